Context: an optimization exercise on an open-source flow, tuned for small area and a short achievable clock period. The choices shown serve that exercise and are no tape-out recipe. Only simulation tests tie the RTL to the original design; equivalence was not proved. Runs are listed by start time; runs that overlapped did not see each other's results, and the first one shown may already differ from the original design. Not every run is shown, and edits may drop behaviour that the tests do not exercise.

`design/flow/config.mk`:
```
export PLATFORM = sky130hd
export DESIGN_NAME = aes_round_top
export DESIGN_NICKNAME = aes_round_top
export VERILOG_FILES = /design/flow/design.v
export SDC_FILE = /design/flow/constraint.sdc
export NUM_CORES = 4
export LEC_CHECK = 0
export CAP_MARGIN = 20
export CORE_MARGIN = 2
export CORE_UTILIZATION = 30
export PLACE_DENSITY = 0.55
export SLEW_MARGIN = 20
```
`design/flow/constraint.sdc`:
```
create_clock -name core_clock -period 7.0 [get_ports {clk}]
set_input_delay 1.4000 -clock core_clock [delete_from_list [all_inputs] [get_ports {clk}]]
set_output_delay 1.4000 -clock core_clock [all_outputs]
set_load 0.01 [all_outputs]
```
`design/flow/design.v`:
```
module inv_mixcol (
    input  wire [31:0] x,
    output wire [31:0] y
);
    wire n32 = x[5] ^ x[21];
    wire n33 = x[13] ^ x[29];
    wire n34 = x[14] ^ x[30];
    wire n35 = x[6] ^ x[22];
    wire n36 = n32 ^ n33;
    wire n37 = x[23] ^ x[27];
    wire n38 = x[3] ^ x[31];
    wire n39 = x[7] ^ x[15];
    wire n40 = x[18] ^ n34;
    wire n41 = x[10] ^ n35;
    wire n42 = x[16] ^ n36;
    wire n43 = x[8] ^ x[24];
    wire n44 = x[9] ^ x[25];
    wire n45 = x[4] ^ x[20];
    wire n46 = x[1] ^ x[17];
    wire n47 = x[12] ^ x[28];
    wire n48 = x[26] ^ n41;
    wire n49 = x[2] ^ n40;
    wire n50 = x[11] ^ x[19];
    wire n51 = n39 ^ n50;
    wire n52 = n37 ^ n38;
    wire n53 = x[0] ^ n42;
    wire n54 = n36 ^ n44;
    wire n55 = x[15] ^ n48;
    wire n56 = x[0] ^ x[31];
    wire n57 = x[7] ^ x[11];
    wire n58 = n45 ^ n47;
    wire n59 = n35 ^ n43;
    wire n60 = n51 ^ n52;
    wire n61 = n46 ^ n54;
    wire n62 = x[15] ^ x[23];
    wire n63 = x[7] ^ x[23];
    wire n64 = x[31] ^ n58;
    wire n65 = x[4] ^ n49;
    wire n66 = n48 ^ n57;
    wire n67 = x[20] ^ n49;
    wire n68 = x[19] ^ n55;
    wire n69 = n34 ^ n53;
    wire n70 = x[17] ^ n56;
    wire n71 = x[25] ^ n56;
    wire n72 = n43 ^ n44;
    wire n73 = n34 ^ n45;
    wire n74 = n32 ^ n37;
    wire n75 = x[28] ^ n38;
    wire n76 = n35 ^ n47;
    wire n77 = n35 ^ n46;
    wire n78 = x[22] ^ n39;
    wire n79 = n34 ^ n70;
    wire n80 = x[26] ^ n59;
    wire n81 = n41 ^ n43;
    wire n82 = x[5] ^ n60;
    wire n83 = n32 ^ n64;
    wire n84 = x[21] ^ n60;
    wire n85 = n49 ^ n63;
    wire n86 = n47 ^ n61;
    wire n87 = x[16] ^ n55;
    wire n88 = n46 ^ n53;
    wire n89 = n45 ^ n61;
    wire n90 = n66 ^ n74;
    wire n91 = x[12] ^ n68;
    wire n92 = x[3] ^ x[26];
    wire n93 = x[10] ^ x[19];
    wire n94 = x[1] ^ x[8];
    wire n95 = x[9] ^ x[24];
    wire n96 = x[14] ^ x[29];
    wire n97 = x[23] ^ x[24];
    wire n98 = x[6] ^ x[14];
    wire n99 = x[6] ^ x[30];
    wire n100 = x[8] ^ x[23];
    wire n101 = x[18] ^ x[27];
    wire n102 = x[7] ^ x[31];
    wire n103 = x[12] ^ x[29];
    wire n104 = x[1] ^ x[9];
    wire n105 = x[13] ^ x[30];
    wire n106 = x[2] ^ x[15];
    wire n107 = x[13] ^ x[28];
    wire n108 = x[2] ^ x[9];
    wire n109 = x[22] ^ x[29];
    wire n110 = x[6] ^ x[13];
    wire n111 = x[17] ^ x[25];
    wire n112 = x[7] ^ x[8];
    wire n113 = x[23] ^ x[30];
    wire n114 = x[21] ^ n33;
    wire n115 = n37 ^ n50;
    wire n116 = x[5] ^ n38;
    wire n117 = n33 ^ n98;
    wire n118 = x[31] ^ n100;
    wire n119 = n57 ^ n101;
    wire n120 = n39 ^ n44;
    wire n121 = x[2] ^ n93;
    wire n122 = x[0] ^ n62;
    wire n123 = n62 ^ n99;
    wire n124 = n33 ^ n113;
    wire n125 = x[24] ^ n39;
    wire n126 = n34 ^ n94;
    wire n127 = n62 ^ n95;
    wire n128 = n120 ^ n126;
    wire n129 = n58 ^ n124;
    wire n130 = n71 ^ n112;
    wire n131 = n38 ^ n119;
    wire n132 = n76 ^ n96;
    wire n133 = n52 ^ n121;
    wire n134 = n40 ^ n51;
    wire n135 = n36 ^ n59;
    wire n136 = n77 ^ n127;
    wire n137 = n40 ^ n71;
    wire n138 = n72 ^ n92;
    wire n139 = n63 ^ n117;
    wire n140 = n76 ^ n105;
    wire n141 = n36 ^ n77;
    wire n142 = n59 ^ n102;
    wire n143 = n73 ^ n109;
    wire n144 = n33 ^ n116;
    wire n145 = n73 ^ n110;
    wire n146 = n75 ^ n114;
    wire n147 = x[14] ^ n78;
    wire n148 = n106 ^ n115;
    wire n149 = x[1] ^ n137;
    wire n150 = n79 ^ n97;
    wire n151 = n80 ^ n104;
    wire n152 = n81 ^ n131;
    wire n153 = n42 ^ n142;
    wire n154 = n72 ^ n133;
    wire n155 = n130 ^ n141;
    wire n156 = n64 ^ n139;
    wire n157 = n80 ^ n148;
    wire n158 = n78 ^ n129;
    wire n159 = n42 ^ n128;
    wire n160 = n134 ^ n138;
    wire n161 = n81 ^ n111;
    wire n162 = n79 ^ n108;
    wire n163 = n42 ^ n136;
    wire n164 = n122 ^ n135;
    wire n165 = n82 ^ n140;
    wire n166 = n51 ^ n65;
    wire n167 = n52 ^ n67;
    wire n168 = n83 ^ n123;
    wire n169 = n66 ^ n75;
    wire n170 = n65 ^ n146;
    wire n171 = n67 ^ n144;
    wire n172 = n65 ^ n103;
    wire n173 = n84 ^ n132;
    wire n174 = n54 ^ n150;
    wire n175 = n53 ^ n160;
    wire n176 = n82 ^ n143;
    wire n177 = n85 ^ n151;
    wire n178 = n83 ^ n147;
    wire n179 = n84 ^ n145;
    wire n180 = n85 ^ n161;
    wire n181 = n67 ^ n107;
    wire n182 = n88 ^ n157;
    wire n183 = n69 ^ n125;
    wire n184 = n37 ^ n89;
    wire n185 = n68 ^ n170;
    wire n186 = n86 ^ n167;
    wire n187 = n90 ^ n172;
    wire n188 = n87 ^ n149;
    wire n189 = n88 ^ n152;
    wire n190 = n87 ^ n162;
    wire n191 = n69 ^ n154;
    wire n192 = n90 ^ n181;
    wire n193 = n86 ^ n166;
    wire n194 = n89 ^ n169;
    wire n195 = n69 ^ n118;
    wire n196 = n91 ^ n184;
    wire n197 = n91 ^ n171;
    assign y[0] = n153;
    assign y[1] = n174;
    assign y[2] = n188;
    assign y[3] = n182;
    assign y[4] = n186;
    assign y[5] = n185;
    assign y[6] = n176;
    assign y[7] = n168;
    assign y[8] = n183;
    assign y[9] = n155;
    assign y[10] = n177;
    assign y[11] = n191;
    assign y[12] = n194;
    assign y[13] = n187;
    assign y[14] = n165;
    assign y[15] = n156;
    assign y[16] = n164;
    assign y[17] = n159;
    assign y[18] = n190;
    assign y[19] = n189;
    assign y[20] = n193;
    assign y[21] = n197;
    assign y[22] = n179;
    assign y[23] = n178;
    assign y[24] = n195;
    assign y[25] = n163;
    assign y[26] = n180;
    assign y[27] = n175;
    assign y[28] = n196;
    assign y[29] = n192;
    assign y[30] = n173;
    assign y[31] = n158;
endmodule
module inv_sbox (
    input  wire clk,
    input  wire [7:0] y,
    output wire [7:0] s
);
    wire n8 = y[4] ^ y[6];
    wire n9 = y[0] ^ y[1];
    wire n10 = y[3] ^ y[4];
    wire n11 = y[3] ^ y[6];
    wire n12 = y[2] ^ y[7];
    wire n13 = n8 ^ n9;
    wire n14 = y[6] ^ y[7];
    wire n15 = y[7] ^ n8;
    wire n16 = n9 ^ n11;
    wire n17 = y[5] ^ n8;
    wire n18 = y[0] ^ y[3];
    wire n19 = y[1] ^ y[2];
    wire n20 = y[4] ^ y[7];
    wire n21 = y[0] ^ y[7];
    wire n22 = y[1] ^ y[5];
    wire n23 = y[5] ^ n10;
    wire n24 = y[0] ^ n10;
    wire n25 = n9 ^ n14;
    wire n26 = y[5] ^ n12;
    wire n27 = n9 ^ n10;
    wire n28 = n11 ^ n21;
    wire n29 = n10 ^ n19;
    wire n30 = n11 ^ n22;
    wire n31 = y[3] ^ n15;
    wire n32 = n12 ^ n13;
    wire n33 = y[0] ^ n17;
    wire n34 = n12 ^ n16;
    wire n35 = y[2] ^ n17;
    wire n36 = y[5] ^ n13;
    wire n37 = ~n26;
    wire n38 = ~n15;
    wire n39 = ~n24;
    wire n40 = ~n30;
    wire n41 = ~n32;
    wire n42 = ~n29;
    wire n43 = ~n13;
    wire n44 = ~n25;
    wire n45 = ~n16;
    wire n46 = ~n8;
    wire n47 = ~n14;
    wire n48 = ~n31;
    wire n49 = ~n18;
    wire n50 = ~n34;
    wire n51 = ~n23;
    wire n52 = ~n33;
    wire n53 = n37 & n43;
    wire n54 = n38 & n20;
    wire n55 = n35 & n44;
    wire n56 = n36 & n45;
    wire n57 = n39 & n46;
    wire n58 = n40 & n27;
    wire n59 = n41 & n10;
    wire n60 = n28 & n47;
    wire n61 = n42 & n48;
    wire n62 = n58 ^ n59;
    wire n63 = n55 ^ n59;
    wire n64 = n53 ^ n60;
    wire n65 = n56 ^ n51;
    wire n66 = n57 ^ n52;
    wire n67 = n54 ^ n50;
    wire n68 = n60 ^ n62;
    wire n69 = n61 ^ n67;
    wire n70 = n61 ^ n62;
    wire n71 = n49 ^ n64;
    wire n72 = n63 ^ n69;
    wire n73 = n66 ^ n70;
    wire n74 = n63 ^ n71;
    wire n75 = n65 ^ n68;
    reg r76;
    reg r77;
    reg r78;
    reg r79;
    reg r80;
    reg r81;
    reg r82;
    reg r83;
    reg r84;
    reg r85;
    reg r86;
    reg r87;
    wire n88 = r80 ^ r82;
    wire n89 = r81 ^ r83;
    wire n90 = r80 ^ r81;
    wire n91 = r82 ^ r83;
    wire n92 = n88 ^ n89;
    wire n93 = r84 ^ r86;
    wire n94 = r85 ^ r87;
    wire n95 = r84 ^ r85;
    wire n96 = r86 ^ r87;
    wire n97 = n93 ^ n94;
    wire n98 = r76 ^ r78;
    wire n99 = r77 ^ r79;
    wire n100 = n99 ^ n98;
    wire n101 = r76 & r78;
    wire n102 = r77 & r79;
    wire n103 = r76 ^ r77;
    wire n104 = r78 ^ r79;
    wire n105 = n103 & n104;
    wire n106 = n105 ^ n101;
    wire n107 = n105 ^ n102;
    wire n108 = n106 ^ n100;
    wire n109 = n107 ^ n99;
    wire n110 = n109 & r78;
    wire n111 = n108 & r79;
    wire n112 = n109 ^ n108;
    wire n113 = r78 ^ r79;
    wire n114 = n112 & n113;
    wire n115 = n114 ^ n110;
    wire n116 = n114 ^ n111;
    wire n117 = n109 & r76;
    wire n118 = n108 & r77;
    wire n119 = n109 ^ n108;
    wire n120 = r76 ^ r77;
    wire n121 = n119 & n120;
    wire n122 = n121 ^ n117;
    wire n123 = n121 ^ n118;
    wire n124 = n115 ^ n122;
    wire n125 = n116 ^ n123;
    wire n126 = n115 ^ n116;
    wire n127 = n122 ^ n123;
    wire n128 = n124 ^ n125;
    wire n129 = n115 & r84;
    wire n130 = n116 & r85;
    wire n131 = n126 & n95;
    wire n132 = n122 & r86;
    wire n133 = n123 & r87;
    wire n134 = n127 & n96;
    wire n135 = n124 & n93;
    wire n136 = n125 & n94;
    wire n137 = n128 & n97;
    wire n138 = n115 & r80;
    wire n139 = n116 & r81;
    wire n140 = n126 & n90;
    wire n141 = n122 & r82;
    wire n142 = n123 & r83;
    wire n143 = n127 & n91;
    wire n144 = n124 & n88;
    wire n145 = n125 & n89;
    wire n146 = n128 & n92;
    wire n147 = n135 ^ n144;
    wire n148 = n134 ^ n147;
    wire n149 = n133 ^ n148;
    wire n150 = n137 ^ n145;
    wire n151 = n142 ^ n143;
    wire n152 = n130 ^ n138;
    wire n153 = n149 ^ n150;
    wire n154 = n140 ^ n141;
    wire n155 = n131 ^ n136;
    wire n156 = n132 ^ n139;
    wire n157 = n129 ^ n152;
    wire n158 = n142 ^ n154;
    wire n159 = n151 ^ n156;
    wire n160 = n146 ^ n149;
    wire n161 = n138 ^ n140;
    wire n162 = n129 ^ n135;
    wire n163 = n133 ^ n145;
    wire n164 = n141 ^ n143;
    wire n165 = n152 ^ n155;
    wire n166 = n155 ^ n162;
    wire n167 = n147 ^ n163;
    wire n168 = n137 ^ n151;
    wire n169 = n150 ^ n157;
    wire n170 = n159 ^ n165;
    wire n171 = n136 ^ n157;
    wire n172 = n148 ^ n159;
    wire n173 = n139 ^ n158;
    wire n174 = n158 ^ n171;
    wire n175 = n167 ^ n170;
    wire n176 = n169 ^ n172;
    wire n177 = n160 ^ n174;
    wire n178 = n153 ^ n164;
    wire n179 = n153 ^ n161;
    wire n180 = n153 ^ n173;
    wire n181 = n160 ^ n168;
    always @(posedge clk) begin
        r76 <= n74;
        r77 <= n72;
        r78 <= n75;
        r79 <= n73;
        r80 <= n37;
        r81 <= n38;
        r82 <= n36;
        r83 <= n39;
        r84 <= n43;
        r85 <= n20;
        r86 <= n45;
        r87 <= n46;
    end
    assign s[0] = n166;
    assign s[1] = n181;
    assign s[2] = n180;
    assign s[3] = n177;
    assign s[4] = n179;
    assign s[5] = n176;
    assign s[6] = n175;
    assign s[7] = n178;
endmodule
module aes_round_top (
    input  wire         clk,
    input  wire         rst,
    input  wire         in_valid,
    input  wire [127:0] state_in,
    input  wire [127:0] round_key,
    output wire         out_valid,
    output wire [127:0] state_out
);
    reg [2:0] vld;
    always @(posedge clk) begin
        if (rst) vld <= 3'd0;
        else     vld <= {vld[1:0], in_valid};
    end
    assign out_valid = vld[2];
    wire [127:0] ark = state_in ^ round_key;
    reg  [127:0] ark_q;
    always @(posedge clk) ark_q <= ark;
    wire [127:0] mc;
    genvar c, r;
    generate
        for (c = 0; c < 4; c = c + 1) begin : g_col
            inv_mixcol u_mc (.x(ark_q[127 - 32*c -: 32]), .y(mc[127 - 32*c -: 32]));
        end
    endgenerate
    wire [127:0] mc_q = mc;
    wire [127:0] sb;
    generate
        for (c = 0; c < 4; c = c + 1) begin : g_sc
            for (r = 0; r < 4; r = r + 1) begin : g_sr
                inv_sbox u_sb (.clk(clk), .y(mc_q[127 - 8*(4*((c + 4 - r) % 4) + r) -: 8]), .s(sb[127 - 8*(4*c + r) -: 8]));
            end
        end
    endgenerate
    reg  [127:0] sb_q;
    always @(posedge clk) sb_q <= sb;
    assign state_out = sb_q;
endmodule
```
`design/flow/run.sh`:
```
#!/bin/bash
# synth_recipe.tcl (not shown) runs the flow's synth.tcl, then flattens the netlist and writes it again
# the make line also repeats each setting of config.mk as NAME=value (left out here)
make -C /OpenROAD-flow-scripts/flow DESIGN_CONFIG=/design/flow/config.mk WORK_HOME=/design/flow/orfs CLKGATE_MAP_FILE= SYNTH_SCRIPT=/design/flow/synth_recipe.tcl finish
```
==> impl_results.md, run 1 <==
- Outcome: no timing/DRC/antenna violations
- GP Congestion: 0.8352
- Worst setup path end: sb_q[23]
- Share of cells above drive strength 1: 6.807%
- Clock Tree Buf Depth: 3
- Layout area overhead: 16.21%
- Simple-gate share of the synthesized area: 11.15%
- Post-synth top area cell: xnor2_1
- Final Cycle Share: 63.18%
- Critical path's largest stage delay: 0.78 ns
- # fillers: 15300
- Crit. End Element: register
- Row count: 142
- Area contributors post-synth: xnor2_1 (24%), dfxtp_1 (20%), xor2_1 (13%)
- R2R depth: 11
- Post-Synth XOR/XNOR Area: 48.06%
- Die X: 391.2 um
- TritonCTS clock tree: done
- Syn Inst Count: 5139
- Hold Path Class: reg -> reg
- Seq/Total Area, Yosys: 20.07%
- Pin count of the biggest net entering global routing: 19
- Total GRT Usage: 13.57%
- Non-Filler Instances: 7349
- Router iterations before antenna repair: 7
- Clock Root Buffer: clkbuf_16
- Tightest Pin Transition: 1.087 ns
- Clk slew on worst S/H paths: 0.06 ns
- Synth warn: 2
- Initial antenna violation count: 7
- Resized Gates After CTS: 0
- Setup violators final: 0
- Slowest CP cell: a22oi_1
- Setup Skew: 0.01574 ns
- Ratio of routed vias to standard cells: 4.561
- Post-Route WL: 106800 um
- Latest clock arrival within the worst-skew pair: 0.64 ns
- Syn Area/Cell: 8.754 sq um
- Initial Util: 30.11%
- Final Max Slew Viols: 0
- Critical path fanouts, max: 13
- CP Class: reg -> reg
- Routed Antenna Nets: 0
- Final worst path period need: 4.423 ns
- Post CTS Setup Buffer Count: 0
- Mapped cell area: 44990 sq um
- #FFs+latches synth: 451
- Highest clock rate: 226.1 MHz
- CP Launch Type: register
- Placed wire-length estimate: 84090 um
- Final hold slack: 0.4450 ns
- CTS Hold Bufs: 0
- Gr ovfl total: 0
- Area share of the largest cell type after synthesis: 23.99%
- Relative slew slack: 27.27%
- Synth async-reset ratio: 0%
- CTS HTree Levels: 2
- Top-Level Pins: 388
- Final hold viol count: 0
- Worst r2r dst: sb_q[23]
- Total negative setup slack: 0 ns
- RSZ-0062 raised after global routing: no
- DR vias: 33520
- Most frequent cells in the layout: xnor2_1 (1229), xor2_1 (658), dfxtp_1 (451)
- Dominant synthesized flop cell: dfxtp_1
- Clock sink count: 451
- Synth Net Count: 5430
- Main combinational cell family by area after synthesis: XOR/XNOR gates
- Synth Area in Adders: 0.9345%
- Diode count: 0
- DRT iter0 DRCs: 1845
- MaxCap Viol Count: 0
- Critical path's most frequent cell: xnor2_1
- Post-synth EDFFs: 0
- Biggest regs: ark_q: 128 flops, sb_q: 128 flops
- DP Cell Count: 7239
- Most common cell after layout, fill and taps aside: xnor2_1
- Launch point of the worst reg-to-reg path: g_sc[3].g_sr[1].u_sb.r77
- Vias in the first global route: 32140
- DIE AREA: 153100 sq um
- Routed len/inst: 14.53 um
- Post-synthesis compound-gate area fraction: 11.75%
- Synth cell types: 74
- First-pass GRT wire length: 171800 um
- Port buffer count: 387
- DRC: 0
- Mux contribution to synthesized area: 4.361%
- WP data arrival: 4.94 ns
- CP Data Required Time: 7.52 ns
- CTS buffer count: 58
- Core area: 149400 sq um
- Worst path cell trace: ha_1 -> xnor3_1 -> xnor2_1 -> mux2_2 -> a22oi_1 -> xnor2_1 -> xnor2_1 -> or2_2 -> xor2_1 -> xor2_1 -> xnor2_1
- Crit. Startpoint: g_sc[3].g_sr[1].u_sb.r77
- Die extent in y: 391.2 um
- Fin nets: 5575
- FF-to-FF setup slack: 2.58 ns
how the worst min path moves through the flow:
stage,depth (start not counted),slack [ns],from,to
2_1_floorplan,1,0.41,vld[0],vld[1]
3_3_place_gp,1,0.42,vld[1],vld[2]
3_5_place_dp,1,0.44,vld[0],vld[1]
4_1_cts,1,0.45,vld[1],vld[2]
5_1_grt,1,0.46,vld[1],vld[2]
6_report,1,0.45,vld[1],vld[2]
cell usage after synthesis, drive strengths merged (7+ instances only):
master      n
o21ai     236
inv        93
a22oi      98
a211o       8
clkbuf    278
ha         32
a211oi     24
and3       18
nand3      66
o22a        9
o22ai      50
nor3       68
mux2       90
xnor3     116
dfxtp     451
a21oi     164
a21o       21
or2        31
a32oi      11
a31oi      31
nand3b     18
xor3       37
mux2i      94
or3        18
a221o      19
o211ai     41
o2bb2ai    25
nand2b     92
nor2      288
nor2b      45
o221ai     11
a221oi      8
a22o       28
xnor2    1292
buf        51
nand2     402
and2       27
nor4        7
xor2      684
through the flow:
| stage | setup slack, ns | util, % | cell area [sq um] |
|---|---|---|---|
| after detailed placement | 2.573 | 33.64 | 50270 |
| after floorplan | 3.557 | - | 44990 |
| after global placement | 2.668 | 33.64 | 50260 |
| after CTS | 2.555 | 34.96 | 52240 |
| final | 2.577 | 34.99 | 52280 |
| after global routing | 2.174 | 34.99 | 52280 |
logic make-up after synthesis:
| kind of cell | after synthesis |
|---|---|
| muxes | 184 |
| and+or+nand+nor | 1097 |
| xor gates and xnor gates | 2129 |
| buffers and inverters | 422 |
| AOI/OAI and AO/OA | 822 |
| DFF | 451 |
| adders and majority gates | 34 |
critical path: cells and delay by family (launching register included):
kind	cells	cell delay, ns
simple gates	1	0.34
flops	1	0.51
mux	1	0.37
fa+ha+maj	1	0.25
xor+xnor	7	2.06
compound gates	1	0.78
cell type report:
cell class / count / area [sq um] / area share [%]
inverter: 93 / 349.1 / 0.6678
timing repair buffer: 414 / 4071 / 7.788
clock buffer: 71 / 1614 / 3.088
sequential: 451 / 9029 / 17.27
clock inverter: 38 / 359.1 / 0.6869
multi-input combinational: 4266 / 34330 / 65.67
tap: 2016 / 2522 / 4.825
routing by layer:
metal  wire length (um)  track usage [%]
met1              50100            17.95
met2              50960            23.27
met3               3816            1.876
met4               1932            3.033
met5                  0                0
Power of run 1 is left out: the tool's default activity adds up to more than one toggle a clock period on the data nets, which glitch-free logic cannot reach.
==> run 2: changes to the inputs <==
==> design/flow/design.v (replaced) <==
module g_xor2 (input wire a, input wire b, output wire y); assign y = a ^ b; endmodule
module g_xnor2 (input wire a, input wire b, output wire y); assign y = ~(a ^ b); endmodule
module g_nand2 (input wire a, input wire b, output wire y); assign y = ~(a & b); endmodule
module g_nor2 (input wire a, input wire b, output wire y); assign y = ~(a | b); endmodule
module g_nand2b (input wire an, input wire b, output wire y); assign y = ~(~an & b); endmodule
module g_inv (input wire a, output wire y); assign y = ~a; endmodule
module inv_mixcol (
    input  wire [31:0] x,
    output wire [31:0] y
);
    wire w32, w33, w34, w35, w36, w37, w38, w39, w40, w41, w42, w43, w44, w45, w46, w47, w48, w49, w50, w51, w52, w53, w54, w55, w56, w57, w58, w59, w60, w61, w62, w63, w64, w65, w66, w67, w68, w69, w70, w71, w72, w73, w74, w75, w76, w77, w78, w79, w80, w81, w82, w83, w84, w85, w86, w87, w88, w89, w90, w91, w92, w93, w94, w95, w96, w97, w98, w99, w100, w101, w102, w103, w104, w105, w106, w107, w108, w109, w110, w111, w112, w113, w114, w115, w116, w117, w118, w119, w120, w121, w122, w123, w124, w125, w126, w127, w128, w129, w130, w131, w132, w133, w134, w135, w136, w137, w138, w139, w140, w141, w142, w143, w144, w145, w146, w147, w148, w149, w150, w151, w152, w153, w154, w155, w156, w157, w158, w159, w160, w161, w162, w163, w164, w165, w166, w167, w168, w169, w170, w171, w172, w173, w174, w175, w176, w177, w178, w179, w180, w181, w182, w183, w184, w185, w186, w187, w188, w189, w190, w191, w192, w193, w194, w195;
    g_xor2 g0 (.a(x[13]), .b(x[29]), .y(w32));
    g_xor2 g1 (.a(x[5]), .b(x[21]), .y(w33));
    g_xor2 g2 (.a(x[14]), .b(x[30]), .y(w34));
    g_xor2 g3 (.a(x[6]), .b(x[22]), .y(w35));
    g_xor2 g4 (.a(w32), .b(w33), .y(w36));
    g_xor2 g5 (.a(x[7]), .b(x[23]), .y(w37));
    g_xor2 g6 (.a(x[15]), .b(x[31]), .y(w38));
    g_xor2 g7 (.a(x[26]), .b(w35), .y(w39));
    g_xor2 g8 (.a(x[18]), .b(w34), .y(w40));
    g_xor2 g9 (.a(x[9]), .b(w36), .y(w41));
    g_xor2 g10 (.a(x[1]), .b(x[17]), .y(w42));
    g_xor2 g11 (.a(x[12]), .b(x[28]), .y(w43));
    g_xor2 g12 (.a(x[0]), .b(x[16]), .y(w44));
    g_xor2 g13 (.a(x[8]), .b(x[24]), .y(w45));
    g_xor2 g14 (.a(x[4]), .b(x[20]), .y(w46));
    g_xor2 g15 (.a(x[3]), .b(x[19]), .y(w47));
    g_xor2 g16 (.a(x[11]), .b(x[27]), .y(w48));
    g_xor2 g17 (.a(x[10]), .b(w39), .y(w49));
    g_xor2 g18 (.a(x[2]), .b(w40), .y(w50));
    g_xor2 g19 (.a(x[25]), .b(w41), .y(w51));
    g_xor2 g20 (.a(w37), .b(w48), .y(w52));
    g_xor2 g21 (.a(w38), .b(w47), .y(w53));
    g_xor2 g22 (.a(x[15]), .b(x[23]), .y(w54));
    g_xor2 g23 (.a(x[7]), .b(x[15]), .y(w55));
    g_xor2 g24 (.a(x[7]), .b(x[31]), .y(w56));
    g_xor2 g25 (.a(x[23]), .b(x[31]), .y(w57));
    g_xor2 g26 (.a(w43), .b(w46), .y(w58));
    g_xor2 g27 (.a(w34), .b(w44), .y(w59));
    g_xor2 g28 (.a(w35), .b(w45), .y(w60));
    g_xor2 g29 (.a(w52), .b(w53), .y(w61));
    g_xor2 g30 (.a(w49), .b(w50), .y(w62));
    g_xor2 g31 (.a(w42), .b(w51), .y(w63));
    g_xor2 g32 (.a(w36), .b(w42), .y(w64));
    g_xor2 g33 (.a(w32), .b(w37), .y(w65));
    g_xor2 g34 (.a(x[19]), .b(w54), .y(w66));
    g_xor2 g35 (.a(w33), .b(w38), .y(w67));
    g_xor2 g36 (.a(w34), .b(w46), .y(w68));
    g_xor2 g37 (.a(w35), .b(w43), .y(w69));
    g_xor2 g38 (.a(w45), .b(w47), .y(w70));
    g_xor2 g39 (.a(x[11]), .b(w55), .y(w71));
    g_xor2 g40 (.a(x[27]), .b(w57), .y(w72));
    g_xor2 g41 (.a(x[3]), .b(w56), .y(w73));
    g_xor2 g42 (.a(w44), .b(w48), .y(w74));
    g_xor2 g43 (.a(w36), .b(w59), .y(w75));
    g_xor2 g44 (.a(w39), .b(w45), .y(w76));
    g_xor2 g45 (.a(w36), .b(w60), .y(w77));
    g_xor2 g46 (.a(x[6]), .b(w58), .y(w78));
    g_xor2 g47 (.a(w40), .b(w44), .y(w79));
    g_xor2 g48 (.a(w33), .b(w52), .y(w80));
    g_xor2 g49 (.a(w32), .b(w53), .y(w81));
    g_xor2 g50 (.a(x[10]), .b(w60), .y(w82));
    g_xor2 g51 (.a(x[2]), .b(w59), .y(w83));
    g_xor2 g52 (.a(x[22]), .b(w58), .y(w84));
    g_xor2 g53 (.a(x[29]), .b(w61), .y(w85));
    g_xor2 g54 (.a(w43), .b(w50), .y(w86));
    g_xor2 g55 (.a(w38), .b(w49), .y(w87));
    g_xor2 g56 (.a(w64), .b(w74), .y(w88));
    g_xor2 g57 (.a(w46), .b(w49), .y(w89));
    g_xor2 g58 (.a(x[13]), .b(w61), .y(w90));
    g_xor2 g59 (.a(w37), .b(w50), .y(w91));
    g_xor2 g60 (.a(w62), .b(w81), .y(w92));
    g_xor2 g61 (.a(w34), .b(w51), .y(w93));
    g_xor2 g62 (.a(w62), .b(w80), .y(w94));
    g_xor2 g63 (.a(w51), .b(w70), .y(w95));
    g_xor2 g64 (.a(w63), .b(w89), .y(w96));
    g_xor2 g65 (.a(w63), .b(w86), .y(w97));
    g_xor2 g66 (.a(x[13]), .b(x[28]), .y(w98));
    g_xor2 g67 (.a(x[4]), .b(x[21]), .y(w99));
    g_xor2 g68 (.a(x[12]), .b(x[27]), .y(w100));
    g_xor2 g69 (.a(x[3]), .b(x[20]), .y(w101));
    g_xor2 g70 (.a(x[1]), .b(x[16]), .y(w102));
    g_xor2 g71 (.a(x[17]), .b(x[24]), .y(w103));
    g_xor2 g72 (.a(x[4]), .b(x[19]), .y(w104));
    g_xor2 g73 (.a(x[11]), .b(x[28]), .y(w105));
    g_xor2 g74 (.a(x[14]), .b(x[31]), .y(w106));
    g_xor2 g75 (.a(x[17]), .b(x[25]), .y(w107));
    g_xor2 g76 (.a(x[5]), .b(x[20]), .y(w108));
    g_xor2 g77 (.a(x[1]), .b(x[9]), .y(w109));
    g_xor2 g78 (.a(x[6]), .b(x[21]), .y(w110));
    g_xor2 g79 (.a(x[14]), .b(x[21]), .y(w111));
    g_xor2 g80 (.a(x[7]), .b(x[14]), .y(w112));
    g_xor2 g81 (.a(x[8]), .b(x[25]), .y(w113));
    g_xor2 g82 (.a(x[5]), .b(x[30]), .y(w114));
    g_xor2 g83 (.a(x[4]), .b(x[12]), .y(w115));
    g_xor2 g84 (.a(x[15]), .b(x[30]), .y(w116));
    g_xor2 g85 (.a(x[1]), .b(x[25]), .y(w117));
    g_xor2 g86 (.a(x[16]), .b(x[24]), .y(w118));
    g_xor2 g87 (.a(x[5]), .b(x[22]), .y(w119));
    g_xor2 g88 (.a(x[9]), .b(x[17]), .y(w120));
    g_xor2 g89 (.a(x[23]), .b(x[30]), .y(w121));
    g_xor2 g90 (.a(x[20]), .b(w98), .y(w122));
    g_xor2 g91 (.a(x[0]), .b(w54), .y(w123));
    g_xor2 g92 (.a(x[0]), .b(w35), .y(w124));
    g_xor2 g93 (.a(w35), .b(w54), .y(w125));
    g_xor2 g94 (.a(x[28]), .b(w99), .y(w126));
    g_xor2 g95 (.a(x[24]), .b(w55), .y(w127));
    g_xor2 g96 (.a(x[12]), .b(w108), .y(w128));
    g_xor2 g97 (.a(w57), .b(w103), .y(w129));
    g_xor2 g98 (.a(w42), .b(w118), .y(w130));
    g_xor2 g99 (.a(x[8]), .b(w57), .y(w131));
    g_xor2 g100 (.a(x[29]), .b(w115), .y(w132));
    g_xor2 g101 (.a(x[8]), .b(w102), .y(w133));
    g_xor2 g102 (.a(w56), .b(w113), .y(w134));
    g_xor2 g103 (.a(x[16]), .b(w56), .y(w135));
    g_xor2 g104 (.a(w65), .b(w116), .y(w136));
    g_xor2 g105 (.a(w72), .b(w101), .y(w137));
    g_xor2 g106 (.a(w125), .b(w130), .y(w138));
    g_xor2 g107 (.a(x[18]), .b(w73), .y(w139));
    g_xor2 g108 (.a(w65), .b(w106), .y(w140));
    g_xor2 g109 (.a(x[10]), .b(w72), .y(w141));
    g_xor2 g110 (.a(w66), .b(w100), .y(w142));
    g_xor2 g111 (.a(w55), .b(w133), .y(w143));
    g_xor2 g112 (.a(x[0]), .b(w129), .y(w144));
    g_xor2 g113 (.a(w71), .b(w104), .y(w145));
    g_xor2 g114 (.a(w73), .b(w105), .y(w146));
    g_xor2 g115 (.a(w67), .b(w121), .y(w147));
    g_xor2 g116 (.a(w69), .b(w114), .y(w148));
    g_xor2 g117 (.a(x[2]), .b(w66), .y(w149));
    g_xor2 g118 (.a(w69), .b(w111), .y(w150));
    g_xor2 g119 (.a(w68), .b(w110), .y(w151));
    g_xor2 g120 (.a(w68), .b(w119), .y(w152));
    g_xor2 g121 (.a(w67), .b(w112), .y(w153));
    g_xor2 g122 (.a(w124), .b(w134), .y(w154));
    g_xor2 g123 (.a(x[26]), .b(w71), .y(w155));
    g_xor2 g124 (.a(w41), .b(w138), .y(w156));
    g_xor2 g125 (.a(w77), .b(w123), .y(w157));
    g_xor2 g126 (.a(w84), .b(w153), .y(w158));
    g_xor2 g127 (.a(w77), .b(w135), .y(w159));
    g_xor2 g128 (.a(w79), .b(w117), .y(w160));
    g_xor2 g129 (.a(w79), .b(w155), .y(w161));
    g_xor2 g130 (.a(w83), .b(w120), .y(w162));
    g_xor2 g131 (.a(w82), .b(w139), .y(w163));
    g_xor2 g132 (.a(w82), .b(w107), .y(w164));
    g_xor2 g133 (.a(w84), .b(w136), .y(w165));
    g_xor2 g134 (.a(w76), .b(w109), .y(w166));
    g_xor2 g135 (.a(w78), .b(w140), .y(w167));
    g_xor2 g136 (.a(w83), .b(w141), .y(w168));
    g_xor2 g137 (.a(w76), .b(w149), .y(w169));
    g_xor2 g138 (.a(w78), .b(w147), .y(w170));
    g_xor2 g139 (.a(w75), .b(w127), .y(w171));
    g_xor2 g140 (.a(w75), .b(w131), .y(w172));
    g_xor2 g141 (.a(w64), .b(w154), .y(w173));
    g_xor2 g142 (.a(w91), .b(w166), .y(w174));
    g_xor2 g143 (.a(w90), .b(w151), .y(w175));
    g_xor2 g144 (.a(w85), .b(w150), .y(w176));
    g_xor2 g145 (.a(w91), .b(w164), .y(w177));
    g_xor2 g146 (.a(w88), .b(w163), .y(w178));
    g_xor2 g147 (.a(w90), .b(w148), .y(w179));
    g_xor2 g148 (.a(w85), .b(w152), .y(w180));
    g_xor2 g149 (.a(w87), .b(w160), .y(w181));
    g_xor2 g150 (.a(w88), .b(w169), .y(w182));
    g_xor2 g151 (.a(w87), .b(w162), .y(w183));
    g_xor2 g152 (.a(w95), .b(w161), .y(w184));
    g_xor2 g153 (.a(w94), .b(w132), .y(w185));
    g_xor2 g154 (.a(w92), .b(w126), .y(w186));
    g_xor2 g155 (.a(w92), .b(w128), .y(w187));
    g_xor2 g156 (.a(w93), .b(w143), .y(w188));
    g_xor2 g157 (.a(w93), .b(w144), .y(w189));
    g_xor2 g158 (.a(w94), .b(w122), .y(w190));
    g_xor2 g159 (.a(w95), .b(w168), .y(w191));
    g_xor2 g160 (.a(w96), .b(w142), .y(w192));
    g_xor2 g161 (.a(w96), .b(w146), .y(w193));
    g_xor2 g162 (.a(w97), .b(w137), .y(w194));
    g_xor2 g163 (.a(w97), .b(w145), .y(w195));
    assign y[0] = w159;
    assign y[1] = w189;
    assign y[2] = w181;
    assign y[3] = w182;
    assign y[4] = w194;
    assign y[5] = w186;
    assign y[6] = w180;
    assign y[7] = w170;
    assign y[8] = w171;
    assign y[9] = w173;
    assign y[10] = w174;
    assign y[11] = w191;
    assign y[12] = w193;
    assign y[13] = w185;
    assign y[14] = w179;
    assign y[15] = w167;
    assign y[16] = w157;
    assign y[17] = w188;
    assign y[18] = w183;
    assign y[19] = w178;
    assign y[20] = w195;
    assign y[21] = w187;
    assign y[22] = w175;
    assign y[23] = w158;
    assign y[24] = w172;
    assign y[25] = w156;
    assign y[26] = w177;
    assign y[27] = w184;
    assign y[28] = w192;
    assign y[29] = w190;
    assign y[30] = w176;
    assign y[31] = w165;
endmodule
module sb_a (
    input  wire [7:0] y,
    output wire [7:0] x,
    output wire [3:0] t
);
    wire w8, w9, w10, w11, w12, w13, w14, w15, w16, w17, w18, w19, w20, w21, w22, w23, w24, w25, w26, w27, w28, w29, w38, w39, w40, w41, w42, w43, w44, w45, w46, w47, w48, w49, w50, w51, w52, w53, w54, w55, w56, w57, w58, w59, w60;
    g_xnor2 g0 (.a(y[1]), .b(y[2]), .y(w8));
    g_xnor2 g1 (.a(y[0]), .b(y[4]), .y(w9));
    g_xor2 g2 (.a(y[0]), .b(y[5]), .y(w10));
    g_xnor2 g3 (.a(y[1]), .b(w9), .y(w11));
    g_xnor2 g4 (.a(y[1]), .b(w10), .y(w12));
    g_xor2 g5 (.a(y[4]), .b(w10), .y(w13));
    g_xor2 g6 (.a(y[2]), .b(w11), .y(w14));
    g_xor2 g7 (.a(y[2]), .b(w12), .y(w15));
    g_xor2 g8 (.a(w11), .b(w15), .y(w16));
    g_xnor2 g9 (.a(y[6]), .b(w15), .y(w17));
    g_xor2 g10 (.a(y[5]), .b(y[7]), .y(w18));
    g_xnor2 g11 (.a(w12), .b(w18), .y(w19));
    g_xor2 g12 (.a(w14), .b(w18), .y(w20));
    g_xor2 g13 (.a(w17), .b(w19), .y(w21));
    g_xnor2 g14 (.a(y[3]), .b(w8), .y(w22));
    g_xor2 g15 (.a(y[0]), .b(w22), .y(w23));
    g_xor2 g16 (.a(y[7]), .b(w23), .y(w24));
    g_xnor2 g17 (.a(w16), .b(w22), .y(w25));
    g_xor2 g18 (.a(w17), .b(w23), .y(w26));
    g_xor2 g19 (.a(w25), .b(w26), .y(w27));
    g_xor2 g20 (.a(w21), .b(w25), .y(w28));
    g_xor2 g21 (.a(w19), .b(w27), .y(w29));
    g_nand2 g22 (.a(w11), .b(w21), .y(w38));
    g_nand2 g23 (.a(w15), .b(w17), .y(w39));
    g_nand2 g24 (.a(w16), .b(w19), .y(w40));
    g_nand2b g25 (.an(y[1]), .b(w25), .y(w41));
    g_nand2 g26 (.a(w10), .b(w26), .y(w42));
    g_nand2 g27 (.a(w12), .b(w27), .y(w43));
    g_nand2 g28 (.a(w9), .b(w28), .y(w44));
    g_nand2 g29 (.a(w8), .b(w23), .y(w45));
    g_nand2 g30 (.a(w14), .b(w29), .y(w46));
    g_xor2 g31 (.a(w40), .b(w44), .y(w47));
    g_xor2 g32 (.a(w43), .b(w44), .y(w48));
    g_xor2 g33 (.a(w39), .b(w46), .y(w49));
    g_xor2 g34 (.a(w47), .b(w49), .y(w50));
    g_xor2 g35 (.a(w13), .b(w50), .y(w51));
    g_xor2 g36 (.a(w42), .b(w46), .y(w52));
    g_xnor2 g37 (.a(y[6]), .b(w48), .y(w53));
    g_xor2 g38 (.a(w52), .b(w53), .y(w54));
    g_xor2 g39 (.a(w41), .b(w45), .y(w55));
    g_xnor2 g40 (.a(w20), .b(w55), .y(w56));
    g_xor2 g41 (.a(w48), .b(w56), .y(w57));
    g_xor2 g42 (.a(w38), .b(w45), .y(w58));
    g_xor2 g43 (.a(w24), .b(w58), .y(w59));
    g_xor2 g44 (.a(w47), .b(w59), .y(w60));
    assign x[0] = w26;
    assign x[1] = w25;
    assign x[2] = w17;
    assign x[3] = w21;
    assign x[4] = w10;
    g_inv g45 (.a(y[1]), .y(x[5]));
    assign x[6] = w15;
    assign x[7] = w11;
    assign t[0] = w54;
    assign t[1] = w57;
    assign t[2] = w51;
    assign t[3] = w60;
endmodule
module sb_b (
    input  wire [7:0] x,
    input  wire [3:0] t,
    output wire [7:0] s
);
    wire w12, w13, w14, w15, w16, w17, w18, w19, w20, w21, w22, w23, w24, w25, w26, w27, w28, w29, w30, w31, w32, w33, w34, w35, w36, w37, w38, w39, w40, w41, w42, w43, w44, w45, w46, w47, w48, w49, w50, w51, w52, w53, w54, w55, w56, w57, w58, w59, w60, w61, w62, w63, w64, w65, w66, w67, w68, w69, w70, w71, w72, w73, w74, w75, w76, w77, w78, w79, w80, w81, w82, w83, w84, w85, w86, w87, w88, w89, w90, w91, w92, w93, w94, w95, w96, w97, w98, w99, w100;
    g_xor2 g0 (.a(x[7]), .b(x[5]), .y(w12));
    g_xor2 g1 (.a(x[6]), .b(x[4]), .y(w13));
    g_xor2 g2 (.a(x[7]), .b(x[6]), .y(w14));
    g_xor2 g3 (.a(x[5]), .b(x[4]), .y(w15));
    g_xor2 g4 (.a(w12), .b(w13), .y(w16));
    g_xor2 g5 (.a(x[3]), .b(x[1]), .y(w17));
    g_xor2 g6 (.a(x[2]), .b(x[0]), .y(w18));
    g_xor2 g7 (.a(x[3]), .b(x[2]), .y(w19));
    g_xor2 g8 (.a(x[1]), .b(x[0]), .y(w20));
    g_xor2 g9 (.a(w17), .b(w18), .y(w21));
    g_xor2 g10 (.a(t[3]), .b(t[1]), .y(w22));
    g_xor2 g11 (.a(t[2]), .b(t[0]), .y(w23));
    g_xor2 g12 (.a(w23), .b(w22), .y(w24));
    g_nand2 g13 (.a(t[3]), .b(t[1]), .y(w25));
    g_nand2 g14 (.a(t[2]), .b(t[0]), .y(w26));
    g_xor2 g15 (.a(t[3]), .b(t[2]), .y(w27));
    g_xor2 g16 (.a(t[1]), .b(t[0]), .y(w28));
    g_nand2 g17 (.a(w27), .b(w28), .y(w29));
    g_xor2 g18 (.a(w29), .b(w25), .y(w30));
    g_xor2 g19 (.a(w29), .b(w26), .y(w31));
    g_xor2 g20 (.a(w30), .b(w24), .y(w32));
    g_xor2 g21 (.a(w31), .b(w23), .y(w33));
    g_nand2 g22 (.a(w33), .b(t[1]), .y(w34));
    g_nand2 g23 (.a(w32), .b(t[0]), .y(w35));
    g_xor2 g24 (.a(w33), .b(w32), .y(w36));
    g_xor2 g25 (.a(t[1]), .b(t[0]), .y(w37));
    g_nand2 g26 (.a(w36), .b(w37), .y(w38));
    g_xor2 g27 (.a(w38), .b(w34), .y(w39));
    g_xor2 g28 (.a(w38), .b(w35), .y(w40));
    g_nand2 g29 (.a(w33), .b(t[3]), .y(w41));
    g_nand2 g30 (.a(w32), .b(t[2]), .y(w42));
    g_xor2 g31 (.a(w33), .b(w32), .y(w43));
    g_xor2 g32 (.a(t[3]), .b(t[2]), .y(w44));
    g_nand2 g33 (.a(w43), .b(w44), .y(w45));
    g_xor2 g34 (.a(w45), .b(w41), .y(w46));
    g_xor2 g35 (.a(w45), .b(w42), .y(w47));
    g_xor2 g36 (.a(w39), .b(w46), .y(w48));
    g_xor2 g37 (.a(w40), .b(w47), .y(w49));
    g_xor2 g38 (.a(w39), .b(w40), .y(w50));
    g_xor2 g39 (.a(w46), .b(w47), .y(w51));
    g_xor2 g40 (.a(w48), .b(w49), .y(w52));
    g_nand2 g41 (.a(w39), .b(x[3]), .y(w53));
    g_nand2 g42 (.a(w40), .b(x[2]), .y(w54));
    g_nand2 g43 (.a(w50), .b(w19), .y(w55));
    g_nand2 g44 (.a(w46), .b(x[1]), .y(w56));
    g_nand2 g45 (.a(w47), .b(x[0]), .y(w57));
    g_nand2 g46 (.a(w51), .b(w20), .y(w58));
    g_nand2 g47 (.a(w48), .b(w17), .y(w59));
    g_nand2 g48 (.a(w49), .b(w18), .y(w60));
    g_nand2 g49 (.a(w52), .b(w21), .y(w61));
    g_nand2 g50 (.a(w39), .b(x[7]), .y(w62));
    g_nand2 g51 (.a(w40), .b(x[6]), .y(w63));
    g_nand2 g52 (.a(w50), .b(w14), .y(w64));
    g_nand2 g53 (.a(w46), .b(x[5]), .y(w65));
    g_nand2 g54 (.a(w47), .b(x[4]), .y(w66));
    g_nand2 g55 (.a(w51), .b(w15), .y(w67));
    g_nand2 g56 (.a(w48), .b(w12), .y(w68));
    g_nand2 g57 (.a(w49), .b(w13), .y(w69));
    g_nand2 g58 (.a(w52), .b(w16), .y(w70));
    g_xor2 g59 (.a(w69), .b(w70), .y(w71));
    g_xnor2 g60 (.a(w63), .b(w71), .y(w72));
    g_xnor2 g61 (.a(w62), .b(w72), .y(w73));
    g_xor2 g62 (.a(w53), .b(w56), .y(w74));
    g_xor2 g63 (.a(w73), .b(w74), .y(w75));
    g_xor2 g64 (.a(w55), .b(w58), .y(w76));
    g_xor2 g65 (.a(w75), .b(w76), .y(w77));
    g_xor2 g66 (.a(w54), .b(w57), .y(w78));
    g_xor2 g67 (.a(w75), .b(w78), .y(w79));
    g_xor2 g68 (.a(w54), .b(w61), .y(w80));
    g_xor2 g69 (.a(w55), .b(w59), .y(w81));
    g_xor2 g70 (.a(w80), .b(w81), .y(w82));
    g_xor2 g71 (.a(w73), .b(w82), .y(w83));
    g_xor2 g72 (.a(w65), .b(w67), .y(w84));
    g_xor2 g73 (.a(w65), .b(w66), .y(w85));
    g_xor2 g74 (.a(w71), .b(w85), .y(w86));
    g_xor2 g75 (.a(w79), .b(w84), .y(w87));
    g_xor2 g76 (.a(w68), .b(w69), .y(w88));
    g_xor2 g77 (.a(w62), .b(w64), .y(w89));
    g_xor2 g78 (.a(w87), .b(w89), .y(w90));
    g_xor2 g79 (.a(w56), .b(w60), .y(w91));
    g_xor2 g80 (.a(w80), .b(w91), .y(w92));
    g_xor2 g81 (.a(w76), .b(w92), .y(w93));
    g_xor2 g82 (.a(w82), .b(w88), .y(w94));
    g_xor2 g83 (.a(w74), .b(w84), .y(w95));
    g_xor2 g84 (.a(w92), .b(w95), .y(w96));
    g_xor2 g85 (.a(w94), .b(w96), .y(w97));
    g_xor2 g86 (.a(w86), .b(w94), .y(w98));
    g_xor2 g87 (.a(w77), .b(w98), .y(w99));
    g_xor2 g88 (.a(w87), .b(w99), .y(w100));
    assign s[0] = w83;
    assign s[1] = w100;
    assign s[2] = w77;
    assign s[3] = w93;
    assign s[4] = w90;
    assign s[5] = w79;
    assign s[6] = w97;
    assign s[7] = w86;
endmodule
module aes_round_top (
    input  wire         clk,
    input  wire         rst,
    input  wire         in_valid,
    input  wire [127:0] state_in,
    input  wire [127:0] round_key,
    output wire         out_valid,
    output wire [127:0] state_out
);
    reg [2:0] vld;
    always @(posedge clk) begin
        if (rst) vld <= 3'd0;
        else     vld <= {vld[1:0], in_valid};
    end
    assign out_valid = vld[2];
    wire [127:0] ark = state_in ^ round_key;
    wire [127:0] ark_q = ark;
    wire [127:0] mc;
    genvar c, i;
    generate
        for (c = 0; c < 4; c = c + 1) begin : g_col
            inv_mixcol u_mc (.x(ark_q[127 - 32*c -: 32]), .y(mc[127 - 32*c -: 32]));
        end
    endgenerate
    reg  [127:0] mc_q;
    always @(posedge clk) mc_q <= mc;
    wire [127:0] x0;
    reg  [127:0] x0_q;
    always @(posedge clk) x0_q <= x0;
    wire [63:0] t0;
    reg  [63:0] t0_q;
    always @(posedge clk) t0_q <= t0;
    wire [127:0] sb;
    generate
        for (i = 0; i < 16; i = i + 1) begin : g_sb
            sb_a u_sb_a (.y(mc_q[127 - 8*i -: 8]), .x(x0[8*i +: 8]), .t(t0[4*i +: 4]));
            sb_b u_sb_b (.x(x0_q[8*i +: 8]), .t(t0_q[4*i +: 4]), .s(sb[127 - 8*(4*(((i / 4) + (i % 4)) % 4) + (i % 4)) -: 8]));
        end
    endgenerate
    reg  [127:0] sb_q;
    always @(posedge clk) sb_q <= sb;
    assign state_out = sb_q;
endmodule
--- a/design/flow/config.mk
+++ b/design/flow/config.mk
@@ -8,5 +8,7 @@
 export CAP_MARGIN = 20
 export CORE_MARGIN = 2
-export CORE_UTILIZATION = 30
-export PLACE_DENSITY = 0.55
+export CORE_UTILIZATION = 50
+export PLACE_DENSITY = 0.65
 export SLEW_MARGIN = 20
+export SYNTH_HIERARCHICAL = 1
+export SYNTH_MINIMUM_KEEP_SIZE = 0
==> impl_results.md, run 2 <==
- Critical path's largest stage delay: 0.43 ns (-0.35 ns)
- Dominant synthesized flop cell: dfxtp_1
- Post CTS Setup Buffer Count: 0 (unchanged)
- Resized Gates After CTS: 0 (unchanged)
- WP data arrival: 4.94 ns (about the same)
- Setup violators final: 0 (unchanged)
- Final Cycle Share: 63.40% (+0.22 points)
- Synth Net Count: 4089 (-25%)
- Critical path's most frequent cell: xor2_1
- CTS Hold Bufs: 0 (unchanged)
- Die extent in y: 269.2 um (-31%)
- CTS HTree Levels: 2 (unchanged)
- DIE AREA: 72440 sq um (-53%)
- DRC: 0 (unchanged)
- Slowest CP cell: dfxtp_1
- Initial antenna violation count: 1 (-6)
- Mapped cell area: 35150 sq um (-22%)
- Relative slew slack: 40.77% (+13 points)
- Synth warn: 7 (+5)
- Layout Utilization: 55.72% (+21 points)
- Post-synth EDFFs: 0 (unchanged)
- Syn Inst Count: 3830 (-25%)
- Commonest cells post-synth: xor2_1 (2160), nand2_1 (560), dfxtp_1 (451)
- Most frequent cells in the layout: xor2_1 (2160), nand2_1 (560), dfxtp_1 (451)
- CP Class: reg -> reg
- Final Max Slew Viols: 0 (unchanged)
- CP Buf/Inv Count: 0 (unchanged)
- Row count: 97 (-32%)
- #FFs+latches synth: 451 (unchanged)
- Area share of the largest cell type after synthesis: 53.82% (+30 points)
- Dpl ws: 2.304 ns (-0.2687 ns)
- Syn Area/Cell: 9.178 sq um (+4.8%)
- Ratio of routed vias to standard cells: 4.386 (-3.8%)
- Clock Root Buffer: clkbuf_16
- GP Congestion: 0.8636 (+3.4%)
- Layout area overhead: 10.62%
- TritonCTS clock tree: done
- Vias in the first global route: 21640 (-33%)
- Diode count: 0 (unchanged)
- Clock Tree Buf Depth: 3 (unchanged)
- Most frequent cell after synthesis: xor2_1
- Gr ovfl total: 0 (unchanged)
- CP Data Required Time: 7.50 ns (-0.02 ns)
- Total GRT Usage: 18.31% (+4.7 points)
- DR vias: 21130 (-37%)
- Highest clock rate: 225.3 MHz (-0.34%)
- CP Launch Type: register
- Clock sink count: 451 (unchanged)
- RSZ-0062 raised after global routing: no
- Clk slew on worst S/H paths: 0.06 ns (about the same)
- Worst path cell trace: xor2_1 -> xor2_1 -> xor2_1 -> xor2_1 -> nand2_1 -> xor2_1 -> xor2_1 -> xor2_1 -> nand2_1 -> xor2_1 -> xnor2_1 -> xnor2_1 -> xor2_1 -> xor2_1 -> xor2_1 -> xor2_1
- Synth cell types: 8 (-89%)
- Hold Path Class: reg -> reg
- Post-Route WL: 67250 um (-37%)
- Biggest regs: mc_q: 128 flops, sb_q: 128 flops, x0_q: 128 flops
- # fillers: 6412 (-58%)
- Worst path top cell family by delay: XOR/XNOR gates
- Top-Level Pins: 388 (unchanged)
- Seq/Total Area, Yosys: 25.68% (+5.6 points)
- Pin count of the biggest net entering global routing: 15 (-4)
- Final WS setup: 2.562 ns (-0.01532 ns)
- Total negative setup slack: 0 ns (unchanged)
- MaxCap Viol Count: 0 (unchanged)
- Synth async-reset ratio: 0% (unchanged)
- Final worst path period need: 4.438 ns (+0.01532 ns)
- Port buffer count: 387 (unchanged)
- Router iterations before antenna repair: 5 (-2)
- Routed Antenna Nets: 0 (unchanged)
- Critical path fanouts, max: 5 (-8)
- Tightest Pin Transition: 0.8854 ns (-0.2018 ns)
- Share of cells above drive strength 1: 2.218% (-4.6 points)
- Outcome: no timing/DRC/antenna violations
- Die X: 269.2 um (-31%)
- Area contributors post-synth: xor2_1 (54%), dfxtp_1 (26%), buf_4 (9.2%)
- DRT iter0 DRCs: 575 (-69%)
- Latest clock arrival within the worst-skew pair: 0.59 ns (-0.05 ns)
- Setup Skew: 0.01552 ns (-0.0002203 ns)
- Post-synth top area cell: xor2_1
- First-pass GRT wire length: 109900 um (-36%)
- Crit. End Element: register
- Placed wire-length estimate: 55780 um (-34%)
- Fin nets: 4099 (-26%)
- Initial Util: 50.37% (+20 points)
- Routed len/inst: 13.96 um (-4.0%)
- CTS buffer count: 51 (-12%)
- Core area: 69790 sq um (-53%)
- Final hold viol count: 0 (unchanged)
- Most common cell after layout, fill and taps aside: xor2_1
run 2: Yosys stat by module (local to each module, per instance), excerpt:
module | flip-flops and latches | copies in the design | cells
g_nand2b | 0 | 16 | 1
g_nand2 | 0 | 560 | 1
sb_a | 0 | 16 | 11
g_xnor2 | 0 | 192 | 1
inv_mixcol | 0 | 4 | 32
sb_b | 0 | 16 | 8
g_inv | 0 | 16 | 1
g_xor2 | 0 | 2032 | 1
run 2: final cells by class:
| class | instances | area (sq um) | share of cell area, % |
|---|---|---|---|
| clock buffer | 68 | 1463 | 3.761 |
| sequential | 451 | 9029 | 23.22 |
| tap | 940 | 1176 | 3.025 |
| multi-input combinational | 2931 | 22820 | 58.69 |
| inverter | 16 | 60.06 | 0.1545 |
| clock inverter | 23 | 447.9 | 1.152 |
| timing repair buffer | 389 | 3889 | 10.00 |
run 2: per-stage QoR:
step | std cells | instance area, sq um | hold slack, ns
6_report | 4818 | 38880 | 0.4375
5_1_grt | 4818 | 38880 | 0.4596
3_5_place_dp | 4727 | 36970 | 0.4303
2_1_floorplan | 3830 | 35150 | 0.4138
3_3_place_gp | 4727 | 36970 | 0.4224
4_1_cts | 4818 | 38880 | 0.4442
run 2: layer usage:
metal	wire, um	GRT usage [%]	vias to the layer above
met1	32360	24.34	9610
met3	2025	2.485	71
met4	1240	4.543	2
met2	31610	31.21	275
met5	13	0	-
li1	-	-	11170
run 2: worst paths after layout:
path	cells past startpoint	slack, ns	start	endpoint
min	1	0.44	vld[1]	vld[2]
min reg2reg	1	0.44	vld[1]	vld[2]
max	16	2.56	t0_q[18]	sb_q[92]
max reg2reg	16	2.56	t0_q[18]	sb_q[92]
run 2: cells by family (layout without fill, tap and decap cells):
logic type	count (synthesis)	count (layout)	synth area share, %
flip-flops	451	451	25.68
AND/OR/NAND/NOR	579	579	6.318
buffers and inverters	448	496	9.397
XOR/XNOR	2352	2352	58.60
Power of run 2 is left out for the same reason.
==> run 3: changes to the inputs <==
--- a/design/flow/config.mk
+++ b/design/flow/config.mk
@@ -10,4 +10,5 @@
 export CORE_UTILIZATION = 50
 export PLACE_DENSITY = 0.65
+export SETUP_SLACK_MARGIN = 4.3
 export SLEW_MARGIN = 20
 export SYNTH_HIERARCHICAL = 1
==> impl_results.md, run 3 <==
- RSZ-0062 raised after global routing: yes
- Core area: 69790 sq um (unchanged)
- Final Cycle Share: 59.73% (-3.7 points)
- Final Max Slew Viols: 0 (unchanged)
- CP Class: reg -> reg
- Top-Level Pins: 388 (unchanged)
- Die X: 269.2 um (unchanged)
- Final hold viol count: 0 (unchanged)
- Vias in the first global route: 27950 (+29%)
- Row count: 97 (unchanged)
- FF+latch area: 9414 sq um (+4.3%)
- Share of cells above drive strength 1: 46.65% (+44 points)
- Initial Util: 50.37% (unchanged)
- Setup violators final: 0 (unchanged)
- CTS buffer count: 52 (+2.0%)
- Clock sink count: 451 (unchanged)
- Commonest cells post-synth: xor2_1 (2160), nand2_1 (560), dfxtp_1 (451)
- Biggest regs: mc_q: 128 flops, sb_q: 128 flops, x0_q: 128 flops
- Dominant synthesized flop cell: dfxtp_1
- Routed Antenna Nets: 0 (unchanged)
- Most frequent cells in the layout: xor2_1 (1305), buf_4 (764), nand2_1 (481)
- FF-to-FF setup slack: 2.82 ns (+0.26 ns)
- Seq/Total Area, Yosys: 25.68% (unchanged)
- Tightest Pin Transition: 0.6532 ns (-0.2322 ns)
- Synth async-reset ratio: 0% (unchanged)
- Mapped cell area: 35150 sq um (unchanged)
- Most common cell after layout, fill and taps aside: xor2_1
- CP Launch Type: register
- Syn Inst Count: 3830 (unchanged)
- Port buffer count: 387 (unchanged)
- DR vias: 25960 (+23%)
- Clk slew on worst S/H paths: 0.06 ns (about the same)
- # fillers: 3711 (-42%)
- Total GRT Usage: 24.19% (+5.9 points)
- DIE AREA: 72440 sq um (unchanged)
- Syn Area/Cell: 9.178 sq um (unchanged)
- CTS HTree Levels: 2 (unchanged)
- Clock Tree Buf Depth: 3 (unchanged)
- DRT iter0 DRCs: 1036 (+80%)
- Synth Net Count: 4089 (unchanged)
- Setup Skew: 0.01829 ns (+0.002769 ns)
- TritonCTS clock tree: done
- Pin count of the biggest net entering global routing: 14 (-1)
- Gr ovfl total: 0 (unchanged)
- Post-Route WL: 100800 um (+50%)
- Post-synth EDFFs: 0 (unchanged)
- Placed wire-length estimate: 59990 um (+7.5%)
- Highest clock rate: 239.2 MHz (+6.1%)
- Most frequent cell after synthesis: xor2_1
- Area of the multi-input gates: 34900 sq um (+53%)
- Router iterations before antenna repair: 5 (unchanged)
- Total negative setup slack: 0 ns (unchanged)
- Routed len/inst: 17.72 um (+27%)
- Hold Path Class: reg -> reg
- Ratio of routed vias to standard cells: 4.566 (+4.1%)
- Final worst path period need: 4.181 ns (-0.2570 ns)
- Latest clock arrival within the worst-skew pair: 0.61 ns (+0.02 ns)
- Critical path fanouts, max: 4 (-1)
- DRC: 0 (unchanged)
- CTS Hold Bufs: 0 (unchanged)
- Fin nets: 4961 (+21%)
- Clock Root Buffer: clkbuf_16
- Crit. End Element: register
- CP Data Required Time: 7.53 ns (+0.03 ns)
- MaxCap Viol Count: 0 (unchanged)
- Outcome: no timing/DRC/antenna violations
- Layout area overhead: 64.50%
- First-pass GRT wire length: 142600 um (+30%)
- Synth warn: 7 (unchanged)
- Final WS setup: 2.819 ns (+0.2571 ns)
- #FFs+latches synth: 451 (unchanged)
- Area share of the largest cell type after synthesis: 53.82% (unchanged)
- Synth cell types: 8 (unchanged)
- Dpl ws: 2.668 ns (+0.3641 ns)
- Area contributors post-synth: xor2_1 (54%), dfxtp_1 (26%), buf_4 (9.2%)
- Relative slew slack: 56.31% (+16 points)
- Die extent in y: 269.2 um (unchanged)
- Post-synth top area cell: xor2_1
- GP Congestion: 0.9049 (+4.8%)
- Initial antenna violation count: 1 (unchanged)
- WP data arrival: 4.71 ns (-0.23 ns)
[run 3: cell counts after synthesis]
Identical to the previous run, type by type.
[run 3: kinds of logic (layout without fill, tap and decap cells)]
| family | count (synthesis) | count (layout) | share of synthesized area [%] |
|---|---|---|---|
| xor gates and xnor gates | 2352 | 2352 | 58.60 |
| buffers and inverters | 448 | 1364 | 9.397 |
| DFF | 451 | 451 | 25.68 |
| other | 0 | 1 | 0 |
| and+or+nand+nor | 579 | 579 | 6.318 |
[run 3: layout make-up]
cell class,count,area share [%]
Multi-Input combinational cell,2931,60.36
Timing Repair Buffer,1250,18.27
Sequential cell,451,16.28
Clock buffer,67,2.471
Tap cell,940,2.034
Clock inverter,31,0.4825
Inverter,16,0.1039
Antenna cell,1,0.004328
[run 3: stage by stage]
| step | hold WS (ns) | instances | area (sq um) | utilization [%] |
|---|---|---|---|---|
| 2_1_floorplan | 0.4138 | 3830 | 39540 | - |
| 3_3_place_gp | 0.4275 | 4725 | 41350 | 59.25 |
| 3_5_place_dp | 0.4322 | 4725 | 41350 | 59.25 |
| 4_1_cts | 0.4470 | 5409 | 52280 | 74.91 |
| 5_1_grt | 0.4690 | 5687 | 57830 | 82.86 |
| 6_report | 0.4382 | 5687 | 57830 | 82.86 |
[run 3: worst max-delay path: stages, from the launching register on]
cell and delay (ns):
dfxtp_4 0.40, xor2_2 0.15, nand2_2 0.11, xor2_2 0.22, xor2_2 0.23, xor2_1 0.21
nand2_2 0.16, xor2_4 0.24, xor2_2 0.19, xor2_1 0.21, nand2_1 0.12, xor2_2 0.18
xnor2_1 0.16, xnor2_1 0.30, xor2_1 0.35, xor2_1 0.34, xor2_1 0.31, xor2_1 0.21
[run 3: final timing paths]
kind / startpoint / end / cells past startpoint
worst min-delay path: vld[1] / vld[2] / 1
worst max register to register: t0_q[52] / sb_q[113] / 17
worst max-delay path: t0_q[52] / sb_q[113] / 17
worst min register to register: vld[1] / vld[2] / 1
[run 3: repair_timing]
item                                    in CTS  in global routing
endpoints found under the setup margin     412                289
resized for setup                         1125                706
setup buffers                              586                277
pin swaps                                  699                614
[run 3: per-layer routing]
layer | GRT usage, % | share of wire [%] | vias to the layer above
met5 | 0 | 0 | -
met4 | 8.571 | 3.7 | 0
met3 | 3.571 | 3.4 | 223
met2 | 44.80 | 54 | 629
met1 | 28.27 | 38 | 12860
li1 | - | - | 12250
[run 3: per-module statistics from Yosys (local to each module, per instance)]
module | times used | cells inside | flip-flops and latches | cell area, sq um
g_xnor2 | 192 | 1 | 0 | 8.758
g_xor2 | 2032 | 1 | 0 | 8.758
aes_round_top | 1 | 582 | 451 | 10170
sb_a | 16 | 11 | 0 | 82.58
sb_b | 16 | 8 | 0 | 60.06
g_inv | 16 | 1 | 0 | 3.754
g_nand2 | 560 | 1 | 0 | 3.754
g_nand2b | 16 | 1 | 0 | 6.256
inv_mixcol | 4 | 32 | 0 | 240.2
Power of run 3 is left out for the same reason.
==> run 4: changes to the inputs <==
==> design/flow/design.v (replaced) <==
module g_xor2 (input wire a, input wire b, output wire y); assign y = a ^ b; endmodule
module g_xnor2 (input wire a, input wire b, output wire y); assign y = ~(a ^ b); endmodule
module g_nand2 (input wire a, input wire b, output wire y); assign y = ~(a & b); endmodule
module g_nor2 (input wire a, input wire b, output wire y); assign y = ~(a | b); endmodule
module g_nand2b (input wire an, input wire b, output wire y); assign y = ~(~an & b); endmodule
module g_inv (input wire a, output wire y); assign y = ~a; endmodule
module inv_mixcol (
    input  wire [31:0] x,
    output wire [31:0] y
);
    wire w32, w33, w34, w35, w36, w37, w38, w39, w40, w41, w42, w43, w44, w45, w46, w47, w48, w49, w50, w51, w52, w53, w54, w55, w56, w57, w58, w59, w60, w61, w62, w63, w64, w65, w66, w67, w68, w69, w70, w71, w72, w73, w74, w75, w76, w77, w78, w79, w80, w81, w82, w83, w84, w85, w86, w87, w88, w89, w90, w91, w92, w93, w94, w95, w96, w97, w98, w99, w100, w101, w102, w103, w104, w105, w106, w107, w108, w109, w110, w111, w112, w113, w114, w115, w116, w117, w118, w119, w120, w121, w122, w123, w124, w125, w126, w127, w128, w129, w130, w131, w132, w133, w134, w135, w136, w137, w138, w139, w140, w141, w142, w143, w144, w145, w146, w147, w148, w149, w150, w151, w152, w153, w154, w155, w156, w157, w158, w159, w160, w161, w162, w163, w164, w165, w166, w167, w168, w169, w170, w171, w172, w173, w174, w175, w176, w177, w178, w179, w180, w181, w182, w183, w184, w185, w186, w187, w188, w189, w190, w191, w192, w193, w194, w195, w196, w197, w198, w199, w200, w201, w202, w203, w204;
    g_xor2 g0 (.a(x[5]), .b(x[21]), .y(w32));
    g_xor2 g1 (.a(x[13]), .b(x[29]), .y(w33));
    g_xor2 g2 (.a(x[14]), .b(x[30]), .y(w34));
    g_xor2 g3 (.a(x[6]), .b(x[22]), .y(w35));
    g_xor2 g4 (.a(w32), .b(w33), .y(w36));
    g_xor2 g5 (.a(x[15]), .b(x[19]), .y(w37));
    g_xor2 g6 (.a(x[7]), .b(x[23]), .y(w38));
    g_xor2 g7 (.a(x[18]), .b(w34), .y(w39));
    g_xor2 g8 (.a(x[3]), .b(x[31]), .y(w40));
    g_xor2 g9 (.a(x[10]), .b(w35), .y(w41));
    g_xor2 g10 (.a(x[25]), .b(w36), .y(w42));
    g_xor2 g11 (.a(x[12]), .b(x[28]), .y(w43));
    g_xor2 g12 (.a(x[26]), .b(w41), .y(w44));
    g_xor2 g13 (.a(x[0]), .b(x[16]), .y(w45));
    g_xor2 g14 (.a(x[1]), .b(x[17]), .y(w46));
    g_xor2 g15 (.a(x[11]), .b(x[27]), .y(w47));
    g_xor2 g16 (.a(x[8]), .b(x[24]), .y(w48));
    g_xor2 g17 (.a(x[4]), .b(x[20]), .y(w49));
    g_xor2 g18 (.a(x[2]), .b(w39), .y(w50));
    g_xor2 g19 (.a(x[9]), .b(w46), .y(w51));
    g_xor2 g20 (.a(w38), .b(w47), .y(w52));
    g_xor2 g21 (.a(w37), .b(w40), .y(w53));
    g_xor2 g22 (.a(w43), .b(w49), .y(w54));
    g_xor2 g23 (.a(x[15]), .b(x[31]), .y(w55));
    g_xor2 g24 (.a(x[9]), .b(w34), .y(w56));
    g_xor2 g25 (.a(w45), .b(w48), .y(w57));
    g_xor2 g26 (.a(w44), .b(w50), .y(w58));
    g_xor2 g27 (.a(x[23]), .b(w36), .y(w59));
    g_xor2 g28 (.a(w52), .b(w53), .y(w60));
    g_xor2 g29 (.a(w42), .b(w51), .y(w61));
    g_xor2 g30 (.a(x[7]), .b(x[11]), .y(w62));
    g_xor2 g31 (.a(x[23]), .b(x[27]), .y(w63));
    g_xor2 g32 (.a(w35), .b(w48), .y(w64));
    g_xor2 g33 (.a(x[7]), .b(w36), .y(w65));
    g_xor2 g34 (.a(w42), .b(w56), .y(w66));
    g_xor2 g35 (.a(x[15]), .b(x[24]), .y(w67));
    g_xor2 g36 (.a(x[9]), .b(x[26]), .y(w68));
    g_xor2 g37 (.a(x[0]), .b(x[31]), .y(w69));
    g_xor2 g38 (.a(x[7]), .b(x[8]), .y(w70));
    g_xor2 g39 (.a(w35), .b(w43), .y(w71));
    g_xor2 g40 (.a(w37), .b(w62), .y(w72));
    g_xor2 g41 (.a(w46), .b(w47), .y(w73));
    g_xor2 g42 (.a(w45), .b(w55), .y(w74));
    g_xor2 g43 (.a(w40), .b(w63), .y(w75));
    g_xor2 g44 (.a(w32), .b(w55), .y(w76));
    g_xor2 g45 (.a(w34), .b(w45), .y(w77));
    g_xor2 g46 (.a(w34), .b(w49), .y(w78));
    g_xor2 g47 (.a(w33), .b(w38), .y(w79));
    g_xor2 g48 (.a(w57), .b(w73), .y(w80));
    g_xor2 g49 (.a(w54), .b(w79), .y(w81));
    g_xor2 g50 (.a(w32), .b(w52), .y(w82));
    g_xor2 g51 (.a(w33), .b(w53), .y(w83));
    g_xor2 g52 (.a(w54), .b(w76), .y(w84));
    g_xor2 g53 (.a(w38), .b(w50), .y(w85));
    g_xor2 g54 (.a(x[29]), .b(w60), .y(w86));
    g_xor2 g55 (.a(x[13]), .b(w60), .y(w87));
    g_xor2 g56 (.a(w44), .b(w74), .y(w88));
    g_xor2 g57 (.a(w35), .b(w59), .y(w89));
    g_xor2 g58 (.a(x[5]), .b(x[22]), .y(w90));
    g_xor2 g59 (.a(x[7]), .b(x[22]), .y(w91));
    g_xor2 g60 (.a(x[5]), .b(x[20]), .y(w92));
    g_xor2 g61 (.a(x[15]), .b(x[30]), .y(w93));
    g_xor2 g62 (.a(x[4]), .b(x[21]), .y(w94));
    g_xor2 g63 (.a(x[2]), .b(x[10]), .y(w95));
    g_xor2 g64 (.a(x[2]), .b(x[26]), .y(w96));
    g_xor2 g65 (.a(x[5]), .b(x[30]), .y(w97));
    g_xor2 g66 (.a(x[6]), .b(x[14]), .y(w98));
    g_xor2 g67 (.a(x[1]), .b(x[16]), .y(w99));
    g_xor2 g68 (.a(x[6]), .b(x[30]), .y(w100));
    g_xor2 g69 (.a(x[17]), .b(x[25]), .y(w101));
    g_xor2 g70 (.a(x[17]), .b(x[24]), .y(w102));
    g_xor2 g71 (.a(x[20]), .b(x[28]), .y(w103));
    g_xor2 g72 (.a(x[8]), .b(x[31]), .y(w104));
    g_xor2 g73 (.a(x[2]), .b(x[17]), .y(w105));
    g_xor2 g74 (.a(x[12]), .b(x[29]), .y(w106));
    g_xor2 g75 (.a(x[14]), .b(x[21]), .y(w107));
    g_xor2 g76 (.a(x[6]), .b(x[21]), .y(w108));
    g_xor2 g77 (.a(w69), .b(w102), .y(w109));
    g_xor2 g78 (.a(x[1]), .b(x[25]), .y(w110));
    g_xor2 g79 (.a(x[16]), .b(x[31]), .y(w111));
    g_xor2 g80 (.a(x[0]), .b(x[15]), .y(w112));
    g_xor2 g81 (.a(w37), .b(w96), .y(w113));
    g_xor2 g82 (.a(x[28]), .b(w49), .y(w114));
    g_xor2 g83 (.a(w48), .b(w101), .y(w115));
    g_xor2 g84 (.a(x[12]), .b(w92), .y(w116));
    g_xor2 g85 (.a(w46), .b(w69), .y(w117));
    g_xor2 g86 (.a(x[12]), .b(w37), .y(w118));
    g_xor2 g87 (.a(x[15]), .b(w70), .y(w119));
    g_xor2 g88 (.a(x[28]), .b(w94), .y(w120));
    g_xor2 g89 (.a(x[16]), .b(w67), .y(w121));
    g_xor2 g90 (.a(x[4]), .b(w106), .y(w122));
    g_xor2 g91 (.a(x[3]), .b(w68), .y(w123));
    g_xor2 g92 (.a(x[4]), .b(w43), .y(w124));
    g_xor2 g93 (.a(x[31]), .b(w98), .y(w125));
    g_xor2 g94 (.a(w40), .b(w62), .y(w126));
    g_xor2 g95 (.a(x[1]), .b(w68), .y(w127));
    g_xor2 g96 (.a(x[22]), .b(w93), .y(w128));
    g_xor2 g97 (.a(x[20]), .b(w43), .y(w129));
    g_xor2 g98 (.a(x[14]), .b(w91), .y(w130));
    g_xor2 g99 (.a(x[19]), .b(w95), .y(w131));
    g_xor2 g100 (.a(w35), .b(w70), .y(w132));
    g_xor2 g101 (.a(x[13]), .b(w103), .y(w133));
    g_xor2 g102 (.a(x[18]), .b(w40), .y(w134));
    g_xor2 g103 (.a(w49), .b(w63), .y(w135));
    g_xor2 g104 (.a(x[23]), .b(w100), .y(w136));
    g_xor2 g105 (.a(w39), .b(w72), .y(w137));
    g_xor2 g106 (.a(w114), .b(w126), .y(w138));
    g_xor2 g107 (.a(w72), .b(w124), .y(w139));
    g_xor2 g108 (.a(w99), .b(w119), .y(w140));
    g_xor2 g109 (.a(x[23]), .b(w109), .y(w141));
    g_xor2 g110 (.a(w56), .b(w105), .y(w142));
    g_xor2 g111 (.a(w71), .b(w107), .y(w143));
    g_xor2 g112 (.a(w41), .b(w134), .y(w144));
    g_xor2 g113 (.a(w64), .b(w127), .y(w145));
    g_xor2 g114 (.a(w51), .b(w121), .y(w146));
    g_xor2 g115 (.a(w64), .b(w111), .y(w147));
    g_xor2 g116 (.a(w78), .b(w90), .y(w148));
    g_xor2 g117 (.a(w117), .b(w132), .y(w149));
    g_xor2 g118 (.a(w78), .b(w108), .y(w150));
    g_xor2 g119 (.a(w75), .b(w129), .y(w151));
    g_xor2 g120 (.a(w67), .b(w77), .y(w152));
    g_xor2 g121 (.a(w75), .b(w131), .y(w153));
    g_xor2 g122 (.a(w64), .b(w112), .y(w154));
    g_xor2 g123 (.a(w77), .b(w104), .y(w155));
    g_xor2 g124 (.a(w41), .b(w115), .y(w156));
    g_xor2 g125 (.a(w71), .b(w97), .y(w157));
    g_xor2 g126 (.a(w118), .b(w135), .y(w158));
    g_xor2 g127 (.a(w57), .b(w123), .y(w159));
    g_xor2 g128 (.a(w39), .b(w110), .y(w160));
    g_xor2 g129 (.a(w44), .b(w138), .y(w161));
    g_xor2 g130 (.a(w82), .b(w133), .y(w162));
    g_xor2 g131 (.a(w57), .b(w153), .y(w163));
    g_xor2 g132 (.a(w59), .b(w155), .y(w164));
    g_xor2 g133 (.a(w84), .b(w130), .y(w165));
    g_xor2 g134 (.a(w42), .b(w149), .y(w166));
    g_xor2 g135 (.a(w65), .b(w152), .y(w167));
    g_xor2 g136 (.a(w80), .b(w144), .y(w168));
    g_xor2 g137 (.a(w82), .b(w122), .y(w169));
    g_xor2 g138 (.a(w42), .b(w137), .y(w170));
    g_xor2 g139 (.a(w50), .b(w139), .y(w171));
    g_xor2 g140 (.a(w50), .b(w151), .y(w172));
    g_xor2 g141 (.a(w81), .b(w125), .y(w173));
    g_xor2 g142 (.a(w80), .b(w113), .y(w174));
    g_xor2 g143 (.a(w65), .b(w147), .y(w175));
    g_xor2 g144 (.a(w59), .b(w154), .y(w176));
    g_xor2 g145 (.a(w84), .b(w136), .y(w177));
    g_xor2 g146 (.a(w44), .b(w158), .y(w178));
    g_xor2 g147 (.a(w61), .b(w178), .y(w179));
    g_xor2 g148 (.a(w83), .b(w120), .y(w180));
    g_xor2 g149 (.a(w81), .b(w128), .y(w181));
    g_xor2 g150 (.a(w83), .b(w116), .y(w182));
    g_xor2 g151 (.a(w88), .b(w160), .y(w183));
    g_xor2 g152 (.a(w58), .b(w162), .y(w184));
    g_xor2 g153 (.a(w86), .b(w148), .y(w185));
    g_xor2 g154 (.a(w85), .b(w156), .y(w186));
    g_xor2 g155 (.a(w87), .b(w150), .y(w187));
    g_xor2 g156 (.a(w85), .b(w145), .y(w188));
    g_xor2 g157 (.a(w66), .b(w163), .y(w189));
    g_xor2 g158 (.a(w66), .b(w141), .y(w190));
    g_xor2 g159 (.a(w89), .b(w174), .y(w191));
    g_xor2 g160 (.a(w65), .b(w168), .y(w192));
    g_xor2 g161 (.a(w66), .b(w140), .y(w193));
    g_xor2 g162 (.a(w61), .b(w172), .y(w194));
    g_xor2 g163 (.a(w58), .b(w180), .y(w195));
    g_xor2 g164 (.a(w61), .b(w171), .y(w196));
    g_xor2 g165 (.a(w87), .b(w157), .y(w197));
    g_xor2 g166 (.a(w89), .b(w146), .y(w198));
    g_xor2 g167 (.a(w88), .b(w142), .y(w199));
    g_xor2 g168 (.a(w58), .b(w169), .y(w200));
    g_xor2 g169 (.a(w61), .b(w161), .y(w201));
    g_xor2 g170 (.a(w159), .b(w170), .y(w202));
    g_xor2 g171 (.a(w58), .b(w182), .y(w203));
    g_xor2 g172 (.a(w86), .b(w143), .y(w204));
    assign y[0] = w175;
    assign y[1] = w190;
    assign y[2] = w183;
    assign y[3] = w191;
    assign y[4] = w194;
    assign y[5] = w195;
    assign y[6] = w185;
    assign y[7] = w177;
    assign y[8] = w167;
    assign y[9] = w166;
    assign y[10] = w188;
    assign y[11] = w189;
    assign y[12] = w201;
    assign y[13] = w200;
    assign y[14] = w197;
    assign y[15] = w173;
    assign y[16] = w176;
    assign y[17] = w193;
    assign y[18] = w199;
    assign y[19] = w192;
    assign y[20] = w196;
    assign y[21] = w203;
    assign y[22] = w187;
    assign y[23] = w165;
    assign y[24] = w164;
    assign y[25] = w198;
    assign y[26] = w186;
    assign y[27] = w202;
    assign y[28] = w179;
    assign y[29] = w184;
    assign y[30] = w204;
    assign y[31] = w181;
endmodule
module sb_a (
    input  wire [7:0] y,
    output wire [7:0] x,
    output wire [3:0] t
);
    wire w8, w9, w10, w11, w12, w13, w14, w15, w16, w17, w18, w19, w20, w21, w22, w23, w24, w25, w26, w27, w28, w29, w30, w31, w32, w33, w34, w43, w44, w45, w46, w47, w48, w49, w50, w51, w52, w53, w54, w55, w56, w57, w58, w59, w60, w61, w62, w63, w64, w65;
    g_xor2 g0 (.a(y[0]), .b(y[1]), .y(w8));
    g_xor2 g1 (.a(y[2]), .b(y[5]), .y(w9));
    g_xor2 g2 (.a(y[6]), .b(y[7]), .y(w10));
    g_xnor2 g3 (.a(y[0]), .b(y[4]), .y(w11));
    g_xor2 g4 (.a(y[7]), .b(w8), .y(w12));
    g_xor2 g5 (.a(y[1]), .b(y[4]), .y(w13));
    g_xor2 g6 (.a(y[2]), .b(y[3]), .y(w14));
    g_xor2 g7 (.a(y[0]), .b(y[5]), .y(w15));
    g_xnor2 g8 (.a(y[1]), .b(y[2]), .y(w16));
    g_xor2 g9 (.a(y[3]), .b(y[5]), .y(w17));
    g_xor2 g10 (.a(y[4]), .b(w8), .y(w18));
    g_xnor2 g11 (.a(w8), .b(w9), .y(w19));
    g_xnor2 g12 (.a(y[4]), .b(w9), .y(w20));
    g_xor2 g13 (.a(w10), .b(w13), .y(w21));
    g_xnor2 g14 (.a(w10), .b(w11), .y(w22));
    g_xor2 g15 (.a(w8), .b(w14), .y(w23));
    g_xor2 g16 (.a(y[6]), .b(w13), .y(w24));
    g_xor2 g17 (.a(w12), .b(w14), .y(w25));
    g_xnor2 g18 (.a(y[5]), .b(w8), .y(w26));
    g_xor2 g19 (.a(w13), .b(w17), .y(w27));
    g_xnor2 g20 (.a(y[5]), .b(w11), .y(w28));
    g_xor2 g21 (.a(w9), .b(w10), .y(w29));
    g_xor2 g22 (.a(y[6]), .b(w17), .y(w30));
    g_xnor2 g23 (.a(w12), .b(w20), .y(w31));
    g_xor2 g24 (.a(y[2]), .b(w18), .y(w32));
    g_xnor2 g25 (.a(y[6]), .b(w19), .y(w33));
    g_xor2 g26 (.a(w14), .b(w21), .y(w34));
    g_nand2 g27 (.a(w18), .b(w29), .y(w43));
    g_nand2 g28 (.a(w19), .b(w33), .y(w44));
    g_nand2 g29 (.a(w20), .b(w12), .y(w45));
    g_nand2b g30 (.an(y[1]), .b(w27), .y(w46));
    g_nand2 g31 (.a(w15), .b(w30), .y(w47));
    g_nand2 g32 (.a(w26), .b(w24), .y(w48));
    g_nand2 g33 (.a(w11), .b(w34), .y(w49));
    g_nand2 g34 (.a(w16), .b(w23), .y(w50));
    g_nand2 g35 (.a(w32), .b(w22), .y(w51));
    g_xor2 g36 (.a(w45), .b(w49), .y(w52));
    g_xor2 g37 (.a(w48), .b(w49), .y(w53));
    g_xor2 g38 (.a(w44), .b(w51), .y(w54));
    g_xor2 g39 (.a(w52), .b(w54), .y(w55));
    g_xor2 g40 (.a(w28), .b(w55), .y(w56));
    g_xor2 g41 (.a(w47), .b(w51), .y(w57));
    g_xnor2 g42 (.a(y[6]), .b(w53), .y(w58));
    g_xor2 g43 (.a(w57), .b(w58), .y(w59));
    g_xor2 g44 (.a(w46), .b(w50), .y(w60));
    g_xnor2 g45 (.a(w31), .b(w60), .y(w61));
    g_xor2 g46 (.a(w53), .b(w61), .y(w62));
    g_xor2 g47 (.a(w43), .b(w50), .y(w63));
    g_xor2 g48 (.a(w25), .b(w63), .y(w64));
    g_xor2 g49 (.a(w52), .b(w64), .y(w65));
    assign x[0] = w30;
    assign x[1] = w27;
    assign x[2] = w33;
    assign x[3] = w29;
    assign x[4] = w15;
    g_inv g50 (.a(y[1]), .y(x[5]));
    assign x[6] = w19;
    assign x[7] = w18;
    assign t[0] = w59;
    assign t[1] = w62;
    assign t[2] = w56;
    assign t[3] = w65;
endmodule
module sb_b (
    input  wire [7:0] x,
    input  wire [3:0] t,
    output wire [3:0] ti
);
    wire w12, w13, w14, w15, w16, w17, w18, w19, w20, w21, w22, w23, w24, w25, w26, w27, w28;
    g_xnor2 g0 (.a(t[2]), .b(t[3]), .y(w12));
    g_nand2 g1 (.a(t[2]), .b(t[0]), .y(w13));
    g_xor2 g2 (.a(t[1]), .b(w13), .y(w14));
    g_xnor2 g3 (.a(t[0]), .b(t[1]), .y(w15));
    g_xor2 g4 (.a(t[3]), .b(w13), .y(w16));
    g_nor2 g5 (.a(w16), .b(w15), .y(w17));
    g_nor2 g6 (.a(w14), .b(w12), .y(w18));
    g_nand2 g7 (.a(t[0]), .b(t[3]), .y(w19));
    g_nor2 g8 (.a(w15), .b(w19), .y(w20));
    g_xor2 g9 (.a(w15), .b(w13), .y(w21));
    g_nand2 g10 (.a(t[1]), .b(t[2]), .y(w22));
    g_nor2 g11 (.a(w12), .b(w22), .y(w23));
    g_xor2 g12 (.a(w12), .b(w13), .y(w24));
    g_xor2 g13 (.a(t[1]), .b(w17), .y(w25));
    g_xor2 g14 (.a(w20), .b(w21), .y(w26));
    g_xor2 g15 (.a(t[3]), .b(w18), .y(w27));
    g_xor2 g16 (.a(w23), .b(w24), .y(w28));
    assign ti[0] = w28;
    assign ti[1] = w27;
    assign ti[2] = w26;
    assign ti[3] = w25;
endmodule
module sb_c (
    input  wire [7:0] x,
    input  wire [3:0] ti,
    output wire [7:0] s
);
    wire w12, w13, w14, w15, w16, w17, w18, w19, w20, w21, w22, w23, w24, w25, w26, w27, w28, w29, w30, w31, w32, w33, w34, w35, w36, w37, w38, w39, w40, w41, w42, w43, w44, w45, w46, w47, w48, w49, w50, w51, w52, w53, w54, w55, w56, w57, w58, w59, w60, w61, w62, w63, w64, w65, w66, w67, w68, w69, w70, w71, w72, w73, w74, w75, w76, w77, w78;
    g_xor2 g0 (.a(x[7]), .b(x[5]), .y(w12));
    g_xor2 g1 (.a(x[6]), .b(x[4]), .y(w13));
    g_xor2 g2 (.a(x[7]), .b(x[6]), .y(w14));
    g_xor2 g3 (.a(x[5]), .b(x[4]), .y(w15));
    g_xor2 g4 (.a(w12), .b(w13), .y(w16));
    g_xor2 g5 (.a(x[3]), .b(x[1]), .y(w17));
    g_xor2 g6 (.a(x[2]), .b(x[0]), .y(w18));
    g_xor2 g7 (.a(x[3]), .b(x[2]), .y(w19));
    g_xor2 g8 (.a(x[1]), .b(x[0]), .y(w20));
    g_xor2 g9 (.a(w17), .b(w18), .y(w21));
    g_xor2 g10 (.a(ti[3]), .b(ti[1]), .y(w22));
    g_xor2 g11 (.a(ti[2]), .b(ti[0]), .y(w23));
    g_xor2 g12 (.a(ti[3]), .b(ti[2]), .y(w24));
    g_xor2 g13 (.a(ti[1]), .b(ti[0]), .y(w25));
    g_xor2 g14 (.a(w22), .b(w23), .y(w26));
    g_nand2 g15 (.a(ti[3]), .b(x[3]), .y(w27));
    g_nand2 g16 (.a(ti[2]), .b(x[2]), .y(w28));
    g_nand2 g17 (.a(w24), .b(w19), .y(w29));
    g_nand2 g18 (.a(ti[1]), .b(x[1]), .y(w30));
    g_nand2 g19 (.a(ti[0]), .b(x[0]), .y(w31));
    g_nand2 g20 (.a(w25), .b(w20), .y(w32));
    g_nand2 g21 (.a(w22), .b(w17), .y(w33));
    g_nand2 g22 (.a(w23), .b(w18), .y(w34));
    g_nand2 g23 (.a(w26), .b(w21), .y(w35));
    g_nand2 g24 (.a(ti[3]), .b(x[7]), .y(w36));
    g_nand2 g25 (.a(ti[2]), .b(x[6]), .y(w37));
    g_nand2 g26 (.a(w24), .b(w14), .y(w38));
    g_nand2 g27 (.a(ti[1]), .b(x[5]), .y(w39));
    g_nand2 g28 (.a(ti[0]), .b(x[4]), .y(w40));
    g_nand2 g29 (.a(w25), .b(w15), .y(w41));
    g_nand2 g30 (.a(w22), .b(w12), .y(w42));
    g_nand2 g31 (.a(w23), .b(w13), .y(w43));
    g_nand2 g32 (.a(w26), .b(w16), .y(w44));
    g_xor2 g33 (.a(w27), .b(w43), .y(w45));
    g_xor2 g34 (.a(w37), .b(w44), .y(w46));
    g_xor2 g35 (.a(w28), .b(w30), .y(w47));
    g_xnor2 g36 (.a(w36), .b(w46), .y(w48));
    g_xor2 g37 (.a(w29), .b(w34), .y(w49));
    g_xor2 g38 (.a(w32), .b(w35), .y(w50));
    g_xor2 g39 (.a(w40), .b(w44), .y(w51));
    g_xor2 g40 (.a(w39), .b(w41), .y(w52));
    g_xor2 g41 (.a(w45), .b(w52), .y(w53));
    g_xor2 g42 (.a(w33), .b(w42), .y(w54));
    g_xnor2 g43 (.a(w31), .b(w47), .y(w55));
    g_xor2 g44 (.a(w45), .b(w48), .y(w56));
    g_xor2 g45 (.a(w28), .b(w29), .y(w57));
    g_xor2 g46 (.a(w39), .b(w43), .y(w58));
    g_xor2 g47 (.a(w31), .b(w41), .y(w59));
    g_xor2 g48 (.a(w35), .b(w43), .y(w60));
    g_xor2 g49 (.a(w29), .b(w32), .y(w61));
    g_xor2 g50 (.a(w50), .b(w54), .y(w62));
    g_xor2 g51 (.a(w49), .b(w50), .y(w63));
    g_xnor2 g52 (.a(w33), .b(w60), .y(w64));
    g_xnor2 g53 (.a(w30), .b(w61), .y(w65));
    g_xor2 g54 (.a(w51), .b(w58), .y(w66));
    g_xnor2 g55 (.a(w38), .b(w46), .y(w67));
    g_xor2 g56 (.a(w49), .b(w54), .y(w68));
    g_xor2 g57 (.a(w51), .b(w59), .y(w69));
    g_xor2 g58 (.a(w48), .b(w64), .y(w70));
    g_xor2 g59 (.a(w53), .b(w55), .y(w71));
    g_xor2 g60 (.a(w53), .b(w68), .y(w72));
    g_xor2 g61 (.a(w62), .b(w69), .y(w73));
    g_xor2 g62 (.a(w47), .b(w63), .y(w74));
    g_xor2 g63 (.a(w57), .b(w70), .y(w75));
    g_xor2 g64 (.a(w67), .b(w71), .y(w76));
    g_xor2 g65 (.a(w56), .b(w65), .y(w77));
    g_xor2 g66 (.a(w55), .b(w56), .y(w78));
    assign s[0] = w75;
    assign s[1] = w73;
    assign s[2] = w77;
    assign s[3] = w74;
    assign s[4] = w76;
    assign s[5] = w78;
    assign s[6] = w72;
    assign s[7] = w66;
endmodule
module aes_round_top (
    input  wire         clk,
    input  wire         rst,
    input  wire         in_valid,
    input  wire [127:0] state_in,
    input  wire [127:0] round_key,
    output wire         out_valid,
    output wire [127:0] state_out
);
    reg [3:0] vld;
    always @(posedge clk) begin
        if (rst) vld <= 4'd0;
        else     vld <= {vld[2:0], in_valid};
    end
    assign out_valid = vld[3];
    wire [127:0] ark = state_in ^ round_key;
    wire [127:0] ark_q = ark;
    wire [127:0] mc;
    genvar c, i;
    generate
        for (c = 0; c < 4; c = c + 1) begin : g_col
            inv_mixcol u_mc (.x(ark_q[127 - 32*c -: 32]), .y(mc[127 - 32*c -: 32]));
        end
    endgenerate
    reg  [127:0] mc_q;
    always @(posedge clk) mc_q <= mc;
    wire [127:0] x0;
    wire [63:0] t0;
    reg  [63:0] t0_q;
    always @(posedge clk) t0_q <= t0;
    reg  [127:0] x0_q;
    always @(posedge clk) x0_q <= x0;
    wire [63:0] ti1;
    reg  [63:0] ti1_q;
    always @(posedge clk) ti1_q <= ti1;
    reg  [127:0] x0_q_q;
    always @(posedge clk) x0_q_q <= x0_q;
    wire [127:0] sb;
    generate
        for (i = 0; i < 16; i = i + 1) begin : g_sb
            sb_a u_sb_a (.y(mc_q[127 - 8*i -: 8]), .x(x0[8*i +: 8]), .t(t0[4*i +: 4]));
            sb_b u_sb_b (.x(x0_q[8*i +: 8]), .t(t0_q[4*i +: 4]), .ti(ti1[4*i +: 4]));
            sb_c u_sb_c (.x(x0_q_q[8*i +: 8]), .ti(ti1_q[4*i +: 4]), .s(sb[127 - 8*(4*(((i / 4) + (i % 4)) % 4) + (i % 4)) -: 8]));
        end
    endgenerate
    reg  [127:0] sb_q;
    always @(posedge clk) sb_q <= sb;
    assign state_out = sb_q;
endmodule
--- a/design/flow/config.mk
+++ b/design/flow/config.mk
@@ -10,5 +10,4 @@
 export CORE_UTILIZATION = 50
 export PLACE_DENSITY = 0.65
-export SETUP_SLACK_MARGIN = 4.3
 export SLEW_MARGIN = 20
 export SYNTH_HIERARCHICAL = 1
==> impl_results.md, run 4 <==
- MaxCap Viol Count: 0 (unchanged)
- DIE AREA: 82230 sq um (+14%)
- Synth cell types: 9 (+1)
- Port buffer count: 387 (unchanged)
- Seq/Total Area, Yosys: 32.25% (+6.6 points)
- Routed Antenna Nets: 0 (unchanged)
- Stages on worst setup path: 7 (-10)
- Gr ovfl total: 0 (unchanged)
- Relative slew slack: 22.89% (-33 points)
- CTS HTree Levels: 3 (+1)
- Final worst path period need: 3.890 ns (-0.2906 ns)
- Final hold slack: 0.3128 ns (-0.1254 ns)
- Top-Level Pins: 388 (unchanged)
- Share of cells above drive strength 1: 3.082% (-44 points)
- Core area: 79130 sq um (+13%)
- Resized Gates After CTS: 0 (-100%)
- Setup violators final: 0 (unchanged)
- Critical path's largest stage delay: 0.49 ns (+0.09 ns)
- Final hold viol count: 0 (unchanged)
- CTS buffer count: 72 (+38%)
- Final Max Slew Viols: 0 (unchanged)
- Hold Path Class: reg -> reg
- Router iterations before antenna repair: 5 (unchanged)
- Outcome: no timing/DRC/antenna violations
- Ratio of routed vias to standard cells: 4.340 (-4.9%)
- CTS Hold Bufs: 0 (unchanged)
- Crit. End Element: register
- Critical path fanouts, max: 4 (unchanged)
- Clock sink count: 644 (+43%)
- Diode count: 0 (-1)
- Most frequent cell after synthesis: xor2_1
- Mapped cell area: 39980 sq um (+14%)
- RSZ-0062 raised after global routing: no
- Initial Util: 50.52% (+0.15 points)
- Post-Synth XOR/XNOR Area: 53.02% (-5.6 points)
- Highest clock rate: 257.0 MHz (+7.5%)
- Routed len/inst: 14.30 um (-19%)
- Latest clock arrival within the worst-skew pair: 0.60 ns (about the same)
- Tightest Pin Transition: 1.153 ns (+0.4996 ns)
- FF+latch area: 12890 sq um (+37%)
- Worst path top cell family by delay: XOR/XNOR gates
- Post-synthesis compound-gate area fraction: 0% (unchanged)
- Critical path's most frequent cell: xor2_1
- Synth async-reset ratio: 0% (unchanged)
- Hold path depth: 0 (-1)
- Vias in the first global route: 22900 (-18%)
- R2R depth: 7 (-10)
- Pin count of the biggest net entering global routing: 16 (+2)
- # fillers: 7078 (+91%)
- Fin nets: 4352 (-12%)
- Syn Inst Count: 4124 (+7.7%)
- DRC: 0 (unchanged)
- #FFs+latches synth: 644 (+43%)
- Total negative setup slack: 0 ns (unchanged)
- Final Cycle Share: 55.58% (-4.2 points)
- Synth warn: 7 (unchanged)
- Most frequent cells in the layout: xor2_1 (2131), dfxtp_1 (644), nand2_1 (464)
- Post-Route WL: 74390 um (-26%)
- Synth Net Count: 4383 (+7.2%)
- DR vias: 22580 (-13%)
- CP Launch Type: input pin
- Die extent in y: 286.8 um (+6.5%)
- Clock Root Buffer: clkbuf_16
- Mux contribution to synthesized area: 0% (unchanged)
- Clk slew on worst S/H paths: 0.06 ns (about the same)
- Post CTS Setup Buffer Count: 0 (-100%)
- GP Congestion: 0.8678 (-4.1%)
- Area contributors post-synth: xor2_1 (47%), dfxtp_1 (32%), buf_4 (9.3%)
- Synth Area in Adders: 0% (unchanged)
- Row count: 103 (+6.2%)
- Area share of the largest cell type after synthesis: 46.71% (-7.1 points)
- WP data arrival: 4.35 ns (-0.36 ns)
- Post-synth top area cell: xor2_1
- Most common cell after layout, fill and taps aside: xor2_1
- Simple-gate share of the synthesized area: 5.270% (-1.0 points)
- First-pass GRT wire length: 118000 um (-17%)
- CP Data Required Time: 7.46 ns (-0.07 ns)
- Layout area overhead: 10.02%
- Slowest CP cell: clkdlybuf4s50_1
- Area of the multi-input gates: 23310 sq um (-33%)
- Clock Tree Buf Depth: 3 (unchanged)
- Setup Skew: 0.01591 ns (-0.002381 ns)
- Initial antenna violation count: 0 (-1)
- Placed wire-length estimate: 61030 um (+1.7%)
- Worst path cell trace: clkdlybuf4s50_1 -> xor2_1 -> xor2_1 -> xor2_1 -> xor2_1 -> xor2_1 -> xor2_1
- Commonest cells post-synth: xor2_1 (2132), dfxtp_1 (644), buf_4 (496)
- Post-synth EDFFs: 0 (unchanged)
- Die X: 286.8 um (+6.5%)
- CP Class: in -> reg
- Main combinational cell family by area after synthesis: XOR/XNOR gates
- TritonCTS clock tree: done
- DRT iter0 DRCs: 789 (-24%)
- Syn Area/Cell: 9.694 sq um (+5.6%)
- Total GRT Usage: 17.83% (-6.4 points)
- CP Buf/Inv Count: 1 (+1)
- Dominant synthesized flop cell: dfxtp_1
## run 4: cell count changes in the layout (fill, tap and decap cells not counted), sizes merged, moves of 96 or more
| cell | previous run | this run |
|---|---|---|
| buf | 916 | 4 |
| clkdlybuf4s50 | 40 | 387 |
| nand2 | 560 | 464 |
| dfxtp | 451 | 644 |
| dlygate4sd2 | 167 | 0 |
| xnor2 | 192 | 288 |
## run 4: layer usage
metal	wire length, um	vias up	track usage (%)	part of all wire (%)
met4	1630	0	4.935	2.2
met5	0	-	0	0
li1	-	11940	-	-
met2	33180	378	28.76	45
met3	3253	100	3.196	4.4
met1	36330	10160	24.43	49
## run 4: final timing paths
check | from | slack, ns | end
max reg2reg | mc_q[65] | 4.64 | t0_q[30]
max | round_key[21] | 3.11 | mc_q[28]
min | x0_q[103] | 0.31 | x0_q_q[103]
min reg2reg | x0_q[103] | 0.31 | x0_q_q[103]
## run 4: cell type report
class	count	share of cell area, %
flip-flops and latches	644	29.31
clock buffers	93	4.529
repair buffers	391	8.875
clock inverters	41	1.163
well taps	1050	2.987
multi-input cells	2968	53.00
inverters	16	0.1365
## run 4: kinds of logic after synthesis
kind of cell	after synthesis
flops	644
buf+inv	512
simple gates	548
xor+xnor	2420
## run 4: stage by stage
step	setup WS (ns)	util (%)	cells	cell area, sq um
after floorplan	3.362	-	4124	39980
after global placement	2.638	52.41	5069	41470
after detailed placement	2.544	52.41	5069	41470
after CTS	3.180	55.58	5203	43980
after global routing	2.975	55.58	5203	43980
final	3.110	55.58	5203	43980
## run 4: modules after synthesis (local to each module, per instance)
module         area (sq um)  times used  cells
inv_mixcol            240.2           4     32
g_xor2                8.758        2004      1
g_xnor2               8.758         288      1
g_nand2b              6.256          16      1
sb_b                  30.03          16      4
sb_a                  82.58          16     11
sb_c                  60.06          16      8
aes_round_top         14040           1    776
g_nand2               3.754         464      1
g_inv                 3.754          16      1
g_nor2                3.754          64      1
## run 4: worst register-to-register path, cell delays in order (launching register included)
cell     delay, ns
dfxtp_1       0.48
xor2_1        0.53
xor2_1        0.39
xor2_1        0.19
nand2_1       0.14
xor2_1        0.19
xor2_1        0.17
xor2_1        0.17
Power of run 4 is left out for the same reason.
==> run 5: changes to the inputs <==
==> design/flow/flow/run.sh (new file) <==
#!/bin/bash
set -euo pipefail
export BUFFER_PORTS_ARGS="-buffer_cell sky130_fd_sc_hd__buf_2"
bash standard.sh > standard_flow.log 2>&1
==> design/flow/standard.sh (new file) <==
#!/bin/bash
# synth_recipe.tcl (not shown) runs the flow's synth.tcl, then flattens the netlist and writes it again
# the make line also repeats each setting of config.mk as NAME=value (left out here)
make -C /OpenROAD-flow-scripts/flow DESIGN_CONFIG=/design/flow/config.mk WORK_HOME=/design/flow/orfs CLKGATE_MAP_FILE= SYNTH_SCRIPT=/design/flow/synth_recipe.tcl "${@:-finish}"
removed: design/flow/run.sh
==> impl_results.md, run 5 <==
- Relative slew slack: 29.92% (+7.0 points)
- Worst r2r dst: t0_q[30]
- Top-Level Pins: 388 (unchanged)
- Diode count: 0 (unchanged)
- First-pass GRT wire length: 116100 um (-1.6%)
- Synth warn: 7 (unchanged)
- Final WS setup: 3.440 ns (+0.3306 ns)
- Setup violators final: 0 (unchanged)
- Routed Antenna Nets: 0 (unchanged)
- Dominant synthesized flop cell: dfxtp_1
- Share of cells above drive strength 1: 12.36% (+9.3 points)
- FF-to-FF setup slack: 4.68 ns (+0.04 ns)
- Critical path fanouts, max: 5 (+1)
- Placed wire-length estimate: 59240 um (-2.9%)
- Layout area overhead: 5.201%
- Outcome: no timing/DRC/antenna violations
- CP Data Required Time: 7.45 ns (about the same)
- Post CTS Setup Buffer Count: 0 (unchanged)
- GP Congestion: 0.8753 (+0.86%)
- Area contributors post-synth: xor2_1 (47%), dfxtp_1 (32%), buf_4 (9.3%)
- Final Max Slew Viols: 0 (unchanged)
- RSZ-0062 raised after global routing: no
- Initial antenna violation count: 1 (+1)
- Row count: 103 (unchanged)
- Syn Inst Count: 4124 (unchanged)
- #FFs+latches synth: 644 (unchanged)
- Die X: 286.8 um (unchanged)
- Most frequent cells in the layout: xor2_1 (2132), dfxtp_1 (644), nand2_1 (464)
- Clock Tree Buf Depth: 3 (unchanged)
- DRT iter0 DRCs: 733 (-7.1%)
- Core area: 79130 sq um (unchanged)
- CTS buffer count: 71 (-1.4%)
- Port buffer count: 387 (unchanged)
- Synth Net Count: 4383 (unchanged)
- Clock sink count: 644 (unchanged)
- DRC: 0 (unchanged)
- Initial Util: 50.52% (unchanged)
- Pin count of the biggest net entering global routing: 16 (unchanged)
- Post-synth top area cell: xor2_1
- Crit. Startpoint: round_key[6]
- Clk slew on worst S/H paths: 0.06 ns (about the same)
- Final worst path period need: 3.560 ns (-0.3306 ns)
- Ratio of routed vias to standard cells: 4.337 (about the same)
- Seq/Total Area, Yosys: 32.25% (unchanged)
- Tightest Pin Transition: 1.048 ns (-0.1052 ns)
- Gr ovfl total: 0 (unchanged)
- Hold Path Class: reg -> reg
- MaxCap Viol Count: 0 (unchanged)
- Final hold viol count: 0 (unchanged)
- Router iterations before antenna repair: 4 (-1)
- Total GRT Usage: 17.37% (-0.46 points)
- Area share of the largest cell type after synthesis: 46.71% (unchanged)
- Die extent in y: 286.8 um (unchanged)
- Most common cell after layout, fill and taps aside: xor2_1
- CP Class: in -> reg
- DIE AREA: 82230 sq um (unchanged)
- Mapped cell area: 39980 sq um (unchanged)
- Fin nets: 4353 (+0.023%)
- Highest clock rate: 280.9 MHz (+9.3%)
- TritonCTS clock tree: done
- Launch point of the worst reg-to-reg path: mc_q[65]
- CP Launch Type: input pin
- Commonest cells post-synth: xor2_1 (2132), dfxtp_1 (644), buf_4 (496)
- Post-Route WL: 72520 um (-2.5%)
- Vias in the first global route: 23070 (+0.73%)
- R2R depth: 7 (unchanged)
- Routed len/inst: 13.94 um (-2.5%)
- Synth cell types: 9 (unchanged)
- DP Area: 39550 sq um (-4.6%)
- Most frequent cell after synthesis: xor2_1
- Clock Root Buffer: clkbuf_16
- WP data arrival: 4.01 ns (-0.34 ns)
- Fin area: 42060 sq um (-4.4%)
- Setup Skew: 0.01652 ns (+0.0006110 ns)
- Post-synth EDFFs: 0 (unchanged)
- Dpl ws: 2.890 ns (+0.3465 ns)
- CTS Hold Bufs: 0 (unchanged)
- Synth async-reset ratio: 0% (unchanged)
- CTS HTree Levels: 3 (unchanged)
- Latest clock arrival within the worst-skew pair: 0.60 ns (about the same)
- DR vias: 22560 (-0.093%)
- Total negative setup slack: 0 ns (unchanged)
- Resized Gates After CTS: 0 (unchanged)
- Final Cycle Share: 50.85% (-4.7 points)
- Syn Area/Cell: 9.694 sq um (unchanged)
- Crit. End Element: register
- Worst setup path end: mc_q[13]
-- run 5: cell count changes in the layout (fill, tap and decap cells not counted), moves of 2 or more --
cell / before / now
buf_2: 0 / 387
buf_4: 4 / 6
clkinvlp_4: 10 / 6
bufinv_16: 8 / 10
clkdlybuf4s50_1: 387 / 0
-- run 5: cells by family after synthesis --
| kind of cell | after synthesis | synth area share, % |
|---|---|---|
| xor gates and xnor gates | 2420 | 53.02 |
| buffers and inverters | 512 | 9.464 |
| DFF | 644 | 32.25 |
| and+or+nand+nor | 548 | 5.270 |
-- run 5: cell type report --
| type | count | area (sq um) |
|---|---|---|
| Timing Repair Buffer | 393 | 1982 |
| Sequential cell | 644 | 12890 |
| Tap cell | 1050 | 1314 |
| Inverter | 16 | 60.06 |
| Clock buffer | 91 | 1953 |
| Clock inverter | 40 | 554.3 |
| Fill cell | 7267 | 37070 |
| Multi-Input combinational cell | 2968 | 23300 |
-- run 5: stage by stage --
stage                     util, %  hold slack (ns)  cells
after floorplan                 -           0.3096   4124
after global placement      49.98           0.3098   5071
after detailed placement    49.98           0.3121   5071
after CTS                   53.15           0.3163   5202
after global routing        53.15           0.3275   5202
final                       53.15           0.3176   5202
-- run 5: worst min path at each step --
stage,cells after the start,from,endpoint
after floorplan,0,x0_q[0],x0_q_q[0]
after global placement,0,x0_q[97],x0_q_q[97]
after detailed placement,0,x0_q[102],x0_q_q[102]
after CTS,0,x0_q[4],x0_q_q[4]
after global routing,0,x0_q[60],x0_q_q[60]
final,0,x0_q[55],x0_q_q[55]
-- run 5: critical path, cell delays in order --
cell and delay (ns):
buf_2 0.10, xor2_1 0.40, xor2_1 0.67, xor2_1 0.42
xor2_1 0.44, xor2_1 0.45, xor2_1 0.13
-- run 5: modules after synthesis (local to each module, per instance) --
module,times used,flip-flops and latches,area [sq um]
sb_a,16,0,82.58
g_nand2,464,0,3.754
g_nand2b,16,0,6.256
g_inv,16,0,3.754
sb_c,16,0,60.06
inv_mixcol,4,0,240.2
aes_round_top,1,644,14040
g_xor2,2004,0,8.758
g_xnor2,288,0,8.758
sb_b,16,0,30.03
g_nor2,64,0,3.754
-- run 5: metal layers --
layer / part of all wire, % / GRT usage (%) / wire length (um)
met1: 48 / 23.35 / 34790
met2: 45 / 28.38 / 32750
met3: 4.5 / 2.862 / 3244
met4: 2.4 / 5.612 / 1732
met5: 0 / 0 / 0
Power of run 5 is left out for the same reason.
==> run 6: changes to the inputs <==
--- a/design/flow/design.v
+++ b/design/flow/design.v
@@ -219,7 +219,7 @@
     input  wire [7:0] y,
     output wire [7:0] x,
-    output wire [3:0] t
+    output wire [3:0] ti
 );
-    wire w8, w9, w10, w11, w12, w13, w14, w15, w16, w17, w18, w19, w20, w21, w22, w23, w24, w25, w26, w27, w28, w29, w30, w31, w32, w33, w34, w43, w44, w45, w46, w47, w48, w49, w50, w51, w52, w53, w54, w55, w56, w57, w58, w59, w60, w61, w62, w63, w64, w65;
+    wire w8, w9, w10, w11, w12, w13, w14, w15, w16, w17, w18, w19, w20, w21, w22, w23, w24, w25, w26, w27, w28, w29, w30, w31, w32, w33, w34, w43, w44, w45, w46, w47, w48, w49, w50, w51, w52, w53, w54, w55, w56, w57, w58, w59, w60, w61, w62, w63, w64, w65, w66, w67, w68, w69, w70, w71, w72, w73, w74, w75, w76, w77, w78, w79, w80, w81, w82;
     g_xor2 g0 (.a(y[0]), .b(y[1]), .y(w8));
     g_xor2 g1 (.a(y[2]), .b(y[5]), .y(w9));
@@ -272,4 +272,21 @@
     g_xor2 g48 (.a(w25), .b(w63), .y(w64));
     g_xor2 g49 (.a(w52), .b(w64), .y(w65));
+    g_xnor2 g50 (.a(w56), .b(w65), .y(w66));
+    g_nand2 g51 (.a(w56), .b(w59), .y(w67));
+    g_xor2 g52 (.a(w62), .b(w67), .y(w68));
+    g_xnor2 g53 (.a(w59), .b(w62), .y(w69));
+    g_xor2 g54 (.a(w65), .b(w67), .y(w70));
+    g_nor2 g55 (.a(w70), .b(w69), .y(w71));
+    g_nor2 g56 (.a(w68), .b(w66), .y(w72));
+    g_nand2 g57 (.a(w59), .b(w65), .y(w73));
+    g_nor2 g58 (.a(w69), .b(w73), .y(w74));
+    g_xor2 g59 (.a(w69), .b(w67), .y(w75));
+    g_nand2 g60 (.a(w62), .b(w56), .y(w76));
+    g_nor2 g61 (.a(w66), .b(w76), .y(w77));
+    g_xor2 g62 (.a(w66), .b(w67), .y(w78));
+    g_xor2 g63 (.a(w62), .b(w71), .y(w79));
+    g_xor2 g64 (.a(w74), .b(w75), .y(w80));
+    g_xor2 g65 (.a(w65), .b(w72), .y(w81));
+    g_xor2 g66 (.a(w77), .b(w78), .y(w82));
     assign x[0] = w30;
     assign x[1] = w27;
@@ -277,42 +294,14 @@
     assign x[3] = w29;
     assign x[4] = w15;
-    g_inv g50 (.a(y[1]), .y(x[5]));
+    g_inv g67 (.a(y[1]), .y(x[5]));
     assign x[6] = w19;
     assign x[7] = w18;
-    assign t[0] = w59;
-    assign t[1] = w62;
-    assign t[2] = w56;
-    assign t[3] = w65;
+    assign ti[0] = w82;
+    assign ti[1] = w81;
+    assign ti[2] = w80;
+    assign ti[3] = w79;
 endmodule
 module sb_b (
     input  wire [7:0] x,
-    input  wire [3:0] t,
-    output wire [3:0] ti
-);
-    wire w12, w13, w14, w15, w16, w17, w18, w19, w20, w21, w22, w23, w24, w25, w26, w27, w28;
-    g_xnor2 g0 (.a(t[2]), .b(t[3]), .y(w12));
-    g_nand2 g1 (.a(t[2]), .b(t[0]), .y(w13));
-    g_xor2 g2 (.a(t[1]), .b(w13), .y(w14));
-    g_xnor2 g3 (.a(t[0]), .b(t[1]), .y(w15));
-    g_xor2 g4 (.a(t[3]), .b(w13), .y(w16));
-    g_nor2 g5 (.a(w16), .b(w15), .y(w17));
-    g_nor2 g6 (.a(w14), .b(w12), .y(w18));
-    g_nand2 g7 (.a(t[0]), .b(t[3]), .y(w19));
-    g_nor2 g8 (.a(w15), .b(w19), .y(w20));
-    g_xor2 g9 (.a(w15), .b(w13), .y(w21));
-    g_nand2 g10 (.a(t[1]), .b(t[2]), .y(w22));
-    g_nor2 g11 (.a(w12), .b(w22), .y(w23));
-    g_xor2 g12 (.a(w12), .b(w13), .y(w24));
-    g_xor2 g13 (.a(t[1]), .b(w17), .y(w25));
-    g_xor2 g14 (.a(w20), .b(w21), .y(w26));
-    g_xor2 g15 (.a(t[3]), .b(w18), .y(w27));
-    g_xor2 g16 (.a(w23), .b(w24), .y(w28));
-    assign ti[0] = w28;
-    assign ti[1] = w27;
-    assign ti[2] = w26;
-    assign ti[3] = w25;
-endmodule
-module sb_c (
-    input  wire [7:0] x,
     input  wire [3:0] ti,
     output wire [7:0] s
@@ -404,10 +393,10 @@
     output wire [127:0] state_out
 );
-    reg [3:0] vld;
+    reg [2:0] vld;
     always @(posedge clk) begin
-        if (rst) vld <= 4'd0;
-        else     vld <= {vld[2:0], in_valid};
+        if (rst) vld <= 3'd0;
+        else     vld <= {vld[1:0], in_valid};
     end
-    assign out_valid = vld[3];
+    assign out_valid = vld[2];
     wire [127:0] ark = state_in ^ round_key;
     wire [127:0] ark_q = ark;
@@ -422,20 +411,14 @@
     always @(posedge clk) mc_q <= mc;
     wire [127:0] x0;
-    wire [63:0] t0;
-    reg  [63:0] t0_q;
-    always @(posedge clk) t0_q <= t0;
+    wire [63:0] ti0;
+    reg  [63:0] ti0_q;
+    always @(posedge clk) ti0_q <= ti0;
     reg  [127:0] x0_q;
     always @(posedge clk) x0_q <= x0;
-    wire [63:0] ti1;
-    reg  [63:0] ti1_q;
-    always @(posedge clk) ti1_q <= ti1;
-    reg  [127:0] x0_q_q;
-    always @(posedge clk) x0_q_q <= x0_q;
     wire [127:0] sb;
     generate
         for (i = 0; i < 16; i = i + 1) begin : g_sb
-            sb_a u_sb_a (.y(mc_q[127 - 8*i -: 8]), .x(x0[8*i +: 8]), .t(t0[4*i +: 4]));
-            sb_b u_sb_b (.x(x0_q[8*i +: 8]), .t(t0_q[4*i +: 4]), .ti(ti1[4*i +: 4]));
-            sb_c u_sb_c (.x(x0_q_q[8*i +: 8]), .ti(ti1_q[4*i +: 4]), .s(sb[127 - 8*(4*(((i / 4) + (i % 4)) % 4) + (i % 4)) -: 8]));
+            sb_a u_sb_a (.y(mc_q[127 - 8*i -: 8]), .x(x0[8*i +: 8]), .ti(ti0[4*i +: 4]));
+            sb_b u_sb_b (.x(x0_q[8*i +: 8]), .ti(ti0_q[4*i +: 4]), .s(sb[127 - 8*(4*(((i / 4) + (i % 4)) % 4) + (i % 4)) -: 8]));
         end
     endgenerate
==> impl_results.md, run 6 <==
- Layout area overhead: 5.398%
- Gr ovfl total: 0 (unchanged)
- Clk slew on worst S/H paths: 0.06 ns (about the same)
- Clock sink count: 451 (-30%)
- Final worst path period need: 3.695 ns (+0.1356 ns)
- GP Congestion: 0.8695 (-0.66%)
- Final Max Slew Viols: 0 (unchanged)
- Synth Area in Adders: 0% (unchanged)
- Mux contribution to synthesized area: 0% (unchanged)
- Final WS setup: 3.305 ns (-0.1356 ns)
- MaxCap Viol Count: 0 (unchanged)
- Crit. End Element: register
- Hold Path Class: reg -> reg
- Synth async-reset ratio: 0% (unchanged)
- Syn Inst Count: 3866 (-6.3%)
- RSZ-0062 raised after global routing: no
- Relative slew slack: 39.35% (+9.4 points)
- Row count: 97 (-5.8%)
- Latest clock arrival within the worst-skew pair: 0.63 ns (+0.03 ns)
- Synth Net Count: 4125 (-5.9%)
- Simple-gate share of the synthesized area: 5.896% (+0.63 points)
- DRT iter0 DRCs: 713 (-2.7%)
- DR vias: 21240 (-5.9%)
- Launch point of the worst reg-to-reg path: mc_q[113]
- Hold Path End: vld[1]
- Most frequent cell after synthesis: xor2_1
- Post-Synth XOR/XNOR Area: 59.49% (+6.5 points)
- Area contributors post-synth: xor2_1 (52%), dfxtp_1 (25%), buf_4 (9.1%)
- Synth warn: 7 (unchanged)
- Initial antenna violation count: 1 (unchanged)
- Initial Util: 50.70% (+0.18 points)
- Ratio of routed vias to standard cells: 4.363 (+0.60%)
- DP Cell Count: 4767 (-6.0%)
- Main combinational cell family by area after synthesis: XOR/XNOR gates
- Dominant synthesized flop cell: dfxtp_1
- #FFs+latches synth: 451 (-30%)
- Post CTS Setup Buffer Count: 0 (unchanged)
- CP Data Required Time: 7.49 ns (+0.04 ns)
- Diode count: 0 (unchanged)
- Router iterations before antenna repair: 5 (+1)
- Port buffer count: 387 (unchanged)
- Pin count of the biggest net entering global routing: 17 (+1)
- Area share of the largest cell type after synthesis: 52.41% (+5.7 points)
- Hold path depth: 1 (+1)
- Die extent in y: 270.9 um (-5.5%)
- Worst r2r dst: ti0_q[5]
- Setup Skew: 0.03953 ns (+0.02301 ns)
- Vias in the first global route: 21980 (-4.7%)
- CP Launch Type: input pin
- Total GRT Usage: 18.99% (+1.6 points)
- Seq/Total Area, Yosys: 25.34% (-6.9 points)
- Clock Root Buffer: clkbuf_16
- Post-synthesis compound-gate area fraction: 0% (unchanged)
- WP data arrival: 4.18 ns (+0.17 ns)
- Total negative setup slack: 0 ns (unchanged)
- Biggest regs: mc_q: 128 flops, sb_q: 128 flops, x0_q: 128 flops
- Resized Gates After CTS: 0 (unchanged)
- Routed Antenna Nets: 0 (unchanged)
- CTS HTree Levels: 2 (-1)
- Min-delay src: vld[0]
- Top-Level Pins: 388 (unchanged)
- Final hold viol count: 0 (unchanged)
- Critical path's largest stage delay: 0.67 ns (about the same)
- Outcome: no timing/DRC/antenna violations
- Mapped cell area: 35630 sq um (-11%)
- Final Cycle Share: 52.79% (+1.9 points)
- Slowest CP cell: xor2_1
- Placed wire-length estimate: 58540 um (-1.2%)
- Post-Route WL: 70170 um (-3.2%)
- Fin nets: 4142 (-4.8%)
- Critical path's most frequent cell: xor2_1
- # fillers: 6482 (-11%)
- Core area: 70270 sq um (-11%)
- Die X: 270.9 um (-5.5%)
- DRC: 0 (unchanged)
- First-pass GRT wire length: 114100 um (-1.7%)
- Highest clock rate: 270.6 MHz (-3.7%)
- Clock Tree Buf Depth: 3 (unchanged)
- Worst path cell trace: buf_2 -> xor2_1 -> xor2_1 -> xor2_1 -> xor2_1 -> xor2_1 -> xor2_1
- CP Class: in -> reg
- Critical path fanouts, max: 5 (unchanged)
- DIE AREA: 73410 sq um (-11%)
- CTS buffer count: 54 (-24%)
- CTS Hold Bufs: 0 (unchanged)
- R2R depth: 11 (+4)
- Post-synth top area cell: xor2_1
- FF-to-FF setup slack: 3.85 ns (-0.83 ns)
- Dpl ws: 2.713 ns (-0.1774 ns)
- TritonCTS clock tree: done
- Post-synth EDFFs: 0 (unchanged)
- Routed len/inst: 14.42 um (+3.4%)
- Commonest cells post-synth: xor2_1 (2132), nand2_1 (464), dfxtp_1 (451)
- Setup violators final: 0 (unchanged)
- Most frequent cells in the layout: xor2_1 (2132), nand2_1 (464), dfxtp_1 (451)
- Non-Filler Instances: 4868 (-6.4%)
- Tightest Pin Transition: 0.9066 ns (-0.1410 ns)
- Syn Area/Cell: 9.216 sq um (-4.9%)
- Share of cells above drive strength 1: 12.45% (+0.094 points)
- Most common cell after layout, fill and taps aside: xor2_1
- Synth cell types: 9 (unchanged)
run 6: cell families after synthesis:
kind of cell | Yosys count
xor gates and xnor gates | 2420
buffers and inverters | 448
and+or+nand+nor | 547
DFF | 451
run 6: worst max-delay path by stage:
stage | startpoint | endpoint | slack (ns)
3_5_place_dp | round_key[38] | mc_q[53] | 2.71
4_1_cts | round_key[38] | mc_q[53] | 3.39
3_3_place_gp | round_key[38] | mc_q[45] | 2.80
5_1_grt | round_key[54] | mc_q[53] | 3.17
2_1_floorplan | round_key[118] | mc_q[101] | 3.36
6_report | round_key[38] | mc_q[53] | 3.30
run 6: per-stage QoR:
step                      cell area (sq um)  util [%]  hold WS [ns]
after floorplan                       35630         -        0.4138
after global placement                35540     50.58        0.4173
after detailed placement              35540     50.58        0.4348
after CTS                             37550     53.44        0.4500
after global routing                  37550     53.44        0.4571
final                                 37550     53.44        0.4427
run 6: worst max-delay path, delay by kind of cell:
kind | cells | cell delay, ns
xor+xnor | 6 | 2.68
buf+inv | 1 | 0.10
run 6: area by class of cell:
class,count,area [sq um],area share [%]
Multi-Input combinational cell,2967,23300,62.04
Sequential cell,451,9029,24.04
Clock buffer,70,1521,4.052
Inverter,16,60.06,0.1599
Clock inverter,31,486.7,1.296
Timing Repair Buffer,393,1982,5.278
Tap cell,940,1176,3.132
run 6: per-module statistics from Yosys, one instance, submodules excluded, excerpt:
module,copies in the design,flops+latches,area (sq um),cells
g_xor2,2004,0,8.758,1
g_xnor2,288,0,8.758,1
g_inv,16,0,3.754,1
sb_b,16,0,60.06,8
aes_round_top,1,451,10170,582
g_nand2,464,0,3.754,1
g_nor2,64,0,3.754,1
g_nand2b,16,0,6.256,1
sb_a,16,0,82.58,11
run 6: metal layers:
layer	track usage [%]	routed length [um]
met1	26.34	35000
met2	31.48	31690
met3	2.592	2375
met4	3.606	1107
met5	0	0
Power of run 6 is left out for the same reason.
==> run 7: changes to the inputs <==
--- a/design/flow/config.mk
+++ b/design/flow/config.mk
@@ -10,4 +10,5 @@
 export CORE_UTILIZATION = 50
 export PLACE_DENSITY = 0.65
+export SETUP_SLACK_MARGIN = 4.1
 export SLEW_MARGIN = 20
 export SYNTH_HIERARCHICAL = 1
==> impl_results.md, run 7 <==
- Outcome: no timing/DRC/antenna violations
- Worst r2r dst: ti0_q[15]
- Relative slew slack: 38.73% (-0.62 points)
- Most frequent cells in the layout: xor2_1 (1848), nand2_1 (458), buf_2 (387)
- First-pass GRT wire length: 106100 um (-7.0%)
- Top-Level Pins: 388 (unchanged)
- Crit. End Element: register
- Post-Synth XOR/XNOR Area: 59.49% (unchanged)
- DIE AREA: 73410 sq um (unchanged)
- CP Class: in -> reg
- Routed len/inst: 13.38 um (-7.2%)
- #FFs+latches synth: 451 (unchanged)
- Share of cells above drive strength 1: 21.90% (+9.4 points)
- FF-to-FF setup slack: 4.27 ns (+0.42 ns)
- Die extent in y: 270.9 um (unchanged)
- # fillers: 6124 (-5.5%)
- Core area: 70270 sq um (unchanged)
- Critical path fanouts, max: 5 (unchanged)
- Simple-gate share of the synthesized area: 5.896% (unchanged)
- WP data arrival: 3.31 ns (-0.87 ns)
- Fin nets: 4160 (+0.43%)
- Tightest Pin Transition: 0.9159 ns (+0.009256 ns)
- Initial antenna violation count: 0 (-1)
- Total negative setup slack: 0 ns (unchanged)
- Final hold viol count: 0 (unchanged)
- Synth Net Count: 4125 (unchanged)
- MaxCap Viol Count: 0 (unchanged)
- Mux contribution to synthesized area: 0% (unchanged)
- Synth Area in Adders: 0% (unchanged)
- DP Area: 37690 sq um (+6.0%)
- Routed Antenna Nets: 0 (unchanged)
- CP Data Required Time: 7.52 ns (+0.03 ns)
- Final Cycle Share: 39.98% (-13 points)
- DRT iter0 DRCs: 506 (-29%)
- Area contributors post-synth: xor2_1 (52%), dfxtp_1 (25%), buf_4 (9.1%)
- Port buffer count: 387 (unchanged)
- R2R depth: 11 (unchanged)
- Diode count: 0 (unchanged)
- Gr ovfl total: 0 (unchanged)
- Synth cell types: 9 (unchanged)
- Synth warn: 7 (unchanged)
- FF+latch area: 9125 sq um (+1.1%)
- Most frequent cell after synthesis: xor2_1
- Clock Tree Buf Depth: 3 (unchanged)
- Clock sink count: 451 (unchanged)
- Placed wire-length estimate: 54250 um (-7.3%)
- Die X: 270.9 um (unchanged)
- CTS Hold Bufs: 0 (unchanged)
- Crit. Startpoint: state_in[102]
- Post-Route WL: 65300 um (-6.9%)
- Biggest regs: mc_q: 128 flops, sb_q: 128 flops, x0_q: 128 flops
- Worst setup path end: mc_q[114]
- Total GRT Usage: 17.41% (-1.6 points)
- Router iterations before antenna repair: 4 (-1)
- Hold Path Class: reg -> reg
- Launch point of the worst reg-to-reg path: mc_q[103]
- Seq/Total Area, Yosys: 25.34% (unchanged)
- DP Cell Count: 4761 (-0.13%)
- Area share of the largest cell type after synthesis: 52.41% (unchanged)
- Final hold slack: 0.4406 ns (-0.002129 ns)
- Ratio of routed vias to standard cells: 4.305 (-1.3%)
- Clock Root Buffer: clkbuf_16
- Post-synth EDFFs: 0 (unchanged)
- Fin area: 40810 sq um (+8.7%)
- CTS buffer count: 51 (-5.6%)
- Synth async-reset ratio: 0% (unchanged)
- Vias in the first global route: 21700 (-1.3%)
- TritonCTS clock tree: done
- Non-Filler Instances: 4881 (+0.27%)
- Pin count of the biggest net entering global routing: 16 (-1)
- Dominant synthesized flop cell: dfxtp_1
- Setup violators final: 0 (unchanged)
- Setup Skew: 0.01936 ns (-0.02017 ns)
- Area of the multi-input gates: 26500 sq um (+14%)
- CP Launch Type: input pin
- Syn Inst Count: 3866 (unchanged)
- Commonest cells post-synth: xor2_1 (2132), nand2_1 (464), dfxtp_1 (451)
- Post-synth top area cell: xor2_1
- Final worst path period need: 2.799 ns (-0.8967 ns)
- GP Congestion: 0.8611 (-0.97%)
- Row count: 97 (unchanged)
- DR vias: 21010 (-1.1%)
- Layout area overhead: 14.54%
- Initial Util: 50.70% (unchanged)
- RSZ-0062 raised after global routing: yes
- Final Max Slew Viols: 0 (unchanged)
- Mapped cell area: 35630 sq um (unchanged)
- DRC: 0 (unchanged)
- Clk slew on worst S/H paths: 0.06 ns (about the same)
- Main combinational cell family by area after synthesis: XOR/XNOR gates
- Syn Area/Cell: 9.216 sq um (unchanged)
- Latest clock arrival within the worst-skew pair: 0.59 ns (-0.04 ns)
- Post-synthesis compound-gate area fraction: 0% (unchanged)
- Highest clock rate: 357.3 MHz (+32%)
- Most common cell after layout, fill and taps aside: xor2_1
- CTS HTree Levels: 2 (unchanged)
-- run 7: cell count changes in the layout (fill, tap and decap cells not counted), sizes merged --
cell	delta
bufinv	-5
clkbuf	+3
buf	+21
clkinv	-11
clkinvlp	+2
inv	+3
-- run 7: routing by layer --
layer	vias to the layer above	track usage [%]	share of wire, %
li1	11120	-	-
met1	9527	21.24	43
met2	289	32.01	52
met3	78	2.388	3.0
met4	0	4.318	2.0
met5	-	0	0
-- run 7: how the worst min path moves through the flow --
stage / from / endpoint / slack (ns) / depth (start not counted)
final: vld[0] / vld[1] / 0.44 / 1
after global routing: vld[1] / vld[2] / 0.46 / 1
after CTS: vld[0] / vld[1] / 0.45 / 1
after detailed placement: vld[0] / vld[1] / 0.43 / 1
after global placement: vld[0] / vld[1] / 0.42 / 1
after floorplan: vld[0] / vld[1] / 0.41 / 1
-- run 7: logic make-up (layout without fill, tap and decap cells) --
family	Yosys count	count (layout)
xor gates and xnor gates	2420	2420
buffers and inverters	448	523
DFF	451	451
and+or+nand+nor	547	547
-- run 7: Yosys stat by module (local to each module, per instance) --
module / area, sq um / copies in the design / flops+latches
g_nor2: 3.754 / 64 / 0
g_nand2: 3.754 / 464 / 0
g_xnor2: 8.758 / 288 / 0
inv_mixcol: 240.2 / 4 / 0
g_nand2b: 6.256 / 16 / 0
sb_a: 82.58 / 16 / 0
sb_b: 60.06 / 16 / 0
g_inv: 3.754 / 16 / 0
g_xor2: 8.758 / 2004 / 0
aes_round_top: 10170 / 1 / 451
-- run 7: worst max-delay path, stage by stage --
cell and delay [ns]:
buf_2 0.13, xor2_4 0.31, xor2_4 0.35, xor2_2 0.29, xor2_2 0.34, xor2_1 0.31, xor2_1 0.18
-- run 7: stage by stage --
step                setup slack (ns)  utilization, %
floorplan                      3.883               -
global placement               3.573           53.64
detailed placement             3.587           53.64
CTS                            4.104           56.52
global route                   4.054           58.07
finish                         4.201           58.07
-- run 7: layout make-up --
class	instances	area share, %
clock buffers	73	3.778
flip-flops and latches	451	22.36
inverters	16	0.1472
well taps	940	2.882
multi-input cells	2967	64.94
clock inverters	20	0.6439
repair buffers	414	5.243
-- run 7: what timing repair did --
action	in CTS	in global routing
endpoints found under the setup margin	63	66
pin swaps	1	28
setup buffers	0	27
hold endpoints to repair	0	0
resized for setup	36	166
Power of run 7 is left out for the same reason.
==> run 8: changes to the inputs <==
==> design/flow/design.v (replaced) <==
module g_xor2 (input wire a, input wire b, output wire y); assign y = a ^ b; endmodule
module g_xnor2 (input wire a, input wire b, output wire y); assign y = ~(a ^ b); endmodule
module g_nand2 (input wire a, input wire b, output wire y); assign y = ~(a & b); endmodule
module g_nor2 (input wire a, input wire b, output wire y); assign y = ~(a | b); endmodule
module g_nand2b (input wire an, input wire b, output wire y); assign y = ~(~an & b); endmodule
module g_inv (input wire a, output wire y); assign y = ~a; endmodule
module inv_mixcol (
    input  wire [31:0] x,
    output wire [31:0] y
);
    wire w32, w33, w34, w35, w36, w37, w38, w39, w40, w41, w42, w43, w44, w45, w46, w47, w48, w49, w50, w51, w52, w53, w54, w55, w56, w57, w58, w59, w60, w61, w62, w63, w64, w65, w66, w67, w68, w69, w70, w71, w72, w73, w74, w75, w76, w77, w78, w79, w80, w81, w82, w83, w84, w85, w86, w87, w88, w89, w90, w91, w92, w93, w94, w95, w96, w97, w98, w99, w100, w101, w102, w103, w104, w105, w106, w107, w108, w109, w110, w111, w112, w113, w114, w115, w116, w117, w118, w119, w120, w121, w122, w123, w124, w125, w126, w127, w128, w129, w130, w131, w132, w133, w134, w135, w136, w137, w138, w139, w140, w141, w142, w143, w144, w145, w146, w147, w148, w149, w150, w151, w152, w153, w154, w155, w156, w157, w158, w159, w160, w161, w162, w163, w164, w165, w166, w167, w168, w169, w170, w171, w172, w173, w174, w175, w176, w177, w178, w179, w180, w181, w182, w183, w184, w185, w186, w187, w188, w189, w190, w191, w192, w193, w194, w195;
    g_xor2 g0 (.a(x[15]), .b(x[31]), .y(w32));
    g_xor2 g1 (.a(x[7]), .b(x[23]), .y(w33));
    g_xor2 g2 (.a(w32), .b(w33), .y(w34));
    g_xor2 g3 (.a(x[18]), .b(w34), .y(w35));
    g_xor2 g4 (.a(x[9]), .b(x[25]), .y(w36));
    g_xor2 g5 (.a(x[11]), .b(x[27]), .y(w37));
    g_xor2 g6 (.a(x[1]), .b(x[17]), .y(w38));
    g_xor2 g7 (.a(x[6]), .b(x[22]), .y(w39));
    g_xor2 g8 (.a(x[12]), .b(x[28]), .y(w40));
    g_xor2 g9 (.a(x[10]), .b(x[26]), .y(w41));
    g_xor2 g10 (.a(x[14]), .b(x[30]), .y(w42));
    g_xor2 g11 (.a(x[4]), .b(x[20]), .y(w43));
    g_xor2 g12 (.a(x[3]), .b(x[19]), .y(w44));
    g_xor2 g13 (.a(x[5]), .b(x[21]), .y(w45));
    g_xor2 g14 (.a(x[0]), .b(x[24]), .y(w46));
    g_xor2 g15 (.a(x[13]), .b(x[29]), .y(w47));
    g_xor2 g16 (.a(x[8]), .b(x[16]), .y(w48));
    g_xor2 g17 (.a(x[2]), .b(w41), .y(w49));
    g_xor2 g18 (.a(w34), .b(w44), .y(w50));
    g_xor2 g19 (.a(w35), .b(w36), .y(w51));
    g_xor2 g20 (.a(x[24]), .b(x[25]), .y(w52));
    g_xor2 g21 (.a(w37), .b(w50), .y(w53));
    g_xor2 g22 (.a(x[8]), .b(x[9]), .y(w54));
    g_xor2 g23 (.a(w37), .b(w38), .y(w55));
    g_xor2 g24 (.a(w45), .b(w47), .y(w56));
    g_xor2 g25 (.a(w39), .b(w42), .y(w57));
    g_xor2 g26 (.a(w40), .b(w43), .y(w58));
    g_xor2 g27 (.a(x[20]), .b(w46), .y(w59));
    g_xor2 g28 (.a(x[4]), .b(w48), .y(w60));
    g_xor2 g29 (.a(w35), .b(w55), .y(w61));
    g_xor2 g30 (.a(x[2]), .b(x[10]), .y(w62));
    g_xor2 g31 (.a(x[1]), .b(x[16]), .y(w63));
    g_xor2 g32 (.a(x[2]), .b(x[26]), .y(w64));
    g_xor2 g33 (.a(x[0]), .b(x[17]), .y(w65));
    g_xor2 g34 (.a(x[2]), .b(x[18]), .y(w66));
    g_xor2 g35 (.a(w42), .b(w43), .y(w67));
    g_xor2 g36 (.a(x[28]), .b(w54), .y(w68));
    g_xor2 g37 (.a(x[31]), .b(w48), .y(w69));
    g_xor2 g38 (.a(w40), .b(w66), .y(w70));
    g_xor2 g39 (.a(w33), .b(w36), .y(w71));
    g_xor2 g40 (.a(w41), .b(w43), .y(w72));
    g_xor2 g41 (.a(x[12]), .b(w52), .y(w73));
    g_xor2 g42 (.a(w44), .b(w47), .y(w74));
    g_xor2 g43 (.a(w33), .b(w47), .y(w75));
    g_xor2 g44 (.a(w38), .b(w54), .y(w76));
    g_xor2 g45 (.a(x[15]), .b(w46), .y(w77));
    g_xor2 g46 (.a(w39), .b(w40), .y(w78));
    g_xor2 g47 (.a(w32), .b(w45), .y(w79));
    g_xor2 g48 (.a(w38), .b(w52), .y(w80));
    g_xor2 g49 (.a(w46), .b(w57), .y(w81));
    g_xor2 g50 (.a(w49), .b(w59), .y(w82));
    g_xor2 g51 (.a(w56), .b(w77), .y(w83));
    g_xor2 g52 (.a(w56), .b(w69), .y(w84));
    g_xor2 g53 (.a(w49), .b(w60), .y(w85));
    g_xor2 g54 (.a(x[22]), .b(w58), .y(w86));
    g_xor2 g55 (.a(x[6]), .b(w58), .y(w87));
    g_xor2 g56 (.a(x[0]), .b(x[3]), .y(w88));
    g_xor2 g57 (.a(w48), .b(w57), .y(w89));
    g_xor2 g58 (.a(x[23]), .b(x[30]), .y(w90));
    g_xor2 g59 (.a(x[13]), .b(x[30]), .y(w91));
    g_xor2 g60 (.a(x[17]), .b(x[19]), .y(w92));
    g_xor2 g61 (.a(x[11]), .b(x[24]), .y(w93));
    g_xor2 g62 (.a(x[1]), .b(x[27]), .y(w94));
    g_xor2 g63 (.a(x[16]), .b(x[19]), .y(w95));
    g_xor2 g64 (.a(x[5]), .b(x[22]), .y(w96));
    g_xor2 g65 (.a(x[3]), .b(x[10]), .y(w97));
    g_xor2 g66 (.a(x[6]), .b(x[21]), .y(w98));
    g_xor2 g67 (.a(x[21]), .b(x[28]), .y(w99));
    g_xor2 g68 (.a(x[0]), .b(x[23]), .y(w100));
    g_xor2 g69 (.a(x[0]), .b(x[1]), .y(w101));
    g_xor2 g70 (.a(x[14]), .b(x[31]), .y(w102));
    g_xor2 g71 (.a(x[7]), .b(x[14]), .y(w103));
    g_xor2 g72 (.a(x[0]), .b(x[19]), .y(w104));
    g_xor2 g73 (.a(x[8]), .b(x[27]), .y(w105));
    g_xor2 g74 (.a(x[8]), .b(x[23]), .y(w106));
    g_xor2 g75 (.a(x[5]), .b(x[12]), .y(w107));
    g_xor2 g76 (.a(x[14]), .b(x[29]), .y(w108));
    g_xor2 g77 (.a(x[16]), .b(x[17]), .y(w109));
    g_xor2 g78 (.a(x[7]), .b(x[16]), .y(w110));
    g_xor2 g79 (.a(x[11]), .b(w92), .y(w111));
    g_xor2 g80 (.a(x[7]), .b(x[24]), .y(w112));
    g_xor2 g81 (.a(x[15]), .b(x[30]), .y(w113));
    g_xor2 g82 (.a(x[26]), .b(w44), .y(w114));
    g_xor2 g83 (.a(w62), .b(w101), .y(w115));
    g_xor2 g84 (.a(x[29]), .b(w96), .y(w116));
    g_xor2 g85 (.a(w63), .b(w107), .y(w117));
    g_xor2 g86 (.a(x[13]), .b(w98), .y(w118));
    g_xor2 g87 (.a(x[11]), .b(w88), .y(w119));
    g_xor2 g88 (.a(w62), .b(w105), .y(w120));
    g_xor2 g89 (.a(x[3]), .b(w94), .y(w121));
    g_xor2 g90 (.a(x[13]), .b(w45), .y(w122));
    g_xor2 g91 (.a(x[27]), .b(w95), .y(w123));
    g_xor2 g92 (.a(w64), .b(w109), .y(w124));
    g_xor2 g93 (.a(x[16]), .b(w97), .y(w125));
    g_xor2 g94 (.a(w65), .b(w99), .y(w126));
    g_xor2 g95 (.a(x[29]), .b(w45), .y(w127));
    g_xor2 g96 (.a(x[5]), .b(w91), .y(w128));
    g_xor2 g97 (.a(x[21]), .b(w108), .y(w129));
    g_xor2 g98 (.a(w39), .b(w106), .y(w130));
    g_xor2 g99 (.a(w64), .b(w104), .y(w131));
    g_xor2 g100 (.a(w42), .b(w100), .y(w132));
    g_xor2 g101 (.a(w39), .b(w112), .y(w133));
    g_xor2 g102 (.a(w42), .b(w110), .y(w134));
    g_xor2 g103 (.a(w59), .b(w70), .y(w135));
    g_xor2 g104 (.a(w49), .b(w80), .y(w136));
    g_xor2 g105 (.a(w72), .b(w123), .y(w137));
    g_xor2 g106 (.a(w60), .b(w70), .y(w138));
    g_xor2 g107 (.a(w68), .b(w72), .y(w139));
    g_xor2 g108 (.a(w74), .b(w117), .y(w140));
    g_xor2 g109 (.a(w67), .b(w118), .y(w141));
    g_xor2 g110 (.a(w79), .b(w103), .y(w142));
    g_xor2 g111 (.a(w63), .b(w71), .y(w143));
    g_xor2 g112 (.a(w34), .b(w55), .y(w144));
    g_xor2 g113 (.a(w75), .b(w113), .y(w145));
    g_xor2 g114 (.a(w67), .b(w116), .y(w146));
    g_xor2 g115 (.a(w78), .b(w129), .y(w147));
    g_xor2 g116 (.a(w32), .b(w76), .y(w148));
    g_xor2 g117 (.a(w68), .b(w122), .y(w149));
    g_xor2 g118 (.a(w32), .b(w80), .y(w150));
    g_xor2 g119 (.a(w75), .b(w102), .y(w151));
    g_xor2 g120 (.a(w93), .b(w114), .y(w152));
    g_xor2 g121 (.a(w74), .b(w126), .y(w153));
    g_xor2 g122 (.a(w41), .b(w76), .y(w154));
    g_xor2 g123 (.a(w36), .b(w120), .y(w155));
    g_xor2 g124 (.a(w79), .b(w90), .y(w156));
    g_xor2 g125 (.a(w65), .b(w71), .y(w157));
    g_xor2 g126 (.a(w78), .b(w128), .y(w158));
    g_xor2 g127 (.a(w73), .b(w127), .y(w159));
    g_xor2 g128 (.a(w82), .b(w149), .y(w160));
    g_xor2 g129 (.a(w34), .b(w136), .y(w161));
    g_xor2 g130 (.a(w82), .b(w140), .y(w162));
    g_xor2 g131 (.a(w119), .b(w139), .y(w163));
    g_xor2 g132 (.a(w86), .b(w145), .y(w164));
    g_xor2 g133 (.a(w87), .b(w151), .y(w165));
    g_xor2 g134 (.a(w84), .b(w132), .y(w166));
    g_xor2 g135 (.a(w111), .b(w138), .y(w167));
    g_xor2 g136 (.a(w85), .b(w159), .y(w168));
    g_xor2 g137 (.a(w73), .b(w137), .y(w169));
    g_xor2 g138 (.a(w89), .b(w157), .y(w170));
    g_xor2 g139 (.a(w87), .b(w156), .y(w171));
    g_xor2 g140 (.a(w81), .b(w148), .y(w172));
    g_xor2 g141 (.a(w81), .b(w143), .y(w173));
    g_xor2 g142 (.a(w83), .b(w134), .y(w174));
    g_xor2 g143 (.a(w131), .b(w144), .y(w175));
    g_xor2 g144 (.a(w83), .b(w130), .y(w176));
    g_xor2 g145 (.a(w85), .b(w153), .y(w177));
    g_xor2 g146 (.a(w50), .b(w155), .y(w178));
    g_xor2 g147 (.a(w121), .b(w135), .y(w179));
    g_xor2 g148 (.a(w86), .b(w142), .y(w180));
    g_xor2 g149 (.a(w35), .b(w154), .y(w181));
    g_xor2 g150 (.a(w84), .b(w133), .y(w182));
    g_xor2 g151 (.a(w89), .b(w150), .y(w183));
    g_xor2 g152 (.a(w51), .b(w124), .y(w184));
    g_xor2 g153 (.a(w53), .b(w141), .y(w185));
    g_xor2 g154 (.a(w51), .b(w152), .y(w186));
    g_xor2 g155 (.a(w61), .b(w160), .y(w187));
    g_xor2 g156 (.a(w53), .b(w147), .y(w188));
    g_xor2 g157 (.a(w61), .b(w125), .y(w189));
    g_xor2 g158 (.a(w51), .b(w177), .y(w190));
    g_xor2 g159 (.a(w51), .b(w162), .y(w191));
    g_xor2 g160 (.a(w53), .b(w158), .y(w192));
    g_xor2 g161 (.a(w61), .b(w168), .y(w193));
    g_xor2 g162 (.a(w53), .b(w146), .y(w194));
    g_xor2 g163 (.a(w51), .b(w115), .y(w195));
    assign y[0] = w181;
    assign y[1] = w175;
    assign y[2] = w179;
    assign y[3] = w190;
    assign y[4] = w194;
    assign y[5] = w171;
    assign y[6] = w182;
    assign y[7] = w170;
    assign y[8] = w184;
    assign y[9] = w178;
    assign y[10] = w163;
    assign y[11] = w193;
    assign y[12] = w192;
    assign y[13] = w165;
    assign y[14] = w174;
    assign y[15] = w183;
    assign y[16] = w161;
    assign y[17] = w189;
    assign y[18] = w167;
    assign y[19] = w191;
    assign y[20] = w185;
    assign y[21] = w180;
    assign y[22] = w176;
    assign y[23] = w173;
    assign y[24] = w195;
    assign y[25] = w186;
    assign y[26] = w169;
    assign y[27] = w187;
    assign y[28] = w188;
    assign y[29] = w164;
    assign y[30] = w166;
    assign y[31] = w172;
endmodule
module sb_a (
    input  wire [7:0] y,
    output wire [7:0] x,
    output wire [3:0] ti
);
    wire w8, w9, w10, w11, w12, w13, w14, w15, w16, w17, w18, w19, w20, w21, w22, w23, w24, w25, w26, w27, w28, w29, w30, w31, w32, w33, w42, w43, w44, w45, w46, w47, w48, w49, w50, w51, w52, w53, w54, w55, w56, w57, w58, w59, w60, w61, w62, w63, w64, w65, w66, w67, w68, w69, w70, w71, w72, w73, w74, w75, w76, w77, w78, w79, w80, w81;
    g_xnor2 g0 (.a(y[0]), .b(y[6]), .y(w8));
    g_xor2 g1 (.a(y[3]), .b(y[7]), .y(w9));
    g_xor2 g2 (.a(y[5]), .b(y[7]), .y(w10));
    g_xnor2 g3 (.a(y[2]), .b(y[4]), .y(w11));
    g_xor2 g4 (.a(y[2]), .b(y[6]), .y(w12));
    g_xnor2 g5 (.a(y[1]), .b(w8), .y(w13));
    g_xnor2 g6 (.a(y[2]), .b(w8), .y(w14));
    g_xor2 g7 (.a(y[3]), .b(y[5]), .y(w15));
    g_xor2 g8 (.a(y[0]), .b(y[4]), .y(w16));
    g_xor2 g9 (.a(y[6]), .b(w9), .y(w17));
    g_xnor2 g10 (.a(w10), .b(w11), .y(w18));
    g_xnor2 g11 (.a(y[2]), .b(y[7]), .y(w19));
    g_xor2 g12 (.a(y[1]), .b(y[4]), .y(w20));
    g_xor2 g13 (.a(y[2]), .b(y[3]), .y(w21));
    g_xnor2 g14 (.a(y[6]), .b(y[7]), .y(w22));
    g_xor2 g15 (.a(w9), .b(w12), .y(w23));
    g_xor2 g16 (.a(w9), .b(w16), .y(w24));
    g_xnor2 g17 (.a(y[0]), .b(w9), .y(w25));
    g_xor2 g18 (.a(w15), .b(w16), .y(w26));
    g_xnor2 g19 (.a(w9), .b(w14), .y(w27));
    g_xor2 g20 (.a(w17), .b(w20), .y(w28));
    g_xor2 g21 (.a(w14), .b(w15), .y(w29));
    g_xor2 g22 (.a(y[1]), .b(w23), .y(w30));
    g_xor2 g23 (.a(y[5]), .b(w13), .y(w31));
    g_xor2 g24 (.a(y[7]), .b(w14), .y(w32));
    g_xor2 g25 (.a(w13), .b(w18), .y(w33));
    g_nand2 g26 (.a(w12), .b(w26), .y(w42));
    g_nand2 g27 (.a(w25), .b(w24), .y(w43));
    g_nand2 g28 (.a(w27), .b(w10), .y(w44));
    g_nand2 g29 (.a(w22), .b(w30), .y(w45));
    g_nand2 g30 (.a(w17), .b(w28), .y(w46));
    g_nor2 g31 (.a(y[3]), .b(w11), .y(w47));
    g_nand2 g32 (.a(w19), .b(w33), .y(w48));
    g_nand2 g33 (.a(w8), .b(w13), .y(w49));
    g_nand2 g34 (.a(w32), .b(w18), .y(w50));
    g_xor2 g35 (.a(w44), .b(w48), .y(w51));
    g_xnor2 g36 (.a(w47), .b(w48), .y(w52));
    g_xor2 g37 (.a(w43), .b(w50), .y(w53));
    g_xor2 g38 (.a(w51), .b(w53), .y(w54));
    g_xor2 g39 (.a(w21), .b(w54), .y(w55));
    g_xor2 g40 (.a(w46), .b(w50), .y(w56));
    g_xnor2 g41 (.a(y[4]), .b(w52), .y(w57));
    g_xor2 g42 (.a(w56), .b(w57), .y(w58));
    g_xor2 g43 (.a(w45), .b(w49), .y(w59));
    g_xnor2 g44 (.a(w29), .b(w59), .y(w60));
    g_xor2 g45 (.a(w52), .b(w60), .y(w61));
    g_xor2 g46 (.a(w42), .b(w49), .y(w62));
    g_xor2 g47 (.a(w31), .b(w62), .y(w63));
    g_xor2 g48 (.a(w51), .b(w63), .y(w64));
    g_xnor2 g49 (.a(w55), .b(w64), .y(w65));
    g_nand2 g50 (.a(w55), .b(w58), .y(w66));
    g_xor2 g51 (.a(w61), .b(w66), .y(w67));
    g_xnor2 g52 (.a(w58), .b(w61), .y(w68));
    g_xor2 g53 (.a(w64), .b(w66), .y(w69));
    g_nor2 g54 (.a(w69), .b(w68), .y(w70));
    g_nor2 g55 (.a(w67), .b(w65), .y(w71));
    g_nand2 g56 (.a(w58), .b(w64), .y(w72));
    g_nor2 g57 (.a(w68), .b(w72), .y(w73));
    g_xor2 g58 (.a(w68), .b(w66), .y(w74));
    g_nand2 g59 (.a(w61), .b(w55), .y(w75));
    g_nor2 g60 (.a(w65), .b(w75), .y(w76));
    g_xor2 g61 (.a(w65), .b(w66), .y(w77));
    g_xor2 g62 (.a(w61), .b(w70), .y(w78));
    g_xor2 g63 (.a(w73), .b(w74), .y(w79));
    g_xor2 g64 (.a(w64), .b(w71), .y(w80));
    g_xor2 g65 (.a(w76), .b(w77), .y(w81));
    assign x[0] = w28;
    assign x[1] = w30;
    assign x[2] = w24;
    assign x[3] = w26;
    assign x[4] = w17;
    assign x[5] = w22;
    assign x[6] = w25;
    assign x[7] = w12;
    assign ti[0] = w81;
    assign ti[1] = w80;
    assign ti[2] = w79;
    assign ti[3] = w78;
endmodule
module sb_b (
    input  wire [7:0] x,
    input  wire [3:0] ti,
    output wire [7:0] s
);
    wire w12, w13, w14, w15, w16, w17, w18, w19, w20, w21, w22, w23, w24, w25, w26, w27, w28, w29, w30, w31, w32, w33, w34, w35, w36, w37, w38, w39, w40, w41, w42, w43, w44, w45, w46, w47, w48, w49, w50, w51, w52, w53, w54, w55, w56, w57, w58, w59, w60, w61, w62, w63, w64, w65, w66, w67, w68, w69, w70, w71, w72, w73, w74, w75, w76, w77, w78;
    g_xor2 g0 (.a(x[7]), .b(x[5]), .y(w12));
    g_xor2 g1 (.a(x[6]), .b(x[4]), .y(w13));
    g_xor2 g2 (.a(x[7]), .b(x[6]), .y(w14));
    g_xor2 g3 (.a(x[5]), .b(x[4]), .y(w15));
    g_xor2 g4 (.a(w12), .b(w13), .y(w16));
    g_xor2 g5 (.a(x[3]), .b(x[1]), .y(w17));
    g_xor2 g6 (.a(x[2]), .b(x[0]), .y(w18));
    g_xor2 g7 (.a(x[3]), .b(x[2]), .y(w19));
    g_xor2 g8 (.a(x[1]), .b(x[0]), .y(w20));
    g_xor2 g9 (.a(w17), .b(w18), .y(w21));
    g_xor2 g10 (.a(ti[3]), .b(ti[1]), .y(w22));
    g_xor2 g11 (.a(ti[2]), .b(ti[0]), .y(w23));
    g_xor2 g12 (.a(ti[3]), .b(ti[2]), .y(w24));
    g_xor2 g13 (.a(ti[1]), .b(ti[0]), .y(w25));
    g_xor2 g14 (.a(w22), .b(w23), .y(w26));
    g_nand2 g15 (.a(ti[3]), .b(x[3]), .y(w27));
    g_nand2 g16 (.a(ti[2]), .b(x[2]), .y(w28));
    g_nand2 g17 (.a(w24), .b(w19), .y(w29));
    g_nand2 g18 (.a(ti[1]), .b(x[1]), .y(w30));
    g_nand2 g19 (.a(ti[0]), .b(x[0]), .y(w31));
    g_nand2 g20 (.a(w25), .b(w20), .y(w32));
    g_nand2 g21 (.a(w22), .b(w17), .y(w33));
    g_nand2 g22 (.a(w23), .b(w18), .y(w34));
    g_nand2 g23 (.a(w26), .b(w21), .y(w35));
    g_nand2 g24 (.a(ti[3]), .b(x[7]), .y(w36));
    g_nand2 g25 (.a(ti[2]), .b(x[6]), .y(w37));
    g_nand2 g26 (.a(w24), .b(w14), .y(w38));
    g_nand2 g27 (.a(ti[1]), .b(x[5]), .y(w39));
    g_nand2 g28 (.a(ti[0]), .b(x[4]), .y(w40));
    g_nand2 g29 (.a(w25), .b(w15), .y(w41));
    g_nand2 g30 (.a(w22), .b(w12), .y(w42));
    g_nand2 g31 (.a(w23), .b(w13), .y(w43));
    g_nand2 g32 (.a(w26), .b(w16), .y(w44));
    g_xor2 g33 (.a(w27), .b(w43), .y(w45));
    g_xor2 g34 (.a(w37), .b(w44), .y(w46));
    g_xor2 g35 (.a(w28), .b(w30), .y(w47));
    g_xnor2 g36 (.a(w36), .b(w46), .y(w48));
    g_xor2 g37 (.a(w29), .b(w34), .y(w49));
    g_xor2 g38 (.a(w32), .b(w35), .y(w50));
    g_xor2 g39 (.a(w40), .b(w44), .y(w51));
    g_xor2 g40 (.a(w39), .b(w41), .y(w52));
    g_xor2 g41 (.a(w45), .b(w52), .y(w53));
    g_xor2 g42 (.a(w33), .b(w42), .y(w54));
    g_xnor2 g43 (.a(w31), .b(w47), .y(w55));
    g_xor2 g44 (.a(w45), .b(w48), .y(w56));
    g_xor2 g45 (.a(w28), .b(w29), .y(w57));
    g_xor2 g46 (.a(w39), .b(w43), .y(w58));
    g_xor2 g47 (.a(w31), .b(w41), .y(w59));
    g_xor2 g48 (.a(w35), .b(w43), .y(w60));
    g_xor2 g49 (.a(w29), .b(w32), .y(w61));
    g_xor2 g50 (.a(w50), .b(w54), .y(w62));
    g_xor2 g51 (.a(w49), .b(w50), .y(w63));
    g_xnor2 g52 (.a(w33), .b(w60), .y(w64));
    g_xnor2 g53 (.a(w30), .b(w61), .y(w65));
    g_xor2 g54 (.a(w51), .b(w58), .y(w66));
    g_xnor2 g55 (.a(w38), .b(w46), .y(w67));
    g_xor2 g56 (.a(w49), .b(w54), .y(w68));
    g_xor2 g57 (.a(w51), .b(w59), .y(w69));
    g_xor2 g58 (.a(w48), .b(w64), .y(w70));
    g_xor2 g59 (.a(w53), .b(w55), .y(w71));
    g_xor2 g60 (.a(w53), .b(w68), .y(w72));
    g_xor2 g61 (.a(w62), .b(w69), .y(w73));
    g_xor2 g62 (.a(w47), .b(w63), .y(w74));
    g_xor2 g63 (.a(w57), .b(w70), .y(w75));
    g_xor2 g64 (.a(w67), .b(w71), .y(w76));
    g_xor2 g65 (.a(w56), .b(w65), .y(w77));
    g_xor2 g66 (.a(w55), .b(w56), .y(w78));
    assign s[0] = w75;
    assign s[1] = w73;
    assign s[2] = w77;
    assign s[3] = w74;
    assign s[4] = w76;
    assign s[5] = w78;
    assign s[6] = w72;
    assign s[7] = w66;
endmodule
module aes_round_top (
    input  wire         clk,
    input  wire         rst,
    input  wire         in_valid,
    input  wire [127:0] state_in,
    input  wire [127:0] round_key,
    output wire         out_valid,
    output wire [127:0] state_out
);
    reg [2:0] vld;
    always @(posedge clk) begin
        if (rst) vld <= 3'd0;
        else     vld <= {vld[1:0], in_valid};
    end
    assign out_valid = vld[2];
    wire [127:0] ark = state_in ^ round_key;
    wire [127:0] ark_q = ark;
    wire [127:0] mc;
    genvar c, i;
    generate
        for (c = 0; c < 4; c = c + 1) begin : g_col
            inv_mixcol u_mc (.x(ark_q[127 - 32*c -: 32]), .y(mc[127 - 32*c -: 32]));
        end
    endgenerate
    reg  [127:0] mc_q;
    always @(posedge clk) mc_q <= mc;
    wire [127:0] x0;
    wire [63:0] ti0;
    reg  [63:0] ti0_q;
    always @(posedge clk) ti0_q <= ti0;
    reg  [127:0] x0_q;
    always @(posedge clk) x0_q <= x0;
    wire [127:0] sb;
    generate
        for (i = 0; i < 16; i = i + 1) begin : g_sb
            sb_a u_sb_a (.y(mc_q[127 - 8*i -: 8]), .x(x0[8*i +: 8]), .ti(ti0[4*i +: 4]));
            sb_b u_sb_b (.x(x0_q[8*i +: 8]), .ti(ti0_q[4*i +: 4]), .s(sb[127 - 8*(4*(((i / 4) + (i % 4)) % 4) + (i % 4)) -: 8]));
        end
    endgenerate
    reg  [127:0] sb_q;
    always @(posedge clk) sb_q <= sb;
    assign state_out = sb_q;
endmodule
==> design/flow/flow/run.sh (replaced) <==
#!/bin/bash
set -euo pipefail
export BUFFER_PORTS_ARGS="-buffer_cell sky130_fd_sc_hd__buf_1"
bash standard.sh > standard_flow.log 2>&1
--- a/design/flow/config.mk
+++ b/design/flow/config.mk
@@ -10,5 +10,5 @@
 export CORE_UTILIZATION = 50
 export PLACE_DENSITY = 0.65
-export SETUP_SLACK_MARGIN = 4.1
+export SETUP_SLACK_MARGIN = 4.2
 export SLEW_MARGIN = 20
 export SYNTH_HIERARCHICAL = 1
==> impl_results.md, run 8 <==
- Routed Antenna Nets: 0 (unchanged)
- Slowest CP cell: xor2_4
- Pin count of the biggest net entering global routing: 15 (-1)
- Fin nets: 4124 (-0.87%)
- CP Data Required Time: 7.50 ns (-0.02 ns)
- Routed len/inst: 13.74 um (+2.7%)
- Gr ovfl total: 0 (unchanged)
- Most frequent cells in the layout: xor2_1 (1818), nand2_1 (452), buf_1 (387)
- RSZ-0062 raised after global routing: yes
- Critical path fanouts, max: 5 (unchanged)
- CP Buf/Inv Count: 1 (unchanged)
- Critical path's largest stage delay: 0.29 ns (-0.06 ns)
- Clock Root Buffer: clkbuf_16
- Final Cycle Share: 39.20% (-0.78 points)
- Port buffer count: 387 (unchanged)
- Worst path cell trace: buf_1 -> xor2_4 -> xor2_4 -> xor2_4 -> xor2_4 -> xor2_4 -> xor2_1
- Area share of the largest cell type after synthesis: 51.37% (-1.0 points)
- Post-synth EDFFs: 0 (unchanged)
- DRT iter0 DRCs: 539 (+6.5%)
- Post-Route WL: 66540 um (+1.9%)
- Syn Inst Count: 3814 (-1.3%)
- Die extent in y: 269.3 um (-0.60%)
- Clock Tree Buf Depth: 3 (unchanged)
- Die X: 269.3 um (-0.60%)
- Diode count: 0 (unchanged)
- CTS buffer count: 53 (+3.9%)
- Total GRT Usage: 17.49% (+0.079 points)
- Most common cell after layout, fill and taps aside: xor2_1
- GP Congestion: 0.8732 (+1.4%)
- Synth cell types: 7 (-2)
- DRC: 0 (unchanged)
- Final Max Slew Viols: 0 (unchanged)
- Share of cells above drive strength 1: 14.30% (-7.6 points)
- Total negative setup slack: 0 ns (unchanged)
- Post-Synth XOR/XNOR Area: 58.93% (-0.56 points)
- Final hold viol count: 0 (unchanged)
- CTS HTree Levels: 2 (unchanged)
- Dominant synthesized flop cell: dfxtp_1
- Vias in the first global route: 21130 (-2.6%)
- Synth warn: 7 (unchanged)
- First-pass GRT wire length: 105100 um (-0.92%)
- WP data arrival: 3.25 ns (-0.06 ns)
- TritonCTS clock tree: done
- Initial antenna violation count: 4 (+4)
- Clock sink count: 451 (unchanged)
- Synth Net Count: 4073 (-1.3%)
- Main combinational cell family by area after synthesis: XOR/XNOR gates
- Mux contribution to synthesized area: 0% (unchanged)
- Seq/Total Area, Yosys: 25.66% (+0.31 points)
- DR vias: 21150 (+0.65%)
- Most frequent cell after synthesis: xor2_1
- Highest clock rate: 364.4 MHz (+2.0%)
- Setup Skew: 0.02033 ns (+0.0009721 ns)
- Tightest Pin Transition: 0.7978 ns (-0.1181 ns)
- Commonest cells post-synth: xor2_1 (2064), nand2_1 (464), dfxtp_1 (451)
- Hold Path Class: reg -> reg
- Worst path top cell family by delay: XOR/XNOR gates
- Placed wire-length estimate: 53870 um (-0.70%)
- Synth async-reset ratio: 0% (unchanged)
- Ratio of routed vias to standard cells: 4.367 (+1.4%)
- Biggest regs: mc_q: 128 flops, sb_q: 128 flops, x0_q: 128 flops
- Router iterations before antenna repair: 4 (unchanged)
- Clk slew on worst S/H paths: 0.06 ns (about the same)
- Post-synthesis compound-gate area fraction: 0% (unchanged)
- Top-Level Pins: 388 (unchanged)
- Initial Util: 50.34% (-0.36 points)
- Crit. End Element: register
- Simple-gate share of the synthesized area: 5.856% (-0.041 points)
- Mapped cell area: 35190 sq um (-1.2%)
- Row count: 97 (unchanged)
- Area contributors post-synth: xor2_1 (51%), dfxtp_1 (26%), buf_4 (9.6%)
- Layout area overhead: 13.83%
- Post-synth top area cell: xor2_1
- CP Launch Type: input pin
- Relative slew slack: 46.63% (+7.9 points)
- Core area: 69910 sq um (-0.52%)
- DIE AREA: 72520 sq um (-1.2%)
- CTS Hold Bufs: 0 (unchanged)
- MaxCap Viol Count: 0 (unchanged)
- Final worst path period need: 2.744 ns (-0.05487 ns)
- Setup violators final: 0 (unchanged)
- Synth Area in Adders: 0% (unchanged)
- Outcome: no timing/DRC/antenna violations
- #FFs+latches synth: 451 (unchanged)
- Latest clock arrival within the worst-skew pair: 0.59 ns (about the same)
- Critical path's most frequent cell: xor2_4
- CP Class: in -> reg
- Syn Area/Cell: 9.227 sq um (+0.12%)
run 8: cell count changes in the layout (fill, tap and decap cells not counted), moves of 52 or more:
cell     change
xnor2_1     -52
xnor2_2     +57
buf_2      -387
buf_1      +387
run 8: layout make-up:
class                           instances  area (sq um)
Clock inverter                         20         282.8
Tap cell                              940          1176
Clock buffer                           73          1524
Sequential cell                       451          9165
Multi-Input combinational cell       2915         26030
Timing Repair Buffer                  444          1881
Fill cell                            6191         29850
run 8: routing by layer:
metal	track usage [%]	wire length (um)	vias to the layer above
met5	0	0	-
met2	29.63	32410	309
met4	4.123	1207	0
li1	-	-	11050
met3	2.440	2040	81
met1	23.54	30890	9712
run 8: metrics by stage:
step           instances  util, %  hold slack [ns]  worst slack (ns)  instance area, sq um
2_1_floorplan       3814        -           0.4138             3.859                 36590
3_3_place_gp        4693    51.29           0.4194             3.584                 35850
3_5_place_dp        4693    51.29           0.4309             3.520                 35850
4_1_cts             4788    54.51           0.4438             4.142                 38100
5_1_grt             4843    57.31           0.4668             4.067                 40060
6_report            4843    57.31           0.4410             4.256                 40060
run 8: final timing paths:
path,startpoint,end,slack [ns],cells past startpoint
worst max register to register,mc_q[79],ti0_q[27],4.27,11
worst min-delay path,vld[0],vld[1],0.44,1
worst max-delay path,round_key[103],mc_q[115],4.26,7
worst min register to register,vld[0],vld[1],0.44,1
run 8: cell families after synthesis:
logic type             count (synthesis)
flip-flops                           451
AND/OR/NAND/NOR                      547
buffers and inverters                448
XOR/XNOR                            2368
run 8: what timing repair did:
| item | in CTS | in global routing |
|---|---|---|
| buffers inserted | 2 | 55 |
| pin swaps | 5 | 61 |
| setup endpoints to repair | 83 | 114 |
| cloned | 0 | 0 |
| resized for setup | 62 | 263 |
run 8: modules after synthesis (local to each module, per instance):
| module | cell area [sq um] | cells |
|---|---|---|
| aes_round_top | 10170 | 582 |
| inv_mixcol | 240.2 | 32 |
| sb_a | 90.09 | 12 |
| sb_b | 60.06 | 8 |
| g_xnor2 | 8.758 | 1 |
| g_xor2 | 8.758 | 1 |
| g_nand2 | 3.754 | 1 |
| g_nor2 | 3.754 | 1 |
Power of run 8 is left out for the same reason.
==> run 9: changes to the inputs <==
==> design/flow/design.v (replaced) <==
module g_xor2 (input wire a, input wire b, output wire y); assign y = a ^ b; endmodule
module g_xnor2 (input wire a, input wire b, output wire y); assign y = ~(a ^ b); endmodule
module g_nand2 (input wire a, input wire b, output wire y); assign y = ~(a & b); endmodule
module g_nor2 (input wire a, input wire b, output wire y); assign y = ~(a | b); endmodule
module g_nand2b (input wire an, input wire b, output wire y); assign y = ~(~an & b); endmodule
module g_inv (input wire a, output wire y); assign y = ~a; endmodule
module inv_mixcol (
    input  wire [31:0] x,
    output wire [31:0] y
);
    wire w32, w33, w34, w35, w36, w37, w38, w39, w40, w41, w42, w43, w44, w45, w46, w47, w48, w49, w50, w51, w52, w53, w54, w55, w56, w57, w58, w59, w60, w61, w62, w63, w64, w65, w66, w67, w68, w69, w70, w71, w72, w73, w74, w75, w76, w77, w78, w79, w80, w81, w82, w83, w84, w85, w86, w87, w88, w89, w90, w91, w92, w93, w94, w95, w96, w97, w98, w99, w100, w101, w102, w103, w104, w105, w106, w107, w108, w109, w110, w111, w112, w113, w114, w115, w116, w117, w118, w119, w120, w121, w122, w123, w124, w125, w126, w127, w128, w129, w130, w131, w132, w133, w134, w135, w136, w137, w138, w139, w140, w141, w142, w143, w144, w145, w146, w147, w148, w149, w150, w151, w152, w153, w154, w155, w156, w157, w158, w159, w160, w161, w162, w163, w164, w165, w166, w167, w168, w169, w170, w171, w172, w173, w174, w175, w176, w177, w178, w179, w180, w181, w182, w183, w184, w185, w186, w187, w188, w189, w190, w191, w192, w193, w194, w195, w196, w197, w198, w199, w200, w201, w202, w203, w204, w205, w206, w207, w208, w209, w210, w211, w212, w213, w214, w215, w216, w217, w218, w219, w220, w221, w222, w223;
    g_xor2 g0 (.a(x[1]), .b(x[31]), .y(w32));
    g_xor2 g1 (.a(x[9]), .b(x[18]), .y(w33));
    g_xor2 g2 (.a(x[2]), .b(x[25]), .y(w34));
    g_xor2 g3 (.a(x[15]), .b(x[17]), .y(w35));
    g_xor2 g4 (.a(x[14]), .b(x[16]), .y(w36));
    g_xor2 g5 (.a(x[0]), .b(x[29]), .y(w37));
    g_xor2 g6 (.a(x[22]), .b(x[24]), .y(w38));
    g_xor2 g7 (.a(x[6]), .b(x[8]), .y(w39));
    g_xor2 g8 (.a(x[23]), .b(x[26]), .y(w40));
    g_xor2 g9 (.a(x[7]), .b(x[10]), .y(w41));
    g_xor2 g10 (.a(x[5]), .b(x[11]), .y(w42));
    g_xor2 g11 (.a(x[13]), .b(x[19]), .y(w43));
    g_xor2 g12 (.a(x[21]), .b(x[27]), .y(w44));
    g_xor2 g13 (.a(x[4]), .b(x[30]), .y(w45));
    g_xor2 g14 (.a(x[3]), .b(x[24]), .y(w46));
    g_xor2 g15 (.a(x[12]), .b(w39), .y(w47));
    g_xor2 g16 (.a(x[0]), .b(w32), .y(w48));
    g_xor2 g17 (.a(x[20]), .b(x[26]), .y(w49));
    g_xor2 g18 (.a(w33), .b(w35), .y(w50));
    g_xor2 g19 (.a(x[17]), .b(x[28]), .y(w51));
    g_xor2 g20 (.a(x[3]), .b(x[7]), .y(w52));
    g_xor2 g21 (.a(x[1]), .b(x[23]), .y(w53));
    g_xor2 g22 (.a(x[9]), .b(x[13]), .y(w54));
    g_xor2 g23 (.a(x[11]), .b(x[21]), .y(w55));
    g_xor2 g24 (.a(x[19]), .b(x[29]), .y(w56));
    g_xor2 g25 (.a(x[5]), .b(x[27]), .y(w57));
    g_xor2 g26 (.a(x[16]), .b(x[28]), .y(w58));
    g_xor2 g27 (.a(x[8]), .b(x[20]), .y(w59));
    g_xor2 g28 (.a(x[9]), .b(w38), .y(w60));
    g_xor2 g29 (.a(w34), .b(w40), .y(w61));
    g_xor2 g30 (.a(x[10]), .b(w36), .y(w62));
    g_xor2 g31 (.a(x[8]), .b(w32), .y(w63));
    g_xor2 g32 (.a(w37), .b(w45), .y(w64));
    g_xor2 g33 (.a(x[25]), .b(w40), .y(w65));
    g_xor2 g34 (.a(w36), .b(w43), .y(w66));
    g_xor2 g35 (.a(x[2]), .b(x[18]), .y(w67));
    g_xor2 g36 (.a(x[12]), .b(x[18]), .y(w68));
    g_xor2 g37 (.a(x[4]), .b(x[25]), .y(w69));
    g_xor2 g38 (.a(x[1]), .b(w49), .y(w70));
    g_xor2 g39 (.a(x[13]), .b(x[21]), .y(w71));
    g_xor2 g40 (.a(w42), .b(w46), .y(w72));
    g_xor2 g41 (.a(w41), .b(w44), .y(w73));
    g_xor2 g42 (.a(w54), .b(w57), .y(w74));
    g_xor2 g43 (.a(x[16]), .b(w46), .y(w75));
    g_xor2 g44 (.a(w38), .b(w56), .y(w76));
    g_xor2 g45 (.a(w51), .b(w52), .y(w77));
    g_xor2 g46 (.a(w42), .b(w59), .y(w78));
    g_xor2 g47 (.a(w43), .b(w58), .y(w79));
    g_xor2 g48 (.a(x[2]), .b(w39), .y(w80));
    g_xor2 g49 (.a(w35), .b(w55), .y(w81));
    g_xor2 g50 (.a(w34), .b(w42), .y(w82));
    g_xor2 g51 (.a(x[24]), .b(w35), .y(w83));
    g_xor2 g52 (.a(w33), .b(w41), .y(w84));
    g_xor2 g53 (.a(x[23]), .b(w34), .y(w85));
    g_xor2 g54 (.a(w48), .b(w85), .y(w86));
    g_xor2 g55 (.a(x[16]), .b(w50), .y(w87));
    g_xor2 g56 (.a(x[4]), .b(x[10]), .y(w88));
    g_xor2 g57 (.a(w47), .b(w72), .y(w89));
    g_xor2 g58 (.a(x[6]), .b(x[27]), .y(w90));
    g_xor2 g59 (.a(w64), .b(w75), .y(w91));
    g_xor2 g60 (.a(x[12]), .b(x[30]), .y(w92));
    g_xor2 g61 (.a(x[0]), .b(x[30]), .y(w93));
    g_xor2 g62 (.a(x[12]), .b(x[22]), .y(w94));
    g_xor2 g63 (.a(x[18]), .b(x[23]), .y(w95));
    g_xor2 g64 (.a(x[2]), .b(x[29]), .y(w96));
    g_xor2 g65 (.a(x[5]), .b(x[15]), .y(w97));
    g_xor2 g66 (.a(x[26]), .b(x[30]), .y(w98));
    g_xor2 g67 (.a(x[4]), .b(x[9]), .y(w99));
    g_xor2 g68 (.a(x[6]), .b(x[20]), .y(w100));
    g_xor2 g69 (.a(x[10]), .b(x[17]), .y(w101));
    g_xor2 g70 (.a(x[8]), .b(x[26]), .y(w102));
    g_xor2 g71 (.a(x[3]), .b(x[30]), .y(w103));
    g_xor2 g72 (.a(x[7]), .b(x[17]), .y(w104));
    g_xor2 g73 (.a(x[19]), .b(x[30]), .y(w105));
    g_xor2 g74 (.a(x[0]), .b(x[31]), .y(w106));
    g_xor2 g75 (.a(x[10]), .b(x[14]), .y(w107));
    g_xor2 g76 (.a(x[25]), .b(x[31]), .y(w108));
    g_xor2 g77 (.a(x[15]), .b(x[28]), .y(w109));
    g_xor2 g78 (.a(x[25]), .b(x[26]), .y(w110));
    g_xor2 g79 (.a(x[7]), .b(x[31]), .y(w111));
    g_xor2 g80 (.a(x[1]), .b(x[22]), .y(w112));
    g_xor2 g81 (.a(w54), .b(w93), .y(w113));
    g_xor2 g82 (.a(w38), .b(w57), .y(w114));
    g_xor2 g83 (.a(w35), .b(w44), .y(w115));
    g_xor2 g84 (.a(w33), .b(w71), .y(w116));
    g_xor2 g85 (.a(w37), .b(w100), .y(w117));
    g_xor2 g86 (.a(w68), .b(w101), .y(w118));
    g_xor2 g87 (.a(w36), .b(w44), .y(w119));
    g_xor2 g88 (.a(x[5]), .b(w34), .y(w120));
    g_xor2 g89 (.a(w59), .b(w104), .y(w121));
    g_xor2 g90 (.a(w34), .b(w58), .y(w122));
    g_xor2 g91 (.a(x[20]), .b(w32), .y(w123));
    g_xor2 g92 (.a(w69), .b(w112), .y(w124));
    g_xor2 g93 (.a(w40), .b(w41), .y(w125));
    g_xor2 g94 (.a(w45), .b(w53), .y(w126));
    g_xor2 g95 (.a(w69), .b(w95), .y(w127));
    g_xor2 g96 (.a(w39), .b(w45), .y(w128));
    g_xor2 g97 (.a(x[10]), .b(w37), .y(w129));
    g_xor2 g98 (.a(w36), .b(w96), .y(w130));
    g_xor2 g99 (.a(w53), .b(w56), .y(w131));
    g_xor2 g100 (.a(w33), .b(w108), .y(w132));
    g_xor2 g101 (.a(x[0]), .b(w43), .y(w133));
    g_xor2 g102 (.a(w41), .b(w53), .y(w134));
    g_xor2 g103 (.a(w44), .b(w97), .y(w135));
    g_xor2 g104 (.a(x[14]), .b(w99), .y(w136));
    g_xor2 g105 (.a(w38), .b(w92), .y(w137));
    g_xor2 g106 (.a(x[11]), .b(w52), .y(w138));
    g_xor2 g107 (.a(w44), .b(w49), .y(w139));
    g_xor2 g108 (.a(w68), .b(w98), .y(w140));
    g_xor2 g109 (.a(w51), .b(w107), .y(w141));
    g_xor2 g110 (.a(w37), .b(w94), .y(w142));
    g_xor2 g111 (.a(w37), .b(w55), .y(w143));
    g_xor2 g112 (.a(w32), .b(w41), .y(w144));
    g_xor2 g113 (.a(w49), .b(w52), .y(w145));
    g_xor2 g114 (.a(w51), .b(w103), .y(w146));
    g_xor2 g115 (.a(w88), .b(w109), .y(w147));
    g_xor2 g116 (.a(w71), .b(w106), .y(w148));
    g_xor2 g117 (.a(w70), .b(w119), .y(w149));
    g_xor2 g118 (.a(w62), .b(w123), .y(w150));
    g_xor2 g119 (.a(w47), .b(w131), .y(w151));
    g_xor2 g120 (.a(w65), .b(w121), .y(w152));
    g_xor2 g121 (.a(w64), .b(w110), .y(w153));
    g_xor2 g122 (.a(w67), .b(w78), .y(w154));
    g_xor2 g123 (.a(w46), .b(w73), .y(w155));
    g_xor2 g124 (.a(x[28]), .b(w81), .y(w156));
    g_xor2 g125 (.a(w47), .b(w132), .y(w157));
    g_xor2 g126 (.a(w80), .b(w113), .y(w158));
    g_xor2 g127 (.a(w63), .b(w122), .y(w159));
    g_xor2 g128 (.a(w48), .b(w114), .y(w160));
    g_xor2 g129 (.a(w82), .b(w141), .y(w161));
    g_xor2 g130 (.a(w65), .b(w105), .y(w162));
    g_xor2 g131 (.a(w60), .b(w79), .y(w163));
    g_xor2 g132 (.a(w84), .b(w124), .y(w164));
    g_xor2 g133 (.a(w38), .b(w116), .y(w165));
    g_xor2 g134 (.a(w61), .b(w146), .y(w166));
    g_xor2 g135 (.a(w118), .b(w126), .y(w167));
    g_xor2 g136 (.a(w78), .b(w83), .y(w168));
    g_xor2 g137 (.a(w83), .b(w144), .y(w169));
    g_xor2 g138 (.a(w62), .b(w127), .y(w170));
    g_xor2 g139 (.a(x[15]), .b(w84), .y(w171));
    g_xor2 g140 (.a(w62), .b(w80), .y(w172));
    g_xor2 g141 (.a(w50), .b(w137), .y(w173));
    g_xor2 g142 (.a(w70), .b(w77), .y(w174));
    g_xor2 g143 (.a(w67), .b(w115), .y(w175));
    g_xor2 g144 (.a(w47), .b(w66), .y(w176));
    g_xor2 g145 (.a(w63), .b(w125), .y(w177));
    g_xor2 g146 (.a(w79), .b(w90), .y(w178));
    g_xor2 g147 (.a(w60), .b(w82), .y(w179));
    g_xor2 g148 (.a(w73), .b(w102), .y(w180));
    g_xor2 g149 (.a(w50), .b(w148), .y(w181));
    g_xor2 g150 (.a(w48), .b(w66), .y(w182));
    g_xor2 g151 (.a(w61), .b(w111), .y(w183));
    g_xor2 g152 (.a(w138), .b(w142), .y(w184));
    g_xor2 g153 (.a(w76), .b(w135), .y(w185));
    g_xor2 g154 (.a(w60), .b(w117), .y(w186));
    g_xor2 g155 (.a(w66), .b(w143), .y(w187));
    g_xor2 g156 (.a(w74), .b(w134), .y(w188));
    g_xor2 g157 (.a(w48), .b(w128), .y(w189));
    g_xor2 g158 (.a(w65), .b(w129), .y(w190));
    g_xor2 g159 (.a(w63), .b(w136), .y(w191));
    g_xor2 g160 (.a(w74), .b(w150), .y(w192));
    g_xor2 g161 (.a(w89), .b(w190), .y(w193));
    g_xor2 g162 (.a(w76), .b(w170), .y(w194));
    g_xor2 g163 (.a(w77), .b(w165), .y(w195));
    g_xor2 g164 (.a(w91), .b(w188), .y(w196));
    g_xor2 g165 (.a(w166), .b(w186), .y(w197));
    g_xor2 g166 (.a(w130), .b(w174), .y(w198));
    g_xor2 g167 (.a(w86), .b(w178), .y(w199));
    g_xor2 g168 (.a(w91), .b(w175), .y(w200));
    g_xor2 g169 (.a(w87), .b(w183), .y(w201));
    g_xor2 g170 (.a(w120), .b(w151), .y(w202));
    g_xor2 g171 (.a(w161), .b(w189), .y(w203));
    g_xor2 g172 (.a(w140), .b(w160), .y(w204));
    g_xor2 g173 (.a(w50), .b(w177), .y(w205));
    g_xor2 g174 (.a(w133), .b(w167), .y(w206));
    g_xor2 g175 (.a(w81), .b(w153), .y(w207));
    g_xor2 g176 (.a(w155), .b(w191), .y(w208));
    g_xor2 g177 (.a(w154), .b(w182), .y(w209));
    g_xor2 g178 (.a(w145), .b(w158), .y(w210));
    g_xor2 g179 (.a(w147), .b(w179), .y(w211));
    g_xor2 g180 (.a(w163), .b(w180), .y(w212));
    g_xor2 g181 (.a(w149), .b(w173), .y(w213));
    g_xor2 g182 (.a(w164), .b(w176), .y(w214));
    g_xor2 g183 (.a(w162), .b(w168), .y(w215));
    g_xor2 g184 (.a(w89), .b(w181), .y(w216));
    g_xor2 g185 (.a(w61), .b(w169), .y(w217));
    g_xor2 g186 (.a(w159), .b(w185), .y(w218));
    g_xor2 g187 (.a(w152), .b(w187), .y(w219));
    g_xor2 g188 (.a(w87), .b(w184), .y(w220));
    g_xor2 g189 (.a(w156), .b(w172), .y(w221));
    g_xor2 g190 (.a(w86), .b(w171), .y(w222));
    g_xor2 g191 (.a(w139), .b(w157), .y(w223));
    assign y[0] = w209;
    assign y[1] = w216;
    assign y[2] = w214;
    assign y[3] = w205;
    assign y[4] = w192;
    assign y[5] = w221;
    assign y[6] = w220;
    assign y[7] = w206;
    assign y[8] = w212;
    assign y[9] = w219;
    assign y[10] = w213;
    assign y[11] = w201;
    assign y[12] = w195;
    assign y[13] = w194;
    assign y[14] = w215;
    assign y[15] = w223;
    assign y[16] = w200;
    assign y[17] = w218;
    assign y[18] = w197;
    assign y[19] = w217;
    assign y[20] = w207;
    assign y[21] = w204;
    assign y[22] = w199;
    assign y[23] = w198;
    assign y[24] = w193;
    assign y[25] = w196;
    assign y[26] = w203;
    assign y[27] = w222;
    assign y[28] = w202;
    assign y[29] = w210;
    assign y[30] = w208;
    assign y[31] = w211;
endmodule
module sb_a (
    input  wire [7:0] y,
    output wire [7:0] x,
    output wire [3:0] ti
);
    wire w8, w9, w10, w11, w12, w13, w14, w15, w16, w17, w18, w19, w20, w21, w22, w23, w24, w25, w26, w27, w28, w29, w30, w31, w32, w33, w34, w35, w36, w37, w38, w47, w48, w49, w50, w51, w52, w53, w54, w55, w56, w57, w58, w59, w60, w61, w62, w63, w64, w65, w66, w67, w68, w69, w70, w71, w72, w73, w74, w75, w76, w77, w78, w79, w80, w81, w82, w83, w84, w85, w86;
    g_xor2 g0 (.a(y[1]), .b(y[6]), .y(w8));
    g_xor2 g1 (.a(y[5]), .b(y[7]), .y(w9));
    g_xor2 g2 (.a(y[2]), .b(y[4]), .y(w10));
    g_xor2 g3 (.a(y[0]), .b(w8), .y(w11));
    g_xor2 g4 (.a(w9), .b(w10), .y(w12));
    g_xor2 g5 (.a(y[4]), .b(y[5]), .y(w13));
    g_xnor2 g6 (.a(y[4]), .b(y[7]), .y(w14));
    g_xnor2 g7 (.a(y[3]), .b(w8), .y(w15));
    g_xor2 g8 (.a(y[2]), .b(y[5]), .y(w16));
    g_xor2 g9 (.a(y[2]), .b(y[7]), .y(w17));
    g_xor2 g10 (.a(y[0]), .b(w16), .y(w18));
    g_xor2 g11 (.a(y[3]), .b(y[6]), .y(w19));
    g_xor2 g12 (.a(w8), .b(w9), .y(w20));
    g_xor2 g13 (.a(y[1]), .b(y[3]), .y(w21));
    g_xor2 g14 (.a(y[0]), .b(y[7]), .y(w22));
    g_xnor2 g15 (.a(y[6]), .b(w14), .y(w23));
    g_xnor2 g16 (.a(w8), .b(w17), .y(w24));
    g_xnor2 g17 (.a(y[6]), .b(w9), .y(w25));
    g_xor2 g18 (.a(y[0]), .b(w10), .y(w26));
    g_xor2 g19 (.a(y[7]), .b(w10), .y(w27));
    g_xnor2 g20 (.a(w16), .b(w19), .y(w28));
    g_xor2 g21 (.a(y[6]), .b(w13), .y(w29));
    g_xor2 g22 (.a(w9), .b(w21), .y(w30));
    g_xor2 g23 (.a(y[5]), .b(w11), .y(w31));
    g_xor2 g24 (.a(y[4]), .b(w20), .y(w32));
    g_xor2 g25 (.a(y[4]), .b(w11), .y(w33));
    g_xor2 g26 (.a(y[0]), .b(w12), .y(w34));
    g_xnor2 g27 (.a(w10), .b(w15), .y(w35));
    g_xor2 g28 (.a(w11), .b(w17), .y(w36));
    g_xor2 g29 (.a(w12), .b(w19), .y(w37));
    g_xnor2 g30 (.a(y[1]), .b(w12), .y(w38));
    g_nand2 g31 (.a(w29), .b(w26), .y(w47));
    g_nand2 g32 (.a(w25), .b(w13), .y(w48));
    g_nand2 g33 (.a(w14), .b(w18), .y(w49));
    g_nand2 g34 (.a(w24), .b(w22), .y(w50));
    g_nand2 g35 (.a(w30), .b(w31), .y(w51));
    g_nand2 g36 (.a(w28), .b(w20), .y(w52));
    g_nand2 g37 (.a(w38), .b(w27), .y(w53));
    g_nand2 g38 (.a(w15), .b(w33), .y(w54));
    g_nand2 g39 (.a(w37), .b(w36), .y(w55));
    g_xor2 g40 (.a(w49), .b(w53), .y(w56));
    g_xor2 g41 (.a(w52), .b(w53), .y(w57));
    g_xor2 g42 (.a(w48), .b(w55), .y(w58));
    g_xor2 g43 (.a(w56), .b(w58), .y(w59));
    g_xor2 g44 (.a(w35), .b(w59), .y(w60));
    g_xor2 g45 (.a(w51), .b(w55), .y(w61));
    g_xnor2 g46 (.a(w23), .b(w57), .y(w62));
    g_xor2 g47 (.a(w61), .b(w62), .y(w63));
    g_xor2 g48 (.a(w50), .b(w54), .y(w64));
    g_xnor2 g49 (.a(w34), .b(w64), .y(w65));
    g_xor2 g50 (.a(w57), .b(w65), .y(w66));
    g_xor2 g51 (.a(w47), .b(w54), .y(w67));
    g_xor2 g52 (.a(w32), .b(w67), .y(w68));
    g_xor2 g53 (.a(w56), .b(w68), .y(w69));
    g_xnor2 g54 (.a(w60), .b(w69), .y(w70));
    g_nand2 g55 (.a(w60), .b(w63), .y(w71));
    g_xor2 g56 (.a(w66), .b(w71), .y(w72));
    g_xnor2 g57 (.a(w63), .b(w66), .y(w73));
    g_xor2 g58 (.a(w69), .b(w71), .y(w74));
    g_nor2 g59 (.a(w74), .b(w73), .y(w75));
    g_nor2 g60 (.a(w72), .b(w70), .y(w76));
    g_nand2 g61 (.a(w63), .b(w69), .y(w77));
    g_nor2 g62 (.a(w73), .b(w77), .y(w78));
    g_xor2 g63 (.a(w73), .b(w71), .y(w79));
    g_nand2 g64 (.a(w66), .b(w60), .y(w80));
    g_nor2 g65 (.a(w70), .b(w80), .y(w81));
    g_xor2 g66 (.a(w70), .b(w71), .y(w82));
    g_xor2 g67 (.a(w66), .b(w75), .y(w83));
    g_xor2 g68 (.a(w78), .b(w79), .y(w84));
    g_xor2 g69 (.a(w69), .b(w76), .y(w85));
    g_xor2 g70 (.a(w81), .b(w82), .y(w86));
    assign x[0] = w31;
    assign x[1] = w22;
    assign x[2] = w13;
    assign x[3] = w26;
    assign x[4] = w30;
    assign x[5] = w24;
    assign x[6] = w25;
    assign x[7] = w29;
    assign ti[0] = w86;
    assign ti[1] = w85;
    assign ti[2] = w84;
    assign ti[3] = w83;
endmodule
module sb_b (
    input  wire [7:0] x,
    input  wire [3:0] ti,
    output wire [7:0] s
);
    wire w12, w13, w14, w15, w16, w17, w18, w19, w20, w21, w22, w23, w24, w25, w26, w27, w28, w29, w30, w31, w32, w33, w34, w35, w36, w37, w38, w39, w40, w41, w42, w43, w44, w45, w46, w47, w48, w49, w50, w51, w52, w53, w54, w55, w56, w57, w58, w59, w60, w61, w62, w63, w64, w65, w66, w67, w68, w69, w70, w71, w72, w73, w74, w75, w76, w77, w78;
    g_xor2 g0 (.a(x[7]), .b(x[5]), .y(w12));
    g_xor2 g1 (.a(x[6]), .b(x[4]), .y(w13));
    g_xor2 g2 (.a(x[7]), .b(x[6]), .y(w14));
    g_xor2 g3 (.a(x[5]), .b(x[4]), .y(w15));
    g_xor2 g4 (.a(w12), .b(w13), .y(w16));
    g_xor2 g5 (.a(x[3]), .b(x[1]), .y(w17));
    g_xor2 g6 (.a(x[2]), .b(x[0]), .y(w18));
    g_xor2 g7 (.a(x[3]), .b(x[2]), .y(w19));
    g_xor2 g8 (.a(x[1]), .b(x[0]), .y(w20));
    g_xor2 g9 (.a(w17), .b(w18), .y(w21));
    g_xor2 g10 (.a(ti[3]), .b(ti[1]), .y(w22));
    g_xor2 g11 (.a(ti[2]), .b(ti[0]), .y(w23));
    g_xor2 g12 (.a(ti[3]), .b(ti[2]), .y(w24));
    g_xor2 g13 (.a(ti[1]), .b(ti[0]), .y(w25));
    g_xor2 g14 (.a(w22), .b(w23), .y(w26));
    g_nand2 g15 (.a(ti[3]), .b(x[3]), .y(w27));
    g_nand2 g16 (.a(ti[2]), .b(x[2]), .y(w28));
    g_nand2 g17 (.a(w24), .b(w19), .y(w29));
    g_nand2 g18 (.a(ti[1]), .b(x[1]), .y(w30));
    g_nand2 g19 (.a(ti[0]), .b(x[0]), .y(w31));
    g_nand2 g20 (.a(w25), .b(w20), .y(w32));
    g_nand2 g21 (.a(w22), .b(w17), .y(w33));
    g_nand2 g22 (.a(w23), .b(w18), .y(w34));
    g_nand2 g23 (.a(w26), .b(w21), .y(w35));
    g_nand2 g24 (.a(ti[3]), .b(x[7]), .y(w36));
    g_nand2 g25 (.a(ti[2]), .b(x[6]), .y(w37));
    g_nand2 g26 (.a(w24), .b(w14), .y(w38));
    g_nand2 g27 (.a(ti[1]), .b(x[5]), .y(w39));
    g_nand2 g28 (.a(ti[0]), .b(x[4]), .y(w40));
    g_nand2 g29 (.a(w25), .b(w15), .y(w41));
    g_nand2 g30 (.a(w22), .b(w12), .y(w42));
    g_nand2 g31 (.a(w23), .b(w13), .y(w43));
    g_nand2 g32 (.a(w26), .b(w16), .y(w44));
    g_xor2 g33 (.a(w27), .b(w43), .y(w45));
    g_xor2 g34 (.a(w37), .b(w44), .y(w46));
    g_xor2 g35 (.a(w28), .b(w30), .y(w47));
    g_xnor2 g36 (.a(w36), .b(w46), .y(w48));
    g_xor2 g37 (.a(w29), .b(w34), .y(w49));
    g_xor2 g38 (.a(w32), .b(w35), .y(w50));
    g_xor2 g39 (.a(w40), .b(w44), .y(w51));
    g_xor2 g40 (.a(w39), .b(w41), .y(w52));
    g_xor2 g41 (.a(w45), .b(w52), .y(w53));
    g_xor2 g42 (.a(w33), .b(w42), .y(w54));
    g_xnor2 g43 (.a(w31), .b(w47), .y(w55));
    g_xor2 g44 (.a(w45), .b(w48), .y(w56));
    g_xor2 g45 (.a(w28), .b(w29), .y(w57));
    g_xor2 g46 (.a(w39), .b(w43), .y(w58));
    g_xor2 g47 (.a(w31), .b(w41), .y(w59));
    g_xor2 g48 (.a(w35), .b(w43), .y(w60));
    g_xor2 g49 (.a(w29), .b(w32), .y(w61));
    g_xor2 g50 (.a(w50), .b(w54), .y(w62));
    g_xor2 g51 (.a(w49), .b(w50), .y(w63));
    g_xnor2 g52 (.a(w33), .b(w60), .y(w64));
    g_xnor2 g53 (.a(w30), .b(w61), .y(w65));
    g_xor2 g54 (.a(w51), .b(w58), .y(w66));
    g_xnor2 g55 (.a(w38), .b(w46), .y(w67));
    g_xor2 g56 (.a(w49), .b(w54), .y(w68));
    g_xor2 g57 (.a(w51), .b(w59), .y(w69));
    g_xor2 g58 (.a(w48), .b(w64), .y(w70));
    g_xor2 g59 (.a(w53), .b(w55), .y(w71));
    g_xor2 g60 (.a(w53), .b(w68), .y(w72));
    g_xor2 g61 (.a(w62), .b(w69), .y(w73));
    g_xor2 g62 (.a(w47), .b(w63), .y(w74));
    g_xor2 g63 (.a(w57), .b(w70), .y(w75));
    g_xor2 g64 (.a(w67), .b(w71), .y(w76));
    g_xor2 g65 (.a(w56), .b(w65), .y(w77));
    g_xor2 g66 (.a(w55), .b(w56), .y(w78));
    assign s[0] = w75;
    assign s[1] = w73;
    assign s[2] = w77;
    assign s[3] = w74;
    assign s[4] = w76;
    assign s[5] = w78;
    assign s[6] = w72;
    assign s[7] = w66;
endmodule
module aes_round_top (
    input  wire         clk,
    input  wire         rst,
    input  wire         in_valid,
    input  wire [127:0] state_in,
    input  wire [127:0] round_key,
    output wire         out_valid,
    output wire [127:0] state_out
);
    reg [2:0] vld;
    always @(posedge clk) begin
        if (rst) vld <= 3'd0;
        else     vld <= {vld[1:0], in_valid};
    end
    assign out_valid = vld[2];
    wire [127:0] ark = state_in ^ round_key;
    wire [127:0] ark_q = ark;
    wire [127:0] mc;
    genvar c, i;
    generate
        for (c = 0; c < 4; c = c + 1) begin : g_col
            inv_mixcol u_mc (.x(ark_q[127 - 32*c -: 32]), .y(mc[127 - 32*c -: 32]));
        end
    endgenerate
    reg  [127:0] mc_q;
    always @(posedge clk) mc_q <= mc;
    wire [127:0] x0;
    wire [63:0] ti0;
    reg  [63:0] ti0_q;
    always @(posedge clk) ti0_q <= ti0;
    reg  [127:0] x0_q;
    always @(posedge clk) x0_q <= x0;
    wire [127:0] sb;
    generate
        for (i = 0; i < 16; i = i + 1) begin : g_sb
            sb_a u_sb_a (.y(mc_q[127 - 8*i -: 8]), .x(x0[8*i +: 8]), .ti(ti0[4*i +: 4]));
            sb_b u_sb_b (.x(x0_q[8*i +: 8]), .ti(ti0_q[4*i +: 4]), .s(sb[127 - 8*(4*(((i / 4) + (i % 4)) % 4) + (i % 4)) -: 8]));
        end
    endgenerate
    reg  [127:0] sb_q;
    always @(posedge clk) sb_q <= sb;
    assign state_out = sb_q;
endmodule
==> impl_results.md, run 9 <==
- Outcome: no timing/DRC/antenna violations
- Share of cells above drive strength 1: 15.61% (+1.3 points)
- Clk slew on worst S/H paths: 0.05 ns (about the same)
- Hold path depth: 1 (unchanged)
- Post-synth EDFFs: 0 (unchanged)
- Row count: 99 (+2.1%)
- Most common cell after layout, fill and taps aside: xor2_1
- Launch point of the worst reg-to-reg path: mc_q[95]
- CP Class: in -> reg
- GP Congestion: 0.9413 (+7.8%)
- Setup violators final: 0 (unchanged)
- Layout area overhead: 15.96%
- Crit. End Element: register
- Post-Route WL: 71060 um (+6.8%)
- Worst r2r dst: ti0_q[19]
- Syn Area/Cell: 9.205 sq um (-0.24%)
- #FFs+latches synth: 451 (unchanged)
- Highest clock rate: 365.1 MHz (+0.18%)
- MaxCap Viol Count: 0 (unchanged)
- CP Data Required Time: 7.50 ns (about the same)
- Syn Inst Count: 4006 (+5.0%)
- First-pass GRT wire length: 111800 um (+6.4%)
- Gr ovfl total: 0 (unchanged)
- Critical path's largest stage delay: 0.39 ns (+0.10 ns)
- Clock sink count: 451 (unchanged)
- Final Max Slew Viols: 0 (unchanged)
- DIE AREA: 75940 sq um (+4.7%)
- Tightest Pin Transition: 0.6535 ns (-0.1443 ns)
- Dominant synthesized flop cell: dfxtp_1
- Layout Utilization: 58.61% (+1.3 points)
- Mux contribution to synthesized area: 0% (unchanged)
- Synth async-reset ratio: 0% (unchanged)
- Initial Util: 50.54% (+0.20 points)
- CTS Hold Bufs: 0 (unchanged)
- Ratio of routed vias to standard cells: 4.364 (about the same)
- Final worst path period need: 2.739 ns (-0.004970 ns)
- Hold Path Class: reg -> reg
- CTS buffer count: 53 (unchanged)
- RSZ-0062 raised after global routing: yes
- Total negative setup slack: 0 ns (unchanged)
- Port buffer count: 387 (unchanged)
- Post-synth top area cell: xor2_1
- Total GRT Usage: 18.04% (+0.55 points)
- Seq/Total Area, Yosys: 24.49% (-1.2 points)
- Mapped cell area: 36870 sq um (+4.8%)
- Router iterations before antenna repair: 4 (unchanged)
- Synth cell types: 7 (unchanged)
- Synth Area in Adders: 0% (unchanged)
- Worst path cell trace: buf_1 -> xor2_4 -> xor2_4 -> xor2_1 -> xor2_1 -> xor2_1
- DRT iter0 DRCs: 627 (+16%)
- Latest clock arrival within the worst-skew pair: 0.59 ns (about the same)
- Biggest regs: mc_q: 128 flops, sb_q: 128 flops, x0_q: 128 flops
- Most frequent cells in the layout: xor2_1 (1952), nand2_1 (461), buf_1 (387)
- Final WS setup: 4.261 ns (+0.004970 ns)
- Hold Path End: vld[2]
- FF-to-FF setup slack: 4.31 ns (+0.04 ns)
- Vias in the first global route: 22540 (+6.7%)
- Area contributors post-synth: xor2_1 (54%), dfxtp_1 (24%), buf_4 (9.1%)
- Top-Level Pins: 388 (unchanged)
- Critical path's most frequent cell: xor2_1
- # fillers: 6369 (+2.9%)
- DRC: 0 (unchanged)
- Routed len/inst: 13.91 um (+1.2%)
- Main combinational cell family by area after synthesis: XOR/XNOR gates
- Relative slew slack: 56.39% (+9.8 points)
- Initial antenna violation count: 3 (-1)
- Post-Synth XOR/XNOR Area: 60.81% (+1.9 points)
- Clock Tree Buf Depth: 3 (unchanged)
- CTS HTree Levels: 2 (unchanged)
- Area share of the largest cell type after synthesis: 54.34% (+3.0 points)
- Routed Antenna Nets: 0 (unchanged)
- WP data arrival: 3.24 ns (about the same)
- Synth Net Count: 4265 (+4.7%)
- Die X: 275.6 um (+2.3%)
- Placed wire-length estimate: 57900 um (+7.5%)
- Synth warn: 7 (unchanged)
- Core area: 72960 sq um (+4.4%)
- DR vias: 22300 (+5.4%)
- Min-delay src: vld[1]
- Dpl ws: 3.674 ns (+0.1538 ns)
- Post-synthesis compound-gate area fraction: 0% (unchanged)
- CP Launch Type: input pin
- R2R depth: 12 (+1)
- Slowest CP cell: xor2_4
- Fin nets: 4371 (+6.0%)
- Die extent in y: 275.6 um (+2.3%)
- Critical path fanouts, max: 5 (unchanged)
- Setup Skew: 0.01423 ns (-0.006108 ns)
- Clock Root Buffer: clkbuf_16
- Commonest cells post-synth: xor2_1 (2288), nand2_1 (480), dfxtp_1 (451)
- Most frequent cell after synthesis: xor2_1
- Pin count of the biggest net entering global routing: 14 (-1)
- TritonCTS clock tree: done
- Final Cycle Share: 39.13% (-0.071 points)
- Final hold viol count: 0 (unchanged)
- Simple-gate share of the synthesized area: 5.589% (-0.27 points)
-- run 9: worst max-delay path by stage --
stage | from | end | slack (ns) | cells past startpoint
2_1_floorplan | round_key[122] | mc_q[107] | 4.19 | 6
3_3_place_gp | round_key[96] | mc_q[121] | 3.67 | 6
3_5_place_dp | round_key[96] | mc_q[121] | 3.67 | 6
4_1_cts | mc_q[62] | ti0_q[32] | 4.18 | 10
5_1_grt | mc_q[103] | ti0_q[15] | 4.11 | 11
6_report | round_key[96] | mc_q[121] | 4.26 | 6
-- run 9: metrics by stage --
| step | hold slack [ns] | std cells | area, sq um |
|---|---|---|---|
| finish | 0.4323 | 5110 | 42760 |
| global route | 0.4718 | 5109 | 42760 |
| detailed placement | 0.4223 | 4904 | 38600 |
| global placement | 0.4271 | 4904 | 38600 |
| CTS | 0.4355 | 5009 | 41180 |
| floorplan | 0.4138 | 4006 | 39310 |
-- run 9: what timing repair did --
action | in CTS | in global routing
gates resized for setup | 142 | 164
setup endpoints to repair | 64 | 64
setup buffers | 12 | 100
pin swaps | 30 | 98
cloned | 0 | 0
-- run 9: worst max-delay path: cells and delay by family --
family	cells	cell delay, ns
XOR/XNOR	5	1.64
buffers and inverters	1	0.19
-- run 9: final cells by class --
class / instances / area [sq um] / share of cell area, %
clock buffers: 72 / 1500 / 3.509
flip-flops and latches: 451 / 9240 / 21.61
multi-input cells: 3107 / 28330 / 66.26
repair buffers: 499 / 2293 / 5.364
clock inverters: 21 / 190.2 / 0.4448
diodes: 1 / 2.502 / 0.005852
well taps: 959 / 1200 / 2.806
-- run 9: cells by family after synthesis --
logic type	Yosys count
xor+xnor	2560
simple gates	547
flops	451
buf+inv	448
-- run 9: per-layer routing --
metal | GRT usage, % | vias up | part of all wire (%)
met5 | 0 | - | 0
met4 | 5.164 | 0 | 2.4
met3 | 2.549 | 118 | 3.3
met2 | 32.03 | 332 | 51
met1 | 22.69 | 10210 | 43
li1 | - | 11640 | -
-- run 9: modules after synthesis, one instance, submodules excluded --
module / copies in the design / cells / area (sq um)
sb_b: 16 / 8 / 60.06
g_nor2: 64 / 1 / 3.754
g_xnor2: 272 / 1 / 8.758
g_xor2: 2160 / 1 / 8.758
g_nand2: 480 / 1 / 3.754
inv_mixcol: 4 / 32 / 240.2
aes_round_top: 1 / 582 / 10170
sb_a: 16 / 12 / 90.09
Power of run 9 is left out for the same reason.
==> run 10: changes to the inputs <==
==> design/flow/design.v: back to that of run 8 <==
--- a/design/flow/config.mk
+++ b/design/flow/config.mk
@@ -10,5 +10,5 @@
 export CORE_UTILIZATION = 50
 export PLACE_DENSITY = 0.65
-export SETUP_SLACK_MARGIN = 4.2
+export SETUP_SLACK_MARGIN = 4.35
 export SLEW_MARGIN = 20
 export SYNTH_HIERARCHICAL = 1
==> impl_results.md, run 10 <==
- Outcome: no timing/DRC/antenna violations
- CP Launch Type: input pin
- Final hold viol count: 0 (unchanged)
- Final hold slack: 0.4466 ns (+0.01432 ns)
- Routed len/inst: 13.85 um (-0.43%)
- MaxCap Viol Count: 0 (unchanged)
- Total GRT Usage: 18.04% (about the same)
- CP Data Required Time: 7.48 ns (-0.02 ns)
- Hold path depth: 1 (unchanged)
- Crit. End Element: register
- Non-Filler Instances: 5010 (-2.0%)
- Area share of the largest cell type after synthesis: 51.37% (-3.0 points)
- Synth Net Count: 4073 (-4.5%)
- DRT iter0 DRCs: 560 (-11%)
- Latest clock arrival within the worst-skew pair: 0.60 ns (about the same)
- Synth async-reset ratio: 0% (unchanged)
- Placed wire-length estimate: 54360 um (-6.1%)
- Syn Inst Count: 3814 (-4.8%)
- # fillers: 5830 (-8.5%)
- Commonest cells post-synth: xor2_1 (2064), nand2_1 (464), dfxtp_1 (451)
- FF+latch area: 9258 sq um (+0.19%)
- R2R depth: 7 (-5)
- Clock Tree Buf Depth: 3 (unchanged)
- Ratio of routed vias to standard cells: 4.368 (+0.10%)
- Synth warn: 7 (unchanged)
- CTS Hold Bufs: 0 (unchanged)
- Post-synth top area cell: xor2_1
- Final Cycle Share: 37.83% (-1.3 points)
- Dominant synthesized flop cell: dfxtp_1
- Vias in the first global route: 22150 (-1.7%)
- Total negative setup slack: 0 ns (unchanged)
- FF-to-FF setup slack: 4.37 ns (+0.06 ns)
- DP Area: 37250 sq um (-3.5%)
- WP data arrival: 3.13 ns (-0.11 ns)
- Mapped cell area: 35190 sq um (-4.6%)
- Router iterations before antenna repair: 5 (+1)
- #FFs+latches synth: 451 (unchanged)
- Tightest Pin Transition: 0.6847 ns (+0.03113 ns)
- Gr ovfl total: 0 (unchanged)
- Min-delay src: vld[1]
- Clk slew on worst S/H paths: 0.06 ns (about the same)
- Fin area: 43630 sq um (+2.0%)
- Top-Level Pins: 388 (unchanged)
- Die extent in y: 269.3 um (-2.3%)
- DRC: 0 (unchanged)
- Area contributors post-synth: xor2_1 (51%), dfxtp_1 (26%), buf_4 (9.6%)
- Share of cells above drive strength 1: 22.32% (+6.7 points)
- Initial antenna violation count: 3 (unchanged)
- Layout area overhead: 23.97%
- Most common cell after layout, fill and taps aside: xor2_1
- RSZ-0062 raised after global routing: yes
- Post-synth EDFFs: 0 (unchanged)
- Biggest regs: mc_q: 128 flops, sb_q: 128 flops, x0_q: 128 flops
- Row count: 97 (-2.0%)
- Setup Skew: 0.02432 ns (+0.01010 ns)
- Initial Util: 50.34% (-0.20 points)
- DIE AREA: 72520 sq um (-4.5%)
- Seq/Total Area, Yosys: 25.66% (+1.2 points)
- CTS HTree Levels: 2 (unchanged)
- Routed Antenna Nets: 0 (unchanged)
- Highest clock rate: 377.6 MHz (+3.4%)
- Pin count of the biggest net entering global routing: 14 (unchanged)
- Synth cell types: 7 (unchanged)
- Most frequent cells in the layout: xor2_1 (1737), nand2_1 (429), buf_1 (361)
- Post-Route WL: 69370 um (-2.4%)
- TritonCTS clock tree: done
- Die X: 269.3 um (-2.3%)
- Critical path fanouts, max: 4 (-1)
- Clock Root Buffer: clkbuf_16
- DP Cell Count: 4693 (-4.3%)
- Clock sink count: 451 (unchanged)
- Core area: 69910 sq um (-4.2%)
- Worst r2r dst: sb_q[101]
- Port buffer count: 387 (unchanged)
- First-pass GRT wire length: 108400 um (-3.0%)
- Hold Path Class: reg -> reg
- Setup violators final: 0 (unchanged)
- Syn Area/Cell: 9.227 sq um (+0.24%)
- Relative slew slack: 54.20% (-2.2 points)
- Area of the multi-input gates: 28160 sq um (-0.59%)
- Most frequent cell after synthesis: xor2_1
- Final Max Slew Viols: 0 (unchanged)
- Final worst path period need: 2.648 ns (-0.09067 ns)
- GP Congestion: 0.8619 (-8.4%)
- Fin nets: 4287 (-1.9%)
- Hold Path End: vld[2]
- CTS buffer count: 51 (-3.8%)
- DR vias: 21890 (-1.9%)
- CP Class: in -> reg
- Launch point of the worst reg-to-reg path: ti0_q[30]
run 10: changes by cell type after synthesis, sizes merged:
cell / before / now
nand2: 480 / 464
nor2: 64 / 80
xnor2: 272 / 304
xor2: 2288 / 2064
run 10: kinds of logic (layout without fill, tap and decap cells):
kind of cell / count (synthesis) / after routing / share of synthesized area, %
xor+xnor: 2368 / 2368 / 58.93
flops: 451 / 451 / 25.66
other cells: 0 / 1 / 0
buf+inv: 448 / 703 / 9.557
simple gates: 547 / 547 / 5.856
run 10: modules after synthesis (local to each module, per instance):
module         cell area [sq um]  cells inside  flops+latches  times used
aes_round_top              10170           582            451           1
g_nor2                     3.754             1              0          80
sb_a                       90.09            12              0          16
inv_mixcol                 240.2            32              0           4
sb_b                       60.06             8              0          16
g_nand2                    3.754             1              0         464
g_xor2                     8.758             1              0        1936
g_xnor2                    8.758             1              0         304
run 10: layout make-up:
class / count / share of cell area (%)
multi-input cells: 2915 / 64.56
well taps: 940 / 2.696
repair buffers: 609 / 7.428
clock buffers: 73 / 3.416
flip-flops and latches: 451 / 21.22
diodes: 1 / 0.005736
clock inverters: 21 / 0.6797
run 10: metrics by stage:
| step | worst slack (ns) | utilization [%] |
|---|---|---|
| 2_1_floorplan | 3.859 | - |
| 3_3_place_gp | 3.587 | 53.29 |
| 3_5_place_dp | 3.475 | 53.29 |
| 4_1_cts | 4.302 | 58.01 |
| 5_1_grt | 4.173 | 62.41 |
| 6_report | 4.352 | 62.41 |
run 10: routing by layer:
metal	GRT usage [%]	share of wire [%]	vias to the layer above	wire length, um
li1	-	-	11330	-
met5	0	0	-	0
met2	32.71	52	317	35870
met1	22.29	43	10140	29690
met3	2.698	3.4	98	2353
met4	4.518	2.1	0	1448
run 10: what timing repair did:
| action | 4_1_cts | 5_1_grt |
|---|---|---|
| buffers inserted | 56 | 166 |
| setup endpoints to repair | 112 | 119 |
| pin swaps | 48 | 220 |
| resized for setup | 187 | 318 |
run 10: worst max-delay path by stage:
stage	startpoint	endpoint	slack, ns	depth (start not counted)
finish	round_key[38]	mc_q[39]	4.35	6
global route	mc_q[110]	ti0_q[8]	4.17	11
CTS	mc_q[6]	ti0_q[62]	4.30	10
detailed placement	round_key[23]	mc_q[25]	3.47	7
global placement	round_key[55]	mc_q[56]	3.59	7
floorplan	state_in[103]	mc_q[104]	3.86	7
run 10: worst max-delay path: stages:
cell and delay, ns:
buf_1 0.19, xor2_4 0.35, xor2_2 0.35, xor2_1 0.31
xor2_1 0.27, xor2_1 0.26
Power of run 10 is left out for the same reason.
==> run 11: changes to the inputs <==
--- a/design/flow/config.mk
+++ b/design/flow/config.mk
@@ -8,7 +8,8 @@
 export CAP_MARGIN = 20
 export CORE_MARGIN = 2
-export CORE_UTILIZATION = 50
-export PLACE_DENSITY = 0.65
-export SETUP_SLACK_MARGIN = 4.35
+export CORE_UTILIZATION = 60
+export CTS_BUF_LIST = sky130_fd_sc_hd__clkbuf_4 sky130_fd_sc_hd__clkbuf_8
+export PLACE_DENSITY = 0.75
+export SETUP_SLACK_MARGIN = 4.2
 export SLEW_MARGIN = 20
 export SYNTH_HIERARCHICAL = 1
==> impl_results.md, run 11 <==
- Syn Inst Count: 3814 (unchanged)
- Pin count of the biggest net entering global routing: 11 (-3)
- Port buffer count: 387 (unchanged)
- DR vias: 21380 (-2.3%)
- Slowest CP cell: xor2_1
- Clock Root Buffer: clkbuf_8
- Final Max Slew Viols: 0 (unchanged)
- Share of cells above drive strength 1: 14.22% (-8.1 points)
- Area share of the largest cell type after synthesis: 51.37% (unchanged)
- Core area: 57810 sq um (-17%)
- Top-Level Pins: 388 (unchanged)
- Layout area overhead: 11.53%
- Vias in the first global route: 21340 (-3.6%)
- Row count: 88 (-9.3%)
- CP Data Required Time: 7.56 ns (+0.08 ns)
- Clock Tree Buf Depth: 3 (unchanged)
- Area of the multi-input gates: 25720 sq um (-8.7%)
- Worst path cell trace: buf_1 -> xor2_1 -> xor2_1 -> xor2_1 -> xor2_1 -> xor2_1 -> xor2_1
- CP Class: in -> reg
- # fillers: 4603 (-21%)
- Latest clock arrival within the worst-skew pair: 0.64 ns (+0.04 ns)
- Clk slew on worst S/H paths: 0.06 ns (about the same)
- MaxCap Viol Count: 0 (unchanged)
- Router iterations before antenna repair: 4 (-1)
- Final hold slack: 0.4303 ns (-0.01639 ns)
- Crit. Startpoint: state_in[3]
- Worst setup path end: mc_q[19]
- FF-to-FF setup slack: 4.23 ns (-0.14 ns)
- Relative slew slack: 36.46% (-18 points)
- Highest clock rate: 360.0 MHz (-4.7%)
- Seq/Total Area, Yosys: 25.66% (unchanged)
- Most frequent cell after synthesis: xor2_1
- TritonCTS clock tree: done
- Final Cycle Share: 39.68% (+1.8 points)
- Fin nets: 4124 (-3.8%)
- CTS buffer count: 77 (+51%)
- Post-synth top area cell: xor2_1
- First-pass GRT wire length: 101000 um (-6.8%)
- Ratio of routed vias to standard cells: 4.557 (+4.3%)
- Final worst path period need: 2.777 ns (+0.1292 ns)
- CP Launch Type: input pin
- Most common cell after layout, fill and taps aside: xor2_1
- Biggest regs: mc_q: 128 flops, sb_q: 128 flops, x0_q: 128 flops
- Mapped cell area: 35190 sq um (unchanged)
- Critical path's largest stage delay: 0.54 ns (+0.19 ns)
- Critical path fanouts, max: 4 (unchanged)
- Total negative setup slack: 0 ns (unchanged)
- R2R depth: 11 (+4)
- RSZ-0062 raised after global routing: yes
- Die extent in y: 246.2 um (-8.6%)
- CTS HTree Levels: 3 (+1)
- Area contributors post-synth: xor2_1 (51%), dfxtp_1 (26%), buf_4 (9.6%)
- WP data arrival: 3.33 ns (+0.20 ns)
- Gr ovfl total: 0 (unchanged)
- Commonest cells post-synth: xor2_1 (2064), nand2_1 (464), dfxtp_1 (451)
- Syn Area/Cell: 9.227 sq um (unchanged)
- Setup violators final: 0 (unchanged)
- FF+latch area: 9148 sq um (-1.2%)
- DP Area: 35640 sq um (-4.3%)
- DIE AREA: 60610 sq um (-16%)
- Routed Antenna Nets: 0 (unchanged)
- Die X: 246.2 um (-8.6%)
- Final hold viol count: 0 (unchanged)
- Post-Route WL: 65240 um (-6.0%)
- Fin area: 39250 sq um (-10%)
- Layout Utilization: 67.90% (+5.5 points)
- Synth warn: 7 (unchanged)
- Most frequent cells in the layout: xor2_1 (1839), nand2_1 (451), buf_1 (387)
- Critical path's most frequent cell: xor2_1
- Synth async-reset ratio: 0% (unchanged)
- #FFs+latches synth: 451 (unchanged)
- Outcome: no timing/DRC/antenna violations
- Initial antenna violation count: 4 (+1)
- Tightest Pin Transition: 0.9499 ns (+0.2652 ns)
- Clock sink count: 451 (unchanged)
- Dominant synthesized flop cell: dfxtp_1
- DRT iter0 DRCs: 557 (-0.54%)
- Placed wire-length estimate: 52600 um (-3.2%)
- Synth Net Count: 4073 (unchanged)
- Launch point of the worst reg-to-reg path: mc_q[32]
- Routed len/inst: 13.90 um (+0.42%)
- Total GRT Usage: 20.42% (+2.4 points)
- DRC: 0 (unchanged)
- GP Congestion: 0.8941 (+3.7%)
- Setup Skew: 0.02094 ns (-0.003378 ns)
- Hold Path Class: reg -> reg
- Initial Util: 60.88% (+11 points)
- Crit. End Element: register
- Post-synth EDFFs: 0 (unchanged)
- Synth cell types: 7 (unchanged)
- Worst r2r dst: ti0_q[45]
## run 11: cell counts after synthesis
No cell type changed its count.
## run 11: through the flow
stage          setup WS (ns)  instances
3_5_place_dp           3.510       4518
3_3_place_gp           3.578       4518
6_report               4.223       4692
2_1_floorplan          3.859       3814
4_1_cts                4.202       4667
5_1_grt                4.068       4692
## run 11: worst min-delay path by stage
stage | startpoint | slack, ns | depth (start not counted) | endpoint
final | vld[1] | 0.43 | 1 | vld[2]
after global routing | vld[1] | 0.45 | 1 | vld[2]
after CTS | vld[1] | 0.44 | 1 | vld[2]
after detailed placement | vld[1] | 0.44 | 1 | vld[2]
after global placement | vld[1] | 0.42 | 1 | vld[2]
after floorplan | vld[0] | 0.41 | 1 | vld[1]
## run 11: kinds of logic (layout without fill, tap and decap cells)
| kind of cell | count (synthesis) | count (layout) | synth area share [%] |
|---|---|---|---|
| XOR/XNOR | 2368 | 2368 | 58.93 |
| AND/OR/NAND/NOR | 547 | 547 | 5.856 |
| flip-flops | 451 | 451 | 25.66 |
| buffers and inverters | 448 | 559 | 9.557 |
| other | 0 | 2 | 0 |
## run 11: worst max-delay path, delay by kind of cell
family,cells,cell delay [ns]
buf+inv,1,0.08
xor+xnor,6,1.84
## run 11: per-module statistics from Yosys, one instance, submodules excluded, a selection
module         area, sq um  cells inside  flip-flops and latches  times used
g_nor2               3.754             1                       0          80
sb_b                 60.06             8                       0          16
g_xor2               8.758             1                       0        1936
g_xnor2              8.758             1                       0         304
aes_round_top        10170           582                     451           1
inv_mixcol           240.2            32                       0           4
## run 11: layout make-up
type                    count  share of cell area (%)
clock buffers             116                   3.797
flip-flops and latches    451                   23.30
well taps                 765                   2.439
multi-input cells        2915                   65.52
diodes                      2                 0.01275
repair buffers            420                   4.332
clock inverters            23                  0.5993
## run 11: what timing repair did
action	CTS	global route
hold buffers	0	0
endpoints found under the setup margin	54	103
pin swaps	5	50
setup buffers	10	23
resized for setup	33	245
## run 11: metal layers
| layer | wire, um | vias to the layer above | GRT usage [%] |
|---|---|---|---|
| met5 | 0 | - | 0 |
| met3 | 2224 | 111 | 2.832 |
| met1 | 28670 | 9841 | 25.70 |
| li1 | - | 11060 | - |
| met2 | 32470 | 370 | 35.24 |
| met4 | 1875 | 0 | 7.914 |
Power of run 11 is left out for the same reason.
==> run 12: changes to the inputs <==
==> design/flow/design.v (replaced) <==
module g_xor2 (input wire a, input wire b, output wire y); assign y = a ^ b; endmodule
module g_xnor2 (input wire a, input wire b, output wire y); assign y = ~(a ^ b); endmodule
module g_nand2 (input wire a, input wire b, output wire y); assign y = ~(a & b); endmodule
module g_nor2 (input wire a, input wire b, output wire y); assign y = ~(a | b); endmodule
module g_nand2b (input wire an, input wire b, output wire y); assign y = ~(~an & b); endmodule
module g_inv (input wire a, output wire y); assign y = ~a; endmodule
module inv_mixcol (
    input  wire [31:0] x,
    output wire [31:0] y
);
    wire w32, w33, w34, w35, w36, w37, w38, w39, w40, w41, w42, w43, w44, w45, w46, w47, w48, w49, w50, w51, w52, w53, w54, w55, w56, w57, w58, w59, w60, w61, w62, w63, w64, w65, w66, w67, w68, w69, w70, w71, w72, w73, w74, w75, w76, w77, w78, w79, w80, w81, w82, w83, w84, w85, w86, w87, w88, w89, w90, w91, w92, w93, w94, w95, w96, w97, w98, w99, w100, w101, w102, w103, w104, w105, w106, w107, w108, w109, w110, w111, w112, w113, w114, w115, w116, w117, w118, w119, w120, w121, w122, w123, w124, w125, w126, w127, w128, w129, w130, w131, w132, w133, w134, w135, w136, w137, w138, w139, w140, w141, w142, w143, w144, w145, w146, w147, w148, w149, w150, w151, w152, w153, w154, w155, w156, w157, w158, w159, w160, w161, w162, w163, w164, w165, w166, w167, w168, w169, w170, w171, w172, w173, w174, w175, w176, w177, w178, w179, w180, w181, w182, w183, w184, w185, w186, w187, w188, w189, w190, w191, w192, w193, w194, w195, w196, w197, w198, w199, w200, w201, w202, w203, w204, w205, w206, w207, w208, w209, w210, w211, w212, w213, w214, w215, w216, w217, w218, w219, w220, w221, w222, w223, w224, w225, w226, w227, w228, w229, w230, w231, w232, w233, w234, w235, w236, w237, w238;
    g_xor2 g0 (.a(x[6]), .b(x[22]), .y(w32));
    g_xor2 g1 (.a(x[14]), .b(x[30]), .y(w33));
    g_xor2 g2 (.a(x[5]), .b(x[29]), .y(w34));
    g_xor2 g3 (.a(x[1]), .b(x[13]), .y(w35));
    g_xor2 g4 (.a(x[9]), .b(x[21]), .y(w36));
    g_xor2 g5 (.a(x[15]), .b(x[24]), .y(w37));
    g_xor2 g6 (.a(x[10]), .b(x[16]), .y(w38));
    g_xor2 g7 (.a(x[8]), .b(x[20]), .y(w39));
    g_xor2 g8 (.a(x[0]), .b(x[26]), .y(w40));
    g_xor2 g9 (.a(x[7]), .b(x[28]), .y(w41));
    g_xor2 g10 (.a(x[4]), .b(x[12]), .y(w42));
    g_xor2 g11 (.a(x[25]), .b(x[31]), .y(w43));
    g_xor2 g12 (.a(x[17]), .b(x[23]), .y(w44));
    g_xor2 g13 (.a(x[11]), .b(x[27]), .y(w45));
    g_xor2 g14 (.a(x[3]), .b(x[19]), .y(w46));
    g_xor2 g15 (.a(x[18]), .b(w32), .y(w47));
    g_xor2 g16 (.a(w34), .b(w35), .y(w48));
    g_xor2 g17 (.a(w33), .b(w36), .y(w49));
    g_xor2 g18 (.a(x[23]), .b(w40), .y(w50));
    g_xor2 g19 (.a(x[2]), .b(x[31]), .y(w51));
    g_xor2 g20 (.a(w38), .b(w41), .y(w52));
    g_xor2 g21 (.a(x[24]), .b(w43), .y(w53));
    g_xor2 g22 (.a(x[18]), .b(w37), .y(w54));
    g_xor2 g23 (.a(w39), .b(w51), .y(w55));
    g_xor2 g24 (.a(x[7]), .b(x[25]), .y(w56));
    g_xor2 g25 (.a(x[0]), .b(x[16]), .y(w57));
    g_xor2 g26 (.a(x[4]), .b(w46), .y(w58));
    g_xor2 g27 (.a(x[5]), .b(x[28]), .y(w59));
    g_xor2 g28 (.a(x[2]), .b(w42), .y(w60));
    g_xor2 g29 (.a(x[12]), .b(w46), .y(w61));
    g_xor2 g30 (.a(x[13]), .b(w34), .y(w62));
    g_xor2 g31 (.a(x[8]), .b(x[16]), .y(w63));
    g_xor2 g32 (.a(x[9]), .b(x[30]), .y(w64));
    g_xor2 g33 (.a(x[1]), .b(x[22]), .y(w65));
    g_xor2 g34 (.a(x[21]), .b(x[27]), .y(w66));
    g_xor2 g35 (.a(x[15]), .b(w32), .y(w67));
    g_xor2 g36 (.a(x[29]), .b(w44), .y(w68));
    g_xor2 g37 (.a(x[17]), .b(w43), .y(w69));
    g_xor2 g38 (.a(x[20]), .b(w47), .y(w70));
    g_xor2 g39 (.a(w35), .b(w45), .y(w71));
    g_xor2 g40 (.a(w48), .b(w56), .y(w72));
    g_xor2 g41 (.a(x[8]), .b(w58), .y(w73));
    g_xor2 g42 (.a(w33), .b(w66), .y(w74));
    g_xor2 g43 (.a(x[6]), .b(x[17]), .y(w75));
    g_xor2 g44 (.a(x[0]), .b(x[7]), .y(w76));
    g_xor2 g45 (.a(w34), .b(w42), .y(w77));
    g_xor2 g46 (.a(x[20]), .b(w40), .y(w78));
    g_xor2 g47 (.a(w38), .b(w45), .y(w79));
    g_xor2 g48 (.a(x[11]), .b(w37), .y(w80));
    g_xor2 g49 (.a(x[24]), .b(w33), .y(w81));
    g_xor2 g50 (.a(x[11]), .b(w38), .y(w82));
    g_xor2 g51 (.a(w42), .b(w44), .y(w83));
    g_xor2 g52 (.a(x[19]), .b(w39), .y(w84));
    g_xor2 g53 (.a(x[14]), .b(w36), .y(w85));
    g_xor2 g54 (.a(x[26]), .b(w33), .y(w86));
    g_xor2 g55 (.a(w59), .b(w75), .y(w87));
    g_xor2 g56 (.a(x[4]), .b(w54), .y(w88));
    g_xor2 g57 (.a(x[28]), .b(w57), .y(w89));
    g_xor2 g58 (.a(w50), .b(w64), .y(w90));
    g_xor2 g59 (.a(w49), .b(w67), .y(w91));
    g_xor2 g60 (.a(w44), .b(w62), .y(w92));
    g_xor2 g61 (.a(w69), .b(w77), .y(w93));
    g_xor2 g62 (.a(x[12]), .b(w53), .y(w94));
    g_xor2 g63 (.a(x[29]), .b(w52), .y(w95));
    g_xor2 g64 (.a(w54), .b(w65), .y(w96));
    g_xor2 g65 (.a(w61), .b(w81), .y(w97));
    g_xor2 g66 (.a(w47), .b(w60), .y(w98));
    g_xor2 g67 (.a(x[13]), .b(w52), .y(w99));
    g_xor2 g68 (.a(w39), .b(w49), .y(w100));
    g_xor2 g69 (.a(w32), .b(w48), .y(w101));
    g_xor2 g70 (.a(w47), .b(w55), .y(w102));
    g_xor2 g71 (.a(x[10]), .b(w50), .y(w103));
    g_xor2 g72 (.a(w73), .b(w86), .y(w104));
    g_xor2 g73 (.a(x[8]), .b(x[28]), .y(w105));
    g_xor2 g74 (.a(x[18]), .b(x[21]), .y(w106));
    g_xor2 g75 (.a(x[3]), .b(x[29]), .y(w107));
    g_xor2 g76 (.a(x[3]), .b(x[4]), .y(w108));
    g_xor2 g77 (.a(x[6]), .b(x[24]), .y(w109));
    g_xor2 g78 (.a(x[2]), .b(x[5]), .y(w110));
    g_xor2 g79 (.a(x[0]), .b(x[17]), .y(w111));
    g_xor2 g80 (.a(x[3]), .b(x[12]), .y(w112));
    g_xor2 g81 (.a(x[3]), .b(w63), .y(w113));
    g_xor2 g82 (.a(x[19]), .b(x[21]), .y(w114));
    g_xor2 g83 (.a(x[8]), .b(x[21]), .y(w115));
    g_xor2 g84 (.a(x[25]), .b(x[27]), .y(w116));
    g_xor2 g85 (.a(w32), .b(w41), .y(w117));
    g_xor2 g86 (.a(w37), .b(w44), .y(w118));
    g_xor2 g87 (.a(x[2]), .b(w76), .y(w119));
    g_xor2 g88 (.a(w32), .b(w56), .y(w120));
    g_xor2 g89 (.a(w41), .b(w66), .y(w121));
    g_xor2 g90 (.a(w45), .b(w64), .y(w122));
    g_xor2 g91 (.a(w59), .b(w116), .y(w123));
    g_xor2 g92 (.a(x[21]), .b(w45), .y(w124));
    g_xor2 g93 (.a(w40), .b(w45), .y(w125));
    g_xor2 g94 (.a(w35), .b(w40), .y(w126));
    g_xor2 g95 (.a(w76), .b(w115), .y(w127));
    g_xor2 g96 (.a(w51), .b(w109), .y(w128));
    g_xor2 g97 (.a(x[26]), .b(w108), .y(w129));
    g_xor2 g98 (.a(x[14]), .b(w57), .y(w130));
    g_xor2 g99 (.a(x[13]), .b(w37), .y(w131));
    g_xor2 g100 (.a(w105), .b(w107), .y(w132));
    g_xor2 g101 (.a(x[5]), .b(w33), .y(w133));
    g_xor2 g102 (.a(x[15]), .b(w36), .y(w134));
    g_xor2 g103 (.a(x[10]), .b(w37), .y(w135));
    g_xor2 g104 (.a(x[1]), .b(w41), .y(w136));
    g_xor2 g105 (.a(w57), .b(w112), .y(w137));
    g_xor2 g106 (.a(x[2]), .b(w35), .y(w138));
    g_xor2 g107 (.a(w83), .b(w126), .y(w139));
    g_xor2 g108 (.a(x[15]), .b(w63), .y(w140));
    g_xor2 g109 (.a(w71), .b(w134), .y(w141));
    g_xor2 g110 (.a(w43), .b(w59), .y(w142));
    g_xor2 g111 (.a(x[16]), .b(w36), .y(w143));
    g_xor2 g112 (.a(w71), .b(w120), .y(w144));
    g_xor2 g113 (.a(w71), .b(w78), .y(w145));
    g_xor2 g114 (.a(w63), .b(w123), .y(w146));
    g_xor2 g115 (.a(x[25]), .b(w58), .y(w147));
    g_xor2 g116 (.a(w49), .b(w138), .y(w148));
    g_xor2 g117 (.a(w50), .b(w132), .y(w149));
    g_xor2 g118 (.a(w53), .b(w84), .y(w150));
    g_xor2 g119 (.a(w55), .b(w82), .y(w151));
    g_xor2 g120 (.a(w39), .b(w82), .y(w152));
    g_xor2 g121 (.a(w62), .b(w129), .y(w153));
    g_xor2 g122 (.a(x[9]), .b(w67), .y(w154));
    g_xor2 g123 (.a(w54), .b(w110), .y(w155));
    g_xor2 g124 (.a(w62), .b(w74), .y(w156));
    g_xor2 g125 (.a(x[0]), .b(w49), .y(w157));
    g_xor2 g126 (.a(w50), .b(w79), .y(w158));
    g_xor2 g127 (.a(w89), .b(w122), .y(w159));
    g_xor2 g128 (.a(w84), .b(w111), .y(w160));
    g_xor2 g129 (.a(w55), .b(w106), .y(w161));
    g_xor2 g130 (.a(w80), .b(w114), .y(w162));
    g_xor2 g131 (.a(w113), .b(w128), .y(w163));
    g_xor2 g132 (.a(w52), .b(w80), .y(w164));
    g_xor2 g133 (.a(w61), .b(w65), .y(w165));
    g_xor2 g134 (.a(w118), .b(w143), .y(w166));
    g_xor2 g135 (.a(x[20]), .b(w61), .y(w167));
    g_xor2 g136 (.a(w74), .b(w136), .y(w168));
    g_xor2 g137 (.a(w68), .b(w117), .y(w169));
    g_xor2 g138 (.a(w83), .b(w133), .y(w170));
    g_xor2 g139 (.a(w69), .b(w127), .y(w171));
    g_xor2 g140 (.a(w53), .b(w87), .y(w172));
    g_xor2 g141 (.a(w48), .b(w137), .y(w173));
    g_xor2 g142 (.a(w49), .b(w140), .y(w174));
    g_xor2 g143 (.a(w85), .b(w119), .y(w175));
    g_xor2 g144 (.a(w60), .b(w130), .y(w176));
    g_xor2 g145 (.a(w150), .b(w156), .y(w177));
    g_xor2 g146 (.a(w90), .b(w146), .y(w178));
    g_xor2 g147 (.a(w103), .b(w161), .y(w179));
    g_xor2 g148 (.a(w55), .b(w87), .y(w180));
    g_xor2 g149 (.a(w68), .b(w85), .y(w181));
    g_xor2 g150 (.a(w148), .b(w169), .y(w182));
    g_xor2 g151 (.a(w100), .b(w165), .y(w183));
    g_xor2 g152 (.a(w95), .b(w125), .y(w184));
    g_xor2 g153 (.a(w99), .b(w147), .y(w185));
    g_xor2 g154 (.a(w72), .b(w174), .y(w186));
    g_xor2 g155 (.a(w72), .b(w97), .y(w187));
    g_xor2 g156 (.a(x[19]), .b(w70), .y(w188));
    g_xor2 g157 (.a(w95), .b(w96), .y(w189));
    g_xor2 g158 (.a(w60), .b(w149), .y(w190));
    g_xor2 g159 (.a(w100), .b(w153), .y(w191));
    g_xor2 g160 (.a(w96), .b(w124), .y(w192));
    g_xor2 g161 (.a(w53), .b(w157), .y(w193));
    g_xor2 g162 (.a(w101), .b(w171), .y(w194));
    g_xor2 g163 (.a(w88), .b(w168), .y(w195));
    g_xor2 g164 (.a(w94), .b(w175), .y(w196));
    g_xor2 g165 (.a(w68), .b(w159), .y(w197));
    g_xor2 g166 (.a(w142), .b(w145), .y(w198));
    g_xor2 g167 (.a(w92), .b(w98), .y(w199));
    g_xor2 g168 (.a(w98), .b(w131), .y(w200));
    g_xor2 g169 (.a(w90), .b(w167), .y(w201));
    g_xor2 g170 (.a(w42), .b(w103), .y(w202));
    g_xor2 g171 (.a(w89), .b(w162), .y(w203));
    g_xor2 g172 (.a(w141), .b(w180), .y(w204));
    g_xor2 g173 (.a(w79), .b(w93), .y(w205));
    g_xor2 g174 (.a(w121), .b(w173), .y(w206));
    g_xor2 g175 (.a(w151), .b(w170), .y(w207));
    g_xor2 g176 (.a(w44), .b(w70), .y(w208));
    g_xor2 g177 (.a(w144), .b(w176), .y(w209));
    g_xor2 g178 (.a(w52), .b(w155), .y(w210));
    g_xor2 g179 (.a(w94), .b(w99), .y(w211));
    g_xor2 g180 (.a(w139), .b(w163), .y(w212));
    g_xor2 g181 (.a(w101), .b(w166), .y(w213));
    g_xor2 g182 (.a(w73), .b(w182), .y(w214));
    g_xor2 g183 (.a(w160), .b(w189), .y(w215));
    g_xor2 g184 (.a(w152), .b(w196), .y(w216));
    g_xor2 g185 (.a(w70), .b(w197), .y(w217));
    g_xor2 g186 (.a(w72), .b(w201), .y(w218));
    g_xor2 g187 (.a(w97), .b(w179), .y(w219));
    g_xor2 g188 (.a(w92), .b(w193), .y(w220));
    g_xor2 g189 (.a(w93), .b(w192), .y(w221));
    g_xor2 g190 (.a(w102), .b(w206), .y(w222));
    g_xor2 g191 (.a(w91), .b(w198), .y(w223));
    g_xor2 g192 (.a(w154), .b(w190), .y(w224));
    g_xor2 g193 (.a(w164), .b(w191), .y(w225));
    g_xor2 g194 (.a(w102), .b(w184), .y(w226));
    g_xor2 g195 (.a(w91), .b(w205), .y(w227));
    g_xor2 g196 (.a(w104), .b(w210), .y(w228));
    g_xor2 g197 (.a(w177), .b(w202), .y(w229));
    g_xor2 g198 (.a(w181), .b(w185), .y(w230));
    g_xor2 g199 (.a(w104), .b(w172), .y(w231));
    g_xor2 g200 (.a(w199), .b(w203), .y(w232));
    g_xor2 g201 (.a(w188), .b(w211), .y(w233));
    g_xor2 g202 (.a(w78), .b(w195), .y(w234));
    g_xor2 g203 (.a(w135), .b(w183), .y(w235));
    g_xor2 g204 (.a(w187), .b(w208), .y(w236));
    g_xor2 g205 (.a(w88), .b(w178), .y(w237));
    g_xor2 g206 (.a(w158), .b(w200), .y(w238));
    assign y[0] = w215;
    assign y[1] = w207;
    assign y[2] = w204;
    assign y[3] = w209;
    assign y[4] = w228;
    assign y[5] = w220;
    assign y[6] = w214;
    assign y[7] = w222;
    assign y[8] = w237;
    assign y[9] = w233;
    assign y[10] = w230;
    assign y[11] = w235;
    assign y[12] = w238;
    assign y[13] = w194;
    assign y[14] = w227;
    assign y[15] = w225;
    assign y[16] = w212;
    assign y[17] = w234;
    assign y[18] = w221;
    assign y[19] = w217;
    assign y[20] = w219;
    assign y[21] = w186;
    assign y[22] = w236;
    assign y[23] = w232;
    assign y[24] = w216;
    assign y[25] = w224;
    assign y[26] = w218;
    assign y[27] = w231;
    assign y[28] = w226;
    assign y[29] = w213;
    assign y[30] = w223;
    assign y[31] = w229;
endmodule
module sb_a (
    input  wire [7:0] y,
    output wire [7:0] x,
    output wire [3:0] ti
);
    wire w8, w9, w10, w11, w12, w13, w14, w15, w16, w17, w18, w19, w20, w21, w22, w23, w32, w33, w34, w35, w36, w37, w38, w39, w40, w41, w42, w43, w44, w45, w46, w47, w48, w49, w50, w51, w52, w53, w54, w55, w56, w57, w58, w59, w60, w61, w62, w63, w64, w65, w66, w67, w68, w69, w70, w71;
    g_xnor2 g0 (.a(y[6]), .b(y[7]), .y(w8));
    g_xor2 g1 (.a(y[2]), .b(y[3]), .y(w9));
    g_xor2 g2 (.a(y[0]), .b(y[1]), .y(w10));
    g_xnor2 g3 (.a(y[4]), .b(y[5]), .y(w11));
    g_xor2 g4 (.a(y[2]), .b(y[6]), .y(w12));
    g_xnor2 g5 (.a(w8), .b(w9), .y(w13));
    g_xor2 g6 (.a(y[1]), .b(y[3]), .y(w14));
    g_xor2 g7 (.a(y[1]), .b(y[5]), .y(w15));
    g_xor2 g8 (.a(y[0]), .b(y[2]), .y(w16));
    g_xnor2 g9 (.a(y[5]), .b(y[7]), .y(w17));
    g_xnor2 g10 (.a(y[4]), .b(y[6]), .y(w18));
    g_xnor2 g11 (.a(w11), .b(w12), .y(w19));
    g_xor2 g12 (.a(w8), .b(w11), .y(w20));
    g_xor2 g13 (.a(w9), .b(w10), .y(w21));
    g_xor2 g14 (.a(w10), .b(w19), .y(w22));
    g_xor2 g15 (.a(w13), .b(w15), .y(w23));
    g_nand2 g16 (.a(y[7]), .b(y[3]), .y(w32));
    g_nand2b g17 (.an(y[6]), .b(y[2]), .y(w33));
    g_nand2 g18 (.a(w8), .b(w9), .y(w34));
    g_nand2b g19 (.an(y[5]), .b(y[1]), .y(w35));
    g_nand2 g20 (.a(y[4]), .b(y[0]), .y(w36));
    g_nand2 g21 (.a(w11), .b(w10), .y(w37));
    g_nand2 g22 (.a(w17), .b(w14), .y(w38));
    g_nand2 g23 (.a(w18), .b(w16), .y(w39));
    g_nand2 g24 (.a(w20), .b(w21), .y(w40));
    g_xor2 g25 (.a(w34), .b(w38), .y(w41));
    g_xor2 g26 (.a(w37), .b(w38), .y(w42));
    g_xor2 g27 (.a(w33), .b(w40), .y(w43));
    g_xor2 g28 (.a(w41), .b(w43), .y(w44));
    g_xor2 g29 (.a(w22), .b(w44), .y(w45));
    g_xor2 g30 (.a(w36), .b(w40), .y(w46));
    g_xnor2 g31 (.a(w12), .b(w42), .y(w47));
    g_xor2 g32 (.a(w46), .b(w47), .y(w48));
    g_xor2 g33 (.a(w35), .b(w39), .y(w49));
    g_xnor2 g34 (.a(w13), .b(w49), .y(w50));
    g_xor2 g35 (.a(w42), .b(w50), .y(w51));
    g_xor2 g36 (.a(w32), .b(w39), .y(w52));
    g_xor2 g37 (.a(w23), .b(w52), .y(w53));
    g_xor2 g38 (.a(w41), .b(w53), .y(w54));
    g_xnor2 g39 (.a(w45), .b(w54), .y(w55));
    g_nand2 g40 (.a(w45), .b(w48), .y(w56));
    g_xor2 g41 (.a(w51), .b(w56), .y(w57));
    g_xnor2 g42 (.a(w48), .b(w51), .y(w58));
    g_xor2 g43 (.a(w54), .b(w56), .y(w59));
    g_nor2 g44 (.a(w59), .b(w58), .y(w60));
    g_nor2 g45 (.a(w57), .b(w55), .y(w61));
    g_nand2 g46 (.a(w48), .b(w54), .y(w62));
    g_nor2 g47 (.a(w58), .b(w62), .y(w63));
    g_xor2 g48 (.a(w58), .b(w56), .y(w64));
    g_nand2 g49 (.a(w51), .b(w45), .y(w65));
    g_nor2 g50 (.a(w55), .b(w65), .y(w66));
    g_xor2 g51 (.a(w55), .b(w56), .y(w67));
    g_xor2 g52 (.a(w51), .b(w60), .y(w68));
    g_xor2 g53 (.a(w63), .b(w64), .y(w69));
    g_xor2 g54 (.a(w54), .b(w61), .y(w70));
    g_xor2 g55 (.a(w66), .b(w67), .y(w71));
    assign x[0] = y[0];
    assign x[1] = y[1];
    assign x[2] = y[2];
    assign x[3] = y[3];
    assign x[4] = y[4];
    g_inv g56 (.a(y[5]), .y(x[5]));
    g_inv g57 (.a(y[6]), .y(x[6]));
    assign x[7] = y[7];
    assign ti[0] = w71;
    assign ti[1] = w70;
    assign ti[2] = w69;
    assign ti[3] = w68;
endmodule
module sb_b (
    input  wire [7:0] x,
    input  wire [3:0] ti,
    output wire [7:0] s
);
    wire w12, w13, w14, w15, w16, w17, w18, w19, w20, w21, w22, w23, w24, w25, w26, w27, w28, w29, w30, w31, w32, w33, w34, w35, w36, w37, w38, w39, w40, w41, w42, w43, w44, w45, w46, w47, w48, w49, w50, w51, w52, w53, w54, w55, w56, w57, w58, w59, w60, w61, w62, w63, w64, w65, w66, w67, w68, w69, w70, w71, w72, w73, w74, w75, w76, w77, w78;
    g_xor2 g0 (.a(x[7]), .b(x[5]), .y(w12));
    g_xor2 g1 (.a(x[6]), .b(x[4]), .y(w13));
    g_xor2 g2 (.a(x[7]), .b(x[6]), .y(w14));
    g_xor2 g3 (.a(x[5]), .b(x[4]), .y(w15));
    g_xor2 g4 (.a(w12), .b(w13), .y(w16));
    g_xor2 g5 (.a(x[3]), .b(x[1]), .y(w17));
    g_xor2 g6 (.a(x[2]), .b(x[0]), .y(w18));
    g_xor2 g7 (.a(x[3]), .b(x[2]), .y(w19));
    g_xor2 g8 (.a(x[1]), .b(x[0]), .y(w20));
    g_xor2 g9 (.a(w17), .b(w18), .y(w21));
    g_xor2 g10 (.a(ti[3]), .b(ti[1]), .y(w22));
    g_xor2 g11 (.a(ti[2]), .b(ti[0]), .y(w23));
    g_xor2 g12 (.a(ti[3]), .b(ti[2]), .y(w24));
    g_xor2 g13 (.a(ti[1]), .b(ti[0]), .y(w25));
    g_xor2 g14 (.a(w22), .b(w23), .y(w26));
    g_nand2 g15 (.a(ti[3]), .b(x[3]), .y(w27));
    g_nand2 g16 (.a(ti[2]), .b(x[2]), .y(w28));
    g_nand2 g17 (.a(w24), .b(w19), .y(w29));
    g_nand2 g18 (.a(ti[1]), .b(x[1]), .y(w30));
    g_nand2 g19 (.a(ti[0]), .b(x[0]), .y(w31));
    g_nand2 g20 (.a(w25), .b(w20), .y(w32));
    g_nand2 g21 (.a(w22), .b(w17), .y(w33));
    g_nand2 g22 (.a(w23), .b(w18), .y(w34));
    g_nand2 g23 (.a(w26), .b(w21), .y(w35));
    g_nand2 g24 (.a(ti[3]), .b(x[7]), .y(w36));
    g_nand2 g25 (.a(ti[2]), .b(x[6]), .y(w37));
    g_nand2 g26 (.a(w24), .b(w14), .y(w38));
    g_nand2 g27 (.a(ti[1]), .b(x[5]), .y(w39));
    g_nand2 g28 (.a(ti[0]), .b(x[4]), .y(w40));
    g_nand2 g29 (.a(w25), .b(w15), .y(w41));
    g_nand2 g30 (.a(w22), .b(w12), .y(w42));
    g_nand2 g31 (.a(w23), .b(w13), .y(w43));
    g_nand2 g32 (.a(w26), .b(w16), .y(w44));
    g_xor2 g33 (.a(w27), .b(w43), .y(w45));
    g_xor2 g34 (.a(w37), .b(w44), .y(w46));
    g_xor2 g35 (.a(w28), .b(w30), .y(w47));
    g_xnor2 g36 (.a(w36), .b(w46), .y(w48));
    g_xor2 g37 (.a(w29), .b(w34), .y(w49));
    g_xor2 g38 (.a(w32), .b(w35), .y(w50));
    g_xor2 g39 (.a(w40), .b(w44), .y(w51));
    g_xor2 g40 (.a(w39), .b(w41), .y(w52));
    g_xor2 g41 (.a(w45), .b(w52), .y(w53));
    g_xor2 g42 (.a(w33), .b(w42), .y(w54));
    g_xnor2 g43 (.a(w31), .b(w47), .y(w55));
    g_xor2 g44 (.a(w45), .b(w48), .y(w56));
    g_xor2 g45 (.a(w28), .b(w29), .y(w57));
    g_xor2 g46 (.a(w39), .b(w43), .y(w58));
    g_xor2 g47 (.a(w31), .b(w41), .y(w59));
    g_xor2 g48 (.a(w35), .b(w43), .y(w60));
    g_xor2 g49 (.a(w29), .b(w32), .y(w61));
    g_xor2 g50 (.a(w50), .b(w54), .y(w62));
    g_xor2 g51 (.a(w49), .b(w50), .y(w63));
    g_xnor2 g52 (.a(w33), .b(w60), .y(w64));
    g_xnor2 g53 (.a(w30), .b(w61), .y(w65));
    g_xor2 g54 (.a(w51), .b(w58), .y(w66));
    g_xnor2 g55 (.a(w38), .b(w46), .y(w67));
    g_xor2 g56 (.a(w49), .b(w54), .y(w68));
    g_xor2 g57 (.a(w51), .b(w59), .y(w69));
    g_xor2 g58 (.a(w48), .b(w64), .y(w70));
    g_xor2 g59 (.a(w53), .b(w55), .y(w71));
    g_xor2 g60 (.a(w53), .b(w68), .y(w72));
    g_xor2 g61 (.a(w62), .b(w69), .y(w73));
    g_xor2 g62 (.a(w47), .b(w63), .y(w74));
    g_xor2 g63 (.a(w57), .b(w70), .y(w75));
    g_xor2 g64 (.a(w67), .b(w71), .y(w76));
    g_xor2 g65 (.a(w56), .b(w65), .y(w77));
    g_xor2 g66 (.a(w55), .b(w56), .y(w78));
    assign s[0] = w75;
    assign s[1] = w73;
    assign s[2] = w77;
    assign s[3] = w74;
    assign s[4] = w76;
    assign s[5] = w78;
    assign s[6] = w72;
    assign s[7] = w66;
endmodule
module aes_round_top (
    input  wire         clk,
    input  wire         rst,
    input  wire         in_valid,
    input  wire [127:0] state_in,
    input  wire [127:0] round_key,
    output wire         out_valid,
    output wire [127:0] state_out
);
    reg [2:0] vld;
    always @(posedge clk) begin
        if (rst) vld <= 3'd0;
        else     vld <= {vld[1:0], in_valid};
    end
    assign out_valid = vld[2];
    wire [127:0] ark = state_in ^ round_key;
    wire [127:0] ark_q = ark;
    wire [127:0] mc;
    genvar c, i;
    generate
        for (c = 0; c < 4; c = c + 1) begin : g_col
            inv_mixcol u_mc (.x(ark_q[127 - 32*c -: 32]), .y(mc[127 - 32*c -: 32]));
        end
    endgenerate
    reg  [127:0] mc_q;
    always @(posedge clk) mc_q <= mc;
    wire [127:0] x0;
    wire [63:0] ti0;
    reg  [63:0] ti0_q;
    always @(posedge clk) ti0_q <= ti0;
    reg  [127:0] x0_q;
    always @(posedge clk) x0_q <= x0;
    wire [127:0] sb;
    generate
        for (i = 0; i < 16; i = i + 1) begin : g_sb
            sb_a u_sb_a (.y(mc_q[127 - 8*i -: 8]), .x(x0[8*i +: 8]), .ti(ti0[4*i +: 4]));
            sb_b u_sb_b (.x(x0_q[8*i +: 8]), .ti(ti0_q[4*i +: 4]), .s(sb[127 - 8*(4*(((i / 4) + (i % 4)) % 4) + (i % 4)) -: 8]));
        end
    endgenerate
    reg  [127:0] sb_q;
    always @(posedge clk) sb_q <= sb;
    assign state_out = sb_q;
endmodule
--- a/design/flow/config.mk
+++ b/design/flow/config.mk
@@ -8,7 +8,6 @@
 export CAP_MARGIN = 20
 export CORE_MARGIN = 2
-export CORE_UTILIZATION = 60
-export CTS_BUF_LIST = sky130_fd_sc_hd__clkbuf_4 sky130_fd_sc_hd__clkbuf_8
-export PLACE_DENSITY = 0.75
+export CORE_UTILIZATION = 50
+export PLACE_DENSITY = 0.65
 export SETUP_SLACK_MARGIN = 4.2
 export SLEW_MARGIN = 20
==> impl_results.md, run 12 <==
- Outcome: no timing/DRC/antenna violations
- DRC: 0 (unchanged)
- Final Cycle Share: 40.27% (+0.59 points)
- GR Util met1: 23.90% (-1.8 points)
- #FFs+latches synth: 451 (unchanged)
- Gr ovfl total: 0 (unchanged)
- Tightest Pin Transition: 0.7732 ns (-0.1767 ns)
- Total negative setup slack: 0 ns (unchanged)
- Synth async-reset ratio: 0% (unchanged)
- Critical path fanouts, max: 4 (unchanged)
- Ratio of routed vias to standard cells: 4.350 (-4.5%)
- Area share of the largest cell type after synthesis: 53.16% (+1.8 points)
- Clk slew on worst S/H paths: 0.06 ns (about the same)
- Pin count of the biggest net entering global routing: 14 (+3)
- Post-synth EDFFs: 0 (unchanged)
- Most frequent cell after synthesis: xor2_1
- DR vias: 21320 (-0.28%)
- DRT iter0 DRCs: 710 (+27%)
- DIE AREA: 72650 sq um (+20%)
- Clock Tree Buf Depth: 3 (unchanged)
- TritonCTS clock tree: done
- GRT busiest layer: met2
- Router iterations before antenna repair: 5 (+1)
- Dpl ws: 3.431 ns (-0.07898 ns)
- Post-Route WL: 69150 um (+6.0%)
- Port buffer count: 387 (unchanged)
- Setup Skew: 0.01939 ns (-0.001560 ns)
- Setup violators final: 0 (unchanged)
- Fin nets: 4179 (+1.3%)
- CTS buffer count: 52 (-32%)
- Final hold slack: 0.4074 ns (-0.02285 ns)
- Mapped cell area: 35260 sq um (+0.18%)
- Hold Path Class: reg -> reg
- CP Data Required Time: 7.52 ns (-0.04 ns)
- Share of cells above drive strength 1: 11.06% (-3.2 points)
- Core area: 69910 sq um (+21%)
- Initial Util: 50.43% (-10 points)
- Top-Level Pins: 388 (unchanged)
- Total GRT Usage: 18.67% (-1.7 points)
- RSZ-0062 raised after global routing: yes
- Synth cell types: 9 (+2)
- Row count: 97 (+10%)
- Final Max Slew Viols: 0 (unchanged)
- Met3 GRT Util: 2.369% (-0.46 points)
- Die extent in y: 269.5 um (+9.5%)
- Vias in the first global route: 21950 (+2.9%)
- Routed len/inst: 14.11 um (+1.5%)
- Highest clock rate: 354.8 MHz (-1.5%)
- Latest clock arrival within the worst-skew pair: 0.59 ns (-0.05 ns)
- CTS Hold Bufs: 0 (unchanged)
- Die X: 269.5 um (+9.5%)
- Initial antenna violation count: 1 (-3)
- Final hold viol count: 0 (unchanged)
- First-pass GRT wire length: 111800 um (+11%)
- CTS HTree Levels: 2 (-1)
- Placed wire-length estimate: 57080 um (+8.5%)
- Clock sink count: 451 (unchanged)
- Commonest cells post-synth: xor2_1 (2140), dfxtp_1 (451), nand2_1 (448)
- Non-Filler Instances: 4901 (+4.5%)
- Met2 Usage GRT: 33.10% (-2.1 points)
- CP Launch Type: input pin
- Routed Antenna Nets: 0 (unchanged)
- Relative slew slack: 48.28% (+12 points)
- Final WS setup: 4.181 ns (-0.04117 ns)
- DP Cell Count: 4737 (+4.8%)
- Seq/Total Area, Yosys: 25.61% (-0.047 points)
- Post-synth top area cell: xor2_1
- Clock Root Buffer: clkbuf_16
- Area contributors post-synth: xor2_1 (53%), dfxtp_1 (26%), buf_4 (8.9%)
- Syn Inst Count: 3826 (+0.31%)
- Most common cell after layout, fill and taps aside: xor2_1
- Most frequent cells in the layout: xor2_1 (1857), dfxtp_1 (451), nand2_1 (448)
- # fillers: 6140 (+33%)
- Synth warn: 7 (unchanged)
- Dominant synthesized flop cell: dfxtp_1
- Final worst path period need: 2.819 ns (+0.04117 ns)
- MaxCap Viol Count: 0 (unchanged)
- WP data arrival: 3.34 ns (about the same)
- CP Class: in -> reg
- GP Congestion: 0.8940 (about the same)
- Crit. End Element: register
- Synth Net Count: 4085 (+0.29%)
- Layout area overhead: 16.92%
- Syn Area/Cell: 9.215 sq um (-0.13%)
- Diode count: 0 (-2)
- Biggest regs: mc_q: 128 flops, sb_q: 128 flops, x0_q: 128 flops
run 12: path summary, 6_finish.rpt:
kind	start	to	slack (ns)	cells past startpoint
hold / removal	mc_q[7]	x0_q[127]	0.41	0
hold reg to reg	mc_q[7]	x0_q[127]	0.41	0
setup reg to reg	mc_q[26]	ti0_q[49]	4.46	10
setup / recovery	round_key[110]	mc_q[127]	4.18	8
run 12: kinds of logic (layout without fill, tap and decap cells):
family | Yosys count | after routing | share of synthesized area (%)
DFF | 451 | 451 | 25.61
xor gates and xnor gates | 2380 | 2380 | 59.12
buffers and inverters | 448 | 583 | 9.198
and+or+nand+nor | 547 | 547 | 6.072
run 12: per-module statistics from Yosys, one instance, submodules excluded, a selection:
module	cells inside	cell area [sq um]
g_xor2	1	8.758
g_xnor2	1	8.758
inv_mixcol	32	240.2
g_nor2	1	3.754
g_inv	1	3.754
sb_b	8	60.06
g_nand2b	1	6.256
g_nand2	1	3.754
aes_round_top	582	10170
run 12: repair_timing:
item | in CTS | in global routing
pin swaps | 5 | 35
resized for setup | 5 | 47
setup endpoints to repair | 11 | 58
buffers inserted | 6 | 63
run 12: area by class of cell:
class                   count  area [sq um]  share of cell area (%)
clock buffers              71          1484                   3.600
clock inverters            24         271.5                  0.6587
inverters                  32         120.1                  0.2914
multi-input cells        2927         27060                   65.64
flip-flops and latches    451          9029                   21.90
well taps                 940          1176                   2.853
repair buffers            456          2083                   5.054
run 12: worst max-delay path: stages:
cell,delay [ns]
buf_1,0.19
xor2_4,0.30
xor2_4,0.27
buf_12,0.16
xor2_1,0.30
xor2_1,0.30
xor2_1,0.25
xor2_1,0.16
run 12: metrics by stage:
stage	cell area, sq um	util [%]
after global routing	41220	58.97
after CTS	40230	57.55
after detailed placement	38370	54.88
final	41220	58.97
after floorplan	38860	-
after global placement	38370	54.88
run 12: per-layer routing:
layer | up-vias | part of all wire, % | wire length [um]
met1 | 9731 | 45 | 30930
met4 | 0 | 2.4 | 1628
li1 | 11150 | - | -
met3 | 106 | 3.1 | 2115
met2 | 338 | 50 | 34480
met5 | - | 0 | 0
Power of run 12 is left out for the same reason.
==> run 13: changes to the inputs <==
==> design/flow/design.v: back to that of run 8 <==
--- a/design/flow/config.mk
+++ b/design/flow/config.mk
@@ -8,6 +8,6 @@
 export CAP_MARGIN = 20
 export CORE_MARGIN = 2
-export CORE_UTILIZATION = 50
-export PLACE_DENSITY = 0.65
+export CORE_UTILIZATION = 60
+export PLACE_DENSITY = 0.75
 export SETUP_SLACK_MARGIN = 4.2
 export SLEW_MARGIN = 20
==> impl_results.md, run 13 <==
- Commonest cells post-synth: xor2_1 (2064), nand2_1 (464), dfxtp_1 (451)
- Final worst path period need: 2.805 ns (-0.01343 ns)
- Area contributors post-synth: xor2_1 (51%), dfxtp_1 (26%), buf_4 (9.6%)
- Final Max Slew Viols: 0 (unchanged)
- Die X: 246.2 um (-8.7%)
- Total GRT Usage: 20.61% (+1.9 points)
- Router iterations before antenna repair: 5 (unchanged)
- Area share of the largest cell type after synthesis: 51.37% (-1.8 points)
- Hold Path End: vld[2]
- Most frequent cell after synthesis: xor2_1
- Total negative setup slack: 0 ns (unchanged)
- Clock Root Buffer: clkbuf_16
- Critical path's most frequent cell: xor2_4
- Most frequent cells in the layout: xor2_1 (1835), nand2_1 (452), buf_1 (387)
- Port buffer count: 387 (unchanged)
- Min-delay src: vld[1]
- First-pass GRT wire length: 102400 um (-8.4%)
- Final Cycle Share: 40.07% (-0.19 points)
- Top routing layer in use: met4
- Relative slew slack: 43.68% (-4.6 points)
- CTS buffer count: 49 (-5.8%)
- Most common cell after layout, fill and taps aside: xor2_1
- WP data arrival: 3.30 ns (-0.04 ns)
- Gr ovfl total: 0 (unchanged)
- Post-synth top area cell: xor2_1
- Hold path depth: 1 (+1)
- TritonCTS clock tree: done
- Worst path cell trace: buf_1 -> xor2_4 -> xor2_4 -> xor2_4 -> xor2_1 -> xor2_2 -> xor2_1
- Ratio of routed vias to standard cells: 4.589 (+5.5%)
- Outcome: no timing/DRC/antenna violations
- DIE AREA: 60610 sq um (-17%)
- CTS HTree Levels: 2 (unchanged)
- Mapped cell area: 35190 sq um (-0.18%)
- Die extent in y: 246.2 um (-8.7%)
- Seq/Total Area, Yosys: 25.66% (+0.047 points)
- WL met2: 33660 um (-2.4%)
- #FFs+latches synth: 451 (unchanged)
- Dominant synthesized flop cell: dfxtp_1
- Critical path's largest stage delay: 0.34 ns (+0.04 ns)
- Synth cell types: 7 (-2)
- Row count: 88 (-9.3%)
- Clock sink count: 451 (unchanged)
- GP Congestion: 0.8941 (about the same)
- Clock Tree Buf Depth: 3 (unchanged)
- Met1 WL: 29000 um (-6.2%)
- Synth async-reset ratio: 0% (unchanged)
- CP Launch Type: input pin
- DR vias: 21470 (+0.68%)
- Final hold viol count: 0 (unchanged)
- Crit. End Element: register
- Latest clock arrival within the worst-skew pair: 0.58 ns (about the same)
- FF-to-FF setup slack: 4.29 ns (-0.17 ns)
- Routed Antenna Nets: 0 (unchanged)
- Hold Path Class: reg -> reg
- Top-Level Pins: 388 (unchanged)
- Syn Inst Count: 3814 (-0.31%)
- Synth warn: 7 (unchanged)
- Initial Util: 60.88% (+10 points)
- Launch point of the worst reg-to-reg path: mc_q[83]
- Biggest regs: mc_q: 128 flops, sb_q: 128 flops, x0_q: 128 flops
- Setup violators final: 0 (unchanged)
- Post-synth EDFFs: 0 (unchanged)
- Vias in the first global route: 21340 (-2.8%)
- Post-Route WL: 66590 um (-3.7%)
- Fin nets: 4132 (-1.1%)
- Clk slew on worst S/H paths: 0.06 ns (about the same)
- RSZ-0062 raised after global routing: yes
- Initial antenna violation count: 3 (+2)
- R2R depth: 10 (unchanged)
- Worst r2r dst: ti0_q[22]
- Highest clock rate: 356.5 MHz (+0.48%)
- MaxCap Viol Count: 0 (unchanged)
- CP Class: in -> reg
- Routed len/inst: 14.24 um (+0.91%)
- Tightest Pin Transition: 0.8419 ns (+0.06871 ns)
- Critical path fanouts, max: 4 (unchanged)
- Met3 wire length: 2217 um (+4.8%)
- DRC: 0 (unchanged)
- Slowest CP cell: xor2_1
- Setup Skew: 0.01211 ns (-0.007273 ns)
- Synth Net Count: 4073 (-0.29%)
- Core area: 57810 sq um (-17%)
- CP Data Required Time: 7.50 ns (-0.02 ns)
- DRT iter0 DRCs: 636 (-10%)
- Layout area overhead: 12.40%
- Pin count of the biggest net entering global routing: 15 (+1)
- Syn Area/Cell: 9.227 sq um (+0.13%)
- Share of cells above drive strength 1: 13.73% (+2.7 points)
- Placed wire-length estimate: 52600 um (-7.9%)
## run 13: cell count changes after synthesis, sizes merged
cell,delta
buf,+32
inv,-32
nor2,+16
xnor2,+64
nand2,+16
xor2,-76
nand2b,-32
## run 13: layout make-up
| class | count | area (sq um) |
|---|---|---|
| Tap cell | 765 | 957.2 |
| Sequential cell | 451 | 9144 |
| Clock inverter | 25 | 280.3 |
| Multi-Input combinational cell | 2915 | 25780 |
| Timing Repair Buffer | 456 | 1983 |
| Clock buffer | 64 | 1405 |
| Antenna cell | 1 | 2.502 |
| Fill cell | 4523 | 18250 |
## run 13: Yosys stat by module (local to each module, per instance)
module / flops+latches / cell area, sq um
sb_b: 0 / 60.06
g_xnor2: 0 / 8.758
g_nand2: 0 / 3.754
sb_a: 0 / 90.09
g_xor2: 0 / 8.758
inv_mixcol: 0 / 240.2
g_nor2: 0 / 3.754
aes_round_top: 451 / 10170
## run 13: layer usage
layer,global-route usage [%],vias up
met5,0,-
met4,6.168,0
met3,2.734,100
met2,36.32,342
met1,26.08,9955
li1,-,11070
## run 13: kinds of logic (layout without fill, tap and decap cells)
kind of cell | after synthesis | count (layout) | share of synthesized area, %
flip-flops | 451 | 451 | 25.66
XOR/XNOR | 2368 | 2368 | 58.93
buffers and inverters | 448 | 545 | 9.557
other | 0 | 1 | 0
AND/OR/NAND/NOR | 547 | 547 | 5.856
## run 13: worst max path at each step
stage | start | end | depth (start not counted)
after global placement | round_key[48] | mc_q[35] | 7
after floorplan | state_in[103] | mc_q[104] | 7
after detailed placement | round_key[55] | mc_q[51] | 7
after CTS | round_key[87] | mc_q[67] | 7
after global routing | mc_q[124] | ti0_q[1] | 11
final | round_key[111] | mc_q[116] | 7
## run 13: per-stage QoR
| step | hold WS [ns] | setup WS, ns | utilization (%) | cells | instance area, sq um |
|---|---|---|---|---|---|
| finish | 0.4412 | 4.195 | 68.43 | 4677 | 39560 |
| global route | 0.4565 | 4.070 | 68.43 | 4676 | 39550 |
| CTS | 0.4494 | 4.165 | 65.39 | 4619 | 37800 |
| detailed placement | 0.4366 | 3.510 | 61.65 | 4518 | 35640 |
| global placement | 0.4226 | 3.578 | 61.65 | 4518 | 35640 |
| floorplan | 0.4138 | 3.859 | - | 3814 | 36590 |
## run 13: what timing repair did
action,in CTS,in global routing
cloned,0,0
endpoints found under the setup margin,76,108
gates resized for setup,52,229
setup buffers,12,57
hold buffers,0,0
pin swaps,4,55
## run 13: critical path, delay by kind of cell
| kind | cells | cell delay (ns) |
|---|---|---|
| XOR/XNOR | 6 | 1.69 |
| buffers and inverters | 1 | 0.21 |
Power of run 13 is left out for the same reason.
==> run 14: changes to the inputs <==
--- a/design/flow/config.mk
+++ b/design/flow/config.mk
@@ -8,6 +8,8 @@
 export CAP_MARGIN = 20
 export CORE_MARGIN = 2
-export CORE_UTILIZATION = 60
-export PLACE_DENSITY = 0.75
+export CORE_UTILIZATION = 50
+export CTS_CLUSTER_DIAMETER = 100
+export CTS_CLUSTER_SIZE = 30
+export PLACE_DENSITY = 0.65
 export SETUP_SLACK_MARGIN = 4.2
 export SLEW_MARGIN = 20
==> impl_results.md, run 14 <==
- Fin nets: 4092 (-0.97%)
- Setup violators final: 0 (unchanged)
- Synth Net Count: 4073 (unchanged)
- Most common cell after layout, fill and taps aside: xor2_1
- Hold Path End: vld[2]
- Synth warn: 7 (unchanged)
- Crit. End Element: register
- Die extent in y: 269.3 um (+9.4%)
- Latest clock arrival within the worst-skew pair: 0.58 ns (about the same)
- Clock sink count: 451 (unchanged)
- Placed wire-length estimate: 53870 um (+2.4%)
- DRT iter0 DRCs: 572 (-10%)
- DR vias: 20880 (-2.7%)
- Final hold viol count: 0 (unchanged)
- Core area: 69910 sq um (+21%)
- RSZ-0062 raised after global routing: yes
- Biggest regs: mc_q: 128 flops, sb_q: 128 flops, x0_q: 128 flops
- Final worst path period need: 2.790 ns (-0.01520 ns)
- Most frequent cell after synthesis: xor2_1
- Row count: 97 (+10%)
- CP Data Required Time: 7.49 ns (about the same)
- Hold path depth: 1 (unchanged)
- Post-Route WL: 65180 um (-2.1%)
- Setup Skew: 0.02128 ns (+0.009166 ns)
- Pin count of the biggest net entering global routing: 31 (+16)
- Port buffer count: 387 (unchanged)
- Final Cycle Share: 39.86% (-0.22 points)
- DRC: 0 (unchanged)
- #FFs+latches synth: 451 (unchanged)
- First-pass GRT wire length: 103800 um (+1.4%)
- # fillers: 6277 (+39%)
- Gr ovfl total: 0 (unchanged)
- Min-delay src: vld[1]
- Routed Antenna Nets: 0 (unchanged)
- CTS buffer count: 23 (-53%)
- Top-Level Pins: 388 (unchanged)
- Syn Inst Count: 3814 (unchanged)
- TritonCTS clock tree: done
- R2R depth: 10 (unchanged)
- CTS HTree Levels: 1 (-1)
- Area contributors post-synth: xor2_1 (51%), dfxtp_1 (26%), buf_4 (9.6%)
- CP Class: in -> reg
- CP Launch Type: input pin
- Die X: 269.3 um (+9.4%)
- Dominant synthesized flop cell: dfxtp_1
- Critical path fanouts, max: 5 (+1)
- GP Congestion: 0.8732 (-2.3%)
- Highest clock rate: 358.4 MHz (+0.54%)
- Post-synth EDFFs: 0 (unchanged)
- Initial antenna violation count: 4 (+1)
- Total negative setup slack: 0 ns (unchanged)
- FF-to-FF setup slack: 4.31 ns (+0.02 ns)
- WP data arrival: 3.28 ns (-0.02 ns)
- Clk slew on worst S/H paths: 0.10 ns (+0.04 ns)
- Diode count: 0 (-1)
- Seq/Total Area, Yosys: 25.66% (unchanged)
- MaxCap Viol Count: 0 (unchanged)
- Tightest Pin Transition: 0.8604 ns (+0.01850 ns)
- CTS Hold Bufs: 0 (unchanged)
- Outcome: no timing/DRC/antenna violations
- Synth cell types: 7 (unchanged)
- Clock Tree Buf Depth: 3 (unchanged)
- Final hold slack: 0.4519 ns (+0.01078 ns)
- Final Max Slew Viols: 0 (unchanged)
- Worst r2r dst: ti0_q[54]
- Syn Area/Cell: 9.227 sq um (unchanged)
- Routed len/inst: 13.62 um (-4.3%)
- Vias in the first global route: 20790 (-2.6%)
- Router iterations before antenna repair: 5 (unchanged)
- Share of cells above drive strength 1: 13.45% (-0.28 points)
- Synth async-reset ratio: 0% (unchanged)
- Launch point of the worst reg-to-reg path: mc_q[22]
- Total GRT Usage: 17.13% (-3.5 points)
- Post-synth top area cell: xor2_1
- Layout area overhead: 11.12%
- Relative slew slack: 42.44% (-1.2 points)
- Commonest cells post-synth: xor2_1 (2064), nand2_1 (464), dfxtp_1 (451)
- DIE AREA: 72520 sq um (+20%)
- Initial Util: 50.34% (-11 points)
- Mapped cell area: 35190 sq um (unchanged)
- Hold Path Class: reg -> reg
- Area share of the largest cell type after synthesis: 51.37% (unchanged)
- Most frequent cells in the layout: xor2_1 (1819), nand2_1 (450), buf_1 (387)
- Clock Root Buffer: clkbuf_16
- Ratio of routed vias to standard cells: 4.364 (-4.9%)
run 14: routing by layer:
| metal | track usage [%] | vias up | share of wire, % | wire length [um] |
|---|---|---|---|---|
| met5 | 0 | - | 0 | 0 |
| met4 | 3.567 | 0 | 1.9 | 1220 |
| met3 | 1.478 | 64 | 2.6 | 1713 |
| met2 | 29.38 | 289 | 49 | 31690 |
| met1 | 23.50 | 9565 | 47 | 30560 |
| li1 | - | 10960 | - | - |
run 14: Yosys stat by module, one instance, submodules excluded:
module / area [sq um] / cells / flops+latches
aes_round_top: 10170 / 582 / 451
g_nand2: 3.754 / 1 / 0
g_nor2: 3.754 / 1 / 0
g_xnor2: 8.758 / 1 / 0
g_xor2: 8.758 / 1 / 0
inv_mixcol: 240.2 / 32 / 0
sb_a: 90.09 / 12 / 0
sb_b: 60.06 / 8 / 0
run 14: worst max-delay path by stage:
stage                   start         to  slack, ns  cells past startpoint
3_3_place_gp   round_key[110]  mc_q[127]       3.58                      6
5_1_grt             mc_q[120]   ti0_q[3]       4.12                     11
2_1_floorplan   state_in[103]  mc_q[104]       3.86                      7
3_5_place_dp   round_key[111]  mc_q[116]       3.52                      7
6_report       round_key[103]   mc_q[99]       4.21                      7
4_1_cts         round_key[55]   mc_q[60]       4.17                      7
run 14: cells by family (layout without fill, tap and decap cells):
| group | Yosys count | in the layout | synth area share (%) |
|---|---|---|---|
| AND/OR/NAND/NOR | 547 | 547 | 5.856 |
| flip-flops | 451 | 451 | 25.66 |
| XOR/XNOR | 2368 | 2368 | 58.93 |
| buffers and inverters | 448 | 479 | 9.557 |
run 14: final cells by class:
class	count	area (sq um)	area share [%]
timing repair buffer	442	1866	4.770
sequential	451	9198	23.52
clock buffer	25	593.1	1.517
tap	940	1176	3.008
multi-input combinational	2915	26090	66.73
clock inverter	12	180.2	0.4607
run 14: per-stage QoR:
step | instance area, sq um | utilization, % | std cells | worst slack [ns]
final | 39110 | 55.94 | 4785 | 4.210
after global routing | 39110 | 55.94 | 4785 | 4.123
after CTS | 37090 | 53.06 | 4733 | 4.174
after detailed placement | 35850 | 51.29 | 4693 | 3.520
after global placement | 35850 | 51.29 | 4693 | 3.584
after floorplan | 36590 | - | 3814 | 3.859
run 14: critical path, cell delays in order:
cell	delay, ns
buf_1	0.21
xor2_4	0.29
xor2_4	0.29
xor2_4	0.34
xor2_4	0.30
xor2_4	0.27
xor2_1	0.16
run 14: repair_timing:
action / CTS / global route
endpoints found under the setup margin: 82 / 116
gates resized for setup: 66 / 282
pin swaps: 5 / 59
buffers inserted: 3 / 52
Power of run 14 is left out for the same reason.
==> run 15: changes to the inputs <==
--- a/design/flow/config.mk
+++ b/design/flow/config.mk
@@ -9,8 +9,6 @@
 export CORE_MARGIN = 2
 export CORE_UTILIZATION = 50
-export CTS_CLUSTER_DIAMETER = 100
-export CTS_CLUSTER_SIZE = 30
 export PLACE_DENSITY = 0.65
-export SETUP_SLACK_MARGIN = 4.2
+export SETUP_SLACK_MARGIN = 4.05
 export SLEW_MARGIN = 20
 export SYNTH_HIERARCHICAL = 1
==> impl_results.md, run 15 <==
- Relative slew slack: 50.48% (+8.0 points)
- MaxCap Viol Count: 0 (unchanged)
- Synth Net Count: 4073 (unchanged)
- Synth warn: 7 (unchanged)
- DRC: 0 (unchanged)
- CP Class: in -> reg
- Critical path fanouts, max: 4 (-1)
- Synth async-reset ratio: 0% (unchanged)
- #FFs+latches synth: 451 (unchanged)
- Clk slew on worst S/H paths: 0.06 ns (-0.04 ns)
- Layout area overhead: 8.266%
- GP Congestion: 0.9123 (+4.5%)
- Clock sink count: 451 (unchanged)
- Outcome: no timing/DRC/antenna violations
- Diode count: 0 (unchanged)
- Hold Path Class: reg -> reg
- Final Max Slew Viols: 0 (unchanged)
- Simple-gate share of the synthesized area: 5.856% (unchanged)
- Mapped cell area: 35190 sq um (unchanged)
- Synth Area in Adders: 0% (unchanged)
- Latest clock arrival within the worst-skew pair: 0.58 ns (about the same)
- Clock Tree Buf Depth: 3 (unchanged)
- CP Launch Type: input pin
- Most common cell after layout, fill and taps aside: xor2_1
- Area contributors post-synth: xor2_1 (51%), dfxtp_1 (26%), buf_4 (9.6%)
- Area share of the largest cell type after synthesis: 51.37% (unchanged)
- Clock Root Buffer: clkbuf_16
- CTS HTree Levels: 2 (+1)
- Most frequent cells in the layout: xor2_1 (1939), nand2_1 (463), dfxtp_1 (407)
- DR vias: 20870 (-0.053%)
- Routed Antenna Nets: 0 (unchanged)
- Mux contribution to synthesized area: 0% (unchanged)
- Highest clock rate: 349.6 MHz (-2.5%)
- Total negative setup slack: 0 ns (unchanged)
- Final hold viol count: 0 (unchanged)
- First-pass GRT wire length: 105800 um (+1.9%)
- Core area: 69910 sq um (unchanged)
- Setup Skew: 0.01527 ns (-0.006011 ns)
- RSZ-0062 raised after global routing: yes
- CTS buffer count: 51 (+120%)
- Placed wire-length estimate: 52700 um (-2.2%)
- WP data arrival: 3.36 ns (+0.08 ns)
- Final Cycle Share: 40.86% (+1.0 points)
- Commonest cells post-synth: xor2_1 (2064), nand2_1 (464), dfxtp_1 (451)
- Post-synthesis compound-gate area fraction: 0% (unchanged)
- Share of cells above drive strength 1: 8.197% (-5.2 points)
- DIE AREA: 72520 sq um (unchanged)
- Dominant synthesized flop cell: dfxtp_1
- Most frequent cell after synthesis: xor2_1
- # fillers: 6405 (+2.0%)
- Router iterations before antenna repair: 5 (unchanged)
- Post-Synth XOR/XNOR Area: 58.93% (unchanged)
- Tightest Pin Transition: 0.7404 ns (-0.1201 ns)
- Post-synth top area cell: xor2_1
- CP Data Required Time: 7.50 ns (about the same)
- Syn Inst Count: 3814 (unchanged)
- Pin count of the biggest net entering global routing: 15 (-52%)
- Main combinational cell family by area after synthesis: XOR/XNOR gates
- Port buffer count: 387 (unchanged)
- Setup violators final: 0 (unchanged)
- Die X: 269.3 um (unchanged)
- Initial Util: 50.34% (unchanged)
- Die extent in y: 269.3 um (unchanged)
- Total GRT Usage: 17.34% (+0.21 points)
- Crit. End Element: register
- Ratio of routed vias to standard cells: 4.352 (-0.26%)
- Synth cell types: 7 (unchanged)
- CTS Hold Bufs: 0 (unchanged)
- TritonCTS clock tree: done
- Seq/Total Area, Yosys: 25.66% (unchanged)
- Final worst path period need: 2.860 ns (+0.07023 ns)
- Row count: 97 (unchanged)
- Top-Level Pins: 388 (unchanged)
- Vias in the first global route: 21460 (+3.2%)
- Fin nets: 4072 (-0.49%)
- Biggest regs: mc_q: 128 flops, sb_q: 128 flops, x0_q: 128 flops
- Routed len/inst: 13.46 um (-1.2%)
- Gr ovfl total: 0 (unchanged)
- Syn Area/Cell: 9.227 sq um (unchanged)
- DRT iter0 DRCs: 675 (+18%)
- Post-synth EDFFs: 0 (unchanged)
- Initial antenna violation count: 0 (-4)
- Post-Route WL: 64540 um (-0.99%)
run 15: cell count changes in the layout (fill, tap and decap cells not counted), moves of 28 or more:
| cell | previous run | this run |
|---|---|---|
| xor2_4 | 63 | 35 |
| buf_4 | 55 | 7 |
| xor2_2 | 182 | 90 |
| clkbuf_16 | 23 | 53 |
| dfxtp_2 | 75 | 44 |
| dfxtp_1 | 356 | 407 |
| xor2_1 | 1819 | 1939 |
run 15: cell families (layout without fill, tap and decap cells):
group | Yosys count | count (layout)
xor gates and xnor gates | 2368 | 2368
and+or+nand+nor | 547 | 547
buffers and inverters | 448 | 489
DFF | 451 | 451
run 15: modules after synthesis, one instance, submodules excluded:
| module | area (sq um) | cells inside | times used | flops+latches |
|---|---|---|---|---|
| inv_mixcol | 240.2 | 32 | 4 | 0 |
| g_nor2 | 3.754 | 1 | 80 | 0 |
| g_nand2 | 3.754 | 1 | 464 | 0 |
| sb_b | 60.06 | 8 | 16 | 0 |
| g_xnor2 | 8.758 | 1 | 304 | 0 |
| sb_a | 90.09 | 12 | 16 | 0 |
| g_xor2 | 8.758 | 1 | 1936 | 0 |
| aes_round_top | 10170 | 582 | 1 | 451 |
run 15: critical path, cell delays in order:
cell and delay, ns:
buf_1 0.19, xor2_4 0.28, xor2_2 0.29, xor2_2 0.38
xor2_1 0.34, xor2_2 0.31, xor2_1 0.18
run 15: final cells by class:
type / instances / area, sq um / share of cell area (%)
tap: 940 / 1176 / 3.087
clock inverter: 27 / 337.8 / 0.8866
multi-input combinational: 2915 / 24560 / 64.45
timing repair buffer: 394 / 1505 / 3.950
clock buffer: 68 / 1443 / 3.786
sequential: 451 / 9084 / 23.84
run 15: final timing paths:
kind,from,to,cells after the start,slack (ns)
worst max register to register,mc_q[115],ti0_q[6],10,4.23
worst min-delay path,vld[0],vld[1],1,0.44
worst min register to register,vld[0],vld[1],1,0.44
worst max-delay path,state_in[71],mc_q[84],7,4.14
run 15: layer usage:
metal | global-route usage [%] | share of wire [%] | vias to the layer above
met2 | 30.04 | 48 | 289
met1 | 22.93 | 47 | 9469
met4 | 3.713 | 1.7 | 0
met3 | 2.369 | 3.2 | 79
li1 | - | - | 11030
met5 | 0 | 0 | -
run 15: stage by stage:
step / setup slack, ns / std cells / area, sq um / util (%) / hold WS [ns]
5_1_grt: 4.006 / 4795 / 38100 / 54.50 / 0.4474
6_report: 4.140 / 4795 / 38100 / 54.50 / 0.4396
3_5_place_dp: 3.503 / 4693 / 35370 / 50.60 / 0.4364
4_1_cts: 4.051 / 4788 / 37210 / 53.22 / 0.4469
3_3_place_gp: 3.558 / 4693 / 35370 / 50.60 / 0.4291
2_1_floorplan: 3.859 / 3814 / 36110 / - / 0.4138
run 15: repair_timing:
item,CTS,global route
setup endpoints to repair,8,91
pin swaps,0,13
gates resized for setup,7,141
setup buffers,0,7
Power of run 15 is left out for the same reason.
==> run 16: changes to the inputs <==
==> design/flow/design.v (replaced) <==
module g_xor2 (input wire a, input wire b, output wire y); assign y = a ^ b; endmodule
module g_xnor2 (input wire a, input wire b, output wire y); assign y = ~(a ^ b); endmodule
module g_nand2 (input wire a, input wire b, output wire y); assign y = ~(a & b); endmodule
module g_nor2 (input wire a, input wire b, output wire y); assign y = ~(a | b); endmodule
module g_nand2b (input wire an, input wire b, output wire y); assign y = ~(~an & b); endmodule
module g_inv (input wire a, output wire y); assign y = ~a; endmodule
module inv_mixcol (
    input  wire [31:0] x,
    output wire [31:0] y
);
    wire w32, w33, w34, w35, w36, w37, w38, w39, w40, w41, w42, w43, w44, w45, w46, w47, w48, w49, w50, w51, w52, w53, w54, w55, w56, w57, w58, w59, w60, w61, w62, w63, w64, w65, w66, w67, w68, w69, w70, w71, w72, w73, w74, w75, w76, w77, w78, w79, w80, w81, w82, w83, w84, w85, w86, w87, w88, w89, w90, w91, w92, w93, w94, w95, w96, w97, w98, w99, w100, w101, w102, w103, w104, w105, w106, w107, w108, w109, w110, w111, w112, w113, w114, w115, w116, w117, w118, w119, w120, w121, w122, w123, w124, w125, w126, w127, w128, w129, w130, w131, w132, w133, w134, w135, w136, w137, w138, w139, w140, w141, w142, w143, w144, w145, w146, w147, w148, w149, w150, w151, w152, w153, w154, w155, w156, w157, w158, w159, w160, w161, w162, w163, w164, w165, w166, w167, w168, w169, w170, w171, w172, w173, w174, w175, w176, w177, w178, w179, w180, w181, w182, w183, w184, w185, w186, w187, w188, w189, w190, w191, w192, w193, w194, w195, w196, w197, w198, w199, w200, w201, w202, w203, w204, w205, w206, w207, w208, w209, w210, w211, w212, w213, w214, w215, w216, w217, w218, w219, w220, w221, w222, w223;
    g_xor2 g0 (.a(x[1]), .b(x[31]), .y(w32));
    g_xor2 g1 (.a(x[9]), .b(x[18]), .y(w33));
    g_xor2 g2 (.a(x[2]), .b(x[25]), .y(w34));
    g_xor2 g3 (.a(x[15]), .b(x[17]), .y(w35));
    g_xor2 g4 (.a(x[14]), .b(x[16]), .y(w36));
    g_xor2 g5 (.a(x[0]), .b(x[29]), .y(w37));
    g_xor2 g6 (.a(x[22]), .b(x[24]), .y(w38));
    g_xor2 g7 (.a(x[6]), .b(x[8]), .y(w39));
    g_xor2 g8 (.a(x[23]), .b(x[26]), .y(w40));
    g_xor2 g9 (.a(x[7]), .b(x[10]), .y(w41));
    g_xor2 g10 (.a(x[5]), .b(x[11]), .y(w42));
    g_xor2 g11 (.a(x[13]), .b(x[19]), .y(w43));
    g_xor2 g12 (.a(x[21]), .b(x[27]), .y(w44));
    g_xor2 g13 (.a(x[4]), .b(x[30]), .y(w45));
    g_xor2 g14 (.a(x[3]), .b(x[24]), .y(w46));
    g_xor2 g15 (.a(x[12]), .b(w39), .y(w47));
    g_xor2 g16 (.a(x[0]), .b(w32), .y(w48));
    g_xor2 g17 (.a(x[20]), .b(x[26]), .y(w49));
    g_xor2 g18 (.a(w33), .b(w35), .y(w50));
    g_xor2 g19 (.a(x[17]), .b(x[28]), .y(w51));
    g_xor2 g20 (.a(x[3]), .b(x[7]), .y(w52));
    g_xor2 g21 (.a(x[1]), .b(x[23]), .y(w53));
    g_xor2 g22 (.a(x[9]), .b(x[13]), .y(w54));
    g_xor2 g23 (.a(x[11]), .b(x[21]), .y(w55));
    g_xor2 g24 (.a(x[19]), .b(x[29]), .y(w56));
    g_xor2 g25 (.a(x[5]), .b(x[27]), .y(w57));
    g_xor2 g26 (.a(x[16]), .b(x[28]), .y(w58));
    g_xor2 g27 (.a(x[8]), .b(x[20]), .y(w59));
    g_xor2 g28 (.a(x[9]), .b(w38), .y(w60));
    g_xor2 g29 (.a(w34), .b(w40), .y(w61));
    g_xor2 g30 (.a(x[10]), .b(w36), .y(w62));
    g_xor2 g31 (.a(x[8]), .b(w32), .y(w63));
    g_xor2 g32 (.a(w37), .b(w45), .y(w64));
    g_xor2 g33 (.a(x[25]), .b(w40), .y(w65));
    g_xor2 g34 (.a(w36), .b(w43), .y(w66));
    g_xor2 g35 (.a(x[2]), .b(x[18]), .y(w67));
    g_xor2 g36 (.a(x[12]), .b(x[18]), .y(w68));
    g_xor2 g37 (.a(x[4]), .b(x[25]), .y(w69));
    g_xor2 g38 (.a(x[1]), .b(w49), .y(w70));
    g_xor2 g39 (.a(x[13]), .b(x[21]), .y(w71));
    g_xor2 g40 (.a(w42), .b(w46), .y(w72));
    g_xor2 g41 (.a(w41), .b(w44), .y(w73));
    g_xor2 g42 (.a(w54), .b(w57), .y(w74));
    g_xor2 g43 (.a(x[16]), .b(w46), .y(w75));
    g_xor2 g44 (.a(w38), .b(w56), .y(w76));
    g_xor2 g45 (.a(w51), .b(w52), .y(w77));
    g_xor2 g46 (.a(w42), .b(w59), .y(w78));
    g_xor2 g47 (.a(w43), .b(w58), .y(w79));
    g_xor2 g48 (.a(x[2]), .b(w39), .y(w80));
    g_xor2 g49 (.a(w35), .b(w55), .y(w81));
    g_xor2 g50 (.a(w34), .b(w42), .y(w82));
    g_xor2 g51 (.a(x[24]), .b(w35), .y(w83));
    g_xor2 g52 (.a(w33), .b(w41), .y(w84));
    g_xor2 g53 (.a(x[23]), .b(w34), .y(w85));
    g_xor2 g54 (.a(w48), .b(w85), .y(w86));
    g_xor2 g55 (.a(x[16]), .b(w50), .y(w87));
    g_xor2 g56 (.a(x[4]), .b(x[10]), .y(w88));
    g_xor2 g57 (.a(w47), .b(w72), .y(w89));
    g_xor2 g58 (.a(x[6]), .b(x[27]), .y(w90));
    g_xor2 g59 (.a(w64), .b(w75), .y(w91));
    g_xor2 g60 (.a(x[12]), .b(x[30]), .y(w92));
    g_xor2 g61 (.a(x[0]), .b(x[30]), .y(w93));
    g_xor2 g62 (.a(x[12]), .b(x[22]), .y(w94));
    g_xor2 g63 (.a(x[18]), .b(x[23]), .y(w95));
    g_xor2 g64 (.a(x[2]), .b(x[29]), .y(w96));
    g_xor2 g65 (.a(x[5]), .b(x[15]), .y(w97));
    g_xor2 g66 (.a(x[26]), .b(x[30]), .y(w98));
    g_xor2 g67 (.a(x[4]), .b(x[9]), .y(w99));
    g_xor2 g68 (.a(x[6]), .b(x[20]), .y(w100));
    g_xor2 g69 (.a(x[10]), .b(x[17]), .y(w101));
    g_xor2 g70 (.a(x[8]), .b(x[26]), .y(w102));
    g_xor2 g71 (.a(x[3]), .b(x[30]), .y(w103));
    g_xor2 g72 (.a(x[7]), .b(x[17]), .y(w104));
    g_xor2 g73 (.a(x[19]), .b(x[30]), .y(w105));
    g_xor2 g74 (.a(x[0]), .b(x[31]), .y(w106));
    g_xor2 g75 (.a(x[10]), .b(x[14]), .y(w107));
    g_xor2 g76 (.a(x[25]), .b(x[31]), .y(w108));
    g_xor2 g77 (.a(x[15]), .b(x[28]), .y(w109));
    g_xor2 g78 (.a(x[25]), .b(x[26]), .y(w110));
    g_xor2 g79 (.a(x[7]), .b(x[31]), .y(w111));
    g_xor2 g80 (.a(x[1]), .b(x[22]), .y(w112));
    g_xor2 g81 (.a(w54), .b(w93), .y(w113));
    g_xor2 g82 (.a(w38), .b(w57), .y(w114));
    g_xor2 g83 (.a(w35), .b(w44), .y(w115));
    g_xor2 g84 (.a(w33), .b(w71), .y(w116));
    g_xor2 g85 (.a(w37), .b(w100), .y(w117));
    g_xor2 g86 (.a(w68), .b(w101), .y(w118));
    g_xor2 g87 (.a(w36), .b(w44), .y(w119));
    g_xor2 g88 (.a(x[5]), .b(w34), .y(w120));
    g_xor2 g89 (.a(w59), .b(w104), .y(w121));
    g_xor2 g90 (.a(w34), .b(w58), .y(w122));
    g_xor2 g91 (.a(x[20]), .b(w32), .y(w123));
    g_xor2 g92 (.a(w69), .b(w112), .y(w124));
    g_xor2 g93 (.a(w40), .b(w41), .y(w125));
    g_xor2 g94 (.a(w45), .b(w53), .y(w126));
    g_xor2 g95 (.a(w69), .b(w95), .y(w127));
    g_xor2 g96 (.a(w39), .b(w45), .y(w128));
    g_xor2 g97 (.a(x[10]), .b(w37), .y(w129));
    g_xor2 g98 (.a(w36), .b(w96), .y(w130));
    g_xor2 g99 (.a(w53), .b(w56), .y(w131));
    g_xor2 g100 (.a(w33), .b(w108), .y(w132));
    g_xor2 g101 (.a(x[0]), .b(w43), .y(w133));
    g_xor2 g102 (.a(w41), .b(w53), .y(w134));
    g_xor2 g103 (.a(w44), .b(w97), .y(w135));
    g_xor2 g104 (.a(x[14]), .b(w99), .y(w136));
    g_xor2 g105 (.a(w38), .b(w92), .y(w137));
    g_xor2 g106 (.a(x[11]), .b(w52), .y(w138));
    g_xor2 g107 (.a(w44), .b(w49), .y(w139));
    g_xor2 g108 (.a(w68), .b(w98), .y(w140));
    g_xor2 g109 (.a(w51), .b(w107), .y(w141));
    g_xor2 g110 (.a(w37), .b(w94), .y(w142));
    g_xor2 g111 (.a(w37), .b(w55), .y(w143));
    g_xor2 g112 (.a(w32), .b(w41), .y(w144));
    g_xor2 g113 (.a(w49), .b(w52), .y(w145));
    g_xor2 g114 (.a(w51), .b(w103), .y(w146));
    g_xor2 g115 (.a(w88), .b(w109), .y(w147));
    g_xor2 g116 (.a(w71), .b(w106), .y(w148));
    g_xor2 g117 (.a(w70), .b(w119), .y(w149));
    g_xor2 g118 (.a(w62), .b(w123), .y(w150));
    g_xor2 g119 (.a(w47), .b(w131), .y(w151));
    g_xor2 g120 (.a(w65), .b(w121), .y(w152));
    g_xor2 g121 (.a(w64), .b(w110), .y(w153));
    g_xor2 g122 (.a(w67), .b(w78), .y(w154));
    g_xor2 g123 (.a(w46), .b(w73), .y(w155));
    g_xor2 g124 (.a(x[28]), .b(w81), .y(w156));
    g_xor2 g125 (.a(w47), .b(w132), .y(w157));
    g_xor2 g126 (.a(w80), .b(w113), .y(w158));
    g_xor2 g127 (.a(w63), .b(w122), .y(w159));
    g_xor2 g128 (.a(w48), .b(w114), .y(w160));
    g_xor2 g129 (.a(w82), .b(w141), .y(w161));
    g_xor2 g130 (.a(w65), .b(w105), .y(w162));
    g_xor2 g131 (.a(w60), .b(w79), .y(w163));
    g_xor2 g132 (.a(w84), .b(w124), .y(w164));
    g_xor2 g133 (.a(w38), .b(w116), .y(w165));
    g_xor2 g134 (.a(w61), .b(w146), .y(w166));
    g_xor2 g135 (.a(w118), .b(w126), .y(w167));
    g_xor2 g136 (.a(w78), .b(w83), .y(w168));
    g_xor2 g137 (.a(w83), .b(w144), .y(w169));
    g_xor2 g138 (.a(w62), .b(w127), .y(w170));
    g_xor2 g139 (.a(x[15]), .b(w84), .y(w171));
    g_xor2 g140 (.a(w62), .b(w80), .y(w172));
    g_xor2 g141 (.a(w50), .b(w137), .y(w173));
    g_xor2 g142 (.a(w70), .b(w77), .y(w174));
    g_xor2 g143 (.a(w67), .b(w115), .y(w175));
    g_xor2 g144 (.a(w47), .b(w66), .y(w176));
    g_xor2 g145 (.a(w63), .b(w125), .y(w177));
    g_xor2 g146 (.a(w79), .b(w90), .y(w178));
    g_xor2 g147 (.a(w60), .b(w82), .y(w179));
    g_xor2 g148 (.a(w73), .b(w102), .y(w180));
    g_xor2 g149 (.a(w50), .b(w148), .y(w181));
    g_xor2 g150 (.a(w48), .b(w66), .y(w182));
    g_xor2 g151 (.a(w61), .b(w111), .y(w183));
    g_xor2 g152 (.a(w138), .b(w142), .y(w184));
    g_xor2 g153 (.a(w76), .b(w135), .y(w185));
    g_xor2 g154 (.a(w60), .b(w117), .y(w186));
    g_xor2 g155 (.a(w66), .b(w143), .y(w187));
    g_xor2 g156 (.a(w74), .b(w134), .y(w188));
    g_xor2 g157 (.a(w48), .b(w128), .y(w189));
    g_xor2 g158 (.a(w65), .b(w129), .y(w190));
    g_xor2 g159 (.a(w63), .b(w136), .y(w191));
    g_xor2 g160 (.a(w74), .b(w150), .y(w192));
    g_xor2 g161 (.a(w89), .b(w190), .y(w193));
    g_xor2 g162 (.a(w76), .b(w170), .y(w194));
    g_xor2 g163 (.a(w77), .b(w165), .y(w195));
    g_xor2 g164 (.a(w91), .b(w188), .y(w196));
    g_xor2 g165 (.a(w166), .b(w186), .y(w197));
    g_xor2 g166 (.a(w130), .b(w174), .y(w198));
    g_xor2 g167 (.a(w86), .b(w178), .y(w199));
    g_xor2 g168 (.a(w91), .b(w175), .y(w200));
    g_xor2 g169 (.a(w87), .b(w183), .y(w201));
    g_xor2 g170 (.a(w120), .b(w151), .y(w202));
    g_xor2 g171 (.a(w161), .b(w189), .y(w203));
    g_xor2 g172 (.a(w140), .b(w160), .y(w204));
    g_xor2 g173 (.a(w50), .b(w177), .y(w205));
    g_xor2 g174 (.a(w133), .b(w167), .y(w206));
    g_xor2 g175 (.a(w81), .b(w153), .y(w207));
    g_xor2 g176 (.a(w155), .b(w191), .y(w208));
    g_xor2 g177 (.a(w154), .b(w182), .y(w209));
    g_xor2 g178 (.a(w145), .b(w158), .y(w210));
    g_xor2 g179 (.a(w147), .b(w179), .y(w211));
    g_xor2 g180 (.a(w163), .b(w180), .y(w212));
    g_xor2 g181 (.a(w149), .b(w173), .y(w213));
    g_xor2 g182 (.a(w164), .b(w176), .y(w214));
    g_xor2 g183 (.a(w162), .b(w168), .y(w215));
    g_xor2 g184 (.a(w89), .b(w181), .y(w216));
    g_xor2 g185 (.a(w61), .b(w169), .y(w217));
    g_xor2 g186 (.a(w159), .b(w185), .y(w218));
    g_xor2 g187 (.a(w152), .b(w187), .y(w219));
    g_xor2 g188 (.a(w87), .b(w184), .y(w220));
    g_xor2 g189 (.a(w156), .b(w172), .y(w221));
    g_xor2 g190 (.a(w86), .b(w171), .y(w222));
    g_xor2 g191 (.a(w139), .b(w157), .y(w223));
    assign y[0] = w209;
    assign y[1] = w216;
    assign y[2] = w214;
    assign y[3] = w205;
    assign y[4] = w192;
    assign y[5] = w221;
    assign y[6] = w220;
    assign y[7] = w206;
    assign y[8] = w212;
    assign y[9] = w219;
    assign y[10] = w213;
    assign y[11] = w201;
    assign y[12] = w195;
    assign y[13] = w194;
    assign y[14] = w215;
    assign y[15] = w223;
    assign y[16] = w200;
    assign y[17] = w218;
    assign y[18] = w197;
    assign y[19] = w217;
    assign y[20] = w207;
    assign y[21] = w204;
    assign y[22] = w199;
    assign y[23] = w198;
    assign y[24] = w193;
    assign y[25] = w196;
    assign y[26] = w203;
    assign y[27] = w222;
    assign y[28] = w202;
    assign y[29] = w210;
    assign y[30] = w208;
    assign y[31] = w211;
endmodule
module sb_a (
    input  wire [7:0] y,
    output wire [7:0] x,
    output wire [6:0] h
);
    wire w8, w9, w10, w11, w12, w13, w14, w15, w16, w17, w18, w19, w20, w21, w22, w23, w24, w25, w26, w27, w28, w29, w30, w31, w32, w33, w34, w35, w36, w37, w38, w47, w48, w49, w50, w51, w52, w53, w54, w55, w56, w57, w58, w59, w60, w61, w62, w63, w64, w65, w66, w67, w68, w69, w70, w71, w72, w73, w74;
    g_xor2 g0 (.a(y[1]), .b(y[6]), .y(w8));
    g_xor2 g1 (.a(y[5]), .b(y[7]), .y(w9));
    g_xor2 g2 (.a(y[2]), .b(y[4]), .y(w10));
    g_xor2 g3 (.a(y[0]), .b(w8), .y(w11));
    g_xor2 g4 (.a(w9), .b(w10), .y(w12));
    g_xor2 g5 (.a(y[4]), .b(y[5]), .y(w13));
    g_xnor2 g6 (.a(y[4]), .b(y[7]), .y(w14));
    g_xnor2 g7 (.a(y[3]), .b(w8), .y(w15));
    g_xor2 g8 (.a(y[2]), .b(y[5]), .y(w16));
    g_xor2 g9 (.a(y[2]), .b(y[7]), .y(w17));
    g_xor2 g10 (.a(y[0]), .b(w16), .y(w18));
    g_xor2 g11 (.a(y[3]), .b(y[6]), .y(w19));
    g_xor2 g12 (.a(w8), .b(w9), .y(w20));
    g_xor2 g13 (.a(y[1]), .b(y[3]), .y(w21));
    g_xor2 g14 (.a(y[0]), .b(y[7]), .y(w22));
    g_xnor2 g15 (.a(y[6]), .b(w14), .y(w23));
    g_xnor2 g16 (.a(w8), .b(w17), .y(w24));
    g_xnor2 g17 (.a(y[6]), .b(w9), .y(w25));
    g_xor2 g18 (.a(y[0]), .b(w10), .y(w26));
    g_xor2 g19 (.a(y[7]), .b(w10), .y(w27));
    g_xnor2 g20 (.a(w16), .b(w19), .y(w28));
    g_xor2 g21 (.a(y[6]), .b(w13), .y(w29));
    g_xor2 g22 (.a(w9), .b(w21), .y(w30));
    g_xor2 g23 (.a(y[5]), .b(w11), .y(w31));
    g_xor2 g24 (.a(y[4]), .b(w20), .y(w32));
    g_xor2 g25 (.a(y[4]), .b(w11), .y(w33));
    g_xor2 g26 (.a(y[0]), .b(w12), .y(w34));
    g_xnor2 g27 (.a(w10), .b(w15), .y(w35));
    g_xor2 g28 (.a(w11), .b(w17), .y(w36));
    g_xor2 g29 (.a(w12), .b(w19), .y(w37));
    g_xnor2 g30 (.a(y[1]), .b(w12), .y(w38));
    g_nand2 g31 (.a(w29), .b(w26), .y(w47));
    g_nand2 g32 (.a(w25), .b(w13), .y(w48));
    g_nand2 g33 (.a(w14), .b(w18), .y(w49));
    g_nand2 g34 (.a(w24), .b(w22), .y(w50));
    g_nand2 g35 (.a(w30), .b(w31), .y(w51));
    g_nand2 g36 (.a(w28), .b(w20), .y(w52));
    g_nand2 g37 (.a(w38), .b(w27), .y(w53));
    g_nand2 g38 (.a(w15), .b(w33), .y(w54));
    g_nand2 g39 (.a(w37), .b(w36), .y(w55));
    g_xor2 g40 (.a(w49), .b(w53), .y(w56));
    g_xor2 g41 (.a(w52), .b(w53), .y(w57));
    g_xor2 g42 (.a(w48), .b(w55), .y(w58));
    g_xor2 g43 (.a(w56), .b(w58), .y(w59));
    g_xnor2 g44 (.a(w35), .b(w59), .y(w60));
    g_xor2 g45 (.a(w51), .b(w55), .y(w61));
    g_xnor2 g46 (.a(w23), .b(w57), .y(w62));
    g_xnor2 g47 (.a(w61), .b(w62), .y(w63));
    g_xor2 g48 (.a(w50), .b(w54), .y(w64));
    g_xnor2 g49 (.a(w34), .b(w64), .y(w65));
    g_xor2 g50 (.a(w57), .b(w65), .y(w66));
    g_xor2 g51 (.a(w47), .b(w54), .y(w67));
    g_xor2 g52 (.a(w32), .b(w67), .y(w68));
    g_xor2 g53 (.a(w56), .b(w68), .y(w69));
    g_xnor2 g54 (.a(w60), .b(w69), .y(w70));
    g_nor2 g55 (.a(w60), .b(w63), .y(w71));
    g_xnor2 g56 (.a(w63), .b(w66), .y(w72));
    g_nand2b g57 (.an(w63), .b(w69), .y(w73));
    g_nand2b g58 (.an(w60), .b(w66), .y(w74));
    assign x[0] = w31;
    assign x[1] = w22;
    assign x[2] = w13;
    assign x[3] = w26;
    assign x[4] = w30;
    assign x[5] = w24;
    assign x[6] = w25;
    assign x[7] = w29;
    assign h[0] = w66;
    assign h[1] = w69;
    assign h[2] = w70;
    assign h[3] = w71;
    assign h[4] = w72;
    g_inv g59 (.a(w73), .y(h[5]));
    g_inv g60 (.a(w74), .y(h[6]));
endmodule
module sb_b (
    input  wire [7:0] x,
    input  wire [6:0] h,
    output wire [7:0] s
);
    wire w15, w16, w17, w18, w19, w20, w21, w22, w23, w24, w25, w26, w27, w28, w29, w30, w31, w32, w33, w34, w35, w36, w37, w38, w39, w40, w41, w42, w43, w44, w45, w46, w47, w48, w49, w50, w51, w52, w53, w54, w55, w56, w57, w58, w59, w60, w61, w62, w63, w64, w65, w66, w67, w68, w69, w70, w71, w72, w73, w74, w75, w76, w77, w78, w79, w80, w81, w82, w83, w84, w85, w86, w87, w88, w89, w90, w91, w92, w93;
    g_xor2 g0 (.a(h[0]), .b(h[3]), .y(w15));
    g_xor2 g1 (.a(h[1]), .b(h[3]), .y(w16));
    g_nand2 g2 (.a(w16), .b(h[4]), .y(w17));
    g_nand2 g3 (.a(w15), .b(h[2]), .y(w18));
    g_nand2 g4 (.a(h[4]), .b(h[5]), .y(w19));
    g_xor2 g5 (.a(h[4]), .b(h[3]), .y(w20));
    g_nand2 g6 (.a(h[2]), .b(h[6]), .y(w21));
    g_xor2 g7 (.a(h[2]), .b(h[3]), .y(w22));
    g_xnor2 g8 (.a(h[0]), .b(w17), .y(w23));
    g_xnor2 g9 (.a(w19), .b(w20), .y(w24));
    g_xnor2 g10 (.a(h[1]), .b(w18), .y(w25));
    g_xnor2 g11 (.a(w21), .b(w22), .y(w26));
    g_xor2 g12 (.a(x[7]), .b(x[5]), .y(w27));
    g_xor2 g13 (.a(x[6]), .b(x[4]), .y(w28));
    g_xor2 g14 (.a(x[7]), .b(x[6]), .y(w29));
    g_xor2 g15 (.a(x[5]), .b(x[4]), .y(w30));
    g_xor2 g16 (.a(w27), .b(w28), .y(w31));
    g_xor2 g17 (.a(x[3]), .b(x[1]), .y(w32));
    g_xor2 g18 (.a(x[2]), .b(x[0]), .y(w33));
    g_xor2 g19 (.a(x[3]), .b(x[2]), .y(w34));
    g_xor2 g20 (.a(x[1]), .b(x[0]), .y(w35));
    g_xor2 g21 (.a(w32), .b(w33), .y(w36));
    g_xor2 g22 (.a(w23), .b(w25), .y(w37));
    g_xor2 g23 (.a(w24), .b(w26), .y(w38));
    g_xor2 g24 (.a(w23), .b(w24), .y(w39));
    g_xor2 g25 (.a(w25), .b(w26), .y(w40));
    g_xor2 g26 (.a(w37), .b(w38), .y(w41));
    g_nand2 g27 (.a(w23), .b(x[3]), .y(w42));
    g_nand2 g28 (.a(w24), .b(x[2]), .y(w43));
    g_nand2 g29 (.a(w39), .b(w34), .y(w44));
    g_nand2 g30 (.a(w25), .b(x[1]), .y(w45));
    g_nand2 g31 (.a(w26), .b(x[0]), .y(w46));
    g_nand2 g32 (.a(w40), .b(w35), .y(w47));
    g_nand2 g33 (.a(w37), .b(w32), .y(w48));
    g_nand2 g34 (.a(w38), .b(w33), .y(w49));
    g_nand2 g35 (.a(w41), .b(w36), .y(w50));
    g_nand2 g36 (.a(w23), .b(x[7]), .y(w51));
    g_nand2 g37 (.a(w24), .b(x[6]), .y(w52));
    g_nand2 g38 (.a(w39), .b(w29), .y(w53));
    g_nand2 g39 (.a(w25), .b(x[5]), .y(w54));
    g_nand2 g40 (.a(w26), .b(x[4]), .y(w55));
    g_nand2 g41 (.a(w40), .b(w30), .y(w56));
    g_nand2 g42 (.a(w37), .b(w27), .y(w57));
    g_nand2 g43 (.a(w38), .b(w28), .y(w58));
    g_nand2 g44 (.a(w41), .b(w31), .y(w59));
    g_xor2 g45 (.a(w42), .b(w58), .y(w60));
    g_xor2 g46 (.a(w52), .b(w59), .y(w61));
    g_xor2 g47 (.a(w43), .b(w45), .y(w62));
    g_xnor2 g48 (.a(w51), .b(w61), .y(w63));
    g_xor2 g49 (.a(w44), .b(w49), .y(w64));
    g_xor2 g50 (.a(w47), .b(w50), .y(w65));
    g_xor2 g51 (.a(w55), .b(w59), .y(w66));
    g_xor2 g52 (.a(w54), .b(w56), .y(w67));
    g_xor2 g53 (.a(w60), .b(w67), .y(w68));
    g_xor2 g54 (.a(w48), .b(w57), .y(w69));
    g_xnor2 g55 (.a(w46), .b(w62), .y(w70));
    g_xor2 g56 (.a(w60), .b(w63), .y(w71));
    g_xor2 g57 (.a(w43), .b(w44), .y(w72));
    g_xor2 g58 (.a(w54), .b(w58), .y(w73));
    g_xor2 g59 (.a(w46), .b(w56), .y(w74));
    g_xor2 g60 (.a(w50), .b(w58), .y(w75));
    g_xor2 g61 (.a(w44), .b(w47), .y(w76));
    g_xor2 g62 (.a(w65), .b(w69), .y(w77));
    g_xor2 g63 (.a(w64), .b(w65), .y(w78));
    g_xnor2 g64 (.a(w48), .b(w75), .y(w79));
    g_xnor2 g65 (.a(w45), .b(w76), .y(w80));
    g_xor2 g66 (.a(w66), .b(w73), .y(w81));
    g_xnor2 g67 (.a(w53), .b(w61), .y(w82));
    g_xor2 g68 (.a(w64), .b(w69), .y(w83));
    g_xor2 g69 (.a(w66), .b(w74), .y(w84));
    g_xor2 g70 (.a(w63), .b(w79), .y(w85));
    g_xor2 g71 (.a(w68), .b(w70), .y(w86));
    g_xor2 g72 (.a(w68), .b(w83), .y(w87));
    g_xor2 g73 (.a(w77), .b(w84), .y(w88));
    g_xor2 g74 (.a(w62), .b(w78), .y(w89));
    g_xor2 g75 (.a(w72), .b(w85), .y(w90));
    g_xor2 g76 (.a(w82), .b(w86), .y(w91));
    g_xor2 g77 (.a(w71), .b(w80), .y(w92));
    g_xor2 g78 (.a(w70), .b(w71), .y(w93));
    assign s[0] = w90;
    assign s[1] = w88;
    assign s[2] = w92;
    assign s[3] = w89;
    assign s[4] = w91;
    assign s[5] = w93;
    assign s[6] = w87;
    assign s[7] = w81;
endmodule
module aes_round_top (
    input  wire         clk,
    input  wire         rst,
    input  wire         in_valid,
    input  wire [127:0] state_in,
    input  wire [127:0] round_key,
    output wire         out_valid,
    output wire [127:0] state_out
);
    reg [2:0] vld;
    always @(posedge clk) begin
        if (rst) vld <= 3'd0;
        else     vld <= {vld[1:0], in_valid};
    end
    assign out_valid = vld[2];
    wire [127:0] ark = state_in ^ round_key;
    wire [127:0] ark_q = ark;
    wire [127:0] mc;
    genvar c, i;
    generate
        for (c = 0; c < 4; c = c + 1) begin : g_col
            inv_mixcol u_mc (.x(ark_q[127 - 32*c -: 32]), .y(mc[127 - 32*c -: 32]));
        end
    endgenerate
    reg  [127:0] mc_q;
    always @(posedge clk) mc_q <= mc;
    wire [127:0] x0;
    wire [111:0] h0;
    reg  [111:0] h0_q;
    always @(posedge clk) h0_q <= h0;
    reg  [127:0] x0_q;
    always @(posedge clk) x0_q <= x0;
    wire [127:0] sb;
    generate
        for (i = 0; i < 16; i = i + 1) begin : g_sb
            sb_a u_sb_a (.y(mc_q[127 - 8*i -: 8]), .x(x0[8*i +: 8]), .h(h0[7*i +: 7]));
            sb_b u_sb_b (.x(x0_q[8*i +: 8]), .h(h0_q[7*i +: 7]), .s(sb[127 - 8*(4*(((i / 4) + (i % 4)) % 4) + (i % 4)) -: 8]));
        end
    endgenerate
    reg  [127:0] sb_q;
    always @(posedge clk) sb_q <= sb;
    assign state_out = sb_q;
endmodule
--- a/design/flow/config.mk
+++ b/design/flow/config.mk
@@ -10,5 +10,5 @@
 export CORE_UTILIZATION = 50
 export PLACE_DENSITY = 0.65
-export SETUP_SLACK_MARGIN = 4.05
+export SETUP_SLACK_MARGIN = 4.3
 export SLEW_MARGIN = 20
 export SYNTH_HIERARCHICAL = 1
==> impl_results.md, run 16 <==
- Clk slew on worst S/H paths: 0.06 ns (about the same)
- Final Cycle Share: 38.29% (-2.6 points)
- Most frequent cells in the layout: xor2_1 (1857), nand2_1 (495), dfxtp_1 (477)
- Worst r2r dst: sb_q[24]
- Area of the multi-input gates: 29190 sq um (+19%)
- Die extent in y: 280.2 um (+4.1%)
- WP data arrival: 3.18 ns (-0.18 ns)
- Setup violators final: 0 (unchanged)
- Synth async-reset ratio: 0% (unchanged)
- Dpl ws: 3.684 ns (+0.1810 ns)
- CP Class: in -> reg
- Final Max Slew Viols: 0 (unchanged)
- # fillers: 6587 (+2.8%)
- CP Data Required Time: 7.50 ns (about the same)
- Highest clock rate: 373.1 MHz (+6.7%)
- Routed Antenna Nets: 0 (unchanged)
- Top-Level Pins: 388 (unchanged)
- Ratio of routed vias to standard cells: 4.366 (+0.30%)
- DR vias: 22310 (+6.9%)
- Launch point of the worst reg-to-reg path: h0_q[84]
- Hold Path End: vld[2]
- Dominant synthesized flop cell: dfxtp_1
- Critical path fanouts, max: 4 (unchanged)
- Final worst path period need: 2.680 ns (-0.1803 ns)
- RSZ-0062 raised after global routing: yes
- Fin nets: 4348 (+6.8%)
- Post-Route WL: 72430 um (+12%)
- Clock Root Buffer: clkbuf_16
- Latest clock arrival within the worst-skew pair: 0.59 ns (about the same)
- Core area: 75700 sq um (+8.3%)
- Placed wire-length estimate: 59950 um (+14%)
- Syn Inst Count: 4102 (+7.6%)
- Routed len/inst: 14.17 um (+5.3%)
- Final hold slack: 0.4331 ns (-0.006514 ns)
- R2R depth: 10 (unchanged)
- Area contributors post-synth: xor2_1 (50%), dfxtp_1 (26%), buf_4 (9.1%)
- Die X: 280.2 um (+4.1%)
- Area share of the largest cell type after synthesis: 50.32% (-1.1 points)
- Post-synth top area cell: xor2_1
- Router iterations before antenna repair: 5 (unchanged)
- Gr ovfl total: 0 (unchanged)
- Most common cell after layout, fill and taps aside: xor2_1
- CTS HTree Levels: 2 (unchanged)
- GP Congestion: 0.8985 (-1.5%)
- Clock sink count: 499 (+11%)
- Post-synth EDFFs: 0 (unchanged)
- CTS Hold Bufs: 0 (unchanged)
- Synth cell types: 9 (+2)
- Crit. End Element: register
- Pin count of the biggest net entering global routing: 14 (-1)
- Min-delay src: vld[1]
- Share of cells above drive strength 1: 12.87% (+4.7 points)
- CTS buffer count: 55 (+7.8%)
- Diode count: 0 (unchanged)
- DRT iter0 DRCs: 575 (-15%)
- Biggest regs: mc_q: 128 flops, sb_q: 128 flops, x0_q: 128 flops
- Clock Tree Buf Depth: 3 (unchanged)
- TritonCTS clock tree: done
- DRC: 0 (unchanged)
- Layout Utilization: 58.00% (+3.5 points)
- Initial Util: 50.41% (+0.064 points)
- FF+latch area: 10020 sq um (+10%)
- Layout area overhead: 15.06%
- Relative slew slack: 62.18% (+12 points)
- Total negative setup slack: 0 ns (unchanged)
- Seq/Total Area, Yosys: 26.18% (+0.53 points)
- FF-to-FF setup slack: 4.42 ns (+0.19 ns)
- Initial antenna violation count: 0 (unchanged)
- CP Launch Type: input pin
- Vias in the first global route: 23050 (+7.4%)
- Synth Net Count: 4361 (+7.1%)
- Most frequent cell after synthesis: xor2_1
- DIE AREA: 78540 sq um (+8.3%)
- Hold path depth: 1 (unchanged)
- #FFs+latches synth: 499 (+11%)
- Commonest cells post-synth: xor2_1 (2192), dfxtp_1 (499), nand2_1 (496)
- Syn Area/Cell: 9.302 sq um (+0.81%)
- Tightest Pin Transition: 0.5668 ns (-0.1736 ns)
- Mapped cell area: 38160 sq um (+8.4%)
- Port buffer count: 387 (unchanged)
- Final hold viol count: 0 (unchanged)
- Final WS setup: 4.320 ns (+0.1803 ns)
- First-pass GRT wire length: 115200 um (+8.9%)
- Outcome: no timing/DRC/antenna violations
- Hold Path Class: reg -> reg
- MaxCap Viol Count: 0 (unchanged)
- Row count: 101 (+4.1%)
- Synth warn: 7 (unchanged)
- Setup Skew: 0.02172 ns (+0.006450 ns)
- Total GRT Usage: 18.02% (+0.68 points)
==> run 16: changes by cell type in the layout (fill, tap and decap cells not counted), moves of 32 or more <==
cell	delta
nor2_1	-64
xor2_4	+77
xor2_1	-82
xor2_2	+133
inv_1	+32
xnor2_1	+39
nand2b_1	+32
nand2_1	+32
dfxtp_1	+70
==> run 16: modules after synthesis (local to each module, per instance), excerpt <==
module,times used,cells inside
sb_a,16,13
g_nor2,16,1
g_nand2,496,1
inv_mixcol,4,32
aes_round_top,1,630
g_xor2,2064,1
g_inv,32,1
sb_b,16,8
==> run 16: layout make-up <==
class / instances / area share, %
Tap cell: 978 / 2.787
Timing Repair Buffer: 394 / 3.429
Clock buffer: 77 / 3.602
Clock inverter: 24 / 0.6127
Sequential cell: 499 / 22.82
Multi-Input combinational cell: 3107 / 66.48
Inverter: 32 / 0.2736
==> run 16: metrics by stage <==
stage	cell area [sq um]	instances
3_3_place_gp	40310	5003
2_1_floorplan	41110	4102
6_report	43900	5111
3_5_place_dp	40310	5003
4_1_cts	42500	5104
5_1_grt	43900	5111
==> run 16: worst max path at each step <==
stage                             start   endpoint  slack [ns]  depth (start not counted)
after floorplan           state_in[105]  mc_q[102]        4.22                          6
after global placement    round_key[47]   mc_q[37]        3.69                          6
after detailed placement  round_key[47]   mc_q[37]        3.68                          6
after CTS                     h0_q[108]   sb_q[37]        4.30                         10
after global routing           h0_q[91]  sb_q[114]        4.24                         10
final                     round_key[49]   mc_q[37]        4.32                          6
==> run 16: critical path: stages <==
cell	delay [ns]
buf_1	0.19
xor2_4	0.32
xor2_2	0.35
xor2_1	0.39
xor2_1	0.31
xor2_1	0.21
==> run 16: timing repair <==
| action | CTS | global route |
|---|---|---|
| pin swaps | 14 | 33 |
| setup buffers | 0 | 7 |
| setup endpoints to repair | 37 | 117 |
| gates resized for setup | 46 | 185 |
==> run 16: cell families after synthesis <==
kind of cell  after synthesis  share of synthesized area (%)
flops                     499                          26.18
buf+inv                   496                          9.444
simple gates              547                          5.611
xor+xnor                 2560                          58.76
==> run 16: per-layer routing <==
metal	global-route usage, %	routed length, um
met1	22.53	31680
met2	32.36	36920
met3	2.515	2183
met4	4.744	1644
met5	0	0
Power of run 16 is left out for the same reason.
==> run 17: changes to the inputs <==
==> design/flow/design.v (replaced) <==
module g_xor2 (input wire a, input wire b, output wire y); assign y = a ^ b; endmodule
module g_xnor2 (input wire a, input wire b, output wire y); assign y = ~(a ^ b); endmodule
module g_nand2 (input wire a, input wire b, output wire y); assign y = ~(a & b); endmodule
module g_nor2 (input wire a, input wire b, output wire y); assign y = ~(a | b); endmodule
module g_nand2b (input wire an, input wire b, output wire y); assign y = ~(~an & b); endmodule
module g_inv (input wire a, output wire y); assign y = ~a; endmodule
module inv_mixcol (
    input  wire [31:0] x,
    output wire [31:0] y
);
    wire w32, w33, w34, w35, w36, w37, w38, w39, w40, w41, w42, w43, w44, w45, w46, w47, w48, w49, w50, w51, w52, w53, w54, w55, w56, w57, w58, w59, w60, w61, w62, w63, w64, w65, w66, w67, w68, w69, w70, w71, w72, w73, w74, w75, w76, w77, w78, w79, w80, w81, w82, w83, w84, w85, w86, w87, w88, w89, w90, w91, w92, w93, w94, w95, w96, w97, w98, w99, w100, w101, w102, w103, w104, w105, w106, w107, w108, w109, w110, w111, w112, w113, w114, w115, w116, w117, w118, w119, w120, w121, w122, w123, w124, w125, w126, w127, w128, w129, w130, w131, w132, w133, w134, w135, w136, w137, w138, w139, w140, w141, w142, w143, w144, w145, w146, w147, w148, w149, w150, w151, w152, w153, w154, w155, w156, w157, w158, w159, w160, w161, w162, w163, w164, w165, w166, w167, w168, w169, w170, w171, w172, w173, w174, w175, w176, w177, w178, w179, w180, w181, w182, w183, w184, w185, w186, w187, w188, w189, w190, w191, w192, w193, w194, w195;
    g_xor2 g0 (.a(x[15]), .b(x[31]), .y(w32));
    g_xor2 g1 (.a(x[7]), .b(x[23]), .y(w33));
    g_xor2 g2 (.a(w32), .b(w33), .y(w34));
    g_xor2 g3 (.a(x[18]), .b(w34), .y(w35));
    g_xor2 g4 (.a(x[9]), .b(x[25]), .y(w36));
    g_xor2 g5 (.a(x[11]), .b(x[27]), .y(w37));
    g_xor2 g6 (.a(x[1]), .b(x[17]), .y(w38));
    g_xor2 g7 (.a(x[6]), .b(x[22]), .y(w39));
    g_xor2 g8 (.a(x[12]), .b(x[28]), .y(w40));
    g_xor2 g9 (.a(x[10]), .b(x[26]), .y(w41));
    g_xor2 g10 (.a(x[14]), .b(x[30]), .y(w42));
    g_xor2 g11 (.a(x[4]), .b(x[20]), .y(w43));
    g_xor2 g12 (.a(x[3]), .b(x[19]), .y(w44));
    g_xor2 g13 (.a(x[5]), .b(x[21]), .y(w45));
    g_xor2 g14 (.a(x[0]), .b(x[24]), .y(w46));
    g_xor2 g15 (.a(x[13]), .b(x[29]), .y(w47));
    g_xor2 g16 (.a(x[8]), .b(x[16]), .y(w48));
    g_xor2 g17 (.a(x[2]), .b(w41), .y(w49));
    g_xor2 g18 (.a(w34), .b(w44), .y(w50));
    g_xor2 g19 (.a(w35), .b(w36), .y(w51));
    g_xor2 g20 (.a(x[24]), .b(x[25]), .y(w52));
    g_xor2 g21 (.a(w37), .b(w50), .y(w53));
    g_xor2 g22 (.a(x[8]), .b(x[9]), .y(w54));
    g_xor2 g23 (.a(w37), .b(w38), .y(w55));
    g_xor2 g24 (.a(w45), .b(w47), .y(w56));
    g_xor2 g25 (.a(w39), .b(w42), .y(w57));
    g_xor2 g26 (.a(w40), .b(w43), .y(w58));
    g_xor2 g27 (.a(x[20]), .b(w46), .y(w59));
    g_xor2 g28 (.a(x[4]), .b(w48), .y(w60));
    g_xor2 g29 (.a(w35), .b(w55), .y(w61));
    g_xor2 g30 (.a(x[2]), .b(x[10]), .y(w62));
    g_xor2 g31 (.a(x[1]), .b(x[16]), .y(w63));
    g_xor2 g32 (.a(x[2]), .b(x[26]), .y(w64));
    g_xor2 g33 (.a(x[0]), .b(x[17]), .y(w65));
    g_xor2 g34 (.a(x[2]), .b(x[18]), .y(w66));
    g_xor2 g35 (.a(w42), .b(w43), .y(w67));
    g_xor2 g36 (.a(x[28]), .b(w54), .y(w68));
    g_xor2 g37 (.a(x[31]), .b(w48), .y(w69));
    g_xor2 g38 (.a(w40), .b(w66), .y(w70));
    g_xor2 g39 (.a(w33), .b(w36), .y(w71));
    g_xor2 g40 (.a(w41), .b(w43), .y(w72));
    g_xor2 g41 (.a(x[12]), .b(w52), .y(w73));
    g_xor2 g42 (.a(w44), .b(w47), .y(w74));
    g_xor2 g43 (.a(w33), .b(w47), .y(w75));
    g_xor2 g44 (.a(w38), .b(w54), .y(w76));
    g_xor2 g45 (.a(x[15]), .b(w46), .y(w77));
    g_xor2 g46 (.a(w39), .b(w40), .y(w78));
    g_xor2 g47 (.a(w32), .b(w45), .y(w79));
    g_xor2 g48 (.a(w38), .b(w52), .y(w80));
    g_xor2 g49 (.a(w46), .b(w57), .y(w81));
    g_xor2 g50 (.a(w49), .b(w59), .y(w82));
    g_xor2 g51 (.a(w56), .b(w77), .y(w83));
    g_xor2 g52 (.a(w56), .b(w69), .y(w84));
    g_xor2 g53 (.a(w49), .b(w60), .y(w85));
    g_xor2 g54 (.a(x[22]), .b(w58), .y(w86));
    g_xor2 g55 (.a(x[6]), .b(w58), .y(w87));
    g_xor2 g56 (.a(x[0]), .b(x[3]), .y(w88));
    g_xor2 g57 (.a(w48), .b(w57), .y(w89));
    g_xor2 g58 (.a(x[23]), .b(x[30]), .y(w90));
    g_xor2 g59 (.a(x[13]), .b(x[30]), .y(w91));
    g_xor2 g60 (.a(x[17]), .b(x[19]), .y(w92));
    g_xor2 g61 (.a(x[11]), .b(x[24]), .y(w93));
    g_xor2 g62 (.a(x[1]), .b(x[27]), .y(w94));
    g_xor2 g63 (.a(x[16]), .b(x[19]), .y(w95));
    g_xor2 g64 (.a(x[5]), .b(x[22]), .y(w96));
    g_xor2 g65 (.a(x[3]), .b(x[10]), .y(w97));
    g_xor2 g66 (.a(x[6]), .b(x[21]), .y(w98));
    g_xor2 g67 (.a(x[21]), .b(x[28]), .y(w99));
    g_xor2 g68 (.a(x[0]), .b(x[23]), .y(w100));
    g_xor2 g69 (.a(x[0]), .b(x[1]), .y(w101));
    g_xor2 g70 (.a(x[14]), .b(x[31]), .y(w102));
    g_xor2 g71 (.a(x[7]), .b(x[14]), .y(w103));
    g_xor2 g72 (.a(x[0]), .b(x[19]), .y(w104));
    g_xor2 g73 (.a(x[8]), .b(x[27]), .y(w105));
    g_xor2 g74 (.a(x[8]), .b(x[23]), .y(w106));
    g_xor2 g75 (.a(x[5]), .b(x[12]), .y(w107));
    g_xor2 g76 (.a(x[14]), .b(x[29]), .y(w108));
    g_xor2 g77 (.a(x[16]), .b(x[17]), .y(w109));
    g_xor2 g78 (.a(x[7]), .b(x[16]), .y(w110));
    g_xor2 g79 (.a(x[11]), .b(w92), .y(w111));
    g_xor2 g80 (.a(x[7]), .b(x[24]), .y(w112));
    g_xor2 g81 (.a(x[15]), .b(x[30]), .y(w113));
    g_xor2 g82 (.a(x[26]), .b(w44), .y(w114));
    g_xor2 g83 (.a(w62), .b(w101), .y(w115));
    g_xor2 g84 (.a(x[29]), .b(w96), .y(w116));
    g_xor2 g85 (.a(w63), .b(w107), .y(w117));
    g_xor2 g86 (.a(x[13]), .b(w98), .y(w118));
    g_xor2 g87 (.a(x[11]), .b(w88), .y(w119));
    g_xor2 g88 (.a(w62), .b(w105), .y(w120));
    g_xor2 g89 (.a(x[3]), .b(w94), .y(w121));
    g_xor2 g90 (.a(x[13]), .b(w45), .y(w122));
    g_xor2 g91 (.a(x[27]), .b(w95), .y(w123));
    g_xor2 g92 (.a(w64), .b(w109), .y(w124));
    g_xor2 g93 (.a(x[16]), .b(w97), .y(w125));
    g_xor2 g94 (.a(w65), .b(w99), .y(w126));
    g_xor2 g95 (.a(x[29]), .b(w45), .y(w127));
    g_xor2 g96 (.a(x[5]), .b(w91), .y(w128));
    g_xor2 g97 (.a(x[21]), .b(w108), .y(w129));
    g_xor2 g98 (.a(w39), .b(w106), .y(w130));
    g_xor2 g99 (.a(w64), .b(w104), .y(w131));
    g_xor2 g100 (.a(w42), .b(w100), .y(w132));
    g_xor2 g101 (.a(w39), .b(w112), .y(w133));
    g_xor2 g102 (.a(w42), .b(w110), .y(w134));
    g_xor2 g103 (.a(w59), .b(w70), .y(w135));
    g_xor2 g104 (.a(w49), .b(w80), .y(w136));
    g_xor2 g105 (.a(w72), .b(w123), .y(w137));
    g_xor2 g106 (.a(w60), .b(w70), .y(w138));
    g_xor2 g107 (.a(w68), .b(w72), .y(w139));
    g_xor2 g108 (.a(w74), .b(w117), .y(w140));
    g_xor2 g109 (.a(w67), .b(w118), .y(w141));
    g_xor2 g110 (.a(w79), .b(w103), .y(w142));
    g_xor2 g111 (.a(w63), .b(w71), .y(w143));
    g_xor2 g112 (.a(w34), .b(w55), .y(w144));
    g_xor2 g113 (.a(w75), .b(w113), .y(w145));
    g_xor2 g114 (.a(w67), .b(w116), .y(w146));
    g_xor2 g115 (.a(w78), .b(w129), .y(w147));
    g_xor2 g116 (.a(w32), .b(w76), .y(w148));
    g_xor2 g117 (.a(w68), .b(w122), .y(w149));
    g_xor2 g118 (.a(w32), .b(w80), .y(w150));
    g_xor2 g119 (.a(w75), .b(w102), .y(w151));
    g_xor2 g120 (.a(w93), .b(w114), .y(w152));
    g_xor2 g121 (.a(w74), .b(w126), .y(w153));
    g_xor2 g122 (.a(w41), .b(w76), .y(w154));
    g_xor2 g123 (.a(w36), .b(w120), .y(w155));
    g_xor2 g124 (.a(w79), .b(w90), .y(w156));
    g_xor2 g125 (.a(w65), .b(w71), .y(w157));
    g_xor2 g126 (.a(w78), .b(w128), .y(w158));
    g_xor2 g127 (.a(w73), .b(w127), .y(w159));
    g_xor2 g128 (.a(w82), .b(w149), .y(w160));
    g_xor2 g129 (.a(w34), .b(w136), .y(w161));
    g_xor2 g130 (.a(w82), .b(w140), .y(w162));
    g_xor2 g131 (.a(w119), .b(w139), .y(w163));
    g_xor2 g132 (.a(w86), .b(w145), .y(w164));
    g_xor2 g133 (.a(w87), .b(w151), .y(w165));
    g_xor2 g134 (.a(w84), .b(w132), .y(w166));
    g_xor2 g135 (.a(w111), .b(w138), .y(w167));
    g_xor2 g136 (.a(w85), .b(w159), .y(w168));
    g_xor2 g137 (.a(w73), .b(w137), .y(w169));
    g_xor2 g138 (.a(w89), .b(w157), .y(w170));
    g_xor2 g139 (.a(w87), .b(w156), .y(w171));
    g_xor2 g140 (.a(w81), .b(w148), .y(w172));
    g_xor2 g141 (.a(w81), .b(w143), .y(w173));
    g_xor2 g142 (.a(w83), .b(w134), .y(w174));
    g_xor2 g143 (.a(w131), .b(w144), .y(w175));
    g_xor2 g144 (.a(w83), .b(w130), .y(w176));
    g_xor2 g145 (.a(w85), .b(w153), .y(w177));
    g_xor2 g146 (.a(w50), .b(w155), .y(w178));
    g_xor2 g147 (.a(w121), .b(w135), .y(w179));
    g_xor2 g148 (.a(w86), .b(w142), .y(w180));
    g_xor2 g149 (.a(w35), .b(w154), .y(w181));
    g_xor2 g150 (.a(w84), .b(w133), .y(w182));
    g_xor2 g151 (.a(w89), .b(w150), .y(w183));
    g_xor2 g152 (.a(w51), .b(w124), .y(w184));
    g_xor2 g153 (.a(w53), .b(w141), .y(w185));
    g_xor2 g154 (.a(w51), .b(w152), .y(w186));
    g_xor2 g155 (.a(w61), .b(w160), .y(w187));
    g_xor2 g156 (.a(w53), .b(w147), .y(w188));
    g_xor2 g157 (.a(w61), .b(w125), .y(w189));
    g_xor2 g158 (.a(w51), .b(w177), .y(w190));
    g_xor2 g159 (.a(w51), .b(w162), .y(w191));
    g_xor2 g160 (.a(w53), .b(w158), .y(w192));
    g_xor2 g161 (.a(w61), .b(w168), .y(w193));
    g_xor2 g162 (.a(w53), .b(w146), .y(w194));
    g_xor2 g163 (.a(w51), .b(w115), .y(w195));
    assign y[0] = w181;
    assign y[1] = w175;
    assign y[2] = w179;
    assign y[3] = w190;
    assign y[4] = w194;
    assign y[5] = w171;
    assign y[6] = w182;
    assign y[7] = w170;
    assign y[8] = w184;
    assign y[9] = w178;
    assign y[10] = w163;
    assign y[11] = w193;
    assign y[12] = w192;
    assign y[13] = w165;
    assign y[14] = w174;
    assign y[15] = w183;
    assign y[16] = w161;
    assign y[17] = w189;
    assign y[18] = w167;
    assign y[19] = w191;
    assign y[20] = w185;
    assign y[21] = w180;
    assign y[22] = w176;
    assign y[23] = w173;
    assign y[24] = w195;
    assign y[25] = w186;
    assign y[26] = w169;
    assign y[27] = w187;
    assign y[28] = w188;
    assign y[29] = w164;
    assign y[30] = w166;
    assign y[31] = w172;
endmodule
module sb_a (
    input  wire [7:0] y,
    output wire [7:0] x,
    output wire [6:0] h
);
    wire w8, w9, w10, w11, w12, w13, w14, w15, w16, w17, w18, w19, w20, w21, w22, w23, w24, w25, w26, w27, w28, w29, w30, w31, w32, w33, w42, w43, w44, w45, w46, w47, w48, w49, w50, w51, w52, w53, w54, w55, w56, w57, w58, w59, w60, w61, w62, w63, w64, w65, w66, w67, w68, w69;
    g_xnor2 g0 (.a(y[0]), .b(y[6]), .y(w8));
    g_xor2 g1 (.a(y[3]), .b(y[7]), .y(w9));
    g_xor2 g2 (.a(y[5]), .b(y[7]), .y(w10));
    g_xnor2 g3 (.a(y[2]), .b(y[4]), .y(w11));
    g_xor2 g4 (.a(y[2]), .b(y[6]), .y(w12));
    g_xnor2 g5 (.a(y[1]), .b(w8), .y(w13));
    g_xnor2 g6 (.a(y[2]), .b(w8), .y(w14));
    g_xor2 g7 (.a(y[3]), .b(y[5]), .y(w15));
    g_xor2 g8 (.a(y[0]), .b(y[4]), .y(w16));
    g_xor2 g9 (.a(y[6]), .b(w9), .y(w17));
    g_xnor2 g10 (.a(w10), .b(w11), .y(w18));
    g_xnor2 g11 (.a(y[2]), .b(y[7]), .y(w19));
    g_xor2 g12 (.a(y[1]), .b(y[4]), .y(w20));
    g_xor2 g13 (.a(y[2]), .b(y[3]), .y(w21));
    g_xnor2 g14 (.a(y[6]), .b(y[7]), .y(w22));
    g_xor2 g15 (.a(w9), .b(w12), .y(w23));
    g_xor2 g16 (.a(w9), .b(w16), .y(w24));
    g_xnor2 g17 (.a(y[0]), .b(w9), .y(w25));
    g_xor2 g18 (.a(w15), .b(w16), .y(w26));
    g_xnor2 g19 (.a(w9), .b(w14), .y(w27));
    g_xor2 g20 (.a(w17), .b(w20), .y(w28));
    g_xor2 g21 (.a(w14), .b(w15), .y(w29));
    g_xor2 g22 (.a(y[1]), .b(w23), .y(w30));
    g_xor2 g23 (.a(y[5]), .b(w13), .y(w31));
    g_xor2 g24 (.a(y[7]), .b(w14), .y(w32));
    g_xor2 g25 (.a(w13), .b(w18), .y(w33));
    g_nand2 g26 (.a(w12), .b(w26), .y(w42));
    g_nand2 g27 (.a(w25), .b(w24), .y(w43));
    g_nand2 g28 (.a(w27), .b(w10), .y(w44));
    g_nand2 g29 (.a(w22), .b(w30), .y(w45));
    g_nand2 g30 (.a(w17), .b(w28), .y(w46));
    g_nor2 g31 (.a(y[3]), .b(w11), .y(w47));
    g_nand2 g32 (.a(w19), .b(w33), .y(w48));
    g_nand2 g33 (.a(w8), .b(w13), .y(w49));
    g_nand2 g34 (.a(w32), .b(w18), .y(w50));
    g_xor2 g35 (.a(w44), .b(w48), .y(w51));
    g_xnor2 g36 (.a(w47), .b(w48), .y(w52));
    g_xor2 g37 (.a(w43), .b(w50), .y(w53));
    g_xor2 g38 (.a(w51), .b(w53), .y(w54));
    g_xnor2 g39 (.a(w21), .b(w54), .y(w55));
    g_xor2 g40 (.a(w46), .b(w50), .y(w56));
    g_xnor2 g41 (.a(y[4]), .b(w52), .y(w57));
    g_xnor2 g42 (.a(w56), .b(w57), .y(w58));
    g_xor2 g43 (.a(w45), .b(w49), .y(w59));
    g_xnor2 g44 (.a(w29), .b(w59), .y(w60));
    g_xor2 g45 (.a(w52), .b(w60), .y(w61));
    g_xor2 g46 (.a(w42), .b(w49), .y(w62));
    g_xor2 g47 (.a(w31), .b(w62), .y(w63));
    g_xor2 g48 (.a(w51), .b(w63), .y(w64));
    g_xnor2 g49 (.a(w55), .b(w64), .y(w65));
    g_nor2 g50 (.a(w55), .b(w58), .y(w66));
    g_xnor2 g51 (.a(w58), .b(w61), .y(w67));
    g_nand2b g52 (.an(w58), .b(w64), .y(w68));
    g_nand2b g53 (.an(w55), .b(w61), .y(w69));
    assign x[0] = w28;
    assign x[1] = w30;
    assign x[2] = w24;
    assign x[3] = w26;
    assign x[4] = w17;
    assign x[5] = w22;
    assign x[6] = w25;
    assign x[7] = w12;
    assign h[0] = w61;
    assign h[1] = w64;
    assign h[2] = w65;
    assign h[3] = w66;
    assign h[4] = w67;
    g_inv g54 (.a(w68), .y(h[5]));
    g_inv g55 (.a(w69), .y(h[6]));
endmodule
module sb_b (
    input  wire [7:0] x,
    input  wire [6:0] h,
    output wire [7:0] s
);
    wire w15, w16, w17, w18, w19, w20, w21, w22, w23, w24, w25, w26, w27, w28, w29, w30, w31, w32, w33, w34, w35, w36, w37, w38, w39, w40, w41, w42, w43, w44, w45, w46, w47, w48, w49, w50, w51, w52, w53, w54, w55, w56, w57, w58, w59, w60, w61, w62, w63, w64, w65, w66, w67, w68, w69, w70, w71, w72, w73, w74, w75, w76, w77, w78, w79, w80, w81, w82, w83, w84, w85, w86, w87, w88, w89, w90, w91, w92, w93;
    g_xor2 g0 (.a(h[0]), .b(h[3]), .y(w15));
    g_xor2 g1 (.a(h[1]), .b(h[3]), .y(w16));
    g_nand2 g2 (.a(w16), .b(h[4]), .y(w17));
    g_nand2 g3 (.a(w15), .b(h[2]), .y(w18));
    g_nand2 g4 (.a(h[4]), .b(h[5]), .y(w19));
    g_xor2 g5 (.a(h[4]), .b(h[3]), .y(w20));
    g_nand2 g6 (.a(h[2]), .b(h[6]), .y(w21));
    g_xor2 g7 (.a(h[2]), .b(h[3]), .y(w22));
    g_xnor2 g8 (.a(h[0]), .b(w17), .y(w23));
    g_xnor2 g9 (.a(w19), .b(w20), .y(w24));
    g_xnor2 g10 (.a(h[1]), .b(w18), .y(w25));
    g_xnor2 g11 (.a(w21), .b(w22), .y(w26));
    g_xor2 g12 (.a(x[7]), .b(x[5]), .y(w27));
    g_xor2 g13 (.a(x[6]), .b(x[4]), .y(w28));
    g_xor2 g14 (.a(x[7]), .b(x[6]), .y(w29));
    g_xor2 g15 (.a(x[5]), .b(x[4]), .y(w30));
    g_xor2 g16 (.a(w27), .b(w28), .y(w31));
    g_xor2 g17 (.a(x[3]), .b(x[1]), .y(w32));
    g_xor2 g18 (.a(x[2]), .b(x[0]), .y(w33));
    g_xor2 g19 (.a(x[3]), .b(x[2]), .y(w34));
    g_xor2 g20 (.a(x[1]), .b(x[0]), .y(w35));
    g_xor2 g21 (.a(w32), .b(w33), .y(w36));
    g_xor2 g22 (.a(w23), .b(w25), .y(w37));
    g_xor2 g23 (.a(w24), .b(w26), .y(w38));
    g_xor2 g24 (.a(w23), .b(w24), .y(w39));
    g_xor2 g25 (.a(w25), .b(w26), .y(w40));
    g_xor2 g26 (.a(w37), .b(w38), .y(w41));
    g_nand2 g27 (.a(w23), .b(x[3]), .y(w42));
    g_nand2 g28 (.a(w24), .b(x[2]), .y(w43));
    g_nand2 g29 (.a(w39), .b(w34), .y(w44));
    g_nand2 g30 (.a(w25), .b(x[1]), .y(w45));
    g_nand2 g31 (.a(w26), .b(x[0]), .y(w46));
    g_nand2 g32 (.a(w40), .b(w35), .y(w47));
    g_nand2 g33 (.a(w37), .b(w32), .y(w48));
    g_nand2 g34 (.a(w38), .b(w33), .y(w49));
    g_nand2 g35 (.a(w41), .b(w36), .y(w50));
    g_nand2 g36 (.a(w23), .b(x[7]), .y(w51));
    g_nand2 g37 (.a(w24), .b(x[6]), .y(w52));
    g_nand2 g38 (.a(w39), .b(w29), .y(w53));
    g_nand2 g39 (.a(w25), .b(x[5]), .y(w54));
    g_nand2 g40 (.a(w26), .b(x[4]), .y(w55));
    g_nand2 g41 (.a(w40), .b(w30), .y(w56));
    g_nand2 g42 (.a(w37), .b(w27), .y(w57));
    g_nand2 g43 (.a(w38), .b(w28), .y(w58));
    g_nand2 g44 (.a(w41), .b(w31), .y(w59));
    g_xor2 g45 (.a(w42), .b(w58), .y(w60));
    g_xor2 g46 (.a(w52), .b(w59), .y(w61));
    g_xor2 g47 (.a(w43), .b(w45), .y(w62));
    g_xnor2 g48 (.a(w51), .b(w61), .y(w63));
    g_xor2 g49 (.a(w44), .b(w49), .y(w64));
    g_xor2 g50 (.a(w47), .b(w50), .y(w65));
    g_xor2 g51 (.a(w55), .b(w59), .y(w66));
    g_xor2 g52 (.a(w54), .b(w56), .y(w67));
    g_xor2 g53 (.a(w60), .b(w67), .y(w68));
    g_xor2 g54 (.a(w48), .b(w57), .y(w69));
    g_xnor2 g55 (.a(w46), .b(w62), .y(w70));
    g_xor2 g56 (.a(w60), .b(w63), .y(w71));
    g_xor2 g57 (.a(w43), .b(w44), .y(w72));
    g_xor2 g58 (.a(w54), .b(w58), .y(w73));
    g_xor2 g59 (.a(w46), .b(w56), .y(w74));
    g_xor2 g60 (.a(w50), .b(w58), .y(w75));
    g_xor2 g61 (.a(w44), .b(w47), .y(w76));
    g_xor2 g62 (.a(w65), .b(w69), .y(w77));
    g_xor2 g63 (.a(w64), .b(w65), .y(w78));
    g_xnor2 g64 (.a(w48), .b(w75), .y(w79));
    g_xnor2 g65 (.a(w45), .b(w76), .y(w80));
    g_xor2 g66 (.a(w66), .b(w73), .y(w81));
    g_xnor2 g67 (.a(w53), .b(w61), .y(w82));
    g_xor2 g68 (.a(w64), .b(w69), .y(w83));
    g_xor2 g69 (.a(w66), .b(w74), .y(w84));
    g_xor2 g70 (.a(w63), .b(w79), .y(w85));
    g_xor2 g71 (.a(w68), .b(w70), .y(w86));
    g_xor2 g72 (.a(w68), .b(w83), .y(w87));
    g_xor2 g73 (.a(w77), .b(w84), .y(w88));
    g_xor2 g74 (.a(w62), .b(w78), .y(w89));
    g_xor2 g75 (.a(w72), .b(w85), .y(w90));
    g_xor2 g76 (.a(w82), .b(w86), .y(w91));
    g_xor2 g77 (.a(w71), .b(w80), .y(w92));
    g_xor2 g78 (.a(w70), .b(w71), .y(w93));
    assign s[0] = w90;
    assign s[1] = w88;
    assign s[2] = w92;
    assign s[3] = w89;
    assign s[4] = w91;
    assign s[5] = w93;
    assign s[6] = w87;
    assign s[7] = w81;
endmodule
module aes_round_top (
    input  wire         clk,
    input  wire         rst,
    input  wire         in_valid,
    input  wire [127:0] state_in,
    input  wire [127:0] round_key,
    output wire         out_valid,
    output wire [127:0] state_out
);
    reg [2:0] vld;
    always @(posedge clk) begin
        if (rst) vld <= 3'd0;
        else     vld <= {vld[1:0], in_valid};
    end
    assign out_valid = vld[2];
    wire [127:0] ark = state_in ^ round_key;
    wire [127:0] ark_q = ark;
    wire [127:0] mc;
    genvar c, i;
    generate
        for (c = 0; c < 4; c = c + 1) begin : g_col
            inv_mixcol u_mc (.x(ark_q[127 - 32*c -: 32]), .y(mc[127 - 32*c -: 32]));
        end
    endgenerate
    reg  [127:0] mc_q;
    always @(posedge clk) mc_q <= mc;
    wire [127:0] x0;
    wire [111:0] h0;
    reg  [111:0] h0_q;
    always @(posedge clk) h0_q <= h0;
    reg  [127:0] x0_q;
    always @(posedge clk) x0_q <= x0;
    wire [127:0] sb;
    generate
        for (i = 0; i < 16; i = i + 1) begin : g_sb
            sb_a u_sb_a (.y(mc_q[127 - 8*i -: 8]), .x(x0[8*i +: 8]), .h(h0[7*i +: 7]));
            sb_b u_sb_b (.x(x0_q[8*i +: 8]), .h(h0_q[7*i +: 7]), .s(sb[127 - 8*(4*(((i / 4) + (i % 4)) % 4) + (i % 4)) -: 8]));
        end
    endgenerate
    reg  [127:0] sb_q;
    always @(posedge clk) sb_q <= sb;
    assign state_out = sb_q;
endmodule
--- a/design/flow/config.mk
+++ b/design/flow/config.mk
@@ -10,5 +10,5 @@
 export CORE_UTILIZATION = 50
 export PLACE_DENSITY = 0.65
-export SETUP_SLACK_MARGIN = 4.3
+export SETUP_SLACK_MARGIN = 4.2
 export SLEW_MARGIN = 20
 export SYNTH_HIERARCHICAL = 1
==> impl_results.md, run 17 <==
- DR vias: 21480 (-3.8%)
- First-pass GRT wire length: 110400 um (-4.1%)
- Layout Utilization: 55.98% (-2.0 points)
- Core area: 72590 sq um (-4.1%)
- Simple-gate share of the synthesized area: 5.869% (+0.26 points)
- Fin nets: 4172 (-4.0%)
- Critical path fanouts, max: 3 (-1)
- Ratio of routed vias to standard cells: 4.367 (about the same)
- CP Class: in -> reg
- Row count: 99 (-2.0%)
- Total GRT Usage: 18.18% (+0.15 points)
- Synth Area in Adders: 0% (unchanged)
- Vias in the first global route: 21760 (-5.6%)
- Worst path cell trace: buf_1 -> xor2_1 -> xor2_1 -> xor2_1 -> xor2_1 -> xor2_1
- Outcome: no timing/DRC/antenna violations
- Die extent in y: 274.1 um (-2.2%)
- TritonCTS clock tree: done
- Area share of the largest cell type after synthesis: 47.26% (-3.1 points)
- Post-Route WL: 70520 um (-2.6%)
- Initial antenna violation count: 0 (unchanged)
- Commonest cells post-synth: xor2_1 (1968), dfxtp_1 (499), nand2_1 (480)
- Die X: 274.1 um (-2.2%)
- Final Cycle Share: 39.97% (+1.7 points)
- Layout area overhead: 11.40%
- Clock Tree Buf Depth: 3 (unchanged)
- MaxCap Viol Count: 0 (unchanged)
- Post-synth EDFFs: 0 (unchanged)
- Critical path's most frequent cell: xor2_1
- Router iterations before antenna repair: 4 (-1)
- Slowest CP cell: xor2_1
- Dominant synthesized flop cell: dfxtp_1
- Final hold viol count: 0 (unchanged)
- Synth Net Count: 4169 (-4.4%)
- Post-Synth XOR/XNOR Area: 56.86% (-1.9 points)
- Final worst path period need: 2.798 ns (+0.1180 ns)
- Routed len/inst: 14.34 um (+1.2%)
- Hold Path Class: reg -> reg
- Setup Skew: 0.02926 ns (+0.007543 ns)
- CTS HTree Levels: 2 (unchanged)
- Pin count of the biggest net entering global routing: 17 (+3)
- Main combinational cell family by area after synthesis: XOR/XNOR gates
- Critical path's largest stage delay: 0.62 ns (+0.23 ns)
- Most frequent cells in the layout: xor2_1 (1764), dfxtp_1 (493), nand2_1 (480)
- CTS Hold Bufs: 0 (unchanged)
- CTS buffer count: 57 (+3.6%)
- Synth async-reset ratio: 0% (unchanged)
- DRT iter0 DRCs: 710 (+23%)
- DRC: 0 (unchanged)
- #FFs+latches synth: 499 (unchanged)
- Syn Area/Cell: 9.328 sq um (+0.29%)
- Relative slew slack: 50.19% (-12 points)
- DIE AREA: 75120 sq um (-4.3%)
- Top-Level Pins: 388 (unchanged)
- Share of cells above drive strength 1: 10.08% (-2.8 points)
- Post-synth top area cell: xor2_1
- Clock sink count: 499 (unchanged)
- Final Max Slew Viols: 0 (unchanged)
- Area contributors post-synth: xor2_1 (47%), dfxtp_1 (27%), xnor2_1 (9.6%)
- Highest clock rate: 357.4 MHz (-4.2%)
- Diode count: 0 (unchanged)
- CP Buf/Inv Count: 1 (unchanged)
- Initial Util: 50.25% (-0.16 points)
- Tightest Pin Transition: 0.7447 ns (+0.1779 ns)
- Latest clock arrival within the worst-skew pair: 0.63 ns (+0.04 ns)
- CP Launch Type: input pin
- GP Congestion: 0.8824 (-1.8%)
- Clock Root Buffer: clkbuf_16
- Non-Filler Instances: 4918 (-3.8%)
- Synth cell types: 9 (unchanged)
- WP data arrival: 3.29 ns (+0.11 ns)
- CP Data Required Time: 7.49 ns (about the same)
- Port buffer count: 387 (unchanged)
- Gr ovfl total: 0 (unchanged)
- Most frequent cell after synthesis: xor2_1
- Mux contribution to synthesized area: 0% (unchanged)
- Most common cell after layout, fill and taps aside: xor2_1
- RSZ-0062 raised after global routing: yes
- Routed Antenna Nets: 0 (unchanged)
- Worst path top cell family by delay: XOR/XNOR gates
- Clk slew on worst S/H paths: 0.06 ns (about the same)
- # fillers: 6573 (-0.21%)
- DP Cell Count: 4793 (-4.2%)
- Synth warn: 7 (unchanged)
- Crit. End Element: register
- Placed wire-length estimate: 57470 um (-4.1%)
- Mapped cell area: 36470 sq um (-4.4%)
- Biggest regs: mc_q: 128 flops, sb_q: 128 flops, x0_q: 128 flops
- Syn Inst Count: 3910 (-4.7%)
- Post-synthesis compound-gate area fraction: 0% (unchanged)
- Total negative setup slack: 0 ns (unchanged)
- Seq/Total Area, Yosys: 27.39% (+1.2 points)
- Setup violators final: 0 (unchanged)
[run 17: worst reg2reg max path, cell delays in order (launching register included)]
cell and delay (ns):
dfxtp_1 0.44, xor2_1 0.17, nand2_1 0.10, xnor2_2 0.31, xor2_1 0.30, xor2_1 0.21, nand2_1 0.15, xor2_1 0.34
xnor2_2 0.18, xor2_1 0.26, xor2_1 0.17
[run 17: per-module statistics from Yosys, one instance, submodules excluded]
| module | copies in the design | cell area (sq um) |
|---|---|---|
| g_nand2b | 32 | 6.256 |
| aes_round_top | 1 | 11130 |
| g_nand2 | 480 | 3.754 |
| sb_a | 16 | 97.59 |
| g_inv | 32 | 3.754 |
| g_xnor2 | 400 | 8.758 |
| g_nor2 | 32 | 3.754 |
| sb_b | 16 | 60.06 |
| inv_mixcol | 4 | 240.2 |
| g_xor2 | 1840 | 8.758 |
[run 17: metrics by stage]
stage,worst slack [ns],hold slack [ns],area [sq um]
after floorplan,3.859,0.4138,37870
after global placement,3.513,0.4160,37050
after detailed placement,3.487,0.4253,37050
after CTS,4.189,0.4389,39320
after global routing,4.157,0.4639,40630
final,4.202,0.4338,40630
[run 17: area by class of cell]
type	instances	area (sq um)	share of cell area, %
clock buffer	76	1628	4.006
inverter	32	120.1	0.2956
clock inverter	29	445.4	1.096
multi-input combinational	2915	25610	63.02
tap	959	1200	2.953
sequential	499	9997	24.60
timing repair buffer	408	1635	4.025
[run 17: final timing paths]
| path | slack (ns) | from | to | cells past startpoint |
|---|---|---|---|---|
| worst max register to register | 4.31 | h0_q[94] | sb_q[114] | 10 |
| worst min-delay path | 0.43 | vld[1] | vld[2] | 1 |
| worst min register to register | 0.43 | vld[1] | vld[2] | 1 |
| worst max-delay path | 4.20 | round_key[57] | mc_q[39] | 6 |
[run 17: logic make-up after synthesis]
logic type             after synthesis
flip-flops                         499
AND/OR/NAND/NOR                    547
XOR/XNOR                          2368
buffers and inverters              496
[run 17: repair_timing]
action	CTS	global route
pin swaps	4	34
gates resized for setup	23	140
endpoints found under the setup margin	26	97
cloned	0	0
setup buffers	0	20
[run 17: per-layer routing]
layer	global-route usage (%)	vias to the layer above	routed length, um
li1	-	11200	-
met1	24.07	9868	32520
met2	30.83	319	33800
met3	2.741	92	2602
met4	4.748	0	1602
met5	0	-	0
Power of run 17 is left out for the same reason.
==> run 18: changes to the inputs <==
==> design/flow/design.v (replaced) <==
module g_xor2 (input wire a, input wire b, output wire y); assign y = a ^ b; endmodule
module g_xnor2 (input wire a, input wire b, output wire y); assign y = ~(a ^ b); endmodule
module g_nand2 (input wire a, input wire b, output wire y); assign y = ~(a & b); endmodule
module g_nor2 (input wire a, input wire b, output wire y); assign y = ~(a | b); endmodule
module g_nand2b (input wire an, input wire b, output wire y); assign y = ~(~an & b); endmodule
module g_inv (input wire a, output wire y); assign y = ~a; endmodule
module inv_mixcol (
    input  wire [31:0] x,
    output wire [31:0] y
);
    wire w32, w33, w34, w35, w36, w37, w38, w39, w40, w41, w42, w43, w44, w45, w46, w47, w48, w49, w50, w51, w52, w53, w54, w55, w56, w57, w58, w59, w60, w61, w62, w63, w64, w65, w66, w67, w68, w69, w70, w71, w72, w73, w74, w75, w76, w77, w78, w79, w80, w81, w82, w83, w84, w85, w86, w87, w88, w89, w90, w91, w92, w93, w94, w95, w96, w97, w98, w99, w100, w101, w102, w103, w104, w105, w106, w107, w108, w109, w110, w111, w112, w113, w114, w115, w116, w117, w118, w119, w120, w121, w122, w123, w124, w125, w126, w127, w128, w129, w130, w131, w132, w133, w134, w135, w136, w137, w138, w139, w140, w141, w142, w143, w144, w145, w146, w147, w148, w149, w150, w151, w152, w153, w154, w155, w156, w157, w158, w159, w160, w161, w162, w163, w164, w165, w166, w167, w168, w169, w170, w171, w172, w173, w174, w175, w176, w177, w178, w179, w180, w181, w182, w183, w184, w185, w186, w187, w188, w189, w190, w191, w192, w193, w194;
    g_xor2 g0 (.a(x[15]), .b(x[23]), .y(w32));
    g_xor2 g1 (.a(x[7]), .b(x[31]), .y(w33));
    g_xor2 g2 (.a(w32), .b(w33), .y(w34));
    g_xor2 g3 (.a(x[3]), .b(w34), .y(w35));
    g_xor2 g4 (.a(x[13]), .b(x[29]), .y(w36));
    g_xor2 g5 (.a(x[1]), .b(x[17]), .y(w37));
    g_xor2 g6 (.a(x[0]), .b(x[9]), .y(w38));
    g_xor2 g7 (.a(x[6]), .b(x[22]), .y(w39));
    g_xor2 g8 (.a(x[10]), .b(x[26]), .y(w40));
    g_xor2 g9 (.a(x[16]), .b(x[25]), .y(w41));
    g_xor2 g10 (.a(x[4]), .b(x[20]), .y(w42));
    g_xor2 g11 (.a(x[2]), .b(x[18]), .y(w43));
    g_xor2 g12 (.a(x[5]), .b(x[21]), .y(w44));
    g_xor2 g13 (.a(x[11]), .b(x[27]), .y(w45));
    g_xor2 g14 (.a(x[14]), .b(x[30]), .y(w46));
    g_xor2 g15 (.a(x[19]), .b(w35), .y(w47));
    g_xor2 g16 (.a(x[12]), .b(x[28]), .y(w48));
    g_xor2 g17 (.a(x[8]), .b(x[24]), .y(w49));
    g_xor2 g18 (.a(w34), .b(w37), .y(w50));
    g_xor2 g19 (.a(w39), .b(w49), .y(w51));
    g_xor2 g20 (.a(w40), .b(w43), .y(w52));
    g_xor2 g21 (.a(w38), .b(w41), .y(w53));
    g_xor2 g22 (.a(w42), .b(w48), .y(w54));
    g_xor2 g23 (.a(w36), .b(w44), .y(w55));
    g_xor2 g24 (.a(x[1]), .b(x[24]), .y(w56));
    g_xor2 g25 (.a(x[8]), .b(x[17]), .y(w57));
    g_xor2 g26 (.a(x[13]), .b(w45), .y(w58));
    g_xor2 g27 (.a(x[23]), .b(w46), .y(w59));
    g_xor2 g28 (.a(x[29]), .b(w45), .y(w60));
    g_xor2 g29 (.a(x[0]), .b(w55), .y(w61));
    g_xor2 g30 (.a(x[15]), .b(w46), .y(w62));
    g_xor2 g31 (.a(x[10]), .b(x[25]), .y(w63));
    g_xor2 g32 (.a(x[9]), .b(x[26]), .y(w64));
    g_xor2 g33 (.a(x[24]), .b(x[25]), .y(w65));
    g_xor2 g34 (.a(x[20]), .b(w56), .y(w66));
    g_xor2 g35 (.a(x[8]), .b(x[9]), .y(w67));
    g_xor2 g36 (.a(w44), .b(w49), .y(w68));
    g_xor2 g37 (.a(w40), .b(w42), .y(w69));
    g_xor2 g38 (.a(x[14]), .b(w33), .y(w70));
    g_xor2 g39 (.a(x[12]), .b(w41), .y(w71));
    g_xor2 g40 (.a(x[4]), .b(w57), .y(w72));
    g_xor2 g41 (.a(x[31]), .b(w37), .y(w73));
    g_xor2 g42 (.a(w39), .b(w48), .y(w74));
    g_xor2 g43 (.a(x[30]), .b(w32), .y(w75));
    g_xor2 g44 (.a(x[28]), .b(w38), .y(w76));
    g_xor2 g45 (.a(w43), .b(w48), .y(w77));
    g_xor2 g46 (.a(w53), .b(w59), .y(w78));
    g_xor2 g47 (.a(x[7]), .b(w39), .y(w79));
    g_xor2 g48 (.a(w42), .b(w46), .y(w80));
    g_xor2 g49 (.a(w36), .b(w54), .y(w81));
    g_xor2 g50 (.a(w34), .b(w43), .y(w82));
    g_xor2 g51 (.a(w51), .b(w62), .y(w83));
    g_xor2 g52 (.a(w52), .b(w53), .y(w84));
    g_xor2 g53 (.a(w52), .b(w68), .y(w85));
    g_xor2 g54 (.a(w44), .b(w54), .y(w86));
    g_xor2 g55 (.a(w78), .b(w79), .y(w87));
    g_xor2 g56 (.a(x[16]), .b(w61), .y(w88));
    g_xor2 g57 (.a(w40), .b(w50), .y(w89));
    g_xor2 g58 (.a(w73), .b(w83), .y(w90));
    g_xor2 g59 (.a(w50), .b(w85), .y(w91));
    g_xor2 g60 (.a(x[19]), .b(x[26]), .y(w92));
    g_xor2 g61 (.a(x[0]), .b(x[27]), .y(w93));
    g_xor2 g62 (.a(x[16]), .b(x[19]), .y(w94));
    g_xor2 g63 (.a(x[6]), .b(x[21]), .y(w95));
    g_xor2 g64 (.a(x[21]), .b(x[28]), .y(w96));
    g_xor2 g65 (.a(x[5]), .b(x[12]), .y(w97));
    g_xor2 g66 (.a(x[3]), .b(x[11]), .y(w98));
    g_xor2 g67 (.a(x[15]), .b(x[22]), .y(w99));
    g_xor2 g68 (.a(x[8]), .b(x[31]), .y(w100));
    g_xor2 g69 (.a(x[7]), .b(x[22]), .y(w101));
    g_xor2 g70 (.a(x[5]), .b(x[30]), .y(w102));
    g_xor2 g71 (.a(x[6]), .b(x[23]), .y(w103));
    g_xor2 g72 (.a(x[19]), .b(x[27]), .y(w104));
    g_xor2 g73 (.a(x[0]), .b(x[2]), .y(w105));
    g_xor2 g74 (.a(x[7]), .b(x[24]), .y(w106));
    g_xor2 g75 (.a(x[11]), .b(x[18]), .y(w107));
    g_xor2 g76 (.a(x[10]), .b(x[16]), .y(w108));
    g_xor2 g77 (.a(x[5]), .b(x[22]), .y(w109));
    g_xor2 g78 (.a(w65), .b(w107), .y(w110));
    g_xor2 g79 (.a(x[2]), .b(x[27]), .y(w111));
    g_xor2 g80 (.a(x[8]), .b(w98), .y(w112));
    g_xor2 g81 (.a(x[14]), .b(x[21]), .y(w113));
    g_xor2 g82 (.a(x[6]), .b(x[31]), .y(w114));
    g_xor2 g83 (.a(w36), .b(w97), .y(w115));
    g_xor2 g84 (.a(x[11]), .b(w94), .y(w116));
    g_xor2 g85 (.a(x[17]), .b(w41), .y(w117));
    g_xor2 g86 (.a(w36), .b(w96), .y(w118));
    g_xor2 g87 (.a(w38), .b(w63), .y(w119));
    g_xor2 g88 (.a(x[18]), .b(w67), .y(w120));
    g_xor2 g89 (.a(x[16]), .b(w33), .y(w121));
    g_xor2 g90 (.a(w92), .b(w105), .y(w122));
    g_xor2 g91 (.a(x[3]), .b(w93), .y(w123));
    g_xor2 g92 (.a(w67), .b(w111), .y(w124));
    g_xor2 g93 (.a(x[2]), .b(w65), .y(w125));
    g_xor2 g94 (.a(x[18]), .b(w45), .y(w126));
    g_xor2 g95 (.a(w37), .b(w108), .y(w127));
    g_xor2 g96 (.a(x[4]), .b(w60), .y(w128));
    g_xor2 g97 (.a(w66), .b(w123), .y(w129));
    g_xor2 g98 (.a(x[24]), .b(w104), .y(w130));
    g_xor2 g99 (.a(w60), .b(w74), .y(w131));
    g_xor2 g100 (.a(w75), .b(w114), .y(w132));
    g_xor2 g101 (.a(w69), .b(w112), .y(w133));
    g_xor2 g102 (.a(w58), .b(w102), .y(w134));
    g_xor2 g103 (.a(w51), .b(w55), .y(w135));
    g_xor2 g104 (.a(w32), .b(w51), .y(w136));
    g_xor2 g105 (.a(w75), .b(w101), .y(w137));
    g_xor2 g106 (.a(w58), .b(w76), .y(w138));
    g_xor2 g107 (.a(w58), .b(w95), .y(w139));
    g_xor2 g108 (.a(w80), .b(w109), .y(w140));
    g_xor2 g109 (.a(w70), .b(w99), .y(w141));
    g_xor2 g110 (.a(x[1]), .b(w119), .y(w142));
    g_xor2 g111 (.a(w45), .b(w122), .y(w143));
    g_xor2 g112 (.a(w77), .b(w116), .y(w144));
    g_xor2 g113 (.a(w71), .b(w130), .y(w145));
    g_xor2 g114 (.a(w64), .b(w110), .y(w146));
    g_xor2 g115 (.a(w72), .b(w118), .y(w147));
    g_xor2 g116 (.a(w126), .b(w127), .y(w148));
    g_xor2 g117 (.a(w59), .b(w100), .y(w149));
    g_xor2 g118 (.a(w64), .b(w117), .y(w150));
    g_xor2 g119 (.a(w66), .b(w115), .y(w151));
    g_xor2 g120 (.a(w63), .b(w124), .y(w152));
    g_xor2 g121 (.a(w71), .b(w128), .y(w153));
    g_xor2 g122 (.a(w76), .b(w133), .y(w154));
    g_xor2 g123 (.a(w70), .b(w103), .y(w155));
    g_xor2 g124 (.a(w62), .b(w106), .y(w156));
    g_xor2 g125 (.a(w50), .b(w143), .y(w157));
    g_xor2 g126 (.a(w72), .b(w144), .y(w158));
    g_xor2 g127 (.a(w61), .b(w136), .y(w159));
    g_xor2 g128 (.a(w35), .b(w148), .y(w160));
    g_xor2 g129 (.a(w82), .b(w150), .y(w161));
    g_xor2 g130 (.a(w77), .b(w129), .y(w162));
    g_xor2 g131 (.a(w81), .b(w155), .y(w163));
    g_xor2 g132 (.a(w74), .b(w134), .y(w164));
    g_xor2 g133 (.a(w121), .b(w135), .y(w165));
    g_xor2 g134 (.a(w84), .b(w147), .y(w166));
    g_xor2 g135 (.a(w60), .b(w140), .y(w167));
    g_xor2 g136 (.a(w113), .b(w131), .y(w168));
    g_xor2 g137 (.a(x[20]), .b(w138), .y(w169));
    g_xor2 g138 (.a(w80), .b(w139), .y(w170));
    g_xor2 g139 (.a(w86), .b(w141), .y(w171));
    g_xor2 g140 (.a(w84), .b(w151), .y(w172));
    g_xor2 g141 (.a(w86), .b(w132), .y(w173));
    g_xor2 g142 (.a(w81), .b(w137), .y(w174));
    g_xor2 g143 (.a(w69), .b(w145), .y(w175));
    g_xor2 g144 (.a(w82), .b(w142), .y(w176));
    g_xor2 g145 (.a(w47), .b(w170), .y(w177));
    g_xor2 g146 (.a(w47), .b(w164), .y(w178));
    g_xor2 g147 (.a(w47), .b(w166), .y(w179));
    g_xor2 g148 (.a(w47), .b(w172), .y(w180));
    g_xor2 g149 (.a(w47), .b(w168), .y(w181));
    g_xor2 g150 (.a(w47), .b(w146), .y(w182));
    g_xor2 g151 (.a(w89), .b(w120), .y(w183));
    g_xor2 g152 (.a(w89), .b(w125), .y(w184));
    g_xor2 g153 (.a(w88), .b(w156), .y(w185));
    g_xor2 g154 (.a(w57), .b(w87), .y(w186));
    g_xor2 g155 (.a(w56), .b(w87), .y(w187));
    g_xor2 g156 (.a(w88), .b(w149), .y(w188));
    g_xor2 g157 (.a(w38), .b(w90), .y(w189));
    g_xor2 g158 (.a(w91), .b(w153), .y(w190));
    g_xor2 g159 (.a(w47), .b(w167), .y(w191));
    g_xor2 g160 (.a(w47), .b(w152), .y(w192));
    g_xor2 g161 (.a(w41), .b(w90), .y(w193));
    g_xor2 g162 (.a(w91), .b(w169), .y(w194));
    assign y[0] = w183;
    assign y[1] = w157;
    assign y[2] = w162;
    assign y[3] = w179;
    assign y[4] = w191;
    assign y[5] = w173;
    assign y[6] = w165;
    assign y[7] = w186;
    assign y[8] = w161;
    assign y[9] = w192;
    assign y[10] = w154;
    assign y[11] = w190;
    assign y[12] = w178;
    assign y[13] = w163;
    assign y[14] = w185;
    assign y[15] = w193;
    assign y[16] = w184;
    assign y[17] = w160;
    assign y[18] = w158;
    assign y[19] = w180;
    assign y[20] = w177;
    assign y[21] = w171;
    assign y[22] = w159;
    assign y[23] = w187;
    assign y[24] = w176;
    assign y[25] = w182;
    assign y[26] = w175;
    assign y[27] = w194;
    assign y[28] = w181;
    assign y[29] = w174;
    assign y[30] = w188;
    assign y[31] = w189;
endmodule
module sb_a (
    input  wire [7:0] y,
    output wire [7:0] x,
    output wire [3:0] ti
);
    wire w8, w9, w10, w11, w12, w13, w14, w15, w16, w17, w18, w19, w20, w21, w22, w23, w24, w25, w26, w27, w28, w29, w30, w31, w32, w33, w42, w43, w44, w45, w46, w47, w48, w49, w50, w51, w52, w53, w54, w55, w56, w57, w58, w59, w60, w61, w62, w63, w64, w65, w66, w67, w68, w69, w70, w71, w72, w73, w74, w75, w76, w77, w78, w79, w80, w81;
    g_xnor2 g0 (.a(y[0]), .b(y[6]), .y(w8));
    g_xnor2 g1 (.a(y[2]), .b(y[7]), .y(w9));
    g_xor2 g2 (.a(y[3]), .b(y[6]), .y(w10));
    g_xor2 g3 (.a(y[0]), .b(y[3]), .y(w11));
    g_xor2 g4 (.a(y[4]), .b(y[5]), .y(w12));
    g_xor2 g5 (.a(y[1]), .b(w10), .y(w13));
    g_xnor2 g6 (.a(y[1]), .b(w8), .y(w14));
    g_xor2 g7 (.a(y[2]), .b(y[3]), .y(w15));
    g_xor2 g8 (.a(y[4]), .b(y[7]), .y(w16));
    g_xnor2 g9 (.a(w9), .b(w12), .y(w17));
    g_xor2 g10 (.a(w8), .b(w9), .y(w18));
    g_xnor2 g11 (.a(y[6]), .b(y[7]), .y(w19));
    g_xnor2 g12 (.a(y[2]), .b(y[4]), .y(w20));
    g_xor2 g13 (.a(y[5]), .b(w15), .y(w21));
    g_xor2 g14 (.a(y[2]), .b(y[6]), .y(w22));
    g_xor2 g15 (.a(y[5]), .b(y[7]), .y(w23));
    g_xnor2 g16 (.a(y[3]), .b(w18), .y(w24));
    g_xor2 g17 (.a(w14), .b(w17), .y(w25));
    g_xnor2 g18 (.a(y[7]), .b(w11), .y(w26));
    g_xor2 g19 (.a(w11), .b(w12), .y(w27));
    g_xor2 g20 (.a(y[7]), .b(w10), .y(w28));
    g_xor2 g21 (.a(y[5]), .b(w14), .y(w29));
    g_xor2 g22 (.a(w11), .b(w16), .y(w30));
    g_xnor2 g23 (.a(w8), .b(w21), .y(w31));
    g_xnor2 g24 (.a(w9), .b(w13), .y(w32));
    g_xor2 g25 (.a(w13), .b(w16), .y(w33));
    g_nand2 g26 (.a(w22), .b(w27), .y(w42));
    g_nand2 g27 (.a(w26), .b(w30), .y(w43));
    g_nand2 g28 (.a(w24), .b(w23), .y(w44));
    g_nand2 g29 (.a(w19), .b(w32), .y(w45));
    g_nand2 g30 (.a(w28), .b(w33), .y(w46));
    g_nor2 g31 (.a(y[3]), .b(w20), .y(w47));
    g_nand2 g32 (.a(w9), .b(w25), .y(w48));
    g_nand2 g33 (.a(w8), .b(w14), .y(w49));
    g_nand2 g34 (.a(w18), .b(w17), .y(w50));
    g_xor2 g35 (.a(w44), .b(w48), .y(w51));
    g_xnor2 g36 (.a(w47), .b(w48), .y(w52));
    g_xor2 g37 (.a(w43), .b(w50), .y(w53));
    g_xor2 g38 (.a(w51), .b(w53), .y(w54));
    g_xor2 g39 (.a(w15), .b(w54), .y(w55));
    g_xor2 g40 (.a(w46), .b(w50), .y(w56));
    g_xnor2 g41 (.a(y[4]), .b(w52), .y(w57));
    g_xor2 g42 (.a(w56), .b(w57), .y(w58));
    g_xor2 g43 (.a(w45), .b(w49), .y(w59));
    g_xnor2 g44 (.a(w31), .b(w59), .y(w60));
    g_xor2 g45 (.a(w52), .b(w60), .y(w61));
    g_xor2 g46 (.a(w42), .b(w49), .y(w62));
    g_xor2 g47 (.a(w29), .b(w62), .y(w63));
    g_xor2 g48 (.a(w51), .b(w63), .y(w64));
    g_xnor2 g49 (.a(w55), .b(w64), .y(w65));
    g_nand2 g50 (.a(w55), .b(w58), .y(w66));
    g_xnor2 g51 (.a(w58), .b(w61), .y(w67));
    g_nand2 g52 (.a(w58), .b(w64), .y(w68));
    g_nand2 g53 (.a(w61), .b(w55), .y(w69));
    g_xor2 g54 (.a(w61), .b(w66), .y(w70));
    g_xor2 g55 (.a(w64), .b(w66), .y(w71));
    g_nor2 g56 (.a(w71), .b(w67), .y(w72));
    g_nor2 g57 (.a(w70), .b(w65), .y(w73));
    g_nor2 g58 (.a(w67), .b(w68), .y(w74));
    g_xor2 g59 (.a(w67), .b(w66), .y(w75));
    g_nor2 g60 (.a(w65), .b(w69), .y(w76));
    g_xor2 g61 (.a(w65), .b(w66), .y(w77));
    g_xor2 g62 (.a(w61), .b(w72), .y(w78));
    g_xor2 g63 (.a(w74), .b(w75), .y(w79));
    g_xor2 g64 (.a(w64), .b(w73), .y(w80));
    g_xor2 g65 (.a(w76), .b(w77), .y(w81));
    assign x[0] = w33;
    assign x[1] = w32;
    assign x[2] = w30;
    assign x[3] = w27;
    assign x[4] = w28;
    assign x[5] = w19;
    assign x[6] = w26;
    assign x[7] = w22;
    assign ti[0] = w81;
    assign ti[1] = w80;
    assign ti[2] = w79;
    assign ti[3] = w78;
endmodule
module sb_b (
    input  wire [7:0] x,
    input  wire [3:0] ti,
    output wire [7:0] s
);
    wire w12, w13, w14, w15, w16, w17, w18, w19, w20, w21, w22, w23, w24, w25, w26, w27, w28, w29, w30, w31, w32, w33, w34, w35, w36, w37, w38, w39, w40, w41, w42, w43, w44, w45, w46, w47, w48, w49, w50, w51, w52, w53, w54, w55, w56, w57, w58, w59, w60, w61, w62, w63, w64, w65, w66, w67, w68, w69, w70, w71, w72, w73, w74, w75, w76, w77;
    g_xor2 g0 (.a(x[7]), .b(x[5]), .y(w12));
    g_xor2 g1 (.a(x[6]), .b(x[4]), .y(w13));
    g_xor2 g2 (.a(x[7]), .b(x[6]), .y(w14));
    g_xor2 g3 (.a(x[5]), .b(x[4]), .y(w15));
    g_xor2 g4 (.a(w12), .b(w13), .y(w16));
    g_xor2 g5 (.a(x[3]), .b(x[1]), .y(w17));
    g_xor2 g6 (.a(x[2]), .b(x[0]), .y(w18));
    g_xor2 g7 (.a(x[3]), .b(x[2]), .y(w19));
    g_xor2 g8 (.a(x[1]), .b(x[0]), .y(w20));
    g_xor2 g9 (.a(w17), .b(w18), .y(w21));
    g_xor2 g10 (.a(ti[3]), .b(ti[1]), .y(w22));
    g_xor2 g11 (.a(ti[2]), .b(ti[0]), .y(w23));
    g_xor2 g12 (.a(ti[3]), .b(ti[2]), .y(w24));
    g_xor2 g13 (.a(ti[1]), .b(ti[0]), .y(w25));
    g_xor2 g14 (.a(w22), .b(w23), .y(w26));
    g_nand2 g15 (.a(ti[3]), .b(x[3]), .y(w27));
    g_nand2 g16 (.a(ti[2]), .b(x[2]), .y(w28));
    g_nand2 g17 (.a(w24), .b(w19), .y(w29));
    g_nand2 g18 (.a(ti[1]), .b(x[1]), .y(w30));
    g_nand2 g19 (.a(ti[0]), .b(x[0]), .y(w31));
    g_nand2 g20 (.a(w25), .b(w20), .y(w32));
    g_nand2 g21 (.a(w22), .b(w17), .y(w33));
    g_nand2 g22 (.a(w23), .b(w18), .y(w34));
    g_nand2 g23 (.a(w26), .b(w21), .y(w35));
    g_nand2 g24 (.a(ti[3]), .b(x[7]), .y(w36));
    g_nand2 g25 (.a(ti[2]), .b(x[6]), .y(w37));
    g_nand2 g26 (.a(w24), .b(w14), .y(w38));
    g_nand2 g27 (.a(ti[1]), .b(x[5]), .y(w39));
    g_nand2 g28 (.a(ti[0]), .b(x[4]), .y(w40));
    g_nand2 g29 (.a(w25), .b(w15), .y(w41));
    g_nand2 g30 (.a(w22), .b(w12), .y(w42));
    g_nand2 g31 (.a(w23), .b(w13), .y(w43));
    g_nand2 g32 (.a(w26), .b(w16), .y(w44));
    g_xor2 g33 (.a(w37), .b(w44), .y(w45));
    g_xor2 g34 (.a(w39), .b(w43), .y(w46));
    g_xor2 g35 (.a(w36), .b(w43), .y(w47));
    g_xor2 g36 (.a(w27), .b(w30), .y(w48));
    g_xor2 g37 (.a(w32), .b(w35), .y(w49));
    g_xnor2 g38 (.a(w28), .b(w45), .y(w50));
    g_xor2 g39 (.a(w41), .b(w42), .y(w51));
    g_xor2 g40 (.a(w40), .b(w44), .y(w52));
    g_xor2 g41 (.a(w29), .b(w34), .y(w53));
    g_xnor2 g42 (.a(w29), .b(w47), .y(w54));
    g_xnor2 g43 (.a(w31), .b(w48), .y(w55));
    g_xnor2 g44 (.a(w33), .b(w51), .y(w56));
    g_xor2 g45 (.a(w50), .b(w55), .y(w57));
    g_xor2 g46 (.a(w33), .b(w35), .y(w58));
    g_xnor2 g47 (.a(w41), .b(w46), .y(w59));
    g_xnor2 g48 (.a(w27), .b(w46), .y(w60));
    g_xor2 g49 (.a(w28), .b(w30), .y(w61));
    g_xor2 g50 (.a(w49), .b(w61), .y(w62));
    g_xor2 g51 (.a(w46), .b(w52), .y(w63));
    g_xnor2 g52 (.a(w31), .b(w52), .y(w64));
    g_xnor2 g53 (.a(w32), .b(w48), .y(w65));
    g_xor2 g54 (.a(w54), .b(w65), .y(w66));
    g_xor2 g55 (.a(w50), .b(w54), .y(w67));
    g_xor2 g56 (.a(w56), .b(w64), .y(w68));
    g_xor2 g57 (.a(w53), .b(w60), .y(w69));
    g_xnor2 g58 (.a(w38), .b(w59), .y(w70));
    g_xor2 g59 (.a(w49), .b(w68), .y(w71));
    g_xor2 g60 (.a(w47), .b(w57), .y(w72));
    g_xor2 g61 (.a(w53), .b(w62), .y(w73));
    g_xor2 g62 (.a(w58), .b(w67), .y(w74));
    g_xor2 g63 (.a(w56), .b(w69), .y(w75));
    g_xor2 g64 (.a(w45), .b(w66), .y(w76));
    g_xor2 g65 (.a(w57), .b(w70), .y(w77));
    assign s[0] = w74;
    assign s[1] = w71;
    assign s[2] = w76;
    assign s[3] = w73;
    assign s[4] = w77;
    assign s[5] = w72;
    assign s[6] = w75;
    assign s[7] = w63;
endmodule
module aes_round_top (
    input  wire         clk,
    input  wire         rst,
    input  wire         in_valid,
    input  wire [127:0] state_in,
    input  wire [127:0] round_key,
    output wire         out_valid,
    output wire [127:0] state_out
);
    reg [2:0] vld;
    always @(posedge clk) begin
        if (rst) vld <= 3'd0;
        else     vld <= {vld[1:0], in_valid};
    end
    assign out_valid = vld[2];
    wire [127:0] ark = state_in ^ round_key;
    wire [127:0] ark_q = ark;
    wire [127:0] mc;
    genvar c, i;
    generate
        for (c = 0; c < 4; c = c + 1) begin : g_col
            inv_mixcol u_mc (.x(ark_q[127 - 32*c -: 32]), .y(mc[127 - 32*c -: 32]));
        end
    endgenerate
    reg  [127:0] mc_q;
    always @(posedge clk) mc_q <= mc;
    wire [127:0] x0;
    wire [63:0] ti0;
    reg  [63:0] ti0_q;
    always @(posedge clk) ti0_q <= ti0;
    reg  [127:0] x0_q;
    always @(posedge clk) x0_q <= x0;
    wire [127:0] sb;
    generate
        for (i = 0; i < 16; i = i + 1) begin : g_sb
            sb_a u_sb_a (.y(mc_q[127 - 8*i -: 8]), .x(x0[8*i +: 8]), .ti(ti0[4*i +: 4]));
            sb_b u_sb_b (.x(x0_q[8*i +: 8]), .ti(ti0_q[4*i +: 4]), .s(sb[127 - 8*(4*(((i / 4) + (i % 4)) % 4) + (i % 4)) -: 8]));
        end
    endgenerate
    reg  [127:0] sb_q;
    always @(posedge clk) sb_q <= sb;
    assign state_out = sb_q;
endmodule
--- a/design/flow/config.mk
+++ b/design/flow/config.mk
@@ -9,4 +9,6 @@
 export CORE_MARGIN = 2
 export CORE_UTILIZATION = 50
+export CTS_CLUSTER_DIAMETER = 100
+export CTS_CLUSTER_SIZE = 30
 export PLACE_DENSITY = 0.65
 export SETUP_SLACK_MARGIN = 4.2
==> impl_results.md, run 18 <==
- Total GRT Usage: 18.07% (-0.10 points)
- Clk slew on worst S/H paths: 0.12 ns (+0.06 ns)
- Critical path's largest stage delay: 0.43 ns (-0.19 ns)
- Most frequent cell after synthesis: xor2_1
- Final worst path period need: 2.815 ns (+0.01742 ns)
- Pin count of the biggest net entering global routing: 31 (+14)
- Min-delay src: vld[0]
- CP Data Required Time: 7.51 ns (+0.02 ns)
- DP Cell Count: 4673 (-2.5%)
- Met2 Usage GRT: 30.72% (-0.12 points)
- Clock Root Buffer: clkbuf_16
- Met3 GRT Util: 1.571% (-1.2 points)
- Die X: 268.6 um (-2.0%)
- CP Buf/Inv Count: 1 (unchanged)
- Launch point of the worst reg-to-reg path: mc_q[12]
- Clock sink count: 451 (-9.6%)
- Port buffer count: 387 (unchanged)
- Syn Area/Cell: 9.230 sq um (-1.1%)
- RSZ-0062 raised after global routing: yes
- Commonest cells post-synth: xor2_1 (1964), nand2_1 (464), dfxtp_1 (451)
- DRT iter0 DRCs: 641 (-9.7%)
- Mapped cell area: 35020 sq um (-4.0%)
- GR Util met1: 25.27% (+1.2 points)
- #FFs+latches synth: 451 (-9.6%)
- Total negative setup slack: 0 ns (unchanged)
- Worst path top cell family by delay: XOR/XNOR gates
- WP data arrival: 3.33 ns (+0.04 ns)
- Crit. Startpoint: round_key[17]
- CP Launch Type: input pin
- Initial Util: 50.27% (about the same)
- DIE AREA: 72170 sq um (-3.9%)
- Layout area overhead: 13.85%
- Final WS setup: 4.185 ns (-0.01742 ns)
- Worst path cell trace: buf_1 -> xor2_2 -> xor2_1 -> xor2_1 -> xor2_1 -> xor2_1 -> xor2_1
- Synth warn: 7 (unchanged)
- Core area: 69660 sq um (-4.0%)
- Area of the multi-input gates: 26460 sq um (+3.4%)
- Area contributors post-synth: xor2_1 (49%), dfxtp_1 (26%), buf_4 (9.6%)
- Final hold viol count: 0 (unchanged)
- Diode count: 0 (unchanged)
- Setup violators final: 0 (unchanged)
- Ratio of routed vias to standard cells: 4.372 (+0.11%)
- CTS Hold Bufs: 0 (unchanged)
- Tightest Pin Transition: 0.9497 ns (+0.2050 ns)
- Gr ovfl total: 0 (unchanged)
- Dpl ws: 3.392 ns (-0.09540 ns)
- Synth Net Count: 4053 (-2.8%)
- FF+latch area: 9195 sq um (-8.0%)
- MaxCap Viol Count: 0 (unchanged)
- Setup Skew: 0.03484 ns (+0.005581 ns)
- Stages on worst setup path: 7 (+1)
- Synth cell types: 7 (-2)
- Highest clock rate: 355.2 MHz (-0.62%)
- # fillers: 6196 (-5.7%)
- First-pass GRT wire length: 105900 um (-4.1%)
- CP Class: in -> reg
- GP Congestion: 0.8692 (-1.5%)
- DRC: 0 (unchanged)
- Die extent in y: 268.6 um (-2.0%)
- Relative slew slack: 36.47% (-14 points)
- Final Cycle Share: 40.22% (+0.25 points)
- Vias in the first global route: 20680 (-5.0%)
- Biggest regs: mc_q: 128 flops, sb_q: 128 flops, x0_q: 128 flops
- Post-synth top area cell: xor2_1
- Top-Level Pins: 388 (unchanged)
- Syn Inst Count: 3794 (-3.0%)
- DR vias: 21000 (-2.2%)
- CTS HTree Levels: 1 (-1)
- Most common cell after layout, fill and taps aside: xor2_1
- Dominant synthesized flop cell: dfxtp_1
- Outcome: no timing/DRC/antenna violations
- Synth async-reset ratio: 0% (unchanged)
- Final Max Slew Viols: 0 (unchanged)
- Post-Route WL: 68270 um (-3.2%)
- Initial antenna violation count: 0 (unchanged)
- CTS buffer count: 23 (-60%)
- Routed Antenna Nets: 0 (unchanged)
- Slowest CP cell: xor2_2
- Most frequent cells in the layout: xor2_1 (1712), nand2_1 (454), buf_1 (387)
- Routed len/inst: 14.21 um (-0.89%)
- Critical path's most frequent cell: xor2_1
- Placed wire-length estimate: 55940 um (-2.7%)
- Non-Filler Instances: 4804 (-2.3%)
- Crit. End Element: register
- Critical path fanouts, max: 3 (unchanged)
- Area share of the largest cell type after synthesis: 49.12% (+1.9 points)
- TritonCTS clock tree: done
- Fin nets: 4110 (-1.5%)
- Seq/Total Area, Yosys: 25.78% (-1.6 points)
- Post-synth EDFFs: 0 (unchanged)
- Share of cells above drive strength 1: 14.44% (+4.4 points)
- Hold Path Class: reg -> reg
- GRT busiest layer: met2
- Latest clock arrival within the worst-skew pair: 0.59 ns (-0.04 ns)
- Hold path depth: 1 (unchanged)
- Row count: 97 (-2.0%)
- Clock Tree Buf Depth: 3 (unchanged)
- R2R depth: 11 (+1)
- Router iterations before antenna repair: 4 (unchanged)
run 18: cell count changes after synthesis:
cell	previous run	this run
xor2_1	1968	1964
nor2_1	32	80
nand2b_1	32	0
inv_1	32	0
nand2_1	480	464
xnor2_1	400	384
buf_4	464	448
dfxtp_1	499	451
run 18: through the flow:
stage / instance area (sq um) / hold WS (ns) / util, %
3_3_place_gp: 36280 / 0.4193 / 52.08
4_1_cts: 37800 / 0.4571 / 54.25
2_1_floorplan: 37010 / 0.4138 / -
6_report: 39870 / 0.4473 / 57.23
5_1_grt: 39870 / 0.4708 / 57.23
3_5_place_dp: 36280 / 0.4309 / 52.08
run 18: final timing paths:
| kind | slack (ns) | endpoint |
|---|---|---|
| worst max-delay path | 4.18 | mc_q[3] |
| worst min-delay path | 0.45 | vld[1] |
| worst max register to register | 4.27 | ti0_q[57] |
| worst min register to register | 0.45 | vld[1] |
run 18: layout make-up:
class | instances | share of cell area (%)
clock buffers | 25 | 1.463
clock inverters | 13 | 0.5241
multi-input cells | 2895 | 66.38
flip-flops and latches | 451 | 23.07
well taps | 940 | 2.950
repair buffers | 480 | 5.615
run 18: Yosys stat by module (local to each module, per instance):
module / copies in the design / cell area, sq um / cells inside / flops+latches
g_xor2: 1836 / 8.758 / 1 / 0
inv_mixcol: 4 / 240.2 / 32 / 0
sb_b: 16 / 60.06 / 8 / 0
g_nor2: 80 / 3.754 / 1 / 0
g_nand2: 464 / 3.754 / 1 / 0
sb_a: 16 / 90.09 / 12 / 0
g_xnor2: 384 / 8.758 / 1 / 0
aes_round_top: 1 / 10170 / 582 / 451
run 18: cells by family (layout without fill, tap and decap cells):
family	after synthesis	in the layout	synth area share [%]
DFF	451	451	25.78
xor gates and xnor gates	2348	2348	58.73
and+or+nand+nor	547	547	5.885
buffers and inverters	448	518	9.604
run 18: layer usage:
metal  up-vias  wire length, um
met3        49             2042
met5         -                0
met1      9693            32390
met4         0              919
li1      10980                -
met2       279            32930
run 18: what timing repair did:
item                                    4_1_cts  5_1_grt
buffers inserted                             17       76
pin swaps                                     6       68
gates cloned                                  0        0
resized for setup                            84      255
endpoints found under the setup margin       91      127
Power of run 18 is left out for the same reason.
==> run 19: changes to the inputs <==
--- a/design/flow/config.mk
+++ b/design/flow/config.mk
@@ -12,5 +12,5 @@
 export CTS_CLUSTER_SIZE = 30
 export PLACE_DENSITY = 0.65
-export SETUP_SLACK_MARGIN = 4.2
+export SETUP_SLACK_MARGIN = 4.1
 export SLEW_MARGIN = 20
 export SYNTH_HIERARCHICAL = 1
==> impl_results.md, run 19 <==
- Outcome: no timing/DRC/antenna violations
- CP Launch Type: input pin
- Worst r2r dst: ti0_q[41]
- Critical path fanouts, max: 7 (+4)
- Crit. Startpoint: state_in[39]
- Final WS setup: 4.119 ns (-0.06578 ns)
- DR vias: 20610 (-1.9%)
- Placed wire-length estimate: 55130 um (-1.4%)
- Port buffer count: 387 (unchanged)
- Main combinational cell family by area after synthesis: XOR/XNOR gates
- Simple-gate share of the synthesized area: 5.885% (unchanged)
- Most frequent cells in the layout: xor2_1 (1781), nand2_1 (464), buf_1 (387)
- DRC: 0 (unchanged)
- Mapped cell area: 35020 sq um (unchanged)
- Share of cells above drive strength 1: 9.989% (-4.5 points)
- GP Congestion: 0.8899 (+2.4%)
- Seq/Total Area, Yosys: 25.78% (unchanged)
- Gr ovfl total: 0 (unchanged)
- Launch point of the worst reg-to-reg path: mc_q[47]
- Latest clock arrival within the worst-skew pair: 0.59 ns (about the same)
- Relative slew slack: 31.57% (-4.9 points)
- Total GRT Usage: 17.50% (-0.57 points)
- Most frequent cell after synthesis: xor2_1
- FF-to-FF setup slack: 4.20 ns (-0.07 ns)
- Tightest Pin Transition: 1.023 ns (+0.07327 ns)
- Clock Tree Buf Depth: 3 (unchanged)
- Post-Synth XOR/XNOR Area: 58.73% (unchanged)
- Area contributors post-synth: xor2_1 (49%), dfxtp_1 (26%), buf_4 (9.6%)
- Setup Skew: 0.03078 ns (-0.004064 ns)
- CTS HTree Levels: 1 (unchanged)
- Dpl ws: 3.453 ns (+0.06094 ns)
- Row count: 97 (unchanged)
- CTS buffer count: 24 (+4.3%)
- Clock sink count: 451 (unchanged)
- Worst setup path end: mc_q[44]
- Routed Antenna Nets: 0 (unchanged)
- Layout Utilization: 55.11% (-2.1 points)
- Die X: 268.6 um (unchanged)
- Syn Inst Count: 3794 (unchanged)
- Synth Area in Adders: 0% (unchanged)
- Die extent in y: 268.6 um (unchanged)
- CP Data Required Time: 7.51 ns (about the same)
- Min-delay src: vld[1]
- Pin count of the biggest net entering global routing: 31 (unchanged)
- Biggest regs: mc_q: 128 flops, sb_q: 128 flops, x0_q: 128 flops
- Post-synth EDFFs: 0 (unchanged)
- Dominant synthesized flop cell: dfxtp_1
- DRT iter0 DRCs: 529 (-17%)
- RSZ-0062 raised after global routing: yes
- TritonCTS clock tree: done
- Highest clock rate: 347.1 MHz (-2.3%)
- Worst path cell trace: buf_1 -> xor2_4 -> xor2_2 -> xor2_4 -> xor2_2 -> xor2_4 -> buf_4 -> xor2_1
- Clk slew on worst S/H paths: 0.11 ns (about the same)
- Post-synthesis compound-gate area fraction: 0% (unchanged)
- Diode count: 0 (unchanged)
- DIE AREA: 72170 sq um (unchanged)
- #FFs+latches synth: 451 (unchanged)
- CP Class: in -> reg
- Synth async-reset ratio: 0% (unchanged)
- Crit. End Element: register
- Final worst path period need: 2.881 ns (+0.06578 ns)
- Post-Route WL: 65280 um (-4.4%)
- Mux contribution to synthesized area: 0% (unchanged)
- DP Area: 36080 sq um (-0.54%)
- Critical path's most frequent cell: xor2_4
- Slowest CP cell: xor2_2
- Most common cell after layout, fill and taps aside: xor2_1
- Final hold viol count: 0 (unchanged)
- Total negative setup slack: 0 ns (unchanged)
- Final Cycle Share: 41.16% (+0.94 points)
- Ratio of routed vias to standard cells: 4.344 (-0.64%)
- Post-synth top area cell: xor2_1
- Synth cell types: 7 (unchanged)
- Layout area overhead: 9.637%
- Commonest cells post-synth: xor2_1 (1964), nand2_1 (464), dfxtp_1 (451)
- Initial antenna violation count: 1 (+1)
- Hold Path Class: reg -> reg
- Clock Root Buffer: clkbuf_16
- Routed len/inst: 13.76 um (-3.2%)
- Setup violators final: 0 (unchanged)
- Top-Level Pins: 388 (unchanged)
- R2R depth: 11 (unchanged)
- MaxCap Viol Count: 0 (unchanged)
- Initial Util: 50.27% (unchanged)
- Core area: 69660 sq um (unchanged)
- Vias in the first global route: 20550 (-0.63%)
- CTS Hold Bufs: 0 (unchanged)
- Critical path's largest stage delay: 0.36 ns (-0.07 ns)
- Final Max Slew Viols: 0 (unchanged)
- Syn Area/Cell: 9.230 sq um (unchanged)
- WP data arrival: 3.39 ns (+0.06 ns)
- Area share of the largest cell type after synthesis: 49.12% (unchanged)
- Fin area: 38390 sq um (-3.7%)
- Router iterations before antenna repair: 4 (unchanged)
- Fin nets: 4050 (-1.5%)
- First-pass GRT wire length: 102800 um (-3.0%)
- Synth Net Count: 4053 (unchanged)
- Synth warn: 7 (unchanged)
-- run 19: how the worst min path moves through the flow --
| stage | slack [ns] | depth (start not counted) | endpoint |
|---|---|---|---|
| finish | 0.45 | 1 | vld[2] |
| global route | 0.47 | 1 | vld[2] |
| CTS | 0.45 | 1 | vld[2] |
| detailed placement | 0.43 | 1 | vld[2] |
| global placement | 0.42 | 1 | vld[2] |
| floorplan | 0.41 | 1 | vld[1] |
-- run 19: cell type report --
class,instances,area [sq um]
clock buffers,28,625.6
clock inverters,11,227.7
fillers,6379,31270
multi-input cells,2895,25520
flip-flops and latches,451,9125
well taps,940,1176
repair buffers,419,1718
-- run 19: metal layers --
metal	wire (um)	GRT usage, %	up-vias
li1	-	-	10890
met1	29930	23.16	9384
met2	32320	30.97	282
met3	1904	1.744	54
met4	1119	3.393	0
met5	0	0	-
-- run 19: modules after synthesis (local to each module, per instance) --
module / flip-flops and latches / copies in the design / area, sq um
sb_a: 0 / 16 / 90.09
inv_mixcol: 0 / 4 / 240.2
aes_round_top: 451 / 1 / 10170
g_xnor2: 0 / 384 / 8.758
sb_b: 0 / 16 / 60.06
g_xor2: 0 / 1836 / 8.758
g_nor2: 0 / 80 / 3.754
g_nand2: 0 / 464 / 3.754
-- run 19: cell families after synthesis --
logic type,Yosys count
simple gates,547
flops,451
xor+xnor,2348
buf+inv,448
-- run 19: what timing repair did --
| item | in CTS | in global routing |
|---|---|---|
| pin swaps | 0 | 11 |
| setup endpoints to repair | 27 | 98 |
| buffers inserted | 0 | 32 |
| gates resized for setup | 24 | 179 |
| cloned | 0 | 0 |
-- run 19: metrics by stage --
stage	hold slack [ns]	std cells
finish	0.4516	4744
global route	0.4683	4744
floorplan	0.4138	3794
CTS	0.4545	4712
global placement	0.4208	4673
detailed placement	0.4278	4673
-- run 19: worst max-delay path, delay by kind of cell --
| kind | cells | cell delay (ns) |
|---|---|---|
| XOR/XNOR | 6 | 1.61 |
| buffers and inverters | 2 | 0.37 |
Power of run 19 is left out for the same reason.
==> run 20: changes to the inputs <==
==> design/flow/flow/run.sh (replaced) <==
#!/bin/bash
set -euo pipefail
export BUFFER_PORTS_ARGS="-buffer_cell sky130_fd_sc_hd__buf_2"
bash standard.sh > standard_flow.log 2>&1
--- a/design/flow/config.mk
+++ b/design/flow/config.mk
@@ -9,8 +9,6 @@
 export CORE_MARGIN = 2
 export CORE_UTILIZATION = 50
-export CTS_CLUSTER_DIAMETER = 100
-export CTS_CLUSTER_SIZE = 30
 export PLACE_DENSITY = 0.65
-export SETUP_SLACK_MARGIN = 4.1
+export SETUP_SLACK_MARGIN = 4.05
 export SLEW_MARGIN = 20
 export SYNTH_HIERARCHICAL = 1
==> impl_results.md, run 20 <==
- Row count: 97 (unchanged)
- Placed wire-length estimate: 56660 um (+2.8%)
- Initial antenna violation count: 2 (+1)
- Highest clock rate: 336.8 MHz (-3.0%)
- Crit. End Element: register
- Clock sink count: 451 (unchanged)
- Relative slew slack: 35.86% (+4.3 points)
- Outcome: no timing/DRC/antenna violations
- Share of cells above drive strength 1: 19.85% (+9.9 points)
- Routed Antenna Nets: 0 (unchanged)
- Layout area overhead: 12.04%
- Synth Area in Adders: 0% (unchanged)
- DRC: 0 (unchanged)
- Synth cell types: 7 (unchanged)
- Total negative setup slack: 0 ns (unchanged)
- Mux contribution to synthesized area: 0% (unchanged)
- Synth async-reset ratio: 0% (unchanged)
- Most frequent cells in the layout: xor2_1 (1797), nand2_1 (463), dfxtp_1 (409)
- Critical path fanouts, max: 4 (-3)
- Setup violators final: 0 (unchanged)
- Ratio of routed vias to standard cells: 4.373 (+0.68%)
- Setup Skew: 0.03341 ns (+0.002633 ns)
- Critical path's most frequent cell: xor2_1
- Post-Synth XOR/XNOR Area: 58.73% (unchanged)
- Clk slew on worst S/H paths: 0.06 ns (-0.05 ns)
- Most common cell after layout, fill and taps aside: xor2_1
- Area share of the largest cell type after synthesis: 49.12% (unchanged)
- Top-Level Pins: 388 (unchanged)
- Clock Tree Buf Depth: 3 (unchanged)
- Post-synth top area cell: xor2_1
- Router iterations before antenna repair: 5 (+1)
- #FFs+latches synth: 451 (unchanged)
- GR Util met1: 24.98% (+1.8 points)
- CTS HTree Levels: 2 (+1)
- Vias in the first global route: 21300 (+3.7%)
- Biggest regs: mc_q: 128 flops, sb_q: 128 flops, x0_q: 128 flops
- CP Class: in -> reg
- MaxCap Viol Count: 0 (unchanged)
- Syn Inst Count: 3794 (unchanged)
- Total GRT Usage: 18.54% (+1.0 points)
- Area contributors post-synth: xor2_1 (49%), dfxtp_1 (26%), buf_4 (9.6%)
- DRT iter0 DRCs: 657 (+24%)
- CTS buffer count: 53 (+120%)
- Met3 GRT Util: 2.658% (+0.91 points)
- GRT busiest layer: met2
- Post-Route WL: 67920 um (+4.1%)
- Tightest Pin Transition: 0.9589 ns (-0.06403 ns)
- Seq/Total Area, Yosys: 25.78% (unchanged)
- Post-synthesis compound-gate area fraction: 0% (unchanged)
- Slowest CP cell: xor2_1
- Dominant synthesized flop cell: dfxtp_1
- Syn Area/Cell: 9.230 sq um (unchanged)
- Gr ovfl total: 0 (unchanged)
- RSZ-0062 raised after global routing: yes
- Post-synth EDFFs: 0 (unchanged)
- First-pass GRT wire length: 107900 um (+5.0%)
- Met2 Usage GRT: 30.98% (about the same)
- Core area: 69660 sq um (unchanged)
- Initial Util: 50.27% (unchanged)
- Simple-gate share of the synthesized area: 5.885% (unchanged)
- Main combinational cell family by area after synthesis: XOR/XNOR gates
- Routed len/inst: 14.20 um (+3.2%)
- DIE AREA: 72170 sq um (unchanged)
- Pin count of the biggest net entering global routing: 15 (-52%)
- Commonest cells post-synth: xor2_1 (1964), nand2_1 (464), dfxtp_1 (451)
- Clock Root Buffer: clkbuf_16
- Synth Net Count: 4053 (unchanged)
- Latest clock arrival within the worst-skew pair: 0.61 ns (+0.02 ns)
- Mapped cell area: 35020 sq um (unchanged)
- Non-Filler Instances: 4784 (+0.84%)
- Fin nets: 4064 (+0.35%)
- Hold Path Class: reg -> reg
- CP Data Required Time: 7.47 ns (-0.04 ns)
- DP Cell Count: 4673 (unchanged)
- Synth warn: 7 (unchanged)
- Port buffer count: 387 (unchanged)
- Final hold viol count: 0 (unchanged)
- Critical path's largest stage delay: 0.37 ns (about the same)
- TritonCTS clock tree: done
- Diode count: 0 (unchanged)
- GP Congestion: 0.8670 (-2.6%)
- Final Max Slew Viols: 0 (unchanged)
- Final worst path period need: 2.969 ns (+0.08758 ns)
- Final Cycle Share: 42.41% (+1.3 points)
- Worst path cell trace: buf_2 -> xor2_4 -> xor2_2 -> xor2_1 -> xor2_1 -> xor2_1 -> xor2_1
- Die extent in y: 268.6 um (unchanged)
- Most frequent cell after synthesis: xor2_1
- DR vias: 20920 (+1.5%)
- Die X: 268.6 um (unchanged)
- CTS Hold Bufs: 0 (unchanged)
- WP data arrival: 3.44 ns (+0.05 ns)
- CP Launch Type: input pin
-- run 20: changes by cell type in the layout (fill, tap and decap cells not counted), moves of 13 or more --
cell / before / now
buf_2: 0 / 387
xor2_1: 1781 / 1797
dfxtp_1: 382 / 409
dfxtp_2: 65 / 42
buf_1: 387 / 0
xor2_4: 74 / 57
xnor2_2: 39 / 55
clkbuf_16: 24 / 53
buf_4: 30 / 17
-- run 20: timing repair --
action | 4_1_cts | 5_1_grt
buffers inserted | 0 | 17
resized for setup | 12 | 138
hold endpoints to repair | 0 | 0
endpoints found under the setup margin | 16 | 68
pin swaps | 0 | 15
-- run 20: final timing paths --
path | slack (ns) | from | depth (start not counted) | to
worst max-delay path | 4.03 | round_key[117] | 7 | mc_q[110]
worst min-delay path | 0.44 | vld[0] | 1 | vld[1]
worst min register to register | 0.44 | vld[0] | 1 | vld[1]
worst max register to register | 4.20 | mc_q[21] | 11 | ti0_q[53]
-- run 20: per-stage QoR --
stage          utilization [%]  setup slack (ns)  hold WS (ns)  area (sq um)
4_1_cts                  54.97             4.051        0.4506         38300
6_report                 56.32             4.031        0.4422         39240
3_3_place_gp             52.28             3.536        0.4277         36420
2_1_floorplan                -             3.909        0.4138         36670
5_1_grt                  56.32             3.997        0.4662         39240
3_5_place_dp             52.28             3.489        0.4380         36420
-- run 20: cell families (layout without fill, tap and decap cells) --
kind of cell / Yosys count / count (layout)
XOR/XNOR: 2348 / 2348
buffers and inverters: 448 / 498
flip-flops: 451 / 451
AND/OR/NAND/NOR: 547 / 547
-- run 20: per-module statistics from Yosys (local to each module, per instance) --
module	copies in the design	flops+latches	cells
aes_round_top	1	451	582
inv_mixcol	4	0	32
sb_a	16	0	12
sb_b	16	0	8
g_xnor2	384	0	1
g_xor2	1836	0	1
g_nand2	464	0	1
g_nor2	80	0	1
-- run 20: worst max-delay path, delay by kind of cell --
family,cells,cell delay [ns]
XOR/XNOR,6,1.89
buffers and inverters,1,0.13
-- run 20: metal layers --
layer  up-vias  share of wire, %
li1      10950                 -
met1      9564                47
met2       316                47
met3        91               3.7
met4         4               2.2
met5         -             0.038
-- run 20: final cells by class --
| cell class | instances | area [sq um] |
|---|---|---|
| Clock inverter | 23 | 315.3 |
| Multi-Input combinational cell | 2895 | 25120 |
| Clock buffer | 71 | 1474 |
| Sequential cell | 451 | 9081 |
| Tap cell | 940 | 1176 |
| Timing Repair Buffer | 404 | 2064 |
| Fill cell | 6365 | 30430 |
Power of run 20 is left out for the same reason.
==> run 21: changes to the inputs <==
--- a/design/flow/config.mk
+++ b/design/flow/config.mk
@@ -10,5 +10,5 @@
 export CORE_UTILIZATION = 50
 export PLACE_DENSITY = 0.65
-export SETUP_SLACK_MARGIN = 4.05
+export SETUP_SLACK_MARGIN = 4.2
 export SLEW_MARGIN = 20
 export SYNTH_HIERARCHICAL = 1
==> impl_results.md, run 21 <==
- Outcome: no timing/DRC/antenna violations
- DRC: 0 (unchanged)
- Final WS setup: 4.206 ns (+0.1746 ns)
- Die X: 268.6 um (unchanged)
- CP Launch Type: input pin
- Dominant synthesized flop cell: dfxtp_1
- Placed wire-length estimate: 56180 um (-0.85%)
- Share of cells above drive strength 1: 24.63% (+4.8 points)
- TritonCTS clock tree: done
- Routed len/inst: 14.29 um (+0.64%)
- Launch point of the worst reg-to-reg path: mc_q[28]
- Syn Area/Cell: 9.230 sq um (unchanged)
- Clock sink count: 451 (unchanged)
- Worst path cell trace: buf_2 -> xor2_2 -> xor2_2 -> xor2_1 -> xor2_1 -> xor2_1 -> xor2_1
- RSZ-0062 raised after global routing: yes
- Ratio of routed vias to standard cells: 4.349 (-0.56%)
- Mapped cell area: 35020 sq um (unchanged)
- Post-synth EDFFs: 0 (unchanged)
- Diode count: 0 (unchanged)
- Clock Root Buffer: clkbuf_16
- Die extent in y: 268.6 um (unchanged)
- Tightest Pin Transition: 0.8076 ns (-0.1513 ns)
- Row count: 97 (unchanged)
- Setup violators final: 0 (unchanged)
- Min-delay src: vld[1]
- DIE AREA: 72170 sq um (unchanged)
- Latest clock arrival within the worst-skew pair: 0.61 ns (about the same)
- Slowest CP cell: xor2_2
- WP data arrival: 3.30 ns (-0.14 ns)
- Post-synth top area cell: xor2_1
- DP Cell Count: 4673 (unchanged)
- Total GRT Usage: 18.56% (+0.025 points)
- DRT iter0 DRCs: 644 (-2.0%)
- Biggest regs: mc_q: 128 flops, sb_q: 128 flops, x0_q: 128 flops
- CP Class: in -> reg
- Dpl ws: 3.437 ns (-0.05243 ns)
- Most common cell after layout, fill and taps aside: xor2_1
- Synth async-reset ratio: 0% (unchanged)
- #FFs+latches synth: 451 (unchanged)
- Total negative setup slack: 0 ns (unchanged)
- Final hold viol count: 0 (unchanged)
- # fillers: 6216 (-2.3%)
- Final Cycle Share: 39.92% (-2.5 points)
- Most frequent cell after synthesis: xor2_1
- GP Congestion: 0.8600 (-0.81%)
- Synth warn: 7 (unchanged)
- Pin count of the biggest net entering global routing: 16 (+1)
- Gr ovfl total: 0 (unchanged)
- CTS buffer count: 53 (unchanged)
- Commonest cells post-synth: xor2_1 (1964), nand2_1 (464), dfxtp_1 (451)
- Crit. End Element: register
- Fin nets: 4101 (+0.91%)
- Most frequent cells in the layout: xor2_1 (1715), nand2_1 (452), buf_2 (387)
- Area contributors post-synth: xor2_1 (49%), dfxtp_1 (26%), buf_4 (9.6%)
- Syn Inst Count: 3794 (unchanged)
- Vias in the first global route: 21330 (+0.11%)
- Router iterations before antenna repair: 4 (-1)
- First-pass GRT wire length: 108500 um (+0.51%)
- Critical path's largest stage delay: 0.42 ns (+0.05 ns)
- Post-Route WL: 68940 um (+1.5%)
- Synth cell types: 7 (unchanged)
- Core area: 69660 sq um (unchanged)
- Setup Skew: 0.03926 ns (+0.005853 ns)
- Relative slew slack: 45.98% (+10 points)
- CP Data Required Time: 7.51 ns (+0.04 ns)
- Clock Tree Buf Depth: 3 (unchanged)
- CTS HTree Levels: 2 (unchanged)
- Top-Level Pins: 388 (unchanged)
- Fin area: 40850 sq um (+4.1%)
- Synth Net Count: 4053 (unchanged)
- Critical path fanouts, max: 3 (-1)
- Hold Path Class: reg -> reg
- MaxCap Viol Count: 0 (unchanged)
- DR vias: 20980 (+0.30%)
- Non-Filler Instances: 4825 (+0.86%)
- Port buffer count: 387 (unchanged)
- Highest clock rate: 357.9 MHz (+6.3%)
- Area of the multi-input gates: 26240 sq um (+4.4%)
- Final Max Slew Viols: 0 (unchanged)
- Initial antenna violation count: 0 (-2)
- FF+latch area: 9175 sq um (+1.0%)
- Initial Util: 50.27% (unchanged)
- Critical path's most frequent cell: xor2_1
- DP Area: 36760 sq um (+0.95%)
- Layout area overhead: 16.66%
- Final worst path period need: 2.794 ns (-0.1746 ns)
- Seq/Total Area, Yosys: 25.78% (unchanged)
- Clk slew on worst S/H paths: 0.06 ns (about the same)
- CTS Hold Bufs: 0 (unchanged)
- Routed Antenna Nets: 0 (unchanged)
- Crit. Startpoint: round_key[30]
- Area share of the largest cell type after synthesis: 49.12% (unchanged)
[run 21: cell count changes in the layout (fill, tap and decap cells not counted), sizes merged]
cell	change
buf	+37
bufinv	+1
clkbuf	-10
clkinv	+1
clkinvlp	+7
inv	+5
[run 21: cell type report]
class                           instances  share of cell area [%]
Multi-Input combinational cell       2895                   64.23
Clock buffer                           61                   3.446
Timing Repair Buffer                  441                   5.887
Tap cell                              940                   2.879
Sequential cell                       451                   22.46
Clock inverter                         37                   1.103
[run 21: worst paths after layout]
check,to,slack [ns],cells past startpoint
worst max-delay path,mc_q[7],4.21,7
worst min register to register,vld[2],0.44,1
worst min-delay path,vld[2],0.44,1
worst max register to register,ti0_q[48],4.26,11
[run 21: through the flow]
stage                     util (%)  hold slack (ns)
after floorplan                  -           0.4138
after global placement       52.77           0.4180
after detailed placement     52.77           0.4284
after CTS                    56.08           0.4425
after global routing         58.64           0.4545
final                        58.64           0.4377
[run 21: cells by family after synthesis]
logic type	Yosys count	synth area share (%)
buffers and inverters	448	9.604
AND/OR/NAND/NOR	547	5.885
XOR/XNOR	2348	58.73
flip-flops	451	25.78
[run 21: layer usage]
metal,GRT usage [%],vias up,wire length [um]
met3,2.575,86,2366
li1,-,10960,-
met1,25.61,9620,32510
met4,4.414,0,1396
met2,30.65,319,32670
met5,0,-,0
[run 21: modules after synthesis (local to each module, per instance)]
module	cells	copies in the design
sb_a	12	16
sb_b	8	16
inv_mixcol	32	4
g_xnor2	1	384
g_nor2	1	80
g_nand2	1	464
g_xor2	1	1836
aes_round_top	582	1
[run 21: repair_timing]
| item | CTS | global route |
|---|---|---|
| setup endpoints to repair | 74 | 109 |
| pin swaps | 3 | 52 |
| setup buffers | 6 | 48 |
| gates resized for setup | 59 | 250 |
[run 21: critical path, delay by kind of cell]
family / cells / cell delay [ns]
buffers and inverters: 1 / 0.11
XOR/XNOR: 6 / 1.79
Power of run 21 is left out for the same reason.
==> run 22: changes to the inputs <==
==> design/flow/run.sh (new file) <==
#!/bin/bash
# synth_recipe.tcl (not shown) runs the flow's synth.tcl, then flattens the netlist and writes it again
# the make line also repeats each setting of config.mk as NAME=value (left out here)
make -C /OpenROAD-flow-scripts/flow DESIGN_CONFIG=/design/flow/config.mk WORK_HOME=/design/flow/orfs CLKGATE_MAP_FILE= SYNTH_SCRIPT=/design/flow/synth_recipe.tcl finish
--- a/design/flow/config.mk
+++ b/design/flow/config.mk
@@ -10,5 +10,5 @@
 export CORE_UTILIZATION = 50
 export PLACE_DENSITY = 0.65
-export SETUP_SLACK_MARGIN = 4.2
+export SETUP_SLACK_MARGIN = 4.0
 export SLEW_MARGIN = 20
 export SYNTH_HIERARCHICAL = 1
removed: design/flow/flow/run.sh
removed: design/flow/standard.sh
==> impl_results.md, run 22 <==
- Outcome: no timing/DRC/antenna violations
- Pin count of the biggest net entering global routing: 15 (-1)
- MaxCap Viol Count: 0 (unchanged)
- Seq/Total Area, Yosys: 25.78% (unchanged)
- Synth Net Count: 4053 (unchanged)
- Initial antenna violation count: 2 (+2)
- Share of cells above drive strength 1: 15.19% (-9.4 points)
- Router iterations before antenna repair: 5 (+1)
- Clock sink count: 451 (unchanged)
- First-pass GRT wire length: 110000 um (+1.4%)
- Top-Level Pins: 388 (unchanged)
- Gr ovfl total: 0 (unchanged)
- Dominant synthesized flop cell: dfxtp_1
- CP Data Required Time: 7.53 ns (+0.02 ns)
- Tightest Pin Transition: 0.8061 ns (-0.001484 ns)
- #FFs+latches synth: 451 (unchanged)
- DRC: 0 (unchanged)
- Final Cycle Share: 43.87% (+4.0 points)
- Placed wire-length estimate: 57300 um (+2.0%)
- Clock Root Buffer: clkbuf_16
- Ratio of routed vias to standard cells: 4.358 (+0.21%)
- CTS buffer count: 52 (-1.9%)
- # fillers: 5700 (-8.3%)
- Syn Inst Count: 3794 (unchanged)
- Met2 Usage GRT: 30.16% (-0.49 points)
- CTS Hold Bufs: 0 (unchanged)
- Met3 GRT Util: 2.447% (-0.13 points)
- Relative slew slack: 46.08% (+0.099 points)
- TritonCTS clock tree: done
- Die X: 268.6 um (unchanged)
- Port buffer count: 387 (unchanged)
- Syn Area/Cell: 9.230 sq um (unchanged)
- CP Class: in -> reg
- CP Launch Type: input pin
- Diode count: 0 (unchanged)
- Setup violators final: 0 (unchanged)
- Critical path fanouts, max: 3 (unchanged)
- Launch point of the worst reg-to-reg path: mc_q[46]
- Core area: 69660 sq um (unchanged)
- Area share of the largest cell type after synthesis: 49.12% (unchanged)
- Worst r2r dst: ti0_q[41]
- Synth cell types: 7 (unchanged)
- Most common cell after layout, fill and taps aside: xor2_1
- Initial Util: 50.27% (unchanged)
- WP data arrival: 3.60 ns (+0.30 ns)
- Synth async-reset ratio: 0% (unchanged)
- CTS HTree Levels: 2 (unchanged)
- Final Max Slew Viols: 0 (unchanged)
- Latest clock arrival within the worst-skew pair: 0.61 ns (about the same)
- Layout area overhead: 25.37%
- Synth warn: 7 (unchanged)
- FF-to-FF setup slack: 4.17 ns (-0.09 ns)
- Routed Antenna Nets: 0 (unchanged)
- Crit. Startpoint: round_key[110]
- Commonest cells post-synth: xor2_1 (1964), nand2_1 (464), dfxtp_1 (451)
- Highest clock rate: 325.6 MHz (-9.0%)
- RSZ-0062 raised after global routing: yes
- Post-synth top area cell: xor2_1
- Setup Skew: 0.02274 ns (-0.01652 ns)
- Clock Tree Buf Depth: 3 (unchanged)
- Most frequent cells in the layout: xor2_1 (1703), nand2_1 (462), dfxtp_1 (425)
- Final hold viol count: 0 (unchanged)
- Post-synth EDFFs: 0 (unchanged)
- Die extent in y: 268.6 um (unchanged)
- Mapped cell area: 35020 sq um (unchanged)
- Vias in the first global route: 21320 (-0.023%)
- Final worst path period need: 3.071 ns (+0.2768 ns)
- Hold Path Class: reg -> reg
- Row count: 97 (unchanged)
- GR Util met1: 26.74% (+1.1 points)
- Worst setup path end: mc_q[111]
- GP Congestion: 0.8726 (+1.5%)
- Fin nets: 4222 (+3.0%)
- GRT busiest layer: met2
- Post-Route WL: 73030 um (+5.9%)
- FF+latch area: 9061 sq um (-1.2%)
- Total GRT Usage: 18.92% (+0.35 points)
- Biggest regs: mc_q: 128 flops, sb_q: 128 flops, x0_q: 128 flops
- DR vias: 21540 (+2.6%)
- Routed len/inst: 14.78 um (+3.4%)
- Clk slew on worst S/H paths: 0.07 ns (about the same)
- Most frequent cell after synthesis: xor2_1
- Total negative setup slack: 0 ns (unchanged)
- Area of the multi-input gates: 26590 sq um (+1.3%)
- R2R depth: 11 (unchanged)
- DIE AREA: 72170 sq um (unchanged)
- Crit. End Element: register
- Area contributors post-synth: xor2_1 (49%), dfxtp_1 (26%), buf_4 (9.6%)
- DRT iter0 DRCs: 853 (+32%)
## run 22: worst min path at each step
stage               cells after the start  endpoint   start
floorplan                               1    vld[1]  vld[0]
global placement                        1    vld[2]  vld[1]
detailed placement                      1    vld[2]  vld[1]
CTS                                     1    vld[2]  vld[1]
global route                            1    vld[2]  vld[1]
finish                                  1    vld[2]  vld[1]
## run 22: kinds of logic (layout without fill, tap and decap cells)
group	count (synthesis)	count (layout)	share of synthesized area (%)
buffers and inverters	448	656	9.604
AND/OR/NAND/NOR	547	547	5.885
XOR/XNOR	2348	2348	58.73
flip-flops	451	451	25.78
## run 22: critical path, stage by stage
cell and delay, ns:
clkdlybuf4s50_1 0.56, xor2_2 0.26, xor2_2 0.26, buf_4 0.19
xor2_2 0.20, xor2_1 0.23, xor2_1 0.32, xor2_1 0.17
## run 22: metrics by stage
stage / instances / instance area [sq um] / util, % / worst slack [ns] / hold WS, ns
3_5_place_dp: 4673 / 38130 / 54.73 / 3.080 / 0.4292
2_1_floorplan: 3794 / 36440 / - / 3.909 / 0.4138
6_report: 4942 / 43900 / 63.02 / 3.929 / 0.4407
5_1_grt: 4942 / 43900 / 63.02 / 3.849 / 0.4626
3_3_place_gp: 4673 / 38130 / 54.73 / 3.083 / 0.4200
4_1_cts: 4797 / 40910 / 58.72 / 3.890 / 0.4474
## run 22: Yosys stat by module, one instance, submodules excluded
module         times used  cell area (sq um)  flip-flops and latches
aes_round_top           1              10170                     451
inv_mixcol              4              240.2                       0
sb_a                   16              90.09                       0
sb_b                   16              60.06                       0
g_xnor2               384              8.758                       0
g_xor2               1836              8.758                       0
g_nand2               464              3.754                       0
g_nor2                 80              3.754                       0
## run 22: layer usage
| metal | up-vias | part of all wire, % |
|---|---|---|
| met4 | 0 | 2.1 |
| li1 | 11200 | - |
| met3 | 89 | 3.7 |
| met5 | - | 0 |
| met1 | 9876 | 47 |
| met2 | 374 | 47 |
## run 22: area by class of cell
class                      instances  share of cell area (%)
clock buffer                      64                   3.298
timing repair buffer             563                   12.13
sequential                       451                   20.64
clock inverter                    29                  0.6926
multi-input combinational       2895                   60.56
tap                              940                   2.679
## run 22: timing repair
action,4_1_cts,5_1_grt
pin swaps,26,100
resized for setup,96,259
endpoints found under the setup margin,87,153
setup buffers,31,145
Power of run 22 is left out for the same reason.
==> run 23: changes to the inputs <==
--- a/design/flow/design.v
+++ b/design/flow/design.v
@@ -296,5 +296,5 @@
     output wire [7:0] s
 );
-    wire w12, w13, w14, w15, w16, w17, w18, w19, w20, w21, w22, w23, w24, w25, w26, w27, w28, w29, w30, w31, w32, w33, w34, w35, w36, w37, w38, w39, w40, w41, w42, w43, w44, w45, w46, w47, w48, w49, w50, w51, w52, w53, w54, w55, w56, w57, w58, w59, w60, w61, w62, w63, w64, w65, w66, w67, w68, w69, w70, w71, w72, w73, w74, w75, w76, w77;
+    wire w12, w13, w14, w15, w16, w17, w18, w19, w20, w21, w22, w23, w24, w25, w26, w27, w28, w29, w30, w31, w32, w33, w34, w35, w36, w37, w38, w39, w40, w41, w42, w43, w44, w45, w46, w47, w48, w49, w50, w51, w52, w53, w54, w55, w56, w57, w58, w59, w60, w61, w62, w63, w64, w65, w66, w67, w68, w69, w70, w71, w72, w73, w74;
     g_xor2 g0 (.a(x[7]), .b(x[5]), .y(w12));
     g_xor2 g1 (.a(x[6]), .b(x[4]), .y(w13));
@@ -330,45 +330,42 @@
     g_nand2 g31 (.a(w23), .b(w13), .y(w43));
     g_nand2 g32 (.a(w26), .b(w16), .y(w44));
-    g_xor2 g33 (.a(w37), .b(w44), .y(w45));
-    g_xor2 g34 (.a(w39), .b(w43), .y(w46));
-    g_xor2 g35 (.a(w36), .b(w43), .y(w47));
+    g_xor2 g33 (.a(w43), .b(w44), .y(w45));
+    g_xnor2 g34 (.a(w37), .b(w45), .y(w46));
+    g_xnor2 g35 (.a(w36), .b(w46), .y(w47));
     g_xor2 g36 (.a(w27), .b(w30), .y(w48));
-    g_xor2 g37 (.a(w32), .b(w35), .y(w49));
-    g_xnor2 g38 (.a(w28), .b(w45), .y(w50));
-    g_xor2 g39 (.a(w41), .b(w42), .y(w51));
-    g_xor2 g40 (.a(w40), .b(w44), .y(w52));
-    g_xor2 g41 (.a(w29), .b(w34), .y(w53));
-    g_xnor2 g42 (.a(w29), .b(w47), .y(w54));
-    g_xnor2 g43 (.a(w31), .b(w48), .y(w55));
-    g_xnor2 g44 (.a(w33), .b(w51), .y(w56));
-    g_xor2 g45 (.a(w50), .b(w55), .y(w57));
-    g_xor2 g46 (.a(w33), .b(w35), .y(w58));
-    g_xnor2 g47 (.a(w41), .b(w46), .y(w59));
-    g_xnor2 g48 (.a(w27), .b(w46), .y(w60));
-    g_xor2 g49 (.a(w28), .b(w30), .y(w61));
-    g_xor2 g50 (.a(w49), .b(w61), .y(w62));
-    g_xor2 g51 (.a(w46), .b(w52), .y(w63));
-    g_xnor2 g52 (.a(w31), .b(w52), .y(w64));
-    g_xnor2 g53 (.a(w32), .b(w48), .y(w65));
+    g_xor2 g37 (.a(w47), .b(w48), .y(w49));
+    g_xor2 g38 (.a(w29), .b(w32), .y(w50));
+    g_xor2 g39 (.a(w49), .b(w50), .y(w51));
+    g_xor2 g40 (.a(w28), .b(w31), .y(w52));
+    g_xor2 g41 (.a(w49), .b(w52), .y(w53));
+    g_xor2 g42 (.a(w28), .b(w35), .y(w54));
+    g_xor2 g43 (.a(w29), .b(w33), .y(w55));
+    g_xor2 g44 (.a(w54), .b(w55), .y(w56));
+    g_xor2 g45 (.a(w47), .b(w56), .y(w57));
+    g_xor2 g46 (.a(w39), .b(w41), .y(w58));
+    g_xor2 g47 (.a(w39), .b(w40), .y(w59));
+    g_xor2 g48 (.a(w45), .b(w59), .y(w60));
+    g_xor2 g49 (.a(w53), .b(w58), .y(w61));
+    g_xor2 g50 (.a(w42), .b(w43), .y(w62));
+    g_xor2 g51 (.a(w36), .b(w38), .y(w63));
+    g_xor2 g52 (.a(w61), .b(w63), .y(w64));
+    g_xor2 g53 (.a(w30), .b(w34), .y(w65));
     g_xor2 g54 (.a(w54), .b(w65), .y(w66));
-    g_xor2 g55 (.a(w50), .b(w54), .y(w67));
-    g_xor2 g56 (.a(w56), .b(w64), .y(w68));
-    g_xor2 g57 (.a(w53), .b(w60), .y(w69));
-    g_xnor2 g58 (.a(w38), .b(w59), .y(w70));
-    g_xor2 g59 (.a(w49), .b(w68), .y(w71));
-    g_xor2 g60 (.a(w47), .b(w57), .y(w72));
-    g_xor2 g61 (.a(w53), .b(w62), .y(w73));
-    g_xor2 g62 (.a(w58), .b(w67), .y(w74));
-    g_xor2 g63 (.a(w56), .b(w69), .y(w75));
-    g_xor2 g64 (.a(w45), .b(w66), .y(w76));
-    g_xor2 g65 (.a(w57), .b(w70), .y(w77));
-    assign s[0] = w74;
-    assign s[1] = w71;
-    assign s[2] = w76;
-    assign s[3] = w73;
-    assign s[4] = w77;
-    assign s[5] = w72;
-    assign s[6] = w75;
-    assign s[7] = w63;
+    g_xor2 g55 (.a(w50), .b(w66), .y(w67));
+    g_xor2 g56 (.a(w56), .b(w62), .y(w68));
+    g_xor2 g57 (.a(w48), .b(w58), .y(w69));
+    g_xor2 g58 (.a(w66), .b(w69), .y(w70));
+    g_xor2 g59 (.a(w68), .b(w70), .y(w71));
+    g_xor2 g60 (.a(w60), .b(w68), .y(w72));
+    g_xor2 g61 (.a(w51), .b(w72), .y(w73));
+    g_xor2 g62 (.a(w61), .b(w73), .y(w74));
+    assign s[0] = w57;
+    assign s[1] = w74;
+    assign s[2] = w51;
+    assign s[3] = w67;
+    assign s[4] = w64;
+    assign s[5] = w53;
+    assign s[6] = w71;
+    assign s[7] = w60;
 endmodule
 module aes_round_top (
==> design/flow/flow/run.sh (new file) <==
#!/bin/bash
set -euo pipefail
export BUFFER_PORTS_ARGS="-buffer_cell sky130_fd_sc_hd__buf_1"
bash standard.sh > standard_flow.log 2>&1
==> design/flow/standard.sh (new file) <==
#!/bin/bash
# synth_recipe.tcl (not shown) runs the flow's synth.tcl, then flattens the netlist and writes it again
# the make line also repeats each setting of config.mk as NAME=value (left out here)
make -C /OpenROAD-flow-scripts/flow DESIGN_CONFIG=/design/flow/config.mk WORK_HOME=/design/flow/orfs CLKGATE_MAP_FILE= SYNTH_SCRIPT=/design/flow/synth_recipe.tcl "${@:-finish}"
--- a/design/flow/config.mk
+++ b/design/flow/config.mk
@@ -10,5 +10,5 @@
 export CORE_UTILIZATION = 50
 export PLACE_DENSITY = 0.65
-export SETUP_SLACK_MARGIN = 4.0
+export SETUP_SLACK_MARGIN = 4.05
 export SLEW_MARGIN = 20
 export SYNTH_HIERARCHICAL = 1
removed: design/flow/run.sh
==> impl_results.md, run 23 <==
- Outcome: no timing/DRC/antenna violations
- Tightest Pin Transition: 0.9167 ns (+0.1106 ns)
- CP Class: in -> reg
- Final Max Slew Viols: 0 (unchanged)
- Critical path fanouts, max: 4 (+1)
- CTS buffer count: 52 (unchanged)
- Clock Tree Buf Depth: 3 (unchanged)
- Total GRT Usage: 18.39% (-0.53 points)
- MaxCap Viol Count: 0 (unchanged)
- Highest clock rate: 336.1 MHz (+3.2%)
- Total negative setup slack: 0 ns (unchanged)
- Most common cell after layout, fill and taps aside: xor2_1
- Die extent in y: 267.0 um (-0.59%)
- First-pass GRT wire length: 106200 um (-3.5%)
- Routed len/inst: 14.11 um (-4.5%)
- Setup violators final: 0 (unchanged)
- Final Cycle Share: 42.50% (-1.4 points)
- Relative slew slack: 38.68% (-7.4 points)
- Area contributors post-synth: xor2_1 (51%), dfxtp_1 (26%), buf_4 (9.7%)
- CTS Hold Bufs: 0 (unchanged)
- Top-Level Pins: 388 (unchanged)
- Dominant synthesized flop cell: dfxtp_1
- CP Data Required Time: 7.52 ns (about the same)
- DRT iter0 DRCs: 579 (-32%)
- Commonest cells post-synth: xor2_1 (2028), nand2_1 (464), dfxtp_1 (451)
- Area share of the largest cell type after synthesis: 51.34% (+2.2 points)
- Clk slew on worst S/H paths: 0.06 ns (about the same)
- GP Congestion: 0.8567 (-1.8%)
- Setup Skew: 0.01164 ns (-0.01110 ns)
- Port buffer count: 387 (unchanged)
- Post-synth top area cell: xor2_1
- Gr ovfl total: 0 (unchanged)
- Initial antenna violation count: 0 (-2)
- #FFs+latches synth: 451 (unchanged)
- Vias in the first global route: 20700 (-2.9%)
- Crit. End Element: register
- Critical path's largest stage delay: 0.49 ns (-0.07 ns)
- Mapped cell area: 34600 sq um (-1.2%)
- Routed Antenna Nets: 0 (unchanged)
- Fin nets: 4031 (-4.5%)
- WP data arrival: 3.50 ns (-0.10 ns)
- DRC: 0 (unchanged)
- Clock sink count: 451 (unchanged)
- Syn Area/Cell: 9.236 sq um (about the same)
- Post-Route WL: 66960 um (-8.3%)
- Seq/Total Area, Yosys: 26.10% (+0.31 points)
- DIE AREA: 71310 sq um (-1.2%)
- Die X: 267.0 um (-0.59%)
- Pin count of the biggest net entering global routing: 15 (unchanged)
- Worst path cell trace: buf_1 -> xor2_2 -> xor2_2 -> xor2_1 -> xor2_1 -> xor2_1 -> xor2_1
- Hold Path Class: reg -> reg
- Core area: 68590 sq um (-1.5%)
- RSZ-0062 raised after global routing: yes
- Clock Root Buffer: clkbuf_16
- Row count: 96 (-1.0%)
- Post-synth EDFFs: 0 (unchanged)
- # fillers: 6085 (+6.8%)
- Syn Inst Count: 3746 (-1.3%)
- DR vias: 20620 (-4.3%)
- Synth async-reset ratio: 0% (unchanged)
- Ratio of routed vias to standard cells: 4.344 (-0.32%)
- Slowest CP cell: xor2_1
- Biggest regs: mc_q: 128 flops, sb_q: 128 flops, x0_q: 128 flops
- Router iterations before antenna repair: 4 (-1)
- Synth cell types: 7 (unchanged)
- Most frequent cell after synthesis: xor2_1
- Diode count: 0 (unchanged)
- TritonCTS clock tree: done
- Critical path's most frequent cell: xor2_1
- Final hold viol count: 0 (unchanged)
- CP Launch Type: input pin
- Initial Util: 50.44% (+0.18 points)
- Share of cells above drive strength 1: 11.64% (-3.6 points)
- Final worst path period need: 2.975 ns (-0.09569 ns)
- CTS HTree Levels: 2 (unchanged)
- Layout area overhead: 12.42%
- Placed wire-length estimate: 54830 um (-4.3%)
- Synth Net Count: 4005 (-1.2%)
- Latest clock arrival within the worst-skew pair: 0.60 ns (about the same)
- Most frequent cells in the layout: xor2_1 (1828), nand2_1 (463), dfxtp_1 (401)
- Synth warn: 7 (unchanged)
[run 23: logic make-up after synthesis]
logic type                synth area share [%]
and+or+nand+nor                          5.956
buffers and inverters                    9.721
DFF                                      26.10
xor gates and xnor gates                 58.23
[run 23: what timing repair did]
action | in CTS | in global routing
setup endpoints to repair | 12 | 126
gates cloned | 0 | 0
resized for setup | 15 | 185
buffers inserted | 6 | 26
pin swaps | 2 | 27
[run 23: metrics by stage]
step | area, sq um | worst slack, ns | cells | hold WS, ns | util, %
finish | 38890 | 4.025 | 4747 | 0.4394 | 56.71
global route | 38890 | 3.931 | 4747 | 0.4621 | 56.71
CTS | 37520 | 4.021 | 4721 | 0.4492 | 54.70
detailed placement | 35510 | 3.464 | 4617 | 0.4313 | 51.78
global placement | 35510 | 3.457 | 4617 | 0.4208 | 51.78
floorplan | 36250 | 3.909 | 3746 | 0.4138 | -
[run 23: final timing paths]
check	startpoint	to	slack, ns	cells past startpoint
max	state_in[123]	mc_q[124]	4.02	7
min	vld[1]	vld[2]	0.44	1
max reg2reg	mc_q[92]	ti0_q[17]	4.19	11
min reg2reg	vld[1]	vld[2]	0.44	1
[run 23: area by class of cell]
class                           instances  area [sq um]  area share [%]
Clock buffer                           69          1476           3.796
Clock inverter                         29         374.1          0.9618
Multi-Input combinational cell       2847         25040           64.37
Sequential cell                       451          9091           23.37
Tap cell                              931          1165           2.995
Timing Repair Buffer                  420          1750           4.500
[run 23: Yosys stat by module, one instance, submodules excluded]
module         cell area, sq um  flops+latches  cells inside
g_nor2                    3.754              0             1
sb_b                      60.06              0             8
g_nand2                   3.754              0             1
inv_mixcol                240.2              0            32
sb_a                      90.09              0            12
aes_round_top             10170            451           582
g_xnor2                   8.758              0             1
g_xor2                    8.758              0             1
[run 23: per-layer routing]
metal  vias up  global-route usage, %  part of all wire (%)
met5         -                      0                     0
met4         0                  4.039                   1.8
met3        80                  2.509                   3.1
met2       284                  29.71                    46
met1      9437                  26.00                    49
li1      10820                      -                     -
[run 23: critical path: cells and delay by family]
| kind | cells | cell delay [ns] |
|---|---|---|
| xor gates and xnor gates | 6 | 1.92 |
| buffers and inverters | 1 | 0.16 |
Power of run 23 is left out for the same reason.
==> run 24: changes to the inputs <==
==> design/flow/design.v: back to that of run 18 <==
--- a/design/flow/config.mk
+++ b/design/flow/config.mk
@@ -9,4 +9,5 @@
 export CORE_MARGIN = 2
 export CORE_UTILIZATION = 50
+export CTS_BUF_LIST = sky130_fd_sc_hd__clkbuf_8 sky130_fd_sc_hd__clkbuf_16
 export PLACE_DENSITY = 0.65
 export SETUP_SLACK_MARGIN = 4.05
==> impl_results.md, run 24 <==
- Clock sink count: 451 (unchanged)
- Tightest Pin Transition: 0.9609 ns (+0.04424 ns)
- WP data arrival: 3.42 ns (-0.08 ns)
- Main combinational cell family by area after synthesis: XOR/XNOR gates
- Top-Level Pins: 388 (unchanged)
- Hold Path End: vld[1]
- Final hold viol count: 0 (unchanged)
- Outcome: no timing/DRC/antenna violations
- Crit. Startpoint: round_key[17]
- DRT iter0 DRCs: 710 (+23%)
- Mux contribution to synthesized area: 0% (unchanged)
- Clock Tree Buf Depth: 3 (unchanged)
- Die X: 268.6 um (+0.60%)
- CP Class: in -> reg
- Setup violators final: 0 (unchanged)
- Initial antenna violation count: 0 (unchanged)
- First-pass GRT wire length: 108400 um (+2.1%)
- #FFs+latches synth: 451 (unchanged)
- Worst path cell trace: buf_1 -> xor2_1 -> xor2_1 -> xor2_1 -> xor2_1 -> xor2_1 -> xor2_1
- Area contributors post-synth: xor2_1 (49%), dfxtp_1 (26%), buf_4 (9.6%)
- MaxCap Viol Count: 0 (unchanged)
- Synth warn: 7 (unchanged)
- Placed wire-length estimate: 56160 um (+2.4%)
- CTS Hold Bufs: 0 (unchanged)
- Layout area overhead: 11.52%
- Synth async-reset ratio: 0% (unchanged)
- R2R depth: 11 (unchanged)
- Biggest regs: mc_q: 128 flops, sb_q: 128 flops, x0_q: 128 flops
- Setup Skew: 0.02132 ns (+0.009680 ns)
- Min-delay src: vld[0]
- Critical path's largest stage delay: 0.67 ns (+0.18 ns)
- Row count: 97 (+1.0%)
- Synth Net Count: 4053 (+1.2%)
- Post-synth EDFFs: 0 (unchanged)
- CP Data Required Time: 7.52 ns (about the same)
- Vias in the first global route: 21290 (+2.9%)
- Hold Path Class: reg -> reg
- Gr ovfl total: 0 (unchanged)
- Fin nets: 4077 (+1.1%)
- # fillers: 6361 (+4.5%)
- Share of cells above drive strength 1: 10.33% (-1.3 points)
- Mapped cell area: 35020 sq um (+1.2%)
- CTS HTree Levels: 2 (unchanged)
- Dominant synthesized flop cell: dfxtp_1
- Most common cell after layout, fill and taps aside: xor2_1
- Final Max Slew Viols: 0 (unchanged)
- Diode count: 0 (unchanged)
- Total GRT Usage: 18.59% (+0.20 points)
- Core area: 69660 sq um (+1.6%)
- Hold path depth: 1 (unchanged)
- Final Cycle Share: 41.41% (-1.1 points)
- Area share of the largest cell type after synthesis: 49.12% (-2.2 points)
- DRC: 0 (unchanged)
- Final worst path period need: 2.899 ns (-0.07674 ns)
- DIE AREA: 72170 sq um (+1.2%)
- Seq/Total Area, Yosys: 25.78% (-0.31 points)
- Clk slew on worst S/H paths: 0.06 ns (about the same)
- Commonest cells post-synth: xor2_1 (1964), nand2_1 (464), dfxtp_1 (451)
- Most frequent cell after synthesis: xor2_1
- Pin count of the biggest net entering global routing: 14 (-1)
- Most frequent cells in the layout: xor2_1 (1790), nand2_1 (463), dfxtp_1 (407)
- Critical path's most frequent cell: xor2_1
- GP Congestion: 0.8846 (+3.3%)
- Die extent in y: 268.6 um (+0.60%)
- Clock Root Buffer: clkbuf_16
- TritonCTS clock tree: done
- Post-Synth XOR/XNOR Area: 58.73% (+0.50 points)
- Critical path fanouts, max: 3 (-1)
- Syn Inst Count: 3794 (+1.3%)
- Latest clock arrival within the worst-skew pair: 0.60 ns (about the same)
- Ratio of routed vias to standard cells: 4.360 (+0.37%)
- Highest clock rate: 345.0 MHz (+2.6%)
- CP Launch Type: input pin
- Synth cell types: 7 (unchanged)
- Post-synth top area cell: xor2_1
- Routed Antenna Nets: 0 (unchanged)
- Router iterations before antenna repair: 4 (unchanged)
- Post-synthesis compound-gate area fraction: 0% (unchanged)
- Initial Util: 50.27% (-0.18 points)
- CTS buffer count: 53 (+1.9%)
- Crit. End Element: register
- Relative slew slack: 35.72% (-3.0 points)
- Routed len/inst: 14.18 um (+0.53%)
- Total negative setup slack: 0 ns (unchanged)
- Simple-gate share of the synthesized area: 5.885% (-0.072 points)
- Post-Route WL: 68090 um (+1.7%)
- Slowest CP cell: xor2_1
- Syn Area/Cell: 9.230 sq um (about the same)
- RSZ-0062 raised after global routing: yes
- FF-to-FF setup slack: 4.20 ns (about the same)
- Synth Area in Adders: 0% (unchanged)
- Launch point of the worst reg-to-reg path: mc_q[5]
- DR vias: 20930 (+1.5%)
- Port buffer count: 387 (unchanged)
- Worst r2r dst: ti0_q[63]
## run 24: cell count changes in the layout (fill, tap and decap cells not counted), moves of 3 or more
| cell | delta |
|---|---|
| xnor2_1 | +120 |
| xor2_1 | -38 |
| xor2_2 | -27 |
| inv_1 | +10 |
| clkbuf_1 | -7 |
| dfxtp_2 | -7 |
| dfxtp_1 | +6 |
| xnor2_2 | -6 |
| clkinv_2 | -5 |
| clkinv_4 | +3 |
## run 24: layout make-up
| cell class | count | area [sq um] | share of cell area, % |
|---|---|---|---|
| clock buffers | 65 | 1514 | 3.877 |
| clock inverters | 33 | 380.4 | 0.9740 |
| multi-input cells | 2895 | 25190 | 64.51 |
| flip-flops and latches | 451 | 9086 | 23.27 |
| well taps | 940 | 1176 | 3.012 |
| repair buffers | 417 | 1704 | 4.364 |
## run 24: through the flow
step                cells  area (sq um)  hold slack (ns)  setup WS (ns)  utilization, %
detailed placement   4673         35930           0.4359          3.431           51.58
global placement     4673         35930           0.4205          3.464           51.58
CTS                  4771         37890           0.4507          4.042           54.39
finish               4801         39050           0.4432          4.101           56.06
global route         4801         39050           0.4700          4.000           56.06
floorplan            3794         36670           0.4138          3.909               -
## run 24: how the worst max path moves through the flow
stage	end	slack (ns)	cells after the start
global route	ti0_q[45]	4.00	11
global placement	mc_q[64]	3.46	7
CTS	ti0_q[63]	4.04	11
detailed placement	mc_q[64]	3.43	7
floorplan	mc_q[100]	3.91	7
finish	mc_q[3]	4.10	7
## run 24: timing repair
item | 4_1_cts | 5_1_grt
setup endpoints to repair | 12 | 95
setup buffers | 0 | 30
pin swaps | 0 | 20
resized for setup | 10 | 151
## run 24: worst max-delay path: cells and delay by family
kind	cells	cell delay, ns
xor gates and xnor gates	6	1.94
buffers and inverters	1	0.09
## run 24: cell families (layout without fill, tap and decap cells)
kind of cell,count (synthesis),count (layout)
buffers and inverters,448,515
XOR/XNOR,2348,2348
AND/OR/NAND/NOR,547,547
flip-flops,451,451
## run 24: per-layer routing
metal | vias up | GRT usage, % | routed length, um
met5 | - | 0 | 0
met1 | 9597 | 25.41 | 32410
met2 | 289 | 31.20 | 32470
met3 | 68 | 2.338 | 2106
met4 | 0 | 4.294 | 1107
li1 | 10980 | - | -
## run 24: modules after synthesis (local to each module, per instance)
module	times used	flops+latches	cell area, sq um	cells inside
g_xnor2	384	0	8.758	1
sb_b	16	0	60.06	8
g_nor2	80	0	3.754	1
g_nand2	464	0	3.754	1
sb_a	16	0	90.09	12
inv_mixcol	4	0	240.2	32
aes_round_top	1	451	10170	582
g_xor2	1836	0	8.758	1
Power of run 24 is left out for the same reason.

## static timing again, ports no longer ideal
In the flow no input, the clock included, has a driving cell. The finished layouts below were timed again as built, in two steps.
Step 1, drivers: a clkbuf_16 drives clk and a buf_2 each remaining input, both assumed.
Step 2 moves the port delays by t, midway between the first and last clock arrival at a register: inputs arrive t later, outputs are due t later. That takes back most of the time a late clock gives input paths.
a / b / c = no drivers / after step 1 / after step 2; a / b = the first two.
| run | t (ns) | slack for setup (ns) | worst setup path at the end |
|---|---|---|---|
| run 1 | 0.714 | 2.577 / 2.577 / 2.577 | register to register |
| run 2 | 0.645 | 2.562 / 2.562 / 2.262 | input to register |
| run 3 | 0.671 | 2.819 / 2.819 / 2.819 | register to register |
| run 4 | 0.660 | 3.110 / 3.147 / 2.487 | input to register |
| run 5 | 0.655 | 3.440 / 3.485 / 2.830 | input to register |
| run 6 | 0.663 | 3.305 / 3.342 / 2.679 | input to register |
| run 7 | 0.637 | 4.201 / 4.233 / 3.596 | input to register |
| run 8 | 0.645 | 4.256 / 4.273 / 3.650 | input to register |
| run 9 | 0.637 | 4.261 / 4.290 / 3.654 | input to register |
| run 10 | 0.640 | 4.352 / 4.370 / 3.736 | input to register |
| run 11 | 0.690 | 4.223 / 4.228 / 3.568 | input to register |
| run 12 | 0.639 | 4.181 / 4.209 / 3.570 | input to register |
| run 13 | 0.637 | 4.195 / 4.225 / 3.588 | input to register |
| run 14 | 0.627 | 4.210 / 4.248 / 3.620 | input to register |
| run 15 | 0.641 | 4.140 / 4.179 / 3.538 | input to register |
| run 16 | 0.650 | 4.320 / 4.325 / 3.714 | input to register |
| run 17 | 0.671 | 4.202 / 4.240 / 3.569 | input to register |
| run 18 | 0.633 | 4.185 / 4.218 / 3.586 | input to register |
| run 19 | 0.641 | 4.119 / 4.147 / 3.506 | input to register |
| run 20 | 0.661 | 4.031 / 4.075 / 3.414 | input to register |
| run 21 | 0.657 | 4.206 / 4.245 / 3.588 | input to register |
| run 22 | 0.664 | 3.929 / 3.962 / 3.306 | input to register |
| run 23 | 0.651 | 4.025 / 4.051 / 3.400 | input to register |
| run 24 | 0.649 | 4.101 / 4.134 / 3.485 | input to register |
After both steps every run listed still meets setup and hold. For run 11, which loses most, drivers alone change the setup slack by +0.005 ns; drivers and shift together by -0.655 ns.
